This is an optimization exercise on Yosys and OpenROAD, whose aim is small area and a short achievable clock period, not a production implementation.
At most, simulation tests tie the RTL to the original design; equivalence was not proved.
Order is by start time. A run may have started before the one above it ended, and the first run may already hold edits.
Some runs may be left out. An edit can pass the tests and still lose a function that they never use.
Only the layout flow was run in runs 3, 4, 12, 13, 22, 35, 36, 46, 56 to 61, 64, 66, 68, 72 and 73; the RTL was not checked for function there.

==> flow/run.sh <==
#!/bin/bash
# synth_recipe.tcl (not shown) runs the flow's synth.tcl, then flattens the netlist and writes it again
# the make line also repeats each setting of config.mk as NAME=value (left out here)
make -C /OpenROAD-flow-scripts/flow DESIGN_CONFIG=/design/flow/config.mk WORK_HOME=/design/flow/orfs CLKGATE_MAP_FILE= SYNTH_SCRIPT=/design/flow/synth_recipe.tcl finish
==> flow/config.mk <==
export PLATFORM = sky130hd
export DESIGN_NAME = mk_mac
export DESIGN_NICKNAME = mk_mac
export VERILOG_FILES = /design/flow/design.v
export SDC_FILE = /design/flow/constraint.sdc
export NUM_CORES = 8
export LEC_CHECK = 0
export CAP_MARGIN = 20
export CORE_MARGIN = 2
export CORE_UTILIZATION = 40
export SLEW_MARGIN = 20
==> flow/constraint.sdc <==
create_clock -name core_clock -period 9.0 [get_ports {CLK}]
set_input_delay 1.8000 -clock core_clock [delete_from_list [all_inputs] [get_ports {CLK}]]
set_output_delay 1.8000 -clock core_clock [all_outputs]
set_load 0.01 [all_outputs]
==> flow/design.v <==
module mk_mac(CLK,
	      RST_N,
	      put_inp_A_a,
	      EN_put_inp_A,
	      RDY_put_inp_A,
	      put_inp_B_b,
	      EN_put_inp_B,
	      RDY_put_inp_B,
	      put_inp_C_c,
	      EN_put_inp_C,
	      RDY_put_inp_C,
	      put_inp_sel_sel,
	      EN_put_inp_sel,
	      RDY_put_inp_sel,
	      get_mac_op,
	      RDY_get_mac_op);
  input  CLK;
  input  RST_N;
  input  [15 : 0] put_inp_A_a;
  input  EN_put_inp_A;
  output RDY_put_inp_A;
  input  [15 : 0] put_inp_B_b;
  input  EN_put_inp_B;
  output RDY_put_inp_B;
  input  [31 : 0] put_inp_C_c;
  input  EN_put_inp_C;
  output RDY_put_inp_C;
  input  put_inp_sel_sel;
  input  EN_put_inp_sel;
  output RDY_put_inp_sel;
  output [31 : 0] get_mac_op;
  output RDY_get_mac_op;
  wire [31 : 0] get_mac_op;
  wire RDY_get_mac_op,
       RDY_put_inp_A,
       RDY_put_inp_B,
       RDY_put_inp_C,
       RDY_put_inp_sel;
  reg bfloat_guard_bit_s9;
  wire bfloat_guard_bit_s9_D_IN, bfloat_guard_bit_s9_EN;
  reg [7 : 0] bfloat_obj_unsignedmult_rg_a;
  wire [7 : 0] bfloat_obj_unsignedmult_rg_a_D_IN;
  wire bfloat_obj_unsignedmult_rg_a_EN;
  reg [7 : 0] bfloat_obj_unsignedmult_rg_b;
  wire [7 : 0] bfloat_obj_unsignedmult_rg_b_D_IN;
  wire bfloat_obj_unsignedmult_rg_b_EN;
  reg [15 : 0] bfloat_obj_unsignedmult_rg_s1_op_0;
  wire [15 : 0] bfloat_obj_unsignedmult_rg_s1_op_0_D_IN;
  wire bfloat_obj_unsignedmult_rg_s1_op_0_EN;
  reg [15 : 0] bfloat_obj_unsignedmult_rg_s1_op_1;
  wire [15 : 0] bfloat_obj_unsignedmult_rg_s1_op_1_D_IN;
  wire bfloat_obj_unsignedmult_rg_s1_op_1_EN;
  reg [15 : 0] bfloat_obj_unsignedmult_rg_s1_op_2;
  wire [15 : 0] bfloat_obj_unsignedmult_rg_s1_op_2_D_IN;
  wire bfloat_obj_unsignedmult_rg_s1_op_2_EN;
  reg [15 : 0] bfloat_obj_unsignedmult_rg_s1_op_3;
  wire [15 : 0] bfloat_obj_unsignedmult_rg_s1_op_3_D_IN;
  wire bfloat_obj_unsignedmult_rg_s1_op_3_EN;
  reg [15 : 0] bfloat_obj_unsignedmult_rg_s1_op_4;
  wire [15 : 0] bfloat_obj_unsignedmult_rg_s1_op_4_D_IN;
  wire bfloat_obj_unsignedmult_rg_s1_op_4_EN;
  reg bfloat_obj_unsignedmult_rg_s1_val;
  wire bfloat_obj_unsignedmult_rg_s1_val_D_IN,
       bfloat_obj_unsignedmult_rg_s1_val_EN;
  reg [15 : 0] bfloat_obj_unsignedmult_rg_s2_op_0;
  wire [15 : 0] bfloat_obj_unsignedmult_rg_s2_op_0_D_IN;
  wire bfloat_obj_unsignedmult_rg_s2_op_0_EN;
  reg [15 : 0] bfloat_obj_unsignedmult_rg_s2_op_1;
  wire [15 : 0] bfloat_obj_unsignedmult_rg_s2_op_1_D_IN;
  wire bfloat_obj_unsignedmult_rg_s2_op_1_EN;
  reg [15 : 0] bfloat_obj_unsignedmult_rg_s2_op_2;
  wire [15 : 0] bfloat_obj_unsignedmult_rg_s2_op_2_D_IN;
  wire bfloat_obj_unsignedmult_rg_s2_op_2_EN;
  reg bfloat_obj_unsignedmult_rg_s2_val;
  wire bfloat_obj_unsignedmult_rg_s2_val_D_IN,
       bfloat_obj_unsignedmult_rg_s2_val_EN;
  reg [15 : 0] bfloat_obj_unsignedmult_rg_s3_op_0;
  wire [15 : 0] bfloat_obj_unsignedmult_rg_s3_op_0_D_IN;
  wire bfloat_obj_unsignedmult_rg_s3_op_0_EN;
  reg [15 : 0] bfloat_obj_unsignedmult_rg_s3_op_1;
  wire [15 : 0] bfloat_obj_unsignedmult_rg_s3_op_1_D_IN;
  wire bfloat_obj_unsignedmult_rg_s3_op_1_EN;
  reg bfloat_obj_unsignedmult_rg_s3_val;
  wire bfloat_obj_unsignedmult_rg_s3_val_D_IN,
       bfloat_obj_unsignedmult_rg_s3_val_EN;
  reg [15 : 0] bfloat_obj_unsignedmult_rg_s4_op;
  wire [15 : 0] bfloat_obj_unsignedmult_rg_s4_op_D_IN;
  wire bfloat_obj_unsignedmult_rg_s4_op_EN;
  reg bfloat_obj_unsignedmult_rg_s4_val;
  wire bfloat_obj_unsignedmult_rg_s4_val_D_IN,
       bfloat_obj_unsignedmult_rg_s4_val_EN;
  reg bfloat_obj_unsignedmult_rg_s5_val;
  wire bfloat_obj_unsignedmult_rg_s5_val_D_IN,
       bfloat_obj_unsignedmult_rg_s5_val_EN;
  reg [31 : 0] bfloat_out;
  wire [31 : 0] bfloat_out_D_IN;
  wire bfloat_out_EN;
  reg [15 : 0] bfloat_rg_A;
  wire [15 : 0] bfloat_rg_A_D_IN;
  wire bfloat_rg_A_EN;
  reg [15 : 0] bfloat_rg_B;
  wire [15 : 0] bfloat_rg_B_D_IN;
  wire bfloat_rg_B_EN;
  reg [31 : 0] bfloat_rg_C;
  wire [31 : 0] bfloat_rg_C_D_IN;
  wire bfloat_rg_C_EN;
  reg [31 : 0] bfloat_rg_C_s1;
  wire [31 : 0] bfloat_rg_C_s1_D_IN;
  wire bfloat_rg_C_s1_EN;
  reg [31 : 0] bfloat_rg_C_s2;
  wire [31 : 0] bfloat_rg_C_s2_D_IN;
  wire bfloat_rg_C_s2_EN;
  reg [31 : 0] bfloat_rg_C_s3;
  wire [31 : 0] bfloat_rg_C_s3_D_IN;
  wire bfloat_rg_C_s3_EN;
  reg [31 : 0] bfloat_rg_C_s4;
  wire [31 : 0] bfloat_rg_C_s4_D_IN;
  wire bfloat_rg_C_s4_EN;
  reg [31 : 0] bfloat_rg_C_s5;
  wire [31 : 0] bfloat_rg_C_s5_D_IN;
  wire bfloat_rg_C_s5_EN;
  reg [31 : 0] bfloat_rg_C_s6;
  wire [31 : 0] bfloat_rg_C_s6_D_IN;
  wire bfloat_rg_C_s6_EN;
  reg [31 : 0] bfloat_rg_C_s7;
  wire [31 : 0] bfloat_rg_C_s7_D_IN;
  wire bfloat_rg_C_s7_EN;
  reg [1 : 0] bfloat_rg_exception_s1;
  wire [1 : 0] bfloat_rg_exception_s1_D_IN;
  wire bfloat_rg_exception_s1_EN;
  reg [1 : 0] bfloat_rg_exception_s2;
  wire [1 : 0] bfloat_rg_exception_s2_D_IN;
  wire bfloat_rg_exception_s2_EN;
  reg [1 : 0] bfloat_rg_exception_s3;
  wire [1 : 0] bfloat_rg_exception_s3_D_IN;
  wire bfloat_rg_exception_s3_EN;
  reg [1 : 0] bfloat_rg_exception_s4;
  wire [1 : 0] bfloat_rg_exception_s4_D_IN;
  wire bfloat_rg_exception_s4_EN;
  reg [1 : 0] bfloat_rg_exception_s6;
  wire [1 : 0] bfloat_rg_exception_s6_D_IN;
  wire bfloat_rg_exception_s6_EN;
  reg [1 : 0] bfloat_rg_exception_s7;
  wire [1 : 0] bfloat_rg_exception_s7_D_IN;
  wire bfloat_rg_exception_s7_EN;
  reg [1 : 0] bfloat_rg_exception_s8;
  wire [1 : 0] bfloat_rg_exception_s8_D_IN;
  wire bfloat_rg_exception_s8_EN;
  reg [7 : 0] bfloat_rg_exp_add_s1;
  wire [7 : 0] bfloat_rg_exp_add_s1_D_IN;
  wire bfloat_rg_exp_add_s1_EN;
  reg [7 : 0] bfloat_rg_exp_add_s2;
  wire [7 : 0] bfloat_rg_exp_add_s2_D_IN;
  wire bfloat_rg_exp_add_s2_EN;
  reg [7 : 0] bfloat_rg_exp_add_s3;
  wire [7 : 0] bfloat_rg_exp_add_s3_D_IN;
  wire bfloat_rg_exp_add_s3_EN;
  reg [7 : 0] bfloat_rg_exp_add_s4;
  wire [7 : 0] bfloat_rg_exp_add_s4_D_IN;
  wire bfloat_rg_exp_add_s4_EN;
  reg [7 : 0] bfloat_rg_exp_diff_s6;
  wire [7 : 0] bfloat_rg_exp_diff_s6_D_IN;
  wire bfloat_rg_exp_diff_s6_EN;
  reg [7 : 0] bfloat_rg_exp_diff_s7;
  wire [7 : 0] bfloat_rg_exp_diff_s7_D_IN;
  wire bfloat_rg_exp_diff_s7_EN;
  reg [7 : 0] bfloat_rg_exponent_s8;
  wire [7 : 0] bfloat_rg_exponent_s8_D_IN;
  wire bfloat_rg_exponent_s8_EN;
  reg [7 : 0] bfloat_rg_exponent_s9;
  wire [7 : 0] bfloat_rg_exponent_s9_D_IN;
  wire bfloat_rg_exponent_s9_EN;
  reg [27 : 0] bfloat_rg_mant_s8;
  wire [27 : 0] bfloat_rg_mant_s8_D_IN;
  wire bfloat_rg_mant_s8_EN;
  reg [26 : 0] bfloat_rg_mant_s9;
  reg [26 : 0] bfloat_rg_mant_s9_D_IN;
  wire bfloat_rg_mant_s9_EN;
  reg [26 : 0] bfloat_rg_mant_shift_s7;
  wire [26 : 0] bfloat_rg_mant_shift_s7_D_IN;
  wire bfloat_rg_mant_shift_s7_EN;
  reg [26 : 0] bfloat_rg_mult_mant_s7;
  wire [26 : 0] bfloat_rg_mult_mant_s7_D_IN;
  wire bfloat_rg_mult_mant_s7_EN;
  reg [31 : 0] bfloat_rg_mult_s5;
  wire [31 : 0] bfloat_rg_mult_s5_D_IN;
  wire bfloat_rg_mult_s5_EN;
  reg [31 : 0] bfloat_rg_mult_s6;
  wire [31 : 0] bfloat_rg_mult_s6_D_IN;
  wire bfloat_rg_mult_s6_EN;
  reg [31 : 0] bfloat_rg_mult_s7;
  wire [31 : 0] bfloat_rg_mult_s7_D_IN;
  wire bfloat_rg_mult_s7_EN;
  reg bfloat_rg_out_valid;
  wire bfloat_rg_out_valid_D_IN, bfloat_rg_out_valid_EN;
  reg bfloat_rg_s10_valid;
  wire bfloat_rg_s10_valid_D_IN, bfloat_rg_s10_valid_EN;
  reg bfloat_rg_s1_valid;
  wire bfloat_rg_s1_valid_D_IN, bfloat_rg_s1_valid_EN;
  reg bfloat_rg_s2_valid;
  wire bfloat_rg_s2_valid_D_IN, bfloat_rg_s2_valid_EN;
  reg bfloat_rg_s3_valid;
  wire bfloat_rg_s3_valid_D_IN, bfloat_rg_s3_valid_EN;
  reg bfloat_rg_s4_valid;
  wire bfloat_rg_s4_valid_D_IN, bfloat_rg_s4_valid_EN;
  reg bfloat_rg_s5_valid;
  wire bfloat_rg_s5_valid_D_IN, bfloat_rg_s5_valid_EN;
  reg bfloat_rg_s6_valid;
  wire bfloat_rg_s6_valid_D_IN, bfloat_rg_s6_valid_EN;
  reg bfloat_rg_s7_valid;
  wire bfloat_rg_s7_valid_D_IN, bfloat_rg_s7_valid_EN;
  reg bfloat_rg_s8_valid;
  wire bfloat_rg_s8_valid_D_IN, bfloat_rg_s8_valid_EN;
  reg bfloat_rg_s9_valid;
  wire bfloat_rg_s9_valid_D_IN, bfloat_rg_s9_valid_EN;
  reg bfloat_rg_sign_s1;
  wire bfloat_rg_sign_s1_D_IN, bfloat_rg_sign_s1_EN;
  reg bfloat_rg_sign_s2;
  wire bfloat_rg_sign_s2_D_IN, bfloat_rg_sign_s2_EN;
  reg bfloat_rg_sign_s3;
  wire bfloat_rg_sign_s3_D_IN, bfloat_rg_sign_s3_EN;
  reg bfloat_rg_sign_s4;
  wire bfloat_rg_sign_s4_D_IN, bfloat_rg_sign_s4_EN;
  reg bfloat_rg_sign_s8;
  wire bfloat_rg_sign_s8_D_IN, bfloat_rg_sign_s8_EN;
  reg bfloat_rg_sign_s9;
  wire bfloat_rg_sign_s9_D_IN, bfloat_rg_sign_s9_EN;
  reg bfloat_round_bit_s9;
  wire bfloat_round_bit_s9_D_IN, bfloat_round_bit_s9_EN;
  reg bfloat_sticky_bit_s9;
  wire bfloat_sticky_bit_s9_D_IN, bfloat_sticky_bit_s9_EN;
  reg [31 : 0] int_8_out;
  wire [31 : 0] int_8_out_D_IN;
  wire int_8_out_EN;
  reg [7 : 0] int_8_rg_a;
  wire [7 : 0] int_8_rg_a_D_IN;
  wire int_8_rg_a_EN;
  reg [7 : 0] int_8_rg_b;
  wire [7 : 0] int_8_rg_b_D_IN;
  wire int_8_rg_b_EN;
  reg [31 : 0] int_8_rg_c;
  wire [31 : 0] int_8_rg_c_D_IN;
  wire int_8_rg_c_EN;
  reg [31 : 0] int_8_rg_c1;
  wire [31 : 0] int_8_rg_c1_D_IN;
  wire int_8_rg_c1_EN;
  reg [15 : 0] int_8_rg_prod1;
  wire [15 : 0] int_8_rg_prod1_D_IN;
  wire int_8_rg_prod1_EN;
  reg [15 : 0] rg_A;
  wire [15 : 0] rg_A_D_IN;
  wire rg_A_EN;
  reg [15 : 0] rg_B;
  wire [15 : 0] rg_B_D_IN;
  wire rg_B_EN;
  reg [31 : 0] rg_C;
  wire [31 : 0] rg_C_D_IN;
  wire rg_C_EN;
  reg [31 : 0] rg_out;
  wire [31 : 0] rg_out_D_IN;
  wire rg_out_EN;
  reg rg_sel;
  wire rg_sel_D_IN, rg_sel_EN;
  wire CAN_FIRE_RL_bfloat_obj_unsignedmult_rg_s1_val__dreg_update,
       CAN_FIRE_RL_bfloat_obj_unsignedmult_rg_s2_val__dreg_update,
       CAN_FIRE_RL_bfloat_obj_unsignedmult_rg_s3_val__dreg_update,
       CAN_FIRE_RL_bfloat_obj_unsignedmult_rg_s4_val__dreg_update,
       CAN_FIRE_RL_bfloat_obj_unsignedmult_rg_s5_val__dreg_update,
       CAN_FIRE_RL_bfloat_obj_unsignedmult_s1,
       CAN_FIRE_RL_bfloat_obj_unsignedmult_s2,
       CAN_FIRE_RL_bfloat_obj_unsignedmult_s3,
       CAN_FIRE_RL_bfloat_obj_unsignedmult_s4,
       CAN_FIRE_RL_bfloat_rg_out_valid__dreg_update,
       CAN_FIRE_RL_bfloat_rg_s10_valid__dreg_update,
       CAN_FIRE_RL_bfloat_rg_s1_valid__dreg_update,
       CAN_FIRE_RL_bfloat_rg_s2_valid__dreg_update,
       CAN_FIRE_RL_bfloat_rg_s3_valid__dreg_update,
       CAN_FIRE_RL_bfloat_rg_s4_valid__dreg_update,
       CAN_FIRE_RL_bfloat_rg_s5_valid__dreg_update,
       CAN_FIRE_RL_bfloat_rg_s6_valid__dreg_update,
       CAN_FIRE_RL_bfloat_rg_s7_valid__dreg_update,
       CAN_FIRE_RL_bfloat_rg_s8_valid__dreg_update,
       CAN_FIRE_RL_bfloat_rg_s9_valid__dreg_update,
       CAN_FIRE_RL_bfloat_stage1,
       CAN_FIRE_RL_bfloat_stage10,
       CAN_FIRE_RL_bfloat_stage2,
       CAN_FIRE_RL_bfloat_stage3,
       CAN_FIRE_RL_bfloat_stage4,
       CAN_FIRE_RL_bfloat_stage5,
       CAN_FIRE_RL_bfloat_stage6,
       CAN_FIRE_RL_bfloat_stage7,
       CAN_FIRE_RL_bfloat_stage8,
       CAN_FIRE_RL_bfloat_stage9,
       CAN_FIRE_RL_inp,
       CAN_FIRE_RL_int_8_add,
       CAN_FIRE_RL_int_8_multiply,
       CAN_FIRE_RL_out,
       CAN_FIRE_put_inp_A,
       CAN_FIRE_put_inp_B,
       CAN_FIRE_put_inp_C,
       CAN_FIRE_put_inp_sel,
       WILL_FIRE_RL_bfloat_obj_unsignedmult_rg_s1_val__dreg_update,
       WILL_FIRE_RL_bfloat_obj_unsignedmult_rg_s2_val__dreg_update,
       WILL_FIRE_RL_bfloat_obj_unsignedmult_rg_s3_val__dreg_update,
       WILL_FIRE_RL_bfloat_obj_unsignedmult_rg_s4_val__dreg_update,
       WILL_FIRE_RL_bfloat_obj_unsignedmult_rg_s5_val__dreg_update,
       WILL_FIRE_RL_bfloat_obj_unsignedmult_s1,
       WILL_FIRE_RL_bfloat_obj_unsignedmult_s2,
       WILL_FIRE_RL_bfloat_obj_unsignedmult_s3,
       WILL_FIRE_RL_bfloat_obj_unsignedmult_s4,
       WILL_FIRE_RL_bfloat_rg_out_valid__dreg_update,
       WILL_FIRE_RL_bfloat_rg_s10_valid__dreg_update,
       WILL_FIRE_RL_bfloat_rg_s1_valid__dreg_update,
       WILL_FIRE_RL_bfloat_rg_s2_valid__dreg_update,
       WILL_FIRE_RL_bfloat_rg_s3_valid__dreg_update,
       WILL_FIRE_RL_bfloat_rg_s4_valid__dreg_update,
       WILL_FIRE_RL_bfloat_rg_s5_valid__dreg_update,
       WILL_FIRE_RL_bfloat_rg_s6_valid__dreg_update,
       WILL_FIRE_RL_bfloat_rg_s7_valid__dreg_update,
       WILL_FIRE_RL_bfloat_rg_s8_valid__dreg_update,
       WILL_FIRE_RL_bfloat_rg_s9_valid__dreg_update,
       WILL_FIRE_RL_bfloat_stage1,
       WILL_FIRE_RL_bfloat_stage10,
       WILL_FIRE_RL_bfloat_stage2,
       WILL_FIRE_RL_bfloat_stage3,
       WILL_FIRE_RL_bfloat_stage4,
       WILL_FIRE_RL_bfloat_stage5,
       WILL_FIRE_RL_bfloat_stage6,
       WILL_FIRE_RL_bfloat_stage7,
       WILL_FIRE_RL_bfloat_stage8,
       WILL_FIRE_RL_bfloat_stage9,
       WILL_FIRE_RL_inp,
       WILL_FIRE_RL_int_8_add,
       WILL_FIRE_RL_int_8_multiply,
       WILL_FIRE_RL_out,
       WILL_FIRE_put_inp_A,
       WILL_FIRE_put_inp_B,
       WILL_FIRE_put_inp_C,
       WILL_FIRE_put_inp_sel;
  reg [22 : 0] CASE_bfloat_rg_exception_s1_1_0_2_0_4194304__q4,
	       CASE_grs4745_0b11_bfloat_rg_mant_s9_102_BITS_2_ETC__q6;
  reg [8 : 0] IF_IF_IF_bfloat_obj_unsignedmult_rg_s5_val_53__ETC___d778;
  reg [7 : 0] CASE_bfloat_rg_exception_s1_1_0_2_255_255__q3;
  wire [31 : 0] mul_result__h25086,
		x__h25881,
		x__h25935,
		x__h25994,
		x__h26236,
		x__h56194;
  wire [30 : 0] IF_bfloat_rg_exception_s1_39_EQ_3_52_THEN_IF_I_ETC___d798;
  wire [28 : 0] IF_bfloat_rg_mult_s7_64_BIT_31_65_XOR_bfloat_r_ETC___d875,
		a_temp__h26821,
		b_temp__h26822;
  wire [26 : 0] IF_bfloat_rg_mant_s8_81_BITS_27_TO_26_82_EQ_0b_ETC___d1061,
		x__h27234,
		x__h33483;
  wire [25 : 0] c_mant_s7__h26489, mantissa__h27163;
  wire [23 : 0] IF_theResult_____15196_EQ_255_THEN_0_ELSE_IF_I_ETC__q2;
  wire [22 : 0] bfloat_rg_mant_s9_102_BITS_26_TO_4_103_PLUS_1___d1104;
  wire [15 : 0] IF_bfloat_obj_unsignedmult_rg_s5_val_53_THEN_b_ETC___d755;
  wire [11 : 0] INV_int_8_rg_a_107_BIT_7_108_AND_int_8_rg_b_10_ETC___d1667;
  wire [9 : 0] INV_int_8_rg_a_107_BIT_7_108_AND_int_8_rg_b_10_ETC___d1666;
  wire [8 : 0] mantissa_round__h25426;
  wire [7 : 0] IF_bfloat_rg_mant_s8_81_BITS_27_TO_26_82_EQ_0b_ETC___d1070,
	       _theResult_____1__h25196,
	       bfloat_obj_unsignedmult_rg_a_0_AND_SEXT_bfloat_ETC___d123,
	       bfloat_obj_unsignedmult_rg_a_0_AND_SEXT_bfloat_ETC___d172,
	       bfloat_obj_unsignedmult_rg_a_0_AND_SEXT_bfloat_ETC___d54,
	       bfloat_obj_unsignedmult_rg_a_0_AND_SEXT_bfloat_ETC___d59,
	       bfloat_obj_unsignedmult_rg_a_0_AND_SEXT_bfloat_ETC___d63,
	       bfloat_obj_unsignedmult_rg_a_0_AND_SEXT_bfloat_ETC___d69,
	       bfloat_obj_unsignedmult_rg_a_0_AND_SEXT_bfloat_ETC___d79,
	       bfloat_obj_unsignedmult_rg_a_0_AND_SEXT_bfloat_ETC___d96,
	       e__h24529,
	       exp___1__h25263,
	       exp___1__h25471,
	       exp__h25186,
	       exp_diff_s6__h25712,
	       exponent__h27162,
	       exponent__h27191,
	       int_8_rg_a_107_BITS_6_TO_0_115_AND_SEXT_int_8__ETC___d1665,
	       mant_1__h25188,
	       op2__h33608,
	       spliced_bits__h19266,
	       x__h24554,
	       y_avValue_snd__h24219,
	       y_avValue_snd__h24235,
	       y_avValue_snd__h24251;
  wire [6 : 0] INV_x5597__q5,
	       int_8_rg_a_107_BITS_6_TO_0_115_AND_SEXT_int_8__ETC___d1117,
	       int_8_rg_a_107_BITS_6_TO_0_115_AND_SEXT_int_8__ETC___d1145,
	       int_8_rg_a_107_BITS_6_TO_0_115_AND_SEXT_int_8__ETC___d1179,
	       int_8_rg_a_107_BITS_6_TO_0_115_AND_SEXT_int_8__ETC___d1190,
	       int_8_rg_a_107_BITS_6_TO_0_115_AND_SEXT_int_8__ETC___d1201,
	       int_8_rg_a_107_BITS_6_TO_0_115_AND_SEXT_int_8__ETC___d1277,
	       int_8_rg_a_107_BITS_6_TO_0_115_AND_SEXT_int_8__ETC___d1280,
	       x__h35597,
	       y__h35599;
  wire [5 : 0] bfloat_obj_unsignedmult_rg_s2_op_0_94_BIT_12_9_ETC___d552,
	       spliced_bits__h10957,
	       spliced_bits__h12223;
  wire [4 : 0] IF_IF_IF_IF_bfloat_rg_mant_s8_81_BIT_25_85_THE_ETC___d979,
	       leftshift_count__h27161,
	       out__h27295,
	       spliced_bits__h27338;
  wire [3 : 0] IF_x0633_OR_y0634_THEN_1_ELSE_0__q1,
	       INV_int_8_rg_a_107_BIT_7_108_AND_int_8_rg_b_10_ETC___d1124,
	       INV_int_8_rg_a_107_BIT_7_108_AND_int_8_rg_b_10_ETC___d1166,
	       bfloat_obj_unsignedmult_rg_a_0_AND_SEXT_bfloat_ETC___d127,
	       bfloat_obj_unsignedmult_rg_a_0_AND_SEXT_bfloat_ETC___d165,
	       bfloat_obj_unsignedmult_rg_a_0_AND_SEXT_bfloat_ETC___d175,
	       bfloat_obj_unsignedmult_rg_a_0_AND_SEXT_bfloat_ETC___d213,
	       bfloat_obj_unsignedmult_rg_a_0_AND_SEXT_bfloat_ETC___d218,
	       bfloat_obj_unsignedmult_rg_a_0_AND_SEXT_bfloat_ETC___d256,
	       bfloat_obj_unsignedmult_rg_a_0_AND_SEXT_bfloat_ETC___d268,
	       bfloat_obj_unsignedmult_rg_a_0_AND_SEXT_bfloat_ETC___d306,
	       bfloat_obj_unsignedmult_rg_a_0_AND_SEXT_bfloat_ETC___d318,
	       bfloat_obj_unsignedmult_rg_s1_op_0_51_BITS_6_T_ETC___d362,
	       bfloat_obj_unsignedmult_rg_s1_op_0_51_BITS_6_T_ETC___d401,
	       bfloat_obj_unsignedmult_rg_s1_op_2_81_BITS_10__ETC___d451,
	       bfloat_obj_unsignedmult_rg_s1_op_2_81_BITS_10__ETC___d489,
	       bfloat_obj_unsignedmult_rg_s2_op_0_94_BIT_10_0_ETC___d528,
	       bfloat_obj_unsignedmult_rg_s2_op_0_94_BIT_10_0_ETC___d551,
	       bfloat_obj_unsignedmult_rg_s3_op_0_60_BITS_11__ETC___d580,
	       bfloat_obj_unsignedmult_rg_s3_op_0_60_BITS_11__ETC___d673,
	       bfloat_obj_unsignedmult_rg_s3_op_0_60_BITS_3_T_ETC___d622,
	       bfloat_obj_unsignedmult_rg_s3_op_0_60_BITS_7_T_ETC___d601,
	       bfloat_obj_unsignedmult_rg_s3_op_0_60_BITS_7_T_ETC___d691,
	       int_8_rg_a_107_BITS_6_TO_0_115_AND_SEXT_int_8__ETC___d1237,
	       int_8_rg_a_107_BITS_6_TO_0_115_AND_SEXT_int_8__ETC___d1303,
	       int_8_rg_a_107_BITS_6_TO_0_115_AND_SEXT_int_8__ETC___d1316,
	       int_8_rg_a_107_BITS_6_TO_0_115_AND_SEXT_int_8__ETC___d1327,
	       int_8_rg_a_107_BITS_6_TO_0_115_AND_SEXT_int_8__ETC___d1372,
	       int_8_rg_a_107_BITS_6_TO_0_115_AND_SEXT_int_8__ETC___d1413,
	       int_8_rg_a_107_BITS_6_TO_0_115_AND_SEXT_int_8__ETC___d1469,
	       int_8_rg_a_107_BITS_6_TO_0_115_AND_SEXT_int_8__ETC___d1485,
	       int_8_rg_a_107_BITS_6_TO_0_115_AND_SEXT_int_8__ETC___d1523,
	       int_8_rg_a_107_BITS_6_TO_0_115_AND_SEXT_int_8__ETC___d1530,
	       int_8_rg_a_107_BITS_6_TO_0_115_AND_SEXT_int_8__ETC___d1579,
	       int_8_rg_prod1_670_BITS_11_TO_8_771_AND_int_8__ETC___d1773,
	       int_8_rg_prod1_670_BITS_11_TO_8_771_AND_int_8__ETC___d1944,
	       int_8_rg_prod1_670_BITS_15_TO_12_750_AND_int_8_ETC___d1752,
	       int_8_rg_prod1_670_BITS_15_TO_12_750_AND_int_8_ETC___d1926,
	       int_8_rg_prod1_670_BITS_3_TO_0_813_AND_int_8_r_ETC___d1815,
	       int_8_rg_prod1_670_BITS_7_TO_4_792_AND_int_8_r_ETC___d1794,
	       int_8_rg_prod1_670_BITS_7_TO_4_792_AND_int_8_r_ETC___d1962,
	       int_8_rg_prod1_670_BIT_15_671_CONCAT_int_8_rg__ETC___d1677,
	       int_8_rg_prod1_670_BIT_15_671_CONCAT_int_8_rg__ETC___d1691,
	       int_8_rg_prod1_670_BIT_15_671_CONCAT_int_8_rg__ETC___d1711,
	       int_8_rg_prod1_670_BIT_15_671_CONCAT_int_8_rg__ETC___d1731,
	       int_8_rg_prod1_670_BIT_15_671_CONCAT_int_8_rg__ETC___d1854,
	       int_8_rg_prod1_670_BIT_15_671_CONCAT_int_8_rg__ETC___d1872,
	       int_8_rg_prod1_670_BIT_15_671_CONCAT_int_8_rg__ETC___d1890,
	       int_8_rg_prod1_670_BIT_15_671_CONCAT_int_8_rg__ETC___d1908,
	       p__h11124,
	       p__h12388,
	       p__h13938,
	       p__h15266,
	       p__h16538,
	       p__h20117,
	       p__h20990,
	       p__h21937,
	       p__h35478,
	       p__h35673,
	       p__h38773,
	       p__h38844,
	       p__h39836,
	       p__h40683,
	       p__h42603,
	       p__h44218,
	       p__h44289,
	       p__h46308,
	       p__h48762,
	       p__h49224,
	       p__h49684,
	       p__h50144,
	       p__h50603,
	       p__h50996,
	       p__h51389,
	       p__h51781,
	       p__h6024,
	       p__h8859,
	       p__h9807,
	       rg_a__h35664,
	       rg_a__h44209,
	       rg_a__h50135,
	       rg_b__h12381,
	       rg_b__h44210,
	       spliced_bits__h11043,
	       spliced_bits__h12308,
	       spliced_bits__h13852,
	       spliced_bits__h15186,
	       spliced_bits__h16457,
	       spliced_bits__h19955,
	       spliced_bits__h19983,
	       spliced_bits__h20011,
	       spliced_bits__h20039,
	       spliced_bits__h27456,
	       spliced_bits__h27484,
	       spliced_bits__h27512,
	       spliced_bits__h27539,
	       spliced_bits__h5886,
	       spliced_bits__h5937,
	       spliced_bits__h8676,
	       spliced_bits__h8727,
	       spliced_bits__h8778,
	       sum__h35480,
	       sum__h35675,
	       sum__h38775,
	       sum__h38846,
	       sum__h39838,
	       sum__h40685,
	       sum__h42605,
	       sum__h44220,
	       sum__h44291,
	       sum__h46310,
	       sum__h48764,
	       sum__h49226,
	       sum__h49686,
	       sum__h50146,
	       sum__h50605,
	       sum__h50998,
	       sum__h51391,
	       sum__h51783;
  wire [2 : 0] bfloat_obj_unsignedmult_rg_s3_op_0_60_BITS_14__ETC___d564,
	       bfloat_obj_unsignedmult_rg_s3_op_0_60_BITS_14__ETC___d566,
	       bfloat_obj_unsignedmult_rg_s3_op_0_60_BITS_14__ETC___d654,
	       grs__h34745,
	       grs_mul_round__h25194,
	       int_8_rg_a_107_BITS_6_TO_0_115_AND_SEXT_int_8__ETC___d1261,
	       int_8_rg_a_107_BITS_6_TO_0_115_AND_SEXT_int_8__ETC___d1263,
	       int_8_rg_a_107_BITS_6_TO_0_115_AND_SEXT_int_8__ETC___d1428,
	       int_8_rg_a_107_BITS_6_TO_0_115_AND_SEXT_int_8__ETC___d1430,
	       spliced_bits__h27658,
	       spliced_bits__h27686,
	       spliced_bits__h27714,
	       spliced_bits__h27742,
	       spliced_bits__h27770,
	       spliced_bits__h27798,
	       spliced_bits__h27825;
  wire [1 : 0] bfloat_obj_unsignedmult_rg_a_0_AND_SEXT_bfloat_ETC___d118,
	       bfloat_obj_unsignedmult_rg_a_0_AND_SEXT_bfloat_ETC___d82,
	       bfloat_obj_unsignedmult_rg_a_0_AND_SEXT_bfloat_ETC___d86,
	       bfloat_obj_unsignedmult_rg_s1_op_0_51_BITS_8_T_ETC___d411,
	       bfloat_obj_unsignedmult_rg_s1_op_0_51_BITS_8_T_ETC___d413,
	       bfloat_obj_unsignedmult_rg_s1_op_2_81_BITS_6_T_ETC___d423,
	       bfloat_obj_unsignedmult_rg_s1_op_2_81_BITS_6_T_ETC___d427,
	       int_8_rg_a_107_BITS_6_TO_0_115_AND_SEXT_int_8__ETC___d1583,
	       int_8_rg_a_107_BITS_6_TO_0_115_AND_SEXT_int_8__ETC___d1587,
	       int_8_rg_a_107_BITS_6_TO_0_115_AND_SEXT_int_8__ETC___d1653,
	       spliced_bits__h28040,
	       spliced_bits__h28109,
	       spliced_bits__h28178,
	       spliced_bits__h28247,
	       spliced_bits__h28316,
	       spliced_bits__h28385,
	       spliced_bits__h28454,
	       spliced_bits__h28523,
	       spliced_bits__h28592,
	       spliced_bits__h28661,
	       spliced_bits__h28730,
	       spliced_bits__h28799,
	       spliced_bits__h28868,
	       x__h26395;
  wire IF_bfloat_rg_exception_s1_39_EQ_3_52_THEN_IF_I_ETC___d802,
       IF_bfloat_rg_mant_s8_81_BITS_27_TO_26_82_EQ_0b_ETC___d1088,
       INV_int_8_rg_a_107_BIT_7_108_AND_int_8_rg_b_10_ETC___d1215,
       INV_int_8_rg_a_107_BIT_7_108_AND_int_8_rg_b_10_ETC___d1223,
       INV_int_8_rg_a_107_BIT_7_108_AND_int_8_rg_b_10_ETC___d1384,
       INV_int_8_rg_a_107_BIT_7_108_AND_int_8_rg_b_10_ETC___d1387,
       INV_int_8_rg_a_107_BIT_7_108_AND_int_8_rg_b_10_ETC___d1417,
       INV_int_8_rg_a_107_BIT_7_108_AND_int_8_rg_b_10_ETC___d1423,
       INV_int_8_rg_a_107_BIT_7_108_AND_int_8_rg_b_10_ETC___d1451,
       INV_int_8_rg_a_107_BIT_7_108_AND_int_8_rg_b_10_ETC___d1457,
       INV_int_8_rg_a_107_BIT_7_108_AND_int_8_rg_b_10_ETC___d1607,
       a__h36785,
       a__h38662,
       a__h42314,
       a__h42512,
       a__h44159,
       b__h42513,
       bfloat_obj_unsignedmult_rg_a_0_AND_SEXT_bfloat_ETC___d66,
       bfloat_rg_mult_mant_s7_59_ULE_bfloat_rg_mant_s_ETC___d861,
       cin__h21930,
       cin__h22880,
       cin__h36787,
       cin__h38527,
       cin__h38664,
       cin__h44024,
       cout__h35674,
       cout__h38845,
       cout__h39837,
       cout__h40684,
       cout__h44290,
       int_8_rg_a_107_BITS_6_TO_0_115_AND_SEXT_int_8__ETC___d1476,
       int_8_rg_a_107_BITS_6_TO_0_115_AND_SEXT_int_8__ETC___d1482,
       int_8_rg_a_107_BITS_6_TO_0_115_AND_SEXT_int_8__ETC___d1553,
       int_8_rg_a_107_BITS_6_TO_0_115_AND_SEXT_int_8__ETC___d1556,
       int_8_rg_a_107_BIT_7_108_AND_int_8_rg_b_109_BI_ETC___d1111,
       int_8_rg_a_107_BIT_7_108_AND_int_8_rg_b_109_BI_ETC___d1609,
       int_8_rg_prod1_670_BITS_11_TO_8_771_AND_int_8__ETC___d1835,
       int_8_rg_prod1_670_BITS_15_TO_12_750_AND_int_8_ETC___d1837,
       int_8_rg_prod1_670_BITS_3_TO_0_813_AND_int_8_r_ETC___d1831,
       int_8_rg_prod1_670_BITS_7_TO_4_792_AND_int_8_r_ETC___d1833,
       int_8_rg_prod1_670_BIT_15_671_CONCAT_int_8_rg__ETC___d1839,
       int_8_rg_prod1_670_BIT_15_671_CONCAT_int_8_rg__ETC___d1841,
       int_8_rg_prod1_670_BIT_15_671_CONCAT_int_8_rg__ETC___d1843,
       mul_sticky_bit__h25267,
       mul_sticky_bit__h25294,
       sum_BIT_0___h39684,
       x__h10047,
       x__h10111,
       x__h10213,
       x__h10280,
       x__h10392,
       x__h10394,
       x__h10396,
       x__h10463,
       x__h10527,
       x__h10613,
       x__h11247,
       x__h11249,
       x__h11316,
       x__h11380,
       x__h11482,
       x__h11549,
       x__h11661,
       x__h11663,
       x__h11665,
       x__h11732,
       x__h11796,
       x__h11882,
       x__h12542,
       x__h12609,
       x__h12929,
       x__h12931,
       x__h12998,
       x__h13062,
       x__h14065,
       x__h14067,
       x__h14134,
       x__h14198,
       x__h14302,
       x__h14369,
       x__h14481,
       x__h14483,
       x__h14485,
       x__h14552,
       x__h14616,
       x__h14702,
       x__h15452,
       x__h15518,
       x__h15825,
       x__h15827,
       x__h15891,
       x__h15952,
       x__h16663,
       x__h16665,
       x__h16732,
       x__h16796,
       x__h16899,
       x__h16966,
       x__h17078,
       x__h17080,
       x__h17082,
       x__h17149,
       x__h17213,
       x__h17299,
       x__h18200,
       x__h18298,
       x__h18394,
       x__h18491,
       x__h18587,
       x__h18684,
       x__h18780,
       x__h18877,
       x__h18973,
       x__h19070,
       x__h20246,
       x__h20313,
       x__h20633,
       x__h20635,
       x__h20702,
       x__h20766,
       x__h21115,
       x__h21117,
       x__h21184,
       x__h21248,
       x__h21396,
       x__h21463,
       x__h21575,
       x__h21577,
       x__h21579,
       x__h21646,
       x__h21710,
       x__h21796,
       x__h22062,
       x__h22064,
       x__h22131,
       x__h22195,
       x__h22346,
       x__h22413,
       x__h22525,
       x__h22527,
       x__h22529,
       x__h22596,
       x__h22660,
       x__h22746,
       x__h23014,
       x__h23016,
       x__h23081,
       x__h23142,
       x__h23291,
       x__h23355,
       x__h33782,
       x__h34065,
       x__h34084,
       x__h34331,
       x__h35688,
       x__h35690,
       x__h35692,
       x__h35747,
       x__h35900,
       x__h35964,
       x__h36050,
       x__h36168,
       x__h36323,
       x__h36325,
       x__h36392,
       x__h36456,
       x__h36531,
       x__h36598,
       x__h36827,
       x__h36872,
       x__h36874,
       x__h36876,
       x__h36878,
       x__h36932,
       x__h37053,
       x__h37174,
       x__h37295,
       x__h37471,
       x__h37513,
       x__h37574,
       x__h37804,
       x__h37806,
       x__h37870,
       x__h38003,
       x__h38213,
       x__h38549,
       x__h38551,
       x__h38553,
       x__h38555,
       x__h38704,
       x__h38788,
       x__h38790,
       x__h38792,
       x__h38794,
       x__h38859,
       x__h38861,
       x__h38863,
       x__h38968,
       x__h39032,
       x__h39118,
       x__h39289,
       x__h39291,
       x__h39358,
       x__h39422,
       x__h39497,
       x__h39564,
       x__h39717,
       x__h39853,
       x__h39855,
       x__h40004,
       x__h40065,
       x__h40297,
       x__h40361,
       x__h40698,
       x__h40700,
       x__h40702,
       x__h40807,
       x__h40871,
       x__h40957,
       x__h41128,
       x__h41130,
       x__h41197,
       x__h41261,
       x__h41336,
       x__h41403,
       x__h41506,
       x__h41548,
       x__h41609,
       x__h41691,
       x__h41858,
       x__h41860,
       x__h41924,
       x__h41985,
       x__h42057,
       x__h42121,
       x__h42227,
       x__h42356,
       x__h42425,
       x__h42554,
       x__h42620,
       x__h42622,
       x__h42771,
       x__h42832,
       x__h43064,
       x__h43128,
       x__h43450,
       x__h43638,
       x__h43707,
       x__h43733,
       x__h43775,
       x__h43836,
       x__h43918,
       x__h44046,
       x__h44048,
       x__h44050,
       x__h44052,
       x__h44233,
       x__h44235,
       x__h44237,
       x__h44304,
       x__h44306,
       x__h44308,
       x__h44413,
       x__h44477,
       x__h44563,
       x__h44734,
       x__h44736,
       x__h44803,
       x__h44867,
       x__h44942,
       x__h45009,
       x__h45194,
       x__h45258,
       x__h45344,
       x__h45515,
       x__h45517,
       x__h45584,
       x__h45648,
       x__h45723,
       x__h45790,
       x__h46012,
       x__h46054,
       x__h46115,
       x__h46197,
       x__h46475,
       x__h46536,
       x__h46832,
       x__h47190,
       x__h47192,
       x__h47256,
       x__h47317,
       x__h47389,
       x__h47453,
       x__h47616,
       x__h47618,
       x__h47682,
       x__h47743,
       x__h47815,
       x__h47879,
       x__h48241,
       x__h48305,
       x__h49239,
       x__h49241,
       x__h49243,
       x__h49418,
       x__h49482,
       x__h49568,
       x__h49699,
       x__h49701,
       x__h49703,
       x__h49878,
       x__h49942,
       x__h50028,
       x__h50159,
       x__h50161,
       x__h50163,
       x__h50338,
       x__h50402,
       x__h50488,
       x__h50618,
       x__h50620,
       x__h50622,
       x__h50731,
       x__h50795,
       x__h50881,
       x__h51011,
       x__h51013,
       x__h51015,
       x__h51124,
       x__h51188,
       x__h51274,
       x__h51404,
       x__h51406,
       x__h51408,
       x__h51517,
       x__h51581,
       x__h51667,
       x__h51798,
       x__h51800,
       x__h51909,
       x__h51973,
       x__h52213,
       x__h52280,
       x__h52651,
       x__h52653,
       x__h52720,
       x__h52784,
       x__h52859,
       x__h52926,
       x__h53091,
       x__h53093,
       x__h53160,
       x__h53224,
       x__h53299,
       x__h53366,
       x__h53531,
       x__h53533,
       x__h53600,
       x__h53664,
       x__h53739,
       x__h53806,
       x__h53971,
       x__h53973,
       x__h54040,
       x__h54104,
       x__h54179,
       x__h54246,
       x__h54411,
       x__h54413,
       x__h54480,
       x__h54544,
       x__h54619,
       x__h54686,
       x__h54851,
       x__h54853,
       x__h54920,
       x__h54984,
       x__h55059,
       x__h55126,
       x__h55291,
       x__h55293,
       x__h55360,
       x__h55424,
       x__h55499,
       x__h55566,
       x__h6363,
       x__h6365,
       x__h6432,
       x__h6496,
       x__h6646,
       x__h6713,
       x__h6825,
       x__h6827,
       x__h6829,
       x__h6896,
       x__h6960,
       x__h7046,
       x__h7624,
       x__h7626,
       x__h7628,
       x__h7652,
       x__h7692,
       x__h7753,
       x__h7852,
       x__h7916,
       x__h8026,
       x__h8028,
       x__h8030,
       x__h8032,
       x__h8094,
       x__h8155,
       x__h8237,
       x__h8982,
       x__h8984,
       x__h9051,
       x__h9115,
       x__h9217,
       x__h9284,
       x__h9396,
       x__h9398,
       x__h9400,
       x__h9467,
       x__h9531,
       x__h9617,
       x__h9978,
       x__h9980,
       y__h10214,
       y__h10216,
       y__h10334,
       y__h10393,
       y__h10395,
       y__h10397,
       y__h10399,
       y__h11248,
       y__h11250,
       y__h11252,
       y__h11483,
       y__h11485,
       y__h11603,
       y__h11662,
       y__h11664,
       y__h11666,
       y__h11668,
       y__h12543,
       y__h12545,
       y__h12751,
       y__h12930,
       y__h12932,
       y__h12934,
       y__h14066,
       y__h14068,
       y__h14070,
       y__h14303,
       y__h14305,
       y__h14423,
       y__h14482,
       y__h14484,
       y__h14486,
       y__h14488,
       y__h15453,
       y__h15455,
       y__h15654,
       y__h15826,
       y__h15828,
       y__h15830,
       y__h16664,
       y__h16666,
       y__h16668,
       y__h16900,
       y__h16902,
       y__h17020,
       y__h17079,
       y__h17081,
       y__h17083,
       y__h17085,
       y__h18299,
       y__h18492,
       y__h18685,
       y__h18878,
       y__h19071,
       y__h20247,
       y__h20249,
       y__h20455,
       y__h20634,
       y__h20636,
       y__h20638,
       y__h21116,
       y__h21118,
       y__h21120,
       y__h21397,
       y__h21399,
       y__h21517,
       y__h21576,
       y__h21578,
       y__h21580,
       y__h21582,
       y__h22063,
       y__h22065,
       y__h22067,
       y__h22347,
       y__h22349,
       y__h22467,
       y__h22526,
       y__h22528,
       y__h22530,
       y__h22532,
       y__h23015,
       y__h23017,
       y__h23019,
       y__h23292,
       y__h23294,
       y__h23407,
       y__h35689,
       y__h35691,
       y__h35693,
       y__h35695,
       y__h36324,
       y__h36326,
       y__h36328,
       y__h36532,
       y__h36534,
       y__h36652,
       y__h36873,
       y__h36875,
       y__h36877,
       y__h36879,
       y__h37472,
       y__h37514,
       y__h37516,
       y__h37575,
       y__h37577,
       y__h37658,
       y__h37805,
       y__h37807,
       y__h37809,
       y__h38004,
       y__h38006,
       y__h38214,
       y__h38550,
       y__h38552,
       y__h38554,
       y__h38556,
       y__h38789,
       y__h38791,
       y__h38793,
       y__h38795,
       y__h38860,
       y__h38862,
       y__h38864,
       y__h38866,
       y__h39290,
       y__h39292,
       y__h39294,
       y__h39498,
       y__h39500,
       y__h39618,
       y__h39854,
       y__h39856,
       y__h39858,
       y__h40066,
       y__h40298,
       y__h40300,
       y__h40497,
       y__h40699,
       y__h40701,
       y__h40703,
       y__h40705,
       y__h41129,
       y__h41131,
       y__h41133,
       y__h41337,
       y__h41339,
       y__h41457,
       y__h41507,
       y__h41549,
       y__h41551,
       y__h41610,
       y__h41612,
       y__h41693,
       y__h41859,
       y__h41861,
       y__h41863,
       y__h42058,
       y__h42060,
       y__h42173,
       y__h42228,
       y__h42426,
       y__h42621,
       y__h42623,
       y__h42625,
       y__h42833,
       y__h43065,
       y__h43067,
       y__h43264,
       y__h43451,
       y__h43708,
       y__h43734,
       y__h43776,
       y__h43778,
       y__h43837,
       y__h43839,
       y__h43920,
       y__h44047,
       y__h44049,
       y__h44051,
       y__h44053,
       y__h44234,
       y__h44236,
       y__h44238,
       y__h44240,
       y__h44305,
       y__h44307,
       y__h44309,
       y__h44311,
       y__h44735,
       y__h44737,
       y__h44739,
       y__h44943,
       y__h44945,
       y__h45063,
       y__h45516,
       y__h45518,
       y__h45520,
       y__h45724,
       y__h45726,
       y__h45844,
       y__h46013,
       y__h46057,
       y__h46537,
       y__h46769,
       y__h46968,
       y__h47191,
       y__h47193,
       y__h47195,
       y__h47390,
       y__h47392,
       y__h47505,
       y__h47617,
       y__h47619,
       y__h47621,
       y__h47816,
       y__h47818,
       y__h47931,
       y__h48069,
       y__h48109,
       y__h48111,
       y__h48171,
       y__h48242,
       y__h48244,
       y__h48357,
       y__h49240,
       y__h49242,
       y__h49244,
       y__h49246,
       y__h49700,
       y__h49702,
       y__h49704,
       y__h49706,
       y__h50160,
       y__h50162,
       y__h50164,
       y__h50166,
       y__h50619,
       y__h50621,
       y__h50623,
       y__h50625,
       y__h51012,
       y__h51014,
       y__h51016,
       y__h51018,
       y__h51405,
       y__h51407,
       y__h51409,
       y__h51411,
       y__h51799,
       y__h51801,
       y__h51803,
       y__h52214,
       y__h52216,
       y__h52422,
       y__h52652,
       y__h52654,
       y__h52656,
       y__h52860,
       y__h52862,
       y__h52980,
       y__h53092,
       y__h53094,
       y__h53096,
       y__h53300,
       y__h53302,
       y__h53420,
       y__h53532,
       y__h53534,
       y__h53536,
       y__h53740,
       y__h53742,
       y__h53860,
       y__h53972,
       y__h53974,
       y__h53976,
       y__h54180,
       y__h54182,
       y__h54300,
       y__h54412,
       y__h54414,
       y__h54416,
       y__h54620,
       y__h54622,
       y__h54740,
       y__h54852,
       y__h54854,
       y__h54856,
       y__h55060,
       y__h55062,
       y__h55180,
       y__h55292,
       y__h55294,
       y__h55296,
       y__h55500,
       y__h55502,
       y__h55620,
       y__h6364,
       y__h6366,
       y__h6368,
       y__h6647,
       y__h6649,
       y__h6767,
       y__h6826,
       y__h6828,
       y__h6830,
       y__h6832,
       y__h7625,
       y__h7627,
       y__h7629,
       y__h7853,
       y__h7855,
       y__h7968,
       y__h8027,
       y__h8029,
       y__h8031,
       y__h8033,
       y__h8983,
       y__h8985,
       y__h8987,
       y__h9218,
       y__h9220,
       y__h9338,
       y__h9397,
       y__h9399,
       y__h9401,
       y__h9403,
       y__h9979,
       y__h9981,
       y__h9983;
  assign RDY_put_inp_A = 1'd1 ;
  assign CAN_FIRE_put_inp_A = 1'd1 ;
  assign WILL_FIRE_put_inp_A = EN_put_inp_A ;
  assign RDY_put_inp_B = 1'd1 ;
  assign CAN_FIRE_put_inp_B = 1'd1 ;
  assign WILL_FIRE_put_inp_B = EN_put_inp_B ;
  assign RDY_put_inp_C = 1'd1 ;
  assign CAN_FIRE_put_inp_C = 1'd1 ;
  assign WILL_FIRE_put_inp_C = EN_put_inp_C ;
  assign RDY_put_inp_sel = 1'd1 ;
  assign CAN_FIRE_put_inp_sel = 1'd1 ;
  assign WILL_FIRE_put_inp_sel = EN_put_inp_sel ;
  assign get_mac_op = rg_out ;
  assign RDY_get_mac_op = 1'd1 ;
  assign CAN_FIRE_RL_out = 1'd1 ;
  assign WILL_FIRE_RL_out = 1'd1 ;
  assign CAN_FIRE_RL_bfloat_stage10 = bfloat_rg_s10_valid ;
  assign WILL_FIRE_RL_bfloat_stage10 = bfloat_rg_s10_valid ;
  assign CAN_FIRE_RL_bfloat_stage9 = bfloat_rg_s9_valid ;
  assign WILL_FIRE_RL_bfloat_stage9 = bfloat_rg_s9_valid ;
  assign CAN_FIRE_RL_bfloat_stage8 = bfloat_rg_s8_valid ;
  assign WILL_FIRE_RL_bfloat_stage8 = bfloat_rg_s8_valid ;
  assign CAN_FIRE_RL_bfloat_stage7 = bfloat_rg_s7_valid ;
  assign WILL_FIRE_RL_bfloat_stage7 = bfloat_rg_s7_valid ;
  assign CAN_FIRE_RL_bfloat_stage6 = bfloat_rg_s6_valid ;
  assign WILL_FIRE_RL_bfloat_stage6 = bfloat_rg_s6_valid ;
  assign CAN_FIRE_RL_bfloat_stage5 = bfloat_rg_s5_valid ;
  assign WILL_FIRE_RL_bfloat_stage5 = bfloat_rg_s5_valid ;
  assign CAN_FIRE_RL_bfloat_stage4 = bfloat_rg_s4_valid ;
  assign WILL_FIRE_RL_bfloat_stage4 = bfloat_rg_s4_valid ;
  assign CAN_FIRE_RL_bfloat_stage3 = bfloat_rg_s3_valid ;
  assign WILL_FIRE_RL_bfloat_stage3 = bfloat_rg_s3_valid ;
  assign CAN_FIRE_RL_bfloat_stage2 = bfloat_rg_s2_valid ;
  assign WILL_FIRE_RL_bfloat_stage2 = bfloat_rg_s2_valid ;
  assign CAN_FIRE_RL_bfloat_stage1 = bfloat_rg_s1_valid ;
  assign WILL_FIRE_RL_bfloat_stage1 = bfloat_rg_s1_valid ;
  assign CAN_FIRE_RL_bfloat_rg_s2_valid__dreg_update = 1'd1 ;
  assign WILL_FIRE_RL_bfloat_rg_s2_valid__dreg_update = 1'd1 ;
  assign CAN_FIRE_RL_bfloat_rg_s3_valid__dreg_update = 1'd1 ;
  assign WILL_FIRE_RL_bfloat_rg_s3_valid__dreg_update = 1'd1 ;
  assign CAN_FIRE_RL_bfloat_rg_s4_valid__dreg_update = 1'd1 ;
  assign WILL_FIRE_RL_bfloat_rg_s4_valid__dreg_update = 1'd1 ;
  assign CAN_FIRE_RL_bfloat_rg_s5_valid__dreg_update = 1'd1 ;
  assign WILL_FIRE_RL_bfloat_rg_s5_valid__dreg_update = 1'd1 ;
  assign CAN_FIRE_RL_bfloat_rg_s6_valid__dreg_update = 1'd1 ;
  assign WILL_FIRE_RL_bfloat_rg_s6_valid__dreg_update = 1'd1 ;
  assign CAN_FIRE_RL_bfloat_rg_s7_valid__dreg_update = 1'd1 ;
  assign WILL_FIRE_RL_bfloat_rg_s7_valid__dreg_update = 1'd1 ;
  assign CAN_FIRE_RL_bfloat_rg_s8_valid__dreg_update = 1'd1 ;
  assign WILL_FIRE_RL_bfloat_rg_s8_valid__dreg_update = 1'd1 ;
  assign CAN_FIRE_RL_bfloat_rg_s9_valid__dreg_update = 1'd1 ;
  assign WILL_FIRE_RL_bfloat_rg_s9_valid__dreg_update = 1'd1 ;
  assign CAN_FIRE_RL_bfloat_rg_s10_valid__dreg_update = 1'd1 ;
  assign WILL_FIRE_RL_bfloat_rg_s10_valid__dreg_update = 1'd1 ;
  assign CAN_FIRE_RL_bfloat_rg_out_valid__dreg_update = 1'd1 ;
  assign WILL_FIRE_RL_bfloat_rg_out_valid__dreg_update = 1'd1 ;
  assign CAN_FIRE_RL_bfloat_obj_unsignedmult_s4 =
	     bfloat_obj_unsignedmult_rg_s4_val ;
  assign WILL_FIRE_RL_bfloat_obj_unsignedmult_s4 =
	     bfloat_obj_unsignedmult_rg_s4_val ;
  assign CAN_FIRE_RL_bfloat_obj_unsignedmult_s3 =
	     bfloat_obj_unsignedmult_rg_s3_val ;
  assign WILL_FIRE_RL_bfloat_obj_unsignedmult_s3 =
	     bfloat_obj_unsignedmult_rg_s3_val ;
  assign CAN_FIRE_RL_bfloat_obj_unsignedmult_s2 = 1'd1 ;
  assign WILL_FIRE_RL_bfloat_obj_unsignedmult_s2 = 1'd1 ;
  assign CAN_FIRE_RL_bfloat_obj_unsignedmult_s1 =
	     bfloat_obj_unsignedmult_rg_s1_val ;
  assign WILL_FIRE_RL_bfloat_obj_unsignedmult_s1 =
	     bfloat_obj_unsignedmult_rg_s1_val ;
  assign CAN_FIRE_RL_bfloat_obj_unsignedmult_rg_s2_val__dreg_update = 1'd1 ;
  assign WILL_FIRE_RL_bfloat_obj_unsignedmult_rg_s2_val__dreg_update = 1'd1 ;
  assign CAN_FIRE_RL_bfloat_obj_unsignedmult_rg_s3_val__dreg_update = 1'd1 ;
  assign WILL_FIRE_RL_bfloat_obj_unsignedmult_rg_s3_val__dreg_update = 1'd1 ;
  assign CAN_FIRE_RL_bfloat_obj_unsignedmult_rg_s4_val__dreg_update = 1'd1 ;
  assign WILL_FIRE_RL_bfloat_obj_unsignedmult_rg_s4_val__dreg_update = 1'd1 ;
  assign CAN_FIRE_RL_bfloat_obj_unsignedmult_rg_s5_val__dreg_update = 1'd1 ;
  assign WILL_FIRE_RL_bfloat_obj_unsignedmult_rg_s5_val__dreg_update = 1'd1 ;
  assign CAN_FIRE_RL_int_8_add = 1'd1 ;
  assign WILL_FIRE_RL_int_8_add = 1'd1 ;
  assign CAN_FIRE_RL_int_8_multiply = 1'd1 ;
  assign WILL_FIRE_RL_int_8_multiply = 1'd1 ;
  assign CAN_FIRE_RL_inp = 1'd1 ;
  assign WILL_FIRE_RL_inp = 1'd1 ;
  assign CAN_FIRE_RL_bfloat_rg_s1_valid__dreg_update = 1'd1 ;
  assign WILL_FIRE_RL_bfloat_rg_s1_valid__dreg_update = 1'd1 ;
  assign CAN_FIRE_RL_bfloat_obj_unsignedmult_rg_s1_val__dreg_update = 1'd1 ;
  assign WILL_FIRE_RL_bfloat_obj_unsignedmult_rg_s1_val__dreg_update = 1'd1 ;
  assign bfloat_guard_bit_s9_D_IN =
	     bfloat_rg_exception_s8 == 2'b0 &&
	     ((bfloat_rg_mant_s8[27:26] == 2'b0) ?
		mantissa__h27163[3] :
		(bfloat_rg_mant_s8[27] ?
		   bfloat_rg_mant_s8[4] :
		   bfloat_rg_mant_s8[3])) ;
  assign bfloat_guard_bit_s9_EN = bfloat_rg_s9_valid ;
  assign bfloat_obj_unsignedmult_rg_a_D_IN = { 1'b1, rg_A[6:0] } ;
  assign bfloat_obj_unsignedmult_rg_a_EN = !rg_sel ;
  assign bfloat_obj_unsignedmult_rg_b_D_IN = { 1'b1, rg_B[6:0] } ;
  assign bfloat_obj_unsignedmult_rg_b_EN = !rg_sel ;
  assign bfloat_obj_unsignedmult_rg_s1_op_0_D_IN =
	     { 1'd0,
	       bfloat_obj_unsignedmult_rg_a_0_AND_SEXT_bfloat_ETC___d54[7],
	       1'b0,
	       x__h8026 | y__h8027,
	       spliced_bits__h5886,
	       bfloat_obj_unsignedmult_rg_a_0_AND_SEXT_bfloat_ETC___d123[7],
	       x__h6825 | y__h6826,
	       spliced_bits__h5937,
	       bfloat_obj_unsignedmult_rg_a_0_AND_SEXT_bfloat_ETC___d123[1:0] } ;
  assign bfloat_obj_unsignedmult_rg_s1_op_0_EN =
	     bfloat_obj_unsignedmult_rg_s1_val ;
  assign bfloat_obj_unsignedmult_rg_s1_op_1_D_IN =
	     { 1'd0,
	       x__h10392 | y__h10393,
	       spliced_bits__h8727,
	       1'd0,
	       x__h9396 | y__h9397,
	       spliced_bits__h8778,
	       spliced_bits__h8676 } ;
  assign bfloat_obj_unsignedmult_rg_s1_op_1_EN =
	     bfloat_obj_unsignedmult_rg_s1_val ;
  assign bfloat_obj_unsignedmult_rg_s1_op_2_D_IN =
	     { 3'd0,
	       bfloat_obj_unsignedmult_rg_a_0_AND_SEXT_bfloat_ETC___d63[7],
	       1'b0,
	       x__h11661 | y__h11662,
	       spliced_bits__h11043,
	       spliced_bits__h10957 } ;
  assign bfloat_obj_unsignedmult_rg_s1_op_2_EN =
	     bfloat_obj_unsignedmult_rg_s1_val ;
  assign bfloat_obj_unsignedmult_rg_s1_op_3_D_IN =
	     { 5'd0,
	       x__h12929 | y__h12930,
	       spliced_bits__h12308,
	       spliced_bits__h12223 } ;
  assign bfloat_obj_unsignedmult_rg_s1_op_3_EN =
	     bfloat_obj_unsignedmult_rg_s1_val ;
  assign bfloat_obj_unsignedmult_rg_s1_op_4_D_IN =
	     { 8'd0,
	       bfloat_obj_unsignedmult_rg_a_0_AND_SEXT_bfloat_ETC___d96[6],
	       7'b0 } ;
  assign bfloat_obj_unsignedmult_rg_s1_op_4_EN =
	     bfloat_obj_unsignedmult_rg_s1_val ;
  assign bfloat_obj_unsignedmult_rg_s1_val_D_IN = !rg_sel ;
  assign bfloat_obj_unsignedmult_rg_s1_val_EN = 1'd1 ;
  assign bfloat_obj_unsignedmult_rg_s2_op_0_D_IN =
	     { 1'd0,
	       bfloat_obj_unsignedmult_rg_s1_op_0[14],
	       bfloat_obj_unsignedmult_rg_s1_op_1[13],
	       bfloat_obj_unsignedmult_rg_s1_op_0[12:9],
	       bfloat_obj_unsignedmult_rg_s1_op_4[8],
	       x__h14481 | y__h14482,
	       spliced_bits__h13852,
	       bfloat_obj_unsignedmult_rg_s1_op_0[2:0] } ;
  assign bfloat_obj_unsignedmult_rg_s2_op_0_EN = 1'd1 ;
  assign bfloat_obj_unsignedmult_rg_s2_op_1_D_IN =
	     { 1'd0,
	       bfloat_obj_unsignedmult_rg_s1_op_1[14],
	       1'b0,
	       bfloat_obj_unsignedmult_rg_s1_op_1[12:10],
	       x__h15825 | y__h15826,
	       spliced_bits__h15186,
	       3'd0,
	       bfloat_obj_unsignedmult_rg_s1_op_1[1],
	       1'b0 } ;
  assign bfloat_obj_unsignedmult_rg_s2_op_1_EN = 1'd1 ;
  assign bfloat_obj_unsignedmult_rg_s2_op_2_D_IN =
	     { 3'd0,
	       bfloat_obj_unsignedmult_rg_s1_op_2[12],
	       x__h17078 | y__h17079,
	       spliced_bits__h16457,
	       7'd0 } ;
  assign bfloat_obj_unsignedmult_rg_s2_op_2_EN = 1'd1 ;
  assign bfloat_obj_unsignedmult_rg_s2_val_D_IN =
	     bfloat_obj_unsignedmult_rg_s1_val ;
  assign bfloat_obj_unsignedmult_rg_s2_val_EN = 1'd1 ;
  assign bfloat_obj_unsignedmult_rg_s3_op_0_D_IN =
	     { 1'd0,
	       bfloat_obj_unsignedmult_rg_s2_op_0[14:13],
	       x__h18973 ^ bfloat_obj_unsignedmult_rg_s2_op_2[12],
	       x__h18780 ^ bfloat_obj_unsignedmult_rg_s2_op_2[11],
	       bfloat_obj_unsignedmult_rg_s2_op_0_94_BIT_10_0_ETC___d528,
	       bfloat_obj_unsignedmult_rg_s2_op_0[6:0] } ;
  assign bfloat_obj_unsignedmult_rg_s3_op_0_EN =
	     bfloat_obj_unsignedmult_rg_s3_val ;
  assign bfloat_obj_unsignedmult_rg_s3_op_1_D_IN =
	     { 1'd0,
	       bfloat_obj_unsignedmult_rg_s2_op_1[14],
	       bfloat_obj_unsignedmult_rg_s2_op_0_94_BIT_12_9_ETC___d552,
	       spliced_bits__h19266 } ;
  assign bfloat_obj_unsignedmult_rg_s3_op_1_EN =
	     bfloat_obj_unsignedmult_rg_s3_val ;
  assign bfloat_obj_unsignedmult_rg_s3_val_D_IN = 1'b1 ;
  assign bfloat_obj_unsignedmult_rg_s3_val_EN = 1'd1 ;
  assign bfloat_obj_unsignedmult_rg_s4_op_D_IN =
	     { spliced_bits__h19955,
	       spliced_bits__h19983,
	       spliced_bits__h20011,
	       spliced_bits__h20039 } ;
  assign bfloat_obj_unsignedmult_rg_s4_op_EN =
	     bfloat_obj_unsignedmult_rg_s4_val ;
  assign bfloat_obj_unsignedmult_rg_s4_val_D_IN =
	     bfloat_obj_unsignedmult_rg_s3_val ;
  assign bfloat_obj_unsignedmult_rg_s4_val_EN = 1'd1 ;
  assign bfloat_obj_unsignedmult_rg_s5_val_D_IN =
	     bfloat_obj_unsignedmult_rg_s4_val ;
  assign bfloat_obj_unsignedmult_rg_s5_val_EN = 1'd1 ;
  assign bfloat_out_D_IN =
	     { bfloat_rg_sign_s9,
	       bfloat_rg_exponent_s9,
	       CASE_grs4745_0b11_bfloat_rg_mant_s9_102_BITS_2_ETC__q6 } ;
  assign bfloat_out_EN = bfloat_rg_s10_valid ;
  assign bfloat_rg_A_D_IN = rg_A ;
  assign bfloat_rg_A_EN = !rg_sel ;
  assign bfloat_rg_B_D_IN = rg_B ;
  assign bfloat_rg_B_EN = !rg_sel ;
  assign bfloat_rg_C_D_IN = rg_C ;
  assign bfloat_rg_C_EN = !rg_sel ;
  assign bfloat_rg_C_s1_D_IN = bfloat_rg_C ;
  assign bfloat_rg_C_s1_EN = bfloat_rg_s1_valid ;
  assign bfloat_rg_C_s2_D_IN = bfloat_rg_C_s1 ;
  assign bfloat_rg_C_s2_EN = bfloat_rg_s2_valid ;
  assign bfloat_rg_C_s3_D_IN = bfloat_rg_C_s2 ;
  assign bfloat_rg_C_s3_EN = bfloat_rg_s3_valid ;
  assign bfloat_rg_C_s4_D_IN = bfloat_rg_C_s3 ;
  assign bfloat_rg_C_s4_EN = bfloat_rg_s4_valid ;
  assign bfloat_rg_C_s5_D_IN =
	     IF_bfloat_rg_exception_s1_39_EQ_3_52_THEN_IF_I_ETC___d802 ?
	       mul_result__h25086 :
	       bfloat_rg_C_s4 ;
  assign bfloat_rg_C_s5_EN = bfloat_rg_s5_valid ;
  assign bfloat_rg_C_s6_D_IN =
	     (bfloat_rg_mult_s5[30:23] != 8'd255 &&
	      bfloat_rg_C_s5[30:23] != 8'd255) ?
	       ((bfloat_rg_mult_s5[30:23] != 8'd0 ||
		 bfloat_rg_C_s5[30:23] != 8'd0) ?
		  bfloat_rg_C_s5 :
		  x__h25935) :
	       x__h26236 ;
  assign bfloat_rg_C_s6_EN = bfloat_rg_s6_valid ;
  assign bfloat_rg_C_s7_D_IN = bfloat_rg_C_s6 ;
  assign bfloat_rg_C_s7_EN = bfloat_rg_s7_valid ;
  assign bfloat_rg_exception_s1_D_IN =
	     (bfloat_rg_A[14:7] == 8'd255 && bfloat_rg_B[14:7] == 8'd0 ||
	      bfloat_rg_A[14:7] == 8'd0 && bfloat_rg_B[14:7] == 8'd255) ?
	       2'd0 :
	       ((bfloat_rg_A[14:7] == 8'd0 || bfloat_rg_B[14:7] == 8'd0) ?
		  2'd1 :
		  ((bfloat_rg_A[14:7] == 8'd255 ||
		    bfloat_rg_B[14:7] == 8'd255) ?
		     2'd2 :
		     2'd3)) ;
  assign bfloat_rg_exception_s1_EN = bfloat_rg_s1_valid ;
  assign bfloat_rg_exception_s2_D_IN = bfloat_rg_exception_s1 ;
  assign bfloat_rg_exception_s2_EN = bfloat_rg_s2_valid ;
  assign bfloat_rg_exception_s3_D_IN = bfloat_rg_exception_s2 ;
  assign bfloat_rg_exception_s3_EN = bfloat_rg_s3_valid ;
  assign bfloat_rg_exception_s4_D_IN = bfloat_rg_exception_s3 ;
  assign bfloat_rg_exception_s4_EN = bfloat_rg_s4_valid ;
  assign bfloat_rg_exception_s6_D_IN =
	     (bfloat_rg_mult_s5[30:23] != 8'd255 &&
	      bfloat_rg_C_s5[30:23] != 8'd255) ?
	       2'd0 :
	       x__h26395 ;
  assign bfloat_rg_exception_s6_EN = bfloat_rg_s6_valid ;
  assign bfloat_rg_exception_s7_D_IN = bfloat_rg_exception_s6 ;
  assign bfloat_rg_exception_s7_EN = bfloat_rg_s7_valid ;
  assign bfloat_rg_exception_s8_D_IN = bfloat_rg_exception_s7 ;
  assign bfloat_rg_exception_s8_EN = bfloat_rg_s8_valid ;
  assign bfloat_rg_exp_add_s1_D_IN =
	     (bfloat_rg_A[14:7] == 8'd255 && bfloat_rg_B[14:7] == 8'd0 ||
	      bfloat_rg_A[14:7] == 8'd0 && bfloat_rg_B[14:7] == 8'd255) ?
	       8'd255 :
	       y_avValue_snd__h24251 ;
  assign bfloat_rg_exp_add_s1_EN = bfloat_rg_s1_valid ;
  assign bfloat_rg_exp_add_s2_D_IN = bfloat_rg_exp_add_s1 ;
  assign bfloat_rg_exp_add_s2_EN = bfloat_rg_s2_valid ;
  assign bfloat_rg_exp_add_s3_D_IN = bfloat_rg_exp_add_s2 ;
  assign bfloat_rg_exp_add_s3_EN = bfloat_rg_s3_valid ;
  assign bfloat_rg_exp_add_s4_D_IN = bfloat_rg_exp_add_s3 ;
  assign bfloat_rg_exp_add_s4_EN = bfloat_rg_s4_valid ;
  assign bfloat_rg_exp_diff_s6_D_IN =
	     (bfloat_rg_mult_s5[30:23] != 8'd255 &&
	      bfloat_rg_C_s5[30:23] != 8'd255) ?
	       exp_diff_s6__h25712 :
	       8'd255 ;
  assign bfloat_rg_exp_diff_s6_EN = bfloat_rg_s6_valid ;
  assign bfloat_rg_exp_diff_s7_D_IN = bfloat_rg_exp_diff_s6 ;
  assign bfloat_rg_exp_diff_s7_EN = bfloat_rg_s7_valid ;
  assign bfloat_rg_exponent_s8_D_IN = bfloat_rg_mult_s7[30:23] ;
  assign bfloat_rg_exponent_s8_EN = bfloat_rg_s8_valid ;
  assign bfloat_rg_exponent_s9_D_IN =
	     (bfloat_rg_exception_s8 == 2'b0) ?
	       IF_bfloat_rg_mant_s8_81_BITS_27_TO_26_82_EQ_0b_ETC___d1070 :
	       8'd255 ;
  assign bfloat_rg_exponent_s9_EN = bfloat_rg_s9_valid ;
  assign bfloat_rg_mant_s8_D_IN =
	     IF_bfloat_rg_mult_s7_64_BIT_31_65_XOR_bfloat_r_ETC___d875[27:0] ;
  assign bfloat_rg_mant_s8_EN = bfloat_rg_s8_valid ;
  always@(bfloat_rg_exception_s8 or
	  IF_bfloat_rg_mant_s8_81_BITS_27_TO_26_82_EQ_0b_ETC___d1061)
  begin
    case (bfloat_rg_exception_s8)
      2'b0:
	  bfloat_rg_mant_s9_D_IN =
	      IF_bfloat_rg_mant_s8_81_BITS_27_TO_26_82_EQ_0b_ETC___d1061;
      2'b01: bfloat_rg_mant_s9_D_IN = 27'd67108864;
      default: bfloat_rg_mant_s9_D_IN = 27'd0;
    endcase
  end
  assign bfloat_rg_mant_s9_EN = bfloat_rg_s9_valid ;
  assign bfloat_rg_mant_shift_s7_D_IN =
	     { 1'b1, c_mant_s7__h26489 } >> bfloat_rg_exp_diff_s6 ;
  assign bfloat_rg_mant_shift_s7_EN = bfloat_rg_s7_valid ;
  assign bfloat_rg_mult_mant_s7_D_IN =
	     { 1'b1, bfloat_rg_mult_s6[22:0], 3'b0 } ;
  assign bfloat_rg_mult_mant_s7_EN = bfloat_rg_s7_valid ;
  assign bfloat_rg_mult_s5_D_IN =
	     IF_bfloat_rg_exception_s1_39_EQ_3_52_THEN_IF_I_ETC___d802 ?
	       bfloat_rg_C_s4 :
	       mul_result__h25086 ;
  assign bfloat_rg_mult_s5_EN = bfloat_rg_s5_valid ;
  assign bfloat_rg_mult_s6_D_IN =
	     (bfloat_rg_mult_s5[30:23] != 8'd255 &&
	      bfloat_rg_C_s5[30:23] != 8'd255) ?
	       ((bfloat_rg_mult_s5[30:23] != 8'd0 ||
		 bfloat_rg_C_s5[30:23] != 8'd0) ?
		  bfloat_rg_mult_s5 :
		  x__h25881) :
	       x__h25994 ;
  assign bfloat_rg_mult_s6_EN = bfloat_rg_s6_valid ;
  assign bfloat_rg_mult_s7_D_IN = bfloat_rg_mult_s6 ;
  assign bfloat_rg_mult_s7_EN = bfloat_rg_s7_valid ;
  assign bfloat_rg_out_valid_D_IN = bfloat_rg_s10_valid ;
  assign bfloat_rg_out_valid_EN = 1'd1 ;
  assign bfloat_rg_s10_valid_D_IN = bfloat_rg_s9_valid ;
  assign bfloat_rg_s10_valid_EN = 1'd1 ;
  assign bfloat_rg_s1_valid_D_IN = !rg_sel ;
  assign bfloat_rg_s1_valid_EN = 1'd1 ;
  assign bfloat_rg_s2_valid_D_IN = bfloat_rg_s1_valid ;
  assign bfloat_rg_s2_valid_EN = 1'd1 ;
  assign bfloat_rg_s3_valid_D_IN = bfloat_rg_s2_valid ;
  assign bfloat_rg_s3_valid_EN = 1'd1 ;
  assign bfloat_rg_s4_valid_D_IN = bfloat_rg_s3_valid ;
  assign bfloat_rg_s4_valid_EN = 1'd1 ;
  assign bfloat_rg_s5_valid_D_IN = bfloat_rg_s4_valid ;
  assign bfloat_rg_s5_valid_EN = 1'd1 ;
  assign bfloat_rg_s6_valid_D_IN = bfloat_rg_s5_valid ;
  assign bfloat_rg_s6_valid_EN = 1'd1 ;
  assign bfloat_rg_s7_valid_D_IN = bfloat_rg_s6_valid ;
  assign bfloat_rg_s7_valid_EN = 1'd1 ;
  assign bfloat_rg_s8_valid_D_IN = bfloat_rg_s7_valid ;
  assign bfloat_rg_s8_valid_EN = 1'd1 ;
  assign bfloat_rg_s9_valid_D_IN = bfloat_rg_s8_valid ;
  assign bfloat_rg_s9_valid_EN = 1'd1 ;
  assign bfloat_rg_sign_s1_D_IN = bfloat_rg_A[15] ^ bfloat_rg_B[15] ;
  assign bfloat_rg_sign_s1_EN = bfloat_rg_s1_valid ;
  assign bfloat_rg_sign_s2_D_IN = bfloat_rg_sign_s1 ;
  assign bfloat_rg_sign_s2_EN = bfloat_rg_s2_valid ;
  assign bfloat_rg_sign_s3_D_IN = bfloat_rg_sign_s2 ;
  assign bfloat_rg_sign_s3_EN = bfloat_rg_s3_valid ;
  assign bfloat_rg_sign_s4_D_IN = bfloat_rg_sign_s3 ;
  assign bfloat_rg_sign_s4_EN = bfloat_rg_s4_valid ;
  assign bfloat_rg_sign_s8_D_IN =
	     bfloat_rg_mult_mant_s7_59_ULE_bfloat_rg_mant_s_ETC___d861 ?
	       bfloat_rg_C_s7[31] :
	       bfloat_rg_mult_s7[31] ;
  assign bfloat_rg_sign_s8_EN = bfloat_rg_s8_valid ;
  assign bfloat_rg_sign_s9_D_IN = bfloat_rg_sign_s8 ;
  assign bfloat_rg_sign_s9_EN = bfloat_rg_s9_valid ;
  assign bfloat_round_bit_s9_D_IN =
	     bfloat_rg_exception_s8 == 2'b0 &&
	     ((bfloat_rg_mant_s8[27:26] == 2'b0) ?
		mantissa__h27163[2] :
		(bfloat_rg_mant_s8[27] ?
		   bfloat_rg_mant_s8[3] :
		   bfloat_rg_mant_s8[2])) ;
  assign bfloat_round_bit_s9_EN = bfloat_rg_s9_valid ;
  assign bfloat_sticky_bit_s9_D_IN =
	     bfloat_rg_exception_s8 == 2'b0 &&
	     IF_bfloat_rg_mant_s8_81_BITS_27_TO_26_82_EQ_0b_ETC___d1088 ;
  assign bfloat_sticky_bit_s9_EN = bfloat_rg_s9_valid ;
  assign int_8_out_D_IN =
	     { sum__h48764,
	       sum__h49226,
	       sum__h49686,
	       sum__h50146,
	       sum__h50605,
	       sum__h50998,
	       sum__h51391,
	       sum__h51783 } ;
  assign int_8_out_EN = 1'd1 ;
  assign int_8_rg_a_D_IN = rg_A[7:0] ;
  assign int_8_rg_a_EN = rg_sel ;
  assign int_8_rg_b_D_IN = rg_B[7:0] ;
  assign int_8_rg_b_EN = rg_sel ;
  assign int_8_rg_c_D_IN = rg_C ;
  assign int_8_rg_c_EN = rg_sel ;
  assign int_8_rg_c1_D_IN = int_8_rg_c ;
  assign int_8_rg_c1_EN = 1'd1 ;
  assign int_8_rg_prod1_D_IN =
	     { sum__h35480[2:0],
	       x__h43733 ^ (x__h47616 | y__h47617),
	       INV_int_8_rg_a_107_BIT_7_108_AND_int_8_rg_b_10_ETC___d1667 } ;
  assign int_8_rg_prod1_EN = 1'd1 ;
  assign rg_A_D_IN = put_inp_A_a ;
  assign rg_A_EN = EN_put_inp_A ;
  assign rg_B_D_IN = put_inp_B_b ;
  assign rg_B_EN = EN_put_inp_B ;
  assign rg_C_D_IN = put_inp_C_c ;
  assign rg_C_EN = EN_put_inp_C ;
  assign rg_out_D_IN = rg_sel ? int_8_out : x__h56194 ;
  assign rg_out_EN = 1'd1 ;
  assign rg_sel_D_IN = put_inp_sel_sel ;
  assign rg_sel_EN = EN_put_inp_sel ;
  assign IF_IF_IF_IF_bfloat_rg_mant_s8_81_BIT_25_85_THE_ETC___d979 =
	     (spliced_bits__h27539[3] & spliced_bits__h27512[3]) ?
	       5'b10000 :
	       ((~spliced_bits__h27539[3]) ?
		  { 1'b0, spliced_bits__h27539 } :
		  { 2'b01, spliced_bits__h27512[2:0] }) ;
  assign IF_bfloat_obj_unsignedmult_rg_s5_val_53_THEN_b_ETC___d755 =
	     bfloat_obj_unsignedmult_rg_s5_val ?
	       bfloat_obj_unsignedmult_rg_s4_op :
	       16'd0 ;
  assign IF_bfloat_rg_exception_s1_39_EQ_3_52_THEN_IF_I_ETC___d798 =
	     (bfloat_rg_exception_s1 == 2'd3) ?
	       { _theResult_____1__h25196,
		 IF_theResult_____15196_EQ_255_THEN_0_ELSE_IF_I_ETC__q2[22:0] } :
	       { CASE_bfloat_rg_exception_s1_1_0_2_255_255__q3,
		 CASE_bfloat_rg_exception_s1_1_0_2_0_4194304__q4 } ;
  assign IF_bfloat_rg_exception_s1_39_EQ_3_52_THEN_IF_I_ETC___d802 =
	     IF_bfloat_rg_exception_s1_39_EQ_3_52_THEN_IF_I_ETC___d798[30:23] <
	     bfloat_rg_C_s4[30:23] ;
  assign IF_bfloat_rg_mant_s8_81_BITS_27_TO_26_82_EQ_0b_ETC___d1061 =
	     (bfloat_rg_mant_s8[27:26] == 2'b0) ?
	       x__h27234 :
	       (bfloat_rg_mant_s8[27] ? bfloat_rg_mant_s8[26:0] : x__h33483) ;
  assign IF_bfloat_rg_mant_s8_81_BITS_27_TO_26_82_EQ_0b_ETC___d1070 =
	     (bfloat_rg_mant_s8[27:26] == 2'b0) ?
	       exponent__h27162 :
	       (bfloat_rg_mant_s8[27] ?
		  exponent__h27191 :
		  bfloat_rg_exponent_s8) ;
  assign IF_bfloat_rg_mant_s8_81_BITS_27_TO_26_82_EQ_0b_ETC___d1088 =
	     (bfloat_rg_mant_s8[27:26] == 2'b0) ?
	       x__h33782 :
	       (bfloat_rg_mant_s8[27] ? x__h34065 : x__h34331) ;
  assign IF_bfloat_rg_mult_s7_64_BIT_31_65_XOR_bfloat_r_ETC___d875 =
	     (bfloat_rg_mult_s7[31] ^ bfloat_rg_C_s7[31]) ?
	       a_temp__h26821 - b_temp__h26822 :
	       a_temp__h26821 + b_temp__h26822 ;
  assign IF_theResult_____15196_EQ_255_THEN_0_ELSE_IF_I_ETC__q2 =
	     (_theResult_____1__h25196 == 8'd255) ?
	       24'd0 :
	       { IF_IF_IF_bfloat_obj_unsignedmult_rg_s5_val_53__ETC___d778[7:0],
		 16'd0 } ;
  assign IF_x0633_OR_y0634_THEN_1_ELSE_0__q1 =
	     (x__h20633 | y__h20634) ? 4'd1 : 4'd0 ;
  assign INV_int_8_rg_a_107_BIT_7_108_AND_int_8_rg_b_10_ETC___d1124 =
	     rg_a__h35664 & INV_x5597__q5[6:3] ;
  assign INV_int_8_rg_a_107_BIT_7_108_AND_int_8_rg_b_10_ETC___d1166 =
	     { x__h36323 | y__h36324,
	       x__h36531 | y__h36532,
	       INV_int_8_rg_a_107_BIT_7_108_AND_int_8_rg_b_10_ETC___d1124[0] |
	       y__h36652,
	       int_8_rg_a_107_BITS_6_TO_0_115_AND_SEXT_int_8__ETC___d1145[5] } ;
  assign INV_int_8_rg_a_107_BIT_7_108_AND_int_8_rg_b_10_ETC___d1215 =
	     x__h38213 | y__h38214 ;
  assign INV_int_8_rg_a_107_BIT_7_108_AND_int_8_rg_b_10_ETC___d1223 =
	     x__h36827 ^ cin__h36787 ;
  assign INV_int_8_rg_a_107_BIT_7_108_AND_int_8_rg_b_10_ETC___d1384 =
	     x__h42227 | y__h42228 ;
  assign INV_int_8_rg_a_107_BIT_7_108_AND_int_8_rg_b_10_ETC___d1387 =
	     x__h38704 ^ cin__h38664 ;
  assign INV_int_8_rg_a_107_BIT_7_108_AND_int_8_rg_b_10_ETC___d1417 =
	     x__h42425 | y__h42426 ;
  assign INV_int_8_rg_a_107_BIT_7_108_AND_int_8_rg_b_10_ETC___d1423 =
	     x__h42356 ^ sum__h38775[3] ;
  assign INV_int_8_rg_a_107_BIT_7_108_AND_int_8_rg_b_10_ETC___d1451 =
	     x__h43450 | y__h43451 ;
  assign INV_int_8_rg_a_107_BIT_7_108_AND_int_8_rg_b_10_ETC___d1457 =
	     x__h42554 ^ sum__h38775[2] ;
  assign INV_int_8_rg_a_107_BIT_7_108_AND_int_8_rg_b_10_ETC___d1607 =
	     x__h38549 | y__h38550 ;
  assign INV_int_8_rg_a_107_BIT_7_108_AND_int_8_rg_b_10_ETC___d1666 =
	     { y__h43920 ^ cin__h38527,
	       x__h46012 ^ (x__h47190 | y__h47191),
	       int_8_rg_a_107_BITS_6_TO_0_115_AND_SEXT_int_8__ETC___d1665 } ;
  assign INV_int_8_rg_a_107_BIT_7_108_AND_int_8_rg_b_10_ETC___d1667 =
	     { y__h43778 ^ (x__h47815 | y__h47816),
	       y__h43839 ^ (y__h43837 | y__h47931),
	       INV_int_8_rg_a_107_BIT_7_108_AND_int_8_rg_b_10_ETC___d1666 } ;
  assign INV_x5597__q5 = ~x__h35597 ;
  assign _theResult_____1__h25196 =
	     IF_IF_IF_bfloat_obj_unsignedmult_rg_s5_val_53__ETC___d778[8] ?
	       exp___1__h25471 :
	       exp__h25186 ;
  assign a__h36785 = x__h36872 | y__h36873 ;
  assign a__h38662 = x__h37471 ^ (x__h37804 | y__h37805) ;
  assign a__h42314 = y__h37516 ^ (x__h38003 | y__h38004) ;
  assign a__h42512 = y__h37577 ^ (y__h37575 | y__h37658) ;
  assign a__h44159 = x__h44233 | y__h44234 ;
  assign a_temp__h26821 =
	     { 2'd0,
	       bfloat_rg_mult_mant_s7_59_ULE_bfloat_rg_mant_s_ETC___d861 ?
		 bfloat_rg_mant_shift_s7 :
		 bfloat_rg_mult_mant_s7 } ;
  assign b__h42513 = x__h42620 | y__h42621 ;
  assign b_temp__h26822 =
	     { 2'd0,
	       bfloat_rg_mult_mant_s7_59_ULE_bfloat_rg_mant_s_ETC___d861 ?
		 bfloat_rg_mult_mant_s7 :
		 bfloat_rg_mant_shift_s7 } ;
  assign bfloat_obj_unsignedmult_rg_a_0_AND_SEXT_bfloat_ETC___d118 =
	     bfloat_obj_unsignedmult_rg_a_0_AND_SEXT_bfloat_ETC___d86 ^
	     { bfloat_obj_unsignedmult_rg_a_0_AND_SEXT_bfloat_ETC___d82[0] |
	       y__h7968,
	       bfloat_obj_unsignedmult_rg_a_0_AND_SEXT_bfloat_ETC___d96[7] } ;
  assign bfloat_obj_unsignedmult_rg_a_0_AND_SEXT_bfloat_ETC___d123 =
	     bfloat_obj_unsignedmult_rg_a &
	     {8{bfloat_obj_unsignedmult_rg_b[0]}} ;
  assign bfloat_obj_unsignedmult_rg_a_0_AND_SEXT_bfloat_ETC___d127 =
	     bfloat_obj_unsignedmult_rg_a_0_AND_SEXT_bfloat_ETC___d123[5:2] &
	     bfloat_obj_unsignedmult_rg_a_0_AND_SEXT_bfloat_ETC___d96[4:1] ;
  assign bfloat_obj_unsignedmult_rg_a_0_AND_SEXT_bfloat_ETC___d165 =
	     { x__h6363 | y__h6364,
	       x__h6646 | y__h6647,
	       bfloat_obj_unsignedmult_rg_a_0_AND_SEXT_bfloat_ETC___d127[0] |
	       y__h6767,
	       bfloat_obj_unsignedmult_rg_a_0_AND_SEXT_bfloat_ETC___d79[0] } ;
  assign bfloat_obj_unsignedmult_rg_a_0_AND_SEXT_bfloat_ETC___d172 =
	     bfloat_obj_unsignedmult_rg_a &
	     {8{bfloat_obj_unsignedmult_rg_b[6]}} ;
  assign bfloat_obj_unsignedmult_rg_a_0_AND_SEXT_bfloat_ETC___d175 =
	     bfloat_obj_unsignedmult_rg_a_0_AND_SEXT_bfloat_ETC___d172[7:4] &
	     bfloat_obj_unsignedmult_rg_a_0_AND_SEXT_bfloat_ETC___d54[6:3] ;
  assign bfloat_obj_unsignedmult_rg_a_0_AND_SEXT_bfloat_ETC___d213 =
	     { x__h9978 | y__h9979,
	       x__h10213 | y__h10214,
	       bfloat_obj_unsignedmult_rg_a_0_AND_SEXT_bfloat_ETC___d175[0] |
	       y__h10334,
	       bfloat_obj_unsignedmult_rg_a_0_AND_SEXT_bfloat_ETC___d63[5] } ;
  assign bfloat_obj_unsignedmult_rg_a_0_AND_SEXT_bfloat_ETC___d218 =
	     bfloat_obj_unsignedmult_rg_a_0_AND_SEXT_bfloat_ETC___d79[5:2] &
	     bfloat_obj_unsignedmult_rg_a_0_AND_SEXT_bfloat_ETC___d69[4:1] ;
  assign bfloat_obj_unsignedmult_rg_a_0_AND_SEXT_bfloat_ETC___d256 =
	     { x__h8982 | y__h8983,
	       x__h9217 | y__h9218,
	       bfloat_obj_unsignedmult_rg_a_0_AND_SEXT_bfloat_ETC___d218[0] |
	       y__h9338,
	       bfloat_obj_unsignedmult_rg_a_0_AND_SEXT_bfloat_ETC___d59[0] } ;
  assign bfloat_obj_unsignedmult_rg_a_0_AND_SEXT_bfloat_ETC___d268 =
	     bfloat_obj_unsignedmult_rg_a_0_AND_SEXT_bfloat_ETC___d59[5:2] &
	     bfloat_obj_unsignedmult_rg_a_0_AND_SEXT_bfloat_ETC___d63[4:1] ;
  assign bfloat_obj_unsignedmult_rg_a_0_AND_SEXT_bfloat_ETC___d306 =
	     { x__h11247 | y__h11248,
	       x__h11482 | y__h11483,
	       bfloat_obj_unsignedmult_rg_a_0_AND_SEXT_bfloat_ETC___d268[0] |
	       y__h11603,
	       bfloat_obj_unsignedmult_rg_a_0_AND_SEXT_bfloat_ETC___d123[6] } ;
  assign bfloat_obj_unsignedmult_rg_a_0_AND_SEXT_bfloat_ETC___d318 =
	     bfloat_obj_unsignedmult_rg_a_0_AND_SEXT_bfloat_ETC___d172[3:0] &
	     rg_b__h12381 ;
  assign bfloat_obj_unsignedmult_rg_a_0_AND_SEXT_bfloat_ETC___d54 =
	     bfloat_obj_unsignedmult_rg_a &
	     {8{bfloat_obj_unsignedmult_rg_b[7]}} ;
  assign bfloat_obj_unsignedmult_rg_a_0_AND_SEXT_bfloat_ETC___d59 =
	     bfloat_obj_unsignedmult_rg_a &
	     {8{bfloat_obj_unsignedmult_rg_b[4]}} ;
  assign bfloat_obj_unsignedmult_rg_a_0_AND_SEXT_bfloat_ETC___d63 =
	     bfloat_obj_unsignedmult_rg_a &
	     {8{bfloat_obj_unsignedmult_rg_b[5]}} ;
  assign bfloat_obj_unsignedmult_rg_a_0_AND_SEXT_bfloat_ETC___d66 =
	     bfloat_obj_unsignedmult_rg_a_0_AND_SEXT_bfloat_ETC___d59[7] ^
	     bfloat_obj_unsignedmult_rg_a_0_AND_SEXT_bfloat_ETC___d63[6] ;
  assign bfloat_obj_unsignedmult_rg_a_0_AND_SEXT_bfloat_ETC___d69 =
	     bfloat_obj_unsignedmult_rg_a &
	     {8{bfloat_obj_unsignedmult_rg_b[3]}} ;
  assign bfloat_obj_unsignedmult_rg_a_0_AND_SEXT_bfloat_ETC___d79 =
	     bfloat_obj_unsignedmult_rg_a &
	     {8{bfloat_obj_unsignedmult_rg_b[2]}} ;
  assign bfloat_obj_unsignedmult_rg_a_0_AND_SEXT_bfloat_ETC___d82 =
	     bfloat_obj_unsignedmult_rg_a_0_AND_SEXT_bfloat_ETC___d79[7:6] &
	     bfloat_obj_unsignedmult_rg_a_0_AND_SEXT_bfloat_ETC___d69[6:5] ;
  assign bfloat_obj_unsignedmult_rg_a_0_AND_SEXT_bfloat_ETC___d86 =
	     bfloat_obj_unsignedmult_rg_a_0_AND_SEXT_bfloat_ETC___d79[7:6] ^
	     bfloat_obj_unsignedmult_rg_a_0_AND_SEXT_bfloat_ETC___d69[6:5] ;
  assign bfloat_obj_unsignedmult_rg_a_0_AND_SEXT_bfloat_ETC___d96 =
	     bfloat_obj_unsignedmult_rg_a &
	     {8{bfloat_obj_unsignedmult_rg_b[1]}} ;
  assign bfloat_obj_unsignedmult_rg_s1_op_0_51_BITS_6_T_ETC___d362 =
	     bfloat_obj_unsignedmult_rg_s1_op_0[6:3] &
	     bfloat_obj_unsignedmult_rg_s1_op_1[6:3] ;
  assign bfloat_obj_unsignedmult_rg_s1_op_0_51_BITS_6_T_ETC___d401 =
	     { x__h14065 | y__h14066,
	       x__h14302 | y__h14303,
	       bfloat_obj_unsignedmult_rg_s1_op_0_51_BITS_6_T_ETC___d362[0] |
	       y__h14423,
	       bfloat_obj_unsignedmult_rg_s1_op_2[3] } ;
  assign bfloat_obj_unsignedmult_rg_s1_op_0_51_BITS_8_T_ETC___d411 =
	     bfloat_obj_unsignedmult_rg_s1_op_0[8:7] &
	     bfloat_obj_unsignedmult_rg_s1_op_1[8:7] ;
  assign bfloat_obj_unsignedmult_rg_s1_op_0_51_BITS_8_T_ETC___d413 =
	     bfloat_obj_unsignedmult_rg_s1_op_0[8:7] ^
	     bfloat_obj_unsignedmult_rg_s1_op_1[8:7] ;
  assign bfloat_obj_unsignedmult_rg_s1_op_2_81_BITS_10__ETC___d451 =
	     bfloat_obj_unsignedmult_rg_s1_op_2[10:7] &
	     bfloat_obj_unsignedmult_rg_s1_op_3[10:7] ;
  assign bfloat_obj_unsignedmult_rg_s1_op_2_81_BITS_10__ETC___d489 =
	     { x__h16663 | y__h16664,
	       x__h16899 | y__h16900,
	       bfloat_obj_unsignedmult_rg_s1_op_2_81_BITS_10__ETC___d451[0] |
	       y__h17020,
	       bfloat_obj_unsignedmult_rg_s1_op_4[7] } ;
  assign bfloat_obj_unsignedmult_rg_s1_op_2_81_BITS_6_T_ETC___d423 =
	     bfloat_obj_unsignedmult_rg_s1_op_2[6:5] &
	     bfloat_obj_unsignedmult_rg_s1_op_3[6:5] ;
  assign bfloat_obj_unsignedmult_rg_s1_op_2_81_BITS_6_T_ETC___d427 =
	     bfloat_obj_unsignedmult_rg_s1_op_2[6:5] ^
	     bfloat_obj_unsignedmult_rg_s1_op_3[6:5] ;
  assign bfloat_obj_unsignedmult_rg_s2_op_0_94_BIT_10_0_ETC___d528 =
	     { x__h18587 ^ bfloat_obj_unsignedmult_rg_s2_op_2[10],
	       x__h18394 ^ bfloat_obj_unsignedmult_rg_s2_op_2[9],
	       x__h18200 ^ bfloat_obj_unsignedmult_rg_s2_op_2[8],
	       bfloat_obj_unsignedmult_rg_s2_op_0[7] ^
	       bfloat_obj_unsignedmult_rg_s2_op_1[7] } ;
  assign bfloat_obj_unsignedmult_rg_s2_op_0_94_BIT_10_0_ETC___d551 =
	     { x__h18684 | y__h18685,
	       x__h18491 | y__h18492,
	       x__h18298 | y__h18299,
	       bfloat_obj_unsignedmult_rg_s2_op_0[7] &
	       bfloat_obj_unsignedmult_rg_s2_op_1[7] } ;
  assign bfloat_obj_unsignedmult_rg_s2_op_0_94_BIT_12_9_ETC___d552 =
	     { x__h19070 | y__h19071,
	       x__h18877 | y__h18878,
	       bfloat_obj_unsignedmult_rg_s2_op_0_94_BIT_10_0_ETC___d551 } ;
  assign bfloat_obj_unsignedmult_rg_s3_op_0_60_BITS_11__ETC___d580 =
	     bfloat_obj_unsignedmult_rg_s3_op_0[11:8] &
	     bfloat_obj_unsignedmult_rg_s3_op_1[11:8] ;
  assign bfloat_obj_unsignedmult_rg_s3_op_0_60_BITS_11__ETC___d673 =
	     { x__h22062 | y__h22063,
	       x__h22346 | y__h22347,
	       bfloat_obj_unsignedmult_rg_s3_op_0_60_BITS_11__ETC___d580[0] |
	       y__h22467,
	       cin__h21930 } ;
  assign bfloat_obj_unsignedmult_rg_s3_op_0_60_BITS_14__ETC___d564 =
	     bfloat_obj_unsignedmult_rg_s3_op_0[14:12] &
	     bfloat_obj_unsignedmult_rg_s3_op_1[14:12] ;
  assign bfloat_obj_unsignedmult_rg_s3_op_0_60_BITS_14__ETC___d566 =
	     bfloat_obj_unsignedmult_rg_s3_op_0[14:12] ^
	     bfloat_obj_unsignedmult_rg_s3_op_1[14:12] ;
  assign bfloat_obj_unsignedmult_rg_s3_op_0_60_BITS_14__ETC___d654 =
	     { x__h23291 | y__h23292,
	       bfloat_obj_unsignedmult_rg_s3_op_0_60_BITS_14__ETC___d564[0] |
	       y__h23407,
	       cin__h22880 } ;
  assign bfloat_obj_unsignedmult_rg_s3_op_0_60_BITS_3_T_ETC___d622 =
	     bfloat_obj_unsignedmult_rg_s3_op_0[3:0] &
	     bfloat_obj_unsignedmult_rg_s3_op_1[3:0] ;
  assign bfloat_obj_unsignedmult_rg_s3_op_0_60_BITS_7_T_ETC___d601 =
	     bfloat_obj_unsignedmult_rg_s3_op_0[7:4] &
	     bfloat_obj_unsignedmult_rg_s3_op_1[7:4] ;
  assign bfloat_obj_unsignedmult_rg_s3_op_0_60_BITS_7_T_ETC___d691 =
	     { x__h21115 | y__h21116,
	       x__h21396 | y__h21397,
	       bfloat_obj_unsignedmult_rg_s3_op_0_60_BITS_7_T_ETC___d601[0] |
	       y__h21517,
	       IF_x0633_OR_y0634_THEN_1_ELSE_0__q1[0] } ;
  assign bfloat_rg_mant_s9_102_BITS_26_TO_4_103_PLUS_1___d1104 =
	     bfloat_rg_mant_s9[26:4] + 23'd1 ;
  assign bfloat_rg_mult_mant_s7_59_ULE_bfloat_rg_mant_s_ETC___d861 =
	     bfloat_rg_mult_mant_s7 <= bfloat_rg_mant_shift_s7 ;
  assign c_mant_s7__h26489 = { bfloat_rg_C_s6[22:0], 3'b0 } ;
  assign cin__h21930 = x__h21575 | y__h21576 ;
  assign cin__h22880 = x__h22525 | y__h22526 ;
  assign cin__h36787 = ~x__h36168 ;
  assign cin__h38527 = x__h44046 | y__h44047 ;
  assign cin__h38664 = x__h38788 | y__h38789 ;
  assign cin__h44024 = x__h46536 & y__h46537 ;
  assign cout__h35674 = x__h35688 | y__h35689 ;
  assign cout__h38845 = x__h38859 | y__h38860 ;
  assign cout__h39837 = x__h39853 | y__h39854 ;
  assign cout__h40684 = x__h40698 | y__h40699 ;
  assign cout__h44290 = x__h44304 | y__h44305 ;
  assign e__h24529 = x__h24554 - 8'd127 ;
  assign exp___1__h25263 = bfloat_rg_exp_add_s4 + 8'd1 ;
  assign exp___1__h25471 = exp__h25186 + 8'd1 ;
  assign exp__h25186 =
	     IF_bfloat_obj_unsignedmult_rg_s5_val_53_THEN_b_ETC___d755[15] ?
	       exp___1__h25263 :
	       bfloat_rg_exp_add_s4 ;
  assign exp_diff_s6__h25712 =
	     bfloat_rg_mult_s5[30:23] - bfloat_rg_C_s5[30:23] ;
  assign exponent__h27162 = bfloat_rg_exponent_s8 - op2__h33608 ;
  assign exponent__h27191 = bfloat_rg_exponent_s8 + 8'd1 ;
  assign grs__h34745 =
	     { bfloat_guard_bit_s9,
	       bfloat_round_bit_s9,
	       bfloat_sticky_bit_s9 } ;
  assign grs_mul_round__h25194 =
	     IF_bfloat_obj_unsignedmult_rg_s5_val_53_THEN_b_ETC___d755[15] ?
	       { IF_bfloat_obj_unsignedmult_rg_s5_val_53_THEN_b_ETC___d755[8:7],
		 mul_sticky_bit__h25267 } :
	       { IF_bfloat_obj_unsignedmult_rg_s5_val_53_THEN_b_ETC___d755[7:6],
		 mul_sticky_bit__h25294 } ;
  assign int_8_rg_a_107_BITS_6_TO_0_115_AND_SEXT_int_8__ETC___d1117 =
	     int_8_rg_a[6:0] & {7{int_8_rg_b[6]}} ;
  assign int_8_rg_a_107_BITS_6_TO_0_115_AND_SEXT_int_8__ETC___d1145 =
	     int_8_rg_a[6:0] & {7{int_8_rg_b[5]}} ;
  assign int_8_rg_a_107_BITS_6_TO_0_115_AND_SEXT_int_8__ETC___d1179 =
	     int_8_rg_a[6:0] & {7{int_8_rg_b[4]}} ;
  assign int_8_rg_a_107_BITS_6_TO_0_115_AND_SEXT_int_8__ETC___d1190 =
	     int_8_rg_a[6:0] & {7{int_8_rg_b[3]}} ;
  assign int_8_rg_a_107_BITS_6_TO_0_115_AND_SEXT_int_8__ETC___d1201 =
	     int_8_rg_a[6:0] & {7{int_8_rg_b[2]}} ;
  assign int_8_rg_a_107_BITS_6_TO_0_115_AND_SEXT_int_8__ETC___d1237 =
	     int_8_rg_a_107_BITS_6_TO_0_115_AND_SEXT_int_8__ETC___d1179[5:2] &
	     int_8_rg_a_107_BITS_6_TO_0_115_AND_SEXT_int_8__ETC___d1145[4:1] ;
  assign int_8_rg_a_107_BITS_6_TO_0_115_AND_SEXT_int_8__ETC___d1261 =
	     int_8_rg_a_107_BITS_6_TO_0_115_AND_SEXT_int_8__ETC___d1117[3:1] &
	     INV_x5597__q5[2:0] ;
  assign int_8_rg_a_107_BITS_6_TO_0_115_AND_SEXT_int_8__ETC___d1263 =
	     int_8_rg_a_107_BITS_6_TO_0_115_AND_SEXT_int_8__ETC___d1117[3:1] ^
	     INV_x5597__q5[2:0] ;
  assign int_8_rg_a_107_BITS_6_TO_0_115_AND_SEXT_int_8__ETC___d1277 =
	     int_8_rg_a[6:0] & {7{int_8_rg_b[0]}} ;
  assign int_8_rg_a_107_BITS_6_TO_0_115_AND_SEXT_int_8__ETC___d1280 =
	     int_8_rg_a[6:0] & {7{int_8_rg_b[1]}} ;
  assign int_8_rg_a_107_BITS_6_TO_0_115_AND_SEXT_int_8__ETC___d1303 =
	     { x__h39289 | y__h39290,
	       x__h39497 | y__h39498,
	       int_8_rg_a_107_BITS_6_TO_0_115_AND_SEXT_int_8__ETC___d1237[0] |
	       y__h39618,
	       int_8_rg_a_107_BITS_6_TO_0_115_AND_SEXT_int_8__ETC___d1117[0] } ;
  assign int_8_rg_a_107_BITS_6_TO_0_115_AND_SEXT_int_8__ETC___d1316 =
	     { x__h40297 | y__h40298,
	       int_8_rg_a_107_BITS_6_TO_0_115_AND_SEXT_int_8__ETC___d1261[0] |
	       y__h40497,
	       y__h40066,
	       1'b0 } ;
  assign int_8_rg_a_107_BITS_6_TO_0_115_AND_SEXT_int_8__ETC___d1327 =
	     int_8_rg_a_107_BITS_6_TO_0_115_AND_SEXT_int_8__ETC___d1201[5:2] &
	     int_8_rg_a_107_BITS_6_TO_0_115_AND_SEXT_int_8__ETC___d1190[4:1] ;
  assign int_8_rg_a_107_BITS_6_TO_0_115_AND_SEXT_int_8__ETC___d1372 =
	     { x__h41128 | y__h41129,
	       x__h41336 | y__h41337,
	       int_8_rg_a_107_BITS_6_TO_0_115_AND_SEXT_int_8__ETC___d1327[0] |
	       y__h41457,
	       int_8_rg_a_107_BITS_6_TO_0_115_AND_SEXT_int_8__ETC___d1179[0] } ;
  assign int_8_rg_a_107_BITS_6_TO_0_115_AND_SEXT_int_8__ETC___d1413 =
	     { x__h41858 | y__h41859,
	       x__h42057 | y__h42058,
	       y__h41610 | y__h42173,
	       int_8_rg_a_107_BITS_6_TO_0_115_AND_SEXT_int_8__ETC___d1280[6] } ;
  assign int_8_rg_a_107_BITS_6_TO_0_115_AND_SEXT_int_8__ETC___d1428 =
	     sum__h38846[2:0] & sum__h39838[2:0] ;
  assign int_8_rg_a_107_BITS_6_TO_0_115_AND_SEXT_int_8__ETC___d1430 =
	     sum__h38846[2:0] ^ sum__h39838[2:0] ;
  assign int_8_rg_a_107_BITS_6_TO_0_115_AND_SEXT_int_8__ETC___d1469 =
	     { x__h43064 | y__h43065,
	       int_8_rg_a_107_BITS_6_TO_0_115_AND_SEXT_int_8__ETC___d1428[0] |
	       y__h43264,
	       y__h42833,
	       1'b0 } ;
  assign int_8_rg_a_107_BITS_6_TO_0_115_AND_SEXT_int_8__ETC___d1476 =
	     x__h43707 | y__h43708 ;
  assign int_8_rg_a_107_BITS_6_TO_0_115_AND_SEXT_int_8__ETC___d1482 =
	     x__h43638 ^ sum__h38775[1] ;
  assign int_8_rg_a_107_BITS_6_TO_0_115_AND_SEXT_int_8__ETC___d1485 =
	     int_8_rg_a_107_BITS_6_TO_0_115_AND_SEXT_int_8__ETC___d1277[5:2] &
	     int_8_rg_a_107_BITS_6_TO_0_115_AND_SEXT_int_8__ETC___d1280[4:1] ;
  assign int_8_rg_a_107_BITS_6_TO_0_115_AND_SEXT_int_8__ETC___d1523 =
	     { x__h44734 | y__h44735,
	       x__h44942 | y__h44943,
	       int_8_rg_a_107_BITS_6_TO_0_115_AND_SEXT_int_8__ETC___d1485[0] |
	       y__h45063,
	       int_8_rg_a_107_BITS_6_TO_0_115_AND_SEXT_int_8__ETC___d1201[0] } ;
  assign int_8_rg_a_107_BITS_6_TO_0_115_AND_SEXT_int_8__ETC___d1530 =
	     rg_a__h44209 & rg_b__h44210 ;
  assign int_8_rg_a_107_BITS_6_TO_0_115_AND_SEXT_int_8__ETC___d1553 =
	     a__h44159 & sum__h42605[2] ;
  assign int_8_rg_a_107_BITS_6_TO_0_115_AND_SEXT_int_8__ETC___d1556 =
	     a__h44159 ^ sum__h42605[2] ;
  assign int_8_rg_a_107_BITS_6_TO_0_115_AND_SEXT_int_8__ETC___d1579 =
	     { x__h45515 | y__h45516,
	       x__h45723 | y__h45724,
	       int_8_rg_a_107_BITS_6_TO_0_115_AND_SEXT_int_8__ETC___d1530[0] |
	       y__h45844,
	       int_8_rg_a_107_BITS_6_TO_0_115_AND_SEXT_int_8__ETC___d1190[0] } ;
  assign int_8_rg_a_107_BITS_6_TO_0_115_AND_SEXT_int_8__ETC___d1583 =
	     sum__h44220[3:2] & sum__h42605[1:0] ;
  assign int_8_rg_a_107_BITS_6_TO_0_115_AND_SEXT_int_8__ETC___d1587 =
	     sum__h44220[3:2] ^ sum__h42605[1:0] ;
  assign int_8_rg_a_107_BITS_6_TO_0_115_AND_SEXT_int_8__ETC___d1653 =
	     int_8_rg_a_107_BITS_6_TO_0_115_AND_SEXT_int_8__ETC___d1587 ^
	     { int_8_rg_a_107_BITS_6_TO_0_115_AND_SEXT_int_8__ETC___d1583[0] |
	       y__h47505,
	       cin__h44024 } ;
  assign int_8_rg_a_107_BITS_6_TO_0_115_AND_SEXT_int_8__ETC___d1665 =
	     { y__h46057 ^ (x__h47389 | y__h47390),
	       int_8_rg_a_107_BITS_6_TO_0_115_AND_SEXT_int_8__ETC___d1653,
	       sum__h46310,
	       int_8_rg_a_107_BITS_6_TO_0_115_AND_SEXT_int_8__ETC___d1277[0] } ;
  assign int_8_rg_a_107_BIT_7_108_AND_int_8_rg_b_109_BI_ETC___d1111 =
	     int_8_rg_a[7] & int_8_rg_b[7] ;
  assign int_8_rg_a_107_BIT_7_108_AND_int_8_rg_b_109_BI_ETC___d1609 =
	     x__h48241 | y__h48242 ;
  assign int_8_rg_prod1_670_BITS_11_TO_8_771_AND_int_8__ETC___d1773 =
	     int_8_rg_prod1[11:8] & int_8_rg_c1[11:8] ;
  assign int_8_rg_prod1_670_BITS_11_TO_8_771_AND_int_8__ETC___d1835 =
	     x__h51011 | y__h51012 ;
  assign int_8_rg_prod1_670_BITS_11_TO_8_771_AND_int_8__ETC___d1944 =
	     { x__h53091 | y__h53092,
	       x__h53299 | y__h53300,
	       int_8_rg_prod1_670_BITS_11_TO_8_771_AND_int_8__ETC___d1773[0] |
	       y__h53420,
	       int_8_rg_prod1_670_BITS_7_TO_4_792_AND_int_8_r_ETC___d1833 } ;
  assign int_8_rg_prod1_670_BITS_15_TO_12_750_AND_int_8_ETC___d1752 =
	     int_8_rg_prod1[15:12] & int_8_rg_c1[15:12] ;
  assign int_8_rg_prod1_670_BITS_15_TO_12_750_AND_int_8_ETC___d1837 =
	     x__h50618 | y__h50619 ;
  assign int_8_rg_prod1_670_BITS_15_TO_12_750_AND_int_8_ETC___d1926 =
	     { x__h53531 | y__h53532,
	       x__h53739 | y__h53740,
	       int_8_rg_prod1_670_BITS_15_TO_12_750_AND_int_8_ETC___d1752[0] |
	       y__h53860,
	       int_8_rg_prod1_670_BITS_11_TO_8_771_AND_int_8__ETC___d1835 } ;
  assign int_8_rg_prod1_670_BITS_3_TO_0_813_AND_int_8_r_ETC___d1815 =
	     int_8_rg_prod1[3:0] & int_8_rg_c1[3:0] ;
  assign int_8_rg_prod1_670_BITS_3_TO_0_813_AND_int_8_r_ETC___d1831 =
	     x__h51798 | y__h51799 ;
  assign int_8_rg_prod1_670_BITS_7_TO_4_792_AND_int_8_r_ETC___d1794 =
	     int_8_rg_prod1[7:4] & int_8_rg_c1[7:4] ;
  assign int_8_rg_prod1_670_BITS_7_TO_4_792_AND_int_8_r_ETC___d1833 =
	     x__h51404 | y__h51405 ;
  assign int_8_rg_prod1_670_BITS_7_TO_4_792_AND_int_8_r_ETC___d1962 =
	     { x__h52651 | y__h52652,
	       x__h52859 | y__h52860,
	       int_8_rg_prod1_670_BITS_7_TO_4_792_AND_int_8_r_ETC___d1794[0] |
	       y__h52980,
	       int_8_rg_prod1_670_BITS_3_TO_0_813_AND_int_8_r_ETC___d1831 } ;
  assign int_8_rg_prod1_670_BIT_15_671_CONCAT_int_8_rg__ETC___d1677 =
	     rg_a__h50135 & int_8_rg_c1[31:28] ;
  assign int_8_rg_prod1_670_BIT_15_671_CONCAT_int_8_rg__ETC___d1691 =
	     rg_a__h50135 & int_8_rg_c1[27:24] ;
  assign int_8_rg_prod1_670_BIT_15_671_CONCAT_int_8_rg__ETC___d1711 =
	     rg_a__h50135 & int_8_rg_c1[23:20] ;
  assign int_8_rg_prod1_670_BIT_15_671_CONCAT_int_8_rg__ETC___d1731 =
	     rg_a__h50135 & int_8_rg_c1[19:16] ;
  assign int_8_rg_prod1_670_BIT_15_671_CONCAT_int_8_rg__ETC___d1839 =
	     x__h50159 | y__h50160 ;
  assign int_8_rg_prod1_670_BIT_15_671_CONCAT_int_8_rg__ETC___d1841 =
	     x__h49699 | y__h49700 ;
  assign int_8_rg_prod1_670_BIT_15_671_CONCAT_int_8_rg__ETC___d1843 =
	     x__h49239 | y__h49240 ;
  assign int_8_rg_prod1_670_BIT_15_671_CONCAT_int_8_rg__ETC___d1854 =
	     { x__h55291 | y__h55292,
	       x__h55499 | y__h55500,
	       int_8_rg_prod1_670_BIT_15_671_CONCAT_int_8_rg__ETC___d1677[0] |
	       y__h55620,
	       int_8_rg_prod1_670_BIT_15_671_CONCAT_int_8_rg__ETC___d1843 } ;
  assign int_8_rg_prod1_670_BIT_15_671_CONCAT_int_8_rg__ETC___d1872 =
	     { x__h54851 | y__h54852,
	       x__h55059 | y__h55060,
	       int_8_rg_prod1_670_BIT_15_671_CONCAT_int_8_rg__ETC___d1691[0] |
	       y__h55180,
	       int_8_rg_prod1_670_BIT_15_671_CONCAT_int_8_rg__ETC___d1841 } ;
  assign int_8_rg_prod1_670_BIT_15_671_CONCAT_int_8_rg__ETC___d1890 =
	     { x__h54411 | y__h54412,
	       x__h54619 | y__h54620,
	       int_8_rg_prod1_670_BIT_15_671_CONCAT_int_8_rg__ETC___d1711[0] |
	       y__h54740,
	       int_8_rg_prod1_670_BIT_15_671_CONCAT_int_8_rg__ETC___d1839 } ;
  assign int_8_rg_prod1_670_BIT_15_671_CONCAT_int_8_rg__ETC___d1908 =
	     { x__h53971 | y__h53972,
	       x__h54179 | y__h54180,
	       int_8_rg_prod1_670_BIT_15_671_CONCAT_int_8_rg__ETC___d1731[0] |
	       y__h54300,
	       int_8_rg_prod1_670_BITS_15_TO_12_750_AND_int_8_ETC___d1837 } ;
  assign leftshift_count__h27161 = out__h27295 + 5'd1 ;
  assign mant_1__h25188 =
	     IF_bfloat_obj_unsignedmult_rg_s5_val_53_THEN_b_ETC___d755[15] ?
	       IF_bfloat_obj_unsignedmult_rg_s5_val_53_THEN_b_ETC___d755[15:8] :
	       IF_bfloat_obj_unsignedmult_rg_s5_val_53_THEN_b_ETC___d755[14:7] ;
  assign mantissa__h27163 =
	     bfloat_rg_mant_s8[25:0] << leftshift_count__h27161 ;
  assign mantissa_round__h25426 = { 1'd0, mant_1__h25188 } + 9'd1 ;
  assign mul_result__h25086 =
	     { bfloat_rg_sign_s4,
	       IF_bfloat_rg_exception_s1_39_EQ_3_52_THEN_IF_I_ETC___d798 } ;
  assign mul_sticky_bit__h25267 =
	     IF_bfloat_obj_unsignedmult_rg_s5_val_53_THEN_b_ETC___d755[6:0] !=
	     7'd0 ;
  assign mul_sticky_bit__h25294 =
	     IF_bfloat_obj_unsignedmult_rg_s5_val_53_THEN_b_ETC___d755[5:0] !=
	     6'd0 ;
  assign op2__h33608 = { 3'd0, leftshift_count__h27161 } ;
  assign out__h27295 =
	     (IF_IF_IF_IF_bfloat_rg_mant_s8_81_BIT_25_85_THE_ETC___d979[4] &
	      spliced_bits__h27338[4]) ?
	       5'b0 :
	       ((~IF_IF_IF_IF_bfloat_rg_mant_s8_81_BIT_25_85_THE_ETC___d979[4]) ?
		  IF_IF_IF_IF_bfloat_rg_mant_s8_81_BIT_25_85_THE_ETC___d979 :
		  { 1'b1, spliced_bits__h27338[3:0] }) ;
  assign p__h11124 =
	     bfloat_obj_unsignedmult_rg_a_0_AND_SEXT_bfloat_ETC___d59[5:2] ^
	     bfloat_obj_unsignedmult_rg_a_0_AND_SEXT_bfloat_ETC___d63[4:1] ;
  assign p__h12388 =
	     bfloat_obj_unsignedmult_rg_a_0_AND_SEXT_bfloat_ETC___d172[3:0] ^
	     rg_b__h12381 ;
  assign p__h13938 =
	     bfloat_obj_unsignedmult_rg_s1_op_0[6:3] ^
	     bfloat_obj_unsignedmult_rg_s1_op_1[6:3] ;
  assign p__h15266 =
	     { bfloat_obj_unsignedmult_rg_s1_op_0_51_BITS_8_T_ETC___d413,
	       bfloat_obj_unsignedmult_rg_s1_op_2_81_BITS_6_T_ETC___d427 } ;
  assign p__h16538 =
	     bfloat_obj_unsignedmult_rg_s1_op_2[10:7] ^
	     bfloat_obj_unsignedmult_rg_s1_op_3[10:7] ;
  assign p__h20117 =
	     bfloat_obj_unsignedmult_rg_s3_op_0[3:0] ^
	     bfloat_obj_unsignedmult_rg_s3_op_1[3:0] ;
  assign p__h20990 =
	     bfloat_obj_unsignedmult_rg_s3_op_0[7:4] ^
	     bfloat_obj_unsignedmult_rg_s3_op_1[7:4] ;
  assign p__h21937 =
	     bfloat_obj_unsignedmult_rg_s3_op_0[11:8] ^
	     bfloat_obj_unsignedmult_rg_s3_op_1[11:8] ;
  assign p__h35478 = { 2'd1, y__h48111, y__h48171 } ;
  assign p__h35673 = rg_a__h35664 ^ INV_x5597__q5[6:3] ;
  assign p__h38773 = { x__h41506, y__h41551, y__h41612, y__h41693 } ;
  assign p__h38844 =
	     int_8_rg_a_107_BITS_6_TO_0_115_AND_SEXT_int_8__ETC___d1179[5:2] ^
	     int_8_rg_a_107_BITS_6_TO_0_115_AND_SEXT_int_8__ETC___d1145[4:1] ;
  assign p__h39836 =
	     { int_8_rg_a_107_BITS_6_TO_0_115_AND_SEXT_int_8__ETC___d1263,
	       int_8_rg_a_107_BITS_6_TO_0_115_AND_SEXT_int_8__ETC___d1277[6] ^
	       int_8_rg_a_107_BITS_6_TO_0_115_AND_SEXT_int_8__ETC___d1280[5] } ;
  assign p__h40683 =
	     int_8_rg_a_107_BITS_6_TO_0_115_AND_SEXT_int_8__ETC___d1201[5:2] ^
	     int_8_rg_a_107_BITS_6_TO_0_115_AND_SEXT_int_8__ETC___d1190[4:1] ;
  assign p__h42603 =
	     { int_8_rg_a_107_BITS_6_TO_0_115_AND_SEXT_int_8__ETC___d1430,
	       int_8_rg_a_107_BITS_6_TO_0_115_AND_SEXT_int_8__ETC___d1179[1] ^
	       int_8_rg_a_107_BITS_6_TO_0_115_AND_SEXT_int_8__ETC___d1145[0] } ;
  assign p__h44218 = rg_a__h44209 ^ rg_b__h44210 ;
  assign p__h44289 =
	     int_8_rg_a_107_BITS_6_TO_0_115_AND_SEXT_int_8__ETC___d1277[5:2] ^
	     int_8_rg_a_107_BITS_6_TO_0_115_AND_SEXT_int_8__ETC___d1280[4:1] ;
  assign p__h46308 =
	     { sum__h44220[1:0],
	       sum__h44291[0],
	       int_8_rg_a_107_BITS_6_TO_0_115_AND_SEXT_int_8__ETC___d1277[1] ^
	       int_8_rg_a_107_BITS_6_TO_0_115_AND_SEXT_int_8__ETC___d1280[0] } ;
  assign p__h48762 = rg_a__h50135 ^ int_8_rg_c1[31:28] ;
  assign p__h49224 = rg_a__h50135 ^ int_8_rg_c1[27:24] ;
  assign p__h49684 = rg_a__h50135 ^ int_8_rg_c1[23:20] ;
  assign p__h50144 = rg_a__h50135 ^ int_8_rg_c1[19:16] ;
  assign p__h50603 = int_8_rg_prod1[15:12] ^ int_8_rg_c1[15:12] ;
  assign p__h50996 = int_8_rg_prod1[11:8] ^ int_8_rg_c1[11:8] ;
  assign p__h51389 = int_8_rg_prod1[7:4] ^ int_8_rg_c1[7:4] ;
  assign p__h51781 = int_8_rg_prod1[3:0] ^ int_8_rg_c1[3:0] ;
  assign p__h6024 =
	     bfloat_obj_unsignedmult_rg_a_0_AND_SEXT_bfloat_ETC___d123[5:2] ^
	     bfloat_obj_unsignedmult_rg_a_0_AND_SEXT_bfloat_ETC___d96[4:1] ;
  assign p__h8859 =
	     bfloat_obj_unsignedmult_rg_a_0_AND_SEXT_bfloat_ETC___d79[5:2] ^
	     bfloat_obj_unsignedmult_rg_a_0_AND_SEXT_bfloat_ETC___d69[4:1] ;
  assign p__h9807 =
	     bfloat_obj_unsignedmult_rg_a_0_AND_SEXT_bfloat_ETC___d172[7:4] ^
	     bfloat_obj_unsignedmult_rg_a_0_AND_SEXT_bfloat_ETC___d54[6:3] ;
  assign rg_a__h35664 =
	     { ~x__h35747,
	       int_8_rg_a_107_BITS_6_TO_0_115_AND_SEXT_int_8__ETC___d1117[6:4] } ;
  assign rg_a__h44209 = { cout__h44290, sum__h44291[3:1] } ;
  assign rg_a__h50135 = {4{int_8_rg_prod1[15]}} ;
  assign rg_b__h12381 =
	     { bfloat_obj_unsignedmult_rg_a_0_AND_SEXT_bfloat_ETC___d54[2:0],
	       bfloat_obj_unsignedmult_rg_a_0_AND_SEXT_bfloat_ETC___d96[5] } ;
  assign rg_b__h44210 =
	     { sum__h40685[2:0],
	       int_8_rg_a_107_BITS_6_TO_0_115_AND_SEXT_int_8__ETC___d1201[1] } ;
  assign spliced_bits__h10957 =
	     { bfloat_obj_unsignedmult_rg_a_0_AND_SEXT_bfloat_ETC___d59[1],
	       1'b0,
	       bfloat_obj_unsignedmult_rg_a_0_AND_SEXT_bfloat_ETC___d69[0],
	       3'b0 } ;
  assign spliced_bits__h11043 =
	     p__h11124 ^
	     bfloat_obj_unsignedmult_rg_a_0_AND_SEXT_bfloat_ETC___d306 ;
  assign spliced_bits__h12223 =
	     { bfloat_obj_unsignedmult_rg_a_0_AND_SEXT_bfloat_ETC___d63[0],
	       5'b0 } ;
  assign spliced_bits__h12308 =
	     p__h12388 ^
	     { x__h12542 | y__h12543,
	       bfloat_obj_unsignedmult_rg_a_0_AND_SEXT_bfloat_ETC___d318[1] |
	       y__h12751,
	       bfloat_obj_unsignedmult_rg_a_0_AND_SEXT_bfloat_ETC___d318[0],
	       1'b0 } ;
  assign spliced_bits__h13852 =
	     p__h13938 ^
	     bfloat_obj_unsignedmult_rg_s1_op_0_51_BITS_6_T_ETC___d401 ;
  assign spliced_bits__h15186 =
	     p__h15266 ^
	     { x__h15452 | y__h15453,
	       bfloat_obj_unsignedmult_rg_s1_op_2_81_BITS_6_T_ETC___d423[1] |
	       y__h15654,
	       bfloat_obj_unsignedmult_rg_s1_op_2_81_BITS_6_T_ETC___d423[0],
	       1'b0 } ;
  assign spliced_bits__h16457 =
	     p__h16538 ^
	     bfloat_obj_unsignedmult_rg_s1_op_2_81_BITS_10__ETC___d489 ;
  assign spliced_bits__h19266 =
	     { bfloat_obj_unsignedmult_rg_s2_op_2[7],
	       bfloat_obj_unsignedmult_rg_s2_op_1[6:5],
	       3'b0,
	       bfloat_obj_unsignedmult_rg_s2_op_1[1],
	       1'b0 } ;
  assign spliced_bits__h19955 =
	     { x__h23014 | y__h23015,
	       bfloat_obj_unsignedmult_rg_s3_op_0_60_BITS_14__ETC___d566 ^
	       bfloat_obj_unsignedmult_rg_s3_op_0_60_BITS_14__ETC___d654 } ;
  assign spliced_bits__h19983 =
	     p__h21937 ^
	     bfloat_obj_unsignedmult_rg_s3_op_0_60_BITS_11__ETC___d673 ;
  assign spliced_bits__h20011 =
	     p__h20990 ^
	     bfloat_obj_unsignedmult_rg_s3_op_0_60_BITS_7_T_ETC___d691 ;
  assign spliced_bits__h20039 =
	     p__h20117 ^
	     { x__h20246 | y__h20247,
	       bfloat_obj_unsignedmult_rg_s3_op_0_60_BITS_3_T_ETC___d622[1] |
	       y__h20455,
	       bfloat_obj_unsignedmult_rg_s3_op_0_60_BITS_3_T_ETC___d622[0],
	       1'b0 } ;
  assign spliced_bits__h27338 =
	     (spliced_bits__h27484[3] & spliced_bits__h27456[3]) ?
	       5'b10000 :
	       ((~spliced_bits__h27484[3]) ?
		  { 1'b0, spliced_bits__h27484 } :
		  { 2'b01, spliced_bits__h27456[2:0] }) ;
  assign spliced_bits__h27456 =
	     spliced_bits__h27658[2] ?
	       4'b1000 :
	       ((~spliced_bits__h27658[2]) ?
		  { 1'b0, spliced_bits__h27658 } :
		  4'd4) ;
  assign spliced_bits__h27484 =
	     (spliced_bits__h27714[2] & spliced_bits__h27686[2]) ?
	       4'b1000 :
	       ((~spliced_bits__h27714[2]) ?
		  { 1'b0, spliced_bits__h27714 } :
		  { 2'b01, spliced_bits__h27686[1:0] }) ;
  assign spliced_bits__h27512 =
	     (spliced_bits__h27770[2] & spliced_bits__h27742[2]) ?
	       4'b1000 :
	       ((~spliced_bits__h27770[2]) ?
		  { 1'b0, spliced_bits__h27770 } :
		  { 2'b01, spliced_bits__h27742[1:0] }) ;
  assign spliced_bits__h27539 =
	     (spliced_bits__h27825[2] & spliced_bits__h27798[2]) ?
	       4'b1000 :
	       ((~spliced_bits__h27825[2]) ?
		  { 1'b0, spliced_bits__h27825 } :
		  { 2'b01, spliced_bits__h27798[1:0] }) ;
  assign spliced_bits__h27658 =
	     spliced_bits__h28868[1] ?
	       3'b100 :
	       ((~spliced_bits__h28868[1]) ?
		  { 1'b0, spliced_bits__h28868 } :
		  3'd2) ;
  assign spliced_bits__h27686 =
	     (spliced_bits__h28730[1] & spliced_bits__h28799[1]) ?
	       3'b100 :
	       ((~spliced_bits__h28730[1]) ?
		  { 1'b0, spliced_bits__h28730 } :
		  { 2'b01, spliced_bits__h28799[0] }) ;
  assign spliced_bits__h27714 =
	     (spliced_bits__h28592[1] & spliced_bits__h28661[1]) ?
	       3'b100 :
	       ((~spliced_bits__h28592[1]) ?
		  { 1'b0, spliced_bits__h28592 } :
		  { 2'b01, spliced_bits__h28661[0] }) ;
  assign spliced_bits__h27742 =
	     (spliced_bits__h28454[1] & spliced_bits__h28523[1]) ?
	       3'b100 :
	       ((~spliced_bits__h28454[1]) ?
		  { 1'b0, spliced_bits__h28454 } :
		  { 2'b01, spliced_bits__h28523[0] }) ;
  assign spliced_bits__h27770 =
	     (spliced_bits__h28316[1] & spliced_bits__h28385[1]) ?
	       3'b100 :
	       ((~spliced_bits__h28316[1]) ?
		  { 1'b0, spliced_bits__h28316 } :
		  { 2'b01, spliced_bits__h28385[0] }) ;
  assign spliced_bits__h27798 =
	     (spliced_bits__h28178[1] & spliced_bits__h28247[1]) ?
	       3'b100 :
	       ((~spliced_bits__h28178[1]) ?
		  { 1'b0, spliced_bits__h28178 } :
		  { 2'b01, spliced_bits__h28247[0] }) ;
  assign spliced_bits__h27825 =
	     (spliced_bits__h28040[1] & spliced_bits__h28109[1]) ?
	       3'b100 :
	       ((~spliced_bits__h28040[1]) ?
		  { 1'b0, spliced_bits__h28040 } :
		  { 2'b01, spliced_bits__h28109[0] }) ;
  assign spliced_bits__h28040 =
	     bfloat_rg_mant_s8[25] ?
	       2'b0 :
	       (bfloat_rg_mant_s8[24] ? 2'b01 : 2'b10) ;
  assign spliced_bits__h28109 =
	     bfloat_rg_mant_s8[23] ?
	       2'b0 :
	       (bfloat_rg_mant_s8[22] ? 2'b01 : 2'b10) ;
  assign spliced_bits__h28178 =
	     bfloat_rg_mant_s8[21] ?
	       2'b0 :
	       (bfloat_rg_mant_s8[20] ? 2'b01 : 2'b10) ;
  assign spliced_bits__h28247 =
	     bfloat_rg_mant_s8[19] ?
	       2'b0 :
	       (bfloat_rg_mant_s8[18] ? 2'b01 : 2'b10) ;
  assign spliced_bits__h28316 =
	     bfloat_rg_mant_s8[17] ?
	       2'b0 :
	       (bfloat_rg_mant_s8[16] ? 2'b01 : 2'b10) ;
  assign spliced_bits__h28385 =
	     bfloat_rg_mant_s8[15] ?
	       2'b0 :
	       (bfloat_rg_mant_s8[14] ? 2'b01 : 2'b10) ;
  assign spliced_bits__h28454 =
	     bfloat_rg_mant_s8[13] ?
	       2'b0 :
	       (bfloat_rg_mant_s8[12] ? 2'b01 : 2'b10) ;
  assign spliced_bits__h28523 =
	     bfloat_rg_mant_s8[11] ?
	       2'b0 :
	       (bfloat_rg_mant_s8[10] ? 2'b01 : 2'b10) ;
  assign spliced_bits__h28592 =
	     bfloat_rg_mant_s8[9] ?
	       2'b0 :
	       (bfloat_rg_mant_s8[8] ? 2'b01 : 2'b10) ;
  assign spliced_bits__h28661 =
	     bfloat_rg_mant_s8[7] ?
	       2'b0 :
	       (bfloat_rg_mant_s8[6] ? 2'b01 : 2'b10) ;
  assign spliced_bits__h28730 =
	     bfloat_rg_mant_s8[5] ?
	       2'b0 :
	       (bfloat_rg_mant_s8[4] ? 2'b01 : 2'b10) ;
  assign spliced_bits__h28799 =
	     bfloat_rg_mant_s8[3] ?
	       2'b0 :
	       (bfloat_rg_mant_s8[2] ? 2'b01 : 2'b10) ;
  assign spliced_bits__h28868 =
	     bfloat_rg_mant_s8[1] ?
	       2'b0 :
	       (bfloat_rg_mant_s8[0] ? 2'b01 : 2'b10) ;
  assign spliced_bits__h5886 =
	     { bfloat_obj_unsignedmult_rg_a_0_AND_SEXT_bfloat_ETC___d66 ^
	       (x__h7624 | y__h7625),
	       x__h7652 ^ (x__h7852 | y__h7853),
	       bfloat_obj_unsignedmult_rg_a_0_AND_SEXT_bfloat_ETC___d118 } ;
  assign spliced_bits__h5937 =
	     p__h6024 ^
	     bfloat_obj_unsignedmult_rg_a_0_AND_SEXT_bfloat_ETC___d165 ;
  assign spliced_bits__h8676 =
	     { bfloat_obj_unsignedmult_rg_a_0_AND_SEXT_bfloat_ETC___d79[1],
	       1'b0,
	       bfloat_obj_unsignedmult_rg_a_0_AND_SEXT_bfloat_ETC___d96[0],
	       1'b0 } ;
  assign spliced_bits__h8727 =
	     p__h9807 ^
	     bfloat_obj_unsignedmult_rg_a_0_AND_SEXT_bfloat_ETC___d213 ;
  assign spliced_bits__h8778 =
	     p__h8859 ^
	     bfloat_obj_unsignedmult_rg_a_0_AND_SEXT_bfloat_ETC___d256 ;
  assign sum_BIT_0___h39684 = ~y__h37658 ;
  assign sum__h35480 =
	     p__h35478 ^
	     { int_8_rg_a_107_BIT_7_108_AND_int_8_rg_b_109_BI_ETC___d1609,
	       int_8_rg_a_107_BIT_7_108_AND_int_8_rg_b_109_BI_ETC___d1609,
	       y__h48109 | y__h48357,
	       INV_int_8_rg_a_107_BIT_7_108_AND_int_8_rg_b_10_ETC___d1607 } ;
  assign sum__h35675 =
	     p__h35673 ^
	     INV_int_8_rg_a_107_BIT_7_108_AND_int_8_rg_b_10_ETC___d1166 ;
  assign sum__h38775 =
	     p__h38773 ^
	     int_8_rg_a_107_BITS_6_TO_0_115_AND_SEXT_int_8__ETC___d1413 ;
  assign sum__h38846 =
	     p__h38844 ^
	     int_8_rg_a_107_BITS_6_TO_0_115_AND_SEXT_int_8__ETC___d1303 ;
  assign sum__h39838 =
	     p__h39836 ^
	     int_8_rg_a_107_BITS_6_TO_0_115_AND_SEXT_int_8__ETC___d1316 ;
  assign sum__h40685 =
	     p__h40683 ^
	     int_8_rg_a_107_BITS_6_TO_0_115_AND_SEXT_int_8__ETC___d1372 ;
  assign sum__h42605 =
	     p__h42603 ^
	     int_8_rg_a_107_BITS_6_TO_0_115_AND_SEXT_int_8__ETC___d1469 ;
  assign sum__h44220 =
	     p__h44218 ^
	     int_8_rg_a_107_BITS_6_TO_0_115_AND_SEXT_int_8__ETC___d1579 ;
  assign sum__h44291 =
	     p__h44289 ^
	     int_8_rg_a_107_BITS_6_TO_0_115_AND_SEXT_int_8__ETC___d1523 ;
  assign sum__h46310 = p__h46308 ^ { y__h46769, y__h46968, y__h46537, 1'b0 } ;
  assign sum__h48764 =
	     p__h48762 ^
	     int_8_rg_prod1_670_BIT_15_671_CONCAT_int_8_rg__ETC___d1854 ;
  assign sum__h49226 =
	     p__h49224 ^
	     int_8_rg_prod1_670_BIT_15_671_CONCAT_int_8_rg__ETC___d1872 ;
  assign sum__h49686 =
	     p__h49684 ^
	     int_8_rg_prod1_670_BIT_15_671_CONCAT_int_8_rg__ETC___d1890 ;
  assign sum__h50146 =
	     p__h50144 ^
	     int_8_rg_prod1_670_BIT_15_671_CONCAT_int_8_rg__ETC___d1908 ;
  assign sum__h50605 =
	     p__h50603 ^
	     int_8_rg_prod1_670_BITS_15_TO_12_750_AND_int_8_ETC___d1926 ;
  assign sum__h50998 =
	     p__h50996 ^
	     int_8_rg_prod1_670_BITS_11_TO_8_771_AND_int_8__ETC___d1944 ;
  assign sum__h51391 =
	     p__h51389 ^
	     int_8_rg_prod1_670_BITS_7_TO_4_792_AND_int_8_r_ETC___d1962 ;
  assign sum__h51783 =
	     p__h51781 ^
	     { x__h52213 | y__h52214,
	       int_8_rg_prod1_670_BITS_3_TO_0_813_AND_int_8_r_ETC___d1815[1] |
	       y__h52422,
	       int_8_rg_prod1_670_BITS_3_TO_0_813_AND_int_8_r_ETC___d1815[0],
	       1'b0 } ;
  assign x__h10047 = p__h9807[2] & p__h9807[1] ;
  assign x__h10111 = x__h10047 & p__h9807[0] ;
  assign x__h10213 =
	     bfloat_obj_unsignedmult_rg_a_0_AND_SEXT_bfloat_ETC___d175[1] |
	     y__h10216 ;
  assign x__h10280 = p__h9807[1] & p__h9807[0] ;
  assign x__h10392 = x__h10394 | y__h10395 ;
  assign x__h10394 = x__h10396 | y__h10397 ;
  assign x__h10396 =
	     bfloat_obj_unsignedmult_rg_a_0_AND_SEXT_bfloat_ETC___d175[3] |
	     y__h10399 ;
  assign x__h10463 = p__h9807[3] & p__h9807[2] ;
  assign x__h10527 = x__h10463 & p__h9807[1] ;
  assign x__h10613 = x__h10527 & p__h9807[0] ;
  assign x__h11247 = x__h11249 | y__h11250 ;
  assign x__h11249 =
	     bfloat_obj_unsignedmult_rg_a_0_AND_SEXT_bfloat_ETC___d268[2] |
	     y__h11252 ;
  assign x__h11316 = p__h11124[2] & p__h11124[1] ;
  assign x__h11380 = x__h11316 & p__h11124[0] ;
  assign x__h11482 =
	     bfloat_obj_unsignedmult_rg_a_0_AND_SEXT_bfloat_ETC___d268[1] |
	     y__h11485 ;
  assign x__h11549 = p__h11124[1] & p__h11124[0] ;
  assign x__h11661 = x__h11663 | y__h11664 ;
  assign x__h11663 = x__h11665 | y__h11666 ;
  assign x__h11665 =
	     bfloat_obj_unsignedmult_rg_a_0_AND_SEXT_bfloat_ETC___d268[3] |
	     y__h11668 ;
  assign x__h11732 = p__h11124[3] & p__h11124[2] ;
  assign x__h11796 = x__h11732 & p__h11124[1] ;
  assign x__h11882 = x__h11796 & p__h11124[0] ;
  assign x__h12542 =
	     bfloat_obj_unsignedmult_rg_a_0_AND_SEXT_bfloat_ETC___d318[2] |
	     y__h12545 ;
  assign x__h12609 = p__h12388[2] & p__h12388[1] ;
  assign x__h12929 = x__h12931 | y__h12932 ;
  assign x__h12931 =
	     bfloat_obj_unsignedmult_rg_a_0_AND_SEXT_bfloat_ETC___d318[3] |
	     y__h12934 ;
  assign x__h12998 = p__h12388[3] & p__h12388[2] ;
  assign x__h13062 = x__h12998 & p__h12388[1] ;
  assign x__h14065 = x__h14067 | y__h14068 ;
  assign x__h14067 =
	     bfloat_obj_unsignedmult_rg_s1_op_0_51_BITS_6_T_ETC___d362[2] |
	     y__h14070 ;
  assign x__h14134 = p__h13938[2] & p__h13938[1] ;
  assign x__h14198 = x__h14134 & p__h13938[0] ;
  assign x__h14302 =
	     bfloat_obj_unsignedmult_rg_s1_op_0_51_BITS_6_T_ETC___d362[1] |
	     y__h14305 ;
  assign x__h14369 = p__h13938[1] & p__h13938[0] ;
  assign x__h14481 = x__h14483 | y__h14484 ;
  assign x__h14483 = x__h14485 | y__h14486 ;
  assign x__h14485 =
	     bfloat_obj_unsignedmult_rg_s1_op_0_51_BITS_6_T_ETC___d362[3] |
	     y__h14488 ;
  assign x__h14552 = p__h13938[3] & p__h13938[2] ;
  assign x__h14616 = x__h14552 & p__h13938[1] ;
  assign x__h14702 = x__h14616 & p__h13938[0] ;
  assign x__h15452 =
	     bfloat_obj_unsignedmult_rg_s1_op_0_51_BITS_8_T_ETC___d411[0] |
	     y__h15455 ;
  assign x__h15518 =
	     bfloat_obj_unsignedmult_rg_s1_op_0_51_BITS_8_T_ETC___d413[0] &
	     bfloat_obj_unsignedmult_rg_s1_op_2_81_BITS_6_T_ETC___d427[1] ;
  assign x__h15825 = x__h15827 | y__h15828 ;
  assign x__h15827 =
	     bfloat_obj_unsignedmult_rg_s1_op_0_51_BITS_8_T_ETC___d411[1] |
	     y__h15830 ;
  assign x__h15891 =
	     bfloat_obj_unsignedmult_rg_s1_op_0_51_BITS_8_T_ETC___d413[1] &
	     bfloat_obj_unsignedmult_rg_s1_op_0_51_BITS_8_T_ETC___d413[0] ;
  assign x__h15952 =
	     x__h15891 &
	     bfloat_obj_unsignedmult_rg_s1_op_2_81_BITS_6_T_ETC___d427[1] ;
  assign x__h16663 = x__h16665 | y__h16666 ;
  assign x__h16665 =
	     bfloat_obj_unsignedmult_rg_s1_op_2_81_BITS_10__ETC___d451[2] |
	     y__h16668 ;
  assign x__h16732 = p__h16538[2] & p__h16538[1] ;
  assign x__h16796 = x__h16732 & p__h16538[0] ;
  assign x__h16899 =
	     bfloat_obj_unsignedmult_rg_s1_op_2_81_BITS_10__ETC___d451[1] |
	     y__h16902 ;
  assign x__h16966 = p__h16538[1] & p__h16538[0] ;
  assign x__h17078 = x__h17080 | y__h17081 ;
  assign x__h17080 = x__h17082 | y__h17083 ;
  assign x__h17082 =
	     bfloat_obj_unsignedmult_rg_s1_op_2_81_BITS_10__ETC___d451[3] |
	     y__h17085 ;
  assign x__h17149 = p__h16538[3] & p__h16538[2] ;
  assign x__h17213 = x__h17149 & p__h16538[1] ;
  assign x__h17299 = x__h17213 & p__h16538[0] ;
  assign x__h18200 =
	     bfloat_obj_unsignedmult_rg_s2_op_0[8] ^
	     bfloat_obj_unsignedmult_rg_s2_op_1[8] ;
  assign x__h18298 =
	     bfloat_obj_unsignedmult_rg_s2_op_0[8] &
	     bfloat_obj_unsignedmult_rg_s2_op_1[8] ;
  assign x__h18394 =
	     bfloat_obj_unsignedmult_rg_s2_op_0[9] ^
	     bfloat_obj_unsignedmult_rg_s2_op_1[9] ;
  assign x__h18491 =
	     bfloat_obj_unsignedmult_rg_s2_op_0[9] &
	     bfloat_obj_unsignedmult_rg_s2_op_1[9] ;
  assign x__h18587 =
	     bfloat_obj_unsignedmult_rg_s2_op_0[10] ^
	     bfloat_obj_unsignedmult_rg_s2_op_1[10] ;
  assign x__h18684 =
	     bfloat_obj_unsignedmult_rg_s2_op_0[10] &
	     bfloat_obj_unsignedmult_rg_s2_op_1[10] ;
  assign x__h18780 =
	     bfloat_obj_unsignedmult_rg_s2_op_0[11] ^
	     bfloat_obj_unsignedmult_rg_s2_op_1[11] ;
  assign x__h18877 =
	     bfloat_obj_unsignedmult_rg_s2_op_0[11] &
	     bfloat_obj_unsignedmult_rg_s2_op_1[11] ;
  assign x__h18973 =
	     bfloat_obj_unsignedmult_rg_s2_op_0[12] ^
	     bfloat_obj_unsignedmult_rg_s2_op_1[12] ;
  assign x__h19070 =
	     bfloat_obj_unsignedmult_rg_s2_op_0[12] &
	     bfloat_obj_unsignedmult_rg_s2_op_1[12] ;
  assign x__h20246 =
	     bfloat_obj_unsignedmult_rg_s3_op_0_60_BITS_3_T_ETC___d622[2] |
	     y__h20249 ;
  assign x__h20313 = p__h20117[2] & p__h20117[1] ;
  assign x__h20633 = x__h20635 | y__h20636 ;
  assign x__h20635 =
	     bfloat_obj_unsignedmult_rg_s3_op_0_60_BITS_3_T_ETC___d622[3] |
	     y__h20638 ;
  assign x__h20702 = p__h20117[3] & p__h20117[2] ;
  assign x__h20766 = x__h20702 & p__h20117[1] ;
  assign x__h21115 = x__h21117 | y__h21118 ;
  assign x__h21117 =
	     bfloat_obj_unsignedmult_rg_s3_op_0_60_BITS_7_T_ETC___d601[2] |
	     y__h21120 ;
  assign x__h21184 = p__h20990[2] & p__h20990[1] ;
  assign x__h21248 = x__h21184 & p__h20990[0] ;
  assign x__h21396 =
	     bfloat_obj_unsignedmult_rg_s3_op_0_60_BITS_7_T_ETC___d601[1] |
	     y__h21399 ;
  assign x__h21463 = p__h20990[1] & p__h20990[0] ;
  assign x__h21575 = x__h21577 | y__h21578 ;
  assign x__h21577 = x__h21579 | y__h21580 ;
  assign x__h21579 =
	     bfloat_obj_unsignedmult_rg_s3_op_0_60_BITS_7_T_ETC___d601[3] |
	     y__h21582 ;
  assign x__h21646 = p__h20990[3] & p__h20990[2] ;
  assign x__h21710 = x__h21646 & p__h20990[1] ;
  assign x__h21796 = x__h21710 & p__h20990[0] ;
  assign x__h22062 = x__h22064 | y__h22065 ;
  assign x__h22064 =
	     bfloat_obj_unsignedmult_rg_s3_op_0_60_BITS_11__ETC___d580[2] |
	     y__h22067 ;
  assign x__h22131 = p__h21937[2] & p__h21937[1] ;
  assign x__h22195 = x__h22131 & p__h21937[0] ;
  assign x__h22346 =
	     bfloat_obj_unsignedmult_rg_s3_op_0_60_BITS_11__ETC___d580[1] |
	     y__h22349 ;
  assign x__h22413 = p__h21937[1] & p__h21937[0] ;
  assign x__h22525 = x__h22527 | y__h22528 ;
  assign x__h22527 = x__h22529 | y__h22530 ;
  assign x__h22529 =
	     bfloat_obj_unsignedmult_rg_s3_op_0_60_BITS_11__ETC___d580[3] |
	     y__h22532 ;
  assign x__h22596 = p__h21937[3] & p__h21937[2] ;
  assign x__h22660 = x__h22596 & p__h21937[1] ;
  assign x__h22746 = x__h22660 & p__h21937[0] ;
  assign x__h23014 = x__h23016 | y__h23017 ;
  assign x__h23016 =
	     bfloat_obj_unsignedmult_rg_s3_op_0_60_BITS_14__ETC___d564[2] |
	     y__h23019 ;
  assign x__h23081 =
	     bfloat_obj_unsignedmult_rg_s3_op_0_60_BITS_14__ETC___d566[2] &
	     bfloat_obj_unsignedmult_rg_s3_op_0_60_BITS_14__ETC___d566[1] ;
  assign x__h23142 =
	     x__h23081 &
	     bfloat_obj_unsignedmult_rg_s3_op_0_60_BITS_14__ETC___d566[0] ;
  assign x__h23291 =
	     bfloat_obj_unsignedmult_rg_s3_op_0_60_BITS_14__ETC___d564[1] |
	     y__h23294 ;
  assign x__h23355 =
	     bfloat_obj_unsignedmult_rg_s3_op_0_60_BITS_14__ETC___d566[1] &
	     bfloat_obj_unsignedmult_rg_s3_op_0_60_BITS_14__ETC___d566[0] ;
  assign x__h24554 = bfloat_rg_A[14:7] + bfloat_rg_B[14:7] ;
  assign x__h25881 = { bfloat_rg_mult_s5[31], 31'd0 } ;
  assign x__h25935 = { bfloat_rg_C_s5[31], 31'd0 } ;
  assign x__h25994 =
	     { bfloat_rg_mult_s5[31],
	       (bfloat_rg_mult_s5[22:0] == 23'd0) ?
		 31'h7F800000 :
		 { 8'd255, bfloat_rg_mult_s5[22:0] } } ;
  assign x__h26236 =
	     { bfloat_rg_C_s5[31],
	       (bfloat_rg_C_s5[22:0] == 23'd0) ?
		 31'h7F800000 :
		 { 8'd255, bfloat_rg_C_s5[22:0] } } ;
  assign x__h26395 =
	     (bfloat_rg_C_s5[22:0] != 23'd0 ||
	      bfloat_rg_mult_s5[22:0] != 23'd0) ?
	       2'd1 :
	       2'd2 ;
  assign x__h27234 = { mantissa__h27163, 1'b0 } ;
  assign x__h33483 = { bfloat_rg_mant_s8[25:0], 1'b0 } ;
  assign x__h33782 = mantissa__h27163[1] | mantissa__h27163[0] ;
  assign x__h34065 = x__h34084 | bfloat_rg_mant_s8[0] ;
  assign x__h34084 = bfloat_rg_mant_s8[2] | bfloat_rg_mant_s8[1] ;
  assign x__h34331 = bfloat_rg_mant_s8[1] | bfloat_rg_mant_s8[0] ;
  assign x__h35597 = int_8_rg_a[6:0] & y__h35599 ;
  assign x__h35688 = x__h35690 | y__h35691 ;
  assign x__h35690 = x__h35692 | y__h35693 ;
  assign x__h35692 =
	     INV_int_8_rg_a_107_BIT_7_108_AND_int_8_rg_b_10_ETC___d1124[3] |
	     y__h35695 ;
  assign x__h35747 = int_8_rg_a[7] & int_8_rg_b[6] ;
  assign x__h35900 = p__h35673[3] & p__h35673[2] ;
  assign x__h35964 = x__h35900 & p__h35673[1] ;
  assign x__h36050 = x__h35964 & p__h35673[0] ;
  assign x__h36168 = int_8_rg_a[7] & int_8_rg_b[5] ;
  assign x__h36323 = x__h36325 | y__h36326 ;
  assign x__h36325 =
	     INV_int_8_rg_a_107_BIT_7_108_AND_int_8_rg_b_10_ETC___d1124[2] |
	     y__h36328 ;
  assign x__h36392 = p__h35673[2] & p__h35673[1] ;
  assign x__h36456 = x__h36392 & p__h35673[0] ;
  assign x__h36531 =
	     INV_int_8_rg_a_107_BIT_7_108_AND_int_8_rg_b_10_ETC___d1124[1] |
	     y__h36534 ;
  assign x__h36598 = p__h35673[1] & p__h35673[0] ;
  assign x__h36827 = a__h36785 ^ sum__h35675[2] ;
  assign x__h36872 = x__h36874 | y__h36875 ;
  assign x__h36874 = x__h36876 | y__h36877 ;
  assign x__h36876 = x__h36878 | y__h36879 ;
  assign x__h36878 =
	     ~x__h36932 &
	     int_8_rg_a_107_BITS_6_TO_0_115_AND_SEXT_int_8__ETC___d1145[6] ;
  assign x__h36932 = int_8_rg_a[7] & int_8_rg_b[4] ;
  assign x__h37053 = int_8_rg_a[7] & int_8_rg_b[3] ;
  assign x__h37174 = int_8_rg_a[7] & int_8_rg_b[2] ;
  assign x__h37295 = int_8_rg_a[7] & int_8_rg_b[1] ;
  assign x__h37471 =
	     ~x__h36932 ^
	     int_8_rg_a_107_BITS_6_TO_0_115_AND_SEXT_int_8__ETC___d1145[6] ;
  assign x__h37513 = x__h37471 & y__h37516 ;
  assign x__h37574 = x__h37513 & y__h37577 ;
  assign x__h37804 = x__h37806 | y__h37807 ;
  assign x__h37806 = y__h37472 | y__h37809 ;
  assign x__h37870 = y__h37516 & y__h37577 ;
  assign x__h38003 = y__h37514 | y__h38006 ;
  assign x__h38213 = a__h36785 & sum__h35675[2] ;
  assign x__h38549 = x__h38551 | y__h38552 ;
  assign x__h38551 = x__h38553 | y__h38554 ;
  assign x__h38553 = x__h38555 | y__h38556 ;
  assign x__h38555 =
	     INV_int_8_rg_a_107_BIT_7_108_AND_int_8_rg_b_10_ETC___d1223 &
	     INV_int_8_rg_a_107_BIT_7_108_AND_int_8_rg_b_10_ETC___d1384 ;
  assign x__h38704 = a__h38662 ^ sum__h35675[1] ;
  assign x__h38788 = x__h38790 | y__h38791 ;
  assign x__h38790 = x__h38792 | y__h38793 ;
  assign x__h38792 = x__h38794 | y__h38795 ;
  assign x__h38794 = cout__h38845 & cout__h39837 ;
  assign x__h38859 = x__h38861 | y__h38862 ;
  assign x__h38861 = x__h38863 | y__h38864 ;
  assign x__h38863 =
	     int_8_rg_a_107_BITS_6_TO_0_115_AND_SEXT_int_8__ETC___d1237[3] |
	     y__h38866 ;
  assign x__h38968 = p__h38844[3] & p__h38844[2] ;
  assign x__h39032 = x__h38968 & p__h38844[1] ;
  assign x__h39118 = x__h39032 & p__h38844[0] ;
  assign x__h39289 = x__h39291 | y__h39292 ;
  assign x__h39291 =
	     int_8_rg_a_107_BITS_6_TO_0_115_AND_SEXT_int_8__ETC___d1237[2] |
	     y__h39294 ;
  assign x__h39358 = p__h38844[2] & p__h38844[1] ;
  assign x__h39422 = x__h39358 & p__h38844[0] ;
  assign x__h39497 =
	     int_8_rg_a_107_BITS_6_TO_0_115_AND_SEXT_int_8__ETC___d1237[1] |
	     y__h39500 ;
  assign x__h39564 = p__h38844[1] & p__h38844[0] ;
  assign x__h39717 = int_8_rg_a[7] & int_8_rg_b[0] ;
  assign x__h39853 = x__h39855 | y__h39856 ;
  assign x__h39855 =
	     int_8_rg_a_107_BITS_6_TO_0_115_AND_SEXT_int_8__ETC___d1261[2] |
	     y__h39858 ;
  assign x__h40004 =
	     int_8_rg_a_107_BITS_6_TO_0_115_AND_SEXT_int_8__ETC___d1263[2] &
	     int_8_rg_a_107_BITS_6_TO_0_115_AND_SEXT_int_8__ETC___d1263[1] ;
  assign x__h40065 =
	     x__h40004 &
	     int_8_rg_a_107_BITS_6_TO_0_115_AND_SEXT_int_8__ETC___d1263[0] ;
  assign x__h40297 =
	     int_8_rg_a_107_BITS_6_TO_0_115_AND_SEXT_int_8__ETC___d1261[1] |
	     y__h40300 ;
  assign x__h40361 =
	     int_8_rg_a_107_BITS_6_TO_0_115_AND_SEXT_int_8__ETC___d1263[1] &
	     int_8_rg_a_107_BITS_6_TO_0_115_AND_SEXT_int_8__ETC___d1263[0] ;
  assign x__h40698 = x__h40700 | y__h40701 ;
  assign x__h40700 = x__h40702 | y__h40703 ;
  assign x__h40702 =
	     int_8_rg_a_107_BITS_6_TO_0_115_AND_SEXT_int_8__ETC___d1327[3] |
	     y__h40705 ;
  assign x__h40807 = p__h40683[3] & p__h40683[2] ;
  assign x__h40871 = x__h40807 & p__h40683[1] ;
  assign x__h40957 = x__h40871 & p__h40683[0] ;
  assign x__h41128 = x__h41130 | y__h41131 ;
  assign x__h41130 =
	     int_8_rg_a_107_BITS_6_TO_0_115_AND_SEXT_int_8__ETC___d1327[2] |
	     y__h41133 ;
  assign x__h41197 = p__h40683[2] & p__h40683[1] ;
  assign x__h41261 = x__h41197 & p__h40683[0] ;
  assign x__h41336 =
	     int_8_rg_a_107_BITS_6_TO_0_115_AND_SEXT_int_8__ETC___d1327[1] |
	     y__h41339 ;
  assign x__h41403 = p__h40683[1] & p__h40683[0] ;
  assign x__h41506 = cout__h38845 ^ cout__h39837 ;
  assign x__h41548 = x__h41506 & y__h41551 ;
  assign x__h41609 = x__h41548 & y__h41612 ;
  assign x__h41691 = x__h41609 & y__h41693 ;
  assign x__h41858 = x__h41860 | y__h41861 ;
  assign x__h41860 = y__h41507 | y__h41863 ;
  assign x__h41924 = y__h41551 & y__h41612 ;
  assign x__h41985 = x__h41924 & y__h41693 ;
  assign x__h42057 = y__h41549 | y__h42060 ;
  assign x__h42121 = y__h41612 & y__h41693 ;
  assign x__h42227 = a__h38662 & sum__h35675[1] ;
  assign x__h42356 = a__h42314 ^ sum__h35675[0] ;
  assign x__h42425 = a__h42314 & sum__h35675[0] ;
  assign x__h42554 = a__h42512 ^ b__h42513 ;
  assign x__h42620 = x__h42622 | y__h42623 ;
  assign x__h42622 =
	     int_8_rg_a_107_BITS_6_TO_0_115_AND_SEXT_int_8__ETC___d1428[2] |
	     y__h42625 ;
  assign x__h42771 =
	     int_8_rg_a_107_BITS_6_TO_0_115_AND_SEXT_int_8__ETC___d1430[2] &
	     int_8_rg_a_107_BITS_6_TO_0_115_AND_SEXT_int_8__ETC___d1430[1] ;
  assign x__h42832 =
	     x__h42771 &
	     int_8_rg_a_107_BITS_6_TO_0_115_AND_SEXT_int_8__ETC___d1430[0] ;
  assign x__h43064 =
	     int_8_rg_a_107_BITS_6_TO_0_115_AND_SEXT_int_8__ETC___d1428[1] |
	     y__h43067 ;
  assign x__h43128 =
	     int_8_rg_a_107_BITS_6_TO_0_115_AND_SEXT_int_8__ETC___d1430[1] &
	     int_8_rg_a_107_BITS_6_TO_0_115_AND_SEXT_int_8__ETC___d1430[0] ;
  assign x__h43450 = a__h42512 & b__h42513 ;
  assign x__h43638 =
	     int_8_rg_a_107_BITS_6_TO_0_115_AND_SEXT_int_8__ETC___d1190[5] ^
	     sum__h42605[3] ;
  assign x__h43707 =
	     int_8_rg_a_107_BITS_6_TO_0_115_AND_SEXT_int_8__ETC___d1190[5] &
	     sum__h42605[3] ;
  assign x__h43733 =
	     INV_int_8_rg_a_107_BIT_7_108_AND_int_8_rg_b_10_ETC___d1223 ^
	     INV_int_8_rg_a_107_BIT_7_108_AND_int_8_rg_b_10_ETC___d1384 ;
  assign x__h43775 = x__h43733 & y__h43778 ;
  assign x__h43836 = x__h43775 & y__h43839 ;
  assign x__h43918 = x__h43836 & y__h43920 ;
  assign x__h44046 = x__h44048 | y__h44049 ;
  assign x__h44048 = x__h44050 | y__h44051 ;
  assign x__h44050 = x__h44052 | y__h44053 ;
  assign x__h44052 =
	     int_8_rg_a_107_BITS_6_TO_0_115_AND_SEXT_int_8__ETC___d1482 &
	     int_8_rg_a_107_BITS_6_TO_0_115_AND_SEXT_int_8__ETC___d1553 ;
  assign x__h44233 = x__h44235 | y__h44236 ;
  assign x__h44235 = x__h44237 | y__h44238 ;
  assign x__h44237 =
	     int_8_rg_a_107_BITS_6_TO_0_115_AND_SEXT_int_8__ETC___d1530[3] |
	     y__h44240 ;
  assign x__h44304 = x__h44306 | y__h44307 ;
  assign x__h44306 = x__h44308 | y__h44309 ;
  assign x__h44308 =
	     int_8_rg_a_107_BITS_6_TO_0_115_AND_SEXT_int_8__ETC___d1485[3] |
	     y__h44311 ;
  assign x__h44413 = p__h44289[3] & p__h44289[2] ;
  assign x__h44477 = x__h44413 & p__h44289[1] ;
  assign x__h44563 = x__h44477 & p__h44289[0] ;
  assign x__h44734 = x__h44736 | y__h44737 ;
  assign x__h44736 =
	     int_8_rg_a_107_BITS_6_TO_0_115_AND_SEXT_int_8__ETC___d1485[2] |
	     y__h44739 ;
  assign x__h44803 = p__h44289[2] & p__h44289[1] ;
  assign x__h44867 = x__h44803 & p__h44289[0] ;
  assign x__h44942 =
	     int_8_rg_a_107_BITS_6_TO_0_115_AND_SEXT_int_8__ETC___d1485[1] |
	     y__h44945 ;
  assign x__h45009 = p__h44289[1] & p__h44289[0] ;
  assign x__h45194 = p__h44218[3] & p__h44218[2] ;
  assign x__h45258 = x__h45194 & p__h44218[1] ;
  assign x__h45344 = x__h45258 & p__h44218[0] ;
  assign x__h45515 = x__h45517 | y__h45518 ;
  assign x__h45517 =
	     int_8_rg_a_107_BITS_6_TO_0_115_AND_SEXT_int_8__ETC___d1530[2] |
	     y__h45520 ;
  assign x__h45584 = p__h44218[2] & p__h44218[1] ;
  assign x__h45648 = x__h45584 & p__h44218[0] ;
  assign x__h45723 =
	     int_8_rg_a_107_BITS_6_TO_0_115_AND_SEXT_int_8__ETC___d1530[1] |
	     y__h45726 ;
  assign x__h45790 = p__h44218[1] & p__h44218[0] ;
  assign x__h46012 =
	     int_8_rg_a_107_BITS_6_TO_0_115_AND_SEXT_int_8__ETC___d1482 ^
	     int_8_rg_a_107_BITS_6_TO_0_115_AND_SEXT_int_8__ETC___d1553 ;
  assign x__h46054 = x__h46012 & y__h46057 ;
  assign x__h46115 =
	     x__h46054 &
	     int_8_rg_a_107_BITS_6_TO_0_115_AND_SEXT_int_8__ETC___d1587[1] ;
  assign x__h46197 =
	     x__h46115 &
	     int_8_rg_a_107_BITS_6_TO_0_115_AND_SEXT_int_8__ETC___d1587[0] ;
  assign x__h46475 = sum__h44220[1] & sum__h44220[0] ;
  assign x__h46536 = x__h46475 & sum__h44291[0] ;
  assign x__h46832 = sum__h44220[0] & sum__h44291[0] ;
  assign x__h47190 = x__h47192 | y__h47193 ;
  assign x__h47192 = y__h46013 | y__h47195 ;
  assign x__h47256 =
	     y__h46057 &
	     int_8_rg_a_107_BITS_6_TO_0_115_AND_SEXT_int_8__ETC___d1587[1] ;
  assign x__h47317 =
	     x__h47256 &
	     int_8_rg_a_107_BITS_6_TO_0_115_AND_SEXT_int_8__ETC___d1587[0] ;
  assign x__h47389 =
	     int_8_rg_a_107_BITS_6_TO_0_115_AND_SEXT_int_8__ETC___d1583[1] |
	     y__h47392 ;
  assign x__h47453 =
	     int_8_rg_a_107_BITS_6_TO_0_115_AND_SEXT_int_8__ETC___d1587[1] &
	     int_8_rg_a_107_BITS_6_TO_0_115_AND_SEXT_int_8__ETC___d1587[0] ;
  assign x__h47616 = x__h47618 | y__h47619 ;
  assign x__h47618 = y__h43734 | y__h47621 ;
  assign x__h47682 = y__h43778 & y__h43839 ;
  assign x__h47743 = x__h47682 & y__h43920 ;
  assign x__h47815 = y__h43776 | y__h47818 ;
  assign x__h47879 = y__h43839 & y__h43920 ;
  assign x__h48241 = y__h48069 | y__h48244 ;
  assign x__h48305 = y__h48111 & y__h48171 ;
  assign x__h49239 = x__h49241 | y__h49242 ;
  assign x__h49241 = x__h49243 | y__h49244 ;
  assign x__h49243 =
	     int_8_rg_prod1_670_BIT_15_671_CONCAT_int_8_rg__ETC___d1691[3] |
	     y__h49246 ;
  assign x__h49418 = p__h49224[3] & p__h49224[2] ;
  assign x__h49482 = x__h49418 & p__h49224[1] ;
  assign x__h49568 = x__h49482 & p__h49224[0] ;
  assign x__h49699 = x__h49701 | y__h49702 ;
  assign x__h49701 = x__h49703 | y__h49704 ;
  assign x__h49703 =
	     int_8_rg_prod1_670_BIT_15_671_CONCAT_int_8_rg__ETC___d1711[3] |
	     y__h49706 ;
  assign x__h49878 = p__h49684[3] & p__h49684[2] ;
  assign x__h49942 = x__h49878 & p__h49684[1] ;
  assign x__h50028 = x__h49942 & p__h49684[0] ;
  assign x__h50159 = x__h50161 | y__h50162 ;
  assign x__h50161 = x__h50163 | y__h50164 ;
  assign x__h50163 =
	     int_8_rg_prod1_670_BIT_15_671_CONCAT_int_8_rg__ETC___d1731[3] |
	     y__h50166 ;
  assign x__h50338 = p__h50144[3] & p__h50144[2] ;
  assign x__h50402 = x__h50338 & p__h50144[1] ;
  assign x__h50488 = x__h50402 & p__h50144[0] ;
  assign x__h50618 = x__h50620 | y__h50621 ;
  assign x__h50620 = x__h50622 | y__h50623 ;
  assign x__h50622 =
	     int_8_rg_prod1_670_BITS_15_TO_12_750_AND_int_8_ETC___d1752[3] |
	     y__h50625 ;
  assign x__h50731 = p__h50603[3] & p__h50603[2] ;
  assign x__h50795 = x__h50731 & p__h50603[1] ;
  assign x__h50881 = x__h50795 & p__h50603[0] ;
  assign x__h51011 = x__h51013 | y__h51014 ;
  assign x__h51013 = x__h51015 | y__h51016 ;
  assign x__h51015 =
	     int_8_rg_prod1_670_BITS_11_TO_8_771_AND_int_8__ETC___d1773[3] |
	     y__h51018 ;
  assign x__h51124 = p__h50996[3] & p__h50996[2] ;
  assign x__h51188 = x__h51124 & p__h50996[1] ;
  assign x__h51274 = x__h51188 & p__h50996[0] ;
  assign x__h51404 = x__h51406 | y__h51407 ;
  assign x__h51406 = x__h51408 | y__h51409 ;
  assign x__h51408 =
	     int_8_rg_prod1_670_BITS_7_TO_4_792_AND_int_8_r_ETC___d1794[3] |
	     y__h51411 ;
  assign x__h51517 = p__h51389[3] & p__h51389[2] ;
  assign x__h51581 = x__h51517 & p__h51389[1] ;
  assign x__h51667 = x__h51581 & p__h51389[0] ;
  assign x__h51798 = x__h51800 | y__h51801 ;
  assign x__h51800 =
	     int_8_rg_prod1_670_BITS_3_TO_0_813_AND_int_8_r_ETC___d1815[3] |
	     y__h51803 ;
  assign x__h51909 = p__h51781[3] & p__h51781[2] ;
  assign x__h51973 = x__h51909 & p__h51781[1] ;
  assign x__h52213 =
	     int_8_rg_prod1_670_BITS_3_TO_0_813_AND_int_8_r_ETC___d1815[2] |
	     y__h52216 ;
  assign x__h52280 = p__h51781[2] & p__h51781[1] ;
  assign x__h52651 = x__h52653 | y__h52654 ;
  assign x__h52653 =
	     int_8_rg_prod1_670_BITS_7_TO_4_792_AND_int_8_r_ETC___d1794[2] |
	     y__h52656 ;
  assign x__h52720 = p__h51389[2] & p__h51389[1] ;
  assign x__h52784 = x__h52720 & p__h51389[0] ;
  assign x__h52859 =
	     int_8_rg_prod1_670_BITS_7_TO_4_792_AND_int_8_r_ETC___d1794[1] |
	     y__h52862 ;
  assign x__h52926 = p__h51389[1] & p__h51389[0] ;
  assign x__h53091 = x__h53093 | y__h53094 ;
  assign x__h53093 =
	     int_8_rg_prod1_670_BITS_11_TO_8_771_AND_int_8__ETC___d1773[2] |
	     y__h53096 ;
  assign x__h53160 = p__h50996[2] & p__h50996[1] ;
  assign x__h53224 = x__h53160 & p__h50996[0] ;
  assign x__h53299 =
	     int_8_rg_prod1_670_BITS_11_TO_8_771_AND_int_8__ETC___d1773[1] |
	     y__h53302 ;
  assign x__h53366 = p__h50996[1] & p__h50996[0] ;
  assign x__h53531 = x__h53533 | y__h53534 ;
  assign x__h53533 =
	     int_8_rg_prod1_670_BITS_15_TO_12_750_AND_int_8_ETC___d1752[2] |
	     y__h53536 ;
  assign x__h53600 = p__h50603[2] & p__h50603[1] ;
  assign x__h53664 = x__h53600 & p__h50603[0] ;
  assign x__h53739 =
	     int_8_rg_prod1_670_BITS_15_TO_12_750_AND_int_8_ETC___d1752[1] |
	     y__h53742 ;
  assign x__h53806 = p__h50603[1] & p__h50603[0] ;
  assign x__h53971 = x__h53973 | y__h53974 ;
  assign x__h53973 =
	     int_8_rg_prod1_670_BIT_15_671_CONCAT_int_8_rg__ETC___d1731[2] |
	     y__h53976 ;
  assign x__h54040 = p__h50144[2] & p__h50144[1] ;
  assign x__h54104 = x__h54040 & p__h50144[0] ;
  assign x__h54179 =
	     int_8_rg_prod1_670_BIT_15_671_CONCAT_int_8_rg__ETC___d1731[1] |
	     y__h54182 ;
  assign x__h54246 = p__h50144[1] & p__h50144[0] ;
  assign x__h54411 = x__h54413 | y__h54414 ;
  assign x__h54413 =
	     int_8_rg_prod1_670_BIT_15_671_CONCAT_int_8_rg__ETC___d1711[2] |
	     y__h54416 ;
  assign x__h54480 = p__h49684[2] & p__h49684[1] ;
  assign x__h54544 = x__h54480 & p__h49684[0] ;
  assign x__h54619 =
	     int_8_rg_prod1_670_BIT_15_671_CONCAT_int_8_rg__ETC___d1711[1] |
	     y__h54622 ;
  assign x__h54686 = p__h49684[1] & p__h49684[0] ;
  assign x__h54851 = x__h54853 | y__h54854 ;
  assign x__h54853 =
	     int_8_rg_prod1_670_BIT_15_671_CONCAT_int_8_rg__ETC___d1691[2] |
	     y__h54856 ;
  assign x__h54920 = p__h49224[2] & p__h49224[1] ;
  assign x__h54984 = x__h54920 & p__h49224[0] ;
  assign x__h55059 =
	     int_8_rg_prod1_670_BIT_15_671_CONCAT_int_8_rg__ETC___d1691[1] |
	     y__h55062 ;
  assign x__h55126 = p__h49224[1] & p__h49224[0] ;
  assign x__h55291 = x__h55293 | y__h55294 ;
  assign x__h55293 =
	     int_8_rg_prod1_670_BIT_15_671_CONCAT_int_8_rg__ETC___d1677[2] |
	     y__h55296 ;
  assign x__h55360 = p__h48762[2] & p__h48762[1] ;
  assign x__h55424 = x__h55360 & p__h48762[0] ;
  assign x__h55499 =
	     int_8_rg_prod1_670_BIT_15_671_CONCAT_int_8_rg__ETC___d1677[1] |
	     y__h55502 ;
  assign x__h55566 = p__h48762[1] & p__h48762[0] ;
  assign x__h56194 = bfloat_rg_out_valid ? bfloat_out : 32'b0 ;
  assign x__h6363 = x__h6365 | y__h6366 ;
  assign x__h6365 =
	     bfloat_obj_unsignedmult_rg_a_0_AND_SEXT_bfloat_ETC___d127[2] |
	     y__h6368 ;
  assign x__h6432 = p__h6024[2] & p__h6024[1] ;
  assign x__h6496 = x__h6432 & p__h6024[0] ;
  assign x__h6646 =
	     bfloat_obj_unsignedmult_rg_a_0_AND_SEXT_bfloat_ETC___d127[1] |
	     y__h6649 ;
  assign x__h6713 = p__h6024[1] & p__h6024[0] ;
  assign x__h6825 = x__h6827 | y__h6828 ;
  assign x__h6827 = x__h6829 | y__h6830 ;
  assign x__h6829 =
	     bfloat_obj_unsignedmult_rg_a_0_AND_SEXT_bfloat_ETC___d127[3] |
	     y__h6832 ;
  assign x__h6896 = p__h6024[3] & p__h6024[2] ;
  assign x__h6960 = x__h6896 & p__h6024[1] ;
  assign x__h7046 = x__h6960 & p__h6024[0] ;
  assign x__h7624 = x__h7626 | y__h7627 ;
  assign x__h7626 = x__h7628 | y__h7629 ;
  assign x__h7628 =
	     bfloat_obj_unsignedmult_rg_a_0_AND_SEXT_bfloat_ETC___d69[7] &
	     bfloat_obj_unsignedmult_rg_a_0_AND_SEXT_bfloat_ETC___d59[6] ;
  assign x__h7652 =
	     bfloat_obj_unsignedmult_rg_a_0_AND_SEXT_bfloat_ETC___d69[7] ^
	     bfloat_obj_unsignedmult_rg_a_0_AND_SEXT_bfloat_ETC___d59[6] ;
  assign x__h7692 =
	     x__h7652 &
	     bfloat_obj_unsignedmult_rg_a_0_AND_SEXT_bfloat_ETC___d86[1] ;
  assign x__h7753 =
	     x__h7692 &
	     bfloat_obj_unsignedmult_rg_a_0_AND_SEXT_bfloat_ETC___d86[0] ;
  assign x__h7852 =
	     bfloat_obj_unsignedmult_rg_a_0_AND_SEXT_bfloat_ETC___d82[1] |
	     y__h7855 ;
  assign x__h7916 =
	     bfloat_obj_unsignedmult_rg_a_0_AND_SEXT_bfloat_ETC___d86[1] &
	     bfloat_obj_unsignedmult_rg_a_0_AND_SEXT_bfloat_ETC___d86[0] ;
  assign x__h8026 = x__h8028 | y__h8029 ;
  assign x__h8028 = x__h8030 | y__h8031 ;
  assign x__h8030 = x__h8032 | y__h8033 ;
  assign x__h8032 =
	     bfloat_obj_unsignedmult_rg_a_0_AND_SEXT_bfloat_ETC___d59[7] &
	     bfloat_obj_unsignedmult_rg_a_0_AND_SEXT_bfloat_ETC___d63[6] ;
  assign x__h8094 =
	     bfloat_obj_unsignedmult_rg_a_0_AND_SEXT_bfloat_ETC___d66 &
	     x__h7652 ;
  assign x__h8155 =
	     x__h8094 &
	     bfloat_obj_unsignedmult_rg_a_0_AND_SEXT_bfloat_ETC___d86[1] ;
  assign x__h8237 =
	     x__h8155 &
	     bfloat_obj_unsignedmult_rg_a_0_AND_SEXT_bfloat_ETC___d86[0] ;
  assign x__h8982 = x__h8984 | y__h8985 ;
  assign x__h8984 =
	     bfloat_obj_unsignedmult_rg_a_0_AND_SEXT_bfloat_ETC___d218[2] |
	     y__h8987 ;
  assign x__h9051 = p__h8859[2] & p__h8859[1] ;
  assign x__h9115 = x__h9051 & p__h8859[0] ;
  assign x__h9217 =
	     bfloat_obj_unsignedmult_rg_a_0_AND_SEXT_bfloat_ETC___d218[1] |
	     y__h9220 ;
  assign x__h9284 = p__h8859[1] & p__h8859[0] ;
  assign x__h9396 = x__h9398 | y__h9399 ;
  assign x__h9398 = x__h9400 | y__h9401 ;
  assign x__h9400 =
	     bfloat_obj_unsignedmult_rg_a_0_AND_SEXT_bfloat_ETC___d218[3] |
	     y__h9403 ;
  assign x__h9467 = p__h8859[3] & p__h8859[2] ;
  assign x__h9531 = x__h9467 & p__h8859[1] ;
  assign x__h9617 = x__h9531 & p__h8859[0] ;
  assign x__h9978 = x__h9980 | y__h9981 ;
  assign x__h9980 =
	     bfloat_obj_unsignedmult_rg_a_0_AND_SEXT_bfloat_ETC___d175[2] |
	     y__h9983 ;
  assign y__h10214 =
	     x__h10280 &
	     bfloat_obj_unsignedmult_rg_a_0_AND_SEXT_bfloat_ETC___d63[5] ;
  assign y__h10216 =
	     p__h9807[1] &
	     bfloat_obj_unsignedmult_rg_a_0_AND_SEXT_bfloat_ETC___d175[0] ;
  assign y__h10334 =
	     p__h9807[0] &
	     bfloat_obj_unsignedmult_rg_a_0_AND_SEXT_bfloat_ETC___d63[5] ;
  assign y__h10393 =
	     x__h10613 &
	     bfloat_obj_unsignedmult_rg_a_0_AND_SEXT_bfloat_ETC___d63[5] ;
  assign y__h10395 =
	     x__h10527 &
	     bfloat_obj_unsignedmult_rg_a_0_AND_SEXT_bfloat_ETC___d175[0] ;
  assign y__h10397 =
	     x__h10463 &
	     bfloat_obj_unsignedmult_rg_a_0_AND_SEXT_bfloat_ETC___d175[1] ;
  assign y__h10399 =
	     p__h9807[3] &
	     bfloat_obj_unsignedmult_rg_a_0_AND_SEXT_bfloat_ETC___d175[2] ;
  assign y__h11248 =
	     x__h11380 &
	     bfloat_obj_unsignedmult_rg_a_0_AND_SEXT_bfloat_ETC___d123[6] ;
  assign y__h11250 =
	     x__h11316 &
	     bfloat_obj_unsignedmult_rg_a_0_AND_SEXT_bfloat_ETC___d268[0] ;
  assign y__h11252 =
	     p__h11124[2] &
	     bfloat_obj_unsignedmult_rg_a_0_AND_SEXT_bfloat_ETC___d268[1] ;
  assign y__h11483 =
	     x__h11549 &
	     bfloat_obj_unsignedmult_rg_a_0_AND_SEXT_bfloat_ETC___d123[6] ;
  assign y__h11485 =
	     p__h11124[1] &
	     bfloat_obj_unsignedmult_rg_a_0_AND_SEXT_bfloat_ETC___d268[0] ;
  assign y__h11603 =
	     p__h11124[0] &
	     bfloat_obj_unsignedmult_rg_a_0_AND_SEXT_bfloat_ETC___d123[6] ;
  assign y__h11662 =
	     x__h11882 &
	     bfloat_obj_unsignedmult_rg_a_0_AND_SEXT_bfloat_ETC___d123[6] ;
  assign y__h11664 =
	     x__h11796 &
	     bfloat_obj_unsignedmult_rg_a_0_AND_SEXT_bfloat_ETC___d268[0] ;
  assign y__h11666 =
	     x__h11732 &
	     bfloat_obj_unsignedmult_rg_a_0_AND_SEXT_bfloat_ETC___d268[1] ;
  assign y__h11668 =
	     p__h11124[3] &
	     bfloat_obj_unsignedmult_rg_a_0_AND_SEXT_bfloat_ETC___d268[2] ;
  assign y__h12543 =
	     x__h12609 &
	     bfloat_obj_unsignedmult_rg_a_0_AND_SEXT_bfloat_ETC___d318[0] ;
  assign y__h12545 =
	     p__h12388[2] &
	     bfloat_obj_unsignedmult_rg_a_0_AND_SEXT_bfloat_ETC___d318[1] ;
  assign y__h12751 =
	     p__h12388[1] &
	     bfloat_obj_unsignedmult_rg_a_0_AND_SEXT_bfloat_ETC___d318[0] ;
  assign y__h12930 =
	     x__h13062 &
	     bfloat_obj_unsignedmult_rg_a_0_AND_SEXT_bfloat_ETC___d318[0] ;
  assign y__h12932 =
	     x__h12998 &
	     bfloat_obj_unsignedmult_rg_a_0_AND_SEXT_bfloat_ETC___d318[1] ;
  assign y__h12934 =
	     p__h12388[3] &
	     bfloat_obj_unsignedmult_rg_a_0_AND_SEXT_bfloat_ETC___d318[2] ;
  assign y__h14066 = x__h14198 & bfloat_obj_unsignedmult_rg_s1_op_2[3] ;
  assign y__h14068 =
	     x__h14134 &
	     bfloat_obj_unsignedmult_rg_s1_op_0_51_BITS_6_T_ETC___d362[0] ;
  assign y__h14070 =
	     p__h13938[2] &
	     bfloat_obj_unsignedmult_rg_s1_op_0_51_BITS_6_T_ETC___d362[1] ;
  assign y__h14303 = x__h14369 & bfloat_obj_unsignedmult_rg_s1_op_2[3] ;
  assign y__h14305 =
	     p__h13938[1] &
	     bfloat_obj_unsignedmult_rg_s1_op_0_51_BITS_6_T_ETC___d362[0] ;
  assign y__h14423 = p__h13938[0] & bfloat_obj_unsignedmult_rg_s1_op_2[3] ;
  assign y__h14482 = x__h14702 & bfloat_obj_unsignedmult_rg_s1_op_2[3] ;
  assign y__h14484 =
	     x__h14616 &
	     bfloat_obj_unsignedmult_rg_s1_op_0_51_BITS_6_T_ETC___d362[0] ;
  assign y__h14486 =
	     x__h14552 &
	     bfloat_obj_unsignedmult_rg_s1_op_0_51_BITS_6_T_ETC___d362[1] ;
  assign y__h14488 =
	     p__h13938[3] &
	     bfloat_obj_unsignedmult_rg_s1_op_0_51_BITS_6_T_ETC___d362[2] ;
  assign y__h15453 =
	     x__h15518 &
	     bfloat_obj_unsignedmult_rg_s1_op_2_81_BITS_6_T_ETC___d423[0] ;
  assign y__h15455 =
	     bfloat_obj_unsignedmult_rg_s1_op_0_51_BITS_8_T_ETC___d413[0] &
	     bfloat_obj_unsignedmult_rg_s1_op_2_81_BITS_6_T_ETC___d423[1] ;
  assign y__h15654 =
	     bfloat_obj_unsignedmult_rg_s1_op_2_81_BITS_6_T_ETC___d427[1] &
	     bfloat_obj_unsignedmult_rg_s1_op_2_81_BITS_6_T_ETC___d423[0] ;
  assign y__h15826 =
	     x__h15952 &
	     bfloat_obj_unsignedmult_rg_s1_op_2_81_BITS_6_T_ETC___d423[0] ;
  assign y__h15828 =
	     x__h15891 &
	     bfloat_obj_unsignedmult_rg_s1_op_2_81_BITS_6_T_ETC___d423[1] ;
  assign y__h15830 =
	     bfloat_obj_unsignedmult_rg_s1_op_0_51_BITS_8_T_ETC___d413[1] &
	     bfloat_obj_unsignedmult_rg_s1_op_0_51_BITS_8_T_ETC___d411[0] ;
  assign y__h16664 = x__h16796 & bfloat_obj_unsignedmult_rg_s1_op_4[7] ;
  assign y__h16666 =
	     x__h16732 &
	     bfloat_obj_unsignedmult_rg_s1_op_2_81_BITS_10__ETC___d451[0] ;
  assign y__h16668 =
	     p__h16538[2] &
	     bfloat_obj_unsignedmult_rg_s1_op_2_81_BITS_10__ETC___d451[1] ;
  assign y__h16900 = x__h16966 & bfloat_obj_unsignedmult_rg_s1_op_4[7] ;
  assign y__h16902 =
	     p__h16538[1] &
	     bfloat_obj_unsignedmult_rg_s1_op_2_81_BITS_10__ETC___d451[0] ;
  assign y__h17020 = p__h16538[0] & bfloat_obj_unsignedmult_rg_s1_op_4[7] ;
  assign y__h17079 = x__h17299 & bfloat_obj_unsignedmult_rg_s1_op_4[7] ;
  assign y__h17081 =
	     x__h17213 &
	     bfloat_obj_unsignedmult_rg_s1_op_2_81_BITS_10__ETC___d451[0] ;
  assign y__h17083 =
	     x__h17149 &
	     bfloat_obj_unsignedmult_rg_s1_op_2_81_BITS_10__ETC___d451[1] ;
  assign y__h17085 =
	     p__h16538[3] &
	     bfloat_obj_unsignedmult_rg_s1_op_2_81_BITS_10__ETC___d451[2] ;
  assign y__h18299 = x__h18200 & bfloat_obj_unsignedmult_rg_s2_op_2[8] ;
  assign y__h18492 = x__h18394 & bfloat_obj_unsignedmult_rg_s2_op_2[9] ;
  assign y__h18685 = x__h18587 & bfloat_obj_unsignedmult_rg_s2_op_2[10] ;
  assign y__h18878 = x__h18780 & bfloat_obj_unsignedmult_rg_s2_op_2[11] ;
  assign y__h19071 = x__h18973 & bfloat_obj_unsignedmult_rg_s2_op_2[12] ;
  assign y__h20247 =
	     x__h20313 &
	     bfloat_obj_unsignedmult_rg_s3_op_0_60_BITS_3_T_ETC___d622[0] ;
  assign y__h20249 =
	     p__h20117[2] &
	     bfloat_obj_unsignedmult_rg_s3_op_0_60_BITS_3_T_ETC___d622[1] ;
  assign y__h20455 =
	     p__h20117[1] &
	     bfloat_obj_unsignedmult_rg_s3_op_0_60_BITS_3_T_ETC___d622[0] ;
  assign y__h20634 =
	     x__h20766 &
	     bfloat_obj_unsignedmult_rg_s3_op_0_60_BITS_3_T_ETC___d622[0] ;
  assign y__h20636 =
	     x__h20702 &
	     bfloat_obj_unsignedmult_rg_s3_op_0_60_BITS_3_T_ETC___d622[1] ;
  assign y__h20638 =
	     p__h20117[3] &
	     bfloat_obj_unsignedmult_rg_s3_op_0_60_BITS_3_T_ETC___d622[2] ;
  assign y__h21116 = x__h21248 & IF_x0633_OR_y0634_THEN_1_ELSE_0__q1[0] ;
  assign y__h21118 =
	     x__h21184 &
	     bfloat_obj_unsignedmult_rg_s3_op_0_60_BITS_7_T_ETC___d601[0] ;
  assign y__h21120 =
	     p__h20990[2] &
	     bfloat_obj_unsignedmult_rg_s3_op_0_60_BITS_7_T_ETC___d601[1] ;
  assign y__h21397 = x__h21463 & IF_x0633_OR_y0634_THEN_1_ELSE_0__q1[0] ;
  assign y__h21399 =
	     p__h20990[1] &
	     bfloat_obj_unsignedmult_rg_s3_op_0_60_BITS_7_T_ETC___d601[0] ;
  assign y__h21517 = p__h20990[0] & IF_x0633_OR_y0634_THEN_1_ELSE_0__q1[0] ;
  assign y__h21576 = x__h21796 & IF_x0633_OR_y0634_THEN_1_ELSE_0__q1[0] ;
  assign y__h21578 =
	     x__h21710 &
	     bfloat_obj_unsignedmult_rg_s3_op_0_60_BITS_7_T_ETC___d601[0] ;
  assign y__h21580 =
	     x__h21646 &
	     bfloat_obj_unsignedmult_rg_s3_op_0_60_BITS_7_T_ETC___d601[1] ;
  assign y__h21582 =
	     p__h20990[3] &
	     bfloat_obj_unsignedmult_rg_s3_op_0_60_BITS_7_T_ETC___d601[2] ;
  assign y__h22063 = x__h22195 & cin__h21930 ;
  assign y__h22065 =
	     x__h22131 &
	     bfloat_obj_unsignedmult_rg_s3_op_0_60_BITS_11__ETC___d580[0] ;
  assign y__h22067 =
	     p__h21937[2] &
	     bfloat_obj_unsignedmult_rg_s3_op_0_60_BITS_11__ETC___d580[1] ;
  assign y__h22347 = x__h22413 & cin__h21930 ;
  assign y__h22349 =
	     p__h21937[1] &
	     bfloat_obj_unsignedmult_rg_s3_op_0_60_BITS_11__ETC___d580[0] ;
  assign y__h22467 = p__h21937[0] & cin__h21930 ;
  assign y__h22526 = x__h22746 & cin__h21930 ;
  assign y__h22528 =
	     x__h22660 &
	     bfloat_obj_unsignedmult_rg_s3_op_0_60_BITS_11__ETC___d580[0] ;
  assign y__h22530 =
	     x__h22596 &
	     bfloat_obj_unsignedmult_rg_s3_op_0_60_BITS_11__ETC___d580[1] ;
  assign y__h22532 =
	     p__h21937[3] &
	     bfloat_obj_unsignedmult_rg_s3_op_0_60_BITS_11__ETC___d580[2] ;
  assign y__h23015 = x__h23142 & cin__h22880 ;
  assign y__h23017 =
	     x__h23081 &
	     bfloat_obj_unsignedmult_rg_s3_op_0_60_BITS_14__ETC___d564[0] ;
  assign y__h23019 =
	     bfloat_obj_unsignedmult_rg_s3_op_0_60_BITS_14__ETC___d566[2] &
	     bfloat_obj_unsignedmult_rg_s3_op_0_60_BITS_14__ETC___d564[1] ;
  assign y__h23292 = x__h23355 & cin__h22880 ;
  assign y__h23294 =
	     bfloat_obj_unsignedmult_rg_s3_op_0_60_BITS_14__ETC___d566[1] &
	     bfloat_obj_unsignedmult_rg_s3_op_0_60_BITS_14__ETC___d564[0] ;
  assign y__h23407 =
	     bfloat_obj_unsignedmult_rg_s3_op_0_60_BITS_14__ETC___d566[0] &
	     cin__h22880 ;
  assign y__h35599 = {7{int_8_rg_b[7]}} ;
  assign y__h35689 =
	     x__h36050 &
	     int_8_rg_a_107_BITS_6_TO_0_115_AND_SEXT_int_8__ETC___d1145[5] ;
  assign y__h35691 =
	     x__h35964 &
	     INV_int_8_rg_a_107_BIT_7_108_AND_int_8_rg_b_10_ETC___d1124[0] ;
  assign y__h35693 =
	     x__h35900 &
	     INV_int_8_rg_a_107_BIT_7_108_AND_int_8_rg_b_10_ETC___d1124[1] ;
  assign y__h35695 =
	     p__h35673[3] &
	     INV_int_8_rg_a_107_BIT_7_108_AND_int_8_rg_b_10_ETC___d1124[2] ;
  assign y__h36324 =
	     x__h36456 &
	     int_8_rg_a_107_BITS_6_TO_0_115_AND_SEXT_int_8__ETC___d1145[5] ;
  assign y__h36326 =
	     x__h36392 &
	     INV_int_8_rg_a_107_BIT_7_108_AND_int_8_rg_b_10_ETC___d1124[0] ;
  assign y__h36328 =
	     p__h35673[2] &
	     INV_int_8_rg_a_107_BIT_7_108_AND_int_8_rg_b_10_ETC___d1124[1] ;
  assign y__h36532 =
	     x__h36598 &
	     int_8_rg_a_107_BITS_6_TO_0_115_AND_SEXT_int_8__ETC___d1145[5] ;
  assign y__h36534 =
	     p__h35673[1] &
	     INV_int_8_rg_a_107_BIT_7_108_AND_int_8_rg_b_10_ETC___d1124[0] ;
  assign y__h36652 =
	     p__h35673[0] &
	     int_8_rg_a_107_BITS_6_TO_0_115_AND_SEXT_int_8__ETC___d1145[5] ;
  assign y__h36873 = x__h37574 & y__h37658 ;
  assign y__h36875 = x__h37574 & y__h37575 ;
  assign y__h36877 = x__h37513 & y__h37514 ;
  assign y__h36879 = x__h37471 & y__h37472 ;
  assign y__h37472 =
	     ~x__h37053 &
	     int_8_rg_a_107_BITS_6_TO_0_115_AND_SEXT_int_8__ETC___d1179[6] ;
  assign y__h37514 =
	     ~x__h37174 &
	     int_8_rg_a_107_BITS_6_TO_0_115_AND_SEXT_int_8__ETC___d1190[6] ;
  assign y__h37516 =
	     ~x__h37053 ^
	     int_8_rg_a_107_BITS_6_TO_0_115_AND_SEXT_int_8__ETC___d1179[6] ;
  assign y__h37575 =
	     ~x__h37295 &
	     int_8_rg_a_107_BITS_6_TO_0_115_AND_SEXT_int_8__ETC___d1201[6] ;
  assign y__h37577 =
	     ~x__h37174 ^
	     int_8_rg_a_107_BITS_6_TO_0_115_AND_SEXT_int_8__ETC___d1190[6] ;
  assign y__h37658 =
	     ~x__h37295 ^
	     int_8_rg_a_107_BITS_6_TO_0_115_AND_SEXT_int_8__ETC___d1201[6] ;
  assign y__h37805 = x__h37870 & y__h37658 ;
  assign y__h37807 = x__h37870 & y__h37575 ;
  assign y__h37809 = y__h37516 & y__h37514 ;
  assign y__h38004 = y__h37577 & y__h37658 ;
  assign y__h38006 = y__h37577 & y__h37575 ;
  assign y__h38214 = x__h36827 & cin__h36787 ;
  assign y__h38550 = x__h43918 & cin__h38527 ;
  assign y__h38552 = x__h43836 & y__h43837 ;
  assign y__h38554 = x__h43775 & y__h43776 ;
  assign y__h38556 = x__h43733 & y__h43734 ;
  assign y__h38789 =
	     x__h41691 &
	     int_8_rg_a_107_BITS_6_TO_0_115_AND_SEXT_int_8__ETC___d1280[6] ;
  assign y__h38791 = x__h41609 & y__h41610 ;
  assign y__h38793 = x__h41548 & y__h41549 ;
  assign y__h38795 = x__h41506 & y__h41507 ;
  assign y__h38860 =
	     x__h39118 &
	     int_8_rg_a_107_BITS_6_TO_0_115_AND_SEXT_int_8__ETC___d1117[0] ;
  assign y__h38862 =
	     x__h39032 &
	     int_8_rg_a_107_BITS_6_TO_0_115_AND_SEXT_int_8__ETC___d1237[0] ;
  assign y__h38864 =
	     x__h38968 &
	     int_8_rg_a_107_BITS_6_TO_0_115_AND_SEXT_int_8__ETC___d1237[1] ;
  assign y__h38866 =
	     p__h38844[3] &
	     int_8_rg_a_107_BITS_6_TO_0_115_AND_SEXT_int_8__ETC___d1237[2] ;
  assign y__h39290 =
	     x__h39422 &
	     int_8_rg_a_107_BITS_6_TO_0_115_AND_SEXT_int_8__ETC___d1117[0] ;
  assign y__h39292 =
	     x__h39358 &
	     int_8_rg_a_107_BITS_6_TO_0_115_AND_SEXT_int_8__ETC___d1237[0] ;
  assign y__h39294 =
	     p__h38844[2] &
	     int_8_rg_a_107_BITS_6_TO_0_115_AND_SEXT_int_8__ETC___d1237[1] ;
  assign y__h39498 =
	     x__h39564 &
	     int_8_rg_a_107_BITS_6_TO_0_115_AND_SEXT_int_8__ETC___d1117[0] ;
  assign y__h39500 =
	     p__h38844[1] &
	     int_8_rg_a_107_BITS_6_TO_0_115_AND_SEXT_int_8__ETC___d1237[0] ;
  assign y__h39618 =
	     p__h38844[0] &
	     int_8_rg_a_107_BITS_6_TO_0_115_AND_SEXT_int_8__ETC___d1117[0] ;
  assign y__h39854 = x__h40065 & y__h40066 ;
  assign y__h39856 =
	     x__h40004 &
	     int_8_rg_a_107_BITS_6_TO_0_115_AND_SEXT_int_8__ETC___d1261[0] ;
  assign y__h39858 =
	     int_8_rg_a_107_BITS_6_TO_0_115_AND_SEXT_int_8__ETC___d1263[2] &
	     int_8_rg_a_107_BITS_6_TO_0_115_AND_SEXT_int_8__ETC___d1261[1] ;
  assign y__h40066 =
	     int_8_rg_a_107_BITS_6_TO_0_115_AND_SEXT_int_8__ETC___d1277[6] &
	     int_8_rg_a_107_BITS_6_TO_0_115_AND_SEXT_int_8__ETC___d1280[5] ;
  assign y__h40298 = x__h40361 & y__h40066 ;
  assign y__h40300 =
	     int_8_rg_a_107_BITS_6_TO_0_115_AND_SEXT_int_8__ETC___d1263[1] &
	     int_8_rg_a_107_BITS_6_TO_0_115_AND_SEXT_int_8__ETC___d1261[0] ;
  assign y__h40497 =
	     int_8_rg_a_107_BITS_6_TO_0_115_AND_SEXT_int_8__ETC___d1263[0] &
	     y__h40066 ;
  assign y__h40699 =
	     x__h40957 &
	     int_8_rg_a_107_BITS_6_TO_0_115_AND_SEXT_int_8__ETC___d1179[0] ;
  assign y__h40701 =
	     x__h40871 &
	     int_8_rg_a_107_BITS_6_TO_0_115_AND_SEXT_int_8__ETC___d1327[0] ;
  assign y__h40703 =
	     x__h40807 &
	     int_8_rg_a_107_BITS_6_TO_0_115_AND_SEXT_int_8__ETC___d1327[1] ;
  assign y__h40705 =
	     p__h40683[3] &
	     int_8_rg_a_107_BITS_6_TO_0_115_AND_SEXT_int_8__ETC___d1327[2] ;
  assign y__h41129 =
	     x__h41261 &
	     int_8_rg_a_107_BITS_6_TO_0_115_AND_SEXT_int_8__ETC___d1179[0] ;
  assign y__h41131 =
	     x__h41197 &
	     int_8_rg_a_107_BITS_6_TO_0_115_AND_SEXT_int_8__ETC___d1327[0] ;
  assign y__h41133 =
	     p__h40683[2] &
	     int_8_rg_a_107_BITS_6_TO_0_115_AND_SEXT_int_8__ETC___d1327[1] ;
  assign y__h41337 =
	     x__h41403 &
	     int_8_rg_a_107_BITS_6_TO_0_115_AND_SEXT_int_8__ETC___d1179[0] ;
  assign y__h41339 =
	     p__h40683[1] &
	     int_8_rg_a_107_BITS_6_TO_0_115_AND_SEXT_int_8__ETC___d1327[0] ;
  assign y__h41457 =
	     p__h40683[0] &
	     int_8_rg_a_107_BITS_6_TO_0_115_AND_SEXT_int_8__ETC___d1179[0] ;
  assign y__h41507 = sum__h38846[3] & sum__h39838[3] ;
  assign y__h41549 = sum_BIT_0___h39684 & cout__h40684 ;
  assign y__h41551 = sum__h38846[3] ^ sum__h39838[3] ;
  assign y__h41610 = ~x__h39717 & sum__h40685[3] ;
  assign y__h41612 = sum_BIT_0___h39684 ^ cout__h40684 ;
  assign y__h41693 = ~x__h39717 ^ sum__h40685[3] ;
  assign y__h41859 =
	     x__h41985 &
	     int_8_rg_a_107_BITS_6_TO_0_115_AND_SEXT_int_8__ETC___d1280[6] ;
  assign y__h41861 = x__h41924 & y__h41610 ;
  assign y__h41863 = y__h41551 & y__h41549 ;
  assign y__h42058 =
	     x__h42121 &
	     int_8_rg_a_107_BITS_6_TO_0_115_AND_SEXT_int_8__ETC___d1280[6] ;
  assign y__h42060 = y__h41612 & y__h41610 ;
  assign y__h42173 =
	     y__h41693 &
	     int_8_rg_a_107_BITS_6_TO_0_115_AND_SEXT_int_8__ETC___d1280[6] ;
  assign y__h42228 = x__h38704 & cin__h38664 ;
  assign y__h42426 = x__h42356 & sum__h38775[3] ;
  assign y__h42621 = x__h42832 & y__h42833 ;
  assign y__h42623 =
	     x__h42771 &
	     int_8_rg_a_107_BITS_6_TO_0_115_AND_SEXT_int_8__ETC___d1428[0] ;
  assign y__h42625 =
	     int_8_rg_a_107_BITS_6_TO_0_115_AND_SEXT_int_8__ETC___d1430[2] &
	     int_8_rg_a_107_BITS_6_TO_0_115_AND_SEXT_int_8__ETC___d1428[1] ;
  assign y__h42833 =
	     int_8_rg_a_107_BITS_6_TO_0_115_AND_SEXT_int_8__ETC___d1179[1] &
	     int_8_rg_a_107_BITS_6_TO_0_115_AND_SEXT_int_8__ETC___d1145[0] ;
  assign y__h43065 = x__h43128 & y__h42833 ;
  assign y__h43067 =
	     int_8_rg_a_107_BITS_6_TO_0_115_AND_SEXT_int_8__ETC___d1430[1] &
	     int_8_rg_a_107_BITS_6_TO_0_115_AND_SEXT_int_8__ETC___d1428[0] ;
  assign y__h43264 =
	     int_8_rg_a_107_BITS_6_TO_0_115_AND_SEXT_int_8__ETC___d1430[0] &
	     y__h42833 ;
  assign y__h43451 = x__h42554 & sum__h38775[2] ;
  assign y__h43708 = x__h43638 & sum__h38775[1] ;
  assign y__h43734 =
	     INV_int_8_rg_a_107_BIT_7_108_AND_int_8_rg_b_10_ETC___d1387 &
	     INV_int_8_rg_a_107_BIT_7_108_AND_int_8_rg_b_10_ETC___d1417 ;
  assign y__h43776 =
	     INV_int_8_rg_a_107_BIT_7_108_AND_int_8_rg_b_10_ETC___d1423 &
	     INV_int_8_rg_a_107_BIT_7_108_AND_int_8_rg_b_10_ETC___d1451 ;
  assign y__h43778 =
	     INV_int_8_rg_a_107_BIT_7_108_AND_int_8_rg_b_10_ETC___d1387 ^
	     INV_int_8_rg_a_107_BIT_7_108_AND_int_8_rg_b_10_ETC___d1417 ;
  assign y__h43837 =
	     INV_int_8_rg_a_107_BIT_7_108_AND_int_8_rg_b_10_ETC___d1457 &
	     int_8_rg_a_107_BITS_6_TO_0_115_AND_SEXT_int_8__ETC___d1476 ;
  assign y__h43839 =
	     INV_int_8_rg_a_107_BIT_7_108_AND_int_8_rg_b_10_ETC___d1423 ^
	     INV_int_8_rg_a_107_BIT_7_108_AND_int_8_rg_b_10_ETC___d1451 ;
  assign y__h43920 =
	     INV_int_8_rg_a_107_BIT_7_108_AND_int_8_rg_b_10_ETC___d1457 ^
	     int_8_rg_a_107_BITS_6_TO_0_115_AND_SEXT_int_8__ETC___d1476 ;
  assign y__h44047 = x__h46197 & cin__h44024 ;
  assign y__h44049 =
	     x__h46115 &
	     int_8_rg_a_107_BITS_6_TO_0_115_AND_SEXT_int_8__ETC___d1583[0] ;
  assign y__h44051 =
	     x__h46054 &
	     int_8_rg_a_107_BITS_6_TO_0_115_AND_SEXT_int_8__ETC___d1583[1] ;
  assign y__h44053 = x__h46012 & y__h46013 ;
  assign y__h44234 =
	     x__h45344 &
	     int_8_rg_a_107_BITS_6_TO_0_115_AND_SEXT_int_8__ETC___d1190[0] ;
  assign y__h44236 =
	     x__h45258 &
	     int_8_rg_a_107_BITS_6_TO_0_115_AND_SEXT_int_8__ETC___d1530[0] ;
  assign y__h44238 =
	     x__h45194 &
	     int_8_rg_a_107_BITS_6_TO_0_115_AND_SEXT_int_8__ETC___d1530[1] ;
  assign y__h44240 =
	     p__h44218[3] &
	     int_8_rg_a_107_BITS_6_TO_0_115_AND_SEXT_int_8__ETC___d1530[2] ;
  assign y__h44305 =
	     x__h44563 &
	     int_8_rg_a_107_BITS_6_TO_0_115_AND_SEXT_int_8__ETC___d1201[0] ;
  assign y__h44307 =
	     x__h44477 &
	     int_8_rg_a_107_BITS_6_TO_0_115_AND_SEXT_int_8__ETC___d1485[0] ;
  assign y__h44309 =
	     x__h44413 &
	     int_8_rg_a_107_BITS_6_TO_0_115_AND_SEXT_int_8__ETC___d1485[1] ;
  assign y__h44311 =
	     p__h44289[3] &
	     int_8_rg_a_107_BITS_6_TO_0_115_AND_SEXT_int_8__ETC___d1485[2] ;
  assign y__h44735 =
	     x__h44867 &
	     int_8_rg_a_107_BITS_6_TO_0_115_AND_SEXT_int_8__ETC___d1201[0] ;
  assign y__h44737 =
	     x__h44803 &
	     int_8_rg_a_107_BITS_6_TO_0_115_AND_SEXT_int_8__ETC___d1485[0] ;
  assign y__h44739 =
	     p__h44289[2] &
	     int_8_rg_a_107_BITS_6_TO_0_115_AND_SEXT_int_8__ETC___d1485[1] ;
  assign y__h44943 =
	     x__h45009 &
	     int_8_rg_a_107_BITS_6_TO_0_115_AND_SEXT_int_8__ETC___d1201[0] ;
  assign y__h44945 =
	     p__h44289[1] &
	     int_8_rg_a_107_BITS_6_TO_0_115_AND_SEXT_int_8__ETC___d1485[0] ;
  assign y__h45063 =
	     p__h44289[0] &
	     int_8_rg_a_107_BITS_6_TO_0_115_AND_SEXT_int_8__ETC___d1201[0] ;
  assign y__h45516 =
	     x__h45648 &
	     int_8_rg_a_107_BITS_6_TO_0_115_AND_SEXT_int_8__ETC___d1190[0] ;
  assign y__h45518 =
	     x__h45584 &
	     int_8_rg_a_107_BITS_6_TO_0_115_AND_SEXT_int_8__ETC___d1530[0] ;
  assign y__h45520 =
	     p__h44218[2] &
	     int_8_rg_a_107_BITS_6_TO_0_115_AND_SEXT_int_8__ETC___d1530[1] ;
  assign y__h45724 =
	     x__h45790 &
	     int_8_rg_a_107_BITS_6_TO_0_115_AND_SEXT_int_8__ETC___d1190[0] ;
  assign y__h45726 =
	     p__h44218[1] &
	     int_8_rg_a_107_BITS_6_TO_0_115_AND_SEXT_int_8__ETC___d1530[0] ;
  assign y__h45844 =
	     p__h44218[0] &
	     int_8_rg_a_107_BITS_6_TO_0_115_AND_SEXT_int_8__ETC___d1190[0] ;
  assign y__h46013 =
	     int_8_rg_a_107_BITS_6_TO_0_115_AND_SEXT_int_8__ETC___d1556 &
	     sum__h38775[0] ;
  assign y__h46057 =
	     int_8_rg_a_107_BITS_6_TO_0_115_AND_SEXT_int_8__ETC___d1556 ^
	     sum__h38775[0] ;
  assign y__h46537 =
	     int_8_rg_a_107_BITS_6_TO_0_115_AND_SEXT_int_8__ETC___d1277[1] &
	     int_8_rg_a_107_BITS_6_TO_0_115_AND_SEXT_int_8__ETC___d1280[0] ;
  assign y__h46769 = x__h46832 & y__h46537 ;
  assign y__h46968 = sum__h44291[0] & y__h46537 ;
  assign y__h47191 = x__h47317 & cin__h44024 ;
  assign y__h47193 =
	     x__h47256 &
	     int_8_rg_a_107_BITS_6_TO_0_115_AND_SEXT_int_8__ETC___d1583[0] ;
  assign y__h47195 =
	     y__h46057 &
	     int_8_rg_a_107_BITS_6_TO_0_115_AND_SEXT_int_8__ETC___d1583[1] ;
  assign y__h47390 = x__h47453 & cin__h44024 ;
  assign y__h47392 =
	     int_8_rg_a_107_BITS_6_TO_0_115_AND_SEXT_int_8__ETC___d1587[1] &
	     int_8_rg_a_107_BITS_6_TO_0_115_AND_SEXT_int_8__ETC___d1583[0] ;
  assign y__h47505 =
	     int_8_rg_a_107_BITS_6_TO_0_115_AND_SEXT_int_8__ETC___d1587[0] &
	     cin__h44024 ;
  assign y__h47617 = x__h47743 & cin__h38527 ;
  assign y__h47619 = x__h47682 & y__h43837 ;
  assign y__h47621 = y__h43778 & y__h43776 ;
  assign y__h47816 = x__h47879 & cin__h38527 ;
  assign y__h47818 = y__h43839 & y__h43837 ;
  assign y__h47931 = y__h43920 & cin__h38527 ;
  assign y__h48069 =
	     int_8_rg_a_107_BIT_7_108_AND_int_8_rg_b_109_BI_ETC___d1111 &
	     cout__h35674 ;
  assign y__h48109 =
	     sum__h35675[3] &
	     INV_int_8_rg_a_107_BIT_7_108_AND_int_8_rg_b_10_ETC___d1215 ;
  assign y__h48111 =
	     int_8_rg_a_107_BIT_7_108_AND_int_8_rg_b_109_BI_ETC___d1111 ^
	     cout__h35674 ;
  assign y__h48171 =
	     sum__h35675[3] ^
	     INV_int_8_rg_a_107_BIT_7_108_AND_int_8_rg_b_10_ETC___d1215 ;
  assign y__h48242 =
	     x__h48305 &
	     INV_int_8_rg_a_107_BIT_7_108_AND_int_8_rg_b_10_ETC___d1607 ;
  assign y__h48244 = y__h48111 & y__h48109 ;
  assign y__h48357 =
	     y__h48171 &
	     INV_int_8_rg_a_107_BIT_7_108_AND_int_8_rg_b_10_ETC___d1607 ;
  assign y__h49240 =
	     x__h49568 &
	     int_8_rg_prod1_670_BIT_15_671_CONCAT_int_8_rg__ETC___d1841 ;
  assign y__h49242 =
	     x__h49482 &
	     int_8_rg_prod1_670_BIT_15_671_CONCAT_int_8_rg__ETC___d1691[0] ;
  assign y__h49244 =
	     x__h49418 &
	     int_8_rg_prod1_670_BIT_15_671_CONCAT_int_8_rg__ETC___d1691[1] ;
  assign y__h49246 =
	     p__h49224[3] &
	     int_8_rg_prod1_670_BIT_15_671_CONCAT_int_8_rg__ETC___d1691[2] ;
  assign y__h49700 =
	     x__h50028 &
	     int_8_rg_prod1_670_BIT_15_671_CONCAT_int_8_rg__ETC___d1839 ;
  assign y__h49702 =
	     x__h49942 &
	     int_8_rg_prod1_670_BIT_15_671_CONCAT_int_8_rg__ETC___d1711[0] ;
  assign y__h49704 =
	     x__h49878 &
	     int_8_rg_prod1_670_BIT_15_671_CONCAT_int_8_rg__ETC___d1711[1] ;
  assign y__h49706 =
	     p__h49684[3] &
	     int_8_rg_prod1_670_BIT_15_671_CONCAT_int_8_rg__ETC___d1711[2] ;
  assign y__h50160 =
	     x__h50488 &
	     int_8_rg_prod1_670_BITS_15_TO_12_750_AND_int_8_ETC___d1837 ;
  assign y__h50162 =
	     x__h50402 &
	     int_8_rg_prod1_670_BIT_15_671_CONCAT_int_8_rg__ETC___d1731[0] ;
  assign y__h50164 =
	     x__h50338 &
	     int_8_rg_prod1_670_BIT_15_671_CONCAT_int_8_rg__ETC___d1731[1] ;
  assign y__h50166 =
	     p__h50144[3] &
	     int_8_rg_prod1_670_BIT_15_671_CONCAT_int_8_rg__ETC___d1731[2] ;
  assign y__h50619 =
	     x__h50881 &
	     int_8_rg_prod1_670_BITS_11_TO_8_771_AND_int_8__ETC___d1835 ;
  assign y__h50621 =
	     x__h50795 &
	     int_8_rg_prod1_670_BITS_15_TO_12_750_AND_int_8_ETC___d1752[0] ;
  assign y__h50623 =
	     x__h50731 &
	     int_8_rg_prod1_670_BITS_15_TO_12_750_AND_int_8_ETC___d1752[1] ;
  assign y__h50625 =
	     p__h50603[3] &
	     int_8_rg_prod1_670_BITS_15_TO_12_750_AND_int_8_ETC___d1752[2] ;
  assign y__h51012 =
	     x__h51274 &
	     int_8_rg_prod1_670_BITS_7_TO_4_792_AND_int_8_r_ETC___d1833 ;
  assign y__h51014 =
	     x__h51188 &
	     int_8_rg_prod1_670_BITS_11_TO_8_771_AND_int_8__ETC___d1773[0] ;
  assign y__h51016 =
	     x__h51124 &
	     int_8_rg_prod1_670_BITS_11_TO_8_771_AND_int_8__ETC___d1773[1] ;
  assign y__h51018 =
	     p__h50996[3] &
	     int_8_rg_prod1_670_BITS_11_TO_8_771_AND_int_8__ETC___d1773[2] ;
  assign y__h51405 =
	     x__h51667 &
	     int_8_rg_prod1_670_BITS_3_TO_0_813_AND_int_8_r_ETC___d1831 ;
  assign y__h51407 =
	     x__h51581 &
	     int_8_rg_prod1_670_BITS_7_TO_4_792_AND_int_8_r_ETC___d1794[0] ;
  assign y__h51409 =
	     x__h51517 &
	     int_8_rg_prod1_670_BITS_7_TO_4_792_AND_int_8_r_ETC___d1794[1] ;
  assign y__h51411 =
	     p__h51389[3] &
	     int_8_rg_prod1_670_BITS_7_TO_4_792_AND_int_8_r_ETC___d1794[2] ;
  assign y__h51799 =
	     x__h51973 &
	     int_8_rg_prod1_670_BITS_3_TO_0_813_AND_int_8_r_ETC___d1815[0] ;
  assign y__h51801 =
	     x__h51909 &
	     int_8_rg_prod1_670_BITS_3_TO_0_813_AND_int_8_r_ETC___d1815[1] ;
  assign y__h51803 =
	     p__h51781[3] &
	     int_8_rg_prod1_670_BITS_3_TO_0_813_AND_int_8_r_ETC___d1815[2] ;
  assign y__h52214 =
	     x__h52280 &
	     int_8_rg_prod1_670_BITS_3_TO_0_813_AND_int_8_r_ETC___d1815[0] ;
  assign y__h52216 =
	     p__h51781[2] &
	     int_8_rg_prod1_670_BITS_3_TO_0_813_AND_int_8_r_ETC___d1815[1] ;
  assign y__h52422 =
	     p__h51781[1] &
	     int_8_rg_prod1_670_BITS_3_TO_0_813_AND_int_8_r_ETC___d1815[0] ;
  assign y__h52652 =
	     x__h52784 &
	     int_8_rg_prod1_670_BITS_3_TO_0_813_AND_int_8_r_ETC___d1831 ;
  assign y__h52654 =
	     x__h52720 &
	     int_8_rg_prod1_670_BITS_7_TO_4_792_AND_int_8_r_ETC___d1794[0] ;
  assign y__h52656 =
	     p__h51389[2] &
	     int_8_rg_prod1_670_BITS_7_TO_4_792_AND_int_8_r_ETC___d1794[1] ;
  assign y__h52860 =
	     x__h52926 &
	     int_8_rg_prod1_670_BITS_3_TO_0_813_AND_int_8_r_ETC___d1831 ;
  assign y__h52862 =
	     p__h51389[1] &
	     int_8_rg_prod1_670_BITS_7_TO_4_792_AND_int_8_r_ETC___d1794[0] ;
  assign y__h52980 =
	     p__h51389[0] &
	     int_8_rg_prod1_670_BITS_3_TO_0_813_AND_int_8_r_ETC___d1831 ;
  assign y__h53092 =
	     x__h53224 &
	     int_8_rg_prod1_670_BITS_7_TO_4_792_AND_int_8_r_ETC___d1833 ;
  assign y__h53094 =
	     x__h53160 &
	     int_8_rg_prod1_670_BITS_11_TO_8_771_AND_int_8__ETC___d1773[0] ;
  assign y__h53096 =
	     p__h50996[2] &
	     int_8_rg_prod1_670_BITS_11_TO_8_771_AND_int_8__ETC___d1773[1] ;
  assign y__h53300 =
	     x__h53366 &
	     int_8_rg_prod1_670_BITS_7_TO_4_792_AND_int_8_r_ETC___d1833 ;
  assign y__h53302 =
	     p__h50996[1] &
	     int_8_rg_prod1_670_BITS_11_TO_8_771_AND_int_8__ETC___d1773[0] ;
  assign y__h53420 =
	     p__h50996[0] &
	     int_8_rg_prod1_670_BITS_7_TO_4_792_AND_int_8_r_ETC___d1833 ;
  assign y__h53532 =
	     x__h53664 &
	     int_8_rg_prod1_670_BITS_11_TO_8_771_AND_int_8__ETC___d1835 ;
  assign y__h53534 =
	     x__h53600 &
	     int_8_rg_prod1_670_BITS_15_TO_12_750_AND_int_8_ETC___d1752[0] ;
  assign y__h53536 =
	     p__h50603[2] &
	     int_8_rg_prod1_670_BITS_15_TO_12_750_AND_int_8_ETC___d1752[1] ;
  assign y__h53740 =
	     x__h53806 &
	     int_8_rg_prod1_670_BITS_11_TO_8_771_AND_int_8__ETC___d1835 ;
  assign y__h53742 =
	     p__h50603[1] &
	     int_8_rg_prod1_670_BITS_15_TO_12_750_AND_int_8_ETC___d1752[0] ;
  assign y__h53860 =
	     p__h50603[0] &
	     int_8_rg_prod1_670_BITS_11_TO_8_771_AND_int_8__ETC___d1835 ;
  assign y__h53972 =
	     x__h54104 &
	     int_8_rg_prod1_670_BITS_15_TO_12_750_AND_int_8_ETC___d1837 ;
  assign y__h53974 =
	     x__h54040 &
	     int_8_rg_prod1_670_BIT_15_671_CONCAT_int_8_rg__ETC___d1731[0] ;
  assign y__h53976 =
	     p__h50144[2] &
	     int_8_rg_prod1_670_BIT_15_671_CONCAT_int_8_rg__ETC___d1731[1] ;
  assign y__h54180 =
	     x__h54246 &
	     int_8_rg_prod1_670_BITS_15_TO_12_750_AND_int_8_ETC___d1837 ;
  assign y__h54182 =
	     p__h50144[1] &
	     int_8_rg_prod1_670_BIT_15_671_CONCAT_int_8_rg__ETC___d1731[0] ;
  assign y__h54300 =
	     p__h50144[0] &
	     int_8_rg_prod1_670_BITS_15_TO_12_750_AND_int_8_ETC___d1837 ;
  assign y__h54412 =
	     x__h54544 &
	     int_8_rg_prod1_670_BIT_15_671_CONCAT_int_8_rg__ETC___d1839 ;
  assign y__h54414 =
	     x__h54480 &
	     int_8_rg_prod1_670_BIT_15_671_CONCAT_int_8_rg__ETC___d1711[0] ;
  assign y__h54416 =
	     p__h49684[2] &
	     int_8_rg_prod1_670_BIT_15_671_CONCAT_int_8_rg__ETC___d1711[1] ;
  assign y__h54620 =
	     x__h54686 &
	     int_8_rg_prod1_670_BIT_15_671_CONCAT_int_8_rg__ETC___d1839 ;
  assign y__h54622 =
	     p__h49684[1] &
	     int_8_rg_prod1_670_BIT_15_671_CONCAT_int_8_rg__ETC___d1711[0] ;
  assign y__h54740 =
	     p__h49684[0] &
	     int_8_rg_prod1_670_BIT_15_671_CONCAT_int_8_rg__ETC___d1839 ;
  assign y__h54852 =
	     x__h54984 &
	     int_8_rg_prod1_670_BIT_15_671_CONCAT_int_8_rg__ETC___d1841 ;
  assign y__h54854 =
	     x__h54920 &
	     int_8_rg_prod1_670_BIT_15_671_CONCAT_int_8_rg__ETC___d1691[0] ;
  assign y__h54856 =
	     p__h49224[2] &
	     int_8_rg_prod1_670_BIT_15_671_CONCAT_int_8_rg__ETC___d1691[1] ;
  assign y__h55060 =
	     x__h55126 &
	     int_8_rg_prod1_670_BIT_15_671_CONCAT_int_8_rg__ETC___d1841 ;
  assign y__h55062 =
	     p__h49224[1] &
	     int_8_rg_prod1_670_BIT_15_671_CONCAT_int_8_rg__ETC___d1691[0] ;
  assign y__h55180 =
	     p__h49224[0] &
	     int_8_rg_prod1_670_BIT_15_671_CONCAT_int_8_rg__ETC___d1841 ;
  assign y__h55292 =
	     x__h55424 &
	     int_8_rg_prod1_670_BIT_15_671_CONCAT_int_8_rg__ETC___d1843 ;
  assign y__h55294 =
	     x__h55360 &
	     int_8_rg_prod1_670_BIT_15_671_CONCAT_int_8_rg__ETC___d1677[0] ;
  assign y__h55296 =
	     p__h48762[2] &
	     int_8_rg_prod1_670_BIT_15_671_CONCAT_int_8_rg__ETC___d1677[1] ;
  assign y__h55500 =
	     x__h55566 &
	     int_8_rg_prod1_670_BIT_15_671_CONCAT_int_8_rg__ETC___d1843 ;
  assign y__h55502 =
	     p__h48762[1] &
	     int_8_rg_prod1_670_BIT_15_671_CONCAT_int_8_rg__ETC___d1677[0] ;
  assign y__h55620 =
	     p__h48762[0] &
	     int_8_rg_prod1_670_BIT_15_671_CONCAT_int_8_rg__ETC___d1843 ;
  assign y__h6364 =
	     x__h6496 &
	     bfloat_obj_unsignedmult_rg_a_0_AND_SEXT_bfloat_ETC___d79[0] ;
  assign y__h6366 =
	     x__h6432 &
	     bfloat_obj_unsignedmult_rg_a_0_AND_SEXT_bfloat_ETC___d127[0] ;
  assign y__h6368 =
	     p__h6024[2] &
	     bfloat_obj_unsignedmult_rg_a_0_AND_SEXT_bfloat_ETC___d127[1] ;
  assign y__h6647 =
	     x__h6713 &
	     bfloat_obj_unsignedmult_rg_a_0_AND_SEXT_bfloat_ETC___d79[0] ;
  assign y__h6649 =
	     p__h6024[1] &
	     bfloat_obj_unsignedmult_rg_a_0_AND_SEXT_bfloat_ETC___d127[0] ;
  assign y__h6767 =
	     p__h6024[0] &
	     bfloat_obj_unsignedmult_rg_a_0_AND_SEXT_bfloat_ETC___d79[0] ;
  assign y__h6826 =
	     x__h7046 &
	     bfloat_obj_unsignedmult_rg_a_0_AND_SEXT_bfloat_ETC___d79[0] ;
  assign y__h6828 =
	     x__h6960 &
	     bfloat_obj_unsignedmult_rg_a_0_AND_SEXT_bfloat_ETC___d127[0] ;
  assign y__h6830 =
	     x__h6896 &
	     bfloat_obj_unsignedmult_rg_a_0_AND_SEXT_bfloat_ETC___d127[1] ;
  assign y__h6832 =
	     p__h6024[3] &
	     bfloat_obj_unsignedmult_rg_a_0_AND_SEXT_bfloat_ETC___d127[2] ;
  assign y__h7625 =
	     x__h7753 &
	     bfloat_obj_unsignedmult_rg_a_0_AND_SEXT_bfloat_ETC___d96[7] ;
  assign y__h7627 =
	     x__h7692 &
	     bfloat_obj_unsignedmult_rg_a_0_AND_SEXT_bfloat_ETC___d82[0] ;
  assign y__h7629 =
	     x__h7652 &
	     bfloat_obj_unsignedmult_rg_a_0_AND_SEXT_bfloat_ETC___d82[1] ;
  assign y__h7853 =
	     x__h7916 &
	     bfloat_obj_unsignedmult_rg_a_0_AND_SEXT_bfloat_ETC___d96[7] ;
  assign y__h7855 =
	     bfloat_obj_unsignedmult_rg_a_0_AND_SEXT_bfloat_ETC___d86[1] &
	     bfloat_obj_unsignedmult_rg_a_0_AND_SEXT_bfloat_ETC___d82[0] ;
  assign y__h7968 =
	     bfloat_obj_unsignedmult_rg_a_0_AND_SEXT_bfloat_ETC___d86[0] &
	     bfloat_obj_unsignedmult_rg_a_0_AND_SEXT_bfloat_ETC___d96[7] ;
  assign y__h8027 =
	     x__h8237 &
	     bfloat_obj_unsignedmult_rg_a_0_AND_SEXT_bfloat_ETC___d96[7] ;
  assign y__h8029 =
	     x__h8155 &
	     bfloat_obj_unsignedmult_rg_a_0_AND_SEXT_bfloat_ETC___d82[0] ;
  assign y__h8031 =
	     x__h8094 &
	     bfloat_obj_unsignedmult_rg_a_0_AND_SEXT_bfloat_ETC___d82[1] ;
  assign y__h8033 =
	     bfloat_obj_unsignedmult_rg_a_0_AND_SEXT_bfloat_ETC___d66 &
	     x__h7628 ;
  assign y__h8983 =
	     x__h9115 &
	     bfloat_obj_unsignedmult_rg_a_0_AND_SEXT_bfloat_ETC___d59[0] ;
  assign y__h8985 =
	     x__h9051 &
	     bfloat_obj_unsignedmult_rg_a_0_AND_SEXT_bfloat_ETC___d218[0] ;
  assign y__h8987 =
	     p__h8859[2] &
	     bfloat_obj_unsignedmult_rg_a_0_AND_SEXT_bfloat_ETC___d218[1] ;
  assign y__h9218 =
	     x__h9284 &
	     bfloat_obj_unsignedmult_rg_a_0_AND_SEXT_bfloat_ETC___d59[0] ;
  assign y__h9220 =
	     p__h8859[1] &
	     bfloat_obj_unsignedmult_rg_a_0_AND_SEXT_bfloat_ETC___d218[0] ;
  assign y__h9338 =
	     p__h8859[0] &
	     bfloat_obj_unsignedmult_rg_a_0_AND_SEXT_bfloat_ETC___d59[0] ;
  assign y__h9397 =
	     x__h9617 &
	     bfloat_obj_unsignedmult_rg_a_0_AND_SEXT_bfloat_ETC___d59[0] ;
  assign y__h9399 =
	     x__h9531 &
	     bfloat_obj_unsignedmult_rg_a_0_AND_SEXT_bfloat_ETC___d218[0] ;
  assign y__h9401 =
	     x__h9467 &
	     bfloat_obj_unsignedmult_rg_a_0_AND_SEXT_bfloat_ETC___d218[1] ;
  assign y__h9403 =
	     p__h8859[3] &
	     bfloat_obj_unsignedmult_rg_a_0_AND_SEXT_bfloat_ETC___d218[2] ;
  assign y__h9979 =
	     x__h10111 &
	     bfloat_obj_unsignedmult_rg_a_0_AND_SEXT_bfloat_ETC___d63[5] ;
  assign y__h9981 =
	     x__h10047 &
	     bfloat_obj_unsignedmult_rg_a_0_AND_SEXT_bfloat_ETC___d175[0] ;
  assign y__h9983 =
	     p__h9807[2] &
	     bfloat_obj_unsignedmult_rg_a_0_AND_SEXT_bfloat_ETC___d175[1] ;
  assign y_avValue_snd__h24219 =
	     (e__h24529 > 8'd1 && e__h24529 < 8'd254) ? e__h24529 : 8'd0 ;
  assign y_avValue_snd__h24235 =
	     (bfloat_rg_A[14:7] == 8'd255 || bfloat_rg_B[14:7] == 8'd255) ?
	       8'd255 :
	       y_avValue_snd__h24219 ;
  assign y_avValue_snd__h24251 =
	     (bfloat_rg_A[14:7] == 8'd0 || bfloat_rg_B[14:7] == 8'd0) ?
	       8'd0 :
	       y_avValue_snd__h24235 ;
  always@(grs_mul_round__h25194 or mant_1__h25188 or mantissa_round__h25426)
  begin
    case (grs_mul_round__h25194)
      3'b011, 3'b110, 3'b111:
	  IF_IF_IF_bfloat_obj_unsignedmult_rg_s5_val_53__ETC___d778 =
	      mantissa_round__h25426;
      default: IF_IF_IF_bfloat_obj_unsignedmult_rg_s5_val_53__ETC___d778 =
		   { 1'd0, mant_1__h25188 };
    endcase
  end
  always@(bfloat_rg_exception_s1)
  begin
    case (bfloat_rg_exception_s1)
      2'd1: CASE_bfloat_rg_exception_s1_1_0_2_255_255__q3 = 8'd0;
      2'd2: CASE_bfloat_rg_exception_s1_1_0_2_255_255__q3 = 8'd255;
      default: CASE_bfloat_rg_exception_s1_1_0_2_255_255__q3 = 8'd255;
    endcase
  end
  always@(bfloat_rg_exception_s1)
  begin
    case (bfloat_rg_exception_s1)
      2'd1, 2'd2: CASE_bfloat_rg_exception_s1_1_0_2_0_4194304__q4 = 23'd0;
      default: CASE_bfloat_rg_exception_s1_1_0_2_0_4194304__q4 = 23'd4194304;
    endcase
  end
  always@(grs__h34745 or
	  bfloat_rg_mant_s9 or
	  bfloat_rg_mant_s9_102_BITS_26_TO_4_103_PLUS_1___d1104)
  begin
    case (grs__h34745)
      3'b011, 3'b110, 3'b111:
	  CASE_grs4745_0b11_bfloat_rg_mant_s9_102_BITS_2_ETC__q6 =
	      bfloat_rg_mant_s9_102_BITS_26_TO_4_103_PLUS_1___d1104;
      default: CASE_grs4745_0b11_bfloat_rg_mant_s9_102_BITS_2_ETC__q6 =
		   bfloat_rg_mant_s9[26:4];
    endcase
  end
  always@(posedge CLK)
  begin
    if (RST_N == 1'b0)
      begin
	bfloat_obj_unsignedmult_rg_s1_op_0 <=  16'd0;
	bfloat_obj_unsignedmult_rg_s1_op_1 <=  16'd0;
	bfloat_obj_unsignedmult_rg_s1_op_2 <=  16'd0;
	bfloat_obj_unsignedmult_rg_s1_op_3 <=  16'd0;
	bfloat_obj_unsignedmult_rg_s1_op_4 <=  16'd0;
	bfloat_obj_unsignedmult_rg_s1_val <=  1'd0;
	bfloat_obj_unsignedmult_rg_s2_op_0 <=  16'd0;
	bfloat_obj_unsignedmult_rg_s2_op_1 <=  16'd0;
	bfloat_obj_unsignedmult_rg_s2_op_2 <=  16'd0;
	bfloat_obj_unsignedmult_rg_s2_val <=  1'd0;
	bfloat_obj_unsignedmult_rg_s3_op_0 <=  16'd0;
	bfloat_obj_unsignedmult_rg_s3_op_1 <=  16'd0;
	bfloat_obj_unsignedmult_rg_s3_val <=  1'd0;
	bfloat_obj_unsignedmult_rg_s4_val <=  1'd0;
	bfloat_obj_unsignedmult_rg_s5_val <=  1'd0;
	bfloat_rg_out_valid <=  1'd0;
	bfloat_rg_s10_valid <=  1'd0;
	bfloat_rg_s1_valid <=  1'd0;
	bfloat_rg_s2_valid <=  1'd0;
	bfloat_rg_s3_valid <=  1'd0;
	bfloat_rg_s4_valid <=  1'd0;
	bfloat_rg_s5_valid <=  1'd0;
	bfloat_rg_s6_valid <=  1'd0;
	bfloat_rg_s7_valid <=  1'd0;
	bfloat_rg_s8_valid <=  1'd0;
	bfloat_rg_s9_valid <=  1'd0;
      end
    else
      begin
        if (bfloat_guard_bit_s9_EN)
	  bfloat_guard_bit_s9 <= 
	      bfloat_guard_bit_s9_D_IN;
	if (bfloat_obj_unsignedmult_rg_a_EN)
	  bfloat_obj_unsignedmult_rg_a <= 
	      bfloat_obj_unsignedmult_rg_a_D_IN;
	if (bfloat_obj_unsignedmult_rg_b_EN)
	  bfloat_obj_unsignedmult_rg_b <= 
	      bfloat_obj_unsignedmult_rg_b_D_IN;
	if (bfloat_obj_unsignedmult_rg_s1_op_0_EN)
	  bfloat_obj_unsignedmult_rg_s1_op_0 <= 
	      bfloat_obj_unsignedmult_rg_s1_op_0_D_IN;
	if (bfloat_obj_unsignedmult_rg_s1_op_1_EN)
	  bfloat_obj_unsignedmult_rg_s1_op_1 <= 
	      bfloat_obj_unsignedmult_rg_s1_op_1_D_IN;
	if (bfloat_obj_unsignedmult_rg_s1_op_2_EN)
	  bfloat_obj_unsignedmult_rg_s1_op_2 <= 
	      bfloat_obj_unsignedmult_rg_s1_op_2_D_IN;
	if (bfloat_obj_unsignedmult_rg_s1_op_3_EN)
	  bfloat_obj_unsignedmult_rg_s1_op_3 <= 
	      bfloat_obj_unsignedmult_rg_s1_op_3_D_IN;
	if (bfloat_obj_unsignedmult_rg_s1_op_4_EN)
	  bfloat_obj_unsignedmult_rg_s1_op_4 <= 
	      bfloat_obj_unsignedmult_rg_s1_op_4_D_IN;
	if (bfloat_obj_unsignedmult_rg_s1_val_EN)
	  bfloat_obj_unsignedmult_rg_s1_val <= 
	      bfloat_obj_unsignedmult_rg_s1_val_D_IN;
	if (bfloat_obj_unsignedmult_rg_s2_op_0_EN)
	  bfloat_obj_unsignedmult_rg_s2_op_0 <= 
	      bfloat_obj_unsignedmult_rg_s2_op_0_D_IN;
	if (bfloat_obj_unsignedmult_rg_s2_op_1_EN)
	  bfloat_obj_unsignedmult_rg_s2_op_1 <= 
	      bfloat_obj_unsignedmult_rg_s2_op_1_D_IN;
	if (bfloat_obj_unsignedmult_rg_s2_op_2_EN)
	  bfloat_obj_unsignedmult_rg_s2_op_2 <= 
	      bfloat_obj_unsignedmult_rg_s2_op_2_D_IN;
	if (bfloat_obj_unsignedmult_rg_s2_val_EN)
	  bfloat_obj_unsignedmult_rg_s2_val <= 
	      bfloat_obj_unsignedmult_rg_s2_val_D_IN;
	if (bfloat_obj_unsignedmult_rg_s3_op_0_EN)
	  bfloat_obj_unsignedmult_rg_s3_op_0 <= 
	      bfloat_obj_unsignedmult_rg_s3_op_0_D_IN;
	if (bfloat_obj_unsignedmult_rg_s3_op_1_EN)
	  bfloat_obj_unsignedmult_rg_s3_op_1 <= 
	      bfloat_obj_unsignedmult_rg_s3_op_1_D_IN;
	if (bfloat_obj_unsignedmult_rg_s3_val_EN)
	  bfloat_obj_unsignedmult_rg_s3_val <= 
	      bfloat_obj_unsignedmult_rg_s3_val_D_IN;
	if (bfloat_obj_unsignedmult_rg_s4_op_EN)
	  bfloat_obj_unsignedmult_rg_s4_op <= 
	      bfloat_obj_unsignedmult_rg_s4_op_D_IN;
	if (bfloat_obj_unsignedmult_rg_s4_val_EN)
	  bfloat_obj_unsignedmult_rg_s4_val <= 
	      bfloat_obj_unsignedmult_rg_s4_val_D_IN;
	if (bfloat_obj_unsignedmult_rg_s5_val_EN)
	  bfloat_obj_unsignedmult_rg_s5_val <= 
	      bfloat_obj_unsignedmult_rg_s5_val_D_IN;
	if (bfloat_out_EN)
	  bfloat_out <=  bfloat_out_D_IN;
	if (bfloat_rg_A_EN)
	  bfloat_rg_A <=  bfloat_rg_A_D_IN;
	if (bfloat_rg_B_EN)
	  bfloat_rg_B <=  bfloat_rg_B_D_IN;
	if (bfloat_rg_C_EN)
	  bfloat_rg_C <=  bfloat_rg_C_D_IN;
	if (bfloat_rg_C_s1_EN)
	  bfloat_rg_C_s1 <=  bfloat_rg_C_s1_D_IN;
	if (bfloat_rg_C_s2_EN)
	  bfloat_rg_C_s2 <=  bfloat_rg_C_s2_D_IN;
	if (bfloat_rg_C_s3_EN)
	  bfloat_rg_C_s3 <=  bfloat_rg_C_s3_D_IN;
	if (bfloat_rg_C_s4_EN)
	  bfloat_rg_C_s4 <=  bfloat_rg_C_s4_D_IN;
	if (bfloat_rg_C_s5_EN)
	  bfloat_rg_C_s5 <=  bfloat_rg_C_s5_D_IN;
	if (bfloat_rg_C_s6_EN)
	  bfloat_rg_C_s6 <=  bfloat_rg_C_s6_D_IN;
	if (bfloat_rg_C_s7_EN)
	  bfloat_rg_C_s7 <=  bfloat_rg_C_s7_D_IN;
	if (bfloat_rg_exception_s1_EN)
	  bfloat_rg_exception_s1 <= 
	      bfloat_rg_exception_s1_D_IN;
	if (bfloat_rg_exception_s2_EN)
	  bfloat_rg_exception_s2 <= 
	      bfloat_rg_exception_s2_D_IN;
	if (bfloat_rg_exception_s3_EN)
	  bfloat_rg_exception_s3 <= 
	      bfloat_rg_exception_s3_D_IN;
	if (bfloat_rg_exception_s4_EN)
	  bfloat_rg_exception_s4 <= 
	      bfloat_rg_exception_s4_D_IN;
	if (bfloat_rg_exception_s6_EN)
	  bfloat_rg_exception_s6 <= 
	      bfloat_rg_exception_s6_D_IN;
	if (bfloat_rg_exception_s7_EN)
	  bfloat_rg_exception_s7 <= 
	      bfloat_rg_exception_s7_D_IN;
	if (bfloat_rg_exception_s8_EN)
	  bfloat_rg_exception_s8 <= 
	      bfloat_rg_exception_s8_D_IN;
	if (bfloat_rg_exp_add_s1_EN)
	  bfloat_rg_exp_add_s1 <= 
	      bfloat_rg_exp_add_s1_D_IN;
	if (bfloat_rg_exp_add_s2_EN)
	  bfloat_rg_exp_add_s2 <= 
	      bfloat_rg_exp_add_s2_D_IN;
	if (bfloat_rg_exp_add_s3_EN)
	  bfloat_rg_exp_add_s3 <= 
	      bfloat_rg_exp_add_s3_D_IN;
	if (bfloat_rg_exp_add_s4_EN)
	  bfloat_rg_exp_add_s4 <= 
	      bfloat_rg_exp_add_s4_D_IN;
	if (bfloat_rg_exp_diff_s6_EN)
	  bfloat_rg_exp_diff_s6 <= 
	      bfloat_rg_exp_diff_s6_D_IN;
	if (bfloat_rg_exp_diff_s7_EN)
	  bfloat_rg_exp_diff_s7 <= 
	      bfloat_rg_exp_diff_s7_D_IN;
	if (bfloat_rg_exponent_s8_EN)
	  bfloat_rg_exponent_s8 <= 
	      bfloat_rg_exponent_s8_D_IN;
	if (bfloat_rg_exponent_s9_EN)
	  bfloat_rg_exponent_s9 <= 
	      bfloat_rg_exponent_s9_D_IN;
	if (bfloat_rg_mant_s8_EN)
	  bfloat_rg_mant_s8 <=  bfloat_rg_mant_s8_D_IN;
	if (bfloat_rg_mant_s9_EN)
	  bfloat_rg_mant_s9 <=  bfloat_rg_mant_s9_D_IN;
	if (bfloat_rg_mant_shift_s7_EN)
	  bfloat_rg_mant_shift_s7 <= 
	      bfloat_rg_mant_shift_s7_D_IN;
	if (bfloat_rg_mult_mant_s7_EN)
	  bfloat_rg_mult_mant_s7 <= 
	      bfloat_rg_mult_mant_s7_D_IN;
	if (bfloat_rg_mult_s5_EN)
	  bfloat_rg_mult_s5 <=  bfloat_rg_mult_s5_D_IN;
	if (bfloat_rg_mult_s6_EN)
	  bfloat_rg_mult_s6 <=  bfloat_rg_mult_s6_D_IN;
	if (bfloat_rg_mult_s7_EN)
	  bfloat_rg_mult_s7 <=  bfloat_rg_mult_s7_D_IN;
	if (bfloat_rg_out_valid_EN)
	  bfloat_rg_out_valid <= 
	      bfloat_rg_out_valid_D_IN;
	if (bfloat_rg_s10_valid_EN)
	  bfloat_rg_s10_valid <= 
	      bfloat_rg_s10_valid_D_IN;
	if (bfloat_rg_s1_valid_EN)
	  bfloat_rg_s1_valid <=  bfloat_rg_s1_valid_D_IN;
	if (bfloat_rg_s2_valid_EN)
	  bfloat_rg_s2_valid <=  bfloat_rg_s2_valid_D_IN;
	if (bfloat_rg_s3_valid_EN)
	  bfloat_rg_s3_valid <=  bfloat_rg_s3_valid_D_IN;
	if (bfloat_rg_s4_valid_EN)
	  bfloat_rg_s4_valid <=  bfloat_rg_s4_valid_D_IN;
	if (bfloat_rg_s5_valid_EN)
	  bfloat_rg_s5_valid <=  bfloat_rg_s5_valid_D_IN;
	if (bfloat_rg_s6_valid_EN)
	  bfloat_rg_s6_valid <=  bfloat_rg_s6_valid_D_IN;
	if (bfloat_rg_s7_valid_EN)
	  bfloat_rg_s7_valid <=  bfloat_rg_s7_valid_D_IN;
	if (bfloat_rg_s8_valid_EN)
	  bfloat_rg_s8_valid <=  bfloat_rg_s8_valid_D_IN;
	if (bfloat_rg_s9_valid_EN)
	  bfloat_rg_s9_valid <=  bfloat_rg_s9_valid_D_IN;
	if (bfloat_rg_sign_s1_EN)
	  bfloat_rg_sign_s1 <=  bfloat_rg_sign_s1_D_IN;
	if (bfloat_rg_sign_s2_EN)
	  bfloat_rg_sign_s2 <=  bfloat_rg_sign_s2_D_IN;
	if (bfloat_rg_sign_s3_EN)
	  bfloat_rg_sign_s3 <=  bfloat_rg_sign_s3_D_IN;
	if (bfloat_rg_sign_s4_EN)
	  bfloat_rg_sign_s4 <=  bfloat_rg_sign_s4_D_IN;
	if (bfloat_rg_sign_s8_EN)
	  bfloat_rg_sign_s8 <=  bfloat_rg_sign_s8_D_IN;
	if (bfloat_rg_sign_s9_EN)
	  bfloat_rg_sign_s9 <=  bfloat_rg_sign_s9_D_IN;
	if (bfloat_round_bit_s9_EN)
	  bfloat_round_bit_s9 <= 
	      bfloat_round_bit_s9_D_IN;
	if (bfloat_sticky_bit_s9_EN)
	  bfloat_sticky_bit_s9 <= 
	      bfloat_sticky_bit_s9_D_IN;
	if (int_8_out_EN) int_8_out <=  int_8_out_D_IN;
	if (int_8_rg_a_EN)
	  int_8_rg_a <=  int_8_rg_a_D_IN;
	if (int_8_rg_b_EN)
	  int_8_rg_b <=  int_8_rg_b_D_IN;
	if (int_8_rg_c_EN)
	  int_8_rg_c <=  int_8_rg_c_D_IN;
	if (int_8_rg_c1_EN)
	  int_8_rg_c1 <=  int_8_rg_c1_D_IN;
	if (int_8_rg_prod1_EN)
	  int_8_rg_prod1 <=  int_8_rg_prod1_D_IN;
	if (rg_A_EN) rg_A <=  rg_A_D_IN;
	if (rg_B_EN) rg_B <=  rg_B_D_IN;
	if (rg_C_EN) rg_C <=  rg_C_D_IN;
	if (rg_out_EN) rg_out <=  rg_out_D_IN;
	if (rg_sel_EN) rg_sel <=  rg_sel_D_IN;
      end
  end
endmodule   
==> results of run 1 <==
-- flip-flops by register name, summed over array words and instances, names as in the netlist, 23 cells and up --
signal                   count
bfloat_rg_mant_s9           23
bfloat_rg_mult_s5           32
bfloat_out                  32
int_8_rg_c1                 32
bfloat_rg_C_s1              32
bfloat_rg_C_s5              32
int_8_out                   32
bfloat_rg_C_s2              32
bfloat_rg_mant_shift_s7     27
rg_out                      32
int_8_rg_c                  32
rg_C                        32
bfloat_rg_mant_s8           28
bfloat_rg_C_s3              32
bfloat_rg_C_s6              24
bfloat_rg_mult_s7           32
bfloat_rg_C_s4              32
bfloat_rg_C                 32
bfloat_rg_mult_s6           32
-- metal layers --
layer  vias to the layer above  wire, um  track usage, %
met5                         -        38               0
met4                         6      2650            5.44
met2                       645     44500            27.9
met3                       156      4200            2.38
met1                     12300     42100            22.8
li1                      12700         -               -
-- cell usage after synthesis, types with 7 or more instances --
cell	n
xor2_1	58
nor4_1	39
xnor2_1	139
nor2b_1	105
inv_1	172
nand4_1	31
buf_1	10
clkbuf_1	108
o41ai_1	8
a21o_1	51
mux4_2	37
ha_1	222
and2_1	203
a221oi_1	10
a22o_1	33
a211oi_1	28
o31ai_1	22
o21bai_1	15
a21boi_0	9
o211a_1	10
a31oi_1	20
nand3_1	59
nand2b_1	27
and4_1	7
or2_2	16
o211ai_1	17
and3_1	16
or3_1	13
buf_2	8
fa_1	43
edfxtp_1	769
a31o_2	10
nor3_1	46
a21oi_1	171
mux2i_1	74
dfxtp_1	111
mux2_2	21
nand2_1	216
nor2_1	193
o21a_1	13
o21ai_0	154
-- area by class of cell --
class	count	share of cell area, %
flip-flops and latches	880	52.1
multi-input cells	2232	34.3
repair buffers	135	2.62
clock inverters	58	1.16
clock buffers	107	4.91
inverters	177	1.37
well taps	1403	3.61
-- worst min path at each step --
stage | startpoint | end | slack (ns)
after floorplan | bfloat_rg_exponent_s9[0]$_SDFFCE_PN1P_ | bfloat_out[23]$_DFFE_PP_ | 0.40
after global placement | int_8_rg_c[12]$_DFFE_PP_ | int_8_rg_c1[12]$_DFFE_PP_ | 0.40
after detailed placement | bfloat_rg_exponent_s9[0]$_SDFFCE_PN1P_ | bfloat_out[23]$_DFFE_PP_ | 0.40
after CTS | bfloat_rg_C[2]$_DFFE_PP_ | bfloat_rg_C_s1[2]$_DFFE_PP_ | 0.42
after global routing | bfloat_rg_mult_s6[26]$_SDFFCE_PN1P_ | bfloat_rg_mult_s7[26]$_DFFE_PP_ | 0.42
final | bfloat_rg_mult_s6[2]$_DFFE_PP_ | bfloat_rg_mult_s7[2]$_DFFE_PP_ | 0.41
-- logic make-up after synthesis --
group | count (synthesis) | synth area share (%)
buf+inv | 312 | 2.86
simple gates | 1000 | 12.1
mux | 136 | 4.41
flops | 880 | 58.7
compound gates | 627 | 9.46
xor+xnor | 198 | 4.06
fa+ha+maj | 265 | 8.43
other cells | 1 | 0.00869
-- per-stage QoR --
step	instances	util [%]	hold WS, ns	instance area [sq um]	worst slack, ns
6_report	4992	45.4	0.415	48600	2.89
2_1_floorplan	3424	-	0.400	43200	3.20
5_1_grt	4992	45.4	0.417	48600	2.21
3_5_place_dp	4827	42.7	0.405	45700	2.86
3_3_place_gp	4827	42.7	0.401	45700	2.94
4_1_cts	4992	45.4	0.416	48600	2.83
==> flow_summary.json, run 1 <==
{
  "crit_cells": 21,
  "worst_slew_pin_slew_ns": 1.03,
  "grt_max_degree": 100,
  "synth_area_per_cell_sq_um": 12.6,
  "insertion_delay_ns": 0.65,
  "postCtsHoldBufs": 0,
  "synth_area_leader_cell": "edfxtp_1",
  "die_h_um": 332,
  "grt-ovfl-total": 0,
  "avgRoutedWirePerCell_um": 18.7,
  "syn2layout_area_growth_pct": 12.7,
  "status": "timing/DRC/antenna clean",
  "synthCells": 3419,
  "drive_gt1_share_pct": 8.05,
  "cp.arrival_ns": 6.50,
  "avgViaCountPerCell": 5.18,
  "min-delay-path-class": "reg -> reg",
  "clock_skew_ns": 0.0257,
  "hpwl_mm": 66.9,
  "post_cts_buffers": 0,
  "fin_setup_tns_ns": 0,
  "reg2reg_to": "bfloat_rg_mult_s5[18]$_DFFE_PP_",
  "port_buffers": 102,
  "rr_startpoint": "bfloat_obj_unsignedmult_rg_s4_op[15]$_DFFE_PP_",
  "finalWirelength_mm": 93.5,
  "clock-sinks": 880,
  "yosysTopAreaCellShare_pct": 53.5,
  "nFillCells": 9664,
  "final_common_cell": "edfxtp_1",
  "ff2ff_path_depth": 21,
  "post-route-period-util_pct": 67.9,
  "fp.dieArea_sq_mm": 0.111,
  "cts_resized": 0,
  "syn_area_sq_mm": 0.0431,
  "multi_input_area_sq_mm": 0.0167,
  "relSlewSlack_pct": 31.1,
  "grt_pass1_wl_mm": 146,
  "ys_ff_latch": 880,
  "clk_pin_slew_ns": 0.06,
  "crit_top_cell": "a21o_1",
  "crit_family": "compound AO/OA/AOI/OAI gates",
  "yosys_most_used_dff": "edfxtp_1",
  "track_usage_pct": 16.8,
  "die_w_um": 332,
  "vias": 25900,
  "root_buffer": "clkbuf_16",
  "start_kind": "flip-flop",
  "row_count": 120,
  "core_area_sq_mm": 0.107,
  "synth_area_leaders": "edfxtp_1 54%, ha_1 6.4%, dfxtp_1 5.2%",
  "hold_depth": 0,
  "clockBufferDepth": 3,
  "cp_slowest_stage_delay_ns": 0.91,
  "synth_enable_flop_cells": 769,
  "ant_nets": 0,
  "most-common-layout-cells": "769 x edfxtp_1, 222 x ha_1, 216 x nand2_1, 194 x and2_1, 193 x nor2_1",
  "path_class": "reg -> reg",
  "synthArstFlopShare_pct": 0,
  "rsz0062_at_grt": "no",
  "crit_path_end_kind": "flip-flop",
  "drtIter0Drc": 2102,
  "startpoint": "bfloat_obj_unsignedmult_rg_s4_op[15]$_DFFE_PP_",
  "final_max_slew_viol_count": 0,
  "gp_congestion": 0.881,
  "dr.pass1.iters": 6,
  "path_cells": "mux2i_1, nor2b_1, ha_1, and4_1, o2111ai_1, a2111oi_2, nand2_1, or3_1, xor2_1, a21oi_1, inv_1, ha_1, a21o_1, a21o_1, a21o_1, a41oi_1, nor2_1, o41ai_4, buf_4, inv_1, mux2_2",
  "slowest_stage": "a2111oi_2",
  "regArea_sq_mm": 0.0253,
  "cts_tree": "yes",
  "yosysUniqueCellTypes": 90,
  "worstPathRequired_ns": 9.39,
  "endpoint": "bfloat_rg_mult_s5[18]$_DFFE_PP_",
  "drc_errors": 0,
  "setup_violations": 0,
  "yosysWarnings": 1,
  "r2r_slack_ns": 2.89,
  "yosysSeqAreaShare_pct": 58.7,
  "cts_made_buffers": 90,
  "finalHoldViolCount": 0,
  "cap_violations": 0,
  "fmax_mhz": 164,
  "cp_max_fo": 81,
  "initial_core_util_pct": 40.3,
  "io_pins": 108,
  "cts-htree-levels": 3,
  "antenna_cells": 0,
  "antenna_found_initial": 3,
  "finalNetCount": 3852,
  "grt_pass1_vias": 25500,
  "crit_buf_inv": 3,
  "min_period_ns": 6.11
}
Power of run 1 is not shown: the default activity estimate is doubtful for this run.
--- run 2: outline of the changes from run 1 ---
flow/design.v: 4329 -> 213 lines; modules unchanged: 0
  mk_mac: edited, 4329 -> 213 lines, shown in part
==> module mk_mac as of run 2, first 33 of 213 lines <==
module mk_mac(CLK,
	      RST_N,
	      put_inp_A_a,
	      EN_put_inp_A,
	      RDY_put_inp_A,
	      put_inp_B_b,
	      EN_put_inp_B,
	      RDY_put_inp_B,
	      put_inp_C_c,
	      EN_put_inp_C,
	      RDY_put_inp_C,
	      put_inp_sel_sel,
	      EN_put_inp_sel,
	      RDY_put_inp_sel,
	      get_mac_op,
	      RDY_get_mac_op);
  input  CLK;
  input  RST_N;
  input  [15 : 0] put_inp_A_a;
  input  EN_put_inp_A;
  output RDY_put_inp_A;
  input  [15 : 0] put_inp_B_b;
  input  EN_put_inp_B;
  output RDY_put_inp_B;
  input  [31 : 0] put_inp_C_c;
  input  EN_put_inp_C;
  output RDY_put_inp_C;
  input  put_inp_sel_sel;
  input  EN_put_inp_sel;
  output RDY_put_inp_sel;
  output [31 : 0] get_mac_op;
  output RDY_get_mac_op;
  assign RDY_put_inp_A = 1'd1;
==> flow_summary.json, run 2 <==
{
  "r2r_slack_ns": 0.56,
  "cp_slowest_stage_delay_ns": 0.79,
  "grt_max_degree": 73,
  "fp.dieArea_sq_mm": 0.0771,
  "fmax_mhz": 119,
  "final_cells": 4002,
  "rsz0062_at_grt": "no",
  "crit_path_end_kind": "flip-flop",
  "vias": 21000,
  "nClkBuffers": 89,
  "cts_made_buffers": 68,
  "pre_cts_ws_ns": 0.687,
  "cap_violations": 0,
  "hold_depth": 0,
  "start_kind": "flip-flop",
  "crit_buf_inv": 2,
  "muxShareOfSynthArea_pct": 4.44,
  "ys_ff_latch": 669,
  "whs_endpoint": "t1_c[21]$_DFF_P_",
  "insertion_delay_ns": 0.63,
  "worstPathRequired_ns": 9.38,
  "status": "timing/DRC/antenna clean",
  "fin_ws_ns": 0.563,
  "gp_congestion": 0.913,
  "grt_pass1_vias": 21100,
  "cts-htree-levels": 3,
  "dr.pass1.iters": 7,
  "drive_gt1_share_pct": 6.96,
  "cts_tree": "yes",
  "core_area_sq_mm": 0.0743,
  "most-common-layout-cells": "572 x dfxtp_1, 263 x nand2_1, 203 x inv_1, 176 x a21oi_1, 172 x ha_1",
  "grt_pass1_wl_mm": 118,
  "reg2reg_to": "i8_r[30]$_DFFE_PP_",
  "avgRoutedWirePerCell_um": 18.7,
  "port_buffers": 102,
  "fin_setup_tns_ns": 0,
  "row_count": 100,
  "synth_area_leader_cell": "dfxtp_1",
  "avgViaCountPerCell": 5.24,
  "io_pins": 108,
  "min_period_ns": 8.44,
  "final_max_slew_viol_count": 0,
  "synthTopCellsByCount": "572 x dfxtp_1, 263 x nand2_1, 203 x inv_1",
  "synth_most_common_cell": "dfxtp_1",
  "yosysWarnings": 1,
  "min_from": "t0_c[21]$_DFF_P_",
  "synth-xor-area-share_pct": 4.90,
  "final_cell_area_sq_mm": 0.0344,
  "dominant_cells": "multi-input gates"
}
==> run 2: worst max path at each step <==
| stage | from | endpoint | slack (ns) | cells past startpoint |
|---|---|---|---|---|
| global route | rg_A[2]$_DFFE_PP_ | i8_r[28]$_DFFE_PP_ | 0.15 | 28 |
| detailed placement | rg_A[3]$_DFFE_PP_ | i8_r[30]$_DFFE_PP_ | 0.69 | 28 |
| CTS | rg_A[3]$_DFFE_PP_ | i8_r[30]$_DFFE_PP_ | 0.70 | 28 |
| floorplan | rg_A[1]$_DFFE_PP_ | i8_r[31]$_DFFE_PP_ | 1.60 | 28 |
| finish | rg_A[3]$_DFFE_PP_ | i8_r[30]$_DFFE_PP_ | 0.56 | 28 |
| global placement | rg_A[2]$_DFFE_PP_ | i8_r[30]$_DFFE_PP_ | 0.99 | 28 |
==> run 2: metal layers <==
layer	GRT usage, %	share of wire [%]
met1	24.2	43
met2	33.7	49
met3	2.78	4.0
met4	7.68	3.7
met5	0	0
Power of run 2 is left out: the tool's default activity adds up to more than one toggle a clock period on the data nets, which glitch-free logic cannot reach.
## Run 3: large edit since run 2, in outline
flow/design.v: 213 -> 337 lines; modules unchanged: 0
  mk_mac: edited, 213 -> 337 lines, not shown
--- a/flow/config.mk
+++ b/flow/config.mk
@@ -10,2 +10,3 @@
 export CORE_UTILIZATION = 40
+export SETUP_SLACK_MARGIN = 5
 export SLEW_MARGIN = 20
==> flow_summary.json, run 3 <==
{
  "cts_tree": "yes",
  "cap_violations": 0,
  "cts_made_buffers": 67,
  "drt-met1-wl_mm": 26.3,
  "whs_endpoint": "t5_e[4]$_DFF_P_",
  "crit_cells": 23,
  "drive_gt1_share_pct": 10.9,
  "cts-htree-levels": 3,
  "grt_max_degree": 74,
  "gp_congestion": 0.890,
  "worstPathRequired_ns": 9.41,
  "use_met3_pct": 3.08,
  "grt_busiest_layer": "met2",
  "synth_area_leader_cell": "dfxtp_1",
  "globalRouteMet2Util_pct": 28.3,
  "grt_pass1_vias": 16400,
  "met1_usage_pct": 22.8,
  "min_period_ns": 4.10,
  "muxShareOfSynthArea_pct": 4.66,
  "dominant_cells": "flip-flops and latches",
  "io_pins": 108,
  "fmax_mhz": 244,
  "final_cells": 3335,
  "core_area_sq_mm": 0.0631,
  "avgRoutedWirePerCell_um": 17.1,
  "synth_most_common_cell": "dfxtp_1",
  "nClkBuffers": 100,
  "fp.dieArea_sq_mm": 0.0658,
  "final_cell_area_sq_mm": 0.0303,
  "crit_path_end_kind": "flip-flop",
  "dr_wl_met3_mm": 1.99,
  "most-common-layout-cells": "562 x dfxtp_1, 172 x nand2_1, 142 x nor2_1, 136 x inv_1, 107 x ha_1",
  "cp_slowest_stage_delay_ns": 0.36,
  "yosysWarnings": 1,
  "grt_pass1_wl_mm": 89.2,
  "final_max_slew_viol_count": 0,
  "endpoint": "t1_c[30]$_DFF_P_",
  "ys_ff_latch": 661,
  "r2r_slack_ns": 4.90,
  "vias": 16400,
  "startpoint": "t0_r1[0]$_DFF_P_",
  "port_buffers": 102,
  "status": "timing/DRC/antenna clean",
  "row_count": 92,
  "insertion_delay_ns": 0.59,
  "avgViaCountPerCell": 4.93,
  "wl_met2_mm": 27.2,
  "fin_setup_tns_ns": 0,
  "reg2reg_to": "t1_c[30]$_DFF_P_"
}
run 3: cell types whose count changed after synthesis, moves of 13 or more:
| cell | before | now |
|---|---|---|
| nand3_1 | 59 | 45 |
| a21oi_1 | 176 | 88 |
| nor3_1 | 57 | 35 |
| fa_1 | 91 | 55 |
| xnor2_1 | 113 | 73 |
| ha_1 | 172 | 114 |
| and2_1 | 59 | 75 |
| nand2_1 | 263 | 173 |
| clkbuf_1 | 78 | 65 |
| inv_1 | 203 | 139 |
| o21ai_0 | 140 | 89 |
| nor2_1 | 159 | 144 |
run 3: worst reg2reg max path: cells and delay by family (launching register included):
| family | cells | cell delay, ns |
|---|---|---|
| AOI/OAI and AO/OA | 11 | 1.77 |
| adders and majority gates | 4 | 0.84 |
| and+or+nand+nor | 3 | 0.51 |
| DFF | 1 | 0.34 |
| xor gates and xnor gates | 2 | 0.29 |
| buffers and inverters | 3 | 0.20 |
Power of run 3 is not shown: the default activity estimate is doubtful for this run.
==> inputs of run 4 (changes only) <==
--- a/flow/config.mk
+++ b/flow/config.mk
@@ -10,3 +10,2 @@
 export CORE_UTILIZATION = 40
-export SETUP_SLACK_MARGIN = 5
 export SLEW_MARGIN = 20
==> flow_summary.json, run 4 <==
{
  "muxShareOfSynthArea_pct": 4.66,
  "synth_area_leaders": "dfxtp_1 44%, edfxtp_1 11%, ha_1 5.6%",
  "final_max_slew_viol_count": 0,
  "fmax_mhz": 211,
  "cp_slowest_stage_delay_ns": 0.51,
  "worstPathRequired_ns": 9.51,
  "crit_cells": 24,
  "row_count": 92,
  "status": "timing/DRC/antenna clean",
  "grt_pass1_vias": 16300,
  "whs_endpoint": "t2_c[4]$_DFF_P_",
  "avgViaCountPerCell": 4.89,
  "vias": 16100,
  "cts_tree": "yes",
  "post-route-period-util_pct": 52.6,
  "r2r_slack_ns": 4.26,
  "final_cells": 3283,
  "io_pins": 108,
  "root_buffer": "clkbuf_16",
  "grt_max_degree": 74,
  "final_cell_area_sq_mm": 0.0297,
  "cts-htree-levels": 3,
  "endpoint": "t1_c[31]$_DFF_P_",
  "fp.dieArea_sq_mm": 0.0658,
  "cap_violations": 0,
  "yosysSeqAreaShare_pct": 55.7,
  "yosysWarnings": 1,
  "startpoint": "t0_r0[0]$_DFF_P_",
  "cts_made_buffers": 67,
  "ant_nets": 0,
  "gp_congestion": 0.881,
  "drive_gt1_share_pct": 7.31,
  "reg2reg_to": "t1_c[31]$_DFF_P_",
  "ys_ff_latch": 661,
  "fin_setup_tns_ns": 0,
  "clock_skew_ns": 0.0253,
  "crit_path_end_kind": "flip-flop",
  "port_buffers": 102,
  "cts_resized": 0,
  "min_period_ns": 4.74,
  "synth_compound_area_share_pct": 9.75,
  "most-common-layout-cells": "564 x dfxtp_1, 173 x nand2_1, 144 x nor2_1, 139 x inv_1, 114 x ha_1",
  "synth_most_common_cell": "dfxtp_1",
  "grt_pass1_wl_mm": 88.8,
  "avgRoutedWirePerCell_um": 17.0,
  "insertion_delay_ns": 0.59,
  "synthTopCellsByCount": "564 x dfxtp_1, 173 x nand2_1, 144 x nor2_1",
  "synth_area_leader_cell": "dfxtp_1",
  "core_area_sq_mm": 0.0631
}
run 4: cell count changes in the layout (fill, tap and decap cells not counted), moves of 5 or more:
cell / change
ha_4: -5
o21ai_0: +14
o21ai_1: -5
ha_1: +7
buf_6: -16
buf_4: -36
a21oi_1: +6
a21oi_2: -6
o21ai_2: -9
run 4: cell type report:
class,count,area [sq um]
timing repair buffer,113,1100
clock inverter,26,337
tap,846,1060
antenna,1,2.50
fill,5769,33400
sequential,661,14200
inverter,144,541
multi-input combinational,1396,10500
clock buffer,96,2030
run 4: metal layers:
metal  global-route usage [%]  wire length, um  share of wire [%]  vias to the layer above
li1                         -                -                  -                     8046
met1                     22.3            25600                 46                     7580
met2                     28.4            26600                 48                      337
met3                     3.06             2310                4.1                       89
met4                     5.30             1340                2.4                        2
met5                        0               13              0.023                        -
Power of run 4 is not shown: the default activity estimate is doubtful for this run.
## Run 5: large edit since run 4, in outline
flow/design.v: 337 -> 957 lines; modules unchanged: 0
  mk_mac: edited, 337 -> 957 lines, not shown
--- a/flow/config.mk
+++ b/flow/config.mk
@@ -7,2 +7,3 @@
 export LEC_CHECK = 0
+export ABC_AREA = 1
 export CAP_MARGIN = 20
@@ -10,2 +11,3 @@
 export CORE_UTILIZATION = 40
+export SETUP_SLACK_MARGIN = 5
 export SLEW_MARGIN = 20
==> flow_summary.json, run 5 <==
{
  "antenna_cells": 0,
  "met1_usage_pct": 21.7,
  "ys_ff_latch": 661,
  "row_count": 91,
  "synth_most_common_cell": "dfxtp_1",
  "regArea_sq_mm": 0.0142,
  "avgRoutedWirePerCell_um": 15.3,
  "buf_share_pct": 3.92,
  "tap-cell-count": 837,
  "cts_resized": 6,
  "multi_input_comb_cells": 1479,
  "use_met3_pct": 2.34,
  "crit_path_end_kind": "flip-flop",
  "nNonClkBuffers": 117,
  "multi_input_area_share_pct": 31.8,
  "endpoint": "t1_c[29]$_DFF_P_",
  "cts-htree-levels": 2,
  "core_area_sq_mm": 0.0618,
  "globalRouteMet2Util_pct": 28.7,
  "fmax_mhz": 260,
  "startpoint": "t0_r0[0]$_DFF_P_",
  "clock_skew_ns": 0.0449,
  "fp.dieArea_sq_mm": 0.0646,
  "reg2reg_to": "t1_c[29]$_DFF_P_",
  "cp_slowest_stage_delay_ns": 0.35,
  "dr_wl_met3_mm": 2.30,
  "dominant_cells": "flip-flops and latches",
  "worstPathRequired_ns": 9.53,
  "final_cells": 3552,
  "synth_area_leader_cell": "dfxtp_1",
  "root_buffer": "clkbuf_16",
  "r2r_slack_ns": 5.15,
  "ant_nets": 0,
  "insertion_delay_ns": 0.64,
  "yosysWarnings": 1,
  "port_buffers": 102,
  "gp_congestion": 0.868,
  "status": "timing/DRC/antenna clean",
  "min_period_ns": 3.85,
  "io_pins": 108,
  "clkCellAreaFrac_pct": 7.12,
  "vias": 16600,
  "drt-met1-wl_mm": 24.3,
  "multi_input_area_sq_mm": 0.00922,
  "avgViaCountPerCell": 4.67,
  "wl_met2_mm": 26.1,
  "nClkBuffers": 89,
  "grt_max_degree": 63,
  "cap_violations": 0
}
-- run 5: metrics by stage --
step | hold slack (ns) | setup WS [ns] | utilization, % | area (sq um)
2_1_floorplan | 0.310 | 5.48 | - | 25100
3_3_place_gp | 0.312 | 4.58 | 43.3 | 26800
3_5_place_dp | 0.312 | 4.35 | 43.3 | 26800
4_1_cts | 0.283 | 5.01 | 46.7 | 28900
5_1_grt | 0.292 | 4.83 | 46.8 | 29000
6_report | 0.287 | 5.15 | 46.8 | 29000
-- run 5: kinds of logic (layout without fill, tap and decap cells) --
| family | after synthesis | in the layout | share of synthesized area (%) |
|---|---|---|---|
| buffers and inverters | 438 | 575 | 6.65 |
| DFF | 661 | 661 | 56.7 |
| AOI/OAI and AO/OA | 331 | 331 | 7.60 |
| adders and majority gates | 171 | 171 | 10.3 |
| xor gates and xnor gates | 116 | 116 | 4.06 |
| muxes | 11 | 11 | 0.440 |
| and+or+nand+nor | 845 | 845 | 14.2 |
| other | 1 | 5 | 0.0150 |
Power of run 5 is not shown: the default activity estimate is doubtful for this run.
==> inputs of run 6 (changes only) <==
==> flow/flow/run.sh (new file) <==
#!/bin/bash
# Standard layout, logged.
bash standard.sh > standard.log 2>&1
==> flow/standard.sh (new file) <==
#!/bin/bash
# synth_recipe.tcl (not shown) runs the flow's synth.tcl, then flattens the netlist and writes it again
# the make line also repeats each setting of config.mk as NAME=value (left out here)
make -C /OpenROAD-flow-scripts/flow DESIGN_CONFIG=/design/flow/config.mk WORK_HOME=/design/flow/orfs CLKGATE_MAP_FILE= SYNTH_SCRIPT=/design/flow/synth_recipe.tcl "${@:-finish}"
removed: flow/run.sh
==> flow_summary.json, run 6 <==
{
  "status": "timing/DRC/antenna clean",
  "io_pins": 108,
  "crit_path_end_kind": "flip-flop",
  "cp_max_fo": 3,
  "port_buffers": 102,
  "pre_cts_ws_ns": 4.35,
  "synth_area_leaders": "dfxtp_1 45%, edfxtp_1 12%, nand2_1 7.3%",
  "post-route-util_pct": 46.8,
  "synthCells": 2574,
  "crit_cells": 24,
  "whs_endpoint": "t3_c[29]$_DFF_P_",
  "ant_nets": 0,
  "avgViaCountPerCell": 4.67,
  "die_h_um": 254,
  "final_max_slew_viol_count": 0,
  "cts_resized": 6,
  "hold_ws_ns": 0.287,
  "endpoint": "t1_c[29]$_DFF_P_",
  "core_area_sq_mm": 0.0618,
  "final_cell_area_sq_mm": 0.0290,
  "clock_skew_ns": 0.0449,
  "r2r_slack_ns": 5.15,
  "worstPathRequired_ns": 9.53,
  "gp_congestion": 0.868,
  "relSlewSlack_pct": 34.4,
  "startpoint": "t0_r0[0]$_DFF_P_",
  "reg2reg_to": "t1_c[29]$_DFF_P_",
  "synth_area_leader_cell": "dfxtp_1",
  "avgRoutedWirePerCell_um": 15.3,
  "root_buffer": "clkbuf_16",
  "antenna_found_initial": 0,
  "vias": 16600,
  "cp_slowest_stage_delay_ns": 0.35,
  "yosysWarnings": 1,
  "postCtsHoldBufs": 0,
  "cts-htree-levels": 2,
  "insertion_delay_ns": 0.64,
  "fin_ws_ns": 5.15,
  "min_period_ns": 3.85,
  "min-delay-path-class": "reg -> reg",
  "grt_max_degree": 63,
  "cap_violations": 0,
  "ys_ff_latch": 661,
  "row_count": 91,
  "antenna_cells": 0,
  "hpwl_mm": 41.7,
  "fp.dieArea_sq_mm": 0.0646,
  "fmax_mhz": 260,
  "final_cells": 3552
}
run 6: routing by layer:
layer / part of all wire, % / global-route usage [%] / vias up
li1: - / - / 8385
met1: 45 / 21.7 / 7775
met2: 48 / 28.7 / 330
met3: 4.2 / 2.34 / 87
met4: 3.0 / 5.95 / 0
met5: 0 / 0 / -
run 6: final cells by class:
class                   instances  area (sq um)
inverters                     343          1290
flip-flops and latches        661         14200
fillers                      5756         32900
multi-input cells            1479          9220
well taps                     837          1050
clock buffers                  89          1760
repair buffers                117          1140
clock inverters                26           299
run 6: kinds of logic (layout without fill, tap and decap cells):
group,Yosys count,count (layout),share of synthesized area (%)
AOI/OAI and AO/OA,331,331,7.60
muxes,11,11,0.440
other,1,5,0.0150
buffers and inverters,438,575,6.65
and+or+nand+nor,845,845,14.2
xor gates and xnor gates,116,116,4.06
adders and majority gates,171,171,10.3
DFF,661,661,56.7
Power of run 6 is not shown: the default activity estimate is doubtful for this run.
==> inputs of run 7 (changes only) <==
==> flow/run.sh (new file) <==
#!/bin/bash
# synth_recipe.tcl (not shown) runs the flow's synth.tcl, then flattens the netlist and writes it again
# the make line also repeats each setting of config.mk as NAME=value (left out here)
make -C /OpenROAD-flow-scripts/flow DESIGN_CONFIG=/design/flow/config.mk WORK_HOME=/design/flow/orfs CLKGATE_MAP_FILE= SYNTH_SCRIPT=/design/flow/synth_recipe.tcl finish
--- a/flow/config.mk
+++ b/flow/config.mk
@@ -10,3 +10,4 @@
 export CORE_MARGIN = 2
-export CORE_UTILIZATION = 40
+export CORE_UTILIZATION = 65
+export PLACE_DENSITY = 0.75
 export SETUP_SLACK_MARGIN = 5
removed: flow/flow/run.sh
removed: flow/standard.sh
==> flow_summary.json, run 7 <==
{
  "status": "timing/DRC/antenna clean",
  "ys_ff_latch": 661,
  "wl_met2_mm": 26.8,
  "synth_area_leader_cell": "dfxtp_1",
  "synth_compound_area_share_pct": 7.60,
  "avgViaCountPerCell": 5.23,
  "cap_violations": 0,
  "grt_max_degree": 63,
  "min-delay-path-class": "reg -> reg",
  "grt_pass1_wl_mm": 85.8,
  "clock_skew_ns": 0.0268,
  "vias": 16900,
  "gp_congestion": 0.900,
  "antenna_found_initial": 0,
  "ant_nets": 0,
  "fin_ws_ns": 5.23,
  "use_met3_pct": 4.57,
  "synth-xor-area-share_pct": 4.06,
  "grt_busiest_layer": "met2",
  "yosys.area_share.adder_pct": 10.3,
  "relSlewSlack_pct": 31.6,
  "synth_area_leaders": "dfxtp_1 45%, edfxtp_1 12%, nand2_1 7.3%",
  "clockBufferDepth": 3,
  "yosys.area_share.simple_pct": 14.2,
  "post-route-util_pct": 76.0,
  "cts-htree-levels": 3,
  "final_max_slew_viol_count": 0,
  "fmax_mhz": 265,
  "postCtsHoldBufs": 0,
  "top_layer_used": "met4",
  "cp_slowest_stage_delay_ns": 0.35,
  "synth_top_family_by_area": "simple AND/OR/NAND/NOR gates",
  "hpwl_mm": 39.9,
  "slowest_stage": "fa_1",
  "core_area_sq_mm": 0.0378,
  "met1_usage_pct": 32.9,
  "pre_cts_ws_ns": 4.41,
  "row_count": 71,
  "insertion_delay_ns": 0.60,
  "cts_resized": 6,
  "worstPathRequired_ns": 9.52,
  "die_h_um": 200,
  "fp.dieArea_sq_mm": 0.0401,
  "synthCells": 2574,
  "crit_path_end_kind": "flip-flop",
  "min_period_ns": 3.77,
  "globalRouteMet2Util_pct": 47.6,
  "antenna_cells": 0,
  "avgRoutedWirePerCell_um": 16.7
}
-- run 7: cell counts after synthesis --
Identical to the previous run, type by type.
-- run 7: final timing paths --
check / slack [ns] / end / startpoint / cells after the start
min reg2reg: 0.30 / t6_e[1]$_DFF_P_ / t5_e[1]$_DFF_P_ / 0
min: 0.30 / t6_e[1]$_DFF_P_ / t5_e[1]$_DFF_P_ / 0
max: 5.23 / t1_c[29]$_DFF_P_ / t0_r0[0]$_DFF_P_ / 24
max reg2reg: 5.23 / t1_c[29]$_DFF_P_ / t0_r0[0]$_DFF_P_ / 24
-- run 7: final cells by class --
type	count	area (sq um)
Clock inverter	34	355
Inverter	343	1290
Multi-Input combinational cell	1479	9240
Tap cell	511	639
Clock buffer	87	1900
Fill cell	2612	9070
Sequential cell	661	14200
Timing Repair Buffer	117	1130
-- run 7: through the flow --
stage	cells	hold slack [ns]
global route	3232	0.304
CTS	3224	0.306
finish	3232	0.300
detailed placement	3101	0.312
global placement	3101	0.310
floorplan	2578	0.310
Power of run 7 is not shown: the default activity estimate is doubtful for this run.
--- run 8: outline of the changes from run 7 ---
flow/design.v: 957 -> 1047 lines; modules unchanged: 0
  mk_mac: edited, 957 -> 1047 lines, not shown
==> flow_summary.json, run 8 <==
{
  "cts_resized": 1,
  "seq_cells": 647,
  "buf_share_pct": 3.78,
  "postCtsHoldBufs": 0,
  "ant_nets": 0,
  "ys_ff_latch": 647,
  "nClkBuffers": 80,
  "endpoint": "t0_r1[10]$_DFF_P_",
  "fin_ws_ns": 5.25,
  "rr_startpoint": "rg_sel$_DFFE_PP_",
  "hold_ws_ns": 0.310,
  "crit_cells": 14,
  "tap-cell-count": 518,
  "post-route-util_pct": 75.0,
  "hold_depth": 0,
  "cap_violations": 0,
  "avgRoutedWirePerCell_um": 18.0,
  "min_from": "t0_c[16]$_DFF_P_",
  "dominant_cells": "flip-flops and latches",
  "clkCellAreaFrac_pct": 7.23,
  "clock_skew_ns": 0.0339,
  "cp_slowest_stage_delay_ns": 0.49,
  "fmax_mhz": 267,
  "crit_path_end_kind": "flip-flop",
  "nFillCells": 2719,
  "regArea_sq_mm": 0.0139,
  "min-delay-path-class": "reg -> reg",
  "grt_max_degree": 67,
  "clockBufferDepth": 3,
  "min_period_ns": 3.75,
  "r2r_slack_ns": 5.25,
  "status": "timing/DRC/antenna clean",
  "die_h_um": 203,
  "nNonClkInverters": 314,
  "whs_endpoint": "t1_c[16]$_DFF_P_",
  "multi_input_area_share_pct": 35.0,
  "worstPathRequired_ns": 9.49,
  "insertion_delay_ns": 0.64,
  "grt_pass1_wl_mm": 96.7,
  "antenna_cells": 0,
  "synth_area_leaders": "dfxtp_1 43%, edfxtp_1 11%, nand2_1 8.9%",
  "reg2reg_to": "t0_r1[10]$_DFF_P_",
  "ff2ff_path_depth": 14,
  "relSlewSlack_pct": 42.5,
  "multi_input_area_sq_mm": 0.0102,
  "multi_input_comb_cells": 1712,
  "place_inst": 3303,
  "slowest_stage": "fa_1",
  "vias": 18700
}
[run 8: changes by cell type in the layout (fill, tap and decap cells not counted), moves of 23 or more]
| cell | delta |
|---|---|
| nand2_1 | +127 |
| inv_1 | -36 |
| xor2_1 | -23 |
| o22ai_1 | -24 |
| nand4_1 | +23 |
| nand3_1 | +203 |
| nor2_1 | -45 |
| o21ai_0 | -60 |
[run 8: cells by family (layout without fill, tap and decap cells)]
logic type               after synthesis  in the layout  synth area share [%]
XOR/XNOR                              98             98                  3.36
AO/OA/AOI/OAI                        259            259                  5.79
AND/OR/NAND/NOR                     1175           1175                  20.2
adder cells (fa/ha/maj)              168            168                  9.87
other                                  1              5                0.0145
buffers and inverters                412            537                  6.44
multiplexers                           7              7                 0.272
flip-flops                           647            647                  54.0
[run 8: per-layer routing]
metal | GRT usage (%) | vias up | wire length (um)
li1 | - | 9114 | -
met4 | 11.9 | 0 | 2330
met1 | 40.1 | 8763 | 26200
met2 | 48.8 | 697 | 28400
met5 | 0 | - | 0
met3 | 6.20 | 134 | 4420
Power of run 8 is not shown: the default activity estimate is doubtful for this run.
==> inputs of run 9 (changes only) <==
==> flow/flow/run.sh (new file) <==
#!/bin/bash
# Standard synthesis, then the standard layout steps with faster port
# buffers and a tighter timing-repair target.
set -e
bash standard.sh synth > synth.log 2>&1
bash standard.sh "BUFFER_PORTS_ARGS=-buffer_cell sky130_fd_sc_hd__buf_2" SETUP_SLACK_MARGIN=6 finish > layout.log 2>&1
==> flow/standard.sh (new file) <==
#!/bin/bash
# synth_recipe.tcl (not shown) runs the flow's synth.tcl, then flattens the netlist and writes it again
# the make line also repeats each setting of config.mk as NAME=value (left out here)
make -C /OpenROAD-flow-scripts/flow DESIGN_CONFIG=/design/flow/config.mk WORK_HOME=/design/flow/orfs CLKGATE_MAP_FILE= SYNTH_SCRIPT=/design/flow/synth_recipe.tcl "${@:-finish}"
removed: flow/run.sh
==> flow_summary.json, run 9 <==
{
  "status": "timing/DRC/antenna clean",
  "insertion_delay_ns": 0.65,
  "ys_ff_latch": 647,
  "dr_wl_met3_mm": 3.84,
  "antenna_cells": 0,
  "avgRoutedWirePerCell_um": 17.8,
  "start_kind": "flip-flop",
  "fmax_mhz": 326,
  "globalRouteMet2Util_pct": 49.1,
  "min_period_ns": 3.07,
  "min_from": "t9[12]$_DFF_P_",
  "nFillCells": 2741,
  "regArea_sq_mm": 0.0139,
  "rr_startpoint": "rg_sel$_DFFE_PP_",
  "synth_most_common_cell": "nand2_1",
  "fin_ws_ns": 5.93,
  "ant_nets": 0,
  "slowest_stage": "fa_2",
  "synth-xor-area-share_pct": 3.36,
  "top_layer_used": "met5",
  "place_inst": 3302,
  "vias": 18900,
  "cp_slowest_stage_delay_ns": 0.54,
  "grt_pass1_wl_mm": 96.2,
  "met1_usage_pct": 40.4,
  "worstPathRequired_ns": 9.50,
  "post-route-util_pct": 74.3,
  "core_area_sq_mm": 0.0389,
  "grt_max_degree": 37,
  "synth_area_leaders": "dfxtp_1 43%, edfxtp_1 11%, nand2_1 8.9%",
  "muxShareOfSynthArea_pct": 0.272,
  "crit_path_end_kind": "flip-flop",
  "yosys.area_share.adder_pct": 9.87,
  "postCtsHoldBufs": 0,
  "synth_top_family_by_area": "simple AND/OR/NAND/NOR gates",
  "drt-met1-wl_mm": 26.8,
  "grt_busiest_layer": "met2",
  "clockBufferDepth": 3,
  "use_met3_pct": 4.43,
  "wl_met2_mm": 28.6,
  "hold_ws_ns": 0.311,
  "min-delay-path-class": "reg -> reg",
  "relSlewSlack_pct": 33.7,
  "synth_compound_area_share_pct": 5.79,
  "yosys.area_share.simple_pct": 20.2,
  "clock_skew_ns": 0.0292,
  "die_h_um": 203,
  "multi_input_area_sq_mm": 0.0103,
  "cap_violations": 0
}
[run 9: cell counts after synthesis]
No cell type changed its count.
[run 9: repair_timing]
item                       4_1_cts  5_1_grt
resized for setup               13       16
buffers inserted                 5       12
setup endpoints to repair       23       31
gates cloned                     4        0
pin swaps                        0        8
[run 9: path summary, 6_finish.rpt]
| check | endpoint | slack [ns] | cells after the start |
|---|---|---|---|
| worst min register to register | t10[12]$_DFF_P_ | 0.31 | 0 |
| worst min-delay path | t10[12]$_DFF_P_ | 0.31 | 0 |
| worst max-delay path | t0_r1[10]$_DFF_P_ | 5.93 | 14 |
| worst max register to register | t0_r1[10]$_DFF_P_ | 5.93 | 14 |
[run 9: cell type report]
cell class                      count  area share [%]
Clock buffer                       82            5.93
Clock inverter                     31            1.34
Inverter                          314            4.14
Multi-Input combinational cell   1712            35.4
Sequential cell                   647            48.1
Tap cell                          518            2.24
Timing Repair Buffer              130            2.71
Timing Repair inverter              2          0.0606
Power of run 9 is not shown: the default activity estimate is doubtful for this run.
==> inputs of run 10 (changes only) <==
--- a/flow/config.mk
+++ b/flow/config.mk
@@ -11,4 +11,5 @@
 export CORE_UTILIZATION = 65
+export CTS_CLUSTER_DIAMETER = 100
+export CTS_CLUSTER_SIZE = 30
 export PLACE_DENSITY = 0.75
-export SETUP_SLACK_MARGIN = 5
 export SLEW_MARGIN = 20
==> flow_summary.json, run 10 <==
{
  "antenna_cells": 0,
  "nNonClkBuffers": 130,
  "dominant_cells": "flip-flops and latches",
  "avgRoutedWirePerCell_um": 17.5,
  "wl_met2_mm": 27.2,
  "buf_share_pct": 2.85,
  "drt-met1-wl_mm": 26.2,
  "synth_area_leaders": "dfxtp_1 43%, edfxtp_1 11%, nand2_1 8.9%",
  "r2r_slack_ns": 5.96,
  "start_kind": "flip-flop",
  "met1_usage_pct": 40.5,
  "hold_depth": 0,
  "cap_violations": 0,
  "fmax_mhz": 329,
  "status": "timing/DRC/antenna clean",
  "grt_busiest_layer": "met2",
  "tap-cell-count": 518,
  "insertion_delay_ns": 0.58,
  "post-route-util_pct": 70.7,
  "grt_max_degree": 37,
  "clock_skew_ns": 0.0131,
  "nClkBuffers": 34,
  "port_buffers": 102,
  "use_met3_pct": 3.37,
  "multi_input_comb_cells": 1712,
  "hold_ws_ns": 0.328,
  "whs_endpoint": "t9[25]$_DFF_P_",
  "synth_most_common_cell": "nand2_1",
  "nNonClkInverters": 316,
  "rr_startpoint": "rg_sel$_DFFE_PP_",
  "vias": 18400,
  "place_inst": 3302,
  "min_from": "t8[25]$_DFF_P_",
  "globalRouteMet2Util_pct": 46.7,
  "min_period_ns": 3.04,
  "core_area_sq_mm": 0.0389,
  "endpoint": "t0_r1[10]$_DFF_P_",
  "ff2ff_path_depth": 14,
  "clockBufferDepth": 3,
  "nFillCells": 2970,
  "die_h_um": 203,
  "ys_ff_latch": 647,
  "post_cts_buffers": 5,
  "fin_ws_ns": 5.96,
  "clkCellAreaFrac_pct": 2.50,
  "cts_resized": 14,
  "multi_input_area_sq_mm": 0.0103,
  "crit_path_end_kind": "flip-flop",
  "grt_pass1_wl_mm": 92.7
}
-- run 10: cell counts after synthesis --
No cell type changed its count.
-- run 10: cells by family (layout without fill, tap and decap cells) --
group,count (synthesis),after routing,share of synthesized area (%)
flip-flops,647,647,54.0
buffers and inverters,412,484,6.44
other,1,5,0.0145
XOR/XNOR,98,98,3.36
AND/OR/NAND/NOR,1175,1175,20.2
adder cells (fa/ha/maj),168,168,9.87
AO/OA/AOI/OAI,259,259,5.79
multiplexers,7,7,0.272
-- run 10: worst max-delay path, cell delays in order (launching register included) --
cell	delay (ns)
edfxtp_1	0.44
buf_12	0.17
inv_16	0.06
nor2_4	0.03
inv_2	0.07
nand2_2	0.05
xor2_1	0.15
inv_1	0.08
fa_2	0.54
inv_2	0.04
fa_2	0.37
inv_2	0.06
fa_1	0.39
inv_1	0.08
fa_1	0.40
Power of run 10 is not shown: the default activity estimate is doubtful for this run.
==> inputs of run 11 (changes only) <==
==> flow/flow/run.sh (replaced) <==
#!/bin/bash
# Standard synthesis, then the standard layout steps with faster port
# buffers and a tighter timing-repair target.
set -e
bash standard.sh synth > synth.log 2>&1
bash standard.sh "BUFFER_PORTS_ARGS=-buffer_cell sky130_fd_sc_hd__buf_2" SETUP_SLACK_MARGIN=6.3 finish > layout.log 2>&1
==> flow_summary.json, run 11 <==
{
  "status": "timing/DRC/antenna clean",
  "grt_max_degree": 37,
  "synth_top_family_by_area": "simple AND/OR/NAND/NOR gates",
  "final_max_slew_viol_count": 0,
  "wl_met2_mm": 27.4,
  "port_buffers": 102,
  "vias": 18600,
  "endpoint": "t0_r1[12]$_DFF_P_",
  "insertion_delay_ns": 0.59,
  "muxShareOfSynthArea_pct": 0.272,
  "antenna_cells": 0,
  "start_kind": "flip-flop",
  "core_area_sq_mm": 0.0389,
  "crit_path_end_kind": "flip-flop",
  "synth_most_common_cell": "nand2_1",
  "r2r_slack_ns": 6.01,
  "min_from": "t0_c[28]$_DFF_P_",
  "yosys.area_share.simple_pct": 20.2,
  "whs_endpoint": "t1_c[28]$_DFF_P_",
  "clockBufferDepth": 3,
  "synth_compound_area_share_pct": 5.79,
  "clock_skew_ns": 0.0181,
  "cts_tree": "yes",
  "met1_usage_pct": 40.6,
  "post-route-period-util_pct": 33.2,
  "drt-met1-wl_mm": 25.9,
  "fp.dieArea_sq_mm": 0.0413,
  "yosys.area_share.adder_pct": 9.87,
  "grt_busiest_layer": "met2",
  "globalRouteMet2Util_pct": 46.3,
  "use_met3_pct": 3.56,
  "hold_ws_ns": 0.329,
  "rr_startpoint": "rg_sel$_DFFE_PP_",
  "cp.arrival_ns": 3.51,
  "fmax_mhz": 335,
  "fin_ws_ns": 6.01,
  "min_period_ns": 2.99,
  "row_count": 72,
  "track_usage_pct": 28.7,
  "rsz0062_at_grt": "yes",
  "grt_pass1_wl_mm": 92.8,
  "synth-xor-area-share_pct": 3.36,
  "ys_ff_latch": 647,
  "place_inst": 3302,
  "avgRoutedWirePerCell_um": 17.6,
  "hold_depth": 0,
  "die_h_um": 203,
  "post-route-util_pct": 72.2,
  "placed_area_sq_mm": 0.0265
}
## run 11: cell counts after synthesis
Identical to the previous run, type by type.
## run 11: cell type report
cell class                      count  area (sq um)
Timing Repair Buffer              159          1130
Clock inverter                      2          20.0
Fill cell                        2944         10800
Tap cell                          518           648
Inverter                          314          1200
Multi-Input combinational cell   1712         10500
Clock buffer                       36           677
Timing Repair inverter              2          17.5
Sequential cell                   647         13900
## run 11: critical path, cell delays in order, from the launching register on
cell	delay, ns
edfxtp_1	0.45
buf_12	0.17
inv_16	0.05
nor2_2	0.03
inv_2	0.08
buf_4	0.11
buf_6	0.09
buf_4	0.12
nand2_1	0.06
xor2_1	0.17
inv_1	0.07
fa_2	0.44
fa_2	0.54
inv_2	0.04
fa_2	0.51
## run 11: what timing repair did
| item | in CTS | in global routing |
|---|---|---|
| cloned | 4 | 0 |
| pin swaps | 7 | 33 |
| setup endpoints to repair | 75 | 85 |
| buffers inserted | 22 | 24 |
| resized for setup | 51 | 84 |
Power of run 11 is not shown: the default activity estimate is doubtful for this run.
--- run 12: outline of the changes from run 11 ---
flow/design.v: 1047 -> 1056 lines; modules unchanged: 0
  mk_mac: edited, 1047 -> 1056 lines, shown in part
==> module mk_mac, changes in run 12, first 8 of 253 lines <==
@@ -63,75 +63,84 @@
   wire [7:0] exp_add = cls_zi ? 8'd255 : (zA | zB) ? 8'd0 : (iA | iB) ? 8'd255 : e_clamp;
-  wire mi  = rg_sel;               
-  wire mx7 = ~rg_sel | rg_A[7];
-  wire my7 = ~rg_sel | rg_B[7];
-  wire mt_1 = (rg_A[0] & rg_B[5]) ^ (rg_A[1] & rg_B[4]);
-  wire mt_2 = (rg_A[0] & rg_B[5]) & (rg_A[1] & rg_B[4]);
-  wire mt_3 = (rg_A[0] & rg_B[6]) ^ (rg_A[1] & rg_B[5]) ^ (rg_A[2] & rg_B[4]);
==> flow/flow/run.sh (replaced) <==
#!/bin/bash
# Standard synthesis, then the standard layout steps with faster port
# buffers and a tighter timing-repair target.
set -e
bash standard.sh synth > synth.log 2>&1
bash standard.sh "BUFFER_PORTS_ARGS=-buffer_cell sky130_fd_sc_hd__buf_2" SETUP_SLACK_MARGIN=6 finish > layout.log 2>&1
==> flow_summary.json, run 12 <==
{
  "rr_startpoint": "rg_B[1]$_DFFE_PP_",
  "synth-xor-area-share_pct": 3.08,
  "avgRoutedWirePerCell_um": 16.7,
  "fin_ws_ns": 6.08,
  "avgViaCountPerCell": 5.39,
  "globalRouteMet2Util_pct": 47.8,
  "min_from": "t0_c[18]$_DFF_P_",
  "use_met3_pct": 2.67,
  "track_usage_pct": 27.3,
  "core_area_sq_mm": 0.0397,
  "status": "timing/DRC/antenna clean",
  "final_max_slew_viol_count": 0,
  "post-route-period-util_pct": 32.4,
  "clockBufferDepth": 3,
  "cp_slowest_stage_delay_ns": 0.37,
  "grt_busiest_layer": "met2",
  "muxShareOfSynthArea_pct": 0.153,
  "antenna_cells": 0,
  "fmax_mhz": 343,
  "yosys.area_share.adder_pct": 9.80,
  "synth_top_family_by_area": "simple AND/OR/NAND/NOR gates",
  "crit_buf_inv": 1,
  "grt_max_degree": 49,
  "ys_ff_latch": 652,
  "cts_resized": 2,
  "wl_met2_mm": 27.7,
  "slowest_stage": "dfxtp_1",
  "insertion_delay_ns": 0.60,
  "post_cts_buffers": 0,
  "row_count": 73,
  "place_inst": 3389,
  "die_h_um": 205,
  "start_kind": "flip-flop",
  "hold_depth": 0,
  "crit_cells": 1,
  "drt-met1-wl_mm": 25.1,
  "crit_family": "flip-flops",
  "syn2layout_area_growth_pct": 5.46,
  "port_buffers": 102,
  "path_cells": "buf_2",
  "vias": 18500,
  "cts_tree": "yes",
  "min_period_ns": 2.92,
  "cp.arrival_ns": 1.12,
  "grt_pass1_wl_mm": 90.1,
  "placed_area_sq_mm": 0.0268,
  "post-route-util_pct": 69.4,
  "yosys.area_share.simple_pct": 20.7,
  "synth_compound_area_share_pct": 5.74
}
run 12: changes by cell type in the layout (fill, tap and decap cells not counted), moves of 18 or more:
cell / before / now
inv_1: 281 / 329
buf_4: 48 / 7
o21ai_0: 83 / 123
nor2_1: 128 / 166
nand2_1: 604 / 640
dfxtp_1: 530 / 552
inv_2: 28 / 7
buf_6: 20 / 1
fa_1: 41 / 60
fa_2: 18 / 0
o21ai_1: 26 / 8
run 12: final cells by class:
class / instances / area [sq um]
sequential: 652 / 14000
fill: 3078 / 12100
multi-input combinational: 1765 / 10400
inverter: 339 / 1280
clock buffer: 37 / 672
tap: 525 / 657
timing repair buffer: 110 / 574
clock inverter: 2 / 28.8
timing repair inverter: 1 / 5.00
run 12: final timing paths:
kind	endpoint	slack [ns]
hold reg to reg	t1_c[18]$_DFF_P_	0.32
setup reg to reg	t0_r1[9]$_DFF_P_	6.18
setup / recovery	get_mac_op[8]	6.08
hold / removal	t1_c[18]$_DFF_P_	0.32
Power of run 12 is not shown: the default activity estimate is doubtful for this run.
--- run 13: outline of the changes from run 12 ---
flow/design.v: 1056 -> 962 lines; modules unchanged: 0
  mk_mac: edited, 1056 -> 962 lines, not shown
==> flow_summary.json, run 13 <==
{
  "status": "timing/DRC/antenna clean",
  "reg2reg_to": "t0_r1[8]$_DFF_P_",
  "post_cts_buffers": 7,
  "nNonClkBuffers": 131,
  "placed_area_sq_mm": 0.0265,
  "post-route-util_pct": 70.6,
  "min_period_ns": 2.90,
  "clockBufferDepth": 3,
  "clkCellAreaFrac_pct": 2.66,
  "multi_input_area_share_pct": 36.9,
  "crit_family": "adder cells",
  "ys_ff_latch": 647,
  "fp.dieArea_sq_mm": 0.0412,
  "crit_cells": 9,
  "seq_cells": 647,
  "synthTopCellsByCount": "683 x nand2_1, 551 x dfxtp_1, 330 x inv_1",
  "multi_input_area_sq_mm": 0.0101,
  "slowest_stage": "fa_1",
  "grt_pass1_wl_mm": 89.7,
  "hold_depth": 0,
  "cts_resized": 2,
  "post-route-period-util_pct": 32.2,
  "insertion_delay_ns": 0.60,
  "nFillCells": 3020,
  "avgViaCountPerCell": 5.37,
  "cap_violations": 0,
  "endpoint": "t0_r1[8]$_DFF_P_",
  "regArea_sq_mm": 0.0139,
  "cp_slowest_stage_delay_ns": 0.55,
  "nClkBuffers": 37,
  "row_count": 72,
  "track_usage_pct": 27.2,
  "tap-cell-count": 518,
  "core_area_sq_mm": 0.0389,
  "path_cells": "buf_4, nand2_1, inv_1, fa_2, fa_1, inv_1, fa_1, inv_1, fa_1",
  "grt_max_degree": 40,
  "cp.arrival_ns": 3.43,
  "place_inst": 3390,
  "whs_endpoint": "t1_c[27]$_DFF_P_",
  "synth_area_per_cell_sq_um": 9.01,
  "port_buffers": 102,
  "crit_buf_inv": 4,
  "vias": 18500,
  "clock_skew_ns": 0.0450,
  "fin_ws_ns": 6.10,
  "fmax_mhz": 345,
  "buf_share_pct": 2.65,
  "multi_input_comb_cells": 1771,
  "nNonClkInverters": 347
}
==> run 13: cell count changes in the layout (fill, tap and decap cells not counted), sizes merged, moves of 8 or more <==
| cell | previous run | this run |
|---|---|---|
| buf | 110 | 131 |
| nand3 | 297 | 286 |
| nand2 | 647 | 690 |
| a21oi | 79 | 87 |
| ha | 109 | 96 |
| xor2 | 78 | 68 |
| o21ai | 133 | 113 |
| nor3 | 24 | 34 |
==> run 13: cell families (layout without fill, tap and decap cells) <==
| family | count (synthesis) | after routing | share of synthesized area [%] |
|---|---|---|---|
| fa+ha+maj | 156 | 156 | 9.33 |
| other cells | 1 | 5 | 0.0146 |
| buf+inv | 443 | 517 | 6.77 |
| mux | 6 | 6 | 0.233 |
| compound gates | 247 | 247 | 5.33 |
| xor+xnor | 84 | 84 | 2.89 |
| simple gates | 1273 | 1273 | 21.4 |
| flops | 647 | 647 | 54.0 |
==> run 13: per-layer routing <==
layer	track usage, %	wire length, um
met1	35.6	24600
met2	48.7	27500
met3	3.05	2670
met4	6.33	1310
met5	0	0
Power of run 13 is not shown: the default activity estimate is doubtful for this run.
--- run 14: outline of the changes from run 13 ---
flow/design.v: 962 -> 962 lines; modules unchanged: 0
  mk_mac: edited, 962 -> 962 lines, shown in part
==> module mk_mac, changes in run 14, first 19 of 76 lines <==
@@ -443,3 +443,4 @@
   wire       nule = ~nexc & (nboth0 | ((npc == 8'd0) & (t2_f <= t2_c[22:16])));
-  reg        t3_s, t3_swp, t3_exc, t3_nan, t3_both0, t3_ule;
+  wire       z3 = (k3 == 2'd3) ? nboth0 : (k3 == 2'd1) ? cz2 : 1'b0;
+  reg        t3_s, t3_asel, t3_exc, t3_nan;
   reg [4:0]  t3_sh;
@@ -447,24 +448,23 @@
   reg [6:0]  t3_f;
-  reg [31:0] t3_c;
+  reg [22:0] t3_cf;
+  reg        t3_cs;
   always @(posedge CLK) begin
-    t3_s <= t2_s;
-    t3_c <= t2_c;
+    t3_s  <= t2_s;
+    t3_cs <= t2_c[31];
+    t3_cf <= z3 ? 23'd0 : t2_c[22:0];
     case (k3)
       2'd3: begin
--- a/flow/config.mk
+++ b/flow/config.mk
@@ -7,3 +7,3 @@
 export LEC_CHECK = 0
-export ABC_AREA = 1
+export ABC_AREA = 0
 export CAP_MARGIN = 20
==> flow_summary.json, run 14 <==
{
  "met1_usage_pct": 32.0,
  "cts_tree": "yes",
  "clock_skew_ns": 0.0224,
  "place_inst": 2727,
  "min_period_ns": 3.02,
  "post-route-util_pct": 71.7,
  "synth_area_per_cell_sq_um": 11.4,
  "drt-met1-wl_mm": 21.2,
  "clk_pin_slew_ns": 0.11,
  "cp_slowest_stage_delay_ns": 0.56,
  "crit_cells": 9,
  "grt_max_degree": 57,
  "rr_startpoint": "t1_c[16]$_DFF_P_",
  "row_count": 71,
  "use_met3_pct": 2.40,
  "vias": 15300,
  "whs_endpoint": "t6_e[6]$_DFF_P_",
  "synthTopCellsByCount": "554 x dfxtp_1, 144 x inv_1, 132 x nor2_1",
  "crit_buf_inv": 0,
  "synth_top_family_by_area": "simple AND/OR/NAND/NOR gates",
  "muxShareOfSynthArea_pct": 6.39,
  "status": "timing/DRC/antenna clean",
  "avgViaCountPerCell": 5.45,
  "dr_wl_met3_mm": 1.87,
  "yosys.area_share.adder_pct": 9.66,
  "slowest_stage": "or4_4",
  "placed_area_sq_mm": 0.0258,
  "cp.arrival_ns": 3.38,
  "wl_met2_mm": 25.1,
  "ys_ff_latch": 650,
  "grt_busiest_layer": "met2",
  "cts_resized": 13,
  "grt_pass1_wl_mm": 77.6,
  "postCtsHoldBufs": 0,
  "synth_compound_area_share_pct": 7.84,
  "reg2reg_to": "i8_res[31]$_DFFE_PN_",
  "core_area_sq_mm": 0.0377,
  "fp.dieArea_sq_mm": 0.0398,
  "synthCells": 2173,
  "path_cells": "or4_4, nor3_4, nor3b_4, nand2_2, or3_4, or3_4, or3_4, mux2i_4, xor2_1",
  "post-route-period-util_pct": 33.6,
  "crit_family": "simple AND/OR/NAND/NOR gates",
  "fin_ws_ns": 5.98,
  "fmax_mhz": 331,
  "cts-htree-levels": 1,
  "cap_violations": 0,
  "insertion_delay_ns": 0.60,
  "yosys.area_share.simple_pct": 11.6,
  "antenna_cells": 0
}
## run 14: worst max path at each step
stage	startpoint	to
global placement	t1_p[15]$_DFF_P_	t2_f[0]$_SDFF_PN0_
finish	t1_c[16]$_DFF_P_	i8_res[31]$_DFFE_PN_
detailed placement	t4_sub$_DFF_P_	t5_m[27]$_DFF_P_
floorplan	md_i8$_DFF_P_	t0_r1[8]$_DFF_P_
global route	t2_e[0]$_DFF_P_	t3_sh[0]$_DFF_P_
CTS	t2_e[0]$_DFF_P_	t3_sh[0]$_DFF_P_
## run 14: area by class of cell
cell class / count / area (sq um)
Sequential cell: 650 / 14000
Fill cell: 2814 / 10700
Multi-Input combinational cell: 1308 / 10200
Timing Repair Buffer: 147 / 865
Clock buffer: 40 / 682
Tap cell: 511 / 639
Inverter: 148 / 561
Clock inverter: 3 / 33.8
Power of run 14 is not shown: the default activity estimate is doubtful for this run.
==> inputs of run 15 (changes only) <==
==> flow/flow/run.sh (replaced) <==
#!/bin/bash
# Standard synthesis, then the standard layout steps with faster port
# buffers and a tighter timing-repair target.
set -e
bash standard.sh synth > synth.log 2>&1
bash standard.sh "BUFFER_PORTS_ARGS=-buffer_cell sky130_fd_sc_hd__buf_2" SETUP_SLACK_MARGIN=6.3 finish > layout.log 2>&1
--- a/flow/config.mk
+++ b/flow/config.mk
@@ -7,3 +7,3 @@
 export LEC_CHECK = 0
-export ABC_AREA = 0
+export ABC_AREA = 1
 export CAP_MARGIN = 20
==> flow_summary.json, run 15 <==
{
  "status": "timing/DRC/antenna clean",
  "vias": 18400,
  "yosys.area_share.adder_pct": 9.32,
  "place_inst": 3395,
  "synthCells": 2858,
  "placed_area_sq_mm": 0.0266,
  "regArea_sq_mm": 0.0140,
  "rr_startpoint": "rg_B[5]$_DFFE_PP_",
  "crit_buf_inv": 1,
  "synth_top_family_by_area": "simple AND/OR/NAND/NOR gates",
  "clkCellAreaFrac_pct": 2.50,
  "nFillCells": 2901,
  "wl_met2_mm": 27.0,
  "synth_area_per_cell_sq_um": 9.02,
  "cp_slowest_stage_delay_ns": 0.35,
  "cp.arrival_ns": 1.05,
  "clock_skew_ns": 0.0168,
  "dr_wl_met3_mm": 2.92,
  "min_period_ns": 2.85,
  "yosys.area_share.simple_pct": 19.8,
  "buf_share_pct": 3.54,
  "use_met3_pct": 3.13,
  "cap_violations": 0,
  "crit_family": "flip-flops",
  "tap-cell-count": 518,
  "grt_max_degree": 45,
  "fp.dieArea_sq_mm": 0.0413,
  "seq_cells": 650,
  "nNonClkBuffers": 147,
  "whs_endpoint": "t0_c[27]$_DFF_P_",
  "cts_tree": "yes",
  "antenna_cells": 1,
  "fin_ws_ns": 6.15,
  "fmax_mhz": 351,
  "clk_pin_slew_ns": 0.11,
  "insertion_delay_ns": 0.60,
  "multi_input_comb_cells": 1753,
  "grt_pass1_wl_mm": 87.3,
  "postCtsHoldBufs": 0,
  "multi_input_area_share_pct": 36.4,
  "ys_ff_latch": 650,
  "drt-met1-wl_mm": 23.4,
  "synthTopCellsByCount": "745 x nand2_1, 554 x dfxtp_1, 356 x inv_1",
  "row_count": 72,
  "nNonClkInverters": 368,
  "slowest_stage": "dfxtp_2",
  "core_area_sq_mm": 0.0389,
  "cts-htree-levels": 1,
  "post-route-util_pct": 71.7
}
run 15: worst max path at each step:
| stage | cells past startpoint | endpoint | slack (ns) | start |
|---|---|---|---|---|
| 6_report | 1 | get_mac_op[8] | 6.15 | rg_out[8]$_DFF_P_ |
| 3_5_place_dp | 7 | t3_cf[9]$_SDFF_PP0_ | 5.97 | md_i8$_DFF_P_ |
| 4_1_cts | 1 | get_mac_op[30] | 6.12 | rg_out[30]$_DFF_P_ |
| 5_1_grt | 1 | get_mac_op[6] | 6.11 | rg_out[6]$_DFF_P_ |
| 2_1_floorplan | 10 | t0_r1[7]$_DFF_P_ | 6.28 | md_va$_DFF_P_ |
| 3_3_place_gp | 7 | t3_cf[1]$_SDFF_PP0_ | 6.06 | md_i8$_DFF_P_ |
run 15: what timing repair did:
item,4_1_cts,5_1_grt
setup endpoints to repair,73,122
setup buffers,33,7
gates resized for setup,48,71
pin swaps,22,31
gates cloned,0,1
Power of run 15 is not shown: the default activity estimate is doubtful for this run.
==> inputs of run 16 (changes only) <==
==> flow/flow/run.sh (replaced) <==
#!/bin/bash
# Standard synthesis, then the standard layout steps with faster port
# buffers and a tighter timing-repair target.
set -e
bash standard.sh synth > synth.log 2>&1
bash standard.sh "BUFFER_PORTS_ARGS=-buffer_cell sky130_fd_sc_hd__buf_2" SETUP_SLACK_MARGIN=6.15 finish > layout.log 2>&1
==> flow_summary.json, run 16 <==
{
  "drive_gt1_share_pct": 9.21,
  "nFillCells": 3012,
  "globalRouteMet2Util_pct": 50.2,
  "grt-ovfl-total": 0,
  "synth_area_leaders": "dfxtp_1 43%, edfxtp_1 11%, nand2_1 11%",
  "cts-htree-levels": 1,
  "status": "timing/DRC/antenna clean",
  "wl_met2_mm": 29.5,
  "postCtsHoldBufs": 0,
  "synthTopCellsByCount": "745 x nand2_1, 554 x dfxtp_1, 356 x inv_1",
  "post-route-util_pct": 71.6,
  "placed_area_sq_mm": 0.0265,
  "yosysSeqAreaShare_pct": 54.2,
  "row_count": 72,
  "fmax_mhz": 350,
  "place_inst": 3394,
  "drt-met1-wl_mm": 24.8,
  "start_kind": "flip-flop",
  "fp.dieArea_sq_mm": 0.0413,
  "insertion_delay_ns": 0.62,
  "hold_ws_ns": 0.325,
  "rr_startpoint": "rg_B[5]$_DFFE_PP_",
  "clk_pin_slew_ns": 0.11,
  "synth_area_per_cell_sq_um": 9.02,
  "yosys.area_share.adder_pct": 9.32,
  "grt_pass1_wl_mm": 91.3,
  "synthCells": 2858,
  "fin_ws_ns": 6.14,
  "crit_family": "flip-flops",
  "clock_skew_ns": 0.0368,
  "cts_tree": "yes",
  "synth_top_family_by_area": "simple AND/OR/NAND/NOR gates",
  "final_max_slew_viol_count": 0,
  "dr_wl_met3_mm": 2.69,
  "ys_ff_latch": 650,
  "yosys.area_share.simple_pct": 19.8,
  "cp.arrival_ns": 1.06,
  "drtIter0Drc": 1464,
  "cts_resized": 25,
  "grt_max_degree": 55,
  "synthArstFlopShare_pct": 0,
  "slowest_stage": "dfxtp_2",
  "vias": 18700,
  "crit_buf_inv": 1,
  "use_met3_pct": 2.92,
  "regArea_sq_mm": 0.0140,
  "whs_endpoint": "t1_c[28]$_DFF_P_",
  "cp_slowest_stage_delay_ns": 0.34,
  "cap_violations": 0
}
## run 16: cell counts after synthesis
No cell type changed its count.
## run 16: worst max path at each step
stage                  startpoint  cells after the start             endpoint  slack (ns)
3_5_place_dp        md_i8$_DFF_P_                      7  t3_cf[1]$_SDFF_PP0_        5.90
4_1_cts        rg_out[28]$_DFF_P_                      1       get_mac_op[28]        6.12
6_report       rg_out[29]$_DFF_P_                      1       get_mac_op[29]        6.14
5_1_grt         rg_B[5]$_DFFE_PP_                      9     t0_r1[8]$_DFF_P_        6.08
3_3_place_gp        md_i8$_DFF_P_                      9     t0_r1[7]$_DFF_P_        5.98
2_1_floorplan       md_i8$_DFF_P_                     11     t0_r1[7]$_DFF_P_        6.15
## run 16: cell type report
class                           count  share of cell area (%)
Clock inverter                      2                  0.0943
Timing Repair Buffer              156                    3.84
Inverter                          368                    5.03
Multi-Input combinational cell   1753                    36.0
Clock buffer                       36                    2.47
Antenna cell                        1                 0.00898
Sequential cell                   650                    50.2
Tap cell                          518                    2.32
Power of run 16 is not shown: the default activity estimate is doubtful for this run.
==> inputs of run 17 (changes only) <==
==> flow/flow/run.sh (replaced) <==
#!/bin/bash
# Standard synthesis, then the standard layout steps with faster port
# buffers and a tighter timing-repair target.
set -e
bash standard.sh synth > synth.log 2>&1
bash standard.sh "BUFFER_PORTS_ARGS=-buffer_cell sky130_fd_sc_hd__buf_2" SETUP_SLACK_MARGIN=6.2 finish > layout.log 2>&1
--- a/flow/config.mk
+++ b/flow/config.mk
@@ -7,3 +7,3 @@
 export LEC_CHECK = 0
-export ABC_AREA = 1
+export ABC_AREA = 0
 export CAP_MARGIN = 20
==> flow_summary.json, run 17 <==
{
  "synthCells": 2173,
  "multi_input_area_share_pct": 37.8,
  "grt-ovfl-total": 0,
  "nFillCells": 2676,
  "drtIter0Drc": 852,
  "yosysSeqAreaShare_pct": 56.2,
  "rr_startpoint": "t1_q[1]$_DFF_P_",
  "cap_violations": 0,
  "wl_met2_mm": 24.9,
  "globalRouteMet2Util_pct": 45.2,
  "cp.arrival_ns": 3.24,
  "insertion_delay_ns": 0.60,
  "crit_family": "simple AND/OR/NAND/NOR gates",
  "cts_resized": 61,
  "vias": 15500,
  "nClkBuffers": 39,
  "clkCellAreaFrac_pct": 2.58,
  "multi_input_comb_cells": 1308,
  "startpoint": "t1_q[1]$_DFF_P_",
  "synthTopCellsByCount": "554 x dfxtp_1, 144 x inv_1, 132 x nor2_1",
  "synthArstFlopShare_pct": 0,
  "synth_area_per_cell_sq_um": 11.4,
  "fp.dieArea_sq_mm": 0.0398,
  "synth_area_leaders": "dfxtp_1 45%, edfxtp_1 12%, fa_1 4.8%",
  "place_inst": 2728,
  "row_count": 71,
  "endpoint": "i8_res[31]$_DFFE_PN_",
  "antenna_cells": 0,
  "slowest_stage": "or4_4",
  "dr_wl_met3_mm": 2.01,
  "seq_cells": 650,
  "fmax_mhz": 346,
  "cp_slowest_stage_delay_ns": 0.55,
  "nNonClkBuffers": 167,
  "clock_skew_ns": 0.0265,
  "grt_pass1_wl_mm": 77.8,
  "fin_ws_ns": 6.11,
  "clk_pin_slew_ns": 0.11,
  "grt_max_degree": 54,
  "use_met3_pct": 2.58,
  "start_kind": "flip-flop",
  "cts_tree": "yes",
  "yosys_most_used_dff": "dfxtp_1",
  "placed_area_sq_mm": 0.0259,
  "crit_buf_inv": 0,
  "crit_cells": 9,
  "ys_ff_latch": 650,
  "drt-met1-wl_mm": 21.1,
  "status": "timing/DRC/antenna clean"
}
run 17: logic make-up after synthesis:
group / count (synthesis) / share of synthesized area [%]
AOI/OAI and AO/OA: 301 / 7.84
xor gates and xnor gates: 141 / 4.97
adders and majority gates: 156 / 9.66
buffers and inverters: 219 / 3.39
DFF: 650 / 56.2
muxes: 137 / 6.39
other: 1 / 0.0151
and+or+nand+nor: 568 / 11.6
run 17: worst min-delay path by stage:
| stage | startpoint | to | slack (ns) |
|---|---|---|---|
| final | t1_c[15]$_DFF_P_ | t2_c[15]$_DFF_P_ | 0.32 |
| after detailed placement | t9[11]$_DFF_P_ | t10[11]$_DFF_P_ | 0.31 |
| after global placement | t0_c[28]$_DFF_P_ | t1_c[28]$_DFF_P_ | 0.31 |
| after floorplan | t9[0]$_DFF_P_ | t10[0]$_DFF_P_ | 0.31 |
| after CTS | t1_c[15]$_DFF_P_ | t2_c[15]$_DFF_P_ | 0.32 |
| after global routing | t0_s$_DFF_P_ | t1_s$_DFF_P_ | 0.33 |
Power of run 17 is not shown: the default activity estimate is doubtful for this run.
==> inputs of run 18 (changes only) <==
==> flow/flow/run.sh (replaced) <==
#!/bin/bash
# Standard synthesis, then the standard layout steps with faster port
# buffers and a tighter timing-repair target.
set -e
bash standard.sh synth > synth.log 2>&1
bash standard.sh "BUFFER_PORTS_ARGS=-buffer_cell sky130_fd_sc_hd__buf_2" SETUP_SLACK_MARGIN=6.0 GPL_TIMING_DRIVEN=1 finish > layout.log 2>&1
==> flow_summary.json, run 18 <==
{
  "status": "timing/DRC/antenna clean",
  "crit_cells": 9,
  "placed_area_sq_mm": 0.0258,
  "finalHoldViolCount": 0,
  "cts_tree": "yes",
  "yosysSeqAreaShare_pct": 56.2,
  "cp_slowest_stage_delay_ns": 0.56,
  "cp.arrival_ns": 3.38,
  "synthTopCellsByCount": "554 x dfxtp_1, 144 x inv_1, 132 x nor2_1",
  "die_w_um": 200,
  "grt-ovfl-total": 0,
  "place_inst": 2727,
  "finalWirelength_mm": 49.6,
  "vias": 15300,
  "final_common_cell": "dfxtp_1",
  "endpoint": "i8_res[31]$_DFFE_PN_",
  "wl_met2_mm": 25.1,
  "clock_skew_ns": 0.0224,
  "muxShareOfSynthArea_pct": 6.39,
  "synth_compound_area_share_pct": 7.84,
  "clk_pin_slew_ns": 0.11,
  "start_kind": "flip-flop",
  "synth_area_leaders": "dfxtp_1 45%, edfxtp_1 12%, fa_1 4.8%",
  "use_met3_pct": 2.40,
  "nFillCells": 2814,
  "crit_family": "simple AND/OR/NAND/NOR gates",
  "drt-met1-wl_mm": 21.2,
  "grt_max_degree": 57,
  "min_from": "t5_e[6]$_DFF_P_",
  "yosys_most_used_dff": "dfxtp_1",
  "startpoint": "t1_c[16]$_DFF_P_",
  "crit_buf_inv": 0,
  "yosys.area_share.adder_pct": 9.66,
  "synth-xor-area-share_pct": 4.97,
  "insertion_delay_ns": 0.60,
  "cap_violations": 0,
  "ys_ff_latch": 650,
  "clockBufferDepth": 3,
  "dr_wl_met3_mm": 1.87,
  "grt_pass1_wl_mm": 77.6,
  "fin_ws_ns": 5.98,
  "slowest_stage": "or4_4",
  "synth_area_per_cell_sq_um": 11.4,
  "synthCells": 2173,
  "antenna_cells": 0,
  "synth_top_family_by_area": "simple AND/OR/NAND/NOR gates",
  "globalRouteMet2Util_pct": 45.3,
  "fp.dieArea_sq_mm": 0.0398,
  "rr_startpoint": "t1_c[16]$_DFF_P_"
}
==> run 18: layout make-up <==
| class | count | area (sq um) | share of cell area [%] |
|---|---|---|---|
| Timing Repair Buffer | 147 | 865 | 3.20 |
| Multi-Input combinational cell | 1308 | 10200 | 37.9 |
| Inverter | 148 | 561 | 2.08 |
| Clock buffer | 40 | 682 | 2.52 |
| Tap cell | 511 | 639 | 2.37 |
| Clock inverter | 3 | 33.8 | 0.125 |
| Sequential cell | 650 | 14000 | 51.8 |
==> run 18: cells by family (layout without fill, tap and decap cells) <==
logic type	Yosys count	count (layout)
AND/OR/NAND/NOR	568	568
adder cells (fa/ha/maj)	156	156
buffers and inverters	219	338
flip-flops	650	650
XOR/XNOR	141	141
other	1	5
AO/OA/AOI/OAI	301	301
multiplexers	137	137
==> run 18: what timing repair did <==
item	in CTS	in global routing
gates cloned	0	0
setup endpoints to repair	58	41
buffers inserted	1	36
gates resized for setup	13	40
pin swaps	1	11
hold endpoints to repair	0	0
Power of run 18 is not shown: the default activity estimate is doubtful for this run.
==> inputs of run 19 (changes only) <==
==> flow/flow/run.sh (replaced) <==
#!/bin/bash
# Standard synthesis, then the standard layout steps with faster port
# buffers and a tighter timing-repair target.
set -e
bash standard.sh synth > synth.log 2>&1
bash standard.sh "BUFFER_PORTS_ARGS=-buffer_cell sky130_fd_sc_hd__buf_2" SETUP_SLACK_MARGIN=6 finish > layout.log 2>&1
--- a/flow/config.mk
+++ b/flow/config.mk
@@ -7,3 +7,3 @@
 export LEC_CHECK = 0
-export ABC_AREA = 0
+export ABC_AREA = 1
 export CAP_MARGIN = 20
==> flow_summary.json, run 19 <==
{
  "status": "timing/DRC/antenna clean",
  "yosysUniqueCellTypes": 56,
  "synth_area_leaders": "dfxtp_1 43%, edfxtp_1 11%, nand2_1 11%",
  "fp.dieArea_sq_mm": 0.0413,
  "avgViaCountPerCell": 5.30,
  "yosysSeqAreaShare_pct": 54.2,
  "min_period_ns": 2.88,
  "post-route-period-util_pct": 32.0,
  "finalWirelength_mm": 55.8,
  "die_h_um": 203,
  "placed_area_sq_mm": 0.0265,
  "final_common_cell": "nand2_1",
  "yosys_most_used_dff": "dfxtp_1",
  "nFillCells": 2972,
  "grt_max_degree": 55,
  "clock_skew_ns": 0.0257,
  "ys_ff_latch": 650,
  "cp.arrival_ns": 1.08,
  "die_w_um": 203,
  "clk_pin_slew_ns": 0.11,
  "startpoint": "rg_out[31]$_DFF_P_",
  "drt-met1-wl_mm": 24.3,
  "synth_area_per_cell_sq_um": 9.02,
  "rr_startpoint": "rg_B[3]$_DFFE_PP_",
  "cap_violations": 0,
  "crit_cells": 1,
  "setup_violations": 0,
  "grt_pass1_wl_mm": 89.2,
  "relSlewSlack_pct": 31.2,
  "endpoint": "get_mac_op[31]",
  "insertion_delay_ns": 0.61,
  "fin_ws_ns": 6.12,
  "pre_cts_ws_ns": 5.88,
  "core_area_sq_mm": 0.0389,
  "place_inst": 3394,
  "cp_slowest_stage_delay_ns": 0.35,
  "antenna_cells": 0,
  "slowest_stage": "dfxtp_1",
  "min_from": "t8[28]$_DFF_P_",
  "crit_family": "flip-flops",
  "clockBufferDepth": 3,
  "wl_met2_mm": 27.6,
  "antenna_found_initial": 0,
  "start_kind": "flip-flop",
  "synthTopCellsByCount": "745 x nand2_1, 554 x dfxtp_1, 356 x inv_1",
  "crit_buf_inv": 1,
  "grt-ovfl-total": 0,
  "finalHoldViolCount": 0,
  "synthArstFlopShare_pct": 0
}
[run 19: cell families (layout without fill, tap and decap cells)]
kind of cell             after synthesis  count (layout)  share of synthesized area [%]
AO/OA/AOI/OAI                        285             285                           6.20
XOR/XNOR                              88              88                           3.02
adder cells (fa/ha/maj)              156             156                           9.32
buffers and inverters                460             533                           7.11
flip-flops                           650             650                           54.2
multiplexers                           7               7                          0.272
other                                  1               5                         0.0145
AND/OR/NAND/NOR                     1211            1211                           19.8
[run 19: repair_timing]
action,CTS,global route
setup endpoints to repair,24,36
pin swaps,0,1
buffers inserted,0,21
gates cloned,0,0
resized for setup,2,14
[run 19: layer usage]
layer	vias to the layer above	track usage, %
met5	-	0
met4	0	7.79
met3	94	2.59
met2	478	48.8
met1	8554	35.2
li1	9164	-
[run 19: layout make-up]
type	instances	area [sq um]	share of cell area (%)
timing repair buffer	127	723	2.63
clock buffer	36	677	2.47
multi-input combinational	1752	10000	36.4
sequential	650	14000	50.9
inverter	368	1400	5.08
clock inverter	2	28.8	0.105
tap	518	648	2.36
Power of run 19 is not shown: the default activity estimate is doubtful for this run.
==> inputs of run 20 (changes only) <==
--- a/flow/config.mk
+++ b/flow/config.mk
@@ -10,6 +10,6 @@
 export CORE_MARGIN = 2
-export CORE_UTILIZATION = 65
+export CORE_UTILIZATION = 50
 export CTS_CLUSTER_DIAMETER = 100
 export CTS_CLUSTER_SIZE = 30
-export PLACE_DENSITY = 0.75
+export PLACE_DENSITY = 0.6
 export SLEW_MARGIN = 20
==> flow_summary.json, run 20 <==
{
  "cp.arrival_ns": 3.41,
  "met1_usage_pct": 29.5,
  "min_period_ns": 2.92,
  "crit_family": "adder cells",
  "rr_startpoint": "rg_B[5]$_DFFE_PP_",
  "use_met3_pct": 2.04,
  "cap_violations": 0,
  "avgViaCountPerCell": 4.93,
  "grt_pass1_wl_mm": 91.2,
  "grt_pass1_vias": 17200,
  "synth_area_leaders": "dfxtp_1 43%, edfxtp_1 11%, nand2_1 11%",
  "finalWirelength_mm": 57.4,
  "initial_core_util_pct": 50.4,
  "crit_top_cell": "fa_1",
  "worst_slew_pin_slew_ns": 0.971,
  "min_from": "t0_c[7]$_DFF_P_",
  "relSlewSlack_pct": 35.1,
  "synthArstFlopShare_pct": 0,
  "endpoint": "t0_r1[8]$_DFF_P_",
  "insertion_delay_ns": 0.61,
  "crit_cells": 8,
  "setup_violations": 0,
  "startpoint": "rg_B[5]$_DFFE_PP_",
  "clock_skew_ns": 0.0236,
  "path_cells": "nand2_1, inv_1, fa_1, fa_1, inv_1, fa_1, inv_1, fa_1",
  "final_common_cell": "nand2_1",
  "synth_area_per_cell_sq_um": 9.02,
  "syn2layout_area_growth_pct": 7.87,
  "die_w_um": 231,
  "grt_max_degree": 45,
  "start_kind": "flip-flop",
  "yosysUniqueCellTypes": 56,
  "finalHoldViolCount": 0,
  "cts_resized": 2,
  "status": "timing/DRC/antenna clean",
  "yosysSeqAreaShare_pct": 54.2,
  "cp_slowest_stage_delay_ns": 0.54,
  "ys_ff_latch": 650,
  "synthTopCellsByCount": "745 x nand2_1, 554 x dfxtp_1, 356 x inv_1",
  "grt_busiest_layer": "met2",
  "crit_buf_inv": 3,
  "core_area_sq_mm": 0.0511,
  "globalRouteMet2Util_pct": 37.4,
  "fp.dieArea_sq_mm": 0.0534,
  "yosys_most_used_dff": "dfxtp_1",
  "post_cts_buffers": 0,
  "wl_met2_mm": 27.4,
  "slowest_stage": "fa_1",
  "post-route-period-util_pct": 32.4
}
run 20: cell counts after synthesis:
Identical to the previous run, type by type.
run 20: layout make-up:
class,instances,area [sq um],area share (%)
clock inverters,7,123,0.441
multi-input cells,1752,9990,35.9
flip-flops and latches,650,14000,50.3
inverters,368,1400,5.02
repair buffers,125,681,2.45
clock buffers,40,777,2.79
well taps,680,851,3.06
run 20: metrics by stage:
| step | cell area (sq um) | setup slack (ns) | std cells |
|---|---|---|---|
| after floorplan | 25800 | 6.06 | 2862 |
| after global placement | 26700 | 5.96 | 3557 |
| after detailed placement | 26700 | 5.80 | 3557 |
| after CTS | 27700 | 6.01 | 3604 |
| after global routing | 27800 | 5.98 | 3622 |
| final | 27800 | 6.08 | 3622 |
run 20: cells by family after synthesis:
kind of cell             synth area share, %
adder cells (fa/ha/maj)                 9.32
multiplexers                           0.272
other                                 0.0145
XOR/XNOR                                3.02
flip-flops                              54.2
buffers and inverters                   7.11
AND/OR/NAND/NOR                         19.8
AO/OA/AOI/OAI                           6.20
Power of run 20 is not shown: the default activity estimate is doubtful for this run.
==> inputs of run 21 (changes only) <==
--- a/flow/config.mk
+++ b/flow/config.mk
@@ -10,6 +10,6 @@
 export CORE_MARGIN = 2
-export CORE_UTILIZATION = 50
+export CORE_UTILIZATION = 75
 export CTS_CLUSTER_DIAMETER = 100
 export CTS_CLUSTER_SIZE = 30
-export PLACE_DENSITY = 0.6
+export PLACE_DENSITY = 0.85
 export SLEW_MARGIN = 20
==> flow_summary.json, run 21 <==
{
  "status": "timing/DRC/antenna clean",
  "min_period_ns": 2.88,
  "grt_pass1_vias": 18800,
  "synthArstFlopShare_pct": 0,
  "relSlewSlack_pct": 28.6,
  "met1_usage_pct": 41.4,
  "synth_area_leaders": "dfxtp_1 43%, edfxtp_1 11%, nand2_1 11%",
  "setup_violations": 0,
  "avgViaCountPerCell": 5.63,
  "yosysUniqueCellTypes": 56,
  "rr_startpoint": "rg_B[5]$_DFFE_PP_",
  "min_from": "t2_s$_DFF_P_",
  "synthTopCellsByCount": "745 x nand2_1, 554 x dfxtp_1, 356 x inv_1",
  "grt_busiest_layer": "met2",
  "synth_compound_area_share_pct": 6.20,
  "cp_slowest_stage_delay_ns": 0.56,
  "cap_violations": 0,
  "startpoint": "rg_B[5]$_DFFE_PP_",
  "final_cells": 3388,
  "finalWirelength_mm": 60.1,
  "worst_slew_pin_slew_ns": 1.07,
  "yosys.area_share.simple_pct": 19.8,
  "ys_ff_latch": 650,
  "place_inst": 3324,
  "die_w_um": 189,
  "finalHoldViolCount": 0,
  "yosys_most_used_dff": "dfxtp_1",
  "globalRouteMet2Util_pct": 60.6,
  "grt_max_degree": 45,
  "start_kind": "flip-flop",
  "synth_top_family_by_area": "simple AND/OR/NAND/NOR gates",
  "synth-xor-area-share_pct": 3.02,
  "post-route-period-util_pct": 32.0,
  "muxShareOfSynthArea_pct": 0.272,
  "final_common_cell": "nand2_1",
  "fp.dieArea_sq_mm": 0.0359,
  "cp.arrival_ns": 3.35,
  "core_area_sq_mm": 0.0337,
  "insertion_delay_ns": 0.60,
  "placed_area_sq_mm": 0.0264,
  "endpoint": "t0_r1[8]$_DFF_P_",
  "initial_core_util_pct": 76.5,
  "clock_skew_ns": 0.0178,
  "grt_pass1_wl_mm": 94.6,
  "final_cell_area_sq_mm": 0.0274,
  "synth_area_per_cell_sq_um": 9.02,
  "whs_endpoint": "t3_s$_DFF_P_",
  "pre_cts_ws_ns": 5.88,
  "slowest_stage": "edfxtp_1"
}
[run 21: changes by cell type in the layout (fill, tap and decap cells not counted), moves of 3 or more]
cell | before | now
clkbuf_16 | 29 | 25
inv_2 | 5 | 9
inv_1 | 355 | 352
buf_4 | 22 | 26
[run 21: layout make-up]
type | count | area, sq um | share of cell area [%]
sequential | 650 | 14000 | 51.0
multi-input combinational | 1753 | 10000 | 36.6
inverter | 368 | 1390 | 5.08
timing repair buffer | 128 | 706 | 2.58
clock buffer | 37 | 671 | 2.45
tap | 448 | 561 | 2.05
clock inverter | 4 | 73.8 | 0.269
[run 21: what timing repair did]
action,in CTS,in global routing
pin swaps,0,3
hold buffers,0,0
endpoints found under the setup margin,30,56
setup buffers,0,22
resized for setup,2,15
gates cloned,0,1
[run 21: critical path, delay by kind of cell (launching register included)]
kind,cells,cell delay [ns]
adder cells (fa/ha/maj),4,1.91
flip-flops,1,0.56
buffers and inverters,3,0.16
AND/OR/NAND/NOR,1,0.11
Power of run 21 is not shown: the default activity estimate is doubtful for this run.
==> inputs of run 22 (changes only) <==
--- a/flow/design.v
+++ b/flow/design.v
@@ -809,3 +809,3 @@
   reg [7:0]  t6_e;
-  reg [4:0]  t6_l, t6_ln;          
+  reg [4:0]  t6_l;
   reg [27:0] t6_m;
@@ -817,3 +817,2 @@
     t6_l   <= lz;
-    t6_ln  <= ~lz;
     t6_m   <= t5_m;
@@ -827,3 +826,3 @@
     t7_s   <= v6 & t6_s;
-    t7_e   <= ~v6 ? 8'd0 : t6_exc ? 8'd255 : t6_e + {3'b111, t6_ln};    
+    t7_e   <= ~v6 ? 8'd0 : t6_exc ? 8'd255 : t6_e + {3'b111, ~t6_l};    
     t7_f   <= ~v6 ? 23'd0 : t6_exc ? (t6_nan ? 23'h400000 : 23'd0) : nm[26:4];
--- a/flow/config.mk
+++ b/flow/config.mk
@@ -10,6 +10,6 @@
 export CORE_MARGIN = 2
-export CORE_UTILIZATION = 75
+export CORE_UTILIZATION = 65
 export CTS_CLUSTER_DIAMETER = 100
 export CTS_CLUSTER_SIZE = 30
-export PLACE_DENSITY = 0.85
+export PLACE_DENSITY = 0.75
 export SLEW_MARGIN = 20
==> flow_summary.json, run 22 <==
{
  "synthTopCellsByCount": "747 x nand2_1, 549 x dfxtp_1, 350 x inv_1",
  "avgViaCountPerCell": 5.24,
  "nNonClkBuffers": 123,
  "yosys_most_used_dff": "dfxtp_1",
  "muxShareOfSynthArea_pct": 0.194,
  "tap-cell-count": 525,
  "core_area_sq_mm": 0.0395,
  "final_common_cell": "nand2_1",
  "crit_cells": 9,
  "status": "timing/DRC/antenna clean",
  "worst_slew_pin_slew_ns": 1.04,
  "yosys.area_share.simple_pct": 20.5,
  "yosysUniqueCellTypes": 62,
  "final_cell_area_sq_mm": 0.0275,
  "finalHoldViolCount": 0,
  "place_inst": 3419,
  "start_kind": "flip-flop",
  "postCtsHoldBufs": 0,
  "initial_core_util_pct": 65.5,
  "clkCellAreaFrac_pct": 2.60,
  "buf_share_pct": 2.49,
  "synth_area_leaders": "dfxtp_1 42%, edfxtp_1 11%, nand2_1 11%",
  "relSlewSlack_pct": 30.4,
  "synth_compound_area_share_pct": 6.33,
  "globalRouteMet2Util_pct": 47.5,
  "multi_input_area_sq_mm": 0.0102,
  "multi_input_comb_cells": 1780,
  "ys_ff_latch": 645,
  "slowest_stage": "fa_1",
  "pre_cts_ws_ns": 5.62,
  "grt_max_degree": 44,
  "seq_share_pct": 50.5,
  "post-route-period-util_pct": 32.3,
  "seq_cells": 645,
  "cts_resized": 4,
  "final_cells": 3476,
  "synth_area_per_cell_sq_um": 8.98,
  "multi_input_area_share_pct": 37.0,
  "regArea_sq_mm": 0.0139,
  "synthArstFlopShare_pct": 0,
  "die_w_um": 203,
  "post_cts_buffers": 0,
  "met1_usage_pct": 34.6,
  "placed_area_sq_mm": 0.0266,
  "finalWirelength_mm": 54.6,
  "setup_violations": 0,
  "min_period_ns": 2.91,
  "fp.dieArea_sq_mm": 0.0414,
  "clock_skew_ns": 0.0247
}
[run 22: cell count changes in the layout (fill, tap and decap cells not counted), moves of 6 or more]
cell / previous run / this run
nand2_2: 4 / 10
nand3_1: 187 / 201
a21oi_1: 85 / 69
o211ai_1: 19 / 30
buf_4: 26 / 19
o21ai_1: 9 / 21
a22oi_1: 2 / 8
nor4_1: 17 / 11
dfxtp_1: 551 / 542
o21ai_0: 120 / 98
nor2_1: 168 / 187
[run 22: path summary, 6_finish.rpt]
| path | from | end |
|---|---|---|
| hold / removal | t0_e[2]$_SDFF_PP1_ | t1_e[2]$_DFF_P_ |
| hold reg to reg | t0_e[2]$_SDFF_PP1_ | t1_e[2]$_DFF_P_ |
| setup reg to reg | rg_A[1]$_DFFE_PP_ | t0_r1[8]$_DFF_P_ |
| setup / recovery | rg_A[1]$_DFFE_PP_ | t0_r1[8]$_DFF_P_ |
Power of run 22 is not shown: the default activity estimate is doubtful for this run.
--- run 23: outline of the changes from run 22 ---
flow/design.v: 961 -> 968 lines; modules unchanged: 0
  mk_mac: edited, 961 -> 968 lines, not shown
--- a/flow/config.mk
+++ b/flow/config.mk
@@ -7,3 +7,3 @@
 export LEC_CHECK = 0
-export ABC_AREA = 1
+export ABC_AREA = 0
 export CAP_MARGIN = 20
==> flow_summary.json, run 23 <==
{
  "cts_resized": 3,
  "ys_ff_latch": 652,
  "postCtsHoldBufs": 0,
  "worst_slew_pin_slew_ns": 0.927,
  "start_kind": "flip-flop",
  "placed_area_sq_mm": 0.0261,
  "multi_input_area_sq_mm": 0.0104,
  "wl_met2_mm": 24.4,
  "synth_area_leaders": "dfxtp_1 44%, edfxtp_1 12%, fa_1 4.8%",
  "status": "timing/DRC/antenna clean",
  "synthTopCellsByCount": "554 x dfxtp_1, 140 x inv_1, 123 x nand2_1",
  "final_max_slew_viol_count": 0,
  "synth_area_per_cell_sq_um": 11.6,
  "fin_setup_tns_ns": 0,
  "gp_congestion": 0.937,
  "initial_core_util_pct": 65.5,
  "die_w_um": 201,
  "yosys_most_used_dff": "dfxtp_1",
  "avgViaCountPerCell": 5.44,
  "regArea_sq_mm": 0.0140,
  "worstPathRequired_ns": 9.54,
  "globalRouteMet2Util_pct": 43.3,
  "post-route-period-util_pct": 32.5,
  "synth_enable_flop_cells": 98,
  "yosys.area_share.simple_pct": 11.2,
  "final_common_cell": "dfxtp_1",
  "muxShareOfSynthArea_pct": 7.62,
  "synthArstFlopShare_pct": 0,
  "relSlewSlack_pct": 38.1,
  "clock-sinks": 652,
  "cp_max_fo": 8,
  "pre_cts_ws_ns": 5.56,
  "startpoint": "rg_A[5]$_DFFE_PP_",
  "synth_compound_area_share_pct": 7.56,
  "core_area_sq_mm": 0.0384,
  "finalWirelength_mm": 49.7,
  "final_cells": 2785,
  "final_cell_area_sq_mm": 0.0270,
  "clockBufferDepth": 3,
  "finalHoldViolCount": 0,
  "clock_skew_ns": 0.0306,
  "place_inst": 2736,
  "fp.dieArea_sq_mm": 0.0403,
  "min_period_ns": 2.93,
  "yosysUniqueCellTypes": 69,
  "setup_violations": 0,
  "slowest_stage": "edfxtp_1",
  "met1_usage_pct": 31.7,
  "syn_area_sq_mm": 0.0252
}
==> run 23: cell types whose count changed after synthesis, moves of 20 or more <==
cell,change
xnor2_1,+57
o21ai_1,-20
nor2b_1,+36
and2_1,+92
nand2b_1,+25
nand2_1,-624
nor2_1,-69
inv_1,-210
o21ai_0,-21
mux2_2,+69
nand3_1,-170
mux2i_1,+66
==> run 23: final cells by class <==
| class | count | area share [%] |
|---|---|---|
| Sequential cell | 652 | 51.9 |
| Multi-Input combinational cell | 1313 | 38.3 |
| Clock buffer | 37 | 2.56 |
| Timing Repair Buffer | 118 | 2.45 |
| Tap cell | 518 | 2.40 |
| Inverter | 142 | 1.99 |
| Clock inverter | 5 | 0.324 |
==> run 23: worst paths after layout <==
check,end,cells after the start
setup reg to reg,t0_r1[9]$_DFF_P_,7
setup / recovery,t0_r1[9]$_DFF_P_,7
hold reg to reg,t1_e[3]$_DFF_P_,0
hold / removal,t1_e[3]$_DFF_P_,0
Power of run 23 is not shown: the default activity estimate is doubtful for this run.
==> inputs of run 24 (changes only) <==
--- a/flow/config.mk
+++ b/flow/config.mk
@@ -7,3 +7,3 @@
 export LEC_CHECK = 0
-export ABC_AREA = 0
+export ABC_AREA = 1
 export CAP_MARGIN = 20
==> flow_summary.json, run 24 <==
{
  "status": "timing/DRC/antenna clean",
  "startpoint": "rg_out[13]$_DFF_P_",
  "synthArstFlopShare_pct": 0,
  "min_period_ns": 2.95,
  "synth_area_leaders": "dfxtp_1 42%, edfxtp_1 11%, nand2_1 11%",
  "clock_skew_ns": 0.0145,
  "pre_cts_ws_ns": 5.90,
  "slowest_stage": "dfxtp_1",
  "final_max_slew_viol_count": 0,
  "setup_violations": 0,
  "fin_setup_tns_ns": 0,
  "crit_cells": 1,
  "core_area_sq_mm": 0.0398,
  "yosys.area_share.simple_pct": 21.6,
  "worstPathRequired_ns": 7.20,
  "post-route-period-util_pct": 32.8,
  "wl_met2_mm": 28.5,
  "avgViaCountPerCell": 5.31,
  "final_cell_area_sq_mm": 0.0278,
  "met1_usage_pct": 36.4,
  "reg2reg_to": "t0_r1[7]$_DFF_P_",
  "muxShareOfSynthArea_pct": 0.305,
  "synth_enable_flop_cells": 98,
  "final_common_cell": "nand2_1",
  "place_inst": 3498,
  "yosys_most_used_dff": "dfxtp_1",
  "clock-sinks": 652,
  "globalRouteMet2Util_pct": 48.9,
  "fp.dieArea_sq_mm": 0.0421,
  "worst_slew_pin_slew_ns": 1.08,
  "synth_area_per_cell_sq_um": 8.90,
  "finalWirelength_mm": 57.4,
  "start_kind": "flip-flop",
  "final_cells": 3550,
  "gp_congestion": 0.934,
  "hold_depth": 0,
  "die_w_um": 205,
  "whs_endpoint": "t6_e[6]$_DFF_P_",
  "endpoint": "get_mac_op[13]",
  "relSlewSlack_pct": 27.7,
  "yosysUniqueCellTypes": 58,
  "syn_area_sq_mm": 0.0263,
  "cp_max_fo": 1,
  "finalHoldViolCount": 0,
  "ys_ff_latch": 652,
  "placed_area_sq_mm": 0.0270,
  "synthTopCellsByCount": "751 x nand2_1, 554 x dfxtp_1, 370 x inv_1",
  "initial_core_util_pct": 66.0,
  "ff2ff_path_depth": 9
}
-- run 24: timing repair --
item                                   4_1_cts  5_1_grt
endpoints found under the hold margin        0        0
cloned                                       0        0
hold buffers                                 0        0
pin swaps                                    0        1
setup buffers                                0       11
setup endpoints to repair                    3       11
resized for setup                            1        8
-- run 24: logic make-up after synthesis --
group,after synthesis
xor+xnor,76
buf+inv,476
other cells,1
fa+ha+maj,156
simple gates,1328
flops,652
compound gates,259
mux,8
-- run 24: layout make-up --
| class | instances | area (sq um) |
|---|---|---|
| antenna | 1 | 2.50 |
| clock buffer | 38 | 684 |
| clock inverter | 2 | 28.8 |
| fill | 3132 | 12000 |
| inverter | 382 | 1440 |
| multi-input combinational | 1832 | 10300 |
| sequential | 652 | 14000 |
| tap | 525 | 657 |
| timing repair buffer | 118 | 644 |
Power of run 24 is not shown: the default activity estimate is doubtful for this run.
==> inputs of run 25 (changes only) <==
==> flow/design.v: back to that of run 14 <==
==> flow/flow/run.sh (replaced) <==
#!/bin/bash
# Standard synthesis, then the standard layout steps with faster port
# buffers and a tighter timing-repair target.
set -e
bash standard.sh synth > synth.log 2>&1
bash standard.sh "BUFFER_PORTS_ARGS=-buffer_cell sky130_fd_sc_hd__buf_2" SETUP_SLACK_MARGIN=6.1 finish > layout.log 2>&1
--- a/flow/config.mk
+++ b/flow/config.mk
@@ -7,3 +7,3 @@
 export LEC_CHECK = 0
-export ABC_AREA = 1
+export ABC_AREA = 0
 export CAP_MARGIN = 20
==> flow_summary.json, run 25 <==
{
  "status": "timing/DRC/antenna clean",
  "endpoint": "i8_res[31]$_DFFE_PN_",
  "fmax_mhz": 332,
  "globalRouteMet2Util_pct": 45.6,
  "clock-sinks": 650,
  "wl_met2_mm": 25.3,
  "post-route-period-util_pct": 33.5,
  "synthTopCellsByCount": "554 x dfxtp_1, 144 x inv_1, 132 x nor2_1",
  "whs_endpoint": "t1_e[0]$_DFF_P_",
  "fin_setup_tns_ns": 0,
  "final_max_slew_viol_count": 0,
  "grt-ovfl-total": 0,
  "synthArstFlopShare_pct": 0,
  "post_cts_buffers": 23,
  "postCtsHoldBufs": 0,
  "final_cell_area_sq_mm": 0.0273,
  "final_cells": 2822,
  "cts_resized": 33,
  "avgViaCountPerCell": 5.45,
  "finalHoldViolCount": 0,
  "initial_core_util_pct": 66.0,
  "clock_skew_ns": 0.0276,
  "die_h_um": 200,
  "start_kind": "flip-flop",
  "hold_depth": 0,
  "worst_slew_pin_slew_ns": 0.908,
  "finalWirelength_mm": 50.3,
  "placed_area_sq_mm": 0.0258,
  "core_area_sq_mm": 0.0377,
  "die_w_um": 200,
  "met1_usage_pct": 32.5,
  "place_inst": 2728,
  "ff2ff_path_depth": 9,
  "min_period_ns": 3.02,
  "yosys_most_used_dff": "dfxtp_1",
  "startpoint": "t1_c[16]$_DFF_P_",
  "ys_ff_latch": 650,
  "relSlewSlack_pct": 39.4,
  "setup_violations": 0,
  "synth_area_per_cell_sq_um": 11.4,
  "synth_enable_flop_cells": 96,
  "nFillCells": 2623,
  "crit_cells": 9,
  "cp_max_fo": 6,
  "yosysUniqueCellTypes": 72,
  "worstPathRequired_ns": 9.35,
  "reg2reg_to": "i8_res[31]$_DFFE_PN_",
  "fp.dieArea_sq_mm": 0.0398,
  "gp_congestion": 0.917
}
[run 25: cell types whose count changed after synthesis, moves of 25 or more]
cell	before	now
o21ai_0	92	67
and2_1	4	97
mux2_2	0	55
nand2b_1	0	27
nor2_1	199	132
xnor2_1	12	80
nor2b_1	0	34
nand2_1	751	125
mux2i_1	8	70
a211oi_1	1	31
inv_1	370	144
nand3_1	252	23
[run 25: kinds of logic (layout without fill, tap and decap cells)]
kind of cell               Yosys count  after routing  share of synthesized area [%]
AOI/OAI and AO/OA                  301            301                           7.84
xor gates and xnor gates           141            141                           4.97
adders and majority gates          156            156                           9.66
buffers and inverters              219            352                           3.39
DFF                                650            650                           56.2
muxes                              137            137                           6.39
other                                1              6                         0.0151
and+or+nand+nor                    568            568                           11.6
[run 25: cell type report]
type	instances	area, sq um	area share, %
timing repair buffer	162	1090	4.01
tap	511	639	2.34
sequential	650	14000	51.3
clock buffer	40	682	2.50
multi-input combinational	1308	10300	37.6
antenna	1	2.50	0.00917
clock inverter	2	31.3	0.115
inverter	148	558	2.04
Power of run 25 is not shown: the default activity estimate is doubtful for this run.
==> inputs of run 26 (changes only) <==
==> flow/design.v: back to that of run 23 <==
==> flow_summary.json, run 26 <==
{
  "status": "timing/DRC/antenna clean",
  "muxShareOfSynthArea_pct": 7.62,
  "synthTopCellsByCount": "554 x dfxtp_1, 140 x inv_1, 123 x nand2_1",
  "grt-ovfl-total": 0,
  "min_period_ns": 2.89,
  "clock_skew_ns": 0.0176,
  "drc_errors": 0,
  "relSlewSlack_pct": 44.1,
  "synth_compound_area_share_pct": 7.56,
  "crit_cells": 8,
  "yosys_most_used_dff": "dfxtp_1",
  "core_area_sq_mm": 0.0384,
  "start_kind": "flip-flop",
  "fin_setup_tns_ns": 0,
  "synth_top_family_by_area": "simple AND/OR/NAND/NOR gates",
  "synth_enable_flop_cells": 98,
  "initial_core_util_pct": 65.5,
  "finalWirelength_mm": 51.8,
  "antenna_cells": 0,
  "hold_depth": 0,
  "final_max_slew_viol_count": 0,
  "fmax_mhz": 346,
  "clock-sinks": 652,
  "die_w_um": 201,
  "reg2reg_to": "t0_r1[8]$_DFF_P_",
  "ys_ff_latch": 652,
  "setup_violations": 0,
  "nFillCells": 2807,
  "ff2ff_path_depth": 8,
  "synth-xor-area-share_pct": 4.91,
  "final_cell_area_sq_mm": 0.0273,
  "whs_endpoint": "t1_e[6]$_DFF_P_",
  "endpoint": "t0_r1[8]$_DFF_P_",
  "yosysUniqueCellTypes": 69,
  "gp_congestion": 0.909,
  "synthArstFlopShare_pct": 0,
  "fp.dieArea_sq_mm": 0.0403,
  "startpoint": "rg_A[1]$_DFFE_PP_",
  "dr.pass1.iters": 7,
  "postCtsHoldBufs": 0,
  "die_h_um": 201,
  "placed_area_sq_mm": 0.0261,
  "synth_area_per_cell_sq_um": 11.6,
  "avgViaCountPerCell": 5.51,
  "clockBufferDepth": 3,
  "worst_slew_pin_slew_ns": 0.838,
  "worstPathRequired_ns": 9.48,
  "place_inst": 2737,
  "post-route-period-util_pct": 32.1
}
[run 26: cell types whose count changed after synthesis, sizes merged, moves of 9 or more]
cell    previous run  this run
o21ai             68        78
a211oi            31        17
nand3             23        32
nor2             132       118
mux2              55        69
nor3              46        36
[run 26: cell type report]
type / instances / area, sq um / share of cell area, %
multi-input cells: 1313 / 10400 / 38.2
well taps: 518 / 648 / 2.38
inverters: 142 / 537 / 1.97
repair buffers: 140 / 853 / 3.13
flip-flops and latches: 652 / 14100 / 51.5
clock buffers: 38 / 696 / 2.55
clock inverters: 4 / 65.1 / 0.238
[run 26: metal layers]
layer	track usage (%)	vias up	share of wire (%)
met5	0	-	0
met4	7.43	0	3.1
met3	2.53	86	3.7
met2	44.8	359	49
met1	33.8	7416	44
li1	-	7599	-
[run 26: timing repair]
action,CTS,global route
endpoints found under the setup margin,64,70
pin swaps,0,13
gates cloned,0,0
gates resized for setup,16,32
setup buffers,10,18
Power of run 26 is not shown: the default activity estimate is doubtful for this run.
==> inputs of run 27 (changes only) <==
==> flow/flow/run.sh (replaced) <==
#!/bin/bash
# Standard synthesis, then the standard layout steps with faster port
# buffers and a tighter timing-repair target.
set -e
bash standard.sh synth > synth.log 2>&1
bash standard.sh "BUFFER_PORTS_ARGS=-buffer_cell sky130_fd_sc_hd__buf_2" SETUP_SLACK_MARGIN=6.2 finish > layout.log 2>&1
--- a/flow/config.mk
+++ b/flow/config.mk
@@ -15 +15,2 @@
 export SLEW_MARGIN = 20
+export TNS_END_PERCENT = 5
==> flow_summary.json, run 27 <==
{
  "globalRouteMet2Util_pct": 43.4,
  "grt_busiest_layer": "met2",
  "drc_errors": 0,
  "initial_core_util_pct": 65.5,
  "grt-ovfl-total": 0,
  "seq_share_pct": 51.9,
  "seq_cells": 652,
  "core_area_sq_mm": 0.0384,
  "ff2ff_path_depth": 7,
  "fin_setup_tns_ns": 0,
  "worst_slew_pin_slew_ns": 0.813,
  "buf_share_pct": 2.61,
  "worstPathRequired_ns": 9.54,
  "ys_ff_latch": 652,
  "wl_met2_mm": 24.5,
  "clkCellAreaFrac_pct": 2.79,
  "yosys_most_used_dff": "dfxtp_1",
  "finalWirelength_mm": 50.2,
  "synthArstFlopShare_pct": 0,
  "hpwl_mm": 38.6,
  "nFillCells": 2844,
  "status": "timing/DRC/antenna clean",
  "clockBufferDepth": 3,
  "startpoint": "rg_A[4]$_DFFE_PP_",
  "nNonClkBuffers": 125,
  "nClkBuffers": 37,
  "crit_cells": 7,
  "final_max_slew_viol_count": 0,
  "dr_wl_met3_mm": 1.70,
  "yosysUniqueCellTypes": 69,
  "relSlewSlack_pct": 45.8,
  "whs_endpoint": "t1_e[2]$_DFF_P_",
  "regArea_sq_mm": 0.0140,
  "die_w_um": 201,
  "met1_usage_pct": 33.7,
  "use_met3_pct": 2.63,
  "dr.pass1.iters": 5,
  "fmax_mhz": 345,
  "avgViaCountPerCell": 5.41,
  "synth_enable_flop_cells": 98,
  "postCtsHoldBufs": 0,
  "synthTopCellsByCount": "554 x dfxtp_1, 140 x inv_1, 123 x nand2_1",
  "reg2reg_to": "t0_r1[9]$_DFF_P_",
  "top_layer_used": "met4",
  "start_kind": "flip-flop",
  "min_period_ns": 2.90,
  "hold_depth": 0,
  "die_h_um": 201,
  "drt-met1-wl_mm": 22.6
}
## run 27: repair_timing
item	4_1_cts	5_1_grt
resized for setup	8	9
setup buffers	6	5
endpoints found under the hold margin	0	0
setup endpoints to repair	109	99
pin swaps	0	1
## run 27: cells by family after synthesis
| group | Yosys count | share of synthesized area, % |
|---|---|---|
| compound gates | 299 | 7.56 |
| simple gates | 553 | 11.2 |
| mux | 159 | 7.62 |
| other cells | 1 | 0.0149 |
| flops | 652 | 55.8 |
| fa+ha+maj | 156 | 9.55 |
| buf+inv | 212 | 3.31 |
| xor+xnor | 141 | 4.91 |
## run 27: per-stage QoR
stage	cell area, sq um	utilization [%]	setup WS, ns	hold WS [ns]	instances
after floorplan	25200	-	6.12	0.310	2177
after global placement	26100	68.1	5.56	0.310	2738
after detailed placement	26100	68.1	5.47	0.312	2738
after CTS	27000	70.3	6.08	0.326	2786
after global routing	27100	70.5	6.00	0.338	2792
final	27100	70.5	6.10	0.323	2792
Power of run 27 is not shown: the default activity estimate is doubtful for this run.
==> inputs of run 28 (changes only) <==
==> flow/flow/run.sh (replaced) <==
#!/bin/bash
# Standard synthesis, then the standard layout steps with faster port
# buffers and a tighter timing-repair target.
set -e
bash standard.sh synth > synth.log 2>&1
bash standard.sh "BUFFER_PORTS_ARGS=-buffer_cell sky130_fd_sc_hd__buf_2" SETUP_SLACK_MARGIN=6.1 finish > layout.log 2>&1
--- a/flow/config.mk
+++ b/flow/config.mk
@@ -8,3 +8,3 @@
 export ABC_AREA = 0
-export CAP_MARGIN = 20
+export CAP_MARGIN = 5
 export CORE_MARGIN = 2
@@ -14,3 +14,2 @@
 export PLACE_DENSITY = 0.75
-export SLEW_MARGIN = 20
-export TNS_END_PERCENT = 5
+export SLEW_MARGIN = 5
==> flow_summary.json, run 28 <==
{
  "worst_slew_pin_slew_ns": 1.27,
  "buf_share_pct": 2.98,
  "seq_cells": 652,
  "hpwl_mm": 39.2,
  "fin_setup_tns_ns": 0,
  "regArea_sq_mm": 0.0141,
  "clockBufferDepth": 3,
  "synth_compound_area_share_pct": 7.56,
  "yosys.area_share.simple_pct": 11.2,
  "final_cells": 2805,
  "finalWirelength_mm": 51.7,
  "synth-xor-area-share_pct": 4.91,
  "hold_ws_ns": 0.316,
  "drc_errors": 0,
  "synthArstFlopShare_pct": 0,
  "yosys_most_used_dff": "dfxtp_1",
  "synth_top_family_by_area": "simple AND/OR/NAND/NOR gates",
  "yosysUniqueCellTypes": 69,
  "status": "timing/DRC/antenna clean",
  "min_period_ns": 2.85,
  "initial_core_util_pct": 65.5,
  "die_h_um": 201,
  "fmax_mhz": 350,
  "fin_ws_ns": 6.15,
  "die_w_um": 201,
  "synthTopCellsByCount": "554 x dfxtp_1, 140 x inv_1, 123 x nand2_1",
  "seq_share_pct": 51.6,
  "cts-htree-levels": 1,
  "final_cell_area_sq_mm": 0.0272,
  "worstPathRequired_ns": 7.20,
  "ff2ff_path_depth": 7,
  "cts_resized": 14,
  "post-route-util_pct": 71.0,
  "pre_cts_ws_ns": 5.49,
  "nFillCells": 2783,
  "final_max_slew_viol_count": 0,
  "clkCellAreaFrac_pct": 2.87,
  "start_kind": "flip-flop",
  "grt-ovfl-total": 0,
  "place_inst": 2736,
  "yosys.area_share.adder_pct": 9.55,
  "dr.pass1.iters": 5,
  "postCtsHoldBufs": 0,
  "hold_depth": 0,
  "syn_area_sq_mm": 0.0252,
  "relSlewSlack_pct": 15.1,
  "placed_area_sq_mm": 0.0261,
  "post_cts_buffers": 11,
  "synth_enable_flop_cells": 98
}
==> run 28: changes by cell type in the layout (fill, tap and decap cells not counted), moves of 3 or more <==
cell / delta
inv_1: -3
buf_4: +13
inv_2: +3
buf_2: -4
dfxtp_1: -9
buf_6: +3
dfxtp_2: +9
==> run 28: layer usage <==
metal / track usage [%] / share of wire, % / up-vias
met1: 33.3 / 44 / 7418
met3: 2.55 / 3.3 / 82
met5: 0 / 0 / -
met4: 7.28 / 3.0 / 0
met2: 44.5 / 50 / 321
li1: - / - / 7592
==> run 28: final timing paths <==
path,startpoint,endpoint,slack (ns)
max,rg_out[4]$_DFF_P_,get_mac_op[4],6.15
min,t0_e[5]$_SDFF_PP1_,t1_e[5]$_DFF_P_,0.32
max reg2reg,rg_B[3]$_DFFE_PP_,t0_r1[8]$_DFF_P_,6.16
min reg2reg,t0_e[5]$_SDFF_PP1_,t1_e[5]$_DFF_P_,0.32
Power of run 28 is not shown: the default activity estimate is doubtful for this run.
==> inputs of run 29 (changes only) <==
==> flow/flow/run.sh (replaced) <==
#!/bin/bash
# Standard synthesis, then the standard layout steps with faster port
# buffers and a tighter timing-repair target.
set -e
bash standard.sh synth > synth.log 2>&1
bash standard.sh "BUFFER_PORTS_ARGS=-buffer_cell sky130_fd_sc_hd__buf_2" SETUP_SLACK_MARGIN=6.2 finish > layout.log 2>&1
--- a/flow/config.mk
+++ b/flow/config.mk
@@ -15 +15,2 @@
 export SLEW_MARGIN = 5
+export TNS_END_PERCENT = 5
==> flow_summary.json, run 29 <==
{
  "hpwl_mm": 38.6,
  "synth_top_family_by_area": "simple AND/OR/NAND/NOR gates",
  "cts_resized": 8,
  "fmax_mhz": 343,
  "drive_gt1_share_pct": 12.3,
  "seq_cells": 652,
  "pre_cts_ws_ns": 5.47,
  "final_max_slew_viol_count": 0,
  "clkCellAreaFrac_pct": 2.79,
  "worstPathRequired_ns": 9.54,
  "r2r_slack_ns": 6.09,
  "synthArstFlopShare_pct": 0,
  "seq_share_pct": 52.0,
  "status": "timing/DRC/antenna clean",
  "regArea_sq_mm": 0.0140,
  "buf_share_pct": 2.49,
  "syn_area_sq_mm": 0.0252,
  "final_cell_area_sq_mm": 0.0270,
  "synth_enable_flop_cells": 98,
  "die_h_um": 201,
  "fin_setup_tns_ns": 0,
  "clockBufferDepth": 3,
  "cts-htree-levels": 1,
  "clk_pin_slew_ns": 0.11,
  "finalHoldViolCount": 0,
  "worst_slew_pin_slew_ns": 1.19,
  "synthTopCellsByCount": "554 x dfxtp_1, 140 x inv_1, 123 x nand2_1",
  "cts_made_buffers": 26,
  "dr.pass1.iters": 5,
  "synth_compound_area_share_pct": 7.56,
  "relSlewSlack_pct": 20.6,
  "initial_core_util_pct": 65.5,
  "post-route-util_pct": 70.4,
  "yosys.area_share.simple_pct": 11.2,
  "fin_ws_ns": 6.09,
  "drc_errors": 0,
  "start_kind": "flip-flop",
  "place_inst": 2738,
  "yosysTopAreaCellShare_pct": 44.1,
  "grt-ovfl-total": 0,
  "yosysUniqueCellTypes": 69,
  "nFillCells": 2851,
  "synth-xor-area-share_pct": 4.91,
  "final_cells": 2790,
  "die_w_um": 201,
  "hold_ws_ns": 0.323,
  "postCtsHoldBufs": 0,
  "placed_area_sq_mm": 0.0261,
  "yosys.area_share.adder_pct": 9.55
}
[run 29: routing by layer]
metal / track usage (%) / vias up / routed length (um)
met4: 7.38 / 0 / 1360
met2: 43.4 / 279 / 24600
met3: 2.63 / 73 / 1610
met5: 0 / - / 0
met1: 33.7 / 7161 / 22500
li1: - / 7562 / -
[run 29: path summary, 6_finish.rpt]
| path | endpoint | from | depth (start not counted) |
|---|---|---|---|
| worst min register to register | t1_e[2]$_DFF_P_ | t0_e[2]$_SDFF_PP1_ | 0 |
| worst max-delay path | t0_r1[9]$_DFF_P_ | rg_B[3]$_DFFE_PP_ | 7 |
| worst max register to register | t0_r1[9]$_DFF_P_ | rg_B[3]$_DFFE_PP_ | 7 |
| worst min-delay path | t1_e[2]$_DFF_P_ | t0_e[2]$_SDFF_PP1_ | 0 |
[run 29: critical path, delay by kind of cell (launching register included)]
kind / cells / cell delay [ns]
adders and majority gates: 4 / 1.99
DFF: 1 / 0.54
and+or+nand+nor: 1 / 0.22
buffers and inverters: 2 / 0.11
Power of run 29 is not shown: the default activity estimate is doubtful for this run.
==> inputs of run 30 (changes only) <==
==> flow/flow/run.sh (replaced) <==
#!/bin/bash
# Standard synthesis, then the standard layout steps with faster port
# buffers and a tighter timing-repair target.
set -e
bash standard.sh synth > synth.log 2>&1
bash standard.sh "BUFFER_PORTS_ARGS=-buffer_cell sky130_fd_sc_hd__buf_2" SETUP_SLACK_MARGIN=6.3 finish > layout.log 2>&1
--- a/flow/config.mk
+++ b/flow/config.mk
@@ -8,3 +8,3 @@
 export ABC_AREA = 0
-export CAP_MARGIN = 5
+export CAP_MARGIN = 0
 export CORE_MARGIN = 2
@@ -14,3 +14,3 @@
 export PLACE_DENSITY = 0.75
-export SLEW_MARGIN = 5
+export SLEW_MARGIN = 0
 export TNS_END_PERCENT = 5
==> flow_summary.json, run 30 <==
{
  "yosysUniqueCellTypes": 69,
  "dr.pass1.iters": 5,
  "drc_errors": 0,
  "final_cell_area_sq_mm": 0.0272,
  "placed_area_sq_mm": 0.0261,
  "yosys.area_share.simple_pct": 11.2,
  "synthArstFlopShare_pct": 0,
  "rr_startpoint": "rg_B[5]$_DFFE_PP_",
  "clkCellAreaFrac_pct": 2.77,
  "globalRouteMet2Util_pct": 43.4,
  "nFillCells": 2806,
  "synth-xor-area-share_pct": 4.91,
  "fin_setup_tns_ns": 0,
  "yosys.area_share.adder_pct": 9.55,
  "cts_resized": 9,
  "seq_cells": 652,
  "initial_core_util_pct": 65.5,
  "synth_enable_flop_cells": 98,
  "finalHoldViolCount": 0,
  "drt-met1-wl_mm": 22.7,
  "met1_usage_pct": 33.7,
  "crit_buf_inv": 1,
  "hold_depth": 0,
  "drive_gt1_share_pct": 13.8,
  "reg2reg_to": "t0_r1[11]$_DFF_P_",
  "pre_cts_ws_ns": 5.47,
  "postCtsHoldBufs": 0,
  "r2r_slack_ns": 6.19,
  "buf_share_pct": 3.05,
  "clockBufferDepth": 3,
  "start_kind": "flip-flop",
  "clk_pin_slew_ns": 0.11,
  "fmax_mhz": 350,
  "synth_compound_area_share_pct": 7.56,
  "wl_met2_mm": 24.7,
  "crit_family": "flip-flops",
  "hpwl_mm": 38.6,
  "worst_slew_pin_slew_ns": 1.18,
  "status": "timing/DRC/antenna clean",
  "ff2ff_path_depth": 8,
  "syn_area_sq_mm": 0.0252,
  "die_w_um": 201,
  "synthTopCellsByCount": "554 x dfxtp_1, 140 x inv_1, 123 x nand2_1",
  "final_max_slew_viol_count": 0,
  "hold_ws_ns": 0.324,
  "final_cells": 2805,
  "min_from": "t0_e[2]$_SDFF_PP1_",
  "dr_wl_met3_mm": 1.60,
  "grt-ovfl-total": 0
}
-- run 30: worst register-to-register path, cell delays in order (launching register included) --
cell and delay (ns):
edfxtp_1 0.45, buf_4 0.18, and2_1 0.17, fa_1 0.44, fa_1 0.49, inv_1 0.05, fa_1 0.47, inv_1 0.05
fa_1 0.43
-- run 30: worst max path at each step --
stage | depth (start not counted) | slack [ns] | startpoint | endpoint
floorplan | 10 | 6.12 | md_i8$_DFF_P_ | t0_r1[8]$_DFF_P_
global placement | 6 | 5.56 | t3_sh[0]$_DFF_P_ | t4_b[0]$_DFF_P_
detailed placement | 6 | 5.47 | t3_sh[0]$_DFF_P_ | t4_b[0]$_DFF_P_
global route | 8 | 6.10 | rg_B[0]$_DFFE_PP_ | t0_r1[7]$_DFF_P_
finish | 1 | 6.14 | rg_out[8]$_DFF_P_ | get_mac_op[8]
CTS | 7 | 6.08 | rg_B[3]$_DFFE_PP_ | t0_r1[9]$_DFF_P_
Power of run 30 is not shown: the default activity estimate is doubtful for this run.
--- run 31: outline of the changes from run 30 ---
flow/design.v: 968 -> 964 lines; modules unchanged: 0
  mk_mac: edited, 968 -> 964 lines, shown in part
==> module mk_mac, changes in run 31, first 16 of 83 lines <==
@@ -442,4 +442,5 @@
   wire       ci2 = (ce2 == 8'd255);
-  wire       nswp = t2_e < ce2;
-  wire [7:0] npc = t2_e - ce2;
+  wire [8:0] npc9 = {1'b0, t2_e} - {1'b0, ce2};
+  wire       nswp = npc9[8];                     
+  wire [7:0] npc = npc9[7:0];
   wire [7:0] ncp = ce2 - t2_e;
@@ -448,5 +449,8 @@
   wire       nboth0 = (t2_e == 8'd0) & cz2;
-  wire       nule = ~nexc & (nboth0 | ((npc == 8'd0) & (t2_f <= t2_c[22:16])));
-  wire       z3 = (k3 == 2'd3) ? nboth0 : (k3 == 2'd1) ? cz2 : 1'b0;
-  reg        t3_s, t3_asel, t3_exc, t3_nan;
+  wire       nasel = nexc ? (ci2 & (t2_e != 8'd255))
+                          : (nboth0 | ({t2_e, t2_f} <= {ce2, t2_c[22:16]}));
+  wire       z3   = (k3 == 2'd3) ? nboth0 : (k3 == 2'd1) ? cz2 : 1'b0;
==> flow_summary.json, run 31 <==
{
  "crit_cells": 11,
  "yosysUniqueCellTypes": 67,
  "dr_wl_met3_mm": 1.78,
  "met1_usage_pct": 33.4,
  "hold_ws_ns": 0.328,
  "final_max_slew_viol_count": 0,
  "crit_buf_inv": 0,
  "buf_share_pct": 2.64,
  "wl_met2_mm": 23.2,
  "fin_setup_tns_ns": 0,
  "seq_cells": 644,
  "synthTopCellsByCount": "546 x dfxtp_1, 142 x inv_1, 123 x nand2_1",
  "die_w_um": 199,
  "rr_startpoint": "t0_r0[0]$_DFF_P_",
  "nFillCells": 2689,
  "clockBufferDepth": 3,
  "grt-ovfl-total": 0,
  "clk_pin_slew_ns": 0.11,
  "hpwl_mm": 37.4,
  "drc_errors": 0,
  "slowest_stage": "a2111oi_4",
  "cts_resized": 15,
  "drive_gt1_share_pct": 12.3,
  "crit_family": "compound AO/OA/AOI/OAI gates",
  "drt-met1-wl_mm": 21.9,
  "worst_slew_pin_slew_ns": 1.07,
  "dr.pass1.iters": 5,
  "final_cells": 2720,
  "relSlewSlack_pct": 28.3,
  "ff2ff_path_depth": 11,
  "syn_area_sq_mm": 0.0247,
  "synth_enable_flop_cells": 98,
  "min_from": "t0_e[4]$_SDFF_PP1_",
  "synthArstFlopShare_pct": 0,
  "startpoint": "t0_r0[0]$_DFF_P_",
  "postCtsHoldBufs": 0,
  "initial_core_util_pct": 65.7,
  "clkCellAreaFrac_pct": 2.85,
  "fmax_mhz": 343,
  "final_cell_area_sq_mm": 0.0267,
  "finalHoldViolCount": 0,
  "start_kind": "flip-flop",
  "placed_area_sq_mm": 0.0257,
  "status": "timing/DRC/antenna clean",
  "pre_cts_ws_ns": 5.45,
  "clock_skew_ns": 0.0236,
  "hold_depth": 0,
  "yosys.area_share.adder_pct": 9.72,
  "cp_max_fo": 3
}
==> run 31: cell types whose count changed in the layout (fill, tap and decap cells not counted), sizes merged, moves of 8 or more <==
cell | before | now
mux2 | 69 | 52
xnor2 | 73 | 91
mux4 | 19 | 30
dfxtp | 554 | 546
xor2 | 68 | 49
a21oi | 73 | 65
or4 | 10 | 2
and2 | 96 | 115
o21a | 17 | 9
buf | 138 | 126
o21ai | 78 | 54
mux2i | 71 | 62
a211oi | 17 | 29
==> run 31: final timing paths <==
| path | endpoint | slack [ns] |
|---|---|---|
| setup reg to reg | t1_q[0]$_DFF_P_ | 6.08 |
| setup / recovery | t1_q[0]$_DFF_P_ | 6.08 |
| hold / removal | t1_e[4]$_DFF_P_ | 0.33 |
| hold reg to reg | t1_e[4]$_DFF_P_ | 0.33 |
==> run 31: cell families after synthesis <==
logic type               Yosys count
flip-flops                       644
other                              1
buffers and inverters            214
AND/OR/NAND/NOR                  553
multiplexers                     144
AO/OA/AOI/OAI                    256
adder cells (fa/ha/maj)          156
XOR/XNOR                         140
Power of run 31 is not shown: the default activity estimate is doubtful for this run.
==> inputs of run 32 (changes only) <==
==> flow/flow/run.sh (replaced) <==
#!/bin/bash
# Standard synthesis, then the standard layout steps with faster port
# buffers and a tighter timing-repair target.
set -e
bash standard.sh synth > synth.log 2>&1
bash standard.sh "BUFFER_PORTS_ARGS=-buffer_cell sky130_fd_sc_hd__buf_2" SETUP_SLACK_MARGIN=6.15 finish > layout.log 2>&1
--- a/flow/config.mk
+++ b/flow/config.mk
@@ -15,2 +15 @@
 export SLEW_MARGIN = 0
-export TNS_END_PERCENT = 5
==> flow_summary.json, run 32 <==
{
  "drt-met1-wl_mm": 22.2,
  "crit_cells": 1,
  "dr.pass1.iters": 5,
  "synth_enable_flop_cells": 98,
  "synthArstFlopShare_pct": 0,
  "drc_errors": 0,
  "final_max_slew_viol_count": 0,
  "clk_pin_slew_ns": 0.12,
  "endpoint": "get_mac_op[11]",
  "met1_usage_pct": 33.5,
  "synthTopCellsByCount": "546 x dfxtp_1, 142 x inv_1, 123 x nand2_1",
  "dr_wl_met3_mm": 1.73,
  "rr_startpoint": "t0_r0[0]$_DFF_P_",
  "yosysUniqueCellTypes": 67,
  "fmax_mhz": 348,
  "r2r_slack_ns": 6.17,
  "wl_met2_mm": 24.3,
  "status": "timing/DRC/antenna clean",
  "startpoint": "rg_out[11]$_DFF_P_",
  "fin_setup_tns_ns": 0,
  "initial_core_util_pct": 65.7,
  "drive_gt1_share_pct": 14.8,
  "pre_cts_ws_ns": 5.38,
  "die_h_um": 199,
  "placed_area_sq_mm": 0.0257,
  "crit_buf_inv": 1,
  "reg2reg_to": "t1_q[0]$_DFF_P_",
  "gp_congestion": 0.897,
  "ff2ff_path_depth": 11,
  "hold_ws_ns": 0.326,
  "min_from": "t1_c[10]$_DFF_P_",
  "avgRoutedWirePerCell_um": 18.0,
  "die_w_um": 199,
  "nFillCells": 2654,
  "buf_share_pct": 3.68,
  "worst_slew_pin_slew_ns": 1.15,
  "hpwl_mm": 37.7,
  "clock_skew_ns": 0.0282,
  "grt-ovfl-total": 0,
  "start_kind": "flip-flop",
  "whs_endpoint": "t2_c[10]$_DFF_P_",
  "syn_area_sq_mm": 0.0247,
  "hold_depth": 0,
  "clkCellAreaFrac_pct": 2.81,
  "postCtsHoldBufs": 0,
  "final_cells": 2749,
  "relSlewSlack_pct": 23.2,
  "final_cell_area_sq_mm": 0.0270,
  "slowest_stage": "dfxtp_2"
}
run 32: cell types whose count changed in the layout (fill, tap and decap cells not counted), moves of 2 or more:
cell | previous run | this run
ha_1 | 95 | 92
buf_2 | 102 | 86
buf_6 | 0 | 18
dfxtp_2 | 6 | 25
clkbuf_8 | 0 | 2
ha_2 | 1 | 3
buf_4 | 23 | 48
dfxtp_1 | 540 | 518
dfxtp_4 | 0 | 3
run 32: cells by family after synthesis:
| group | Yosys count | share of synthesized area [%] |
|---|---|---|
| fa+ha+maj | 156 | 9.72 |
| simple gates | 553 | 11.5 |
| other cells | 1 | 0.0152 |
| buf+inv | 214 | 3.35 |
| flops | 644 | 56.2 |
| xor+xnor | 140 | 4.96 |
| mux | 144 | 7.62 |
| compound gates | 256 | 6.68 |
run 32: timing repair:
item,4_1_cts,5_1_grt
pin swaps,12,18
cloned,0,0
gates resized for setup,31,44
endpoints found under the setup margin,53,95
buffers inserted,16,21
Power of run 32 is not shown: the default activity estimate is doubtful for this run.
==> inputs of run 33 (changes only) <==
==> flow/flow/run.sh (replaced) <==
#!/bin/bash
# Standard synthesis, then the standard layout steps with faster port
# buffers and a tighter timing-repair target.
set -e
bash standard.sh synth > synth.log 2>&1
bash standard.sh "BUFFER_PORTS_ARGS=-buffer_cell sky130_fd_sc_hd__buf_2" SETUP_SLACK_MARGIN=6.25 finish > layout.log 2>&1
--- a/flow/config.mk
+++ b/flow/config.mk
@@ -15 +15,2 @@
 export SLEW_MARGIN = 0
+export TNS_END_PERCENT = 30
==> flow_summary.json, run 33 <==
{
  "die_h_um": 199,
  "synthArstFlopShare_pct": 0,
  "crit_buf_inv": 0,
  "synth_area_leaders": "dfxtp_1 44%, edfxtp_1 12%, fa_1 4.9%",
  "relSlewSlack_pct": 29.4,
  "regArea_sq_mm": 0.0139,
  "grt_max_degree": 45,
  "muxShareOfSynthArea_pct": 7.62,
  "setup_violations": 0,
  "syn_area_sq_mm": 0.0247,
  "yosysUniqueCellTypes": 67,
  "fmax_mhz": 333,
  "final_cell_area_sq_mm": 0.0269,
  "placed_area_sq_mm": 0.0257,
  "clk_pin_slew_ns": 0.11,
  "gp_congestion": 0.916,
  "status": "timing/DRC/antenna clean",
  "grt-ovfl-total": 0,
  "drive_gt1_share_pct": 13.7,
  "postCtsHoldBufs": 0,
  "pre_cts_ws_ns": 5.45,
  "worst_slew_pin_slew_ns": 1.06,
  "dr.pass1.iters": 5,
  "drt-met1-wl_mm": 22.2,
  "synth_enable_flop_cells": 98,
  "die_w_um": 199,
  "synthTopCellsByCount": "546 x dfxtp_1, 142 x inv_1, 123 x nand2_1",
  "multi_input_area_sq_mm": 0.0102,
  "avgRoutedWirePerCell_um": 18.1,
  "initial_core_util_pct": 65.7,
  "finalHoldViolCount": 0,
  "synth_compound_area_share_pct": 6.68,
  "final_max_slew_viol_count": 0,
  "post-route-util_pct": 71.6,
  "clkCellAreaFrac_pct": 2.82,
  "synth-xor-area-share_pct": 4.96,
  "drc_errors": 0,
  "yosys.area_share.simple_pct": 11.5,
  "fin_setup_tns_ns": 0,
  "buf_share_pct": 3.31,
  "cp_slowest_stage_delay_ns": 0.45,
  "hpwl_mm": 37.4,
  "final_cells": 2737,
  "multi_input_comb_cells": 1254,
  "grt_pass1_wl_mm": 77.1,
  "clock_skew_ns": 0.0256,
  "start_kind": "flip-flop",
  "yosys.area_share.adder_pct": 9.72,
  "slowest_stage": "a2111oi_4"
}
-- run 33: final timing paths --
| path | start | endpoint | slack (ns) | cells past startpoint |
|---|---|---|---|---|
| setup / recovery | t0_r0[0]$_DFF_P_ | t1_q[0]$_DFF_P_ | 6.00 | 11 |
| hold / removal | t0_e[4]$_SDFF_PP1_ | t1_e[4]$_DFF_P_ | 0.33 | 0 |
| setup reg to reg | t0_r0[0]$_DFF_P_ | t1_q[0]$_DFF_P_ | 6.00 | 11 |
| hold reg to reg | t0_e[4]$_SDFF_PP1_ | t1_e[4]$_DFF_P_ | 0.33 | 0 |
-- run 33: timing repair --
action | 4_1_cts | 5_1_grt
pin swaps | 5 | 10
gates cloned | 1 | 0
endpoints found under the setup margin | 84 | 127
endpoints found under the hold margin | 0 | 0
resized for setup | 21 | 28
setup buffers | 18 | 8
-- run 33: layer usage --
layer,vias up,GRT usage (%)
li1,7336,-
met1,7170,33.9
met2,339,43.6
met3,80,2.49
met4,0,8.40
met5,-,0
Power of run 33 is not shown: the default activity estimate is doubtful for this run.
--- run 34: outline of the changes from run 33 ---
flow/design.v: 964 -> 970 lines; modules unchanged: 0
  mk_mac: edited, 964 -> 970 lines, not shown
==> flow/flow/run.sh (replaced) <==
#!/bin/bash
# Standard synthesis, then the standard layout steps with faster port
# buffers and a tighter timing-repair target.
set -e
bash standard.sh synth > synth.log 2>&1
bash standard.sh "BUFFER_PORTS_ARGS=-buffer_cell sky130_fd_sc_hd__buf_2" SETUP_SLACK_MARGIN=6.3 finish > layout.log 2>&1
--- a/flow/config.mk
+++ b/flow/config.mk
@@ -15,2 +15,2 @@
 export SLEW_MARGIN = 0
-export TNS_END_PERCENT = 30
+export TNS_END_PERCENT = 5
==> flow_summary.json, run 34 <==
{
  "wl_met2_mm": 24.6,
  "muxShareOfSynthArea_pct": 7.30,
  "grt-ovfl-total": 0,
  "gp_congestion": 0.946,
  "pre_cts_ws_ns": 5.77,
  "finalHoldViolCount": 0,
  "final_max_slew_viol_count": 0,
  "post_cts_buffers": 11,
  "synth_area_leaders": "dfxtp_1 45%, edfxtp_1 12%, fa_1 4.8%",
  "met1_usage_pct": 33.1,
  "final_cells": 2732,
  "cp_slowest_stage_delay_ns": 0.38,
  "grt_busiest_layer": "met2",
  "synthArstFlopShare_pct": 0,
  "yosysUniqueCellTypes": 72,
  "drc_errors": 0,
  "drive_gt1_share_pct": 12.3,
  "yosys.area_share.adder_pct": 9.67,
  "fmax_mhz": 349,
  "post-route-util_pct": 71.3,
  "worst_slew_pin_slew_ns": 1.13,
  "multi_input_area_sq_mm": 0.0101,
  "cap_violations": 0,
  "syn_area_sq_mm": 0.0248,
  "drt-met1-wl_mm": 22.2,
  "dr.pass1.iters": 5,
  "placed_area_sq_mm": 0.0258,
  "globalRouteMet2Util_pct": 45.1,
  "yosys.area_share.simple_pct": 10.6,
  "die_h_um": 199,
  "crit_buf_inv": 1,
  "hpwl_mm": 37.8,
  "regArea_sq_mm": 0.0141,
  "setup_violations": 0,
  "clkCellAreaFrac_pct": 2.61,
  "postCtsHoldBufs": 0,
  "die_w_um": 199,
  "cts_resized": 17,
  "synth-xor-area-share_pct": 5.11,
  "grt_max_degree": 45,
  "yosysTopAreaCellShare_pct": 44.7,
  "start_kind": "flip-flop",
  "synth_compound_area_share_pct": 7.63,
  "synthTopCellsByCount": "554 x dfxtp_1, 131 x inv_1, 117 x nor2_1",
  "relSlewSlack_pct": 24.1,
  "synth_enable_flop_cells": 98,
  "clk_pin_slew_ns": 0.12,
  "avgRoutedWirePerCell_um": 18.2,
  "status": "timing/DRC/antenna clean"
}
## run 34: cell families (layout without fill, tap and decap cells)
| kind of cell | after synthesis | after routing |
|---|---|---|
| multiplexers | 151 | 151 |
| AND/OR/NAND/NOR | 515 | 515 |
| adder cells (fa/ha/maj) | 156 | 156 |
| AO/OA/AOI/OAI | 292 | 292 |
| XOR/XNOR | 145 | 145 |
| flip-flops | 652 | 652 |
| buffers and inverters | 200 | 304 |
| other | 1 | 6 |
## run 34: path summary, 6_finish.rpt
| kind | startpoint | end | slack, ns | depth (start not counted) |
|---|---|---|---|---|
| worst max-delay path | rg_out[26]$_DFF_P_ | get_mac_op[26] | 6.13 | 1 |
| worst min-delay path | t0_c[26]$_DFF_P_ | t1_c[26]$_DFF_P_ | 0.30 | 0 |
| worst max register to register | t4_sub$_DFF_P_ | t5_m[17]$_DFF_P_ | 6.21 | 11 |
| worst min register to register | t0_c[26]$_DFF_P_ | t1_c[26]$_DFF_P_ | 0.30 | 0 |
Power of run 34 is not shown: the default activity estimate is doubtful for this run.
--- run 35: outline of the changes from run 34 ---
flow/design.v: 970 -> 966 lines; modules unchanged: 0
  mk_mac: edited, 970 -> 966 lines, shown in part
==> module mk_mac, changes in run 35, first 6 of 83 lines <==
@@ -451,4 +451,6 @@
                           : (nboth0 | ({t2_e, t2_f} <= {ce2, t2_c[22:16]}));
-  wire       z3 = (k3 == 2'd3) ? nboth0 : (k3 == 2'd1) ? cz2 : 1'b0;
-  reg        t3_s, t3_asel, t3_exc, t3_nan;
+  wire       z3   = (k3 == 2'd3) ? nboth0 : (k3 == 2'd1) ? cz2 : 1'b0;
+  wire       exc3 = (k3 == 2'd3) ? nexc : (k3 == 2'd1) ? ci2 : 1'b1;
==> flow/flow/run.sh (replaced) <==
#!/bin/bash
# Standard synthesis, then the standard layout steps with faster port
# buffers and a tighter timing-repair target.
set -e
bash standard.sh synth > synth.log 2>&1
bash standard.sh "BUFFER_PORTS_ARGS=-buffer_cell sky130_fd_sc_hd__buf_2" SETUP_SLACK_MARGIN=6.15 finish > layout.log 2>&1
--- a/flow/config.mk
+++ b/flow/config.mk
@@ -15,2 +15 @@
 export SLEW_MARGIN = 0
-export TNS_END_PERCENT = 5
==> flow_summary.json, run 35 <==
{
  "synth_area_leaders": "dfxtp_1 44%, edfxtp_1 12%, fa_1 4.8%",
  "drt-met1-wl_mm": 22.4,
  "rsz0062_at_grt": "yes",
  "ff2ff_path_depth": 12,
  "status": "timing/DRC/antenna clean",
  "syn_area_sq_mm": 0.0248,
  "yosysTopAreaCellShare_pct": 44.0,
  "avgViaCountPerCell": 5.49,
  "final_common_cell": "dfxtp_1",
  "clock_skew_ns": 0.0203,
  "ant_nets": 0,
  "fmax_mhz": 347,
  "crit_buf_inv": 1,
  "drc_errors": 0,
  "dr.pass1.iters": 5,
  "r2r_slack_ns": 6.18,
  "drive_gt1_share_pct": 14.2,
  "cp_slowest_stage_delay_ns": 0.37,
  "die_h_um": 199,
  "reg2reg_to": "t3_sh[2]$_SDFF_PN1_",
  "hold_depth": 0,
  "final_max_slew_viol_count": 0,
  "synthArstFlopShare_pct": 0,
  "start_kind": "flip-flop",
  "die_w_um": 199,
  "setup_violations": 0,
  "placed_area_sq_mm": 0.0258,
  "finalHoldViolCount": 0,
  "grt-ovfl-total": 0,
  "cap_violations": 0,
  "postCtsHoldBufs": 0,
  "post-route-period-util_pct": 32.0,
  "worst_slew_pin_slew_ns": 1.10,
  "final_cells": 2734,
  "min-delay-path-class": "reg -> reg",
  "whs_endpoint": "t1_e[7]$_DFF_P_",
  "relSlewSlack_pct": 26.7,
  "grt_max_degree": 49,
  "clk_pin_slew_ns": 0.11,
  "grt_busiest_layer": "met2",
  "globalRouteMet2Util_pct": 44.3,
  "min_from": "t0_e[7]$_SDFF_PP1_",
  "startpoint": "rg_out[0]$_DFF_P_",
  "synthTopCellsByCount": "545 x dfxtp_1, 124 x inv_1, 122 x nor2_1",
  "met1_usage_pct": 33.7,
  "wl_met2_mm": 24.8,
  "synth_enable_flop_cells": 98,
  "gp_congestion": 0.933,
  "crit_cells": 1
}
==> run 35: timing repair <==
action	CTS	global route
setup endpoints to repair	97	93
gates resized for setup	31	51
setup buffers	3	22
cloned	0	1
pin swaps	2	14
==> run 35: cell families after synthesis <==
group	Yosys count	synth area share, %
DFF	643	55.8
adders and majority gates	156	9.68
and+or+nand+nor	548	11.4
AOI/OAI and AO/OA	282	7.43
buffers and inverters	200	3.14
xor gates and xnor gates	139	4.90
muxes	142	7.58
other	1	0.0151
==> run 35: layout make-up <==
class,instances,area (sq um)
flip-flops and latches,643,13900
fillers,2737,10700
clock buffers,38,674
inverters,126,478
repair buffers,140,922
well taps,511,639
multi-input cells,1272,10300
clock inverters,4,61.3
==> run 35: metrics by stage <==
step | util [%] | hold slack, ns | worst slack [ns]
floorplan | - | 0.310 | 6.16
detailed placement | 68.5 | 0.312 | 5.60
CTS | 70.8 | 0.329 | 6.09
global route | 71.7 | 0.338 | 6.08
global placement | 68.5 | 0.310 | 5.74
finish | 71.7 | 0.328 | 6.12
Power of run 35 is not shown: the default activity estimate is doubtful for this run.
==> inputs of run 36 (changes only) <==
==> flow/flow/run.sh (replaced) <==
#!/bin/bash
# Standard synthesis, then the standard layout steps with faster port
# buffers and a tighter timing-repair target.
set -e
bash standard.sh synth > synth.log 2>&1
bash standard.sh "BUFFER_PORTS_ARGS=-buffer_cell sky130_fd_sc_hd__buf_2" SETUP_SLACK_MARGIN=6.3 finish > layout.log 2>&1
--- a/flow/config.mk
+++ b/flow/config.mk
@@ -15 +15,2 @@
 export SLEW_MARGIN = 0
+export TNS_END_PERCENT = 5
==> flow_summary.json, run 36 <==
{
  "seq_share_pct": 51.6,
  "grt_max_degree": 49,
  "tap-cell-count": 511,
  "clk_pin_slew_ns": 0.11,
  "r2r_slack_ns": 6.19,
  "worst_slew_pin_slew_ns": 1.12,
  "ff2ff_path_depth": 9,
  "nFillCells": 2725,
  "die_w_um": 199,
  "die_h_um": 199,
  "yosys.area_share.adder_pct": 9.68,
  "met1_usage_pct": 34.8,
  "regArea_sq_mm": 0.0139,
  "multi_input_comb_cells": 1273,
  "crit_cells": 1,
  "syn_area_sq_mm": 0.0248,
  "fin_ws_ns": 6.14,
  "min_from": "t0_e[0]$_SDFF_PP1_",
  "dominant_cells": "flip-flops and latches",
  "avgViaCountPerCell": 5.48,
  "synthTopCellsByCount": "545 x dfxtp_1, 124 x inv_1, 122 x nor2_1",
  "drc_errors": 0,
  "synth_compound_area_share_pct": 7.43,
  "post-route-period-util_pct": 31.8,
  "synthArstFlopShare_pct": 0,
  "relSlewSlack_pct": 25.5,
  "setup_violations": 0,
  "pre_cts_ws_ns": 5.62,
  "finalHoldViolCount": 0,
  "drive_gt1_share_pct": 13.4,
  "wl_met2_mm": 25.0,
  "clock_skew_ns": 0.0316,
  "start_kind": "flip-flop",
  "grt_busiest_layer": "met2",
  "whs_endpoint": "t1_e[0]$_DFF_P_",
  "nNonClkBuffers": 133,
  "globalRouteMet2Util_pct": 45.5,
  "buf_share_pct": 3.04,
  "multi_input_area_sq_mm": 0.0103,
  "yosysTopAreaCellShare_pct": 44.0,
  "synth-xor-area-share_pct": 4.90,
  "synth_area_leaders": "dfxtp_1 44%, edfxtp_1 12%, fa_1 4.8%",
  "fmax_mhz": 349,
  "dr.pass1.iters": 6,
  "crit_buf_inv": 1,
  "multi_input_area_share_pct": 38.5,
  "yosys.area_share.simple_pct": 11.4,
  "cp_slowest_stage_delay_ns": 0.37,
  "status": "timing/DRC/antenna clean"
}
-- run 36: timing repair --
item	4_1_cts	5_1_grt
setup buffers	4	16
cloned	1	1
pin swaps	1	11
hold buffers	0	0
resized for setup	21	34
setup endpoints to repair	120	115
-- run 36: cells by family (layout without fill, tap and decap cells) --
kind of cell    Yosys count  after routing
flops                   643            643
simple gates            548            549
compound gates          282            282
buf+inv                 200            300
fa+ha+maj               156            156
mux                     142            142
xor+xnor                139            139
other cells               1              5
-- run 36: metrics by stage --
step	utilization [%]	hold WS [ns]	std cells	area, sq um
2_1_floorplan	-	0.310	2115	24900
6_report	71.3	0.328	2727	26900
3_5_place_dp	68.5	0.312	2664	25800
4_1_cts	70.7	0.331	2710	26600
5_1_grt	71.3	0.342	2727	26900
3_3_place_gp	68.5	0.310	2664	25800
Power of run 36 is not shown: the default activity estimate is doubtful for this run.
==> inputs of run 37 (changes only) <==
--- a/flow/design.v
+++ b/flow/design.v
@@ -813,5 +813,3 @@
   reg [7:0]  t6_e;
-  wire       z16 = (t5_m[27:12] == 16'd0);
-  reg [3:0]  t6_l;
-  reg [4:0]  t6_ln;                
+  reg [4:0]  t6_l, t6_ln;          
   reg [27:0] t6_m;
@@ -820,5 +818,5 @@
     t6_e   <= t5_e;                 
-    t6_l   <= lz[3:0];
+    t6_l   <= lz;
     t6_ln  <= ~lz;
-    t6_m   <= z16 ? {t5_m[11:0], 16'd0} : t5_m;
+    t6_m   <= t5_m;
   end
==> flow/flow/run.sh (replaced) <==
#!/bin/bash
# Standard synthesis, then the standard layout steps with faster port
# buffers and a tighter timing-repair target.
set -e
bash standard.sh synth > synth.log 2>&1
bash standard.sh "BUFFER_PORTS_ARGS=-buffer_cell sky130_fd_sc_hd__buf_2" SETUP_SLACK_MARGIN=6.2 finish > layout.log 2>&1
--- a/flow/config.mk
+++ b/flow/config.mk
@@ -15,2 +15,2 @@
 export SLEW_MARGIN = 0
-export TNS_END_PERCENT = 5
+export TNS_END_PERCENT = 10
==> flow_summary.json, run 37 <==
{
  "status": "timing/DRC/antenna clean",
  "whs_endpoint": "t1_c[27]$_DFF_P_",
  "drive_gt1_share_pct": 13.0,
  "synth_area_leaders": "dfxtp_1 44%, edfxtp_1 12%, fa_1 4.9%",
  "ff2ff_path_depth": 11,
  "cts_resized": 17,
  "grt_max_degree": 45,
  "place_inst": 2669,
  "grt_busiest_layer": "met2",
  "yosys.area_share.adder_pct": 9.72,
  "clock_skew_ns": 0.0256,
  "syn_area_sq_mm": 0.0247,
  "synthArstFlopShare_pct": 0,
  "drc_errors": 0,
  "finalHoldViolCount": 0,
  "yosys.area_share.simple_pct": 11.5,
  "r2r_slack_ns": 6.04,
  "crit_buf_inv": 0,
  "final_cell_area_sq_mm": 0.0268,
  "postCtsHoldBufs": 0,
  "final_cells": 2735,
  "fmax_mhz": 338,
  "grt_pass1_vias": 14400,
  "synthTopCellsByCount": "546 x dfxtp_1, 142 x inv_1, 123 x nand2_1",
  "placed_area_sq_mm": 0.0257,
  "dr.pass1.iters": 5,
  "avgViaCountPerCell": 5.39,
  "rr_startpoint": "t0_r0[0]$_DFF_P_",
  "synth-xor-area-share_pct": 4.96,
  "post-route-period-util_pct": 32.9,
  "yosysTopAreaCellShare_pct": 44.2,
  "root_buffer": "clkbuf_16",
  "post_cts_buffers": 15,
  "min_from": "t0_c[27]$_DFF_P_",
  "globalRouteMet2Util_pct": 42.9,
  "fin_ws_ns": 6.04,
  "cp_slowest_stage_delay_ns": 0.46,
  "setup_violations": 0,
  "pre_cts_ws_ns": 5.42,
  "startpoint": "t0_r0[0]$_DFF_P_",
  "met1_usage_pct": 33.7,
  "relSlewSlack_pct": 26.6,
  "hold_ws_ns": 0.320,
  "die_w_um": 199,
  "crit_path_end_kind": "flip-flop",
  "post-route-util_pct": 71.3,
  "worst_slew_pin_slew_ns": 1.10,
  "start_kind": "flip-flop",
  "synth_compound_area_share_pct": 6.68
}
## run 37: changes by cell type in the layout (fill, tap and decap cells not counted), sizes merged, moves of 9 or more
| cell | change |
|---|---|
| inv | +17 |
| xor2 | -15 |
| o211ai | +9 |
| nand2b | -9 |
| xnor2 | +16 |
| nor2 | -10 |
| o21ai | -9 |
| nand2 | +12 |
## run 37: area by class of cell
class	instances	area (sq um)
clock buffer	38	674
inverter	144	541
multi-input combinational	1254	10200
tap	511	639
timing repair buffer	141	841
clock inverter	3	66.3
fill	2693	10800
sequential	644	13900
## run 37: how the worst max path moves through the flow
stage,end,cells after the start
after floorplan,t0_r1[9]$_DFF_P_,9
after detailed placement,t3_sh[3]$_SDFF_PN1_,10
final,t1_q[0]$_DFF_P_,11
after global placement,t3_sh[3]$_SDFF_PN1_,10
after global routing,t1_q[0]$_DFF_P_,11
after CTS,t5_m[17]$_DFF_P_,10
Power of run 37 is not shown: the default activity estimate is doubtful for this run.
--- run 38: outline of the changes from run 37 ---
changed, not shown: flow/flow/run.sh
==> flow/flow/equiv.ys.in (new file) <==
# Equivalence of the re-mapped netlist with the standard one; the flip-flops
# pair up by instance name.
read_liberty -wb -ignore_miss_func @LIB@
read_verilog @GOLD@
rename mk_mac gold
read_verilog @GATE@
rename mk_mac gate
flatten -wb gold gate
opt_clean gold gate
async2sync
equiv_make gold gate equiv
hierarchy -top equiv
equiv_simple
equiv_status
==> flow/flow/resyn.abc (new file) <==
strash
dch
map -B 0.9
topo
stime -c
buffer -c
upsize -c
dnsize -c
==> flow/flow/resyn.ys.in (new file) <==
# Re-map the combinational logic of the standard synthesis netlist, keeping
# every flip-flop instance (name, cell type and connections) as it is.
read_liberty -wb -ignore_miss_func @LIB@
setattr -mod -set keep_hierarchy 1 @KEEP@
read_verilog @IN@
hierarchy -top mk_mac
flatten -wb
opt -purge
abc -script @SCRIPT@ -liberty @LIB@ @DU@ -constr @CONSTR@ -D 9.0
opt_clean -purge
hilomap -singleton -hicell sky130_fd_sc_hd__conb_1 HI -locell sky130_fd_sc_hd__conb_1 LO
insbuf -buf sky130_fd_sc_hd__buf_4 A X
splitnets
opt_clean -purge
stat -liberty @LIB@
write_verilog -noattr -noexpr -nohex -nodec @OUT@
--- a/flow/config.mk
+++ b/flow/config.mk
@@ -15,2 +15,2 @@
 export SLEW_MARGIN = 0
-export TNS_END_PERCENT = 10
+export TNS_END_PERCENT = 5
==> flow_summary.json, run 38 <==
{
  "cp_slowest_stage_delay_ns": 0.40,
  "fin_ws_ns": 6.06,
  "post-route-period-util_pct": 32.6,
  "syn_area_sq_mm": 0.0248,
  "antenna_cells": 0,
  "rr_startpoint": "t6_l[1]$_DFF_P_",
  "worst_slew_pin_slew_ns": 0.882,
  "relSlewSlack_pct": 41.2,
  "placed_area_sq_mm": 0.0256,
  "grt_busiest_layer": "met2",
  "drc_errors": 0,
  "final_cells": 3523,
  "wl_met2_mm": 27.5,
  "finalHoldViolCount": 0,
  "hpwl_mm": 43.3,
  "fmax_mhz": 340,
  "die_w_um": 199,
  "grt_pass1_wl_mm": 90.5,
  "dr.pass1.iters": 6,
  "use_met3_pct": 3.02,
  "cts_resized": 2,
  "met1_usage_pct": 38.2,
  "startpoint": "rg_out[23]$_DFF_P_",
  "initial_core_util_pct": 65.9,
  "grt_max_degree": 53,
  "post-route-util_pct": 70.3,
  "cts-htree-levels": 1,
  "start_kind": "flip-flop",
  "pre_cts_ws_ns": 5.77,
  "crit_path_end_kind": "output port",
  "clock_skew_ns": 0.0144,
  "min_from": "t8[6]$_DFF_P_",
  "clk_pin_slew_ns": 0.11,
  "root_buffer": "clkbuf_16",
  "globalRouteMet2Util_pct": 51.0,
  "io_pins": 108,
  "grt_pass1_vias": 17700,
  "post_cts_buffers": 0,
  "hold_ws_ns": 0.328,
  "final_cell_area_sq_mm": 0.0264,
  "avgViaCountPerCell": 5.26,
  "crit_buf_inv": 1,
  "drive_gt1_share_pct": 8.07,
  "gp_congestion": 0.956,
  "path_class": "reg -> out",
  "status": "timing/DRC/antenna clean",
  "place_inst": 3475,
  "setup_violations": 0,
  "postCtsHoldBufs": 0
}
==> run 38: changes by cell type in the layout (fill, tap and decap cells not counted), sizes merged, moves of 52 or more <==
| cell | change |
|---|---|
| and2 | -114 |
| fa | -60 |
| ha | -96 |
| inv | +221 |
| mux2 | -52 |
| nand2 | +661 |
| nor2 | +211 |
| o21ai | +124 |
| xor2 | +86 |
==> run 38: cell type report <==
cell class | count | area, sq um
Sequential cell | 644 | 13900
Clock inverter | 3 | 22.5
Clock buffer | 35 | 663
Timing Repair Buffer | 112 | 609
Fill cell | 2981 | 11200
Multi-Input combinational cell | 1846 | 9190
Timing Repair inverter | 2 | 12.5
Tap cell | 511 | 639
Inverter | 370 | 1400
==> run 38: worst paths after layout <==
kind | to | slack [ns] | depth (start not counted)
setup / recovery | get_mac_op[23] | 6.06 | 1
hold / removal | t9[6]$_DFF_P_ | 0.33 | 0
setup reg to reg | t7_f[10]$_SDFF_PP0_ | 6.26 | 6
hold reg to reg | t9[6]$_DFF_P_ | 0.33 | 0
Power of run 38 is not shown: the default activity estimate is doubtful for this run.
==> inputs of run 39 (changes only) <==
==> flow/flow/resyn.abc (replaced) <==
strash
&get -n
&st
&syn2
&dch -f
&nf
&put
buffer -c
upsize -c
dnsize -c
==> flow_summary.json, run 39 <==
{
  "post-route-util_pct": 70.6,
  "startpoint": "i8_ch[0]$_DFFE_PN_",
  "relSlewSlack_pct": 18.4,
  "crit_path_end_kind": "flip-flop",
  "rr_startpoint": "i8_ch[0]$_DFFE_PN_",
  "final_common_cell": "dfxtp_1",
  "cts_resized": 4,
  "setup_violations": 0,
  "place_inst": 2744,
  "start_kind": "flip-flop",
  "antenna_cells": 0,
  "post-route-period-util_pct": 32.8,
  "root_buffer": "clkbuf_16",
  "grt_pass1_wl_mm": 77.9,
  "finalHoldViolCount": 0,
  "status": "timing/DRC/antenna clean",
  "post_cts_buffers": 0,
  "final_cells": 2790,
  "grt_pass1_vias": 14900,
  "fmax_mhz": 339,
  "slowest_stage": "or4_4",
  "min_from": "t0_e[6]$_SDFF_PP1_",
  "clk_pin_slew_ns": 0.11,
  "drive_gt1_share_pct": 10.6,
  "placed_area_sq_mm": 0.0248,
  "worst_slew_pin_slew_ns": 1.22,
  "row_count": 70,
  "fin_ws_ns": 6.05,
  "initial_core_util_pct": 65.8,
  "postCtsHoldBufs": 0,
  "gp_congestion": 0.923,
  "die_w_um": 196,
  "clock_skew_ns": 0.0149,
  "path_class": "reg -> reg",
  "hold_ws_ns": 0.323,
  "core_area_sq_mm": 0.0364,
  "hpwl_mm": 37.8,
  "drc_errors": 0,
  "final_cell_area_sq_mm": 0.0257,
  "cts_tree": "yes",
  "cts-htree-levels": 1,
  "avgViaCountPerCell": 5.53,
  "grt_max_degree": 77,
  "port_buffers": 102,
  "syn2layout_area_growth_pct": 7.34,
  "dr.pass1.iters": 7,
  "cp_slowest_stage_delay_ns": 0.60,
  "syn_area_sq_mm": 0.0240,
  "io_pins": 108
}
## run 39: layout make-up
type,instances,area [sq um]
flip-flops and latches,644,13900
clock buffers,34,659
inverters,41,154
well taps,468,586
repair buffers,118,634
clock inverters,2,21.3
multi-input cells,1483,9790
fillers,2778,10700
## run 39: path summary, 6_finish.rpt
kind	endpoint	slack, ns	depth (start not counted)
max	rg_out[31]$_DFF_P_	6.05	9
min	t1_e[6]$_DFF_P_	0.32	0
max reg2reg	rg_out[31]$_DFF_P_	6.05	9
min reg2reg	t1_e[6]$_DFF_P_	0.32	0
## run 39: metal layers
metal  vias up  global-route usage (%)  share of wire, %
li1       7782                       -                 -
met1      7168                    34.0                44
met2       392                    45.4                49
met3        79                    2.29               4.1
met4         0                    7.04               2.5
met5         -                       0                 0
## run 39: critical path, delay by kind of cell (launching register included)
family / cells / cell delay, ns
AND/OR/NAND/NOR: 6 / 1.96
multiplexers: 1 / 0.16
AO/OA/AOI/OAI: 1 / 0.08
flip-flops: 1 / 0.48
XOR/XNOR: 1 / 0.14
Power of run 39 is not shown: the default activity estimate is doubtful for this run.
==> inputs of run 40 (changes only) <==
--- a/flow/flow/run.sh
+++ b/flow/flow/run.sh
@@ -35,2 +35,2 @@
 
-bash standard.sh "BUFFER_PORTS_ARGS=-buffer_cell sky130_fd_sc_hd__buf_2" SETUP_SLACK_MARGIN=6.3 finish > layout.log 2>&1
+bash standard.sh "BUFFER_PORTS_ARGS=-buffer_cell sky130_fd_sc_hd__buf_2" SETUP_SLACK_MARGIN=6.2 finish > layout.log 2>&1
==> flow/flow/resyn.abc (replaced) <==
strash
dch
map -B 0.9
topo
stime -c
buffer -c
upsize -c
dnsize -c
--- a/flow/config.mk
+++ b/flow/config.mk
@@ -15,2 +15 @@
 export SLEW_MARGIN = 0
-export TNS_END_PERCENT = 5
==> flow_summary.json, run 40 <==
{
  "slowest_stage": "dfxtp_2",
  "hpwl_mm": 43.3,
  "finalHoldViolCount": 0,
  "use_met3_pct": 2.95,
  "met1_usage_pct": 38.2,
  "clk_pin_slew_ns": 0.11,
  "setup_violations": 0,
  "gp_congestion": 0.956,
  "fin_ws_ns": 6.13,
  "drc_errors": 0,
  "rr_startpoint": "rg_A[7]$_DFFE_PP_",
  "cts-htree-levels": 1,
  "crit_buf_inv": 1,
  "syn2layout_area_growth_pct": 7.53,
  "drive_gt1_share_pct": 8.96,
  "place_inst": 3475,
  "ff2ff_path_depth": 8,
  "placed_area_sq_mm": 0.0256,
  "cp_slowest_stage_delay_ns": 0.38,
  "min_from": "t8[6]$_DFF_P_",
  "nNonClkInverters": 372,
  "dr.pass1.iters": 5,
  "status": "timing/DRC/antenna clean",
  "dominant_cells": "flip-flops and latches",
  "die_w_um": 199,
  "row_count": 71,
  "whs_endpoint": "t9[6]$_DFF_P_",
  "clock_skew_ns": 0.0133,
  "crit_path_end_kind": "output port",
  "hold_ws_ns": 0.333,
  "antenna_cells": 0,
  "post-route-period-util_pct": 31.9,
  "start_kind": "flip-flop",
  "reg2reg_to": "t3_cf[8]$_SDFF_PP0_",
  "port_buffers": 102,
  "final_common_cell": "nand2_1",
  "r2r_slack_ns": 6.43,
  "nFillCells": 2941,
  "syn_area_sq_mm": 0.0248,
  "worst_slew_pin_slew_ns": 0.840,
  "globalRouteMet2Util_pct": 51.2,
  "tap-cell-count": 511,
  "buf_share_pct": 2.93,
  "grt_pass1_wl_mm": 90.7,
  "nNonClkBuffers": 113,
  "final_cell_area_sq_mm": 0.0266,
  "core_area_sq_mm": 0.0376,
  "initial_core_util_pct": 65.9,
  "grt_pass1_vias": 17700
}
-- run 40: how the worst max path moves through the flow --
stage	depth (start not counted)	slack [ns]	from	endpoint
floorplan	4	6.67	EN_put_inp_sel	md_w$_DFF_P_
global placement	6	5.90	md_i8$_DFF_P_	t3_cf[22]$_DFF_P_
detailed placement	6	5.77	md_i8$_DFF_P_	t3_cf[22]$_DFF_P_
CTS	1	6.12	rg_out[28]$_DFF_P_	get_mac_op[28]
global route	1	6.11	rg_out[25]$_DFF_P_	get_mac_op[25]
finish	1	6.13	rg_out[23]$_DFF_P_	get_mac_op[23]
-- run 40: per-layer routing --
| metal | up-vias | part of all wire (%) |
|---|---|---|
| met4 | 0 | 3.5 |
| met1 | 8518 | 43 |
| met2 | 576 | 48 |
| met5 | - | 0 |
| li1 | 9330 | - |
| met3 | 118 | 5.3 |
-- run 40: timing repair --
action,4_1_cts,5_1_grt
setup endpoints to repair,78,77
resized for setup,40,24
pin swaps,1,1
buffers inserted,0,7
gates cloned,1,2
hold endpoints to repair,0,0
Power of run 40 is not shown: the default activity estimate is doubtful for this run.
==> inputs of run 41 (changes only) <==
--- a/flow/flow/run.sh
+++ b/flow/flow/run.sh
@@ -9,2 +9,3 @@
 W=$(pwd)
+ABC_D=2400          # delay target (ps) for the gate sizing in ABC
 bash standard.sh synth > synth.log 2>&1
@@ -22,3 +23,3 @@
     -e "s#@SCRIPT@#$W/flow/resyn.abc#g" -e "s#@DU@#$DU#g" -e "s#@CONSTR@#$OBJ/abc.constr#g" \
-    -e "s#@OUT@#$W/resyn_netlist.v#g" flow/resyn.ys.in > resyn.ys
+    -e "s#@D@#$ABC_D#g" -e "s#@OUT@#$W/resyn_netlist.v#g" flow/resyn.ys.in > resyn.ys
 sed -e "s#@LIB@#$LIB#g" -e "s#@GOLD@#$W/std_netlist.v#g" -e "s#@GATE@#$W/resyn_netlist.v#g" \
==> flow/flow/resyn.abc (replaced) <==
strash
&get -n
&st
&syn2
&dch -f
&nf
&put
upsize -c
dnsize -c
--- a/flow/flow/resyn.ys.in
+++ b/flow/flow/resyn.ys.in
@@ -8,3 +8,3 @@
 opt -purge
-abc -script @SCRIPT@ -liberty @LIB@ @DU@ -constr @CONSTR@ -D 9.0
+abc -script @SCRIPT@ -liberty @LIB@ @DU@ -constr @CONSTR@ -D @D@
 opt_clean -purge
==> flow_summary.json, run 41 <==
{
  "r2r_slack_ns": 5.99,
  "slowest_stage": "or4_4",
  "endpoint": "rg_out[31]$_DFF_P_",
  "drc_errors": 0,
  "dr_wl_met3_mm": 2.08,
  "clk_pin_slew_ns": 0.11,
  "crit_cells": 9,
  "drive_gt1_share_pct": 10.0,
  "grt_pass1_wl_mm": 77.7,
  "core_area_sq_mm": 0.0357,
  "whs_endpoint": "t2_c[11]$_DFF_P_",
  "antenna_cells": 0,
  "ant_nets": 0,
  "grt_pass1_vias": 15100,
  "fin_ws_ns": 5.99,
  "rr_startpoint": "i8_ch[1]$_DFFE_PN_",
  "ff2ff_path_depth": 9,
  "hpwl_mm": 36.8,
  "final_common_cell": "dfxtp_1",
  "finalHoldViolCount": 0,
  "worst_slew_pin_slew_ns": 1.22,
  "startpoint": "i8_ch[1]$_DFFE_PN_",
  "status": "timing/DRC/antenna clean",
  "synthCells": 2168,
  "clock_skew_ns": 0.0356,
  "port_buffers": 102,
  "die_w_um": 195,
  "syn2layout_area_growth_pct": 10.3,
  "fin_setup_tns_ns": 0,
  "syn_area_sq_mm": 0.0236,
  "setup_violations": 0,
  "cp_slowest_stage_delay_ns": 0.59,
  "crit_buf_inv": 0,
  "cts-htree-levels": 1,
  "met1_usage_pct": 33.6,
  "post-route-period-util_pct": 33.4,
  "reg2reg_to": "rg_out[31]$_DFF_P_",
  "drt-met1-wl_mm": 21.7,
  "start_kind": "flip-flop",
  "use_met3_pct": 2.62,
  "min_from": "t1_c[11]$_DFF_P_",
  "insertion_delay_ns": 0.62,
  "initial_core_util_pct": 66.3,
  "dr.pass1.iters": 5,
  "wl_met2_mm": 23.8,
  "globalRouteMet2Util_pct": 44.7,
  "crit_path_end_kind": "flip-flop",
  "row_count": 69,
  "top_layer_used": "met4"
}
run 41: final cells by class:
type	count	area [sq um]
Clock inverter	2	36.3
Tap cell	461	577
Inverter	41	154
Sequential cell	644	13900
Multi-Input combinational cell	1484	9860
Fill cell	2541	9580
Timing Repair Buffer	135	875
Clock buffer	38	674
run 41: repair_timing:
action	CTS	global route
endpoints found under the setup margin	89	104
setup buffers	4	19
endpoints found under the hold margin	0	0
resized for setup	40	46
cloned	0	1
hold buffers	0	0
pin swaps	3	19
run 41: metrics by stage:
stage	area [sq um]	hold WS (ns)	util (%)	cells
global route	26100	0.312	73.1	2805
floorplan	23700	0.310	-	2172
detailed placement	24800	0.312	69.6	2741
CTS	25700	0.313	72.1	2785
finish	26100	0.312	73.1	2805
global placement	24800	0.310	69.6	2741
Power of run 41 is not shown: the default activity estimate is doubtful for this run.
==> inputs of run 42 (changes only) <==
==> flow/flow/resyn.abc (replaced) <==
strash
&get -n
&st
&dch -f
&nf
&st
&syn2
&dch -f
&nf
&put
upsize -c
dnsize -c
==> flow_summary.json, run 42 <==
{
  "r2r_slack_ns": 6.02,
  "hpwl_mm": 35.6,
  "cts_resized": 72,
  "initial_core_util_pct": 66.1,
  "slowest_stage": "maj3_2",
  "whs_endpoint": "t1_c[8]$_DFF_P_",
  "start_kind": "flip-flop",
  "finalHoldViolCount": 0,
  "cts-htree-levels": 1,
  "min_from": "t0_c[8]$_DFF_P_",
  "insertion_delay_ns": 0.59,
  "ff2ff_path_depth": 12,
  "ant_nets": 0,
  "final_cell_area_sq_mm": 0.0264,
  "crit_cells": 12,
  "status": "timing/DRC/antenna clean",
  "syn2layout_area_growth_pct": 12.4,
  "drive_gt1_share_pct": 12.7,
  "nFillCells": 2493,
  "setup_violations": 0,
  "fin_setup_tns_ns": 0,
  "core_area_sq_mm": 0.0356,
  "post-route-util_pct": 74.3,
  "clock_skew_ns": 0.0193,
  "drc_errors": 0,
  "synth_area_per_cell_sq_um": 10.9,
  "reg2reg_to": "t1_q[0]$_DFF_P_",
  "rr_startpoint": "t0_r1[1]$_DFF_P_",
  "endpoint": "t1_q[0]$_DFF_P_",
  "syn_area_sq_mm": 0.0235,
  "finalNetCount": 2420,
  "clk_pin_slew_ns": 0.12,
  "crit_top_cell": "maj3_2",
  "post_cts_buffers": 26,
  "grt_pass1_wl_mm": 76.9,
  "crit_buf_inv": 0,
  "dr.pass1.iters": 5,
  "crit_path_end_kind": "flip-flop",
  "worst_slew_pin_slew_ns": 1.12,
  "final_common_cell": "dfxtp_1",
  "postCtsHoldBufs": 0,
  "die_w_um": 194,
  "startpoint": "t0_r1[1]$_DFF_P_",
  "post-route-period-util_pct": 33.1,
  "placed_area_sq_mm": 0.0248,
  "port_buffers": 102,
  "row_count": 69,
  "cp_slowest_stage_delay_ns": 0.35,
  "antenna_cells": 0
}
==> run 42: metal layers <==
metal / vias up / track usage [%] / part of all wire [%]
met3: 91 / 2.90 / 3.9
met4: 0 / 6.99 / 3.4
met1: 7271 / 33.4 / 44
met5: - / 0 / 0
li1: 7867 / - / -
met2: 394 / 44.0 / 49
==> run 42: layout make-up <==
type / instances / area, sq um / area share [%]
Clock inverter: 4 / 75.1 / 0.284
Timing Repair Buffer: 159 / 1090 / 4.11
Clock buffer: 36 / 688 / 2.60
Inverter: 39 / 148 / 0.559
Sequential cell: 644 / 13900 / 52.7
Multi-Input combinational cell: 1479 / 9910 / 37.5
Tap cell: 461 / 577 / 2.18
==> run 42: metrics by stage <==
stage / setup slack (ns) / hold slack, ns / std cells
floorplan: 6.05 / 0.310 / 2165
global placement: 5.75 / 0.310 / 2732
detailed placement: 5.72 / 0.312 / 2732
CTS: 5.96 / 0.319 / 2798
global route: 5.88 / 0.318 / 2822
finish: 6.02 / 0.320 / 2822
Power of run 42 is not shown: the default activity estimate is doubtful for this run.
==> inputs of run 43 (changes only) <==
==> flow/design.v: back to that of run 34 <==
--- a/flow/flow/run.sh
+++ b/flow/flow/run.sh
@@ -9,3 +9,3 @@
 W=$(pwd)
-ABC_D=2400          # delay target (ps) for the gate sizing in ABC
+ABC_D=9.0          # delay target (ps) for the gate sizing in ABC
 bash standard.sh synth > synth.log 2>&1
==> flow/flow/resyn.abc (replaced) <==
strash
&get -n
&st
&syn2
&dch -f
&nf
&put
buffer -c
upsize -c
dnsize -c
==> flow_summary.json, run 43 <==
{
  "status": "timing/DRC/antenna clean",
  "worst_slew_pin_slew_ns": 1.14,
  "globalRouteMet2Util_pct": 48.3,
  "crit_buf_inv": 1,
  "cp_slowest_stage_delay_ns": 0.38,
  "port_buffers": 102,
  "setup_violations": 0,
  "whs_endpoint": "t1_e[1]$_DFF_P_",
  "met1_usage_pct": 34.9,
  "startpoint": "rg_out[30]$_DFF_P_",
  "r2r_slack_ns": 6.17,
  "synth_area_per_cell_sq_um": 10.5,
  "cts_resized": 50,
  "initial_core_util_pct": 66.1,
  "pre_cts_ws_ns": 6.03,
  "endpoint": "get_mac_op[30]",
  "min_from": "t0_e[1]$_SDFF_PP1_",
  "hpwl_mm": 39.7,
  "slowest_stage": "dfxtp_4",
  "crit_path_end_kind": "output port",
  "syn_area_sq_mm": 0.0242,
  "final_common_cell": "dfxtp_1",
  "post_cts_buffers": 11,
  "grt_busiest_layer": "met2",
  "yosysWarnings": 1,
  "post-route-period-util_pct": 32.2,
  "crit_cells": 1,
  "top_layer_used": "met4",
  "finalNetCount": 2461,
  "nFillCells": 2649,
  "use_met3_pct": 2.75,
  "row_count": 70,
  "insertion_delay_ns": 0.60,
  "wl_met2_mm": 26.7,
  "antenna_cells": 0,
  "drc_errors": 0,
  "reg2reg_to": "rg_out[31]$_DFF_P_",
  "finalHoldViolCount": 0,
  "ff2ff_path_depth": 10,
  "fin_ws_ns": 6.10,
  "avgRoutedWirePerCell_um": 18.5,
  "drt-met1-wl_mm": 22.8,
  "dr_wl_met3_mm": 2.36,
  "syn2layout_area_growth_pct": 8.84,
  "rr_startpoint": "i8_q[0]$_DFFE_PN_",
  "clk_pin_slew_ns": 0.11,
  "start_kind": "flip-flop",
  "clock_skew_ns": 0.0278,
  "cts-htree-levels": 1
}
==> run 43: cell types whose count changed in the layout (fill, tap and decap cells not counted), sizes merged, moves of 19 or more <==
cell    before  now
buf        159  133
nor2       217  245
clkinv      41    3
nand2      194  220
inv          2   51
xor2        99  118
==> run 43: through the flow <==
| stage | util, % | cells | cell area, sq um |
|---|---|---|---|
| after floorplan | - | 2313 | 24200 |
| after global placement | 68.5 | 2806 | 25100 |
| after detailed placement | 68.5 | 2806 | 25100 |
| after CTS | 71.3 | 2859 | 26100 |
| after global routing | 72.0 | 2872 | 26400 |
| final | 72.0 | 2872 | 26400 |
==> run 43: layout make-up <==
class	instances	area, sq um	share of cell area (%)
Sequential cell	652	14100	53.4
Inverter	49	184	0.698
Clock buffer	37	692	2.63
Clock inverter	5	61.3	0.233
Tap cell	468	586	2.22
Timing Repair Buffer	133	898	3.41
Multi-Input combinational cell	1528	9860	37.4
Power of run 43 is not shown: the default activity estimate is doubtful for this run.
==> inputs of run 44 (changes only) <==
==> flow/design.v: back to that of run 31 <==
--- a/flow/config.mk
+++ b/flow/config.mk
@@ -7,3 +7,3 @@
 export LEC_CHECK = 0
-export ABC_AREA = 0
+export ABC_AREA = 1
 export CAP_MARGIN = 0
==> flow_summary.json, run 44 <==
{
  "finalHoldViolCount": 0,
  "syn2layout_area_growth_pct": 10.4,
  "placed_area_sq_mm": 0.0251,
  "use_met3_pct": 3.20,
  "final_cell_area_sq_mm": 0.0267,
  "crit_family": "simple AND/OR/NAND/NOR gates",
  "synth_area_per_cell_sq_um": 10.5,
  "finalNetCount": 2488,
  "drc_errors": 0,
  "initial_core_util_pct": 66.1,
  "top_layer_used": "met4",
  "final_common_cell": "dfxtp_1",
  "setup_violations": 0,
  "hold_ws_ns": 0.318,
  "grt_busiest_layer": "met2",
  "post-route-util_pct": 73.0,
  "post_cts_buffers": 40,
  "row_count": 70,
  "met1_usage_pct": 35.0,
  "grt-ovfl-total": 0,
  "crit_buf_inv": 0,
  "drt-met1-wl_mm": 23.1,
  "wl_met2_mm": 24.0,
  "crit_path_end_kind": "flip-flop",
  "insertion_delay_ns": 0.60,
  "cts-htree-levels": 1,
  "dr_wl_met3_mm": 2.12,
  "fin_ws_ns": 6.10,
  "status": "timing/DRC/antenna clean",
  "drive_gt1_share_pct": 14.7,
  "pre_cts_ws_ns": 5.57,
  "worst_slew_pin_slew_ns": 1.03,
  "hpwl_mm": 37.3,
  "antenna_cells": 0,
  "r2r_slack_ns": 6.10,
  "start_kind": "flip-flop",
  "post-route-period-util_pct": 32.2,
  "slowest_stage": "edfxtp_1",
  "clk_pin_slew_ns": 0.11,
  "syn_area_sq_mm": 0.0242,
  "globalRouteMet2Util_pct": 44.0,
  "ant_nets": 0,
  "cp_slowest_stage_delay_ns": 0.44,
  "min_period_ns": 2.90,
  "clock_skew_ns": 0.0377,
  "port_buffers": 102,
  "cts_resized": 47,
  "yosysWarnings": 1,
  "final_cells": 2898
}
run 44: changes by cell type in the layout (fill, tap and decap cells not counted), moves of 14 or more:
cell     delta
nand3_1    +16
dfxtp_1    -17
a21oi_1    -19
o21ai_0    +14
buf_4      +30
mux2i_1    +16
run 44: path summary, 6_finish.rpt:
| kind | start | to | cells after the start |
|---|---|---|---|
| hold reg to reg | t8[13]$_DFF_P_ | t9[13]$_DFF_P_ | 0 |
| hold / removal | t8[13]$_DFF_P_ | t9[13]$_DFF_P_ | 0 |
| setup reg to reg | i8_ch[0]$_DFFE_PN_ | rg_out[31]$_DFF_P_ | 9 |
| setup / recovery | i8_ch[0]$_DFFE_PN_ | rg_out[31]$_DFF_P_ | 9 |
run 44: layout make-up:
cell class | instances | area [sq um]
clock inverters | 4 | 30.0
clock buffers | 36 | 667
fillers | 2634 | 9900
well taps | 468 | 586
repair buffers | 175 | 1220
inverters | 48 | 181
flip-flops and latches | 644 | 13900
multi-input cells | 1523 | 10100
Power of run 44 is not shown: the default activity estimate is doubtful for this run.
==> inputs of run 45 (changes only) <==
--- a/flow/flow/run.sh
+++ b/flow/flow/run.sh
@@ -9,3 +9,2 @@
 W=$(pwd)
-ABC_D=9.0          # delay target (ps) for the gate sizing in ABC
 bash standard.sh synth > synth.log 2>&1
@@ -23,3 +22,3 @@
     -e "s#@SCRIPT@#$W/flow/resyn.abc#g" -e "s#@DU@#$DU#g" -e "s#@CONSTR@#$OBJ/abc.constr#g" \
-    -e "s#@D@#$ABC_D#g" -e "s#@OUT@#$W/resyn_netlist.v#g" flow/resyn.ys.in > resyn.ys
+    -e "s#@OUT@#$W/resyn_netlist.v#g" flow/resyn.ys.in > resyn.ys
 sed -e "s#@LIB@#$LIB#g" -e "s#@GOLD@#$W/std_netlist.v#g" -e "s#@GATE@#$W/resyn_netlist.v#g" \
--- a/flow/flow/resyn.ys.in
+++ b/flow/flow/resyn.ys.in
@@ -8,3 +8,3 @@
 opt -purge
-abc -script @SCRIPT@ -liberty @LIB@ @DU@ -constr @CONSTR@ -D @D@
+abc -script @SCRIPT@ -liberty @LIB@ @DU@ -constr @CONSTR@ -D 9.0
 opt_clean -purge
--- a/flow/config.mk
+++ b/flow/config.mk
@@ -7,3 +7,3 @@
 export LEC_CHECK = 0
-export ABC_AREA = 1
+export ABC_AREA = 0
 export CAP_MARGIN = 0
==> flow_summary.json, run 45 <==
{
  "grt-ovfl-total": 0,
  "drive_gt1_share_pct": 12.0,
  "fin_setup_tns_ns": 0,
  "multi_input_area_sq_mm": 0.00980,
  "clock_skew_ns": 0.0307,
  "post-route-period-util_pct": 31.8,
  "drc_errors": 0,
  "finalHoldViolCount": 0,
  "cp_slowest_stage_delay_ns": 0.38,
  "yosysWarnings": 1,
  "reg2reg_to": "rg_out[31]$_DFF_P_",
  "final_common_cell": "dfxtp_1",
  "finalNetCount": 2398,
  "crit_buf_inv": 1,
  "cts-htree-levels": 1,
  "ant_nets": 0,
  "regArea_sq_mm": 0.0139,
  "crit_path_end_kind": "output port",
  "insertion_delay_ns": 0.59,
  "antenna_cells": 0,
  "avgViaCountPerCell": 5.51,
  "hold_depth": 0,
  "worst_slew_pin_slew_ns": 1.03,
  "pre_cts_ws_ns": 5.83,
  "syn_area_sq_mm": 0.0240,
  "whs_endpoint": "t1_c[4]$_DFF_P_",
  "port_buffers": 102,
  "fp.dieArea_sq_mm": 0.0384,
  "nFillCells": 2690,
  "min_from": "t0_c[4]$_DFF_P_",
  "status": "timing/DRC/antenna clean",
  "row_count": 70,
  "grt_pass1_wl_mm": 78.1,
  "ff2ff_path_depth": 9,
  "post-route-util_pct": 71.6,
  "worstPathRequired_ns": 7.20,
  "rr_startpoint": "i8_ch[0]$_DFFE_PN_",
  "slowest_stage": "dfxtp_2",
  "cp.arrival_ns": 1.06,
  "crit_cells": 1,
  "syn2layout_area_growth_pct": 8.87,
  "endpoint": "get_mac_op[30]",
  "initial_core_util_pct": 65.8,
  "most-common-layout-cells": "520 x dfxtp_1, 227 x nor2_1, 181 x nand2_1, 168 x xnor2_1",
  "fin_ws_ns": 6.14,
  "clk_pin_slew_ns": 0.10,
  "startpoint": "rg_out[30]$_DFF_P_",
  "r2r_slack_ns": 6.18,
  "setup_violations": 0
}
==> run 45: final cells by class <==
cell class | count | area share, %
Multi-Input combinational cell | 1483 | 37.6
Inverter | 41 | 0.590
Sequential cell | 644 | 53.3
Tap cell | 468 | 2.24
Timing Repair Buffer | 131 | 3.32
Clock inverter | 4 | 0.221
Clock buffer | 38 | 2.75
==> run 45: stage by stage <==
stage	instance area (sq um)	hold WS [ns]	cells
finish	26100	0.327	2809
global route	26100	0.334	2809
CTS	25800	0.324	2793
detailed placement	24800	0.312	2746
global placement	24800	0.310	2746
floorplan	24000	0.310	2249
==> run 45: routing by layer <==
layer | vias up | wire, um | track usage [%]
met5 | - | 0 | 0
met1 | 7213 | 22000 | 33.5
li1 | 7833 | - | -
met4 | 0 | 1510 | 7.77
met2 | 368 | 24400 | 45.6
met3 | 73 | 1890 | 2.73
==> run 45: repair_timing <==
item | in CTS | in global routing
setup buffers | 5 | 16
pin swaps | 2 | 10
gates resized for setup | 37 | 38
endpoints found under the setup margin | 63 | 82
Power of run 45 is not shown: the default activity estimate is doubtful for this run.
==> run 46: too many edits to list; what changed since run 45 <==
flow/design.v: 964 -> 954 lines; modules unchanged: 0
  mk_mac: edited, 964 -> 954 lines, not shown
--- a/flow/flow/run.sh
+++ b/flow/flow/run.sh
@@ -9,2 +9,3 @@
 W=$(pwd)
+ABC_D=9.0          # delay target (ps) for the gate sizing in ABC
 bash standard.sh synth > synth.log 2>&1
@@ -22,3 +23,3 @@
     -e "s#@SCRIPT@#$W/flow/resyn.abc#g" -e "s#@DU@#$DU#g" -e "s#@CONSTR@#$OBJ/abc.constr#g" \
-    -e "s#@OUT@#$W/resyn_netlist.v#g" flow/resyn.ys.in > resyn.ys
+    -e "s#@D@#$ABC_D#g" -e "s#@OUT@#$W/resyn_netlist.v#g" flow/resyn.ys.in > resyn.ys
 sed -e "s#@LIB@#$LIB#g" -e "s#@GOLD@#$W/std_netlist.v#g" -e "s#@GATE@#$W/resyn_netlist.v#g" \
--- a/flow/flow/resyn.ys.in
+++ b/flow/flow/resyn.ys.in
@@ -8,3 +8,3 @@
 opt -purge
-abc -script @SCRIPT@ -liberty @LIB@ @DU@ -constr @CONSTR@ -D 9.0
+abc -script @SCRIPT@ -liberty @LIB@ @DU@ -constr @CONSTR@ -D @D@
 opt_clean -purge
==> flow_summary.json, run 46 <==
{
  "endpoint": "rg_out[31]$_DFF_P_",
  "yosysWarnings": 1,
  "final_common_cell": "dfxtp_1",
  "status": "timing/DRC/antenna clean",
  "ff2ff_path_depth": 10,
  "drc_errors": 0,
  "row_count": 70,
  "syn2layout_area_growth_pct": 14.3,
  "grt-ovfl-total": 0,
  "placed_area_sq_mm": 0.0247,
  "cp.arrival_ns": 3.37,
  "pre_cts_ws_ns": 5.51,
  "place_inst": 2756,
  "grt_pass1_wl_mm": 84.1,
  "min-delay-path-class": "reg -> reg",
  "post-route-period-util_pct": 32.3,
  "fin_setup_tns_ns": 0,
  "ant_nets": 0,
  "hold_ws_ns": 0.329,
  "io_pins": 108,
  "r2r_slack_ns": 6.10,
  "insertion_delay_ns": 0.61,
  "port_buffers": 102,
  "setup_violations": 0,
  "finalNetCount": 2471,
  "post-route-util_pct": 74.9,
  "drive_gt1_share_pct": 19.7,
  "drtIter0Drc": 981,
  "reg2reg_to": "rg_out[31]$_DFF_P_",
  "synth_area_per_cell_sq_um": 10.6,
  "worst_slew_pin_slew_ns": 1.08,
  "antenna_cells": 0,
  "clk_pin_slew_ns": 0.10,
  "fp.dieArea_sq_mm": 0.0382,
  "fin_ws_ns": 6.10,
  "syn_area_sq_mm": 0.0238,
  "initial_core_util_pct": 65.6,
  "rr_startpoint": "i8_q[0]$_DFFE_PN_",
  "most-common-layout-cells": "501 x dfxtp_1, 213 x nor2_1, 185 x nand2_1, 151 x xnor2_1, 111 x xor2_1",
  "final_cells": 2880,
  "fmax_mhz": 344,
  "clock_skew_ns": 0.0259,
  "cts-htree-levels": 1,
  "root_buffer": "clkbuf_16",
  "hold_depth": 0,
  "avgViaCountPerCell": 5.71,
  "worstPathRequired_ns": 9.47,
  "finalHoldViolCount": 0,
  "whs_endpoint": "t2_c[6]$_DFF_P_"
}
## run 46: repair_timing
item,in CTS,in global routing
gates resized for setup,138,130
pin swaps,23,51
setup endpoints to repair,128,122
setup buffers,41,40
gates cloned,4,0
## run 46: final cells by class
type	count	area, sq um
timing repair buffer	198	1410
inverter	42	158
fill	2457	9110
clock buffer	35	663
multi-input combinational	1504	10700
tap	468	586
sequential	629	13600
clock inverter	4	56.3
## run 46: worst max-delay path, cell delays in order, from the launching register on
cell      delay, ns
edfxtp_1       0.40
or4_4          0.58
nor4b_4        0.25
nand2b_1       0.13
nor3_2         0.17
nand2b_1       0.10
or3_4          0.35
or3_4          0.35
mux2i_2        0.18
xnor2_1        0.17
a21oi_1        0.09
## run 46: layer usage
metal  track usage [%]  routed length [um]
met3              2.75                1990
met5                 0                   0
met4              9.36                2070
met2              50.3               27900
met1              35.5               23600
Power of run 46 is not shown: the default activity estimate is doubtful for this run.
==> inputs of run 47 (changes only) <==
==> flow/design.v: back to that of run 31 <==
==> flow/flow/resyn.abc (replaced) <==
strash
&get -n
&st
&dch -f
&nf
&st
&dch -f
&nf
&put
buffer -c
upsize -c
dnsize -c
==> flow_summary.json, run 47 <==
{
  "io_pins": 108,
  "min-delay-path-class": "reg -> reg",
  "fin_ws_ns": 5.93,
  "clk_pin_slew_ns": 0.11,
  "post-route-util_pct": 71.9,
  "drive_gt1_share_pct": 14.1,
  "reg2reg_to": "t0_e[5]$_SDFF_PP1_",
  "ff2ff_path_depth": 11,
  "row_count": 70,
  "final_max_slew_viol_count": 0,
  "drtIter0Drc": 856,
  "post-route-period-util_pct": 34.1,
  "port_buffers": 102,
  "slowest_stage": "edfxtp_1",
  "path_cells": "nor2_4, a21oi_2, maj3_2, maj3_2, maj3_2, maj3_2, maj3_2, xnor2_4, nor3_2, a21oi_4, o21ai_1",
  "worst_slew_pin_slew_ns": 1.13,
  "final_cells": 2827,
  "ant_nets": 0,
  "most-common-layout-cells": "513 x dfxtp_1, 190 x nor2_1, 189 x nand2_1, 146 x xnor2_1, 109 x a21oi_1",
  "cp.arrival_ns": 3.52,
  "final_common_cell": "dfxtp_1",
  "fmax_mhz": 326,
  "rr_startpoint": "rg_A[7]$_DFFE_PP_",
  "whs_endpoint": "t6_e[3]$_DFF_P_",
  "fin_setup_tns_ns": 0,
  "finalNetCount": 2419,
  "worstPathRequired_ns": 9.45,
  "pre_cts_ws_ns": 5.82,
  "grt-ovfl-total": 0,
  "r2r_slack_ns": 5.93,
  "avgViaCountPerCell": 5.62,
  "synth_area_per_cell_sq_um": 10.5,
  "cts-htree-levels": 1,
  "insertion_delay_ns": 0.59,
  "status": "timing/DRC/antenna clean",
  "yosysWarnings": 1,
  "clock_skew_ns": 0.0151,
  "regArea_sq_mm": 0.0139,
  "crit_top_cell": "maj3_2",
  "finalHoldViolCount": 0,
  "drc_errors": 0,
  "initial_core_util_pct": 65.5,
  "endpoint": "t0_e[5]$_SDFF_PP1_",
  "root_buffer": "clkbuf_16",
  "grt_pass1_wl_mm": 79.4,
  "cp_slowest_stage_delay_ns": 0.46,
  "setup_violations": 0,
  "hold_depth": 0,
  "syn2layout_area_growth_pct": 9.68
}
-- run 47: area by class of cell --
class,count,share of cell area (%)
sequential,644,53.4
multi-input combinational,1479,37.0
clock inverter,3,0.245
tap,468,2.25
clock buffer,35,2.54
timing repair buffer,142,3.71
inverter,56,0.807
-- run 47: metal layers --
layer | share of wire (%) | track usage (%) | vias up | routed length, um
li1 | - | - | 7911 | -
met1 | 43 | 34.2 | 7480 | 22100
met2 | 49 | 46.9 | 420 | 25500
met3 | 4.3 | 2.88 | 77 | 2210
met4 | 3.3 | 8.68 | 0 | 1730
met5 | 0 | 0 | - | 0
-- run 47: worst max-delay path: cells and delay by family, from the launching register on --
kind,cells,cell delay [ns]
fa+ha+maj,5,1.63
xor+xnor,1,0.23
compound gates,3,0.37
simple gates,2,0.25
flops,1,0.46
-- run 47: repair_timing --
item	in CTS	in global routing
buffers inserted	15	16
pin swaps	8	22
resized for setup	57	64
cloned	0	0
hold buffers	0	0
setup endpoints to repair	71	85
Power of run 47 is not shown: the default activity estimate is doubtful for this run.
==> inputs of run 48 (changes only) <==
==> flow/flow/resyn.abc (replaced) <==
strash
&get -n
&st
&syn2
&dch -f
&nf
&st
&mfs
&nf
&put
buffer -c
upsize -c
dnsize -c
==> flow_summary.json, run 48 <==
{
  "cp_slowest_stage_delay_ns": 0.56,
  "crit_cells": 9,
  "setup_violations": 0,
  "hold_depth": 0,
  "status": "timing/DRC/antenna clean",
  "initial_core_util_pct": 65.9,
  "grt_pass1_wl_mm": 77.5,
  "met1_usage_pct": 32.3,
  "ff2ff_path_depth": 9,
  "clock_skew_ns": 0.0296,
  "insertion_delay_ns": 0.60,
  "clk_pin_slew_ns": 0.11,
  "postCtsHoldBufs": 0,
  "drtIter0Drc": 978,
  "globalRouteMet2Util_pct": 44.4,
  "finalHoldViolCount": 0,
  "worstPathRequired_ns": 9.52,
  "worst_slew_pin_slew_ns": 1.07,
  "reg2reg_to": "rg_out[30]$_DFF_P_",
  "endpoint": "rg_out[30]$_DFF_P_",
  "top_layer_used": "met4",
  "rr_startpoint": "i8_q[0]$_DFFE_PN_",
  "post-route-period-util_pct": 32.4,
  "crit_buf_inv": 0,
  "path_cells": "or4_4, nor4_4, nand2b_2, or4_4, or4_4, nor3_4, a21oi_2, or2_0, a31oi_1",
  "pre_cts_ws_ns": 5.82,
  "io_pins": 108,
  "fin_setup_tns_ns": 0,
  "drive_gt1_share_pct": 15.2,
  "port_buffers": 102,
  "r2r_slack_ns": 6.08,
  "yosysWarnings": 1,
  "syn2layout_area_growth_pct": 9.66,
  "final_cells": 2809,
  "cts-htree-levels": 1,
  "ant_nets": 0,
  "avgViaCountPerCell": 5.65,
  "post-route-util_pct": 72.2,
  "root_buffer": "clkbuf_16",
  "grt-ovfl-total": 0,
  "final_max_slew_viol_count": 0,
  "crit_top_cell": "or4_4",
  "grt_busiest_layer": "met2",
  "wl_met2_mm": 24.3,
  "crit_family": "simple AND/OR/NAND/NOR gates",
  "cp.arrival_ns": 3.44,
  "final_common_cell": "dfxtp_1",
  "min-delay-path-class": "reg -> reg",
  "synth_area_per_cell_sq_um": 10.9
}
run 48: cell count changes in the layout (fill, tap and decap cells not counted), moves of 9 or more:
| cell | before | now |
|---|---|---|
| mux4_2 | 0 | 14 |
| a21oi_1 | 109 | 73 |
| or4_1 | 2 | 12 |
| buf_4 | 38 | 59 |
| xor2_1 | 95 | 80 |
| nor3_1 | 38 | 29 |
| xnor2_1 | 146 | 167 |
| o21ai_0 | 99 | 84 |
| nor2_1 | 190 | 164 |
| nand3_1 | 22 | 33 |
| maj3_1 | 18 | 35 |
| nor2b_1 | 36 | 26 |
run 48: layout make-up:
class	count	area, sq um
Clock inverter	3	26.3
Multi-Input combinational cell	1435	9920
Timing Repair Buffer	164	1110
Clock buffer	37	671
Tap cell	468	586
Fill cell	2609	10200
Antenna cell	2	5.00
Sequential cell	644	13900
Inverter	56	210
run 48: repair_timing:
item / 4_1_cts / 5_1_grt
pin swaps: 30 / 22
resized for setup: 54 / 46
setup buffers: 30 / 22
setup endpoints to repair: 105 / 113
Power of run 48 is not shown: the default activity estimate is doubtful for this run.
==> inputs of run 49 (changes only) <==
--- a/flow/design.v
+++ b/flow/design.v
@@ -61,4 +61,2 @@
   wire [7:0] e_sum = (eA + eB + 8'd1) ^ 8'h80;     
-  wire [7:0] e_clamp = (e_sum[7:1] != 7'd0 && e_sum[7:1] != 7'h7f) ? e_sum : 8'd0;
-  wire [7:0] exp_add = cls_zi ? 8'd255 : (zA | zB) ? 8'd0 : (iA | iB) ? 8'd255 : e_clamp;
   wire nx_sel = EN_put_inp_sel ? put_inp_sel_sel : rg_sel;
@@ -192,3 +190,4 @@
   reg        t0_s;
-  reg [7:0]  t0_e;
+  reg [7:0]  t0_e;                  
+  reg [1:0]  t0_k;                  
   reg [17:0] t0_r0, t0_r1;
@@ -197,3 +196,4 @@
     t0_s  <= rg_A[15] ^ rg_B[15];
-    t0_e  <= exp_add;
+    t0_e  <= e_sum;
+    t0_k  <= cls_in;
     t0_r0 <= mt_r0;
@@ -202,2 +202,4 @@
   end
+  wire [7:0] e_clamp = (t0_e[7:1] != 7'd0 && t0_e[7:1] != 7'h7f) ? t0_e : 8'd0;
+  wire [7:0] exp_add = (t0_k == 2'd3) ? e_clamp : (t0_k == 2'd1) ? 8'd0 : 8'd255;
   wire ca_g1 = t0_r0[0] & t0_r1[0];
@@ -334,3 +336,3 @@
     t1_s <= t0_s;
-    t1_e <= t0_e;
+    t1_e <= exp_add;
     t1_p <= t0_sum[15:0];
==> flow/flow/resyn.abc (replaced) <==
strash
&get -n
&st
&dch -f
&nf
&st
&dch -f
&nf
&put
buffer -c
upsize -c
dnsize -c
==> flow_summary.json, run 49 <==
{
  "status": "timing/DRC/antenna clean",
  "drtIter0Drc": 796,
  "clkCellAreaFrac_pct": 2.67,
  "cp.arrival_ns": 1.05,
  "final_common_cell": "dfxtp_1",
  "nFillCells": 2655,
  "wl_met2_mm": 23.8,
  "seq_share_pct": 53.3,
  "cts_resized": 43,
  "finalHoldViolCount": 0,
  "port_buffers": 102,
  "cp_slowest_stage_delay_ns": 0.37,
  "cts-htree-levels": 1,
  "synth_area_per_cell_sq_um": 10.5,
  "path_cells": "buf_6",
  "drive_gt1_share_pct": 12.5,
  "insertion_delay_ns": 0.59,
  "io_pins": 108,
  "nClkBuffers": 36,
  "grt-ovfl-total": 0,
  "post_cts_buffers": 6,
  "setup_violations": 0,
  "regArea_sq_mm": 0.0140,
  "avgViaCountPerCell": 5.62,
  "top_layer_used": "met4",
  "root_buffer": "clkbuf_16",
  "clock_skew_ns": 0.0207,
  "antenna_cells": 0,
  "buf_share_pct": 3.52,
  "multi_input_area_sq_mm": 0.00977,
  "min-delay-path-class": "reg -> reg",
  "initial_core_util_pct": 66.0,
  "nNonClkInverters": 63,
  "post-route-period-util_pct": 31.7,
  "seq_cells": 646,
  "fin_setup_tns_ns": 0,
  "postCtsHoldBufs": 0,
  "grt_pass1_wl_mm": 79.7,
  "worst_slew_pin_slew_ns": 1.10,
  "crit_family": "flip-flops",
  "worstPathRequired_ns": 7.20,
  "multi_input_comb_cells": 1513,
  "dominant_cells": "flip-flops and latches",
  "crit_buf_inv": 1,
  "final_max_slew_viol_count": 0,
  "multi_input_area_share_pct": 37.3,
  "ant_nets": 0,
  "tap-cell-count": 468,
  "clk_pin_slew_ns": 0.11
}
## run 49: metrics by stage
stage | utilization, % | cell area [sq um] | cells | setup WS, ns
finish | 71.7 | 26200 | 2865 | 6.15
global route | 71.7 | 26200 | 2865 | 6.00
CTS | 70.9 | 25900 | 2844 | 6.14
detailed placement | 68.4 | 25000 | 2801 | 5.88
global placement | 68.4 | 25000 | 2801 | 5.94
floorplan | - | 24100 | 2302 | 6.40
## run 49: path summary, 6_finish.rpt
kind	from	to	slack, ns	cells after the start
setup / recovery	rg_out[20]$_DFF_P_	get_mac_op[20]	6.15	1
hold / removal	t1_c[4]$_DFF_P_	t2_c[4]$_DFF_P_	0.32	0
setup reg to reg	i8_ch[0]$_DFFE_PN_	rg_out[31]$_DFF_P_	6.19	10
hold reg to reg	t1_c[4]$_DFF_P_	t2_c[4]$_DFF_P_	0.32	0
## run 49: layer usage
metal / GRT usage [%] / up-vias
li1: - / 8062
met1: 35.4 / 7527
met2: 43.5 / 427
met3: 3.34 / 92
met4: 8.31 / 0
met5: 0 / -
Power of run 49 is not shown: the default activity estimate is doubtful for this run.
==> inputs of run 50 (changes only) <==
==> flow/flow/resyn.abc (replaced) <==
strash
&get -n
&st
&syn2
&dch -f
&nf
&put
buffer -c
upsize -c
dnsize -c
==> flow_summary.json, run 50 <==
{
  "whs_endpoint": "t2_c[2]$_DFF_P_",
  "nFillCells": 2721,
  "cp.arrival_ns": 1.05,
  "syn2layout_area_growth_pct": 7.47,
  "insertion_delay_ns": 0.58,
  "worst_slew_pin_slew_ns": 1.09,
  "final_max_slew_viol_count": 0,
  "clock-sinks": 646,
  "cts-htree-levels": 1,
  "globalRouteMet2Util_pct": 46.1,
  "post_cts_buffers": 0,
  "final_cell_area_sq_mm": 0.0260,
  "worstPathRequired_ns": 7.20,
  "drive_gt1_share_pct": 11.2,
  "min-delay-path-class": "reg -> reg",
  "clk_pin_slew_ns": 0.11,
  "rr_startpoint": "t7_f[0]$_SDFF_PN0_",
  "crit_family": "flip-flops",
  "hold_depth": 0,
  "postCtsHoldBufs": 0,
  "ff2ff_path_depth": 10,
  "clock_skew_ns": 0.0137,
  "min_from": "t1_c[2]$_DFF_P_",
  "place_inst": 2784,
  "io_pins": 108,
  "grt-ovfl-total": 0,
  "wl_met2_mm": 24.6,
  "synth_area_per_cell_sq_um": 10.6,
  "pre_cts_ws_ns": 6.03,
  "reg2reg_to": "t8[22]$_DFF_P_",
  "antenna_cells": 0,
  "fin_ws_ns": 6.15,
  "grt_pass1_wl_mm": 78.0,
  "drtIter0Drc": 924,
  "status": "timing/DRC/antenna clean",
  "post-route-period-util_pct": 31.6,
  "r2r_slack_ns": 6.35,
  "setup_violations": 0,
  "top_layer_used": "met4",
  "root_buffer": "clkbuf_16",
  "cp_slowest_stage_delay_ns": 0.34,
  "placed_area_sq_mm": 0.0251,
  "finalHoldViolCount": 0,
  "avgViaCountPerCell": 5.58,
  "use_met3_pct": 2.09,
  "crit_buf_inv": 1,
  "grt_busiest_layer": "met2",
  "port_buffers": 102,
  "cts_resized": 12
}
run 50: final cells by class:
cell class	count	area (sq um)	share of cell area (%)
sequential	646	13900	53.6
multi-input combinational	1504	9820	37.7
timing repair buffer	125	785	3.02
clock buffer	37	671	2.58
tap	468	586	2.25
inverter	51	191	0.736
clock inverter	3	26.3	0.101
run 50: worst max path at each step:
stage | startpoint | slack (ns) | to | depth (start not counted)
2_1_floorplan | t4_a[0]$_SDFF_PN0_ | 6.54 | t5_m[22]$_DFF_P_ | 10
3_3_place_gp | t1_p[15]$_DFF_P_ | 6.19 | t2_e[7]$_DFF_P_ | 10
3_5_place_dp | t1_p[15]$_DFF_P_ | 6.03 | t2_e[7]$_DFF_P_ | 10
4_1_cts | rg_out[13]$_DFF_P_ | 6.14 | get_mac_op[13] | 1
5_1_grt | rg_out[10]$_DFF_P_ | 6.13 | get_mac_op[10] | 1
6_report | rg_out[10]$_DFF_P_ | 6.15 | get_mac_op[10] | 1
Power of run 50 is not shown: the default activity estimate is doubtful for this run.
==> inputs of run 51 (changes only) <==
--- a/flow/flow/run.sh
+++ b/flow/flow/run.sh
@@ -36,2 +36,2 @@
 
-bash standard.sh "BUFFER_PORTS_ARGS=-buffer_cell sky130_fd_sc_hd__buf_2" SETUP_SLACK_MARGIN=6.2 finish > layout.log 2>&1
+bash standard.sh "BUFFER_PORTS_ARGS=-buffer_cell sky130_fd_sc_hd__buf_2" SETUP_SLACK_MARGIN=6.15 finish > layout.log 2>&1
==> flow_summary.json, run 51 <==
{
  "status": "timing/DRC/antenna clean",
  "setup_violations": 0,
  "insertion_delay_ns": 0.58,
  "io_pins": 108,
  "port_buffers": 102,
  "drive_gt1_share_pct": 11.0,
  "post-route-period-util_pct": 31.6,
  "wl_met2_mm": 24.7,
  "clock-sinks": 646,
  "top_layer_used": "met4",
  "avgViaCountPerCell": 5.60,
  "track_usage_pct": 25.2,
  "initial_core_util_pct": 66.1,
  "crit_family": "flip-flops",
  "placed_area_sq_mm": 0.0251,
  "hold_ws_ns": 0.329,
  "use_met3_pct": 2.09,
  "clock_skew_ns": 0.0138,
  "fin_ws_ns": 6.15,
  "postCtsHoldBufs": 0,
  "grt-ovfl-total": 0,
  "cts-htree-levels": 1,
  "final_cell_area_sq_mm": 0.0260,
  "rsz0062_at_grt": "yes",
  "cp_slowest_stage_delay_ns": 0.34,
  "worstPathRequired_ns": 7.20,
  "cts_tree": "yes",
  "finalHoldViolCount": 0,
  "root_buffer": "clkbuf_16",
  "syn2layout_area_growth_pct": 7.35,
  "globalRouteMet2Util_pct": 46.1,
  "worst_slew_pin_slew_ns": 1.09,
  "dr.pass1.iters": 5,
  "pre_cts_ws_ns": 6.03,
  "final_cells": 2831,
  "crit_buf_inv": 1,
  "r2r_slack_ns": 6.32,
  "place_inst": 2784,
  "drtIter0Drc": 797,
  "clk_pin_slew_ns": 0.11,
  "hpwl_mm": 36.9,
  "antenna_cells": 0,
  "grt_pass1_wl_mm": 78.0,
  "final_max_slew_viol_count": 0,
  "syn_area_sq_mm": 0.0242,
  "cp.arrival_ns": 1.05,
  "drt-met1-wl_mm": 21.4,
  "grt_busiest_layer": "met2",
  "synth_area_per_cell_sq_um": 10.6
}
-- run 51: final timing paths --
kind / cells past startpoint / start / end
min reg2reg: 0 / t1_c[3]$_DFF_P_ / t2_c[3]$_DFF_P_
max reg2reg: 10 / t1_p[7]$_DFF_P_ / t2_e[7]$_DFF_P_
min: 0 / t1_c[3]$_DFF_P_ / t2_c[3]$_DFF_P_
max: 1 / rg_out[10]$_DFF_P_ / get_mac_op[10]
-- run 51: final cells by class --
cell class                 instances  area [sq um]
clock buffer                      37           671
fill                            2727         10600
clock inverter                     3          26.3
timing repair buffer             122           761
sequential                       646         13900
multi-input combinational       1504          9820
tap                              468           586
inverter                          51           191
-- run 51: what timing repair did --
item | CTS | global route
resized for setup | 12 | 29
setup buffers | 0 | 7
pin swaps | 0 | 1
endpoints found under the hold margin | 0 | 0
endpoints found under the setup margin | 19 | 50
Power of run 51 is not shown: the default activity estimate is doubtful for this run.
==> inputs of run 52 (changes only) <==
--- a/flow/flow/run.sh
+++ b/flow/flow/run.sh
@@ -36,2 +36,2 @@
 
-bash standard.sh "BUFFER_PORTS_ARGS=-buffer_cell sky130_fd_sc_hd__buf_2" SETUP_SLACK_MARGIN=6.15 finish > layout.log 2>&1
+bash standard.sh "BUFFER_PORTS_ARGS=-buffer_cell sky130_fd_sc_hd__buf_2" SETUP_SLACK_MARGIN=6.2 finish > layout.log 2>&1
==> flow/flow/resyn.abc (replaced) <==
strash
&get -n
&st
&syn2
&dch -f
&nf
&put
upsize -c
dnsize -c
==> flow_summary.json, run 52 <==
{
  "dr.pass1.iters": 5,
  "syn_area_sq_mm": 0.0238,
  "cp_max_fo": 1,
  "reg2reg_to": "t8[22]$_DFF_P_",
  "crit_family": "flip-flops",
  "status": "timing/DRC/antenna clean",
  "crit_buf_inv": 1,
  "drt-met1-wl_mm": 22.2,
  "cts_tree": "yes",
  "port_buffers": 102,
  "multi_input_area_sq_mm": 0.00981,
  "grt_busiest_layer": "met2",
  "r2r_slack_ns": 6.31,
  "io_pins": 108,
  "startpoint": "rg_out[13]$_DFF_P_",
  "setup_violations": 0,
  "min_from": "t0_c[1]$_DFF_P_",
  "ff2ff_path_depth": 10,
  "grt-ovfl-total": 0,
  "clock_skew_ns": 0.0189,
  "crit_cells": 1,
  "hpwl_mm": 37.8,
  "antenna_found_initial": 1,
  "rr_startpoint": "t7_f[0]$_SDFF_PN0_",
  "initial_core_util_pct": 65.5,
  "globalRouteMet2Util_pct": 47.0,
  "root_buffer": "clkbuf_16",
  "regArea_sq_mm": 0.0139,
  "cts-htree-levels": 1,
  "hold_depth": 0,
  "cp_slowest_stage_delay_ns": 0.37,
  "antenna_cells": 0,
  "postCtsHoldBufs": 0,
  "clock-sinks": 646,
  "drtIter0Drc": 962,
  "wl_met2_mm": 24.7,
  "syn2layout_area_growth_pct": 9.67,
  "avgViaCountPerCell": 5.61,
  "post-route-period-util_pct": 31.9,
  "endpoint": "get_mac_op[13]",
  "worst_slew_pin_slew_ns": 1.08,
  "worstPathRequired_ns": 7.20,
  "clk_pin_slew_ns": 0.11,
  "synth_area_per_cell_sq_um": 10.8,
  "nFillCells": 2571,
  "top_layer_used": "met4",
  "track_usage_pct": 26.3,
  "grt_pass1_wl_mm": 79.4,
  "final_max_slew_viol_count": 0
}
## run 52: what timing repair did
action                                  CTS  global route
gates resized for setup                  37            32
endpoints found under the setup margin   90            66
pin swaps                                 5             6
buffers inserted                          6            10
endpoints found under the hold margin     0             0
## run 52: stage by stage
| step | hold slack [ns] | instances | util [%] | worst slack [ns] | area (sq um) |
|---|---|---|---|---|---|
| 2_1_floorplan | 0.310 | 2205 | - | 6.21 | 23800 |
| 3_3_place_gp | 0.310 | 2781 | 68.7 | 5.74 | 25000 |
| 3_5_place_dp | 0.312 | 2781 | 68.7 | 5.54 | 25000 |
| 4_1_cts | 0.334 | 2828 | 71.3 | 6.12 | 25900 |
| 5_1_grt | 0.339 | 2838 | 71.8 | 6.10 | 26100 |
| 6_report | 0.334 | 2838 | 71.8 | 6.13 | 26100 |
## run 52: area by class of cell
class                      count  area share (%)
inverter                      51           0.734
clock buffer                  37            2.61
sequential                   646            53.4
timing repair buffer         128            3.14
clock inverter                 4           0.235
multi-input combinational   1504            37.6
tap                          468            2.24
Power of run 52 is not shown: the default activity estimate is doubtful for this run.
--- run 53: outline of the changes from run 52 ---
flow/design.v: 966 -> 957 lines; modules unchanged: 0
  mk_mac: edited, 966 -> 957 lines, not shown
--- a/flow/flow/run.sh
+++ b/flow/flow/run.sh
@@ -36,2 +36,2 @@
 
-bash standard.sh "BUFFER_PORTS_ARGS=-buffer_cell sky130_fd_sc_hd__buf_2" SETUP_SLACK_MARGIN=6.2 finish > layout.log 2>&1
+bash standard.sh "BUFFER_PORTS_ARGS=-buffer_cell sky130_fd_sc_hd__buf_2" SETUP_SLACK_MARGIN=6.15 finish > layout.log 2>&1
==> flow/flow/resyn.abc (replaced) <==
strash
&get -n
&st
&syn2
&dch -f
&nf
&put
buffer -c
upsize -c
dnsize -c
==> flow_summary.json, run 53 <==
{
  "final_max_slew_viol_count": 0,
  "wl_met2_mm": 25.5,
  "cts_tree": "yes",
  "drt-met1-wl_mm": 22.4,
  "track_usage_pct": 26.3,
  "grt_max_degree": 95,
  "top_layer_used": "met4",
  "final_cell_area_sq_mm": 0.0261,
  "avgViaCountPerCell": 5.61,
  "clk_pin_slew_ns": 0.11,
  "clock-sinks": 636,
  "syn2layout_area_growth_pct": 9.54,
  "setup_violations": 0,
  "place_inst": 2762,
  "worstPathRequired_ns": 9.45,
  "grt_pass1_wl_mm": 79.6,
  "grt-ovfl-total": 0,
  "cp_slowest_stage_delay_ns": 0.57,
  "status": "complete, but fails checks",
  "fin_ws_ns": 6.09,
  "antenna_found_initial": 0,
  "post-route-period-util_pct": 32.3,
  "final_cells": 2833,
  "hold_ws_ns": 0.324,
  "crit_family": "simple AND/OR/NAND/NOR gates",
  "drtIter0Drc": 900,
  "syn_area_sq_mm": 0.0239,
  "post-route-util_pct": 71.9,
  "cp_max_fo": 3,
  "crit_buf_inv": 0,
  "dr.pass1.iters": 5,
  "cts-htree-levels": 1,
  "postCtsHoldBufs": 0,
  "pre_cts_ws_ns": 5.49,
  "port_buffers": 102,
  "hpwl_mm": 38.1,
  "synth_area_per_cell_sq_um": 10.5,
  "placed_area_sq_mm": 0.0247,
  "ant_nets": 1,
  "grt_busiest_layer": "met2",
  "clock_skew_ns": 0.0229,
  "initial_core_util_pct": 65.7,
  "drive_gt1_share_pct": 14.0,
  "io_pins": 108,
  "failed_checks": "antenna rules",
  "start_kind": "flip-flop",
  "globalRouteMet2Util_pct": 46.7,
  "worst_slew_pin_slew_ns": 1.08,
  "dr_wl_met3_mm": 1.95
}
==> run 53: final timing paths <==
| path | endpoint | start | cells past startpoint | slack (ns) |
|---|---|---|---|---|
| max reg2reg | rg_out[31]$_DFF_P_ | i8_ch[0]$_DFFE_PN_ | 10 | 6.09 |
| max | rg_out[31]$_DFF_P_ | i8_ch[0]$_DFFE_PN_ | 10 | 6.09 |
| min reg2reg | t1_s$_DFF_P_ | t0_s$_DFF_P_ | 0 | 0.32 |
| min | t1_s$_DFF_P_ | t0_s$_DFF_P_ | 0 | 0.32 |
==> run 53: repair_timing <==
action	4_1_cts	5_1_grt
pin swaps	8	17
gates resized for setup	45	70
buffers inserted	13	15
setup endpoints to repair	79	55
==> run 53: cell type report <==
class,instances,area (sq um)
fill,2639,10200
multi-input combinational,1497,9970
sequential,636,13800
clock inverter,2,25.0
antenna,5,12.5
timing repair buffer,140,916
tap,468,586
clock buffer,36,687
inverter,49,184
Power of run 53 is not shown: the default activity estimate is doubtful for this run.
==> inputs of run 54 (changes only) <==
==> flow/flow/resyn.abc (replaced) <==
strash
&get -n
&st
&dch -f
&nf
&st
&dch -f
&nf
&put
buffer -c
upsize -c
dnsize -c
==> flow_summary.json, run 54 <==
{
  "final_cells": 2823,
  "multi_input_area_sq_mm": 0.00950,
  "wl_met2_mm": 23.7,
  "worst_slew_pin_slew_ns": 1.05,
  "startpoint": "rg_out[2]$_DFF_P_",
  "hold_ws_ns": 0.326,
  "post-route-period-util_pct": 31.5,
  "track_usage_pct": 25.2,
  "syn_area_sq_mm": 0.0237,
  "antenna_found_initial": 3,
  "clk_pin_slew_ns": 0.11,
  "die_h_um": 195,
  "cp_slowest_stage_delay_ns": 0.33,
  "regArea_sq_mm": 0.0137,
  "cts_resized": 11,
  "drt-met1-wl_mm": 21.5,
  "place_inst": 2755,
  "cts-htree-levels": 1,
  "fin_ws_ns": 6.16,
  "hpwl_mm": 36.5,
  "cts_tree": "yes",
  "io_pins": 108,
  "dr_wl_met3_mm": 2.10,
  "synth_area_per_cell_sq_um": 10.5,
  "pre_cts_ws_ns": 5.94,
  "clock_skew_ns": 0.0188,
  "status": "timing/DRC/antenna clean",
  "globalRouteMet2Util_pct": 44.5,
  "clock-sinks": 636,
  "port_buffers": 102,
  "avgViaCountPerCell": 5.64,
  "grt_busiest_layer": "met2",
  "placed_area_sq_mm": 0.0246,
  "ant_nets": 0,
  "drive_gt1_share_pct": 12.5,
  "worstPathRequired_ns": 7.20,
  "start_kind": "flip-flop",
  "final_max_slew_viol_count": 0,
  "cp_max_fo": 1,
  "syn2layout_area_growth_pct": 8.13,
  "rr_startpoint": "i8_q[0]$_DFFE_PN_",
  "drtIter0Drc": 934,
  "top_layer_used": "met4",
  "post_cts_buffers": 0,
  "final_cell_area_sq_mm": 0.0257,
  "fmax_mhz": 352,
  "initial_core_util_pct": 66.4,
  "grt_max_degree": 98,
  "grt_pass1_wl_mm": 77.0
}
## run 54: worst register-to-register path, stage by stage, from the launching register on
cell      delay (ns)
edfxtp_1        0.43
nor3_2          0.24
nand2b_2        0.11
nor4_4          0.29
nor3b_4         0.32
nand2b_4        0.10
nor4_4          0.28
nand2b_4        0.10
or4_4           0.42
and2_4          0.16
xor2_2          0.14
a21oi_2         0.07
## run 54: cell type report
type | instances | share of cell area (%)
flip-flops and latches | 636 | 53.5
multi-input cells | 1477 | 37.0
repair buffers | 138 | 3.43
clock buffers | 39 | 2.64
well taps | 461 | 2.25
inverters | 67 | 0.990
clock inverters | 4 | 0.151
diodes | 1 | 0.00975
## run 54: final timing paths
kind                                            to  cells past startpoint
worst max-delay path                 get_mac_op[2]                      1
worst min-delay path               t5_e[7]$_DFF_P_                      0
worst min register to register     t5_e[7]$_DFF_P_                      0
worst max register to register  rg_out[31]$_DFF_P_                     11
Power of run 54 is not shown: the default activity estimate is doubtful for this run.
==> inputs of run 55 (changes only) <==
--- a/flow/flow/run.sh
+++ b/flow/flow/run.sh
@@ -18,3 +18,3 @@
 DU=$(grep -o -- '-dont_use [A-Za-z0-9_]*' "$LOGD/1_2_yosys.log" | sort -u | tr '\n' ' ')
-KEEP="=sky130_fd_sc_hd__dfxtp_1 =sky130_fd_sc_hd__edfxtp_1 =sky130_fd_sc_hd__conb_1"
+KEEP="=sky130_fd_sc_hd__dfxtp_1 =sky130_fd_sc_hd__edfxtp_1 =sky130_fd_sc_hd__conb_1 =sky130_fd_sc_hd__fa_1 =sky130_fd_sc_hd__ha_1"
 cp "$RES/1_2_yosys.v" "$W/std_netlist.v"
==> flow_summary.json, run 55 <==
{
  "seq_share_pct": 51.9,
  "placed_area_sq_mm": 0.0248,
  "nNonClkInverters": 130,
  "clk_pin_slew_ns": 0.11,
  "cts-htree-levels": 1,
  "syn2layout_area_growth_pct": 11.3,
  "hpwl_mm": 38.5,
  "cts_tree": "yes",
  "die_h_um": 195,
  "clock-sinks": 636,
  "drt-met1-wl_mm": 22.3,
  "clock_skew_ns": 0.0169,
  "multi_input_area_share_pct": 36.5,
  "ant_nets": 0,
  "final_cells": 2731,
  "antenna_cells": 0,
  "hold_depth": 0,
  "worst_slew_pin_slew_ns": 1.10,
  "clkCellAreaFrac_pct": 2.59,
  "cts_resized": 47,
  "initial_core_util_pct": 65.6,
  "dr_wl_met3_mm": 2.24,
  "grt_busiest_layer": "met2",
  "start_kind": "flip-flop",
  "rr_startpoint": "t4_sub$_DFF_P_",
  "ff2ff_path_depth": 11,
  "multi_input_area_sq_mm": 0.00968,
  "multi_input_comb_cells": 1287,
  "reg2reg_to": "t5_m[17]$_DFF_P_",
  "top_layer_used": "met5",
  "whs_endpoint": "t1_c[28]$_DFF_P_",
  "regArea_sq_mm": 0.0138,
  "pre_cts_ws_ns": 5.21,
  "grt_pass1_wl_mm": 81.7,
  "buf_share_pct": 4.89,
  "drtIter0Drc": 855,
  "fin_ws_ns": 5.89,
  "fmax_mhz": 322,
  "hold_ws_ns": 0.331,
  "seq_cells": 636,
  "post_cts_buffers": 19,
  "port_buffers": 102,
  "nNonClkBuffers": 173,
  "cp_slowest_stage_delay_ns": 0.43,
  "cp_max_fo": 4,
  "nClkBuffers": 34,
  "status": "timing/DRC/antenna clean",
  "io_pins": 108,
  "globalRouteMet2Util_pct": 48.9
}
[run 55: changes by cell type in the layout (fill, tap and decap cells not counted), sizes merged, moves of 34 or more]
cell   delta
and2     +37
buf      +34
fa       +60
ha       +97
inv      +62
nand2    -68
o21ai    -37
xnor2   -102
[run 55: how the worst max path moves through the flow]
| stage | from | to | slack (ns) | depth (start not counted) |
|---|---|---|---|---|
| floorplan | t4_sub$_DFF_P_ | t5_m[22]$_DFF_P_ | 6.09 | 12 |
| global placement | rg_sel$_DFFE_PP_ | t0_r1[9]$_DFF_P_ | 5.25 | 10 |
| detailed placement | rg_sel$_DFFE_PP_ | t0_r1[9]$_DFF_P_ | 5.21 | 10 |
| CTS | t4_sub$_DFF_P_ | t5_m[27]$_DFF_P_ | 5.88 | 12 |
| global route | t4_sub$_DFF_P_ | t5_m[27]$_DFF_P_ | 5.75 | 12 |
| finish | t4_sub$_DFF_P_ | t5_m[17]$_DFF_P_ | 5.89 | 11 |
Power of run 55 is not shown: the default activity estimate is doubtful for this run.
--- run 56: outline of the changes from run 55 ---
flow/design.v: 957 -> 951 lines; modules unchanged: 0
  mk_mac: edited, 957 -> 951 lines, not shown
--- a/flow/flow/run.sh
+++ b/flow/flow/run.sh
@@ -18,3 +18,3 @@
 DU=$(grep -o -- '-dont_use [A-Za-z0-9_]*' "$LOGD/1_2_yosys.log" | sort -u | tr '\n' ' ')
-KEEP="=sky130_fd_sc_hd__dfxtp_1 =sky130_fd_sc_hd__edfxtp_1 =sky130_fd_sc_hd__conb_1 =sky130_fd_sc_hd__fa_1 =sky130_fd_sc_hd__ha_1"
+KEEP="=sky130_fd_sc_hd__dfxtp_1 =sky130_fd_sc_hd__edfxtp_1 =sky130_fd_sc_hd__conb_1"
 cp "$RES/1_2_yosys.v" "$W/std_netlist.v"
==> flow_summary.json, run 56 <==
{
  "multi_input_area_sq_mm": 0.00956,
  "status": "timing/DRC/antenna clean",
  "whs_endpoint": "t2_s$_DFF_P_",
  "drtIter0Drc": 839,
  "clk_pin_slew_ns": 0.11,
  "fin_ws_ns": 6.13,
  "clock_skew_ns": 0.0186,
  "io_pins": 108,
  "rr_startpoint": "t4_a[4]$_SDFF_PN0_",
  "port_buffers": 102,
  "core_area_sq_mm": 0.0363,
  "clock-sinks": 634,
  "avgViaCountPerCell": 5.68,
  "pre_cts_ws_ns": 6.04,
  "cts-htree-levels": 1,
  "endpoint": "get_mac_op[16]",
  "grt_pass1_wl_mm": 81.5,
  "finalWirelength_mm": 51.6,
  "grt-ovfl-total": 0,
  "place_inst": 2749,
  "hold_depth": 0,
  "placed_area_sq_mm": 0.0246,
  "initial_core_util_pct": 65.5,
  "cp_slowest_stage_delay_ns": 0.34,
  "regArea_sq_mm": 0.0137,
  "ant_nets": 0,
  "grt_max_degree": 85,
  "cp.arrival_ns": 1.07,
  "die_h_um": 195,
  "final_cells": 2793,
  "startpoint": "rg_out[16]$_DFF_P_",
  "crit_cells": 1,
  "ff2ff_path_depth": 11,
  "cp_max_fo": 1,
  "worst_slew_pin_slew_ns": 1.24,
  "dr.pass1.iters": 5,
  "r2r_slack_ns": 6.33,
  "hold_ws_ns": 0.320,
  "antenna_cells": 0,
  "grt_busiest_layer": "met2",
  "fmax_mhz": 349,
  "start_kind": "flip-flop",
  "syn2layout_area_growth_pct": 7.67,
  "insertion_delay_ns": 0.59,
  "final_max_slew_viol_count": 0,
  "hpwl_mm": 38.9,
  "track_usage_pct": 27.0,
  "globalRouteMet2Util_pct": 48.1,
  "min_period_ns": 2.87
}
## run 56: cell count changes in the layout (fill, tap and decap cells not counted), sizes merged, moves of 54 or more
cell,before,now
xnor2,56,154
inv,131,64
fa,60,0
ha,97,0
nand2,129,206
buf,171,117
## run 56: area by class of cell
type,instances,area share [%]
Clock buffer,34,2.58
Clock inverter,5,0.264
Inverter,63,0.925
Multi-Input combinational cell,1472,37.4
Sequential cell,634,53.5
Tap cell,468,2.29
Timing Repair Buffer,117,3.00
## run 56: per-layer routing
metal	up-vias	routed length [um]
li1	7862	-
met1	7520	22700
met2	414	25400
met5	-	0
met4	0	1440
met3	72	2060
## run 56: repair_timing
item	CTS	global route
setup buffers	0	5
endpoints found under the hold margin	0	0
cloned	0	0
gates resized for setup	31	24
pin swaps	0	0
endpoints found under the setup margin	27	76
Power of run 56 is not shown: the default activity estimate is doubtful for this run.
==> inputs of run 57 (changes only) <==
==> flow/flow/resyn.abc (replaced) <==
strash
&get -n
&st
&syn2
&dch -f
&nf
&put
buffer -c
upsize -c
dnsize -c
==> flow_summary.json, run 57 <==
{
  "clock-sinks": 634,
  "core_area_sq_mm": 0.0363,
  "multi_input_area_sq_mm": 0.00983,
  "antenna_cells": 1,
  "ff2ff_path_depth": 9,
  "dominant_cells": "flip-flops and latches",
  "tap-cell-count": 468,
  "nNonClkInverters": 49,
  "fmax_mhz": 352,
  "clock_skew_ns": 0.0153,
  "grt_max_degree": 76,
  "io_pins": 108,
  "die_h_um": 195,
  "r2r_slack_ns": 6.25,
  "grt_pass1_wl_mm": 82.6,
  "status": "timing/DRC/antenna clean",
  "drtIter0Drc": 1010,
  "wl_met2_mm": 26.1,
  "worst_slew_pin_slew_ns": 1.10,
  "multi_input_area_share_pct": 38.0,
  "drt-met1-wl_mm": 22.5,
  "reg2reg_to": "t0_e[7]$_DFF_P_",
  "hold_depth": 0,
  "cp.arrival_ns": 1.04,
  "startpoint": "rg_out[27]$_DFF_P_",
  "start_kind": "flip-flop",
  "avgViaCountPerCell": 5.69,
  "regArea_sq_mm": 0.0137,
  "clk_pin_slew_ns": 0.11,
  "dr_wl_met3_mm": 2.30,
  "globalRouteMet2Util_pct": 48.8,
  "rr_startpoint": "rg_B[7]$_DFFE_PP_",
  "finalWirelength_mm": 52.6,
  "seq_share_pct": 53.0,
  "seq_cells": 634,
  "top_layer_used": "met5",
  "cts-htree-levels": 1,
  "cp_slowest_stage_delay_ns": 0.37,
  "initial_core_util_pct": 65.6,
  "track_usage_pct": 27.4,
  "endpoint": "get_mac_op[27]",
  "syn2layout_area_growth_pct": 8.53,
  "nNonClkBuffers": 123,
  "port_buffers": 102,
  "final_max_slew_viol_count": 0,
  "whs_endpoint": "t1_c[25]$_DFF_P_",
  "clkCellAreaFrac_pct": 2.74,
  "cp_max_fo": 1,
  "insertion_delay_ns": 0.58
}
==> run 57: cell types whose count changed in the layout (fill, tap and decap cells not counted), moves of 8 or more <==
cell | previous run | this run
xnor2_1 | 154 | 168
xor2_1 | 71 | 85
inv_1 | 60 | 47
maj3_1 | 23 | 35
nand2_1 | 206 | 194
and2_1 | 62 | 73
nand2b_1 | 35 | 24
nor3_1 | 31 | 42
dfxtp_1 | 516 | 506
dfxtp_2 | 21 | 31
a22o_1 | 10 | 2
==> run 57: through the flow <==
stage	cells	cell area [sq um]	util, %	hold WS (ns)	setup slack (ns)
after floorplan	2250	23800	-	0.310	6.39
after global placement	2745	24700	68.0	0.310	5.95
after detailed placement	2745	24700	68.0	0.312	5.83
after CTS	2788	25600	70.5	0.331	6.13
after global routing	2795	25900	71.2	0.337	6.10
final	2796	25900	71.2	0.334	6.16
==> run 57: what timing repair did <==
action | in CTS | in global routing
setup endpoints to repair | 65 | 80
gates resized for setup | 47 | 46
cloned | 0 | 1
pin swaps | 0 | 8
setup buffers | 4 | 6
Power of run 57 is not shown: the default activity estimate is doubtful for this run.
==> inputs of run 58 (changes only) <==
==> flow/flow/resyn.abc (replaced) <==
strash
&get -n
&st
&dch -f
&nf
&st
&dch -f
&nf
&put
buffer -c
upsize -c
dnsize -c
--- a/flow/config.mk
+++ b/flow/config.mk
@@ -10,6 +10,6 @@
 export CORE_MARGIN = 2
-export CORE_UTILIZATION = 65
+export CORE_UTILIZATION = 60
 export CTS_CLUSTER_DIAMETER = 100
 export CTS_CLUSTER_SIZE = 30
-export PLACE_DENSITY = 0.75
+export PLACE_DENSITY = 0.7
 export SLEW_MARGIN = 0
==> flow_summary.json, run 58 <==
{
  "status": "timing/DRC/antenna clean",
  "post_cts_buffers": 0,
  "cp.arrival_ns": 1.07,
  "regArea_sq_mm": 0.0137,
  "hold_ws_ns": 0.324,
  "port_buffers": 102,
  "cts_resized": 33,
  "clock_skew_ns": 0.0204,
  "setup_violations": 0,
  "grt_max_degree": 85,
  "relSlewSlack_pct": 19.0,
  "row_count": 72,
  "multi_input_area_sq_mm": 0.00955,
  "r2r_slack_ns": 6.32,
  "drt-met1-wl_mm": 23.3,
  "grt_pass1_wl_mm": 82.4,
  "core_area_sq_mm": 0.0388,
  "cp_max_fo": 1,
  "clock-sinks": 634,
  "track_usage_pct": 25.3,
  "final_max_slew_viol_count": 0,
  "clk_pin_slew_ns": 0.11,
  "antenna_cells": 0,
  "avgViaCountPerCell": 5.52,
  "finalWirelength_mm": 52.0,
  "syn_area_sq_mm": 0.0237,
  "reg2reg_to": "t0_r0[11]$_DFF_P_",
  "insertion_delay_ns": 0.59,
  "avgRoutedWirePerCell_um": 18.3,
  "globalRouteMet2Util_pct": 45.9,
  "worst_slew_pin_slew_ns": 1.21,
  "top_layer_used": "met4",
  "initial_core_util_pct": 61.2,
  "pre_cts_ws_ns": 6.00,
  "die_h_um": 203,
  "wl_met2_mm": 25.9,
  "fmax_mhz": 348,
  "drtIter0Drc": 940,
  "syn2layout_area_growth_pct": 7.81,
  "io_pins": 108,
  "hold_depth": 0,
  "grt_busiest_layer": "met2",
  "cts-htree-levels": 1,
  "place_inst": 2799,
  "cts_made_buffers": 25,
  "start_kind": "flip-flop",
  "final_cells": 2841,
  "final_cell_area_sq_mm": 0.0256,
  "path_cells": "buf_6"
}
run 58: layout make-up:
type / count / area share, %
clock inverter: 3 / 0.142
timing repair buffer: 116 / 2.98
sequential: 634 / 53.5
tap: 518 / 2.53
clock buffer: 35 / 2.63
multi-input combinational: 1472 / 37.3
inverter: 63 / 0.924
run 58: how the worst max path moves through the flow:
stage	startpoint	end	slack [ns]	depth (start not counted)
global placement	rg_sel$_DFFE_PP_	t0_r0[11]$_DFF_P_	6.06	9
global route	rg_out[28]$_DFF_P_	get_mac_op[28]	6.09	1
detailed placement	rg_sel$_DFFE_PP_	t0_r0[11]$_DFF_P_	6.00	9
CTS	rg_out[30]$_DFF_P_	get_mac_op[30]	6.11	1
finish	rg_out[30]$_DFF_P_	get_mac_op[30]	6.13	1
floorplan	rg_B[7]$_DFFE_PP_	t0_e[7]$_DFF_P_	6.64	9
Power of run 58 is not shown: the default activity estimate is doubtful for this run.
==> inputs of run 59 (changes only) <==
--- a/flow/config.mk
+++ b/flow/config.mk
@@ -10,6 +10,6 @@
 export CORE_MARGIN = 2
-export CORE_UTILIZATION = 60
+export CORE_UTILIZATION = 70
 export CTS_CLUSTER_DIAMETER = 100
 export CTS_CLUSTER_SIZE = 30
-export PLACE_DENSITY = 0.7
+export PLACE_DENSITY = 0.8
 export SLEW_MARGIN = 0
==> flow_summary.json, run 59 <==
{
  "syn_area_sq_mm": 0.0237,
  "path_class": "reg -> reg",
  "port_buffers": 102,
  "finalHoldViolCount": 0,
  "cp_max_fo": 5,
  "hold_ws_ns": 0.329,
  "drtIter0Drc": 1185,
  "grt_pass1_wl_mm": 86.1,
  "path_cells": "o22ai_2, a21oi_1, a21oi_2, o21ai_1, maj3_1, maj3_2, maj3_1, xnor2_1",
  "min_period_ns": 2.91,
  "hold_depth": 0,
  "final_max_slew_viol_count": 0,
  "core_area_sq_mm": 0.0334,
  "grt_max_degree": 85,
  "postCtsHoldBufs": 0,
  "pre_cts_ws_ns": 6.04,
  "io_pins": 108,
  "worst_slew_pin_slew_ns": 1.16,
  "setup_violations": 0,
  "fin_setup_tns_ns": 0,
  "cts_made_buffers": 25,
  "rsz0062_at_grt": "yes",
  "clock_skew_ns": 0.0187,
  "row_count": 67,
  "final_cell_area_sq_mm": 0.0256,
  "cts-htree-levels": 1,
  "reg2reg_to": "t0_e[7]$_DFF_P_",
  "start_kind": "flip-flop",
  "clk_pin_slew_ns": 0.11,
  "track_usage_pct": 30.7,
  "insertion_delay_ns": 0.58,
  "finalWirelength_mm": 54.8,
  "initial_core_util_pct": 71.0,
  "relSlewSlack_pct": 22.8,
  "status": "timing/DRC/antenna clean",
  "startpoint": "rg_B[8]$_DFFE_PP_",
  "fmax_mhz": 343,
  "final_cells": 2782,
  "place_inst": 2730,
  "antenna_cells": 0,
  "clock-sinks": 634,
  "avgRoutedWirePerCell_um": 19.7,
  "endpoint": "t0_e[7]$_DFF_P_",
  "syn2layout_area_growth_pct": 7.77,
  "die_h_um": 188,
  "avgViaCountPerCell": 5.86,
  "r2r_slack_ns": 6.09,
  "cp.arrival_ns": 3.40,
  "cp_slowest_stage_delay_ns": 0.51
}
[run 59: area by class of cell]
cell class / instances / area, sq um / share of cell area, %
inverters: 63 / 236 / 0.924
well taps: 448 / 561 / 2.19
repair buffers: 126 / 791 / 3.09
clock buffers: 37 / 692 / 2.70
clock inverters: 2 / 27.5 / 0.108
multi-input cells: 1472 / 9590 / 37.5
flip-flops and latches: 634 / 13700 / 53.5
[run 59: routing by layer]
metal  GRT usage [%]  wire length [um]  vias up
li1                -                 -     7883
met2            54.6             27600      548
met5               0                 0        -
met1            39.7             22600     7781
met3            2.91              2730      103
met4            10.1              1780        0
[run 59: worst max-delay path: cells and delay by family (launching register included)]
family | cells | cell delay (ns)
XOR/XNOR | 1 | 0.23
AO/OA/AOI/OAI | 4 | 0.88
flip-flops | 1 | 0.51
adder cells (fa/ha/maj) | 3 | 1.20
[run 59: repair_timing]
action,4_1_cts,5_1_grt
gates cloned,0,0
setup buffers,3,10
pin swaps,0,3
setup endpoints to repair,42,67
gates resized for setup,24,32
Power of run 59 is not shown: the default activity estimate is doubtful for this run.
==> inputs of run 60 (changes only) <==
==> flow/flow/resyn.abc (replaced) <==
strash
&get -n
&st
&b
&dch -f
&nf
&st
&dch -f
&nf
&put
buffer -c
upsize -c
dnsize -c
--- a/flow/config.mk
+++ b/flow/config.mk
@@ -10,6 +10,6 @@
 export CORE_MARGIN = 2
-export CORE_UTILIZATION = 70
+export CORE_UTILIZATION = 65
 export CTS_CLUSTER_DIAMETER = 100
 export CTS_CLUSTER_SIZE = 30
-export PLACE_DENSITY = 0.8
+export PLACE_DENSITY = 0.75
 export SLEW_MARGIN = 0
==> flow_summary.json, run 60 <==
{
  "status": "timing/DRC/antenna clean",
  "buf_share_pct": 3.79,
  "met1_usage_pct": 36.0,
  "nNonClkBuffers": 144,
  "post_cts_buffers": 4,
  "die_h_um": 195,
  "finalWirelength_mm": 54.0,
  "insertion_delay_ns": 0.58,
  "globalRouteMet2Util_pct": 49.0,
  "wl_met2_mm": 26.5,
  "cts-htree-levels": 1,
  "relSlewSlack_pct": 14.0,
  "cp_slowest_stage_delay_ns": 0.38,
  "tap-cell-count": 468,
  "postCtsHoldBufs": 0,
  "dominant_cells": "flip-flops and latches",
  "antenna_cells": 1,
  "setup_violations": 0,
  "path_cells": "buf_6",
  "initial_core_util_pct": 65.5,
  "grt_max_degree": 81,
  "port_buffers": 102,
  "grt_busiest_layer": "met2",
  "seq_share_pct": 53.1,
  "row_count": 70,
  "min_period_ns": 2.86,
  "start_kind": "flip-flop",
  "syn_area_sq_mm": 0.0237,
  "crit_buf_inv": 1,
  "multi_input_area_share_pct": 37.3,
  "track_usage_pct": 27.7,
  "nNonClkInverters": 54,
  "multi_input_area_sq_mm": 0.00964,
  "cts_made_buffers": 25,
  "crit_family": "flip-flops",
  "avgRoutedWirePerCell_um": 18.9,
  "fmax_mhz": 350,
  "cp_max_fo": 1,
  "clk_pin_slew_ns": 0.11,
  "worst_slew_pin_slew_ns": 1.29,
  "dr_wl_met3_mm": 2.26,
  "clkCellAreaFrac_pct": 2.71,
  "core_area_sq_mm": 0.0363,
  "drt-met1-wl_mm": 23.5,
  "syn2layout_area_growth_pct": 8.72,
  "r2r_slack_ns": 6.25,
  "top_layer_used": "met4",
  "cp.arrival_ns": 1.06,
  "avgViaCountPerCell": 5.76
}
run 60: per-stage QoR:
| stage | utilization [%] | instances | hold slack [ns] | cell area [sq um] | worst slack [ns] |
|---|---|---|---|---|---|
| global placement | 67.8 | 2783 | 0.310 | 24600 | 5.52 |
| global route | 71.2 | 2856 | 0.339 | 25800 | 6.07 |
| CTS | 70.2 | 2826 | 0.329 | 25500 | 6.12 |
| detailed placement | 67.8 | 2783 | 0.312 | 24600 | 5.67 |
| floorplan | - | 2296 | 0.310 | 23800 | 6.38 |
| finish | 71.2 | 2857 | 0.326 | 25800 | 6.14 |
run 60: final timing paths:
path / from / to / cells after the start
max reg2reg: t1_q[1]$_DFF_P_ / i8_res[31]$_DFFE_PN_ / 10
max: rg_out[30]$_DFF_P_ / get_mac_op[30] / 1
min: t7_e[5]$_SDFF_PN0_ / t8[28]$_DFF_P_ / 0
min reg2reg: t7_e[5]$_SDFF_PN0_ / t8[28]$_DFF_P_ / 0
Power of run 60 is not shown: the default activity estimate is doubtful for this run.
==> inputs of run 61 (changes only) <==
==> flow/flow/resyn.abc (replaced) <==
strash
&get -n
&st
&dch -f
&nf
&st
&dch -f
&nf
&st
&dch -f
&nf
&put
buffer -c
upsize -c
dnsize -c
==> flow_summary.json, run 61 <==
{
  "crit_buf_inv": 1,
  "fin_ws_ns": 6.15,
  "pre_cts_ws_ns": 5.94,
  "cts_made_buffers": 25,
  "cts-htree-levels": 1,
  "post-route-period-util_pct": 31.7,
  "path_cells": "buf_6",
  "rr_startpoint": "t1_c[16]$_DFF_P_",
  "insertion_delay_ns": 0.58,
  "r2r_slack_ns": 6.21,
  "min_from": "t0_c[27]$_DFF_P_",
  "crit_family": "flip-flops",
  "port_buffers": 102,
  "final_cells": 2804,
  "fmax_mhz": 351,
  "syn2layout_area_growth_pct": 8.10,
  "initial_core_util_pct": 65.4,
  "post-route-util_pct": 70.7,
  "cp_max_fo": 1,
  "status": "timing/DRC/antenna clean",
  "start_kind": "flip-flop",
  "setup_violations": 0,
  "endpoint": "get_mac_op[25]",
  "placed_area_sq_mm": 0.0246,
  "min_period_ns": 2.85,
  "avgRoutedWirePerCell_um": 18.6,
  "die_h_um": 195,
  "reg2reg_to": "i8_res[31]$_DFFE_PN_",
  "crit_cells": 1,
  "relSlewSlack_pct": 25.8,
  "hold_ws_ns": 0.331,
  "startpoint": "rg_out[25]$_DFF_P_",
  "cp_slowest_stage_delay_ns": 0.37,
  "grt_max_degree": 86,
  "row_count": 70,
  "place_inst": 2751,
  "most-common-layout-cells": "508 x dfxtp_1, 237 x nand2_1, 160 x nor2_1, 159 x xnor2_1, 108 x a21oi_1",
  "postCtsHoldBufs": 0,
  "whs_endpoint": "t1_c[27]$_DFF_P_",
  "final_common_cell": "dfxtp_1",
  "avgViaCountPerCell": 5.66,
  "antenna_cells": 0,
  "cp.arrival_ns": 1.05,
  "clk_pin_slew_ns": 0.10,
  "dr.pass1.iters": 6,
  "track_usage_pct": 26.9,
  "syn_area_sq_mm": 0.0238,
  "worst_slew_pin_slew_ns": 1.11,
  "hold_depth": 0
}
-- run 61: changes by cell type in the layout (fill, tap and decap cells not counted), moves of 12 or more --
cell / before / now
a222oi_1: 20 / 2
nand3_1: 39 / 27
mux2i_1: 31 / 50
buf_4: 40 / 18
nand2_1: 211 / 237
xnor2_1: 137 / 159
and2_1: 75 / 63
mux2_2: 47 / 59
nor2_1: 195 / 160
-- run 61: layout make-up --
type	instances	area, sq um
flip-flops and latches	634	13700
fillers	2697	10600
multi-input cells	1475	9620
repair buffers	124	855
clock buffers	37	671
well taps	468	586
inverters	63	238
clock inverters	3	31.3
-- run 61: repair_timing --
action                     CTS  global route
setup endpoints to repair   31            58
gates cloned                 0             1
buffers inserted             0            12
pin swaps                    0             3
resized for setup           36            39
-- run 61: routing by layer --
metal  wire (um)  track usage, %
met5           0               0
met4        1380            7.86
met1       22700            35.3
met3        2310            2.63
met2       25800            47.5
Power of run 61 is not shown: the default activity estimate is doubtful for this run.
==> inputs of run 62 (changes only) <==
==> flow/design.v: back to that of run 53 <==
--- a/flow/flow/run.sh
+++ b/flow/flow/run.sh
@@ -36,2 +36,2 @@
 
-bash standard.sh "BUFFER_PORTS_ARGS=-buffer_cell sky130_fd_sc_hd__buf_2" SETUP_SLACK_MARGIN=6.15 finish > layout.log 2>&1
+bash standard.sh "BUFFER_PORTS_ARGS=-buffer_cell sky130_fd_sc_hd__buf_2" SETUP_SLACK_MARGIN=6.05 finish > layout.log 2>&1
==> flow/flow/resyn.abc (replaced) <==
strash
&get -n
&st
&dch -f
&nf
&st
&dch -f
&nf
&put
buffer -c
upsize -c
dnsize -c
==> flow_summary.json, run 62 <==
{
  "wl_met2_mm": 23.4,
  "globalRouteMet2Util_pct": 44.5,
  "fmax_mhz": 347,
  "row_count": 69,
  "worst_slew_pin_slew_ns": 1.06,
  "multi_input_area_sq_mm": 0.00946,
  "setup_violations": 0,
  "pre_cts_ws_ns": 5.94,
  "clk_pin_slew_ns": 0.11,
  "antenna_cells": 0,
  "place_inst": 2755,
  "gp_congestion": 0.961,
  "crit_family": "compound AO/OA/AOI/OAI gates",
  "top_layer_used": "met4",
  "cp.arrival_ns": 3.34,
  "nClkBuffers": 39,
  "drt-met1-wl_mm": 21.2,
  "multi_input_comb_cells": 1477,
  "avgRoutedWirePerCell_um": 17.3,
  "seq_share_pct": 54.0,
  "cts_made_buffers": 25,
  "nNonClkInverters": 67,
  "syn2layout_area_growth_pct": 7.09,
  "buf_share_pct": 2.71,
  "tap-cell-count": 461,
  "cp_max_fo": 3,
  "initial_core_util_pct": 66.4,
  "hold_ws_ns": 0.333,
  "die_h_um": 195,
  "cts-htree-levels": 1,
  "status": "timing/DRC/antenna clean",
  "port_buffers": 102,
  "multi_input_area_share_pct": 37.2,
  "post-route-period-util_pct": 32.0,
  "fin_ws_ns": 6.12,
  "placed_area_sq_mm": 0.0246,
  "nFillCells": 2713,
  "track_usage_pct": 25.2,
  "final_cells": 2807,
  "dr.pass1.iters": 7,
  "post_cts_buffers": 0,
  "insertion_delay_ns": 0.58,
  "cp_slowest_stage_delay_ns": 0.40,
  "min_period_ns": 2.88,
  "grt_busiest_layer": "met2",
  "relSlewSlack_pct": 29.3,
  "seq_cells": 636,
  "avgViaCountPerCell": 5.64,
  "dr_wl_met3_mm": 2.22
}
run 62: cell types whose count changed in the layout (fill, tap and decap cells not counted), sizes merged, moves of 10 or more:
cell / before / now
mux2i: 50 / 34
nand2: 237 / 197
nor3: 27 / 48
nor2: 166 / 197
o21ai: 106 / 123
a21oi: 112 / 122
run 62: worst paths after layout:
kind / start / to / slack (ns) / cells after the start
setup / recovery: t0_r0[1]$_DFF_P_ / t1_q[0]$_DFF_P_ / 6.12 / 11
hold / removal: t1_c[11]$_DFF_P_ / t2_c[11]$_DFF_P_ / 0.33 / 0
setup reg to reg: t0_r0[1]$_DFF_P_ / t1_q[0]$_DFF_P_ / 6.12 / 11
hold reg to reg: t1_c[11]$_DFF_P_ / t2_c[11]$_DFF_P_ / 0.33 / 0
run 62: worst reg2reg max path: cells and delay by family (launching register included):
family | cells | cell delay [ns]
compound gates | 6 | 1.23
xor+xnor | 1 | 0.35
fa+ha+maj | 1 | 0.33
flops | 1 | 0.40
simple gates | 3 | 0.46
Power of run 62 is not shown: the default activity estimate is doubtful for this run.
==> inputs of run 63 (changes only) <==
--- a/flow/flow/run.sh
+++ b/flow/flow/run.sh
@@ -36,2 +36,2 @@
 
-bash standard.sh "BUFFER_PORTS_ARGS=-buffer_cell sky130_fd_sc_hd__buf_2" SETUP_SLACK_MARGIN=6.05 finish > layout.log 2>&1
+bash standard.sh "BUFFER_PORTS_ARGS=-buffer_cell sky130_fd_sc_hd__buf_2" SETUP_SLACK_MARGIN=6.25 finish > layout.log 2>&1
==> flow_summary.json, run 63 <==
{
  "status": "timing/DRC/antenna clean",
  "fmax_mhz": 352,
  "slowest_stage": "dfxtp_2",
  "drt-met1-wl_mm": 21.4,
  "avgRoutedWirePerCell_um": 17.5,
  "clockBufferDepth": 3,
  "cp_max_fo": 1,
  "cts_resized": 17,
  "row_count": 69,
  "vias": 16000,
  "cp_slowest_stage_delay_ns": 0.34,
  "avgViaCountPerCell": 5.65,
  "port_buffers": 102,
  "insertion_delay_ns": 0.58,
  "dr.pass1.iters": 7,
  "grt_busiest_layer": "met2",
  "worstPathRequired_ns": 7.20,
  "setup_violations": 0,
  "track_usage_pct": 25.2,
  "finalHoldViolCount": 0,
  "worst_slew_pin_slew_ns": 1.06,
  "syn2layout_area_growth_pct": 8.50,
  "cp.arrival_ns": 1.04,
  "hpwl_mm": 36.5,
  "finalNetCount": 2421,
  "cts-htree-levels": 1,
  "crit_family": "flip-flops",
  "fin_ws_ns": 6.16,
  "post-route-util_pct": 72.1,
  "gp_congestion": 0.961,
  "relSlewSlack_pct": 29.1,
  "pre_cts_ws_ns": 5.94,
  "top_layer_used": "met5",
  "die_h_um": 195,
  "drtIter0Drc": 983,
  "post_cts_buffers": 4,
  "globalRouteMet2Util_pct": 44.4,
  "cts_made_buffers": 25,
  "post-route-period-util_pct": 31.5,
  "min_period_ns": 2.84,
  "crit_path_end_kind": "output port",
  "dr_wl_met3_mm": 2.31,
  "start_kind": "flip-flop",
  "initial_core_util_pct": 66.4,
  "clk_pin_slew_ns": 0.11,
  "antenna_found_initial": 4,
  "antenna_cells": 0,
  "wl_met2_mm": 23.8,
  "grt_pass1_vias": 15100
}
[run 63: metrics by stage]
step | cell area (sq um) | instances | hold WS [ns]
after floorplan | 23800 | 2269 | 0.310
after global placement | 24600 | 2755 | 0.310
after detailed placement | 24600 | 2755 | 0.312
after CTS | 25400 | 2802 | 0.323
after global routing | 25800 | 2827 | 0.330
final | 25800 | 2827 | 0.328
[run 63: worst paths after layout]
check	slack, ns	startpoint	cells after the start	to
worst max-delay path	6.16	rg_out[15]$_DFF_P_	1	get_mac_op[15]
worst min-delay path	0.33	t4_e[6]$_DFF_P_	0	t5_e[6]$_DFF_P_
worst min register to register	0.33	t4_e[6]$_DFF_P_	0	t5_e[6]$_DFF_P_
worst max register to register	6.35	t0_r0[1]$_DFF_P_	11	t1_q[0]$_DFF_P_
[run 63: cell type report]
type                            count  area (sq um)
Sequential cell                   636         13700
Fill cell                        2662          9990
Multi-Input combinational cell   1477          9540
Timing Repair Buffer              143           926
Clock buffer                       39           678
Tap cell                          461           577
Inverter                           67           254
Clock inverter                      4          38.8
Power of run 63 is not shown: the default activity estimate is doubtful for this run.
==> inputs of run 64 (changes only) <==
==> flow/design.v: back to that of run 56 <==
--- a/flow/flow/run.sh
+++ b/flow/flow/run.sh
@@ -36,2 +36,2 @@
 
-bash standard.sh "BUFFER_PORTS_ARGS=-buffer_cell sky130_fd_sc_hd__buf_2" SETUP_SLACK_MARGIN=6.25 finish > layout.log 2>&1
+bash standard.sh "BUFFER_PORTS_ARGS=-buffer_cell sky130_fd_sc_hd__buf_2" SETUP_SLACK_MARGIN=6.15 finish > layout.log 2>&1
==> flow/flow/resyn.abc (replaced) <==
strash
ifraig
dc2
&get -n
&st
&dch -f
&nf
&st
&dch -f
&nf
&put
buffer -c
upsize -c
dnsize -c
==> flow_summary.json, run 64 <==
{
  "status": "timing/DRC/antenna clean",
  "fin_ws_ns": 5.89,
  "final_cells": 2866,
  "min_period_ns": 3.11,
  "clk_pin_slew_ns": 0.11,
  "globalRouteMet2Util_pct": 49.1,
  "hold_ws_ns": 0.332,
  "antenna_cells": 0,
  "syn2layout_area_growth_pct": 11.4,
  "top_layer_used": "met4",
  "post-route-period-util_pct": 34.5,
  "placed_area_sq_mm": 0.0245,
  "port_buffers": 102,
  "finalHoldViolCount": 0,
  "antenna_found_initial": 0,
  "clockBufferDepth": 3,
  "wl_met2_mm": 26.9,
  "start_kind": "flip-flop",
  "relSlewSlack_pct": 16.7,
  "clock-sinks": 634,
  "setup_violations": 0,
  "die_h_um": 195,
  "drt-met1-wl_mm": 22.5,
  "fmax_mhz": 322,
  "cp.arrival_ns": 3.57,
  "post-route-util_pct": 73.7,
  "crit_family": "compound AO/OA/AOI/OAI gates",
  "cp_max_fo": 3,
  "gp_congestion": 0.946,
  "avgRoutedWirePerCell_um": 18.8,
  "worst_slew_pin_slew_ns": 1.25,
  "track_usage_pct": 27.7,
  "cts-htree-levels": 1,
  "cp_slowest_stage_delay_ns": 0.42,
  "initial_core_util_pct": 66.2,
  "finalNetCount": 2463,
  "final_cell_area_sq_mm": 0.0263,
  "grt_pass1_vias": 15800,
  "cts_made_buffers": 25,
  "dr.pass1.iters": 5,
  "crit_path_end_kind": "flip-flop",
  "dr_wl_met3_mm": 2.55,
  "insertion_delay_ns": 0.58,
  "worstPathRequired_ns": 9.47,
  "r2r_slack_ns": 5.89,
  "grt_busiest_layer": "met2",
  "vias": 16300,
  "hpwl_mm": 38.2,
  "nFillCells": 2525
}
run 64: worst paths after layout:
path | depth (start not counted) | start | endpoint
worst min register to register | 0 | t0_c[11]$_DFF_P_ | t1_c[11]$_DFF_P_
worst min-delay path | 0 | t0_c[11]$_DFF_P_ | t1_c[11]$_DFF_P_
worst max register to register | 13 | t4_b[0]$_DFF_P_ | t5_m[27]$_DFF_P_
worst max-delay path | 13 | t4_b[0]$_DFF_P_ | t5_m[27]$_DFF_P_
run 64: final cells by class:
type	instances	area, sq um	share of cell area, %
Clock buffer	37	681	2.59
Clock inverter	3	30.0	0.114
Inverter	73	278	1.06
Multi-Input combinational cell	1479	9640	36.7
Sequential cell	634	13700	52.2
Tap cell	461	577	2.20
Timing Repair Buffer	179	1360	5.16
run 64: what timing repair did:
action | in CTS | in global routing
gates cloned | 0 | 1
endpoints found under the setup margin | 50 | 68
resized for setup | 68 | 74
setup buffers | 39 | 28
pin swaps | 12 | 14
Power of run 64 is not shown: the default activity estimate is doubtful for this run.
==> inputs of run 65 (changes only) <==
==> flow/design.v: back to that of run 53 <==
==> flow/flow/resyn.abc (replaced) <==
strash
&get -n
&st
&dch -f
&nf
&st
&dch -f
&nf
&put
buffer -c
upsize -c
dnsize -c
--- a/flow/config.mk
+++ b/flow/config.mk
@@ -11,4 +11,4 @@
 export CORE_UTILIZATION = 65
-export CTS_CLUSTER_DIAMETER = 100
-export CTS_CLUSTER_SIZE = 30
+export CTS_CLUSTER_DIAMETER = 110
+export CTS_CLUSTER_SIZE = 34
 export PLACE_DENSITY = 0.75
==> flow_summary.json, run 65 <==
{
  "grt_busiest_layer": "met2",
  "finalNetCount": 2405,
  "clock-sinks": 636,
  "cts_made_buffers": 22,
  "start_kind": "flip-flop",
  "hpwl_mm": 36.5,
  "syn2layout_area_growth_pct": 7.61,
  "hold_depth": 0,
  "min_from": "t0_c[27]$_DFF_P_",
  "fin_ws_ns": 6.17,
  "vias": 15900,
  "crit_path_end_kind": "output port",
  "fmax_mhz": 353,
  "status": "timing/DRC/antenna clean",
  "post-route-period-util_pct": 31.4,
  "cts_resized": 10,
  "ff2ff_path_depth": 11,
  "rr_startpoint": "t0_r0[1]$_DFF_P_",
  "wl_met2_mm": 23.8,
  "track_usage_pct": 25.1,
  "finalHoldViolCount": 0,
  "startpoint": "rg_out[2]$_DFF_P_",
  "clk_pin_slew_ns": 0.12,
  "cp_slowest_stage_delay_ns": 0.33,
  "crit_cells": 1,
  "avgRoutedWirePerCell_um": 17.6,
  "final_max_slew_viol_count": 0,
  "port_buffers": 102,
  "clockBufferDepth": 3,
  "setup_violations": 0,
  "relSlewSlack_pct": 29.1,
  "initial_core_util_pct": 66.4,
  "post-route-util_pct": 71.5,
  "dr_wl_met3_mm": 2.43,
  "cp.arrival_ns": 1.03,
  "antenna_found_initial": 3,
  "dr.pass1.iters": 6,
  "gp_congestion": 0.961,
  "cts-htree-levels": 1,
  "worstPathRequired_ns": 7.20,
  "worst_slew_pin_slew_ns": 1.06,
  "r2r_slack_ns": 6.25,
  "globalRouteMet2Util_pct": 44.6,
  "yosysWarnings": 1,
  "nFillCells": 2688,
  "insertion_delay_ns": 0.57,
  "min_period_ns": 2.83,
  "cp_max_fo": 1,
  "grt_pass1_vias": 15100
}
==> run 65: final cells by class <==
cell class              count  area [sq um]  share of cell area, %
flip-flops and latches    636         13700                   53.8
well taps                 461           577                   2.26
multi-input cells        1477          9510                   37.2
clock inverters             2          13.8                 0.0539
repair buffers            130           825                   3.23
clock buffers              37           628                   2.46
inverters                  67           253                  0.989
diodes                      1          2.50                0.00980
==> run 65: path summary, 6_finish.rpt <==
| path | endpoint |
|---|---|
| worst max-delay path | get_mac_op[2] |
| worst min-delay path | t1_c[27]$_DFF_P_ |
| worst max register to register | t1_q[0]$_DFF_P_ |
| worst min register to register | t1_c[27]$_DFF_P_ |
==> run 65: metrics by stage <==
stage / hold WS, ns / cells / area, sq um
floorplan: 0.310 / 2269 / 23800
global placement: 0.310 / 2755 / 24600
detailed placement: 0.312 / 2755 / 24600
CTS: 0.328 / 2794 / 25300
global route: 0.335 / 2811 / 25500
finish: 0.321 / 2811 / 25500
Power of run 65 is not shown: the default activity estimate is doubtful for this run.
==> inputs of run 66 (changes only) <==
==> flow/design.v: back to that of run 56 <==
==> flow_summary.json, run 66 <==
{
  "path_class": "reg -> out",
  "insertion_delay_ns": 0.58,
  "final_cells": 2788,
  "dr.pass1.iters": 5,
  "synth_area_per_cell_sq_um": 10.6,
  "crit_buf_inv": 1,
  "cts-htree-levels": 1,
  "avgRoutedWirePerCell_um": 18.5,
  "crit_path_end_kind": "output port",
  "die_h_um": 195,
  "start_kind": "flip-flop",
  "place_inst": 2749,
  "grt_pass1_vias": 15500,
  "worst_slew_pin_slew_ns": 1.22,
  "post_cts_buffers": 0,
  "grt_busiest_layer": "met2",
  "cts_resized": 32,
  "gp_congestion": 0.935,
  "min_period_ns": 2.86,
  "final_max_slew_viol_count": 0,
  "syn2layout_area_growth_pct": 7.57,
  "initial_core_util_pct": 65.5,
  "post-route-util_pct": 70.4,
  "post-route-period-util_pct": 31.7,
  "antenna_cells": 0,
  "yosysWarnings": 1,
  "hpwl_mm": 38.9,
  "track_usage_pct": 26.8,
  "cp.arrival_ns": 1.06,
  "clock-sinks": 634,
  "setup_violations": 0,
  "clk_pin_slew_ns": 0.12,
  "nFillCells": 2733,
  "finalHoldViolCount": 0,
  "top_layer_used": "met4",
  "cts_made_buffers": 23,
  "status": "timing/DRC/antenna clean",
  "hold_ws_ns": 0.332,
  "fin_setup_tns_ns": 0,
  "clockBufferDepth": 3,
  "cp_max_fo": 1,
  "cp_slowest_stage_delay_ns": 0.35,
  "port_buffers": 102,
  "worstPathRequired_ns": 7.20,
  "grt_pass1_wl_mm": 81.1,
  "antenna_found_initial": 0,
  "relSlewSlack_pct": 18.9,
  "globalRouteMet2Util_pct": 48.5,
  "fmax_mhz": 350
}
## run 66: per-stage QoR
stage	setup slack (ns)	instance area (sq um)
global route	6.11	25500
finish	6.14	25500
detailed placement	6.04	24600
CTS	6.14	25400
floorplan	6.64	23800
global placement	6.08	24600
## run 66: cell type report
class                           count  area [sq um]  share of cell area [%]
Inverter                           63           236                   0.926
Clock inverter                      3          77.6                   0.304
Timing Repair Buffer              117           786                    3.08
Sequential cell                   634         13700                    53.6
Tap cell                          468           586                    2.29
Clock buffer                       31           606                    2.37
Multi-Input combinational cell   1472          9560                    37.4
## run 66: final timing paths
kind,cells past startpoint,end,startpoint
hold reg to reg,0,t6_e[3]$_DFF_P_,t5_e[3]$_DFF_P_
hold / removal,0,t6_e[3]$_DFF_P_,t5_e[3]$_DFF_P_
setup reg to reg,7,t4_b[1]$_DFF_P_,t3_asel$_SDFF_PN0_
setup / recovery,1,get_mac_op[16],rg_out[16]$_DFF_P_
Power of run 66 is not shown: the default activity estimate is doubtful for this run.
==> inputs of run 67 (changes only) <==
==> flow/design.v: back to that of run 53 <==
--- a/flow/config.mk
+++ b/flow/config.mk
@@ -11,4 +11,4 @@
 export CORE_UTILIZATION = 65
-export CTS_CLUSTER_DIAMETER = 110
-export CTS_CLUSTER_SIZE = 34
+export CTS_CLUSTER_DIAMETER = 100
+export CTS_CLUSTER_SIZE = 32
 export PLACE_DENSITY = 0.75
==> flow_summary.json, run 67 <==
{
  "status": "timing/DRC/antenna clean",
  "clkCellAreaFrac_pct": 2.48,
  "multi_input_comb_cells": 1477,
  "nNonClkInverters": 67,
  "cts_made_buffers": 23,
  "min_from": "t0_c[27]$_DFF_P_",
  "place_inst": 2755,
  "cp_max_fo": 1,
  "antenna_found_initial": 3,
  "clockBufferDepth": 3,
  "crit_path_end_kind": "output port",
  "cts_resized": 9,
  "start_kind": "flip-flop",
  "insertion_delay_ns": 0.57,
  "globalRouteMet2Util_pct": 44.4,
  "track_usage_pct": 25.0,
  "dr.pass1.iters": 5,
  "nClkBuffers": 37,
  "cp.arrival_ns": 1.02,
  "post_cts_buffers": 0,
  "tap-cell-count": 461,
  "gp_congestion": 0.961,
  "multi_input_area_share_pct": 37.3,
  "reg2reg_to": "rg_out[31]$_DFF_P_",
  "nNonClkBuffers": 130,
  "port_buffers": 102,
  "worst_slew_pin_slew_ns": 1.06,
  "worstPathRequired_ns": 7.20,
  "avgRoutedWirePerCell_um": 17.5,
  "cts-htree-levels": 1,
  "grt_pass1_wl_mm": 76.5,
  "final_max_slew_viol_count": 0,
  "relSlewSlack_pct": 29.5,
  "rr_startpoint": "i8_ch[0]$_DFFE_PN_",
  "finalHoldViolCount": 0,
  "post-route-util_pct": 71.3,
  "post-route-period-util_pct": 31.3,
  "ff2ff_path_depth": 11,
  "antenna_cells": 0,
  "clk_pin_slew_ns": 0.11,
  "min_period_ns": 2.82,
  "grt_pass1_vias": 15000,
  "buf_share_pct": 3.06,
  "multi_input_area_sq_mm": 0.00950,
  "fmax_mhz": 355,
  "final_cells": 2809,
  "syn2layout_area_growth_pct": 7.34,
  "regArea_sq_mm": 0.0137,
  "nFillCells": 2700
}
[run 67: metrics by stage]
stage / instance area (sq um) / hold WS, ns / setup slack (ns)
floorplan: 23800 / 0.310 / 6.51
global route: 25500 / 0.339 / 6.11
finish: 25500 / 0.332 / 6.18
global placement: 24600 / 0.310 / 5.98
detailed placement: 24600 / 0.312 / 5.94
CTS: 25300 / 0.332 / 6.16
[run 67: worst max-delay path by stage]
stage	slack (ns)	depth (start not counted)	end	from
floorplan	6.51	11	rg_out[31]$_DFF_P_	i8_ch[0]$_DFFE_PN_
global placement	5.98	9	t0_r0[11]$_DFF_P_	rg_sel$_DFFE_PP_
detailed placement	5.94	9	t0_r0[11]$_DFF_P_	rg_sel$_DFFE_PP_
CTS	6.16	1	get_mac_op[4]	rg_out[4]$_DFF_P_
global route	6.11	11	rg_out[31]$_DFF_P_	i8_q[1]$_DFFE_PN_
finish	6.18	1	get_mac_op[4]	rg_out[4]$_DFF_P_
Power of run 67 is not shown: the default activity estimate is doubtful for this run.
==> inputs of run 68 (changes only) <==
==> flow/design.v: back to that of run 56 <==
==> flow_summary.json, run 68 <==
{
  "hold_ws_ns": 0.322,
  "post-route-util_pct": 70.3,
  "crit_path_end_kind": "output port",
  "postCtsHoldBufs": 0,
  "worst_slew_pin_slew_ns": 1.20,
  "worstPathRequired_ns": 7.20,
  "min_period_ns": 2.85,
  "startpoint": "rg_out[23]$_DFF_P_",
  "nFillCells": 2720,
  "relSlewSlack_pct": 19.7,
  "final_cells": 2788,
  "rr_startpoint": "rg_A[7]$_DFFE_PP_",
  "grt_pass1_vias": 15600,
  "fmax_mhz": 351,
  "clock_skew_ns": 0.0211,
  "finalNetCount": 2379,
  "slowest_stage": "dfxtp_2",
  "cts_made_buffers": 23,
  "cp.arrival_ns": 1.05,
  "grt_pass1_wl_mm": 81.2,
  "crit_family": "flip-flops",
  "crit_buf_inv": 1,
  "final_cell_area_sq_mm": 0.0255,
  "port_buffers": 102,
  "min_from": "t2_c[31]$_DFF_P_",
  "clk_pin_slew_ns": 0.12,
  "cts-htree-levels": 1,
  "gp_congestion": 0.935,
  "fin_ws_ns": 6.15,
  "antenna_cells": 0,
  "placed_area_sq_mm": 0.0246,
  "syn2layout_area_growth_pct": 7.37,
  "antenna_found_initial": 0,
  "synthCells": 2249,
  "avgRoutedWirePerCell_um": 18.5,
  "place_inst": 2749,
  "pre_cts_ws_ns": 6.04,
  "clockBufferDepth": 3,
  "start_kind": "flip-flop",
  "path_cells": "buf_6",
  "post-route-period-util_pct": 31.6,
  "dr.pass1.iters": 5,
  "finalHoldViolCount": 0,
  "status": "timing/DRC/antenna clean",
  "track_usage_pct": 26.8,
  "final_max_slew_viol_count": 0,
  "cp_max_fo": 1,
  "r2r_slack_ns": 6.28,
  "insertion_delay_ns": 0.58
}
## run 68: per-layer routing
metal  share of wire (%)  global-route usage [%]
met5                   0                       0
met4                 2.3                    6.96
met2                  50                    48.2
met1                  44                    34.9
met3                 4.1                    2.21
## run 68: worst paths after layout
path,endpoint,depth (start not counted)
hold reg to reg,t3_cs$_DFF_P_,0
hold / removal,t3_cs$_DFF_P_,0
setup / recovery,get_mac_op[23],1
setup reg to reg,t0_e[7]$_DFF_P_,8
## run 68: repair_timing
item	4_1_cts	5_1_grt
setup endpoints to repair	19	66
cloned	0	0
gates resized for setup	30	27
setup buffers	0	2
pin swaps	0	1
## run 68: area by class of cell
class                           count  area [sq um]  area share, %
Multi-Input combinational cell   1472          9560           37.5
Sequential cell                   634         13700           53.7
Timing Repair Buffer              114           748           2.93
Clock buffer                       34           617           2.42
Tap cell                          468           586           2.30
Inverter                           63           236          0.928
Clock inverter                      3          56.3          0.221
Power of run 68 is not shown: the default activity estimate is doubtful for this run.
==> inputs of run 69 (changes only) <==
==> flow/design.v: back to that of run 53 <==
==> flow/flow/resyn.abc (replaced) <==
strash
&get -n
&st
&syn2
&dch -f
&nf
&put
buffer -c
upsize -c
dnsize -c
==> flow_summary.json, run 69 <==
{
  "ff2ff_path_depth": 10,
  "relSlewSlack_pct": 28.8,
  "post-route-util_pct": 71.6,
  "hold_depth": 0,
  "synthCells": 2264,
  "startpoint": "i8_ch[0]$_DFFE_PN_",
  "avgRoutedWirePerCell_um": 18.1,
  "tap-cell-count": 468,
  "crit_path_end_kind": "flip-flop",
  "reg2reg_to": "rg_out[31]$_DFF_P_",
  "clockBufferDepth": 3,
  "min_from": "t9[22]$_DFF_P_",
  "insertion_delay_ns": 0.58,
  "antenna_cells": 2,
  "fmax_mhz": 346,
  "worst_slew_pin_slew_ns": 1.06,
  "buf_share_pct": 3.60,
  "nNonClkBuffers": 141,
  "finalNetCount": 2419,
  "post-route-period-util_pct": 32.1,
  "endpoint": "rg_out[31]$_DFF_P_",
  "clk_pin_slew_ns": 0.12,
  "worstPathRequired_ns": 9.46,
  "finalHoldViolCount": 0,
  "dominant_cells": "flip-flops and latches",
  "postCtsHoldBufs": 0,
  "cp.arrival_ns": 3.34,
  "dr.pass1.iters": 5,
  "status": "timing/DRC/antenna clean",
  "hold_ws_ns": 0.329,
  "pre_cts_ws_ns": 5.49,
  "rr_startpoint": "i8_ch[0]$_DFFE_PN_",
  "start_kind": "flip-flop",
  "nNonClkInverters": 49,
  "final_cells": 2827,
  "r2r_slack_ns": 6.11,
  "track_usage_pct": 26.3,
  "path_cells": "or4_4, nor3_4, nand2_2, or4_4, or3_4, nor3_4, nor3b_2, a21oi_2, xor2_2, a21oi_1",
  "antenna_found_initial": 0,
  "seq_cells": 636,
  "final_max_slew_viol_count": 0,
  "whs_endpoint": "t10[22]$_DFF_P_",
  "fin_ws_ns": 6.11,
  "nClkBuffers": 34,
  "place_inst": 2762,
  "grt_pass1_vias": 15100,
  "port_buffers": 102,
  "min_period_ns": 2.89,
  "clkCellAreaFrac_pct": 2.45
}
-- run 69: changes by cell type in the layout (fill, tap and decap cells not counted), sizes merged, moves of 16 or more --
cell	previous run	this run
nand2	206	187
inv	62	46
o21ai	109	89
buf	114	141
nor2	189	237
a21oi	102	137
nand2b	35	19
xor2	72	100
-- run 69: layer usage --
| metal | routed length [um] | GRT usage, % | up-vias |
|---|---|---|---|
| met5 | 0 | 0 | - |
| met4 | 1410 | 7.44 | 0 |
| met3 | 1960 | 2.44 | 81 |
| met2 | 25500 | 46.8 | 383 |
| met1 | 22200 | 34.3 | 7467 |
| li1 | - | - | 7926 |
-- run 69: repair_timing --
item | CTS | global route
resized for setup | 46 | 53
pin swaps | 9 | 16
endpoints found under the hold margin | 0 | 0
setup buffers | 15 | 14
endpoints found under the setup margin | 69 | 55
-- run 69: worst max-delay path: cells and delay by family (launching register included) --
family,cells,cell delay (ns)
AOI/OAI and AO/OA,2,0.16
xor gates and xnor gates,1,0.17
DFF,1,0.40
and+or+nand+nor,7,2.03
Power of run 69 is not shown: the default activity estimate is doubtful for this run.
==> inputs of run 70 (changes only) <==
--- a/flow/design.v
+++ b/flow/design.v
@@ -61,6 +61,14 @@
   wire [7:0] e_sum = (eA + eB + 8'd1) ^ 8'h80;     
-  wire md_i8 = rg_sel;
-  wire md_ua = rg_sel & ~rg_A[7], md_va = rg_sel & rg_A[7];
-  wire md_ub = rg_sel & ~rg_B[7], md_vb = rg_sel & rg_B[7];
-  wire md_w  = ~rg_sel | (rg_A[7] & rg_B[7]);
+  wire nx_sel = EN_put_inp_sel ? put_inp_sel_sel : rg_sel;
+  wire nx_a7  = EN_put_inp_A ? put_inp_A_a[7] : rg_A[7];
+  wire nx_b7  = EN_put_inp_B ? put_inp_B_b[7] : rg_B[7];
+  reg md_i8, md_ua, md_va, md_ub, md_vb, md_w;
+  always @(posedge CLK) begin
+    md_i8 <= nx_sel;
+    md_ua <= nx_sel & ~nx_a7;
+    md_va <= nx_sel & nx_a7;
+    md_ub <= nx_sel & ~nx_b7;
+    md_vb <= nx_sel & nx_b7;
+    md_w  <= ~nx_sel | (nx_a7 & nx_b7);
+  end
   wire mt_1 = (md_i8 & rg_C[5]) ^ (rg_A[0] & rg_B[5]);
@@ -807,3 +815,3 @@
   reg [7:0]  t6_e;
-  reg [4:0]  t6_l;
+  reg [4:0]  t6_l, t6_ln;          
   reg [27:0] t6_m;
@@ -813,2 +821,3 @@
     t6_l   <= lz;
+    t6_ln  <= ~lz;
     t6_m   <= t5_m;
@@ -822,3 +831,3 @@
     t7_s   <= v6 & t6_s;
-    t7_e   <= ~v6 ? 8'd0 : t6_e + {3'b111, ~t6_l};    
+    t7_e   <= ~v6 ? 8'd0 : t6_e + {3'b111, t6_ln};    
     t7_f   <= ~v6 ? 23'd0 : nm[26:4];
==> flow/flow/resyn.abc (replaced) <==
strash
&get -n
&st
&dch -f
&nf
&st
&dch -f
&nf
&put
buffer -c
upsize -c
dnsize -c
==> flow_summary.json, run 70 <==
{
  "top_layer_used": "met4",
  "core_area_sq_mm": 0.0365,
  "worst_slew_pin_slew_ns": 1.09,
  "clk_pin_slew_ns": 0.12,
  "clkCellAreaFrac_pct": 2.63,
  "worstPathRequired_ns": 7.20,
  "start_kind": "flip-flop",
  "dr_wl_met3_mm": 2.63,
  "cap_violations": 0,
  "hold_ws_ns": 0.310,
  "buf_share_pct": 3.40,
  "min_period_ns": 2.84,
  "drt-met1-wl_mm": 23.1,
  "dr.pass1.iters": 5,
  "port_buffers": 102,
  "initial_core_util_pct": 66.0,
  "fmax_mhz": 352,
  "nNonClkBuffers": 135,
  "clockBufferDepth": 3,
  "synthCells": 2298,
  "nFillCells": 2675,
  "finalNetCount": 2454,
  "track_usage_pct": 25.8,
  "crit_family": "flip-flops",
  "wl_met2_mm": 23.8,
  "crit_buf_inv": 1,
  "insertion_delay_ns": 0.58,
  "status": "timing/DRC/antenna clean",
  "path_cells": "buf_2",
  "io_pins": 108,
  "post-route-period-util_pct": 31.6,
  "crit_path_end_kind": "output port",
  "final_cells": 2861,
  "tap-cell-count": 468,
  "seq_cells": 646,
  "finalHoldViolCount": 0,
  "cp.arrival_ns": 1.04,
  "fin_ws_ns": 6.16,
  "nNonClkInverters": 63,
  "pre_cts_ws_ns": 5.88,
  "postCtsHoldBufs": 0,
  "post-route-util_pct": 71.4,
  "nClkBuffers": 33,
  "dominant_cells": "flip-flops and latches",
  "grt-ovfl-total": 0,
  "avgRoutedWirePerCell_um": 17.8,
  "grt_pass1_vias": 15300,
  "place_inst": 2801,
  "antenna_found_initial": 0
}
==> run 70: worst paths after layout <==
check / startpoint / endpoint / slack, ns / depth (start not counted)
worst min register to register: t1_s$_DFF_P_ / t2_s$_DFF_P_ / 0.31 / 0
worst max-delay path: rg_out[23]$_DFF_P_ / get_mac_op[23] / 6.16 / 1
worst min-delay path: t1_s$_DFF_P_ / t2_s$_DFF_P_ / 0.31 / 0
worst max register to register: i8_ch[0]$_DFFE_PN_ / rg_out[31]$_DFF_P_ / 6.19 / 10
==> run 70: per-layer routing <==
layer	vias up	track usage (%)
li1	8056	-
met1	7495	35.1
met2	441	43.6
met3	78	3.23
met4	0	7.21
met5	-	0
==> run 70: repair_timing <==
action                     in CTS  in global routing
gates cloned                    0                  1
pin swaps                       0                 14
resized for setup              31                 43
setup buffers                   1                 22
setup endpoints to repair      48                 70
Power of run 70 is not shown: the default activity estimate is doubtful for this run.
--- run 71: outline of the changes from run 70 ---
flow/design.v: 966 -> 957 lines; modules unchanged: 0
  mk_mac: edited, 966 -> 957 lines, not shown
--- a/flow/flow/run.sh
+++ b/flow/flow/run.sh
@@ -36,2 +36,2 @@
 
-bash standard.sh "BUFFER_PORTS_ARGS=-buffer_cell sky130_fd_sc_hd__buf_2" SETUP_SLACK_MARGIN=6.15 finish > layout.log 2>&1
+bash standard.sh "BUFFER_PORTS_ARGS=-buffer_cell sky130_fd_sc_hd__buf_2" SETUP_SLACK_MARGIN=6.2 finish > layout.log 2>&1
==> flow_summary.json, run 71 <==
{
  "path_cells": "buf_6",
  "hold_ws_ns": 0.332,
  "rr_startpoint": "i8_ch[0]$_DFFE_PN_",
  "final_common_cell": "dfxtp_1",
  "fmax_mhz": 355,
  "worst_slew_pin_slew_ns": 1.05,
  "grt_pass1_vias": 15000,
  "reg2reg_to": "rg_out[31]$_DFF_P_",
  "final_cells": 2811,
  "min_from": "t1_c[11]$_DFF_P_",
  "clk_pin_slew_ns": 0.11,
  "crit_cells": 1,
  "whs_endpoint": "t2_c[11]$_DFF_P_",
  "hold_depth": 0,
  "post-route-util_pct": 71.5,
  "avgRoutedWirePerCell_um": 17.4,
  "nFillCells": 2685,
  "dr.pass1.iters": 6,
  "grt-ovfl-total": 0,
  "worstPathRequired_ns": 7.20,
  "fin_ws_ns": 6.18,
  "crit_family": "flip-flops",
  "finalNetCount": 2408,
  "min_period_ns": 2.82,
  "hpwl_mm": 36.5,
  "cp.arrival_ns": 1.02,
  "cap_violations": 0,
  "grt_max_degree": 98,
  "initial_core_util_pct": 66.4,
  "avgViaCountPerCell": 5.64,
  "cp_slowest_stage_delay_ns": 0.34,
  "antenna_found_initial": 3,
  "startpoint": "rg_out[4]$_DFF_P_",
  "crit_buf_inv": 1,
  "finalHoldViolCount": 0,
  "port_buffers": 102,
  "insertion_delay_ns": 0.57,
  "track_usage_pct": 25.0,
  "crit_path_end_kind": "output port",
  "r2r_slack_ns": 6.30,
  "place_inst": 2755,
  "io_pins": 108,
  "status": "timing/DRC/antenna clean",
  "grt_pass1_wl_mm": 76.6,
  "postCtsHoldBufs": 0,
  "synthCells": 2265,
  "core_area_sq_mm": 0.0357,
  "synth_area_per_cell_sq_um": 10.5,
  "endpoint": "get_mac_op[4]"
}
==> run 71: per-layer routing <==
metal | wire (um) | track usage, % | up-vias
li1 | - | - | 7920
met1 | 21100 | 32.2 | 7356
met2 | 23600 | 44.5 | 466
met3 | 2270 | 2.49 | 100
met4 | 1900 | 8.37 | 0
met5 | 0 | 0 | -
==> run 71: area by class of cell <==
| type | count | area share [%] |
|---|---|---|
| well taps | 461 | 2.26 |
| multi-input cells | 1477 | 37.2 |
| inverters | 67 | 0.993 |
| flip-flops and latches | 636 | 53.7 |
| clock inverters | 1 | 0.0196 |
| repair buffers | 132 | 3.29 |
| clock buffers | 37 | 2.46 |
==> run 71: timing repair <==
| action | in CTS | in global routing |
|---|---|---|
| pin swaps | 0 | 4 |
| buffers inserted | 0 | 16 |
| gates resized for setup | 15 | 39 |
| endpoints found under the setup margin | 79 | 97 |
| gates cloned | 0 | 2 |
Power of run 71 is not shown: the default activity estimate is doubtful for this run.
==> inputs of run 72 (changes only) <==
--- a/flow/design.v
+++ b/flow/design.v
@@ -415,8 +415,5 @@
   wire [8:0] m9 = {1'b0, m1} + {8'd0, rnd1};
-  wire [7:0] e1p1 = t1_e + 8'd1;
-  wire [7:0] e1p2 = t1_e + 8'd2;
-  wire       mcy = rnd1 & (m1 == 8'hff);
-  wire [7:0] e1 = (t1_p[15] & mcy) ? e1p2 : (t1_p[15] | mcy) ? e1p1 : t1_e;
-  wire       e1max = (t1_p[15] & mcy) ? (t1_e == 8'd253) :
-                     (t1_p[15] | mcy) ? (t1_e == 8'd254) : (t1_e == 8'd255);
+  wire       mcy = m9[8];
+  wire [7:0] e1 = t1_e + {6'd0, t1_p[15] & mcy, t1_p[15] ^ mcy};
+  wire       e1max = (e1 == 8'd255);
   wire [6:0] f1 = e1max ? 7'd0 : m9[6:0];
--- a/flow/flow/run.sh
+++ b/flow/flow/run.sh
@@ -36,2 +36,2 @@
 
-bash standard.sh "BUFFER_PORTS_ARGS=-buffer_cell sky130_fd_sc_hd__buf_2" SETUP_SLACK_MARGIN=6.2 finish > layout.log 2>&1
+bash standard.sh "BUFFER_PORTS_ARGS=-buffer_cell sky130_fd_sc_hd__buf_2" SETUP_SLACK_MARGIN=6.15 finish > layout.log 2>&1
==> flow/flow/resyn.abc (replaced) <==
strash
&get -n
&st
&syn2
&dch -f
&nf
&put
buffer -c
upsize -c
dnsize -c
==> flow_summary.json, run 72 <==
{
  "worstPathRequired_ns": 7.20,
  "track_usage_pct": 26.4,
  "setup_violations": 0,
  "whs_endpoint": "t2_c[5]$_DFF_P_",
  "insertion_delay_ns": 0.58,
  "cts-htree-levels": 1,
  "status": "timing/DRC/antenna clean",
  "synth_area_per_cell_sq_um": 10.6,
  "port_buffers": 102,
  "nFillCells": 2704,
  "finalNetCount": 2404,
  "final_common_cell": "dfxtp_1",
  "fmax_mhz": 352,
  "core_area_sq_mm": 0.0363,
  "grt-ovfl-total": 0,
  "postCtsHoldBufs": 0,
  "cp_slowest_stage_delay_ns": 0.37,
  "met1_usage_pct": 34.7,
  "r2r_slack_ns": 6.16,
  "fin_ws_ns": 6.16,
  "reg2reg_to": "t1_q[0]$_DFF_P_",
  "path_cells": "buf_6",
  "crit_family": "flip-flops",
  "wl_met2_mm": 24.9,
  "worst_slew_pin_slew_ns": 1.24,
  "grt_max_degree": 103,
  "dr.pass1.iters": 5,
  "cp.arrival_ns": 1.04,
  "hold_ws_ns": 0.324,
  "drt-met1-wl_mm": 22.3,
  "dr_wl_met3_mm": 1.93,
  "grt_pass1_vias": 15100,
  "top_layer_used": "met4",
  "final_cells": 2812,
  "grt_pass1_wl_mm": 79.8,
  "clk_pin_slew_ns": 0.12,
  "avgRoutedWirePerCell_um": 18.0,
  "avgViaCountPerCell": 5.57,
  "use_met3_pct": 2.26,
  "min_period_ns": 2.84,
  "endpoint": "get_mac_op[24]",
  "startpoint": "rg_out[24]$_DFF_P_",
  "hpwl_mm": 37.8,
  "crit_path_end_kind": "output port",
  "crit_cells": 1,
  "synthCells": 2255,
  "finalHoldViolCount": 0,
  "cap_violations": 0,
  "rr_startpoint": "t0_r1[8]$_DFF_P_"
}
[run 72: area by class of cell]
type / instances / area (sq um) / share of cell area, %
Multi-Input combinational cell: 1492 / 9750 / 37.7
Tap cell: 468 / 586 / 2.27
Clock inverter: 2 / 41.3 / 0.160
Clock buffer: 35 / 663 / 2.57
Timing Repair Buffer: 133 / 861 / 3.33
Sequential cell: 636 / 13800 / 53.3
Inverter: 46 / 173 / 0.668
[run 72: repair_timing]
item,CTS,global route
setup endpoints to repair,49,74
pin swaps,7,18
buffers inserted,7,14
gates cloned,0,0
resized for setup,32,62
[run 72: metrics by stage]
| stage | instance area (sq um) | util, % |
|---|---|---|
| floorplan | 23800 | - |
| global placement | 24700 | 67.9 |
| detailed placement | 24700 | 67.9 |
| CTS | 25600 | 70.3 |
| global route | 25900 | 71.1 |
| finish | 25900 | 71.1 |
Power of run 72 is not shown: the default activity estimate is doubtful for this run.
==> inputs of run 73 (changes only) <==
==> flow/flow/resyn.abc (replaced) <==
strash
&get -n
&st
&dch -f
&nf
&st
&dch -f
&nf
&put
buffer -c
upsize -c
dnsize -c
==> flow_summary.json, run 73 <==
{
  "status": "timing/DRC/antenna clean",
  "path_cells": "buf_6",
  "finalNetCount": 2419,
  "finalWirelength_mm": 51.0,
  "cp.arrival_ns": 1.05,
  "rr_startpoint": "rg_B[7]$_DFFE_PP_",
  "clockBufferDepth": 3,
  "regArea_sq_mm": 0.0137,
  "crit_cells": 1,
  "r2r_slack_ns": 6.25,
  "crit_family": "flip-flops",
  "final_common_cell": "dfxtp_1",
  "avgRoutedWirePerCell_um": 18.0,
  "hpwl_mm": 38.0,
  "clk_pin_slew_ns": 0.11,
  "whs_endpoint": "t9[14]$_DFF_P_",
  "port_buffers": 102,
  "worst_slew_pin_slew_ns": 1.05,
  "met1_usage_pct": 33.7,
  "worstPathRequired_ns": 7.20,
  "setup_violations": 0,
  "cp_slowest_stage_delay_ns": 0.35,
  "antenna_found_initial": 1,
  "track_usage_pct": 26.1,
  "cts_resized": 19,
  "top_layer_used": "met4",
  "grt_pass1_wl_mm": 79.5,
  "dr.pass1.iters": 5,
  "postCtsHoldBufs": 0,
  "core_area_sq_mm": 0.0364,
  "crit_path_end_kind": "output port",
  "use_met3_pct": 2.68,
  "multi_input_area_sq_mm": 0.00975,
  "endpoint": "get_mac_op[21]",
  "post_cts_buffers": 0,
  "synthCells": 2279,
  "insertion_delay_ns": 0.59,
  "cts-htree-levels": 1,
  "reg2reg_to": "t3_cf[7]$_SDFF_PP0_",
  "wl_met2_mm": 24.7,
  "grt_pass1_vias": 15300,
  "synth_area_per_cell_sq_um": 10.5,
  "grt_max_degree": 65,
  "nFillCells": 2661,
  "avgViaCountPerCell": 5.70,
  "finalHoldViolCount": 0,
  "cap_violations": 0,
  "drt-met1-wl_mm": 22.1,
  "grt-ovfl-total": 0
}
-- run 73: worst reg2reg max path: cells and delay by family (launching register included) --
kind	cells	cell delay (ns)
buffers and inverters	1	0.19
AO/OA/AOI/OAI	1	0.08
multiplexers	1	0.38
flip-flops	1	0.48
AND/OR/NAND/NOR	6	1.58
-- run 73: area by class of cell --
class | instances | area share, %
clock inverter | 3 | 0.0679
multi-input combinational | 1495 | 37.8
tap | 468 | 2.27
sequential | 636 | 53.3
clock buffer | 35 | 2.41
inverter | 65 | 0.946
timing repair buffer | 127 | 3.19
-- run 73: per-stage QoR --
step	setup slack (ns)	std cells	utilization (%)	hold slack, ns	area, sq um
4_1_cts	6.12	2815	70.1	0.325	25500
5_1_grt	6.06	2829	70.8	0.334	25800
6_report	6.15	2829	70.8	0.328	25800
2_1_floorplan	6.53	2283	-	0.310	24000
3_5_place_dp	5.80	2777	68.1	0.312	24800
3_3_place_gp	5.86	2777	68.1	0.310	24800
Power of run 73 is not shown: the default activity estimate is doubtful for this run.
==> inputs of run 74 (changes only) <==
--- a/flow/design.v
+++ b/flow/design.v
@@ -415,5 +415,8 @@
   wire [8:0] m9 = {1'b0, m1} + {8'd0, rnd1};
-  wire       mcy = m9[8];
-  wire [7:0] e1 = t1_e + {6'd0, t1_p[15] & mcy, t1_p[15] ^ mcy};
-  wire       e1max = (e1 == 8'd255);
+  wire [7:0] e1p1 = t1_e + 8'd1;
+  wire [7:0] e1p2 = t1_e + 8'd2;
+  wire       mcy = rnd1 & (m1 == 8'hff);
+  wire [7:0] e1 = (t1_p[15] & mcy) ? e1p2 : (t1_p[15] | mcy) ? e1p1 : t1_e;
+  wire       e1max = (t1_p[15] & mcy) ? (t1_e == 8'd253) :
+                     (t1_p[15] | mcy) ? (t1_e == 8'd254) : (t1_e == 8'd255);
   wire [6:0] f1 = e1max ? 7'd0 : m9[6:0];
--- a/flow/config.mk
+++ b/flow/config.mk
@@ -10,6 +10,6 @@
 export CORE_MARGIN = 2
-export CORE_UTILIZATION = 65
+export CORE_UTILIZATION = 80
 export CTS_CLUSTER_DIAMETER = 100
 export CTS_CLUSTER_SIZE = 32
-export PLACE_DENSITY = 0.75
+export PLACE_DENSITY = 0.88
 export SLEW_MARGIN = 0
==> flow_summary.json, run 74 <==
{
  "status": "timing/DRC/antenna clean",
  "tap-cell-count": 390,
  "synthCells": 2265,
  "placed_area_sq_mm": 0.0245,
  "track_usage_pct": 37.4,
  "final_cell_area_sq_mm": 0.0256,
  "finalHoldViolCount": 0,
  "nNonClkInverters": 67,
  "insertion_delay_ns": 0.60,
  "cap_violations": 0,
  "clk_pin_slew_ns": 0.12,
  "synth_area_per_cell_sq_um": 10.5,
  "final_cells": 2745,
  "seq_share_pct": 53.6,
  "dominant_cells": "flip-flops and latches",
  "use_met3_pct": 5.08,
  "path_cells": "buf_12, and2_2, nand2_1, o22ai_1, o21ai_1, o21a_1, a21o_1, xnor2_1, xor2_1",
  "finalWirelength_mm": 62.1,
  "fin_ws_ns": 5.99,
  "setup_violations": 0,
  "avgRoutedWirePerCell_um": 22.6,
  "multi_input_area_share_pct": 37.3,
  "nClkBuffers": 36,
  "core_area_sq_mm": 0.0294,
  "pre_cts_ws_ns": 5.66,
  "met1_usage_pct": 43.6,
  "worst_slew_pin_slew_ns": 1.11,
  "worstPathRequired_ns": 9.50,
  "place_inst": 2683,
  "nNonClkBuffers": 136,
  "cp.arrival_ns": 3.51,
  "initial_core_util_pct": 80.7,
  "grt-ovfl-total": 0,
  "multi_input_comb_cells": 1477,
  "crit_family": "compound AO/OA/AOI/OAI gates",
  "clkCellAreaFrac_pct": 2.63,
  "cts-htree-levels": 1,
  "nFillCells": 1286,
  "buf_share_pct": 3.51,
  "antenna_found_initial": 3,
  "dr.pass1.iters": 9,
  "crit_path_end_kind": "flip-flop",
  "grt_max_degree": 53,
  "multi_input_area_sq_mm": 0.00956,
  "clockBufferDepth": 3,
  "port_buffers": 102,
  "hold_ws_ns": 0.334,
  "wl_met2_mm": 30.4,
  "avgViaCountPerCell": 6.47
}
[run 74: cell count changes in the layout (fill, tap and decap cells not counted), sizes merged, moves of 8 or more]
cell	before	now
or2	17	9
xnor2	149	158
o211ai	13	4
nor3	27	48
a21o	13	4
a21oi	103	122
nor2b	32	23
buf	125	136
[run 74: worst paths after layout]
| check | start | to | depth (start not counted) | slack (ns) |
|---|---|---|---|---|
| worst min register to register | t0_c[23]$_DFF_P_ | t1_c[23]$_DFF_P_ | 0 | 0.33 |
| worst max register to register | rg_sel$_DFFE_PP_ | t0_r1[13]$_DFF_P_ | 9 | 5.99 |
| worst max-delay path | rg_sel$_DFFE_PP_ | t0_r1[13]$_DFF_P_ | 9 | 5.99 |
| worst min-delay path | t0_c[23]$_DFF_P_ | t1_c[23]$_DFF_P_ | 0 | 0.33 |
[run 74: timing repair]
action | in CTS | in global routing
pin swaps | 0 | 10
resized for setup | 31 | 49
hold buffers | 0 | 0
endpoints found under the setup margin | 57 | 87
buffers inserted | 3 | 20
Power of run 74 is not shown: the default activity estimate is doubtful for this run.
==> inputs of run 75 (changes only) <==
--- a/flow/config.mk
+++ b/flow/config.mk
@@ -10,6 +10,6 @@
 export CORE_MARGIN = 2
-export CORE_UTILIZATION = 80
+export CORE_UTILIZATION = 72
 export CTS_CLUSTER_DIAMETER = 100
 export CTS_CLUSTER_SIZE = 32
-export PLACE_DENSITY = 0.88
+export PLACE_DENSITY = 0.82
 export SLEW_MARGIN = 0
==> flow_summary.json, run 75 <==
{
  "use_met3_pct": 2.88,
  "grt_max_degree": 98,
  "avgRoutedWirePerCell_um": 19.9,
  "buf_share_pct": 3.28,
  "setup_violations": 0,
  "synth_area_per_cell_sq_um": 10.5,
  "hold_ws_ns": 0.330,
  "path_cells": "buf_2",
  "min_from": "t9[31]$_DFF_P_",
  "track_usage_pct": 31.0,
  "crit_path_end_kind": "output port",
  "initial_core_util_pct": 73.0,
  "multi_input_area_share_pct": 37.1,
  "nNonClkInverters": 67,
  "clkCellAreaFrac_pct": 2.80,
  "finalHoldViolCount": 0,
  "met1_usage_pct": 37.9,
  "dr.pass1.iters": 6,
  "ff2ff_path_depth": 9,
  "seq_share_pct": 53.6,
  "worst_slew_pin_slew_ns": 1.04,
  "synthCells": 2265,
  "antenna_found_initial": 1,
  "reg2reg_to": "t0_e[7]$_DFF_P_",
  "hold_depth": 0,
  "nFillCells": 2045,
  "whs_endpoint": "t10[31]$_DFF_P_",
  "clk_pin_slew_ns": 0.11,
  "grt-ovfl-total": 0,
  "r2r_slack_ns": 6.14,
  "postCtsHoldBufs": 0,
  "port_buffers": 102,
  "rr_startpoint": "rg_A[8]$_DFFE_PP_",
  "dominant_cells": "flip-flops and latches",
  "multi_input_area_sq_mm": 0.00951,
  "fin_ws_ns": 6.14,
  "nNonClkBuffers": 132,
  "placed_area_sq_mm": 0.0246,
  "crit_family": "flip-flops",
  "finalWirelength_mm": 55.7,
  "worstPathRequired_ns": 7.20,
  "multi_input_comb_cells": 1477,
  "final_cell_area_sq_mm": 0.0256,
  "core_area_sq_mm": 0.0325,
  "cts-htree-levels": 1,
  "nClkBuffers": 37,
  "status": "timing/DRC/antenna clean",
  "place_inst": 2735,
  "avgViaCountPerCell": 5.97
}
[run 75: how the worst max path moves through the flow]
stage | slack (ns) | to | cells past startpoint | from
6_report | 6.14 | get_mac_op[10] | 1 | rg_out[10]$_DFF_P_
5_1_grt | 5.99 | t0_e[7]$_DFF_P_ | 8 | rg_A[9]$_DFFE_PP_
3_3_place_gp | 6.00 | t0_r0[11]$_DFF_P_ | 9 | rg_sel$_DFFE_PP_
3_5_place_dp | 5.90 | t7_e[7]$_SDFF_PN0_ | 11 | t6_l[1]$_SDFF_PN1_
2_1_floorplan | 6.51 | rg_out[31]$_DFF_P_ | 11 | i8_ch[0]$_DFFE_PN_
4_1_cts | 6.14 | get_mac_op[5] | 1 | rg_out[5]$_DFF_P_
[run 75: what timing repair did]
item,4_1_cts,5_1_grt
pin swaps,0,4
buffers inserted,4,13
endpoints found under the setup margin,51,88
gates cloned,0,2
gates resized for setup,9,40
Power of run 75 is not shown: the default activity estimate is doubtful for this run.
==> inputs of run 76 (changes only) <==
--- a/flow/flow/resyn.ys.in
+++ b/flow/flow/resyn.ys.in
@@ -10,2 +10,6 @@
 opt_clean -purge
+flatten -wb
+opt -purge
+abc -script @SCRIPT@ -liberty @LIB@ @DU@ -constr @CONSTR@ -D @D@
+opt_clean -purge
 hilomap -singleton -hicell sky130_fd_sc_hd__conb_1 HI -locell sky130_fd_sc_hd__conb_1 LO
--- a/flow/config.mk
+++ b/flow/config.mk
@@ -10,6 +10,6 @@
 export CORE_MARGIN = 2
-export CORE_UTILIZATION = 72
+export CORE_UTILIZATION = 65
 export CTS_CLUSTER_DIAMETER = 100
 export CTS_CLUSTER_SIZE = 32
-export PLACE_DENSITY = 0.82
+export PLACE_DENSITY = 0.75
 export SLEW_MARGIN = 0
==> flow_summary.json, run 76 <==
{
  "status": "timing/DRC/antenna clean",
  "whs_endpoint": "t1_c[27]$_DFF_P_",
  "dr.pass1.iters": 5,
  "hold_depth": 0,
  "place_inst": 2755,
  "grt-ovfl-total": 0,
  "clk_pin_slew_ns": 0.11,
  "setup_violations": 0,
  "syn_area_sq_mm": 0.0237,
  "drt-met1-wl_mm": 21.2,
  "endpoint": "get_mac_op[4]",
  "finalHoldViolCount": 0,
  "crit_family": "flip-flops",
  "core_area_sq_mm": 0.0357,
  "nFillCells": 2700,
  "post-route-period-util_pct": 31.3,
  "fmax_mhz": 355,
  "crit_path_end_kind": "output port",
  "post-route-util_pct": 71.3,
  "rsz0062_at_grt": "yes",
  "r2r_slack_ns": 6.31,
  "ff2ff_path_depth": 11,
  "initial_core_util_pct": 66.4,
  "synthCells": 2265,
  "use_met3_pct": 2.49,
  "grt_max_degree": 98,
  "rr_startpoint": "i8_ch[0]$_DFFE_PN_",
  "avgViaCountPerCell": 5.66,
  "track_usage_pct": 25.0,
  "slowest_stage": "dfxtp_2",
  "cts-htree-levels": 1,
  "avgRoutedWirePerCell_um": 17.5,
  "antenna_found_initial": 3,
  "finalWirelength_mm": 49.2,
  "reg2reg_to": "rg_out[31]$_DFF_P_",
  "startpoint": "rg_out[4]$_DFF_P_",
  "row_count": 69,
  "worstPathRequired_ns": 7.20,
  "finalNetCount": 2406,
  "relSlewSlack_pct": 29.5,
  "port_buffers": 102,
  "root_buffer": "clkbuf_16",
  "synth_area_per_cell_sq_um": 10.5,
  "min_from": "t0_c[27]$_DFF_P_",
  "worst_slew_pin_slew_ns": 1.06,
  "globalRouteMet2Util_pct": 44.4,
  "met1_usage_pct": 32.2,
  "path_cells": "buf_6",
  "crit_cells": 1
}
[run 76: timing repair]
| item | 4_1_cts | 5_1_grt |
|---|---|---|
| buffers inserted | 0 | 13 |
| resized for setup | 9 | 25 |
| pin swaps | 0 | 2 |
| hold buffers | 0 | 0 |
| setup endpoints to repair | 44 | 62 |
| gates cloned | 0 | 3 |
[run 76: area by class of cell]
class | count | area, sq um | area share, %
clock inverter | 1 | 5.00 | 0.0196
multi-input combinational | 1477 | 9500 | 37.3
clock buffer | 37 | 628 | 2.47
tap | 461 | 577 | 2.26
inverter | 67 | 254 | 0.997
timing repair buffer | 130 | 781 | 3.06
sequential | 636 | 13700 | 53.9
[run 76: through the flow]
step	hold WS [ns]	setup WS [ns]	cell area (sq um)
2_1_floorplan	0.310	6.51	23800
3_3_place_gp	0.310	5.98	24600
3_5_place_dp	0.312	5.94	24600
4_1_cts	0.332	6.16	25300
5_1_grt	0.339	6.11	25500
6_report	0.332	6.18	25500
Power of run 76 is not shown: the default activity estimate is doubtful for this run.

-- static timing again, ports no longer ideal --
In the flow no input, the clock included, has a driving cell. The finished layouts below were timed again as built, in two steps. Step 1 sets driving cells, clkbuf_16 on the clock port and buf_2 on the other inputs (assumed; they add their load-dependent delay and slew). Step 2 moves the port delays by t, midway between the first and last clock arrival at a register: inputs arrive t later, outputs are due t later. That takes back most of the time a late clock gives input paths. a / b / c = ideal ports / drivers / drivers and shift; a / b = the first two.
run | t (ns) | setup slack, ns | hold WS [ns] | cell pins on the clock port's net
run 1 | 0.708 | 2.886 / 2.886 / 2.886 | 0.415 / 0.415 / 0.415 | 1
run 2 | 0.672 | 0.563 / 0.563 / 0.563 | 0.309 / 0.309 / 0.309 | 1
run 3 | 0.641 | 4.896 / 4.896 / 4.896 | 0.313 / 0.313 / 0.313 | 1
run 4 | 0.640 | 4.263 / 4.263 / 4.263 | 0.310 / 0.310 / 0.310 | 1
run 5 | 0.673 | 5.154 / 5.154 / 5.154 | 0.287 / 0.287 / 0.287 | 1
run 6 | 0.673 | 5.154 / 5.154 / 5.154 | 0.287 / 0.287 / 0.287 | 1
run 7 | 0.639 | 5.232 / 5.232 / 5.232 | 0.300 / 0.300 / 0.300 | 1
run 8 | 0.681 | 5.252 / 5.252 / 5.252 | 0.310 / 0.310 / 0.310 | 1
run 9 | 0.691 | 5.932 / 5.932 / 5.932 | 0.311 / 0.311 / 0.311 | 1
run 10 | 0.631 | 5.962 / 5.962 / 5.962 | 0.328 / 0.328 / 0.328 | 1
run 11 | 0.635 | 6.011 / 6.011 / 6.011 | 0.329 / 0.329 / 0.329 | 1
run 12 | 0.649 | 6.082 / 6.023 / 6.141 | 0.324 / 0.324 / 0.324 | 1
run 13 | 0.639 | 6.105 / 6.069 / 6.105 | 0.317 / 0.317 / 0.317 | 1
run 14 | 0.649 | 5.975 / 5.975 / 5.975 | 0.330 / 0.330 / 0.330 | 1
run 15 | 0.647 | 6.147 / 6.092 / 6.131 | 0.333 / 0.333 / 0.333 | 1
run 16 | 0.655 | 6.141 / 6.082 / 6.152 | 0.325 / 0.325 / 0.325 | 1
run 17 | 0.639 | 6.109 / 6.094 / 6.109 | 0.317 / 0.317 / 0.317 | 1
run 18 | 0.649 | 5.975 / 5.975 / 5.975 | 0.330 / 0.330 / 0.330 | 1
run 19 | 0.657 | 6.116 / 6.057 / 6.132 | 0.329 / 0.329 / 0.329 | 1
run 20 | 0.661 | 6.082 / 6.064 / 6.082 | 0.330 / 0.330 / 0.330 | 1
run 21 | 0.649 | 6.121 / 6.075 / 6.121 | 0.324 / 0.324 / 0.324 | 1
run 22 | 0.653 | 6.092 / 6.069 / 6.092 | 0.327 / 0.327 / 0.327 | 1
run 23 | 0.637 | 6.072 / 6.062 / 6.072 | 0.315 / 0.315 / 0.315 | 1
run 24 | 0.649 | 6.046 / 5.989 / 6.060 | 0.332 / 0.332 / 0.332 | 1
run 25 | 0.643 | 5.984 / 5.984 / 5.984 | 0.328 / 0.328 / 0.328 | 1
run 26 | 0.646 | 6.111 / 6.073 / 6.111 | 0.328 / 0.328 / 0.328 | 1
run 27 | 0.641 | 6.103 / 6.058 / 6.103 | 0.323 / 0.323 / 0.323 | 1
run 28 | 0.641 | 6.147 / 6.090 / 6.159 | 0.316 / 0.316 / 0.316 | 1
run 29 | 0.640 | 6.088 / 6.060 / 6.088 | 0.323 / 0.323 / 0.323 | 1
run 30 | 0.639 | 6.144 / 6.089 / 6.177 | 0.324 / 0.324 / 0.324 | 1
run 31 | 0.647 | 6.084 / 6.050 / 6.084 | 0.328 / 0.328 / 0.328 | 1
run 32 | 0.646 | 6.123 / 6.064 / 6.165 | 0.326 / 0.326 / 0.326 | 1
run 33 | 0.647 | 5.997 / 5.997 / 5.997 | 0.328 / 0.328 / 0.328 | 1
run 34 | 0.649 | 6.134 / 6.078 / 6.124 | 0.305 / 0.305 / 0.305 | 1
run 35 | 0.641 | 6.117 / 6.064 / 6.144 | 0.328 / 0.328 / 0.328 | 1
run 36 | 0.633 | 6.138 / 6.086 / 6.156 | 0.328 / 0.328 / 0.328 | 1
run 37 | 0.649 | 6.038 / 6.026 / 6.038 | 0.320 / 0.320 / 0.320 | 1
run 38 | 0.633 | 6.063 / 6.006 / 6.181 | 0.328 / 0.328 / 0.328 | 1
run 39 | 0.612 | 6.049 / 6.023 / 6.049 | 0.323 / 0.323 / 0.323 | 1
run 40 | 0.637 | 6.131 / 6.071 / 6.188 | 0.333 / 0.333 / 0.333 | 1
run 41 | 0.653 | 5.994 / 5.994 / 5.994 | 0.312 / 0.312 / 0.312 | 1
run 42 | 0.645 | 6.018 / 6.018 / 6.018 | 0.320 / 0.320 / 0.320 | 1
run 43 | 0.635 | 6.101 / 6.048 / 6.100 | 0.311 / 0.311 / 0.311 | 1
run 44 | 0.637 | 6.099 / 6.083 / 6.099 | 0.318 / 0.318 / 0.318 | 1
run 45 | 0.629 | 6.136 / 6.081 / 6.157 | 0.327 / 0.327 / 0.327 | 1
run 46 | 0.647 | 6.097 / 6.080 / 6.039 | 0.329 / 0.329 / 0.329 | 1
run 47 | 0.635 | 5.928 / 5.928 / 5.928 | 0.329 / 0.329 / 0.329 | 1
run 48 | 0.633 | 6.080 / 6.080 / 6.080 | 0.333 / 0.333 / 0.333 | 1
run 49 | 0.630 | 6.150 / 6.096 / 6.163 | 0.325 / 0.325 / 0.325 | 1
run 50 | 0.633 | 6.152 / 6.097 / 6.138 | 0.329 / 0.329 / 0.329 | 1
run 51 | 0.631 | 6.152 / 6.097 / 6.143 | 0.329 / 0.329 / 0.329 | 1
run 52 | 0.648 | 6.133 / 6.079 / 6.088 | 0.334 / 0.334 / 0.334 | 1
run 53 | 0.625 | 6.090 / 6.076 / 6.090 | 0.324 / 0.324 / 0.324 | 1
run 54 | 0.632 | 6.161 / 6.106 / 6.205 | 0.326 / 0.326 / 0.326 | 1
run 55 | 0.619 | 5.890 / 5.890 / 5.890 | 0.331 / 0.331 / 0.331 | 1
run 56 | 0.635 | 6.135 / 6.077 / 6.280 | 0.320 / 0.320 / 0.320 | 1
run 57 | 0.629 | 6.158 / 6.104 / 6.235 | 0.334 / 0.334 / 0.334 | 1
run 58 | 0.633 | 6.126 / 6.069 / 6.283 | 0.324 / 0.324 / 0.324 | 1
run 59 | 0.622 | 6.088 / 6.079 / 6.088 | 0.329 / 0.329 / 0.329 | 1
run 60 | 0.629 | 6.140 / 6.085 / 6.212 | 0.326 / 0.326 / 0.326 | 1
run 61 | 0.624 | 6.150 / 6.093 / 6.213 | 0.331 / 0.331 / 0.331 | 1
run 62 | 0.629 | 6.116 / 6.094 / 6.116 | 0.333 / 0.333 / 0.333 | 1
run 63 | 0.633 | 6.163 / 6.107 / 6.203 | 0.328 / 0.328 / 0.328 | 1
run 64 | 0.623 | 5.895 / 5.895 / 5.895 | 0.332 / 0.332 / 0.332 | 1
run 65 | 0.619 | 6.170 / 6.116 / 6.217 | 0.321 / 0.321 / 0.321 | 1
run 66 | 0.617 | 6.144 / 6.089 / 6.291 | 0.332 / 0.332 / 0.332 | 1
run 67 | 0.610 | 6.183 / 6.129 / 6.215 | 0.332 / 0.332 / 0.332 | 1
run 68 | 0.622 | 6.152 / 6.096 / 6.278 | 0.322 / 0.322 / 0.322 | 1
run 69 | 0.621 | 6.112 / 6.065 / 6.112 | 0.329 / 0.329 / 0.329 | 1
run 70 | 0.629 | 6.160 / 6.104 / 6.162 | 0.310 / 0.310 / 0.310 | 1
run 71 | 0.613 | 6.182 / 6.128 / 6.217 | 0.332 / 0.332 / 0.332 | 1
run 72 | 0.624 | 6.155 / 6.101 / 6.159 | 0.324 / 0.324 / 0.324 | 1
run 73 | 0.627 | 6.146 / 6.097 / 6.211 | 0.328 / 0.328 / 0.328 | 1
run 74 | 0.642 | 5.990 / 5.990 / 5.990 | 0.334 / 0.334 / 0.334 | 1
run 75 | 0.629 | 6.143 / 6.090 / 6.143 | 0.330 / 0.330 / 0.330 | 1
run 76 | 0.610 | 6.183 / 6.129 / 6.215 | 0.332 / 0.332 / 0.332 | 1
The setup slack of run 46, which loses most, moves by -0.017 ns with the drivers and by -0.058 ns with both steps.
